From an optimization exercise on the open Yosys and OpenROAD flow, aimed at small area and a short achievable clock period; shortcuts taken in it are not production practice. Where RTL was checked, it was by simulation tests only, not by an equivalence proof against the original. Order is by start time. A run may have started before the one above it ended, and the first run may already hold edits. Not every run is shown, and edits may drop behaviour that the tests do not exercise. No functional check of the RTL was part of runs 2 to 8, 12, 15 to 20, 22, 24, 26 to 32 and 40. The clock cells of runs 10 to 27 and 29 to 40 come from the design's own scripts or RTL, not from TritonCTS. The flow treats the clock pin as an ideal source. Dropping or thinning the clock tree relies on that and would not hold on a real chip.

==> design/flow/design.v <==
module ram_dp_ar_aw (
clk       ,  
address_0 ,  
data_0    ,  
cs_0      ,  
we_0      ,  
oe_0      ,  
address_1 ,  
data_1    ,  
cs_1      ,  
we_1      ,  
oe_1         
); 
parameter DATA_WIDTH = 8 ;
parameter ADDR_WIDTH = 8 ;
parameter RAM_DEPTH = 1 << ADDR_WIDTH;
input clk ;
input [ADDR_WIDTH-1:0] address_0 ;
input cs_0 ;
input we_0 ;
input oe_0 ; 
input [ADDR_WIDTH-1:0] address_1 ;
input cs_1 ;
input we_1 ;
input oe_1 ; 
input  [DATA_WIDTH-1:0] data_0 ; 
output [DATA_WIDTH-1:0] data_1 ;
reg [DATA_WIDTH-1:0] data_1_out ;
reg [DATA_WIDTH-1:0] mem [0:RAM_DEPTH-1];
always @ (posedge clk)
begin : MEM_WRITE
  if ( cs_0 && we_0 ) begin
     mem[address_0] <= data_0;
  end
end
assign data_1 = (cs_1 && oe_1 && !we_1) ? data_1_out : {DATA_WIDTH{1'b0}}; 
always @ (*)
begin : MEM_READ_1
  if (cs_1 && !we_1 && oe_1) begin
    data_1_out = mem[address_1]; 
  end else begin
    data_1_out = 0; 
  end
end
endmodule  
module syn_fifo (
clk      ,  
rst      ,  
wr_cs    ,  
rd_cs    ,  
data_in  ,  
rd_en    ,  
wr_en    ,  
data_out ,  
empty    ,  
full        
);    
parameter DATA_WIDTH = 8;
parameter ADDR_WIDTH = 8;
parameter RAM_DEPTH = (1 << ADDR_WIDTH);
input clk ;
input rst ;
input wr_cs ;
input rd_cs ;
input rd_en ;
input wr_en ;
input [DATA_WIDTH-1:0] data_in ;
output full ;
output empty ;
output [DATA_WIDTH-1:0] data_out ;
reg [ADDR_WIDTH-1:0] wr_pointer;
reg [ADDR_WIDTH-1:0] rd_pointer;
reg [ADDR_WIDTH :0] status_cnt;
reg [DATA_WIDTH-1:0] data_out ;
wire [DATA_WIDTH-1:0] data_ram ;
assign full = (status_cnt == (RAM_DEPTH-1));
assign empty = (status_cnt == 0);
always @ (posedge clk or posedge rst)
begin : WRITE_POINTER
  if (rst) 
   begin
    wr_pointer <= 0;
   end 
  else 
   if (wr_cs && wr_en )
    begin
     wr_pointer <= wr_pointer + 1;
    end
end
always @ (posedge clk or posedge rst)
begin : READ_POINTER
  if (rst) begin
    rd_pointer <= 0;
  end 
 else 
  if (rd_cs && rd_en ) 
   begin
    rd_pointer <= rd_pointer + 1;
   end
  end
always  @ (posedge clk or posedge rst)
begin : READ_DATA
  if (rst) 
   begin
    data_out <= 0;
   end 
 else 
  if (rd_cs && rd_en ) 
   begin
    data_out <= data_ram;
   end
  end
always @ (posedge clk or posedge rst)
begin : STATUS_COUNTER
  if (rst) begin
    status_cnt <= 0;
  end else if ((rd_cs && rd_en) && !(wr_cs && wr_en) 
                && (status_cnt != 0)) begin
    status_cnt <= status_cnt - 1;
  end else if ((wr_cs && wr_en) && !(rd_cs && rd_en) 
               && (status_cnt != RAM_DEPTH)) begin
    status_cnt <= status_cnt + 1;
  end
end 
ram_dp_ar_aw #(DATA_WIDTH,ADDR_WIDTH)DP_RAM (
.clk       (clk)        ,  
.address_0 (wr_pointer) ,  
.data_0    (data_in)    ,  
.cs_0      (wr_cs)      ,  
.we_0      (wr_en)      ,  
.oe_0      (1'b0)       ,  
.address_1 (rd_pointer) ,  
.data_1    (data_ram)   ,  
.cs_1      (rd_cs)      ,  
.we_1      (1'b0)       ,  
.oe_1      (rd_en)         
);     
endmodule
==> design/flow/run.sh <==
#!/bin/bash
# synth_recipe.tcl (not shown) runs the flow's synth.tcl, then flattens the netlist and writes it again
# the make line also repeats each setting of config.mk as NAME=value (left out here)
make -C /OpenROAD-flow-scripts/flow DESIGN_CONFIG=/design/flow/config.mk WORK_HOME=/design/flow/orfs CLKGATE_MAP_FILE= SYNTH_SCRIPT=/design/flow/synth_recipe.tcl finish
==> design/flow/constraint.sdc <==
create_clock -name core_clock -period 4.0 [get_ports {clk}]
set_input_delay 0.8000 -clock core_clock [delete_from_list [all_inputs] [get_ports {clk}]]
set_output_delay 0.8000 -clock core_clock [all_outputs]
set_load 0.01 [all_outputs]
==> design/flow/config.mk <==
export PLATFORM = sky130hd
export DESIGN_NAME = syn_fifo
export DESIGN_NICKNAME = syn_fifo
export VERILOG_FILES = /design/flow/design.v
export SDC_FILE = /design/flow/constraint.sdc
export NUM_CORES = 8
export LEC_CHECK = 0
export CAP_MARGIN = 20
export CORE_MARGIN = 2
export CORE_UTILIZATION = 40
export SLEW_MARGIN = 20
export SYNTH_MEMORY_MAX_BITS = 4096
==> results of run 1 <==
==> layer usage <==
layer / routed length [um] / track usage, %
met1: 89000 / 29.7
met2: 102000 / 32.7
met3: 17400 / 3.75
met4: 7110 / 6.76
met5: 0 / 0
==> synth_stat cells (9+ instances only) <==
cell type / instances / share of area (%)
buf_6: 37 / 0.51
mux2i_1: 166 / 2.0
mux2_2: 12 / 0.17
a22oi_1: 44 / 0.41
nor2_1: 288 / 1.3
buf_4: 19 / 0.18
buf_1: 17 / 0.078
or2_2: 9 / 0.069
dfrtp_1: 33 / 1.0
o21ai_0: 30 / 0.18
nor3_1: 18 / 0.11
inv_1: 10 / 0.046
buf_2: 62 / 0.38
a21oi_1: 62 / 0.38
o211ai_1: 9 / 0.083
xnor2_1: 18 / 0.19
edfxtp_1: 2048 / 76
ha_1: 12 / 0.18
a211oi_1: 20 / 0.18
nand2_1: 109 / 0.50
nand3_1: 47 / 0.29
mux4_2: 498 / 14
o22ai_1: 26 / 0.20
clkbuf_1: 84 / 0.39
nor2b_1: 19 / 0.15
a31oi_1: 10 / 0.077
a221oi_1: 21 / 0.23
==> cell families (layout without fill, tap and decap cells) <==
group                    Yosys count  count (layout)  share of synthesized area [%]
multiplexers                     676             676                           16.0
buffers and inverters            237             876                           1.70
flip-flops                      2081            2081                           76.6
XOR/XNOR                          20              20                          0.215
other                              0               4                              0
adder cells (fa/ha/maj)           13              13                          0.209
AO/OA/AOI/OAI                    292             292                           2.49
AND/OR/NAND/NOR                  531             531                           2.79
==> how the worst min path moves through the flow <==
stage,endpoint,start,slack (ns),cells after the start
floorplan,rd_pointer[7],rd_pointer[7],0.48,1
global placement,wr_pointer[5],wr_pointer[5],0.52,1
detailed placement,wr_pointer[5],wr_pointer[5],0.53,1
CTS,status_cnt[6],rst,0.50,2
global route,DP_RAM.mem[176][2],data_in[2],0.41,1
finish,DP_RAM.mem[176][2],data_in[2],0.43,1
==> cells in the final DEF (no fill, tap or decap), drive strengths merged, types with 15 or more instances in the layout <==
cell type,n
nand3,47
inv,16
a211oi,21
clkbuf,264
a22oi,44
nor2,288
mux2i,166
o21ai,33
o22ai,26
edfxtp,2048
bufinv,15
clkdlybuf4s50,15
buf,463
clkinv,98
nor3,18
a221oi,21
nor2b,19
nand2,109
mux4,498
a21oi,62
xnor2,18
dfrtp,33
==> per-stage QoR <==
| stage | std cells | instance area, um^2 | hold slack, ns |
|---|---|---|---|
| 3_5_place_dp | 6782 | 87700 | 0.526 |
| 6_report | 7165 | 94300 | 0.433 |
| 5_1_grt | 7162 | 94300 | 0.407 |
| 3_3_place_gp | 6782 | 87700 | 0.517 |
| 4_1_cts | 7160 | 94200 | 0.497 |
| 2_1_floorplan | 3850 | 81400 | 0.477 |
==> sequential cells by signal (all words and copies together) (netlist names) <==
register and cells:
DP_RAM.mem 2048, data_out 8, rd_pointer 8, status_cnt 9
wr_pointer 8
==> cell type report <==
cell class | instances | area (um^2)
clock buffers | 256 | 5460
well taps | 2672 | 3340
fillers | 16607 | 108000
flip-flops and latches | 2081 | 62300
clock inverters | 122 | 1120
repair buffers | 486 | 4260
multi-input cells | 1532 | 17700
inverters | 12 | 50.0
diodes | 4 | 10.0
==> results.py, run 1 <==
metrics = {
    "run_status": {
        "outcome": "timing/DRC/antenna clean",
    },
    "synth": {
        "ys_async_sr_fraction_pct": 1.59,
        "synth_edf_count": 2048,
        "synth_area_um2": 81400,
        "seq_area_frac_synth_pct": 76.6,
        "synthCells": 3850,
        "ys.flop_type": "edfxtp_1",
        "syn_nets": 3877,
        "yosysUniqueCellTypes": 73,
        "syn_avg_cell_area_um2": 21.1,
        "synth-seq-cells": 2081,
        "ys.warnings.count": 2,
    },
    "routing": {
        "wl_um": 216000,
        "drt_iter0_drc": 5277,
        "postRouteAntennaNets": 0,
        "dr_total_vias": 41412,
        "dr.pass1.iters": 5,
        "avgRoutedWirePerCell_um": 30.1,
        "via_per_inst": 5.78,
        "route.detailed.drc": 0,
    },
    "sta": {
        "rsz0062_at_grt": "false",
        "final_hold_viol_count": 0,
        "skew_ns": 0.0525,
        "max_freq_mhz": 266,
        "fin_tns_setup_ns": 0,
        "max-slew-margin-rel_pct": 31.9,
        "finalMaxSlewViolations": 0,
        "fin_crit_ns": 3.76,
        "tightest_slew_ns": 1.02,
        "final.setup.worst_slack_ns": 0.243,
        "setup_violations": 0,
        "fin_crit_sh_pct": 93.9,
    },
    "grt": {
        "grt_max_degree": 141,
        "grt_pass1_vias": 41393,
        "track_usage_pct": 20.9,
        "grt_antenna_before_repair": 7,
        "grt_pass1_wl_um": 309000,
        "grt-ovfl-total": 0,
    },
    "setup_path": {
        "path_delay_family": "simple AND/OR/NAND/NOR gates",
        "critPathMaxFanout": 32,
        "r2r_slack_ns": 0.24,
        "r2r-start": "rd_pointer[1]",
        "critical_path.max_stage_delay_ns": 0.85,
        "crit_arrival_ns": 4.48,
        "end_kind": "register",
        "critical_path_required_ns": 4.72,
        "endpoint": "data_out[5]",
        "critPathLaunchType": "register",
        "path_depth": 9,
        "critPathLaunch": "rd_pointer[1]",
        "worstPathCellList": "buf_12 -> buf_12 -> mux4_2 -> mux4_2 -> nand2_1 -> a21oi_1 -> nor4_1 -> o21ai_1 -> o2bb2ai_1",
        "crit-reg2reg-capture": "data_out[5]",
        "worstSetupPathType": "register to register",
        "path_buf_inv": 2,
        "r2r_cells": 9,
        "slowest_stage": "dfrtp_4",
    },
    "floorplan": {
        "rows": 165,
        "fp.dieH_um": 455,
        "fp.dieW_um": 455,
        "initial_core_util_pct": 40.3,
        "core_um2": 202000,
        "pin_count": 24,
        "dieArea_um2": 207000,
    },
    "place": {
        "dp_hpwl_um": 137000,
        "port_buffers": 23,
        "post-place-ws_ns": 0.304,
        "gp_congestion": 0.867,
    },
    "clock_network": {
        "cts_max_path_buffers": 3,
        "cts_setup_buffers": 0,
        "tritoncts": "built",
        "cts-root-buf": "clkbuf_16",
        "htree_levels": 4,
        "clock_sinks": 2081,
        "clk_pin_slew_ns": 0.07,
        "clk_latency_ns": 0.85,
        "postCtsHoldBufs": 0,
        "cts_buffers": 206,
        "cts.repair.resized": 0,
    },
    "finish": {
        "nNetsFinal": 4346,
        "drive_gt1_share_pct": 28.8,
        "area_growth_pct": 15.9,
        "fin_util_pct": 46.6,
    },
    "flow_run": {
        "maxCapViolCount": 0,
    },
    "hold_path": {
        "hold_class": "input pin to register",
    },
}
Power of run 1 is not shown: the default activity estimate is doubtful for this run.
==> inputs of run 2 (changes only) <==
==> design/flow/design.v (replaced) <==
module ram_dp_ar_aw (
  input             clk,
  input             we,        
  input       [7:0] waddr,     
  input       [7:0] wdata,
  input      [15:0] rsel_hi,   
  input      [15:0] rsel_lo,   
  output reg  [7:0] rdata
);
reg [7:0] mem [0:255];
always @(posedge clk)
  if (we)
    mem[waddr] <= wdata;
integer g, l;
reg [7:0] grp;
always @(*) begin
  rdata = 8'd0;
  for (g = 0; g < 16; g = g + 1) begin
    grp = 8'd0;
    for (l = 0; l < 16; l = l + 1)
      grp = grp | (mem[g*16+l] & {8{rsel_lo[l]}});
    rdata = rdata | (grp & {8{rsel_hi[g]}});
  end
end
endmodule
module syn_fifo (
  input        clk,
  input        rst,
  input        wr_cs,
  input        rd_cs,
  input  [7:0] data_in,
  input        rd_en,
  input        wr_en,
  output reg [7:0] data_out,
  output reg   empty,
  output reg   full
);
wire wr = wr_cs & wr_en;
wire rd = rd_cs & rd_en;
reg  [7:0]  wr_pointer;
reg  [15:0] rd_hi, rd_lo;      
reg  [7:0]  status_cnt;        
wire [7:0]  data_ram;
always @(posedge clk or posedge rst)
  if (rst)
    wr_pointer <= 8'd0;
  else if (wr)
    wr_pointer <= wr_pointer + 8'd1;
always @(posedge clk or posedge rst)
  if (rst) begin
    rd_lo <= 16'd1;
    rd_hi <= 16'd1;
  end else if (rd) begin
    rd_lo <= {rd_lo[14:0], rd_lo[15]};
    if (rd_lo[15])
      rd_hi <= {rd_hi[14:0], rd_hi[15]};
  end
always @(posedge clk or posedge rst)
  if (rst)
    data_out <= 8'd0;
  else if (rd)
    data_out <= data_ram;
always @(posedge clk or posedge rst)
  if (rst) begin
    status_cnt <= 8'd0;
    empty      <= 1'b1;
    full       <= 1'b0;
  end else if (rd & ~wr) begin
    status_cnt <= status_cnt - 8'd1;
    empty      <= (status_cnt == 8'd1);
    full       <= 1'b0;
  end else if (wr & ~rd) begin
    status_cnt <= status_cnt + 8'd1;
    empty      <= 1'b0;
    full       <= (status_cnt == 8'd254);
  end
ram_dp_ar_aw DP_RAM (
  .clk     (clk),
  .we      (wr),
  .waddr   (wr_pointer),
  .wdata   (data_in),
  .rsel_hi (rd_hi),
  .rsel_lo (rd_lo),
  .rdata   (data_ram)
);
endmodule
==> run 2 against run 1 <==
Compared with the run above: clock skew decreased by 0.013 ns; hold slack got worse by 0.034 ns; area after synthesis decreased by 5.7%; die area decreased by 5.7%; non-clock buffer count decreased by 113; final area decreased by 5.8%; core utilization about the same; largest cell class unchanged.
==> results.py, run 2 <==
metrics = {
    "sta": {
        "setup_violations": 0,
        "max_freq_mhz": 299,
        "fin_crit_sh_pct": 83.7,
        "max-slew-margin-rel_pct": 29.7,
        "tightest_slew_ns": 1.06,
        "skew_ns": 0.0398,
        "finalMaxSlewViolations": 0,
        "final_hold_viol_count": 0,
        "fin_tns_setup_ns": 0,
        "rsz0062_at_grt": "false",
        "fin_crit_ns": 3.35,
    },
    "finish": {
        "reg_top3": "DP_RAM.mem (2048), rd_hi (16), rd_lo (16)",
        "largest_reg_flops": 2048,
        "final_cell_mix": "2,048 x edfxtp_1, 526 x a22o_1, 524 x a221oi_1",
        "nNetsFinal": 4391,
        "final_common_cell": "edfxtp_1",
        "n_fill_cell": 15660,
        "drive_gt1_share_pct": 15.7,
        "largest-register": "DP_RAM.mem",
        "area_growth_pct": 15.8,
    },
    "clock_network": {
        "postCtsHoldBufs": 0,
        "cts-root-buf": "clkbuf_16",
        "htree_levels": 4,
        "cts_buffers": 207,
        "cts.repair.resized": 0,
        "cts_max_path_buffers": 3,
        "tritoncts": "built",
        "cts_setup_buffers": 0,
        "clk_pin_slew_ns": 0.06,
        "clk_latency_ns": 0.85,
        "clock_sinks": 2106,
    },
    "synth": {
        "ys.warnings.count": 2,
        "synth_top_area_cell": "edfxtp_1",
        "synthCells": 4068,
        "syn_avg_cell_area_um2": 18.9,
        "synthXorXnorAreaFrac_pct": 0.171,
        "synth_fa_ha_area_share_pct": 0.147,
        "synth_compound_area_share_pct": 12.5,
        "seq_area_frac_synth_pct": 82.1,
        "yosys-top-cells-area": "edfxtp_1 80%, a22o_1 6.0%, a221oi_1 6.0%, dfrtp_1 1.8%, nor2_1 1.3%",
        "synth_commonest_cells": "2,048 x edfxtp_1, 526 x a22o_1, 524 x a221oi_1",
        "synth_top_family_by_area": "compound AO/OA/AOI/OAI gates",
        "ys_async_sr_fraction_pct": 2.75,
        "synthMostInstantiatedCell": "edfxtp_1",
        "synthMuxAreaShare_pct": 0.263,
        "yosysUniqueCellTypes": 37,
        "synth_edf_count": 2048,
        "synth_area_um2": 76700,
        "synth-seq-cells": 2106,
        "synthSimpleGateAreaFrac_pct": 3.14,
        "synth_top_cell_area_share_pct": 80.2,
        "ys.flop_type": "edfxtp_1",
        "syn_nets": 4091,
    },
    "grt": {
        "grt-ovfl-total": 0,
        "grt_pass1_vias": 41711,
        "grt_antenna_before_repair": 2,
        "grt_max_degree": 99,
        "track_usage_pct": 21.7,
        "grt_pass1_wl_um": 309000,
    },
    "floorplan": {
        "initial_core_util_pct": 40.3,
        "dieArea_um2": 195000,
        "fp.dieH_um": 442,
        "rows": 160,
        "fp.dieW_um": 442,
        "pin_count": 24,
        "core_um2": 190000,
    },
    "place": {
        "gp_congestion": 0.880,
        "dp_hpwl_um": 132000,
        "port_buffers": 23,
    },
    "routing": {
        "dr.pass1.iters": 6,
        "postRouteAntennaNets": 0,
        "avgRoutedWirePerCell_um": 30.7,
        "via_per_inst": 6.10,
        "dr_total_vias": 43027,
        "wl_um": 217000,
        "route.detailed.drc": 0,
        "drt_iter0_drc": 6058,
    },
    "setup_path": {
        "end_kind": "register",
        "r2r_cells": 7,
        "r2r-start": "rd_lo[9]",
        "worstSetupPathType": "register to register",
        "r2r_slack_ns": 0.65,
        "crit-reg2reg-capture": "data_out[0]",
        "critPathLaunchType": "register",
        "critPathMaxFanout": 61,
        "crit_arrival_ns": 4.05,
        "critical_path_required_ns": 4.70,
    },
    "flow_run": {
        "maxCapViolCount": 0,
    },
    "hold_path": {
        "holdPathStages": 1,
        "hold_class": "input pin to register",
        "hp-start": "data_in[0]",
        "whs_endpoint": "DP_RAM.mem[169][0]",
    },
    "run_status": {
        "outcome": "timing/DRC/antenna clean",
    },
}
-- run 2: layer usage --
layer	global-route usage (%)	wire length, um	vias to the layer above
met1	31.1	88600	22504
met4	5.72	5550	0
met5	0	0	-
li1	-	-	17907
met3	3.97	20300	317
met2	34.3	102000	2299
-- run 2: how the worst max path moves through the flow --
stage,startpoint,cells past startpoint,slack [ns],end
global route,rd_lo[9],7,0.54,data_out[0]
finish,rd_lo[9],7,0.65,data_out[0]
global placement,wr_cs,6,0.60,DP_RAM.mem[36][4]
detailed placement,wr_cs,6,0.50,DP_RAM.mem[182][0]
CTS,rd_lo[9],7,0.66,data_out[0]
floorplan,rd_cs,10,1.37,status_cnt[6]
-- run 2: metrics by stage --
stage	cell area, um^2	utilization [%]	setup WS [ns]	hold WS [ns]	std cells
2_1_floorplan	76700	-	1.37	0.444	4068
5_1_grt	88800	46.7	0.544	0.386	7055
3_3_place_gp	82000	43.1	0.600	0.478	6670
3_5_place_dp	82000	43.1	0.497	0.472	6670
6_report	88800	46.7	0.650	0.399	7057
4_1_cts	88800	46.7	0.665	0.366	7053
-- run 2: worst max-delay path: stages, from the launching register on --
cell      delay, ns
dfrtp_4        0.83
buf_4          0.43
buf_4          0.23
a221oi_1       0.42
nand4_1        0.32
a22o_1         0.26
a221oi_1       0.45
a41oi_1        0.18
-- run 2: area by class of cell --
| cell class | instances | area [um^2] | share of cell area [%] |
|---|---|---|---|
| Clock buffer | 256 | 5420 | 6.10 |
| Timing Repair Buffer | 373 | 3350 | 3.77 |
| Sequential cell | 2106 | 63000 | 70.9 |
| Tap cell | 2511 | 3140 | 3.54 |
| Inverter | 7 | 26.3 | 0.0296 |
| Clock inverter | 127 | 1380 | 1.55 |
| Multi-Input combinational cell | 1673 | 12500 | 14.1 |
| Antenna cell | 4 | 10.0 | 0.0113 |
-- run 2: kinds of logic (layout without fill, tap and decap cells) --
logic type,count (synthesis),in the layout
flip-flops,2106,2106
AO/OA/AOI/OAI,1104,1104
other,0,4
multiplexers,18,18
buffers and inverters,289,763
XOR/XNOR,15,15
AND/OR/NAND/NOR,527,527
adder cells (fa/ha/maj),9,9
Power of run 2 is not shown: the default activity estimate is doubtful for this run.
==> inputs of run 3 (changes only) <==
--- a/design/flow/config.mk
+++ b/design/flow/config.mk
@@ -8,5 +8,6 @@
 export CAP_MARGIN = 20
 export CORE_MARGIN = 2
-export CORE_UTILIZATION = 40
+export CORE_UTILIZATION = 60
+export SETUP_SLACK_MARGIN = 2.0
 export SLEW_MARGIN = 20
 export SYNTH_MEMORY_MAX_BITS = 4096
==> run 3 against run 2 <==
Compared with the run above: first-iteration DRC count rose by 14%; maximum frequency up 20%; count of clock-buffer cells in the layout grew 7; final area up 4.3%; core utilization rose by 26 points; global-route usage up 15 points; flip-flop and latch count unchanged; die area decreased by 33%; synthesized cell count is the same; critical path type unchanged; critical endpoint is now data_out[3]; largest cell class unchanged.
==> results.py, run 3 <==
metrics = {
    "grt": {
        "grt_max_degree": 86,
        "grt_antenna_before_repair": 4,
        "grt_pass1_wl_um": 334000,
        "grt-ovfl-total": 0,
        "track_usage_pct": 36.9,
        "grt_pass1_vias": 43817,
    },
    "synth": {
        "synth_commonest_cells": "2,048 x edfxtp_1, 526 x a22o_1, 524 x a221oi_1",
        "ys.warnings.count": 2,
        "yosysUniqueCellTypes": 37,
        "synth-seq-cells": 2106,
        "yosys-top-cells-area": "edfxtp_1 80%, a22o_1 6.0%, a221oi_1 6.0%, dfrtp_1 1.8%, nor2_1 1.3%",
        "ys.flop_type": "edfxtp_1",
        "ys_async_sr_fraction_pct": 2.75,
        "synth_top_area_cell": "edfxtp_1",
        "syn_nets": 4091,
        "synthMostInstantiatedCell": "edfxtp_1",
        "synth_top_cell_area_share_pct": 80.2,
        "synthCells": 4068,
        "synth_area_um2": 76700,
        "synth_edf_count": 2048,
        "syn_avg_cell_area_um2": 18.9,
        "seq_area_frac_synth_pct": 82.1,
    },
    "clock_network": {
        "cts_max_path_buffers": 3,
        "cts-root-buf": "clkbuf_16",
        "cts_buffers": 202,
        "clk_latency_ns": 0.84,
        "htree_levels": 4,
        "clk_pin_slew_ns": 0.06,
        "clock_sinks": 2106,
        "tritoncts": "built",
    },
    "flow_run": {
        "maxCapViolCount": 0,
    },
    "routing": {
        "via_per_inst": 7.25,
        "postRouteAntennaNets": 0,
        "dr_total_vias": 44966,
        "dr.pass1.iters": 6,
        "drt_iter0_drc": 6900,
        "route.detailed.drc": 0,
        "avgRoutedWirePerCell_um": 39.2,
        "wl_um": 243000,
    },
    "floorplan": {
        "fp.dieW_um": 362,
        "initial_core_util_pct": 60.3,
        "fp.dieH_um": 362,
        "rows": 131,
        "dieArea_um2": 131000,
        "core_um2": 127000,
        "pin_count": 24,
    },
    "finish": {
        "largest-register": "DP_RAM.mem",
        "final_common_cell": "edfxtp_1",
        "largest_reg_flops": 2048,
        "drive_gt1_share_pct": 26.7,
        "n_fill_cell": 7417,
        "final_cell_mix": "2,048 x edfxtp_1, 518 x a22o_1, 350 x a221oi_1",
        "reg_top3": "DP_RAM.mem (2048), rd_hi (16), rd_lo (16)",
        "area_growth_pct": 20.7,
        "nNetsFinal": 4390,
        "final_cells": 6199,
    },
    "setup_path": {
        "r2r_slack_ns": 1.21,
        "slowest_stage": "a221oi_1",
        "critical_path_required_ns": 4.71,
        "crit_arrival_ns": 3.49,
        "critical_path.max_stage_delay_ns": 0.53,
        "worstPathCellList": "buf_12 -> a22o_1 -> a221oi_1 -> nand4_1 -> a221oi_2 -> a41oi_2",
        "critPathMaxFanout": 80,
        "end_kind": "register",
        "critPathLaunchType": "register",
        "worstSetupPathType": "register to register",
    },
    "sta": {
        "skew_ns": 0.0233,
        "finalMaxSlewViolations": 0,
        "max_freq_mhz": 359,
        "max-slew-margin-rel_pct": 36.2,
        "tightest_slew_ns": 0.957,
        "fin_tns_setup_ns": 0,
        "setup_violations": 0,
        "fin_crit_ns": 2.79,
        "final_hold_viol_count": 0,
        "rsz0062_at_grt": "true",
        "fin_crit_sh_pct": 69.7,
    },
    "place": {
        "port_buffers": 23,
        "place_inst": 5641,
        "dp_hpwl_um": 137000,
        "gp_congestion": 0.890,
    },
    "run_status": {
        "outcome": "timing/DRC/antenna clean",
    },
    "hold_path": {
        "hold_class": "register to register",
    },
}
==> run 3: cell counts after synthesis <==
No cell type changed its count.
==> run 3: path summary, 6_finish.rpt <==
path,startpoint,endpoint,cells past startpoint
worst max-delay path,rd_lo[6],data_out[3],6
worst min-delay path,status_cnt[7],empty,1
worst max register to register,rd_lo[6],data_out[3],6
worst min register to register,status_cnt[7],empty,1
max in group asynchronous,rst,data_out[2],3
min in group asynchronous,rst,status_cnt[2],2
==> run 3: worst max-delay path, delay by kind of cell, from the launching register on <==
kind | cells | cell delay [ns]
simple gates | 1 | 0.31
buf+inv | 1 | 0.20
flops | 1 | 0.51
compound gates | 4 | 1.40
==> run 3: area by class of cell <==
| type | count | area, um^2 | share of cell area (%) |
|---|---|---|---|
| sequential | 2106 | 63000 | 68.1 |
| multi-input combinational | 1674 | 16200 | 17.5 |
| clock buffer | 263 | 5510 | 5.94 |
| timing repair buffer | 376 | 5000 | 5.40 |
| tap | 1662 | 2080 | 2.25 |
| clock inverter | 105 | 692 | 0.747 |
| inverter | 7 | 56.3 | 0.0608 |
| antenna | 6 | 15.0 | 0.0162 |
==> run 3: kinds of logic (layout without fill, tap and decap cells) <==
| group | after synthesis | count (layout) | share of synthesized area, % |
|---|---|---|---|
| and+or+nand+nor | 527 | 528 | 3.14 |
| buffers and inverters | 289 | 751 | 1.69 |
| xor gates and xnor gates | 15 | 15 | 0.171 |
| AOI/OAI and AO/OA | 1104 | 1104 | 12.5 |
| DFF | 2106 | 2106 | 82.1 |
| adders and majority gates | 9 | 9 | 0.147 |
| muxes | 18 | 18 | 0.263 |
| other | 0 | 6 | 0 |
==> run 3: stage by stage <==
step	utilization (%)	instance area (um^2)	setup WS, ns	hold slack [ns]
after floorplan	-	78500	1.79	0.443
after global placement	63.8	81200	0.373	0.475
after detailed placement	63.8	81200	0.465	0.474
after CTS	72.0	91600	1.36	0.474
after global routing	72.8	92600	1.22	0.521
final	72.8	92600	1.21	0.483
==> run 3: repair_timing <==
action / CTS / global route
buffers inserted: 141 / 27
resized for setup: 441 / 74
setup endpoints to repair: 2038 / 1216
cloned: 8 / 8
pin swaps: 128 / 80
hold buffers: 0 / 0
==> run 3: metal layers <==
layer | vias up | global-route usage (%) | part of all wire, %
met1 | 23353 | 52.0 | 37
met4 | 0 | 15.4 | 4.6
li1 | 18036 | - | -
met5 | - | 0 | 0
met2 | 3074 | 56.6 | 47
met3 | 503 | 8.01 | 12
Power of run 3 is not shown: the default activity estimate is doubtful for this run.
==> inputs of run 4 (changes only) <==
--- a/design/flow/config.mk
+++ b/design/flow/config.mk
@@ -6,8 +6,10 @@
 export NUM_CORES = 8
 export LEC_CHECK = 0
+export ABC_CLOCK_PERIOD_IN_PS = 1000
 export CAP_MARGIN = 20
 export CORE_MARGIN = 2
 export CORE_UTILIZATION = 60
-export SETUP_SLACK_MARGIN = 2.0
+export SETUP_SLACK_MARGIN = 2.2
 export SLEW_MARGIN = 20
 export SYNTH_MEMORY_MAX_BITS = 4096
+export TNS_END_PERCENT = 100
==> run 4 against run 3 <==
Compared with the run above: routed wire length rose by 4.6%; largest cell class unchanged; hold slack got worse by 0.0079 ns; critical path type unchanged; final area rose by 4.0%; die area unchanged; register-to-register slack lost 0.099 ns; setup slack got worse by 0.099 ns.
==> results.py, run 4 <==
metrics = {
    "place": {
        "port_buffers": 23,
        "dp_hpwl_um": 136000,
        "gp_congestion": 0.923,
        "dpl_cell_area_um2": 81700,
    },
    "floorplan": {
        "fp.dieW_um": 362,
        "rows": 131,
        "pin_count": 24,
        "core_um2": 127000,
        "dieArea_um2": 131000,
        "fp.dieH_um": 362,
        "initial_core_util_pct": 60.3,
    },
    "setup_path": {
        "crit-reg2reg-capture": "data_out[5]",
        "r2r_cells": 8,
        "r2r-start": "rd_lo[0]",
        "endpoint": "data_out[5]",
        "path_buf_inv": 2,
        "critical_path_required_ns": 4.68,
        "path_depth": 8,
        "critPathLaunch": "rd_lo[0]",
        "crit_arrival_ns": 3.57,
        "critPathMaxFanout": 19,
        "r2r_slack_ns": 1.11,
        "worstPathCellList": "buf_12 -> buf_4 -> a22o_1 -> a221oi_1 -> nand4_1 -> a22oi_2 -> and4_1 -> a41oi_1",
        "end_kind": "register",
        "critical_path.max_stage_delay_ns": 0.58,
        "critPathLaunchType": "register",
        "path_delay_family": "compound AO/OA/AOI/OAI gates",
        "worstSetupPathType": "register to register",
        "slowest_stage": "dfstp_4",
    },
    "clock_network": {
        "cts_max_path_buffers": 3,
        "htree_levels": 4,
        "clk_pin_slew_ns": 0.07,
        "clock_sinks": 2106,
        "cts_buffers": 198,
        "clk_latency_ns": 0.85,
        "cts-root-buf": "clkbuf_16",
        "tritoncts": "built",
    },
    "synth": {
        "synth_area_um2": 76700,
        "synth_commonest_cells": "2,048 x edfxtp_1, 526 x a22o_1, 524 x a221oi_1",
        "syn_nets": 4091,
        "synthSimpleGateAreaFrac_pct": 3.14,
        "syn_avg_cell_area_um2": 18.9,
        "synth_fa_ha_area_share_pct": 0.147,
        "yosysUniqueCellTypes": 37,
        "ys_async_sr_fraction_pct": 2.75,
        "synth_top_area_cell": "edfxtp_1",
        "synthMostInstantiatedCell": "edfxtp_1",
        "synth-seq-cells": 2106,
        "synth_top_cell_area_share_pct": 80.2,
        "synth_top_family_by_area": "compound AO/OA/AOI/OAI gates",
        "yosys-top-cells-area": "edfxtp_1 80%, a22o_1 6.0%, a221oi_1 6.0%, dfrtp_1 1.8%, nor2_1 1.3%",
        "ys.flop_type": "edfxtp_1",
        "synthCells": 4068,
        "synth_compound_area_share_pct": 12.5,
        "ys.warnings.count": 2,
        "synthXorXnorAreaFrac_pct": 0.171,
        "synthMuxAreaShare_pct": 0.263,
        "seq_area_frac_synth_pct": 82.1,
        "synth_edf_count": 2048,
    },
    "routing": {
        "postRouteAntennaNets": 0,
        "dr_total_vias": 46379,
        "via_per_inst": 7.28,
        "avgRoutedWirePerCell_um": 39.9,
        "drt_iter0_drc": 7707,
        "dr.pass1.iters": 7,
        "route.detailed.drc": 0,
        "wl_um": 254000,
    },
    "finish": {
        "drive_gt1_share_pct": 30.3,
        "final_cell_mix": "2,048 x edfxtp_1, 521 x a22o_1, 336 x a221oi_1",
        "largest_reg_flops": 2048,
        "nNetsFinal": 4572,
        "fin_util_pct": 75.7,
        "reg_top3": "DP_RAM.mem (2048), rd_hi (16), rd_lo (16)",
        "area_growth_pct": 25.6,
        "n_fill_cell": 6817,
        "fin_area_um2": 96300,
        "largest-register": "DP_RAM.mem",
        "final_common_cell": "edfxtp_1",
    },
    "sta": {
        "tightest_slew_ns": 1.14,
        "setup_violations": 0,
        "fin_tns_setup_ns": 0,
        "max_freq_mhz": 347,
        "max-slew-margin-rel_pct": 24.0,
        "final_hold_viol_count": 0,
        "finalMaxSlewViolations": 0,
        "skew_ns": 0.0401,
        "fin_crit_sh_pct": 72.1,
        "fin_crit_ns": 2.89,
        "rsz0062_at_grt": "true",
    },
    "hold_path": {
        "hold_class": "register to register",
    },
    "grt": {
        "grt-ovfl-total": 0,
        "grt_pass1_wl_um": 346000,
        "track_usage_pct": 38.4,
        "grt_max_degree": 96,
        "grt_antenna_before_repair": 12,
        "grt_pass1_vias": 44572,
    },
    "flow_run": {
        "maxCapViolCount": 0,
    },
    "run_status": {
        "outcome": "timing/DRC/antenna clean",
    },
}
## run 4: cell counts after synthesis
No cell type changed its count.
## run 4: layout make-up
class | count | area [um^2] | share of cell area (%)
timing repair buffer | 556 | 8060 | 8.37
multi-input combinational | 1679 | 16800 | 17.5
clock inverter | 99 | 817 | 0.848
clock buffer | 258 | 5420 | 5.63
inverter | 7 | 56.3 | 0.0585
sequential | 2106 | 63000 | 65.4
timing repair inverter | 1 | 16.3 | 0.0169
tap | 1662 | 2080 | 2.16
antenna | 4 | 10.0 | 0.0104
## run 4: per-stage QoR
step	instances	hold WS [ns]	setup WS, ns
3_5_place_dp	5626	0.477	0.274
4_1_cts	6293	0.442	1.27
2_1_floorplan	4068	0.443	1.85
5_1_grt	6369	0.503	1.13
6_report	6372	0.476	1.11
3_3_place_gp	5626	0.470	0.330
## run 4: metal layers
layer,vias to the layer above,track usage [%],routed length [um]
met4,14,17.3,14800
met5,-,0,107
met3,728,10.8,35400
met1,23785,53.1,89800
li1,18407,-,-
met2,3445,57.5,114000
## run 4: worst min-delay path by stage
stage / start / to / slack (ns) / depth (start not counted)
after floorplan: status_cnt[7] / empty / 0.44 / 1
after global placement: status_cnt[7] / empty / 0.47 / 1
after detailed placement: status_cnt[7] / empty / 0.48 / 1
after CTS: wr_en / wr_pointer[2] / 0.44 / 3
after global routing: status_cnt[7] / empty / 0.50 / 1
final: status_cnt[7] / empty / 0.48 / 1
## run 4: logic make-up (layout without fill, tap and decap cells)
group	count (synthesis)	in the layout
AOI/OAI and AO/OA	1104	1104
xor gates and xnor gates	15	15
adders and majority gates	9	9
buffers and inverters	289	921
DFF	2106	2106
muxes	18	18
other	0	4
and+or+nand+nor	527	533
## run 4: what timing repair did
item | 4_1_cts | 5_1_grt
gates resized for setup | 550 | 164
setup buffers | 292 | 68
hold buffers | 0 | 0
cloned | 18 | 7
pin swaps | 263 | 151
setup endpoints to repair | 2092 | 2074
## run 4: worst reg2reg max path, cell delays in order (launching register included)
cell,delay [ns]
dfstp_4,0.58
buf_12,0.20
buf_4,0.24
a22o_1,0.28
a221oi_1,0.40
nand4_1,0.21
a22oi_2,0.40
and4_1,0.26
a41oi_1,0.15
Power of run 4 is not shown: the default activity estimate is doubtful for this run.
==> inputs of run 5 (changes only) <==
==> design/flow/design.v (replaced) <==
module ram_dp_ar_aw (
  input             clk,
  input             we,         
  input       [7:0] waddr,      
  input       [7:0] wdata,
  input      [31:0] row_sel,    
  input      [31:0] row_sel0,   
  output reg [63:0] col_q       
);
reg [7:0] mem [0:255];
always @(posedge clk)
  if (we)
    mem[waddr] <= wdata;
integer r, c;
reg [63:0] col_d;
always @(*) begin
  col_d = 64'd0;
  for (c = 0; c < 8; c = c + 1)
    for (r = 0; r < 32; r = r + 1)
      col_d[8*c +: 8] = col_d[8*c +: 8] |
        (mem[8*r+c] & {8{(c == 0) ? row_sel0[r] : row_sel[r]}});
end
always @(posedge clk)
  col_q <= col_d;
endmodule
module syn_fifo (
  input        clk,
  input        rst,
  input        wr_cs,
  input        rd_cs,
  input  [7:0] data_in,
  input        rd_en,
  input        wr_en,
  output reg [7:0] data_out,
  output reg   empty,
  output reg   full
);
wire wr = wr_cs & wr_en;
wire rd = rd_cs & rd_en;
reg        wr_q;
reg  [7:0] din_q, din_qq;
reg  [7:0] wr_pointer;
always @(posedge clk or posedge rst)
  if (rst)
    wr_q <= 1'b0;
  else
    wr_q <= wr;
always @(posedge clk) begin
  din_q  <= data_in;
  din_qq <= din_q;
end
always @(posedge clk or posedge rst)
  if (rst)
    wr_pointer <= 8'd0;
  else if (wr_q)
    wr_pointer <= wr_pointer + 8'd1;
reg  [7:0]  rd_col;
reg  [31:0] rd_row;
always @(posedge clk or posedge rst)
  if (rst) begin
    rd_col <= 8'd1;
    rd_row <= 32'd1;
  end else if (rd) begin
    rd_col <= {rd_col[6:0], rd_col[7]};
    if (rd_col[7])
      rd_row <= {rd_row[30:0], rd_row[31]};
  end
wire [31:0] row_sel0 = rd_col[0] ? rd_row : {rd_row[30:0], rd_row[31]};
reg  [7:0] status_cnt;
reg        byp1, byp2;     
always @(posedge clk or posedge rst)
  if (rst) begin
    status_cnt <= 8'd0;
    empty      <= 1'b1;
    full       <= 1'b0;
  end else if (rd & ~wr) begin
    status_cnt <= status_cnt - 8'd1;
    empty      <= (status_cnt == 8'd1);
    full       <= 1'b0;
  end else if (wr & ~rd) begin
    status_cnt <= status_cnt + 8'd1;
    empty      <= 1'b0;
    full       <= (status_cnt == 8'd254);
  end
always @(posedge clk or posedge rst)
  if (rst) begin
    byp1 <= 1'b0;
    byp2 <= 1'b0;
  end else begin
    byp1 <= wr   & (rd ? (status_cnt == 8'd1) : (status_cnt == 8'd0));
    byp2 <= wr_q & (rd ? (status_cnt == 8'd2) : (status_cnt == 8'd1));
  end
wire [63:0] col_q;
reg  [7:0]  col_word;
integer c;
always @(*) begin
  col_word = 8'd0;
  for (c = 0; c < 8; c = c + 1)
    col_word = col_word | (col_q[8*c +: 8] & {8{rd_col[c]}});
end
wire [7:0] head = byp1 ? din_q : (byp2 ? din_qq : col_word);
always @(posedge clk or posedge rst)
  if (rst)
    data_out <= 8'd0;
  else if (rd)
    data_out <= head;
ram_dp_ar_aw DP_RAM (
  .clk      (clk),
  .we       (wr_q),
  .waddr    (wr_pointer),
  .wdata    (din_q),
  .row_sel  (rd_row),
  .row_sel0 (row_sel0),
  .col_q    (col_q)
);
endmodule
==> design/flow/config.mk (replaced) <==
export PLATFORM = sky130hd
export DESIGN_NAME = syn_fifo
export DESIGN_NICKNAME = syn_fifo
export VERILOG_FILES = /design/flow/design.v
export SDC_FILE = /design/flow/constraint.sdc
export NUM_CORES = 8
export LEC_CHECK = 0
export CAP_MARGIN = 20
export CORE_MARGIN = 2
export CORE_UTILIZATION = 60
export SETUP_SLACK_MARGIN = 2.0
export SLEW_MARGIN = 20
export SYNTH_MEMORY_MAX_BITS = 4096
==> run 5 against run 4 <==
Compared with the run above: final area is 5.5% higher; first-iteration DRC count increased by 51%; setup slack improved by 0.33 ns; final cell count rose by 12%; count of clock-buffer cells in the layout up 30; largest cell class unchanged; routed wire length up 28%; still clean; critical path depth decreased by 4.
==> results.py, run 5 <==
metrics = {
    "finish": {
        "final_common_cell": "edfxtp_1",
        "area_growth_pct": 27.8,
        "largest-register": "DP_RAM.mem",
        "n_fill_cell": 7043,
        "drive_gt1_share_pct": 32.7,
        "nNetsFinal": 5223,
        "seqCellArea_um2": 65000,
        "multi_input_comb_area_um2": 16700,
        "reg_top3": "DP_RAM.mem (2048), DP_RAM.col_q (64), rd_row (32)",
        "largest_reg_flops": 2048,
        "final_cell_mix": "2,048 x edfxtp_1, 673 x a22oi_1, 408 x buf_4",
    },
    "setup_path": {
        "critical_path.max_stage_delay_ns": 1.20,
        "critPathMaxFanout": 7,
        "end_kind": "register",
        "cp_common_cell": "a21oi_1",
        "worstPathCellList": "a222oi_1 -> a311oi_1 -> a21oi_1 -> a21oi_1",
        "path_buf_inv": 0,
        "critical_path_required_ns": 4.70,
        "path_delay_family": "compound AO/OA/AOI/OAI gates",
        "crit_arrival_ns": 3.26,
        "slowest_stage": "a222oi_1",
        "critPathLaunchType": "register",
        "worstSetupPathType": "register to register",
    },
    "synth": {
        "yosys-top-cells-area": "edfxtp_1 77%, a22oi_1 7.4%, dfrtp_1 2.1%, dfxtp_1 2.0%, a221oi_1 1.5%",
        "ys.warnings.count": 2,
        "synth_area_um2": 79500,
        "yosysUniqueCellTypes": 44,
        "syn_nets": 4477,
        "synthMostInstantiatedCell": "edfxtp_1",
        "syn_avg_cell_area_um2": 17.9,
        "ys_async_sr_fraction_pct": 3.14,
        "synth_top_cell_area_share_pct": 77.4,
        "synthCells": 4453,
        "synth_commonest_cells": "2,048 x edfxtp_1, 779 x a22oi_1, 269 x nor2_1",
        "synth_edf_count": 2048,
        "seq_area_frac_synth_pct": 81.6,
        "synth-seq-cells": 2197,
        "synth_top_area_cell": "edfxtp_1",
        "ys.flop_type": "edfxtp_1",
    },
    "run_status": {
        "outcome": "timing/DRC/antenna clean",
    },
    "clock_network": {
        "clk_latency_ns": 0.86,
        "cts_buffers": 213,
        "htree_levels": 4,
        "cts_max_path_buffers": 3,
        "clock_sinks": 2197,
        "clk_pin_slew_ns": 0.06,
        "tritoncts": "built",
        "cts-root-buf": "clkbuf_16",
    },
    "routing": {
        "postRouteAntennaNets": 0,
        "dr.pass1.iters": 9,
        "avgRoutedWirePerCell_um": 45.5,
        "dr_total_vias": 54281,
        "drt_iter0_drc": 11666,
        "via_per_inst": 7.58,
        "wl_um": 326000,
        "route.detailed.drc": 0,
    },
    "sta": {
        "finalMaxSlewViolations": 0,
        "rsz0062_at_grt": "true",
        "fin_tns_setup_ns": 0,
        "fin_crit_ns": 2.56,
        "fin_crit_sh_pct": 64.0,
        "final_hold_viol_count": 0,
        "max-slew-margin-rel_pct": 6.68,
        "skew_ns": 0.0400,
        "setup_violations": 0,
        "max_freq_mhz": 391,
        "tightest_slew_ns": 1.40,
    },
    "floorplan": {
        "fp.dieW_um": 368,
        "dieArea_um2": 135000,
        "rows": 133,
        "pin_count": 24,
        "core_um2": 131000,
        "fp.dieH_um": 368,
        "initial_core_util_pct": 60.5,
    },
    "grt": {
        "grt_antenna_before_repair": 35,
        "grt_pass1_wl_um": 427000,
        "grt_max_degree": 123,
        "grt-ovfl-total": 0,
        "grt_pass1_vias": 49763,
        "track_usage_pct": 47.2,
    },
    "place": {
        "dp_hpwl_um": 162000,
        "port_buffers": 23,
        "gp_congestion": 0.941,
    },
    "hold_path": {
        "hold_class": "input pin to async pin",
    },
    "flow_run": {
        "maxCapViolCount": 0,
    },
}
run 5: timing repair:
item / 4_1_cts / 5_1_grt
setup buffers: 403 / 75
hold buffers: 0 / 0
gates resized for setup: 844 / 195
pin swaps: 240 / 119
hold endpoints to repair: 0 / 0
setup endpoints to repair: 2068 / 1095
cloned: 29 / 10
run 5: area by class of cell:
cell class | count | share of cell area, %
sequential | 2197 | 64.0
multi-input combinational | 1956 | 16.5
timing repair buffer | 822 | 10.3
clock buffer | 288 | 5.86
tap | 1755 | 2.16
clock inverter | 117 | 1.10
antenna | 17 | 0.0419
inverter | 9 | 0.0369
run 5: worst reg2reg max path: stages, from the launching register on:
cell      delay (ns)
dfrtp_2         0.49
a222oi_1        1.21
a311oi_1        0.24
a21oi_1         0.34
a21oi_1         0.13
run 5: final timing paths:
| path | from | end | slack [ns] | cells past startpoint |
|---|---|---|---|---|
| setup / recovery | rd_col[3] | data_out[6] | 1.44 | 4 |
| hold / removal | rst | status_cnt[2] | 0.30 | 2 |
| setup reg to reg | rd_col[3] | data_out[6] | 1.44 | 4 |
| hold reg to reg | status_cnt[5] | status_cnt[5] | 0.52 | 1 |
| max in group asynchronous | rst | rd_row[10] | 2.73 | 3 |
| min in group core_clock | data_in[3] | din_q[3] | 0.38 | 1 |
run 5: routing by layer:
metal | vias to the layer above | wire length, um | track usage, %
li1 | 20026 | - | -
met1 | 27349 | 107000 | 63.8
met2 | 5540 | 136000 | 65.3
met3 | 1322 | 58000 | 18.9
met4 | 44 | 24700 | 26.9
met5 | - | 443 | 0
run 5: kinds of logic (layout without fill, tap and decap cells):
family                   count (synthesis)  count (layout)  synth area share [%]
AND/OR/NAND/NOR                        733             734                  4.56
adder cells (fa/ha/maj)                 10              10                 0.157
other                                    0              17                     0
multiplexers                            76              76                  1.11
AO/OA/AOI/OAI                         1121            1121                  11.0
XOR/XNOR                                15              15                 0.165
flip-flops                            2197            2197                  81.6
buffers and inverters                  301            1236                  1.49
run 5: stage by stage:
stage	worst slack, ns	instances	utilization, %	hold WS (ns)	cell area, um^2
after floorplan	1.54	4453	-	0.447	79500
after global placement	0.915	6220	63.4	0.485	83300
after detailed placement	0.913	6220	63.4	0.483	83300
after CTS	1.51	7057	75.8	0.276	99700
after global routing	1.47	7147	77.3	0.315	102000
final	1.44	7161	77.3	0.304	102000
Power of run 5 is not shown: the default activity estimate is doubtful for this run.
==> inputs of run 6 (changes only) <==
--- a/design/flow/config.mk
+++ b/design/flow/config.mk
@@ -9,5 +9,5 @@
 export CORE_MARGIN = 2
 export CORE_UTILIZATION = 60
-export SETUP_SLACK_MARGIN = 2.0
+export SETUP_SLACK_MARGIN = 1.6
 export SLEW_MARGIN = 20
 export SYNTH_MEMORY_MAX_BITS = 4096
==> run 6 against run 5 <==
Compared with the run above: die area is the same; final area decreased by 7.8%; sequential share of layout area is 5.4 points higher; critical path type unchanged; critical path depth increased by 3; flip-flop and latch count is the same; setup slack better by 0.022 ns; area after synthesis unchanged.
==> results.py, run 6 <==
metrics = {
    "finish": {
        "drive_gt1_share_pct": 21.5,
        "largest_reg_flops": 2048,
        "largest-register": "DP_RAM.mem",
        "reg_top3": "DP_RAM.mem (2048), DP_RAM.col_q (64), rd_row (32)",
        "final_common_cell": "edfxtp_1",
        "n_fill_cell": 8241,
        "area_growth_pct": 17.9,
        "fin_util_pct": 71.3,
        "nNetsFinal": 4856,
        "final_cells": 6785,
        "final_cell_mix": "2,048 x edfxtp_1, 765 x a22oi_1, 321 x buf_4",
    },
    "clock_network": {
        "clock_sinks": 2197,
        "cts_buffers": 213,
        "clk_pin_slew_ns": 0.06,
        "postCtsHoldBufs": 0,
        "htree_levels": 4,
        "tritoncts": "built",
        "cts-root-buf": "clkbuf_16",
        "clk_latency_ns": 0.85,
        "cts_max_path_buffers": 3,
    },
    "place": {
        "port_buffers": 23,
        "place_inst": 6220,
        "dp_hpwl_um": 162000,
        "gp_congestion": 0.941,
    },
    "sta": {
        "finalMaxSlewViolations": 0,
        "hold-worst-slack_ns": 0.302,
        "max-slew-margin-rel_pct": 9.52,
        "setup_violations": 0,
        "tightest_slew_ns": 1.36,
        "fin_crit_ns": 2.54,
        "rsz0062_at_grt": "true",
        "final_hold_viol_count": 0,
        "fin_crit_sh_pct": 63.4,
        "skew_ns": 0.0283,
        "fin_tns_setup_ns": 0,
        "max_freq_mhz": 394,
    },
    "floorplan": {
        "dieArea_um2": 135000,
        "fp.dieH_um": 368,
        "initial_core_util_pct": 60.5,
        "core_um2": 131000,
        "pin_count": 24,
        "rows": 133,
        "fp.dieW_um": 368,
    },
    "routing": {
        "via_per_inst": 7.42,
        "avgRoutedWirePerCell_um": 43.0,
        "dr.pass1.iters": 9,
        "postRouteAntennaNets": 0,
        "route.detailed.drc": 0,
        "wl_um": 292000,
        "drt_iter0_drc": 9389,
        "dr_total_vias": 50370,
    },
    "synth": {
        "yosys-top-cells-area": "edfxtp_1 77%, a22oi_1 7.4%, dfrtp_1 2.1%, dfxtp_1 2.0%, a221oi_1 1.5%",
        "synthMostInstantiatedCell": "edfxtp_1",
        "synth-seq-cells": 2197,
        "synth_commonest_cells": "2,048 x edfxtp_1, 779 x a22oi_1, 269 x nor2_1",
        "yosysUniqueCellTypes": 44,
        "ys_async_sr_fraction_pct": 3.14,
        "ys.flop_type": "edfxtp_1",
        "seq_area_frac_synth_pct": 81.6,
        "synth_top_area_cell": "edfxtp_1",
        "synthCells": 4453,
        "synth_edf_count": 2048,
        "ys.warnings.count": 2,
        "syn_avg_cell_area_um2": 17.9,
        "synth_area_um2": 79500,
        "syn_nets": 4477,
        "synth_top_cell_area_share_pct": 77.4,
    },
    "setup_path": {
        "path_buf_inv": 3,
        "worstPathCellList": "buf_12 -> buf_16 -> mux2_4 -> buf_12 -> a22oi_1 -> nand3_1 -> or4_1",
        "worstSetupPathType": "register to register",
        "critical_path.max_stage_delay_ns": 0.65,
        "critical_path_required_ns": 4.71,
        "path_depth": 7,
        "end_kind": "register",
        "slowest_stage": "dfstp_4",
        "r2r_cells": 7,
        "path_delay_family": "simple AND/OR/NAND/NOR gates",
        "cp_common_cell": "buf_12",
        "crit_arrival_ns": 3.25,
        "critPathMaxFanout": 5,
        "critPathLaunchType": "register",
    },
    "grt": {
        "grt_max_degree": 123,
        "grt_pass1_wl_um": 393000,
        "grt_pass1_vias": 46428,
        "track_usage_pct": 43.1,
        "grt-ovfl-total": 0,
        "grt_antenna_before_repair": 16,
    },
    "run_status": {
        "outcome": "timing/DRC/antenna clean",
    },
    "hold_path": {
        "hold_class": "input pin to async pin",
    },
    "flow_run": {
        "maxCapViolCount": 0,
    },
}
run 6: changes by cell type in the layout (fill, tap and decap cells not counted), moves of 87 or more:
cell	before	now
a22oi_1	673	765
buf_4	408	321
a22oi_2	106	14
buf_6	103	16
buf_12	211	85
a221oi_1	28	118
run 6: area by class of cell:
cell class | instances | area (um^2) | area share (%)
Clock buffer | 288 | 5950 | 6.35
Tap cell | 1755 | 2200 | 2.34
Timing Repair Buffer | 456 | 4740 | 5.06
Clock inverter | 117 | 1110 | 1.19
Antenna cell | 8 | 20.0 | 0.0214
Sequential cell | 2197 | 65000 | 69.4
Multi-Input combinational cell | 1955 | 14600 | 15.6
Inverter | 9 | 37.5 | 0.0401
run 6: per-layer routing:
metal,part of all wire (%),global-route usage [%]
met2,43,61.3
met3,16,13.2
met5,0.052,0
met1,36,61.6
met4,5.4,19.9
run 6: metrics by stage:
stage	setup slack (ns)	area, um^2
6_report	1.46	93700
5_1_grt	1.45	93700
4_1_cts	1.34	92900
3_5_place_dp	0.913	83300
3_3_place_gp	0.915	83300
2_1_floorplan	1.54	79500
run 6: logic make-up after synthesis:
family                   count (synthesis)  share of synthesized area, %
AO/OA/AOI/OAI                         1121                          11.0
XOR/XNOR                                15                         0.165
adder cells (fa/ha/maj)                 10                         0.157
buffers and inverters                  301                          1.49
flip-flops                            2197                          81.6
multiplexers                            76                          1.11
AND/OR/NAND/NOR                        733                          4.56
run 6: worst paths after layout:
| kind | start | end | slack (ns) |
|---|---|---|---|
| setup / recovery | rd_col[0] | DP_RAM.col_q[7] | 1.46 |
| hold / removal | rst | status_cnt[2] | 0.30 |
| setup reg to reg | rd_col[0] | DP_RAM.col_q[7] | 1.46 |
| hold reg to reg | status_cnt[5] | status_cnt[5] | 0.49 |
| max in group asynchronous | rst | rd_row[10] | 2.78 |
| min in group core_clock | data_in[3] | din_q[3] | 0.38 |
run 6: timing repair:
action / 4_1_cts / 5_1_grt
pin swaps: 6 / 17
buffers inserted: 113 / 34
setup endpoints to repair: 1242 / 1150
cloned: 2 / 1
resized for setup: 240 / 96
Power of run 6 is not shown: the default activity estimate is doubtful for this run.
==> inputs of run 7 (changes only) <==
==> design/flow/design.v (replaced) <==
module ram_dp_ar_aw (
  input             clk,
  input             we,         
  input       [7:0] wcol,       
  input       [4:0] wrow,       
  input       [7:0] wdata,
  input      [31:0] row_sel,    
  input      [31:0] row_sel0,   
  output reg [63:0] col_q       
);
reg [7:0] mem [0:255];
integer r, c;
always @(posedge clk)
  for (r = 0; r < 32; r = r + 1)
    for (c = 0; c < 8; c = c + 1)
      if (we && wcol[c] && wrow == r)
        mem[8*r+c] <= wdata;
reg [63:0] col_d;
always @(*) begin
  col_d = 64'd0;
  for (c = 0; c < 8; c = c + 1)
    for (r = 0; r < 32; r = r + 1)
      col_d[8*c +: 8] = col_d[8*c +: 8] |
        (mem[8*r+c] & {8{(c == 0) ? row_sel0[r] : row_sel[r]}});
end
always @(posedge clk)
  col_q <= col_d;
endmodule
module syn_fifo (
  input        clk,
  input        rst,
  input        wr_cs,
  input        rd_cs,
  input  [7:0] data_in,
  input        rd_en,
  input        wr_en,
  output [7:0] data_out,
  output       empty,
  output       full
);
wire wr = wr_cs & wr_en;
wire rd = rd_cs & rd_en;
reg        wr_q;
reg  [7:0] din_q, din_qq;
reg  [7:1] wr_col_h;           
reg        wr_col0_n;
reg  [4:0] wr_row;             
wire [7:0] wr_col = {wr_col_h, ~wr_col0_n};
always @(posedge clk or posedge rst)
  if (rst)
    wr_q <= 1'b0;
  else
    wr_q <= wr;
always @(posedge clk) begin
  din_q  <= data_in;
  din_qq <= din_q;
end
always @(posedge clk or posedge rst)
  if (rst) begin
    wr_col_h  <= 7'd0;
    wr_col0_n <= 1'b0;
    wr_row    <= 5'd0;
  end else if (wr_q) begin
    wr_col_h  <= wr_col[6:0];
    wr_col0_n <= ~wr_col[7];
    if (wr_col[7])
      wr_row <= wr_row + 5'd1;
  end
reg  [7:1]  rd_col_h;
reg         rd_col0_n;
reg  [31:1] rd_row_h;
reg         rd_row0_n;
reg  [31:1] rd_nrow_h;         
reg         rd_nrow0_n;
wire [7:0]  rd_col  = {rd_col_h, ~rd_col0_n};
wire [31:0] rd_row  = {rd_row_h, ~rd_row0_n};
wire [31:0] rd_row0 = {rd_nrow_h, ~rd_nrow0_n};
always @(posedge clk or posedge rst)
  if (rst) begin
    rd_col_h   <= 7'd0;
    rd_col0_n  <= 1'b0;
    rd_row_h   <= 31'd0;
    rd_row0_n  <= 1'b0;
    rd_nrow_h  <= 31'd0;
    rd_nrow0_n <= 1'b0;
  end else if (rd) begin
    rd_col_h  <= rd_col[6:0];
    rd_col0_n <= ~rd_col[7];
    if (rd_col[7]) begin
      rd_row_h  <= rd_row[30:0];
      rd_row0_n <= ~rd_row[31];
    end
    if (rd_col[0]) begin
      rd_nrow_h  <= rd_row0[30:0];
      rd_nrow0_n <= ~rd_row0[31];
    end
  end
reg  [7:0] status_cnt;
reg        not_empty, is1, is2, is254, full_r;
reg        byp1, byp2;     
wire       inc = wr & ~rd;
wire       dec = rd & ~wr;
always @(posedge clk or posedge rst)
  if (rst) begin
    status_cnt <= 8'd0;
    not_empty  <= 1'b0;
    is1        <= 1'b0;
    is2        <= 1'b0;
    is254      <= 1'b0;
    full_r     <= 1'b0;
  end else if (dec) begin
    status_cnt <= status_cnt - 8'd1;
    not_empty  <= ~is1;
    is1        <= is2;
    is2        <= (status_cnt == 8'd3);
    is254      <= full_r;
    full_r     <= 1'b0;
  end else if (inc) begin
    status_cnt <= status_cnt + 8'd1;
    not_empty  <= 1'b1;
    is1        <= ~not_empty;
    is2        <= is1;
    is254      <= (status_cnt == 8'd253);
    full_r     <= is254;
  end
always @(posedge clk or posedge rst)
  if (rst) begin
    byp1 <= 1'b0;
    byp2 <= 1'b0;
  end else begin
    byp1 <= wr   & (rd ? is1 : ~not_empty);
    byp2 <= wr_q & (rd ? is2 : is1);
  end
assign empty = ~not_empty;
assign full  = full_r;
wire [63:0] col_q;
reg  [7:0]  col_word;
integer c;
always @(*) begin
  col_word = 8'd0;
  for (c = 0; c < 8; c = c + 1)
    col_word = col_word | (col_q[8*c +: 8] & {8{rd_col[c]}});
end
wire [7:0] head = byp1 ? din_q : (byp2 ? din_qq : col_word);
reg [7:0] data_out_r;
always @(posedge clk or posedge rst)
  if (rst)
    data_out_r <= 8'd0;
  else if (rd)
    data_out_r <= head;
assign data_out = data_out_r;
ram_dp_ar_aw DP_RAM (
  .clk      (clk),
  .we       (wr_q),
  .wcol     (wr_col),
  .wrow     (wr_row),
  .wdata    (din_q),
  .row_sel  (rd_row),
  .row_sel0 (rd_row0),
  .col_q    (col_q)
);
endmodule
==> run 7 against run 6 <==
Compared with the run above: die area grew 0.73%; clock skew shrank 0.0051 ns; via count shrank 1.4%; routed wire length shrank 0.59%; final area shrank 1.4%; still clean on timing, DRC and antenna; sequential share of layout area grew 2.1 points; core utilization shrank 1.8 points; register-to-register slack lost 0.03 ns.
==> results.py, run 7 <==
metrics = {
    "synth": {
        "synth_compound_area_share_pct": 10.5,
        "ys.warnings.count": 3,
        "synth_area_um2": 80100,
        "synth_fa_ha_area_share_pct": 0.228,
        "syn_nets": 4468,
        "yosys-top-cells-area": "edfxtp_1 77%, a22oi_1 9.5%, dfrtp_1 3.4%, nand4_1 2.0%, dfxtp_1 2.0%",
        "synthCells": 4440,
        "synth_top_area_cell": "edfxtp_1",
        "ys.flop_type": "edfxtp_1",
        "synth_top_family_by_area": "compound AO/OA/AOI/OAI gates",
        "yosysUniqueCellTypes": 47,
        "synth-seq-cells": 2237,
        "synthMostInstantiatedCell": "edfxtp_1",
        "synthMuxAreaShare_pct": 0.955,
        "ys_async_sr_fraction_pct": 4.87,
        "synth_edf_count": 2048,
        "synth_top_cell_area_share_pct": 76.8,
        "seq_area_frac_synth_pct": 82.2,
        "synthXorXnorAreaFrac_pct": 0.0547,
        "syn_avg_cell_area_um2": 18.0,
        "synth_commonest_cells": "2,048 x edfxtp_1, 1,014 x a22oi_1, 262 x nor2_1",
        "synthSimpleGateAreaFrac_pct": 4.48,
    },
    "finish": {
        "fin_area_um2": 92300,
        "largest-register": "DP_RAM.mem",
        "final_common_cell": "edfxtp_1",
        "n_fill_cell": 8637,
        "seqCellArea_um2": 66000,
        "final_cells": 6741,
        "nNetsFinal": 4805,
        "largest_reg_flops": 2048,
        "fin_util_pct": 69.5,
        "drive_gt1_share_pct": 18.4,
        "final_cell_mix": "2,048 x edfxtp_1, 1,012 x a22oi_1, 308 x buf_4",
        "area_growth_pct": 15.3,
        "reg_top3": "DP_RAM.mem (2048), DP_RAM.col_q (64)",
        "multi_input_comb_area_um2": 13400,
    },
    "grt": {
        "grt_use_met3_pct": 12.3,
        "track_usage_pct": 42.6,
        "grt_max_degree": 135,
        "gr-max-usage-layer": "met2",
        "grt_pass1_wl_um": 390000,
        "met2_usage_pct": 61.7,
        "grt_pass1_vias": 46269,
        "met1_usage_pct": 60.1,
        "grt-ovfl-total": 0,
        "grt_antenna_before_repair": 20,
    },
    "setup_path": {
        "crit-reg2reg-capture": "DP_RAM.mem[143][7]",
        "critPathLaunch": "wr_row[2]",
        "endpoint": "DP_RAM.mem[143][7]",
        "end_kind": "register",
        "r2r_cells": 5,
        "crit_arrival_ns": 3.12,
        "cp_common_cell": "buf_4",
        "worstSetupPathType": "register to register",
        "critical_path_required_ns": 4.55,
        "critPathMaxFanout": 8,
        "r2r-start": "wr_row[2]",
        "r2r_slack_ns": 1.43,
        "worstPathCellList": "nor2_2 -> nand3_1 -> buf_4 -> nor2_1 -> buf_4",
        "slowest_stage": "nand3_1",
        "critical_path.max_stage_delay_ns": 0.56,
        "critPathLaunchType": "register",
    },
    "sta": {
        "skew_ns": 0.0232,
        "tightest_slew_ns": 1.04,
        "final_hold_viol_count": 0,
        "max-slew-margin-rel_pct": 31.0,
        "fin_tns_setup_ns": 0,
        "fin_crit_sh_pct": 64.2,
        "fin_crit_ns": 2.57,
        "rsz0062_at_grt": "true",
        "finalMaxSlewViolations": 0,
        "setup_violations": 0,
        "max_freq_mhz": 390,
    },
    "clock_network": {
        "cts_buffers": 214,
        "clock_sinks": 2237,
        "htree_levels": 4,
        "postCtsHoldBufs": 0,
        "clk_pin_slew_ns": 0.06,
        "tritoncts": "built",
        "cts_max_path_buffers": 3,
        "cts-root-buf": "clkbuf_16",
        "clk_latency_ns": 0.87,
    },
    "floorplan": {
        "core_um2": 133000,
        "dieArea_um2": 136000,
        "fp.dieH_um": 369,
        "initial_core_util_pct": 60.2,
        "pin_count": 24,
        "rows": 134,
        "fp.dieW_um": 369,
    },
    "routing": {
        "drt_iter0_drc": 9563,
        "dr_total_vias": 49687,
        "route.detailed.drc": 0,
        "postRouteAntennaNets": 0,
        "via_per_inst": 7.37,
        "avgRoutedWirePerCell_um": 43.0,
        "wl_um": 290000,
        "dr.pass1.iters": 9,
    },
    "hold_path": {
        "hold_class": "input pin to register",
    },
    "place": {
        "place_inst": 6270,
        "dpl_cell_area_um2": 84100,
        "gp_congestion": 0.911,
        "dp_hpwl_um": 158000,
        "port_buffers": 23,
    },
    "flow_run": {
        "maxCapViolCount": 0,
    },
    "run_status": {
        "outcome": "timing/DRC/antenna clean",
    },
}
run 7: cell types whose count changed in the layout (fill, tap and decap cells not counted), moves of 50 or more:
cell      change
nand3_1     -128
a22o_1      -125
nand4_1     +125
a22oi_1     +247
a221oi_1    -109
dfrtp_1      +50
run 7: critical path: cells and delay by family (launching register included):
| kind | cells | cell delay [ns] |
|---|---|---|
| and+or+nand+nor | 3 | 1.10 |
| buffers and inverters | 2 | 0.69 |
| DFF | 1 | 0.46 |
run 7: area by class of cell:
| type | instances | share of cell area (%) |
|---|---|---|
| Antenna cell | 11 | 0.0298 |
| Clock inverter | 106 | 0.845 |
| Multi-Input combinational cell | 1901 | 14.5 |
| Clock buffer | 295 | 6.50 |
| Tap cell | 1768 | 2.40 |
| Inverter | 24 | 0.111 |
| Timing Repair Buffer | 399 | 4.17 |
| Sequential cell | 2237 | 71.4 |
run 7: worst min path at each step:
stage                   from       endpoint  cells past startpoint
3_5_place_dp   data_out_r[7]  data_out_r[7]                      2
3_3_place_gp       wr_col0_n      wr_col0_n                      1
2_1_floorplan      not_empty           byp1                      1
6_report          data_in[7]       din_q[7]                      1
5_1_grt           data_in[3]       din_q[3]                      1
4_1_cts           data_in[7]       din_q[7]                      1
run 7: metrics by stage:
stage | hold WS, ns | worst slack, ns
3_5_place_dp | 0.475 | 0.855
6_report | 0.369 | 1.43
4_1_cts | 0.325 | 1.49
2_1_floorplan | 0.423 | 1.14
3_3_place_gp | 0.457 | 0.815
5_1_grt | 0.362 | 1.49
run 7: repair_timing:
| item | 4_1_cts | 5_1_grt |
|---|---|---|
| pin swaps | 0 | 1 |
| buffers inserted | 42 | 17 |
| resized for setup | 128 | 31 |
| setup endpoints to repair | 870 | 646 |
run 7: logic make-up after synthesis:
kind of cell             after synthesis
flip-flops                          2237
AO/OA/AOI/OAI                       1124
AND/OR/NAND/NOR                      690
buffers and inverters                302
multiplexers                          68
adder cells (fa/ha/maj)               14
XOR/XNOR                               5
run 7: metal layers:
layer	part of all wire (%)	vias to the layer above	routed length, um
li1	-	19099	-
met1	35	25463	102000
met2	44	4283	128000
met3	15	821	43800
met4	5.5	21	15900
met5	0.13	-	391
Power of run 7 is not shown: the default activity estimate is doubtful for this run.
==> inputs of run 8 (changes only) <==
--- a/design/flow/config.mk
+++ b/design/flow/config.mk
@@ -9,5 +9,5 @@
 export CORE_MARGIN = 2
 export CORE_UTILIZATION = 60
-export SETUP_SLACK_MARGIN = 1.6
+export SETUP_SLACK_MARGIN = 1.8
 export SLEW_MARGIN = 20
 export SYNTH_MEMORY_MAX_BITS = 4096
==> run 8 against run 7 <==
Compared with the run above: still clean on timing, DRC and antenna; flip-flop and latch count unchanged; sequential share of layout area decreased by 1.4 points; die area unchanged; maximum frequency increased by 8.7%; global-route usage increased by 1.5 points; area after synthesis unchanged; register-to-register slack improved by 0.21 ns; hold slack improved by 0.0035 ns; non-clock buffer count increased by 112; critical path depth increased by 1.
==> results.py, run 8 <==
metrics = {
    "run_status": {
        "outcome": "timing/DRC/antenna clean",
    },
    "hold_path": {
        "whs_endpoint": "din_q[7]",
        "hold_class": "input pin to register",
        "hp-start": "data_in[7]",
        "holdPathStages": 1,
    },
    "setup_path": {
        "crit_arrival_ns": 2.90,
        "r2r_slack_ns": 1.64,
        "worstPathCellList": "inv_1 -> ha_2 -> nand3_2 -> buf_4 -> nor2_1 -> buf_4",
        "critical_path.max_stage_delay_ns": 0.42,
        "worstSetupPathType": "register to register",
        "critPathLaunch": "wr_row[1]",
        "critical_path_required_ns": 4.54,
        "path_delay_family": "buffers and inverters",
        "critPathMaxFanout": 8,
        "r2r-start": "wr_row[1]",
        "r2r_cells": 6,
        "end_kind": "register",
        "crit-reg2reg-capture": "DP_RAM.mem[166][1]",
        "path_buf_inv": 3,
        "cp_common_cell": "buf_4",
        "critPathLaunchType": "register",
        "slowest_stage": "dfrtp_1",
    },
    "synth": {
        "synth_compound_area_share_pct": 10.5,
        "syn_nets": 4468,
        "synthXorXnorAreaFrac_pct": 0.0547,
        "synth_top_cell_area_share_pct": 76.8,
        "yosysUniqueCellTypes": 47,
        "syn_avg_cell_area_um2": 18.0,
        "synthCells": 4440,
        "synth_area_um2": 80100,
        "ys_async_sr_fraction_pct": 4.87,
        "synth_fa_ha_area_share_pct": 0.228,
        "seq_area_frac_synth_pct": 82.2,
        "synthMuxAreaShare_pct": 0.955,
        "synthMostInstantiatedCell": "edfxtp_1",
        "synth_commonest_cells": "2,048 x edfxtp_1, 1,014 x a22oi_1, 262 x nor2_1",
        "synth_top_family_by_area": "compound AO/OA/AOI/OAI gates",
        "synthSimpleGateAreaFrac_pct": 4.48,
        "synth-seq-cells": 2237,
        "ys.flop_type": "edfxtp_1",
        "synth_edf_count": 2048,
        "synth_top_area_cell": "edfxtp_1",
        "ys.warnings.count": 3,
        "yosys-top-cells-area": "edfxtp_1 77%, a22oi_1 9.5%, dfrtp_1 3.4%, nand4_1 2.0%, dfxtp_1 2.0%",
    },
    "grt": {
        "track_usage_pct": 44.0,
        "grt-ovfl-total": 0,
        "grt_antenna_before_repair": 23,
        "grt_pass1_wl_um": 401000,
        "grt_pass1_vias": 46932,
        "grt_max_degree": 135,
    },
    "sta": {
        "fin_crit_ns": 2.36,
        "rsz0062_at_grt": "true",
        "max-slew-margin-rel_pct": 32.6,
        "final_hold_viol_count": 0,
        "max_freq_mhz": 423,
        "setup_violations": 0,
        "fin_crit_sh_pct": 59.0,
        "tightest_slew_ns": 1.01,
        "finalMaxSlewViolations": 0,
        "skew_ns": 0.0294,
        "fin_tns_setup_ns": 0,
    },
    "finish": {
        "seqCellArea_um2": 66000,
        "final_cell_mix": "2,048 x edfxtp_1, 1,011 x a22oi_1, 345 x buf_4",
        "final_common_cell": "edfxtp_1",
        "reg_top3": "DP_RAM.mem (2048), DP_RAM.col_q (64)",
        "multi_input_comb_area_um2": 13700,
        "drive_gt1_share_pct": 21.4,
        "n_fill_cell": 8387,
        "area_growth_pct": 17.7,
        "largest_reg_flops": 2048,
        "largest-register": "DP_RAM.mem",
        "nNetsFinal": 4917,
    },
    "floorplan": {
        "fp.dieW_um": 369,
        "fp.dieH_um": 369,
        "core_um2": 133000,
        "pin_count": 24,
        "initial_core_util_pct": 60.2,
        "dieArea_um2": 136000,
        "rows": 134,
    },
    "clock_network": {
        "clock_sinks": 2237,
        "cts-root-buf": "clkbuf_16",
        "postCtsHoldBufs": 0,
        "tritoncts": "built",
        "cts_max_path_buffers": 3,
        "htree_levels": 4,
        "clk_pin_slew_ns": 0.06,
        "clk_latency_ns": 0.86,
        "cts_buffers": 214,
    },
    "flow_run": {
        "maxCapViolCount": 0,
    },
    "routing": {
        "wl_met1_um": 103000,
        "drt_iter0_drc": 9878,
        "wl_um": 299000,
        "avgRoutedWirePerCell_um": 43.5,
        "postRouteAntennaNets": 0,
        "route.detailed.drc": 0,
        "met3_length_um": 47400,
        "via_per_inst": 7.45,
        "wl_met2_um": 130000,
        "dr.pass1.iters": 8,
        "highest_layer": "met5",
        "dr_total_vias": 51079,
    },
    "place": {
        "dp_hpwl_um": 158000,
        "gp_congestion": 0.911,
        "port_buffers": 23,
    },
}
## run 8: cell counts after synthesis
Identical to the previous run, type by type.
## run 8: logic make-up (layout without fill, tap and decap cells)
kind of cell / after synthesis / in the layout
AO/OA/AOI/OAI: 1124 / 1124
XOR/XNOR: 5 / 5
adder cells (fa/ha/maj): 14 / 14
buffers and inverters: 302 / 936
flip-flops: 2237 / 2237
multiplexers: 68 / 68
other: 0 / 18
AND/OR/NAND/NOR: 690 / 690
## run 8: worst max path at each step
stage	to	slack, ns	cells after the start
2_1_floorplan	status_cnt[6]	1.14	11
3_3_place_gp	status_cnt[6]	0.82	10
3_5_place_dp	status_cnt[6]	0.85	10
4_1_cts	DP_RAM.mem[156][5]	1.59	5
5_1_grt	DP_RAM.mem[155][5]	1.67	5
6_report	DP_RAM.mem[166][1]	1.64	6
## run 8: layout make-up
cell class,count,area share (%)
multi-input combinational,1901,14.6
clock buffer,295,6.38
sequential,2237,70.0
antenna,18,0.0478
tap,1768,2.35
timing repair buffer,511,5.67
inverter,24,0.121
clock inverter,106,0.829
## run 8: metal layers
layer,global-route usage [%],vias to the layer above
li1,-,19342
met1,60.4,26116
met2,62.8,4655
met3,15.7,944
met4,22.3,22
met5,0.214,-
## run 8: per-stage QoR
step / setup slack (ns) / area (um^2) / hold WS, ns / utilization [%] / instances
global route: 1.67 / 94200 / 0.362 / 70.8 / 6842
detailed placement: 0.855 / 84100 / 0.475 / 63.2 / 6270
floorplan: 1.14 / 80100 / 0.423 / - / 4440
global placement: 0.815 / 84100 / 0.457 / 63.2 / 6270
finish: 1.64 / 94200 / 0.373 / 70.9 / 6860
CTS: 1.59 / 93600 / 0.325 / 70.4 / 6819
## run 8: repair_timing
action,CTS,global route
pin swaps,3,17
gates resized for setup,240,80
gates cloned,0,0
setup buffers,148,23
setup endpoints to repair,1531,1275
Power of run 8 is not shown: the default activity estimate is doubtful for this run.
==> inputs of run 9 (changes only) <==
--- a/design/flow/design.v
+++ b/design/flow/design.v
@@ -2,6 +2,6 @@
   input             clk,
   input             we,         
-  input       [7:0] wcol,       
-  input       [4:0] wrow,       
+  input      [15:0] wlo,        
+  input      [15:0] whi,        
   input       [7:0] wdata,
   input      [31:0] row_sel,    
@@ -10,10 +10,13 @@
 );
 reg [7:0] mem [0:255];
+genvar wi;
+generate
+  for (wi = 0; wi < 256; wi = wi + 1) begin : wr_g
+    always @(posedge clk)
+      if (we && whi[wi/16] && wlo[wi%16])
+        mem[wi] <= wdata;
+  end
+endgenerate
 integer r, c;
-always @(posedge clk)
-  for (r = 0; r < 32; r = r + 1)
-    for (c = 0; c < 8; c = c + 1)
-      if (we && wcol[c] && wrow == r)
-        mem[8*r+c] <= wdata;
 reg [63:0] col_d;
 always @(*) begin
@@ -43,8 +46,10 @@
 reg        wr_q;
 reg  [7:0] din_q, din_qq;
-reg  [7:1] wr_col_h;           
-reg        wr_col0_n;
-reg  [4:0] wr_row;             
-wire [7:0] wr_col = {wr_col_h, ~wr_col0_n};
+reg  [15:1] wr_lo_h;           
+reg         wr_lo0_n;          
+reg  [15:1] wr_hi_h;           
+reg         wr_hi0_n;
+wire [15:0] wr_lo = {wr_lo_h, ~wr_lo0_n};
+wire [15:0] wr_hi = {wr_hi_h, ~wr_hi0_n};
 always @(posedge clk or posedge rst)
   if (rst)
@@ -58,12 +63,15 @@
 always @(posedge clk or posedge rst)
   if (rst) begin
-    wr_col_h  <= 7'd0;
-    wr_col0_n <= 1'b0;
-    wr_row    <= 5'd0;
+    wr_lo_h  <= 15'd0;
+    wr_lo0_n <= 1'b0;
+    wr_hi_h  <= 15'd0;
+    wr_hi0_n <= 1'b0;
   end else if (wr_q) begin
-    wr_col_h  <= wr_col[6:0];
-    wr_col0_n <= ~wr_col[7];
-    if (wr_col[7])
-      wr_row <= wr_row + 5'd1;
+    wr_lo_h  <= wr_lo[14:0];
+    wr_lo0_n <= ~wr_lo[15];
+    if (wr_lo[15]) begin
+      wr_hi_h  <= wr_hi[14:0];
+      wr_hi0_n <= ~wr_hi[15];
+    end
   end
 reg  [7:1]  rd_col_h;
@@ -96,12 +104,25 @@
     end
   end
-reg  [7:0] status_cnt;
+reg  [7:0] cnt_q;
+reg        inc_q, dec_q;
 reg        not_empty, is1, is2, is254, full_r;
 reg        byp1, byp2;     
 wire       inc = wr & ~rd;
 wire       dec = rd & ~wr;
+wire [7:0] cnt = cnt_q + {{7{dec_q}}, dec_q | inc_q};
+wire       cnt_is3   = inc_q ? (cnt_q == 8'd2)   : dec_q ? (cnt_q == 8'd4)   : (cnt_q == 8'd3);
+wire       cnt_is253 = inc_q ? (cnt_q == 8'd252) : dec_q ? (cnt_q == 8'd254) : (cnt_q == 8'd253);
 always @(posedge clk or posedge rst)
   if (rst) begin
-    status_cnt <= 8'd0;
+    cnt_q <= 8'd0;
+    inc_q <= 1'b0;
+    dec_q <= 1'b0;
+  end else begin
+    cnt_q <= cnt;
+    inc_q <= inc;
+    dec_q <= dec;
+  end
+always @(posedge clk or posedge rst)
+  if (rst) begin
     not_empty  <= 1'b0;
     is1        <= 1'b0;
@@ -110,16 +131,14 @@
     full_r     <= 1'b0;
   end else if (dec) begin
-    status_cnt <= status_cnt - 8'd1;
     not_empty  <= ~is1;
     is1        <= is2;
-    is2        <= (status_cnt == 8'd3);
+    is2        <= cnt_is3;
     is254      <= full_r;
     full_r     <= 1'b0;
   end else if (inc) begin
-    status_cnt <= status_cnt + 8'd1;
     not_empty  <= 1'b1;
     is1        <= ~not_empty;
     is2        <= is1;
-    is254      <= (status_cnt == 8'd253);
+    is254      <= cnt_is253;
     full_r     <= is254;
   end
@@ -153,6 +172,6 @@
   .clk      (clk),
   .we       (wr_q),
-  .wcol     (wr_col),
-  .wrow     (wr_row),
+  .wlo      (wr_lo),
+  .whi      (wr_hi),
   .wdata    (din_q),
   .row_sel  (rd_row),
==> run 9 against run 8 <==
Compared with the run above: die area rose by 1.4%; critical path depth fell by 5; hold slack improved by 0.019 ns; setup slack improved by 0.087 ns; first-iteration DRC count fell by 6.7%; sequential share of layout area rose by 1.9 points; count of clock-buffer cells in the layout rose by 18; synthesized cell count rose by 0.77%; routed wire length fell by 5.5%; non-clock buffer count fell by 269; still clean on timing, DRC and antenna; final area fell by 1.9%.
==> results.py, run 9 <==
metrics = {
    "run_status": {
        "outcome": "timing/DRC/antenna clean",
    },
    "synth": {
        "synth_commonest_cells": "2,048 x edfxtp_1, 1,008 x a22oi_1, 257 x nand4_1",
        "seq_area_frac_synth_pct": 81.7,
        "ys.flop_type": "edfxtp_1",
        "yosysUniqueCellTypes": 49,
        "synth_area_um2": 81200,
        "synthSimpleGateAreaFrac_pct": 4.98,
        "ys_async_sr_fraction_pct": 5.76,
        "synth_top_family_by_area": "compound AO/OA/AOI/OAI gates",
        "synth_fa_ha_area_share_pct": 0.163,
        "synth_edf_count": 2048,
        "syn_nets": 4498,
        "yosys-top-cells-area": "edfxtp_1 76%, a22oi_1 9.3%, dfrtp_1 4.0%, nand4_1 2.0%, dfxtp_1 2.0%",
        "ys.warnings.count": 3,
        "synth_top_area_cell": "edfxtp_1",
        "synthMuxAreaShare_pct": 0.857,
        "synth-seq-cells": 2258,
        "syn_avg_cell_area_um2": 18.2,
        "synth_compound_area_share_pct": 10.5,
        "synth_top_cell_area_share_pct": 75.7,
        "synthCells": 4474,
        "synthMostInstantiatedCell": "edfxtp_1",
        "synthXorXnorAreaFrac_pct": 0.0647,
    },
    "floorplan": {
        "core_um2": 134000,
        "initial_core_util_pct": 60.6,
        "dieArea_um2": 138000,
        "fp.dieW_um": 372,
        "fp.dieH_um": 372,
        "rows": 134,
        "pin_count": 24,
    },
    "place": {
        "dpl_cell_area_um2": 83500,
        "gp_congestion": 0.881,
        "port_buffers": 23,
        "dp_hpwl_um": 151000,
        "place_inst": 6053,
    },
    "sta": {
        "finalMaxSlewViolations": 0,
        "skew_ns": 0.0268,
        "fin_tns_setup_ns": 0,
        "max_freq_mhz": 440,
        "rsz0062_at_grt": "true",
        "final_hold_viol_count": 0,
        "max-slew-margin-rel_pct": 30.7,
        "setup_violations": 0,
        "fin_crit_ns": 2.27,
        "fin_crit_sh_pct": 56.9,
        "tightest_slew_ns": 1.04,
    },
    "finish": {
        "area_growth_pct": 13.8,
        "nNetsFinal": 4653,
        "fin_util_pct": 69.0,
        "final_cells": 6593,
        "largest_reg_flops": 2048,
        "n_fill_cell": 8635,
        "largest-register": "DP_RAM.mem",
        "final_common_cell": "edfxtp_1",
        "reg_top3": "DP_RAM.mem (2048), DP_RAM.col_q (64)",
        "fin_area_um2": 92500,
        "final_cell_mix": "2,048 x edfxtp_1, 1,005 x a22oi_1, 257 x nand4_1",
        "drive_gt1_share_pct": 16.1,
    },
    "clock_network": {
        "clk_latency_ns": 0.85,
        "htree_levels": 4,
        "cts_buffers": 216,
        "cts-root-buf": "clkbuf_16",
        "cts_max_path_buffers": 3,
        "clk_pin_slew_ns": 0.07,
        "clock_sinks": 2258,
        "tritoncts": "built",
    },
    "hold_path": {
        "hp-start": "data_in[5]",
        "holdPathStages": 1,
        "hold_class": "input pin to register",
        "whs_endpoint": "din_q[5]",
    },
    "grt": {
        "grt_pass1_wl_um": 381000,
        "grt_antenna_before_repair": 29,
        "grt_pass1_vias": 45532,
        "grt_max_degree": 155,
        "track_usage_pct": 41.1,
        "grt-ovfl-total": 0,
    },
    "setup_path": {
        "path_buf_inv": 1,
        "slowest_stage": "dfrtp_2",
        "crit_arrival_ns": 1.47,
        "critPathLaunchType": "register",
        "worstPathCellList": "buf_6",
        "worstSetupPathType": "register to primary output",
        "critical_path_required_ns": 3.20,
        "critPathLaunch": "data_out_r[3]",
        "path_delay_family": "flip-flops",
        "crit-reg2reg-capture": "DP_RAM.col_q[14]",
        "r2r-start": "rd_row_h[16]",
        "r2r_slack_ns": 1.75,
        "end_kind": "primary output",
        "critPathMaxFanout": 2,
        "critical_path.max_stage_delay_ns": 0.48,
        "r2r_cells": 4,
    },
    "routing": {
        "dr.pass1.iters": 8,
        "via_per_inst": 7.46,
        "postRouteAntennaNets": 0,
        "drt_iter0_drc": 9215,
        "dr_total_vias": 49154,
        "avgRoutedWirePerCell_um": 42.8,
        "route.detailed.drc": 0,
        "wl_um": 282000,
    },
    "flow_run": {
        "maxCapViolCount": 0,
    },
}
[run 9: per-stage QoR]
step / worst slack [ns] / hold WS [ns]
after detailed placement: 0.884 / 0.502
after global placement: 0.791 / 0.477
final: 1.73 / 0.392
after floorplan: 1.59 / 0.423
after CTS: 1.55 / 0.348
after global routing: 1.70 / 0.375
[run 9: cells by family (layout without fill, tap and decap cells)]
logic type | after synthesis | in the layout
DFF | 2258 | 2258
AOI/OAI and AO/OA | 1137 | 1137
and+or+nand+nor | 664 | 664
buffers and inverters | 337 | 683
muxes | 62 | 62
adders and majority gates | 10 | 10
xor gates and xnor gates | 6 | 6
other | 0 | 5
[run 9: area by class of cell]
class | instances | area, um^2 | area share [%]
sequential | 2258 | 66500 | 71.9
clock inverter | 96 | 684 | 0.740
antenna | 5 | 12.5 | 0.0135
timing repair buffer | 242 | 3060 | 3.31
clock buffer | 313 | 6160 | 6.66
inverter | 32 | 136 | 0.148
tap | 1768 | 2210 | 2.39
multi-input combinational | 1879 | 13700 | 14.8
[run 9: repair_timing]
action | CTS | global route
hold buffers | 0 | 0
pin swaps | 0 | 7
endpoints found under the setup margin | 1620 | 247
setup buffers | 105 | 20
gates resized for setup | 167 | 42
cloned | 0 | 0
[run 9: worst max-delay path by stage]
| stage | to | slack [ns] | cells after the start |
|---|---|---|---|
| 6_report | data_out[3] | 1.73 | 1 |
| 5_1_grt | data_out[2] | 1.70 | 1 |
| 4_1_cts | data_out[2] | 1.55 | 1 |
| 3_5_place_dp | is2 | 0.88 | 8 |
| 3_3_place_gp | is2 | 0.79 | 8 |
| 2_1_floorplan | byp1 | 1.59 | 1 |
[run 9: layer usage]
metal,up-vias,part of all wire [%],track usage [%]
li1,18995,-,-
met2,3974,44,59.7
met4,20,5.0,18.2
met5,-,0.056,0
met3,764,14,11.9
met1,25401,36,58.4
Power of run 9 is not shown: the default activity estimate is doubtful for this run.
==> inputs of run 10 (changes only) <==
--- a/design/flow/design.v
+++ b/design/flow/design.v
@@ -5,7 +5,7 @@
   input      [15:0] whi,        
   input       [7:0] wdata,
-  input      [31:0] row_sel,    
-  input      [31:0] row_sel0,   
-  output reg [63:0] col_q       
+  input      [15:0] row_sel,    
+  input      [15:0] row_sel0,   
+  output reg [127:0] col_q      
 );
 reg [7:0] mem [0:255];
@@ -19,11 +19,11 @@
 endgenerate
 integer r, c;
-reg [63:0] col_d;
+reg [127:0] col_d;
 always @(*) begin
-  col_d = 64'd0;
-  for (c = 0; c < 8; c = c + 1)
-    for (r = 0; r < 32; r = r + 1)
+  col_d = 128'd0;
+  for (c = 0; c < 16; c = c + 1)
+    for (r = 0; r < 16; r = r + 1)
       col_d[8*c +: 8] = col_d[8*c +: 8] |
-        (mem[8*r+c] & {8{(c == 0) ? row_sel0[r] : row_sel[r]}});
+        (mem[16*r+c] & {8{(c == 0) ? row_sel0[r] : row_sel[r]}});
 end
 always @(posedge clk)
@@ -75,31 +75,31 @@
     end
   end
-reg  [7:1]  rd_col_h;
+reg  [15:1] rd_col_h;
 reg         rd_col0_n;
-reg  [31:1] rd_row_h;
+reg  [15:1] rd_row_h;
 reg         rd_row0_n;
-reg  [31:1] rd_nrow_h;         
+reg  [15:1] rd_nrow_h;         
 reg         rd_nrow0_n;
-wire [7:0]  rd_col  = {rd_col_h, ~rd_col0_n};
-wire [31:0] rd_row  = {rd_row_h, ~rd_row0_n};
-wire [31:0] rd_row0 = {rd_nrow_h, ~rd_nrow0_n};
+wire [15:0] rd_col  = {rd_col_h, ~rd_col0_n};
+wire [15:0] rd_row  = {rd_row_h, ~rd_row0_n};
+wire [15:0] rd_row0 = {rd_nrow_h, ~rd_nrow0_n};
 always @(posedge clk or posedge rst)
   if (rst) begin
-    rd_col_h   <= 7'd0;
+    rd_col_h   <= 15'd0;
     rd_col0_n  <= 1'b0;
-    rd_row_h   <= 31'd0;
+    rd_row_h   <= 15'd0;
     rd_row0_n  <= 1'b0;
-    rd_nrow_h  <= 31'd0;
+    rd_nrow_h  <= 15'd0;
     rd_nrow0_n <= 1'b0;
   end else if (rd) begin
-    rd_col_h  <= rd_col[6:0];
-    rd_col0_n <= ~rd_col[7];
-    if (rd_col[7]) begin
-      rd_row_h  <= rd_row[30:0];
-      rd_row0_n <= ~rd_row[31];
+    rd_col_h  <= rd_col[14:0];
+    rd_col0_n <= ~rd_col[15];
+    if (rd_col[15]) begin
+      rd_row_h  <= rd_row[14:0];
+      rd_row0_n <= ~rd_row[15];
     end
     if (rd_col[0]) begin
-      rd_nrow_h  <= rd_row0[30:0];
-      rd_nrow0_n <= ~rd_row0[31];
+      rd_nrow_h  <= rd_row0[14:0];
+      rd_nrow0_n <= ~rd_row0[15];
     end
   end
@@ -153,10 +153,10 @@
 assign empty = ~not_empty;
 assign full  = full_r;
-wire [63:0] col_q;
+wire [127:0] col_q;
 reg  [7:0]  col_word;
 integer c;
 always @(*) begin
   col_word = 8'd0;
-  for (c = 0; c < 8; c = c + 1)
+  for (c = 0; c < 16; c = c + 1)
     col_word = col_word | (col_q[8*c +: 8] & {8{rd_col[c]}});
 end
==> design/flow/flow/run.sh (new file) <==
#!/bin/bash
# Own flow: the standard layout, except that the clock tree is built by
# flow/mcts.tcl (a shallow H-like tree of clkbuf_16) instead of TritonCTS.
# Every tool's output goes to the ORFS logs under orfs/logs; this script's
# own output goes to run.log.
set -euo pipefail
cd "$(dirname "$0")/.."
exec > >(tee run.log) 2>&1
bash standard.sh PRE_CTS_TCL="$PWD/flow/cts_hook.tcl" finish
==> design/flow/flow/cts_hook.tcl (new file) <==
# PRE_CTS_TCL hook: build the clock tree by hand (flow/mcts.tcl) in place of
# TritonCTS, then let the rest of ORFS's CTS step (legalisation, timing
# repair) run as usual.
source [file join [file dirname [info script]] mcts.tcl]
set mcts_grids {{12 12 sky130_fd_sc_hd__clkbuf_8} {4 4} {2 2}}
if {[info exists ::env(MCTS_GRIDS)]} { set mcts_grids $::env(MCTS_GRIDS) }
mcts_build $mcts_grids
rename clock_tree_synthesis tritoncts_unused
proc clock_tree_synthesis {args} {
  puts "clock tree built by flow/mcts.tcl"
  set_propagated_clock [all_clocks]
}
==> design/flow/flow/mcts.tcl (new file) <==
proc mcts_centroid {insts} {
  set sx 0; set sy 0
  foreach b $insts { set l [$b getLocation]; set sx [expr {$sx+[lindex $l 0]}]; set sy [expr {$sy+[lindex $l 1]}] }
  return [list [expr {int($sx/[llength $insts])}] [expr {int($sy/[llength $insts])}]]
}
proc mcts_build {grids {bufname sky130_fd_sc_hd__clkbuf_16}} {
  set db [ord::get_db]
  set block [ord::get_db_block]
  set clknet [$block findNet clk]
  set core [$block getCoreArea]
  set x0 [$core xMin]; set y0 [$core yMin]
  set w [expr {double([$core xMax]-$x0)}]; set h [expr {double([$core yMax]-$y0)}]
  # items: list of {iterm x y}
  set items {}
  foreach it [$clknet getITerms] {
    set l [[$it getInst] getLocation]
    lappend items [list $it [lindex $l 0] [lindex $l 1]]
  }
  set lvl 0
  foreach g $grids {
    lassign $g gx gy bn
    if {$bn eq ""} { set bn $bufname }
    set buf [$db findMaster $bn]
    array unset cl
    foreach item $items {
      lassign $item it x y
      set i [expr {max(0,min($gx-1, int(($x-$x0)/$w*$gx)))}]
      set j [expr {max(0,min($gy-1, int(($y-$y0)/$h*$gy)))}]
      lappend cl($i,$j) $item
    }
    set next {}
    foreach key [lsort [array names cl]] {
      lassign [split $key ,] i j
      set sx 0; set sy 0
      foreach item $cl($key) { set sx [expr {$sx+[lindex $item 1]}]; set sy [expr {$sy+[lindex $item 2]}] }
      set n [llength $cl($key)]
      set cx [expr {int($sx/$n)}]; set cy [expr {int($sy/$n)}]
      set bi [odb::dbInst_create $block $buf "ctsbuf_L${lvl}_${i}_${j}"]
      $bi setLocation $cx $cy
      $bi setPlacementStatus PLACED
      set net [odb::dbNet_create $block "clknet_L${lvl}_${i}_${j}"]
      $net setSigType CLOCK
      foreach item $cl($key) { set it [lindex $item 0]; $it disconnect; $it connect $net }
      [$bi findITerm X] connect $net
      lappend next [list [$bi findITerm A] $cx $cy]
    }
    puts "mcts: level $lvl: [llength $next] buffers for [llength $items] loads"
    set items $next
    incr lvl
  }
  foreach item $items { [lindex $item 0] connect $clknet }
}
==> design/flow/standard.sh (new file) <==
#!/bin/bash
# synth_recipe.tcl (not shown) runs the flow's synth.tcl, then flattens the netlist and writes it again
# the make line also repeats each setting of config.mk as NAME=value (left out here)
make -C /OpenROAD-flow-scripts/flow DESIGN_CONFIG=/design/flow/config.mk WORK_HOME=/design/flow/orfs CLKGATE_MAP_FILE= SYNTH_SCRIPT=/design/flow/synth_recipe.tcl "${@:-finish}"
--- a/design/flow/config.mk
+++ b/design/flow/config.mk
@@ -9,5 +9,5 @@
 export CORE_MARGIN = 2
 export CORE_UTILIZATION = 60
-export SETUP_SLACK_MARGIN = 1.8
+export SETUP_SLACK_MARGIN = 2.1
 export SLEW_MARGIN = 20
 export SYNTH_MEMORY_MAX_BITS = 4096
removed: design/flow/run.sh
==> run 10 against run 9 <==
Compared with the run above: critical path depth up 3; final cell count is 1.0% lower; clock skew up 0.032 ns; routed wire length fell by 9.4%; maximum frequency is 0.17% lower; hold slack gained 0.084 ns; critical endpoint is now data_out_r[6]; final area decreased by 2.2%; die area rose by 1.3%; first-iteration DRC count fell by 21%; still clean on timing, DRC and antenna; register-to-register slack worse by 0.03 ns.
==> results.py, run 10 <==
metrics = {
    "finish": {
        "reg_top3": "DP_RAM.mem (2048), DP_RAM.col_q (128)",
        "largest_reg_flops": 2048,
        "fin_util_pct": 66.6,
        "final_cells": 6525,
        "area_growth_pct": 9.86,
        "final_cell_mix": "2,048 x edfxtp_1, 415 x a221oi_1, 382 x a22o_1",
        "nNetsFinal": 4742,
        "final_common_cell": "edfxtp_1",
        "drive_gt1_share_pct": 16.4,
        "largest-register": "DP_RAM.mem",
    },
    "synth": {
        "ys.warnings.count": 3,
        "yosys-top-cells-area": "edfxtp_1 75%, a221oi_1 5.5%, a22o_1 4.1%, dfxtp_1 3.5%, dfrtp_1 3.2%",
        "seq_area_frac_synth_pct": 81.5,
        "synth_top_cell_area_share_pct": 74.7,
        "synth_edf_count": 2048,
        "syn_nets": 4627,
        "yosysUniqueCellTypes": 42,
        "synth_commonest_cells": "2,048 x edfxtp_1, 513 x a221oi_1, 384 x a22o_1",
        "ys.flop_type": "edfxtp_1",
        "synthCells": 4603,
        "synth-seq-cells": 2298,
        "ys_async_sr_fraction_pct": 4.61,
        "synth_top_area_cell": "edfxtp_1",
        "synthMostInstantiatedCell": "edfxtp_1",
        "syn_avg_cell_area_um2": 17.9,
        "synth_area_um2": 82300,
    },
    "flow_run": {
        "maxCapViolCount": 0,
    },
    "grt": {
        "grt_antenna_before_repair": 22,
        "grt_pass1_vias": 44255,
        "grt_max_degree": 165,
        "grt-ovfl-total": 0,
        "grt_pass1_wl_um": 350000,
        "track_usage_pct": 35.5,
    },
    "floorplan": {
        "initial_core_util_pct": 60.6,
        "core_um2": 136000,
        "fp.dieW_um": 374,
        "fp.dieH_um": 374,
        "pin_count": 24,
        "rows": 135,
        "dieArea_um2": 140000,
    },
    "clock_network": {
        "postCtsHoldBufs": 0,
        "clk_latency_ns": 0.58,
        "clk_pin_slew_ns": 0.11,
    },
    "routing": {
        "via_per_inst": 7.31,
        "dr_total_vias": 47680,
        "dr.pass1.iters": 7,
        "avgRoutedWirePerCell_um": 39.2,
        "drt_iter0_drc": 7315,
        "wl_um": 256000,
        "postRouteAntennaNets": 0,
        "route.detailed.drc": 0,
    },
    "setup_path": {
        "critical_path_required_ns": 4.46,
        "worstSetupPathType": "register to register",
        "critPathMaxFanout": 5,
        "crit_arrival_ns": 2.74,
        "end_kind": "register",
        "r2r_cells": 4,
        "critPathLaunchType": "register",
    },
    "sta": {
        "fin_tns_setup_ns": 0,
        "max_freq_mhz": 439,
        "skew_ns": 0.0589,
        "final_hold_viol_count": 0,
        "max-slew-margin-rel_pct": 31.8,
        "rsz0062_at_grt": "true",
        "hold-worst-slack_ns": 0.476,
        "setup_violations": 0,
        "tightest_slew_ns": 1.02,
        "fin_crit_ns": 2.28,
        "fin_crit_sh_pct": 56.9,
        "finalMaxSlewViolations": 0,
    },
    "run_status": {
        "outcome": "timing/DRC/antenna clean",
    },
    "place": {
        "dp_hpwl_um": 142000,
        "gp_congestion": 0.884,
        "place_inst": 6202,
        "port_buffers": 23,
    },
    "hold_path": {
        "hold_class": "register to register",
        "holdPathStages": 2,
    },
}
==> run 10: critical path, stage by stage (launching register included) <==
cell	delay [ns]
dfrtp_2	0.44
a222oi_1	0.77
nand3_1	0.41
a2111oi_4	0.47
o31ai_1	0.10
==> run 10: kinds of logic (layout without fill, tap and decap cells) <==
| family | after synthesis | count (layout) | share of synthesized area, % |
|---|---|---|---|
| DFF | 2298 | 2298 | 81.5 |
| AOI/OAI and AO/OA | 1159 | 1159 | 11.5 |
| and+or+nand+nor | 596 | 596 | 3.96 |
| buffers and inverters | 489 | 602 | 2.27 |
| muxes | 44 | 44 | 0.599 |
| adders and majority gates | 10 | 10 | 0.161 |
| xor gates and xnor gates | 7 | 7 | 0.0745 |
| other | 0 | 28 | 0 |
==> run 10: final timing paths <==
check	start	to	slack (ns)
min	DP_RAM.mem[174][4]	DP_RAM.col_q[116]	0.48
max	rd_col_h[3]	data_out_r[6]	1.72
min reg2reg	DP_RAM.mem[174][4]	DP_RAM.col_q[116]	0.48
max reg2reg	rd_col_h[3]	data_out_r[6]	1.72
min in group asynchronous	rst	cnt_q[6]	0.65
max in group asynchronous	rst	rd_col_h[6]	2.53
==> run 10: layout make-up <==
type	count	area [um^2]
antenna	28	70.1
fill	9192	45400
sequential	2298	67200
timing repair buffer	276	3370
multi-input combinational	1816	14400
tap	1781	2230
inverter	162	614
buffer	164	2480
==> run 10: timing repair <==
| item | CTS | global route |
|---|---|---|
| pin swaps | 24 | 27 |
| setup buffers | 84 | 37 |
| setup endpoints to repair | 2116 | 327 |
| gates cloned | 2 | 6 |
| resized for setup | 241 | 145 |
==> run 10: routing by layer <==
| metal | GRT usage [%] | vias to the layer above | share of wire, % |
|---|---|---|---|
| met5 | 0 | - | 0.034 |
| met1 | 52.9 | 25003 | 39 |
| met3 | 6.58 | 418 | 12 |
| met2 | 54.2 | 3259 | 46 |
| li1 | - | 18988 | - |
| met4 | 10.5 | 12 | 3.3 |
==> run 10: per-stage QoR <==
step / area, um^2 / setup WS [ns]
floorplan: 82300 / 1.50
global placement: 85000 / 1.15
detailed placement: 85000 / 1.18
CTS: 89200 / 1.85
global route: 90300 / 1.82
finish: 90400 / 1.72
Power of run 10 is not shown: the default activity estimate is doubtful for this run.
==> inputs of run 11 (changes only) <==
==> design/flow/design.v: back to that of run 9 <==
--- a/design/flow/flow/cts_hook.tcl
+++ b/design/flow/flow/cts_hook.tcl
@@ -3,5 +3,5 @@
 # repair) run as usual.
 source [file join [file dirname [info script]] mcts.tcl]
-set mcts_grids {{12 12 sky130_fd_sc_hd__clkbuf_8} {4 4} {2 2}}
+set mcts_grids {{12 12} {4 4} {2 2}}
 if {[info exists ::env(MCTS_GRIDS)]} { set mcts_grids $::env(MCTS_GRIDS) }
 mcts_build $mcts_grids
--- a/design/flow/flow/mcts.tcl
+++ b/design/flow/flow/mcts.tcl
@@ -5,6 +5,6 @@
 }
 proc mcts_build {grids {bufname sky130_fd_sc_hd__clkbuf_16}} {
-  set db [ord::get_db]
   set block [ord::get_db_block]
+  set buf [[ord::get_db] findMaster $bufname]
   set clknet [$block findNet clk]
   set core [$block getCoreArea]
@@ -19,7 +19,5 @@
   set lvl 0
   foreach g $grids {
-    lassign $g gx gy bn
-    if {$bn eq ""} { set bn $bufname }
-    set buf [$db findMaster $bn]
+    lassign $g gx gy
     array unset cl
     foreach item $items {
==> run 11 against run 10 <==
Compared with the run above: critical endpoint is now DP_RAM.col_q[28]; register-to-register slack better by 0.08 ns; global-route usage is 7.6 points higher; final area is 4.0% higher; first-iteration DRC count is 38% higher; highest routed layer unchanged.
==> results.py, run 11 <==
metrics = {
    "synth": {
        "synth_area_um2": 81200,
        "synth_edf_count": 2048,
        "synth-seq-cells": 2258,
        "ys_async_sr_fraction_pct": 5.76,
        "syn_nets": 4498,
        "ys.flop_type": "edfxtp_1",
        "syn_avg_cell_area_um2": 18.2,
        "synthMostInstantiatedCell": "edfxtp_1",
        "yosysUniqueCellTypes": 49,
        "synthCells": 4474,
        "synth_top_area_cell": "edfxtp_1",
        "yosys-top-cells-area": "edfxtp_1 76%, a22oi_1 9.3%, dfrtp_1 4.0%, nand4_1 2.0%, dfxtp_1 2.0%",
        "synth_top_cell_area_share_pct": 75.7,
        "synth_commonest_cells": "2,048 x edfxtp_1, 1,008 x a22oi_1, 257 x nand4_1",
        "ys.warnings.count": 3,
        "seq_area_frac_synth_pct": 81.7,
    },
    "sta": {
        "max-slew-margin-rel_pct": 32.2,
        "fin_crit_sh_pct": 55.0,
        "skew_ns": 0.0375,
        "rsz0062_at_grt": "true",
        "setup_violations": 0,
        "tightest_slew_ns": 1.01,
        "fin_tns_setup_ns": 0,
        "max_freq_mhz": 455,
        "fin_crit_ns": 2.20,
        "finalMaxSlewViolations": 0,
        "final_hold_viol_count": 0,
    },
    "grt": {
        "grt_pass1_vias": 45797,
        "gr-max-usage-layer": "met2",
        "met1_usage_pct": 61.0,
        "track_usage_pct": 43.1,
        "grt_pass1_wl_um": 399000,
        "grt_max_degree": 155,
        "grt-ovfl-total": 0,
        "grt_antenna_before_repair": 23,
        "met2_usage_pct": 61.8,
        "grt_use_met3_pct": 13.0,
    },
    "setup_path": {
        "end_kind": "register",
        "r2r_cells": 5,
        "worstPathCellList": "buf_12 -> buf_16 -> a22oi_2 -> nand4_1 -> or4_1",
        "critical_path_required_ns": 4.44,
        "r2r_slack_ns": 1.80,
        "crit_arrival_ns": 2.64,
        "worstSetupPathType": "register to register",
        "critPathMaxFanout": 6,
        "crit-reg2reg-capture": "DP_RAM.col_q[28]",
        "slowest_stage": "or4_1",
        "r2r-start": "rd_row_h[4]",
        "critPathLaunchType": "register",
        "critical_path.max_stage_delay_ns": 0.63,
    },
    "hold_path": {
        "hold_class": "register to register",
        "hp-start": "is254",
        "whs_endpoint": "is254",
        "holdPathStages": 2,
    },
    "clock_network": {
        "clk_latency_ns": 0.58,
        "postCtsHoldBufs": 0,
        "clk_pin_slew_ns": 0.08,
    },
    "floorplan": {
        "core_um2": 134000,
        "rows": 134,
        "fp.dieH_um": 372,
        "initial_core_util_pct": 60.6,
        "fp.dieW_um": 372,
        "dieArea_um2": 138000,
        "pin_count": 24,
    },
    "run_status": {
        "outcome": "timing/DRC/antenna clean",
    },
    "finish": {
        "reg_top3": "DP_RAM.mem (2048), DP_RAM.col_q (64)",
        "nNetsFinal": 4751,
        "fin_area_um2": 94000,
        "largest-register": "DP_RAM.mem",
        "final_cell_mix": "2,048 x edfxtp_1, 827 x a22oi_1, 257 x nand4_1",
        "largest_reg_flops": 2048,
        "n_fill_cell": 8311,
        "drive_gt1_share_pct": 23.4,
        "final_common_cell": "edfxtp_1",
        "area_growth_pct": 15.8,
    },
    "flow_run": {
        "maxCapViolCount": 0,
    },
    "routing": {
        "via_per_inst": 7.80,
        "route.detailed.drc": 0,
        "avgRoutedWirePerCell_um": 47.0,
        "dr.pass1.iters": 8,
        "drt_iter0_drc": 10078,
        "wl_um": 306000,
        "dr_total_vias": 50853,
        "postRouteAntennaNets": 0,
    },
    "place": {
        "port_buffers": 23,
        "dpl_cell_area_um2": 83500,
        "dp_hpwl_um": 151000,
        "gp_congestion": 0.881,
    },
}
run 11: changes by cell type in the layout (fill, tap and decap cells not counted), sizes merged, moves of 11 or more:
cell	delta
inv	-133
a221oi	-503
buf	+100
mux2	+18
o21ai	-136
a22o	-376
a21oi	+19
dfrtp	+24
nor2	+11
dfxtp	-64
a22oi	+984
nand2	-123
nand4	+117
or4	+63
run 11: final cells by class:
cell class	count	area, um^2	share of cell area, %
Sequential cell	2258	66500	70.8
Multi-Input combinational cell	1879	14900	15.8
Timing Repair Buffer	391	6090	6.47
Buffer	164	4100	4.36
Tap cell	1768	2210	2.35
Inverter	32	145	0.154
Antenna cell	27	67.6	0.0719
Timing Repair inverter	1	8.76	0.00932
run 11: cell families after synthesis:
| logic type | after synthesis | synth area share, % |
|---|---|---|
| simple gates | 664 | 4.98 |
| xor+xnor | 6 | 0.0647 |
| fa+ha+maj | 10 | 0.163 |
| flops | 2258 | 81.7 |
| mux | 62 | 0.857 |
| buf+inv | 337 | 1.71 |
| compound gates | 1137 | 10.5 |
run 11: critical path, delay by kind of cell (launching register included):
family	cells	cell delay [ns]
flip-flops	1	0.52
AND/OR/NAND/NOR	2	0.99
buffers and inverters	2	0.34
AO/OA/AOI/OAI	1	0.17
run 11: worst max path at each step:
stage | start | endpoint | slack, ns | depth (start not counted)
floorplan | rst | byp1 | 1.59 | 1
global placement | rd_cs | is2 | 0.79 | 8
detailed placement | rd_cs | is2 | 0.88 | 8
CTS | rd_row_h[5] | DP_RAM.col_q[14] | 1.89 | 4
global route | rd_row_h[4] | DP_RAM.col_q[47] | 1.85 | 6
finish | rd_row_h[4] | DP_RAM.col_q[28] | 1.80 | 5
run 11: timing repair:
action	4_1_cts	5_1_grt
pin swaps	96	113
gates resized for setup	470	207
endpoints found under the setup margin	2170	478
cloned	29	17
endpoints found under the hold margin	0	0
buffers inserted	182	47
run 11: through the flow:
step | hold WS (ns) | worst slack (ns) | instances | utilization [%]
2_1_floorplan | 0.423 | 1.59 | 4474 | -
3_3_place_gp | 0.477 | 0.791 | 6053 | 62.3
3_5_place_dp | 0.502 | 0.884 | 6053 | 62.3
4_1_cts | 0.535 | 1.89 | 6428 | 68.8
5_1_grt | 0.578 | 1.85 | 6494 | 70.1
6_report | 0.539 | 1.80 | 6520 | 70.2
run 11: routing by layer:
| metal | up-vias | wire, um |
|---|---|---|
| li1 | 19042 | - |
| met5 | - | 98 |
| met2 | 4709 | 131000 |
| met3 | 931 | 49200 |
| met4 | 14 | 19600 |
| met1 | 26157 | 106000 |
Power of run 11 is not shown: the default activity estimate is doubtful for this run.
==> inputs of run 12 (changes only) <==
--- a/design/flow/design.v
+++ b/design/flow/design.v
@@ -5,7 +5,7 @@
   input      [15:0] whi,        
   input       [7:0] wdata,
-  input      [31:0] row_sel,    
-  input      [31:0] row_sel0,   
-  output reg [63:0] col_q       
+  input      [15:0] row_sel,    
+  input      [15:0] row_sel0,   
+  output reg [127:0] col_q      
 );
 reg [7:0] mem [0:255];
@@ -19,11 +19,11 @@
 endgenerate
 integer r, c;
-reg [63:0] col_d;
+reg [127:0] col_d;
 always @(*) begin
-  col_d = 64'd0;
-  for (c = 0; c < 8; c = c + 1)
-    for (r = 0; r < 32; r = r + 1)
+  col_d = 128'd0;
+  for (c = 0; c < 16; c = c + 1)
+    for (r = 0; r < 16; r = r + 1)
       col_d[8*c +: 8] = col_d[8*c +: 8] |
-        (mem[8*r+c] & {8{(c == 0) ? row_sel0[r] : row_sel[r]}});
+        (mem[16*r+c] & {8{(c == 0) ? row_sel0[r] : row_sel[r]}});
 end
 always @(posedge clk)
@@ -75,36 +75,37 @@
     end
   end
-reg  [7:1]  rd_col_h;
+reg  [15:1] rd_col_h;
 reg         rd_col0_n;
-reg  [31:1] rd_row_h;
+reg  [15:1] rd_row_h;
 reg         rd_row0_n;
-reg  [31:1] rd_nrow_h;         
+reg  [15:1] rd_nrow_h;         
 reg         rd_nrow0_n;
-wire [7:0]  rd_col  = {rd_col_h, ~rd_col0_n};
-wire [31:0] rd_row  = {rd_row_h, ~rd_row0_n};
-wire [31:0] rd_row0 = {rd_nrow_h, ~rd_nrow0_n};
+wire [15:0] rd_col  = {rd_col_h, ~rd_col0_n};
+wire [15:0] rd_row  = {rd_row_h, ~rd_row0_n};
+wire [15:0] rd_row0 = {rd_nrow_h, ~rd_nrow0_n};
 always @(posedge clk or posedge rst)
   if (rst) begin
-    rd_col_h   <= 7'd0;
+    rd_col_h   <= 15'd0;
     rd_col0_n  <= 1'b0;
-    rd_row_h   <= 31'd0;
+    rd_row_h   <= 15'd0;
     rd_row0_n  <= 1'b0;
-    rd_nrow_h  <= 31'd0;
+    rd_nrow_h  <= 15'd0;
     rd_nrow0_n <= 1'b0;
   end else if (rd) begin
-    rd_col_h  <= rd_col[6:0];
-    rd_col0_n <= ~rd_col[7];
-    if (rd_col[7]) begin
-      rd_row_h  <= rd_row[30:0];
-      rd_row0_n <= ~rd_row[31];
+    rd_col_h  <= rd_col[14:0];
+    rd_col0_n <= ~rd_col[15];
+    if (rd_col[15]) begin
+      rd_row_h  <= rd_row[14:0];
+      rd_row0_n <= ~rd_row[15];
     end
     if (rd_col[0]) begin
-      rd_nrow_h  <= rd_row0[30:0];
-      rd_nrow0_n <= ~rd_row0[31];
+      rd_nrow_h  <= rd_row0[14:0];
+      rd_nrow0_n <= ~rd_row0[15];
     end
   end
 reg  [7:0] cnt_q;
 reg        inc_q, dec_q;
-reg        not_empty, is1, is2, is254, full_r;
+reg        empty_r, is1, is2, is254, full_r;
+wire       not_empty = ~empty_r;
 reg        byp1, byp2;     
 wire       inc = wr & ~rd;
@@ -125,20 +126,25 @@
 always @(posedge clk or posedge rst)
   if (rst) begin
-    not_empty  <= 1'b0;
     is1        <= 1'b0;
     is2        <= 1'b0;
     is254      <= 1'b0;
-    full_r     <= 1'b0;
   end else if (dec) begin
-    not_empty  <= ~is1;
     is1        <= is2;
     is2        <= cnt_is3;
     is254      <= full_r;
-    full_r     <= 1'b0;
   end else if (inc) begin
-    not_empty  <= 1'b1;
     is1        <= ~not_empty;
     is2        <= is1;
     is254      <= cnt_is253;
+  end
+always @(posedge clk)
+  if (rst) begin
+    empty_r    <= 1'b1;
+    full_r     <= 1'b0;
+  end else if (dec) begin
+    empty_r    <= is1;
+    full_r     <= 1'b0;
+  end else if (inc) begin
+    empty_r    <= 1'b0;
     full_r     <= is254;
   end
@@ -151,17 +157,17 @@
     byp2 <= wr_q & (rd ? is2 : is1);
   end
-assign empty = ~not_empty;
+assign empty = empty_r;
 assign full  = full_r;
-wire [63:0] col_q;
+wire [127:0] col_q;
 reg  [7:0]  col_word;
 integer c;
 always @(*) begin
   col_word = 8'd0;
-  for (c = 0; c < 8; c = c + 1)
+  for (c = 0; c < 16; c = c + 1)
     col_word = col_word | (col_q[8*c +: 8] & {8{rd_col[c]}});
 end
 wire [7:0] head = byp1 ? din_q : (byp2 ? din_qq : col_word);
 reg [7:0] data_out_r;
-always @(posedge clk or posedge rst)
+always @(posedge clk)
   if (rst)
     data_out_r <= 8'd0;
==> design/flow/flow/run.sh (replaced) <==
#!/bin/bash
# Own flow: the standard layout, except that
#  - the clock tree is built by flow/mcts.tcl (a shallow tree of clock
#    buffers over a grid of flip-flop clusters) instead of TritonCTS, and
#  - sky130_fd_sc_hd__a222oi_1, which comes in one weak size only, is added
#    to the platform's don't-use list, so that synthesis does not put it on
#    paths that the resizer then cannot speed up.
# Every tool's output goes to the ORFS logs under orfs/logs; this script's
# own output goes to run.log.
set -euo pipefail
cd "$(dirname "$0")/.."
exec > >(tee run.log) 2>&1
DU="sky130_fd_sc_hd__probe_p_8 sky130_fd_sc_hd__probec_p_8 sky130_fd_sc_hd__lpflow_bleeder_1 sky130_fd_sc_hd__lpflow_clkbufkapwr_1 sky130_fd_sc_hd__lpflow_clkbufkapwr_16 sky130_fd_sc_hd__lpflow_clkbufkapwr_2 sky130_fd_sc_hd__lpflow_clkbufkapwr_4 sky130_fd_sc_hd__lpflow_clkbufkapwr_8 sky130_fd_sc_hd__lpflow_clkinvkapwr_1 sky130_fd_sc_hd__lpflow_clkinvkapwr_16 sky130_fd_sc_hd__lpflow_clkinvkapwr_2 sky130_fd_sc_hd__lpflow_clkinvkapwr_4 sky130_fd_sc_hd__lpflow_clkinvkapwr_8 sky130_fd_sc_hd__lpflow_decapkapwr_12 sky130_fd_sc_hd__lpflow_decapkapwr_3 sky130_fd_sc_hd__lpflow_decapkapwr_4 sky130_fd_sc_hd__lpflow_decapkapwr_6 sky130_fd_sc_hd__lpflow_decapkapwr_8 sky130_fd_sc_hd__lpflow_inputiso0n_1 sky130_fd_sc_hd__lpflow_inputiso0p_1 sky130_fd_sc_hd__lpflow_inputiso1n_1 sky130_fd_sc_hd__lpflow_inputiso1p_1 sky130_fd_sc_hd__lpflow_inputisolatch_1 sky130_fd_sc_hd__lpflow_isobufsrc_1 sky130_fd_sc_hd__lpflow_isobufsrc_16 sky130_fd_sc_hd__lpflow_isobufsrc_2 sky130_fd_sc_hd__lpflow_isobufsrc_4 sky130_fd_sc_hd__lpflow_isobufsrc_8 sky130_fd_sc_hd__lpflow_isobufsrckapwr_16 sky130_fd_sc_hd__lpflow_lsbuf_lh_hl_isowell_tap_1 sky130_fd_sc_hd__lpflow_lsbuf_lh_hl_isowell_tap_2 sky130_fd_sc_hd__lpflow_lsbuf_lh_hl_isowell_tap_4 sky130_fd_sc_hd__lpflow_lsbuf_lh_isowell_4 sky130_fd_sc_hd__lpflow_lsbuf_lh_isowell_tap_1 sky130_fd_sc_hd__lpflow_lsbuf_lh_isowell_tap_2 sky130_fd_sc_hd__lpflow_lsbuf_lh_isowell_tap_4 sky130_fd_sc_hd__a222oi_1"
bash standard.sh DONT_USE_CELLS="$DU" PRE_CTS_TCL="$PWD/flow/cts_hook.tcl" finish
--- a/design/flow/flow/cts_hook.tcl
+++ b/design/flow/flow/cts_hook.tcl
@@ -3,5 +3,5 @@
 # repair) run as usual.
 source [file join [file dirname [info script]] mcts.tcl]
-set mcts_grids {{12 12} {4 4} {2 2}}
+set mcts_grids {{14 14 sky130_fd_sc_hd__clkbuf_8} {4 4} {2 2}}
 if {[info exists ::env(MCTS_GRIDS)]} { set mcts_grids $::env(MCTS_GRIDS) }
 mcts_build $mcts_grids
--- a/design/flow/flow/mcts.tcl
+++ b/design/flow/flow/mcts.tcl
@@ -5,6 +5,6 @@
 }
 proc mcts_build {grids {bufname sky130_fd_sc_hd__clkbuf_16}} {
+  set db [ord::get_db]
   set block [ord::get_db_block]
-  set buf [[ord::get_db] findMaster $bufname]
   set clknet [$block findNet clk]
   set core [$block getCoreArea]
@@ -19,5 +19,7 @@
   set lvl 0
   foreach g $grids {
-    lassign $g gx gy
+    lassign $g gx gy bn
+    if {$bn eq ""} { set bn $bufname }
+    set buf [$db findMaster $bn]
     array unset cl
     foreach item $items {
--- a/design/flow/config.mk
+++ b/design/flow/config.mk
@@ -9,5 +9,5 @@
 export CORE_MARGIN = 2
 export CORE_UTILIZATION = 60
-export SETUP_SLACK_MARGIN = 2.1
+export SETUP_SLACK_MARGIN = 2.0
 export SLEW_MARGIN = 20
 export SYNTH_MEMORY_MAX_BITS = 4096
==> run 12 against run 11 <==
Compared with the run above: register-to-register slack improved by 0.12 ns; global-route usage is 8.1 points lower; via count shrank 8.1%; area after synthesis up 2.3%; core utilization shrank 4.7 points; setup slack improved by 0.12 ns; critical path type unchanged; critical endpoint is now data_out_r[1]; largest cell class unchanged.
==> results.py, run 12 <==
metrics = {
    "setup_path": {
        "critical_path_required_ns": 4.47,
        "critPathMaxFanout": 10,
        "critical_path.max_stage_delay_ns": 0.67,
        "crit_arrival_ns": 2.55,
        "worstPathCellList": "a22o_1 -> a221oi_1 -> nand4_1 -> nor2_1 -> nor3_1",
        "worstSetupPathType": "register to register",
        "end_kind": "register",
        "critPathLaunchType": "register",
        "slowest_stage": "dfrtp_1",
    },
    "synth": {
        "seq_area_frac_synth_pct": 80.6,
        "ys.flop_type": "edfxtp_1",
        "syn_nets": 4667,
        "synthCells": 4643,
        "yosys-top-cells-area": "edfxtp_1 74%, a221oi_1 4.9%, a22o_1 4.2%, dfxtp_1 3.7%, dfrtp_1 2.9%",
        "synthMostInstantiatedCell": "edfxtp_1",
        "syn_avg_cell_area_um2": 17.9,
        "synth_top_cell_area_share_pct": 74.0,
        "synth_edf_count": 2048,
        "yosysUniqueCellTypes": 53,
        "synth_commonest_cells": "2,048 x edfxtp_1, 464 x a221oi_1, 400 x a22o_1",
        "ys_async_sr_fraction_pct": 4.18,
        "synth_top_area_cell": "edfxtp_1",
        "synth-seq-cells": 2298,
        "ys.warnings.count": 3,
        "synth_area_um2": 83100,
    },
    "floorplan": {
        "initial_core_util_pct": 60.4,
        "fp.dieH_um": 376,
        "dieArea_um2": 142000,
        "core_um2": 137000,
        "pin_count": 24,
        "fp.dieW_um": 376,
        "rows": 136,
    },
    "finish": {
        "final_cell_mix": "2,048 x edfxtp_1, 446 x a221oi_1, 400 x a22o_1",
        "drive_gt1_share_pct": 15.7,
        "largest-register": "DP_RAM.mem",
        "nNetsFinal": 4771,
        "seqCellArea_um2": 67200,
        "final_common_cell": "edfxtp_1",
        "reg_top3": "DP_RAM.mem (2048), DP_RAM.col_q (128)",
        "largest_reg_flops": 2048,
        "area_growth_pct": 8.42,
        "n_fill_cell": 9444,
        "multi_input_comb_area_um2": 14400,
    },
    "place": {
        "port_buffers": 23,
        "gp_congestion": 0.860,
        "dp_hpwl_um": 139000,
        "post-place-ws_ns": 1.18,
    },
    "clock_network": {
        "clk_latency_ns": 0.58,
        "clk_pin_slew_ns": 0.09,
    },
    "sta": {
        "skew_ns": 0.0594,
        "max-slew-margin-rel_pct": 20.6,
        "fin_crit_sh_pct": 52.0,
        "fin_tns_setup_ns": 0,
        "max_freq_mhz": 481,
        "finalMaxSlewViolations": 0,
        "final_hold_viol_count": 0,
        "setup_violations": 0,
        "final.setup.worst_slack_ns": 1.92,
        "tightest_slew_ns": 1.19,
        "fin_crit_ns": 2.08,
        "rsz0062_at_grt": "true",
    },
    "hold_path": {
        "hold_class": "register to register",
    },
    "routing": {
        "wl_met2_um": 114000,
        "route.detailed.drc": 0,
        "highest_layer": "met5",
        "dr_total_vias": 46726,
        "dr.pass1.iters": 6,
        "wl_met1_um": 100000,
        "wl_um": 250000,
        "avgRoutedWirePerCell_um": 38.2,
        "met3_length_um": 26300,
        "postRouteAntennaNets": 0,
        "drt_iter0_drc": 6643,
        "via_per_inst": 7.13,
    },
    "run_status": {
        "outcome": "timing/DRC/antenna clean",
    },
    "grt": {
        "grt_max_degree": 112,
        "grt_antenna_before_repair": 10,
        "grt-ovfl-total": 0,
        "grt_pass1_wl_um": 347000,
        "grt_pass1_vias": 44445,
        "track_usage_pct": 35.0,
    },
    "flow_run": {
        "maxCapViolCount": 0,
    },
}
-- run 12: cell types whose count changed after synthesis, moves of 64 or more --
cell and change:
o21ai_0 +120, dfxtp_1 +74, a22o_1 +392, inv_1 +124, a22oi_1 -984, or4_1 -64
nand2_1 +157, nand4_1 -119, a221oi_1 +454
-- run 12: worst max-delay path, delay by kind of cell, from the launching register on --
| kind | cells | cell delay, ns |
|---|---|---|
| flip-flops | 1 | 0.67 |
| AND/OR/NAND/NOR | 3 | 0.51 |
| AO/OA/AOI/OAI | 2 | 0.79 |
-- run 12: final timing paths --
kind | from | end | slack (ns) | cells after the start
max reg2reg | rd_col_h[9] | data_out_r[1] | 1.92 | 5
min | DP_RAM.mem[135][1] | DP_RAM.col_q[57] | 0.47 | 2
min reg2reg | DP_RAM.mem[135][1] | DP_RAM.col_q[57] | 0.47 | 2
min in group asynchronous | rst | wr_lo_h[3] | 0.75 | 3
max in group asynchronous | rst | wr_hi_h[4] | 2.27 | 4
max | rd_col_h[9] | data_out_r[1] | 1.92 | 5
-- run 12: through the flow --
step / hold WS (ns) / std cells / util [%] / instance area [um^2]
final: 0.466 / 6550 / 65.5 / 90100
after CTS: 0.474 / 6533 / 65.3 / 89700
after global routing: 0.481 / 6539 / 65.5 / 90100
after floorplan: 0.443 / 4643 / - / 83100
after global placement: 0.454 / 6265 / 62.1 / 85400
after detailed placement: 0.457 / 6265 / 62.1 / 85400
-- run 12: cell type report --
cell class	instances	area share, %
flip-flops and latches	2298	74.5
plain buffers	216	3.55
well taps	1794	2.49
multi-input cells	1864	16.0
diodes	11	0.0305
inverters	154	0.651
repair buffers	213	2.79
-- run 12: routing by layer --
layer / global-route usage (%) / up-vias
li1: - / 19065
met1: 52.0 / 24455
met2: 53.0 / 2732
met3: 6.45 / 472
met4: 11.7 / 2
met5: 0 / -
-- run 12: logic make-up after synthesis --
group	after synthesis	share of synthesized area, %
flip-flops	2298	80.6
AO/OA/AOI/OAI	1151	11.8
AND/OR/NAND/NOR	664	4.26
buffers and inverters	481	2.68
multiplexers	32	0.452
adder cells (fa/ha/maj)	10	0.160
XOR/XNOR	7	0.0738
-- run 12: timing repair --
action / in CTS / in global routing
hold buffers: 0 / 0
gates resized for setup: 152 / 133
pin swaps: 4 / 4
gates cloned: 3 / 0
setup buffers: 49 / 6
setup endpoints to repair: 1379 / 597
Power of run 12 is not shown: the default activity estimate is doubtful for this run.
==> inputs of run 13 (changes only) <==
--- a/design/flow/design.v
+++ b/design/flow/design.v
@@ -106,6 +106,5 @@
 reg  [7:0] cnt_q;
 reg        inc_q, dec_q;
-reg        empty_r, is1, is2, is254, full_r;
-wire       not_empty = ~empty_r;
+reg        not_empty, is1, is2, is254, full_r;
 reg        byp1, byp2;     
 wire       inc = wr & ~rd;
@@ -126,25 +125,20 @@
 always @(posedge clk or posedge rst)
   if (rst) begin
+    not_empty  <= 1'b0;
     is1        <= 1'b0;
     is2        <= 1'b0;
     is254      <= 1'b0;
+    full_r     <= 1'b0;
   end else if (dec) begin
+    not_empty  <= ~is1;
     is1        <= is2;
     is2        <= cnt_is3;
     is254      <= full_r;
+    full_r     <= 1'b0;
   end else if (inc) begin
+    not_empty  <= 1'b1;
     is1        <= ~not_empty;
     is2        <= is1;
     is254      <= cnt_is253;
-  end
-always @(posedge clk)
-  if (rst) begin
-    empty_r    <= 1'b1;
-    full_r     <= 1'b0;
-  end else if (dec) begin
-    empty_r    <= is1;
-    full_r     <= 1'b0;
-  end else if (inc) begin
-    empty_r    <= 1'b0;
     full_r     <= is254;
   end
@@ -157,5 +151,5 @@
     byp2 <= wr_q & (rd ? is2 : is1);
   end
-assign empty = empty_r;
+assign empty = ~not_empty;
 assign full  = full_r;
 wire [127:0] col_q;
@@ -169,5 +163,5 @@
 wire [7:0] head = byp1 ? din_q : (byp2 ? din_qq : col_word);
 reg [7:0] data_out_r;
-always @(posedge clk)
+always @(posedge clk or posedge rst)
   if (rst)
     data_out_r <= 8'd0;
==> design/flow/flow/run.sh (replaced) <==
#!/bin/bash
# Own flow: the standard layout, except that
#  - the clock tree is built by flow/mcts.tcl (a shallow tree of clock
#    buffers over flip-flop clusters found by recursive bisection) instead
#    of TritonCTS,
#  - the port buffers are buf_4 (buffer_ports otherwise picks a delay
#    buffer, which is slow on the input and output paths), and
#  - sky130_fd_sc_hd__a222oi_1, which comes in one weak size only, is added
#    to the platform's don't-use list, so that synthesis does not put it on
#    paths that the resizer then cannot speed up.
# Every tool's output goes to the ORFS logs under orfs/logs; this script's
# own output goes to run.log.
set -euo pipefail
cd "$(dirname "$0")/.."
exec > >(tee run.log) 2>&1
DU="sky130_fd_sc_hd__probe_p_8 sky130_fd_sc_hd__probec_p_8 sky130_fd_sc_hd__lpflow_bleeder_1 sky130_fd_sc_hd__lpflow_clkbufkapwr_1 sky130_fd_sc_hd__lpflow_clkbufkapwr_16 sky130_fd_sc_hd__lpflow_clkbufkapwr_2 sky130_fd_sc_hd__lpflow_clkbufkapwr_4 sky130_fd_sc_hd__lpflow_clkbufkapwr_8 sky130_fd_sc_hd__lpflow_clkinvkapwr_1 sky130_fd_sc_hd__lpflow_clkinvkapwr_16 sky130_fd_sc_hd__lpflow_clkinvkapwr_2 sky130_fd_sc_hd__lpflow_clkinvkapwr_4 sky130_fd_sc_hd__lpflow_clkinvkapwr_8 sky130_fd_sc_hd__lpflow_decapkapwr_12 sky130_fd_sc_hd__lpflow_decapkapwr_3 sky130_fd_sc_hd__lpflow_decapkapwr_4 sky130_fd_sc_hd__lpflow_decapkapwr_6 sky130_fd_sc_hd__lpflow_decapkapwr_8 sky130_fd_sc_hd__lpflow_inputiso0n_1 sky130_fd_sc_hd__lpflow_inputiso0p_1 sky130_fd_sc_hd__lpflow_inputiso1n_1 sky130_fd_sc_hd__lpflow_inputiso1p_1 sky130_fd_sc_hd__lpflow_inputisolatch_1 sky130_fd_sc_hd__lpflow_isobufsrc_1 sky130_fd_sc_hd__lpflow_isobufsrc_16 sky130_fd_sc_hd__lpflow_isobufsrc_2 sky130_fd_sc_hd__lpflow_isobufsrc_4 sky130_fd_sc_hd__lpflow_isobufsrc_8 sky130_fd_sc_hd__lpflow_isobufsrckapwr_16 sky130_fd_sc_hd__lpflow_lsbuf_lh_hl_isowell_tap_1 sky130_fd_sc_hd__lpflow_lsbuf_lh_hl_isowell_tap_2 sky130_fd_sc_hd__lpflow_lsbuf_lh_hl_isowell_tap_4 sky130_fd_sc_hd__lpflow_lsbuf_lh_isowell_4 sky130_fd_sc_hd__lpflow_lsbuf_lh_isowell_tap_1 sky130_fd_sc_hd__lpflow_lsbuf_lh_isowell_tap_2 sky130_fd_sc_hd__lpflow_lsbuf_lh_isowell_tap_4 sky130_fd_sc_hd__a222oi_1"
bash standard.sh DONT_USE_CELLS="$DU" PRE_CTS_TCL="$PWD/flow/cts_hook.tcl" \
  BUFFER_PORTS_ARGS="-buffer_cell sky130_fd_sc_hd__buf_4" finish
==> design/flow/flow/cts_hook.tcl (replaced) <==
# PRE_CTS_TCL hook: build the clock tree by hand (flow/mcts.tcl) in place of
# TritonCTS, then let the rest of ORFS's CTS step (legalisation, timing
# repair) run as usual.
source [file join [file dirname [info script]] mcts.tcl]
set mcts_levels {{128 sky130_fd_sc_hd__clkbuf_8} {16 sky130_fd_sc_hd__clkbuf_16} {4 sky130_fd_sc_hd__clkbuf_16}}
if {[info exists ::env(MCTS_LEVELS)]} { set mcts_levels $::env(MCTS_LEVELS) }
mcts_build2 $mcts_levels
rename clock_tree_synthesis tritoncts_unused
proc clock_tree_synthesis {args} {
  puts "clock tree built by flow/mcts.tcl"
  set_propagated_clock [all_clocks]
}
==> design/flow/flow/mcts.tcl (replaced) <==
proc mcts_split {items n} {
  # items: list of {obj x y}; return n groups (n a power of 2)
  if {$n <= 1} { return [list $items] }
  set xs {}; set ys {}
  foreach it $items { lappend xs [lindex $it 1]; lappend ys [lindex $it 2] }
  set xs [lsort -integer $xs]; set ys [lsort -integer $ys]
  set dx [expr {[lindex $xs end]-[lindex $xs 0]}]
  set dy [expr {[lindex $ys end]-[lindex $ys 0]}]
  set k [expr {$dx >= $dy ? 1 : 2}]
  set s [lsort -integer -index $k $items]
  set h [expr {[llength $s]/2}]
  set a [lrange $s 0 [expr {$h-1}]]; set b [lrange $s $h end]
  return [concat [mcts_split $a [expr {$n/2}]] [mcts_split $b [expr {$n/2}]]]
}
proc mcts_build2 {levels} {
  # levels: list of {ngroups master} from the leaves up
  set block [ord::get_db_block]
  set db [ord::get_db]
  set clknet [$block findNet clk]
  set items {}
  foreach it [$clknet getITerms] {
    set l [[$it getInst] getLocation]
    lappend items [list $it [lindex $l 0] [lindex $l 1]]
  }
  set lvl 0
  foreach lv $levels {
    lassign $lv ng bn
    set buf [$db findMaster $bn]
    set next {}
    set gi 0
    foreach grp [mcts_split $items $ng] {
      set sx 0; set sy 0
      foreach item $grp { set sx [expr {$sx+[lindex $item 1]}]; set sy [expr {$sy+[lindex $item 2]}] }
      set n [llength $grp]
      set cx [expr {int($sx/$n)}]; set cy [expr {int($sy/$n)}]
      set bi [odb::dbInst_create $block $buf "ctsbuf_L${lvl}_${gi}"]
      $bi setLocation $cx $cy
      $bi setPlacementStatus PLACED
      set net [odb::dbNet_create $block "clknet_L${lvl}_${gi}"]
      $net setSigType CLOCK
      foreach item $grp { set it [lindex $item 0]; $it disconnect; $it connect $net }
      [$bi findITerm X] connect $net
      lappend next [list [$bi findITerm A] $cx $cy]
      incr gi
    }
    puts "mcts: level $lvl: [llength $next] x $bn for [llength $items] loads"
    set items $next
    incr lvl
  }
  foreach item $items { [lindex $item 0] connect $clknet }
}
--- a/design/flow/config.mk
+++ b/design/flow/config.mk
@@ -9,5 +9,5 @@
 export CORE_MARGIN = 2
 export CORE_UTILIZATION = 60
-export SETUP_SLACK_MARGIN = 2.0
+export SETUP_SLACK_MARGIN = 2.1
 export SLEW_MARGIN = 20
 export SYNTH_MEMORY_MAX_BITS = 4096
==> run 13 against run 12 <==
Compared with the run above: via count increased by 0.55%; critical path type is now register to primary output; setup slack improved by 0.083 ns; die area decreased by 0.95%; highest routed layer unchanged.
==> results.py, run 13 <==
metrics = {
    "finish": {
        "largest_reg_flops": 2048,
        "largest-register": "DP_RAM.mem",
        "fin_util_pct": 66.0,
        "nNetsFinal": 4706,
        "drive_gt1_share_pct": 15.6,
        "multi_input_comb_area_um2": 14300,
        "final_cell_mix": "2,048 x edfxtp_1, 437 x a221oi_1, 384 x a22o_1",
        "area_growth_pct": 8.95,
        "n_fill_cell": 9314,
        "reg_top3": "DP_RAM.mem (2048), DP_RAM.col_q (128)",
        "final_common_cell": "edfxtp_1",
        "fin_area_um2": 89700,
        "seqCellArea_um2": 67200,
        "final_cells": 6473,
    },
    "setup_path": {
        "worstPathCellList": "buf_6",
        "end_kind": "primary output",
        "slowest_stage": "dfrtp_2",
        "r2r_slack_ns": 2.03,
        "critPathLaunchType": "register",
        "crit_arrival_ns": 1.20,
        "path_buf_inv": 1,
        "critical_path_required_ns": 3.20,
        "worstSetupPathType": "register to primary output",
        "critical_path.max_stage_delay_ns": 0.49,
        "path_delay_family": "flip-flops",
        "critPathMaxFanout": 2,
    },
    "synth": {
        "yosys-top-cells-area": "edfxtp_1 75%, a221oi_1 5.5%, a22o_1 4.1%, dfxtp_1 3.5%, dfrtp_1 3.2%",
        "synthCells": 4610,
        "syn_nets": 4634,
        "synth-seq-cells": 2298,
        "yosysUniqueCellTypes": 40,
        "synthMostInstantiatedCell": "edfxtp_1",
        "synth_top_cell_area_share_pct": 74.7,
        "ys.warnings.count": 3,
        "synth_top_area_cell": "edfxtp_1",
        "synth_edf_count": 2048,
        "seq_area_frac_synth_pct": 81.4,
        "syn_avg_cell_area_um2": 17.9,
        "ys.flop_type": "edfxtp_1",
        "synth_commonest_cells": "2,048 x edfxtp_1, 513 x a221oi_1, 384 x a22o_1",
        "synth_area_um2": 82300,
        "ys_async_sr_fraction_pct": 4.61,
    },
    "clock_network": {
        "clk_latency_ns": 0.57,
        "postCtsHoldBufs": 0,
        "clk_pin_slew_ns": 0.11,
    },
    "hold_path": {
        "hold_class": "input pin to async pin",
    },
    "sta": {
        "rsz0062_at_grt": "true",
        "max-slew-margin-rel_pct": 34.4,
        "tightest_slew_ns": 0.984,
        "fin_crit_sh_pct": 50.0,
        "max_freq_mhz": 500,
        "setup_violations": 0,
        "skew_ns": 0.0270,
        "fin_crit_ns": 2.00,
        "final_hold_viol_count": 0,
        "finalMaxSlewViolations": 0,
        "fin_tns_setup_ns": 0,
    },
    "run_status": {
        "outcome": "timing/DRC/antenna clean",
    },
    "routing": {
        "via_per_inst": 7.26,
        "dr.pass1.iters": 6,
        "postRouteAntennaNets": 0,
        "avgRoutedWirePerCell_um": 39.2,
        "dr_total_vias": 46982,
        "wl_um": 254000,
        "drt_iter0_drc": 7623,
        "route.detailed.drc": 0,
    },
    "grt": {
        "grt_max_degree": 103,
        "met1_usage_pct": 54.1,
        "track_usage_pct": 35.7,
        "grt_pass1_wl_um": 350000,
        "grt_pass1_vias": 43956,
        "gr-max-usage-layer": "met1",
        "met2_usage_pct": 54.0,
        "grt-ovfl-total": 0,
        "grt_antenna_before_repair": 21,
        "grt_use_met3_pct": 6.03,
    },
    "floorplan": {
        "core_um2": 136000,
        "fp.dieH_um": 374,
        "dieArea_um2": 140000,
        "pin_count": 24,
        "rows": 135,
        "fp.dieW_um": 374,
        "initial_core_util_pct": 60.6,
    },
    "place": {
        "port_buffers": 23,
        "dpl_cell_area_um2": 84900,
        "gp_congestion": 0.877,
        "dp_hpwl_um": 141000,
        "place_inst": 6210,
    },
    "flow_run": {
        "maxCapViolCount": 0,
    },
}
run 13: changes by cell type after synthesis, moves of 21 or more:
cell	delta
buf_1	+21
nand2_1	-30
buf_2	-75
a22oi_1	+24
a221oi_1	+49
buf_6	-37
a221oi_2	-62
clkbuf_1	+100
run 13: worst paths after layout:
path | end | cells after the start | start
min in group core_clock | din_q[7] | 1 | data_in[7]
max in group asynchronous | wr_hi_h[6] | 3 | rst
min reg2reg | DP_RAM.col_q[46] | 2 | DP_RAM.mem[165][6]
min | rd_nrow_h[14] | 2 | rst
max | data_out[6] | 1 | data_out_r[6]
max reg2reg | DP_RAM.col_q[103] | 5 | rd_row_h[11]
run 13: per-layer routing:
metal | up-vias | wire length (um)
met5 | - | 103
met1 | 24545 | 100000
met4 | 16 | 8120
met2 | 3090 | 116000
li1 | 18873 | -
met3 | 458 | 29300
run 13: final cells by class:
| cell class | count | area share [%] |
|---|---|---|
| Sequential cell | 2298 | 74.9 |
| Multi-Input combinational cell | 1828 | 16.0 |
| Timing Repair Buffer | 248 | 3.36 |
| Buffer | 148 | 2.52 |
| Tap cell | 1781 | 2.49 |
| Inverter | 158 | 0.670 |
| Antenna cell | 12 | 0.0335 |
run 13: repair_timing:
action / CTS / global route
gates cloned: 0 / 2
buffers inserted: 91 / 10
resized for setup: 228 / 86
pin swaps: 9 / 20
setup endpoints to repair: 2209 / 189
run 13: cells by family after synthesis:
family | after synthesis | synth area share, %
mux | 44 | 0.599
compound gates | 1159 | 11.4
buf+inv | 484 | 2.25
flops | 2298 | 81.4
fa+ha+maj | 10 | 0.161
simple gates | 608 | 4.04
xor+xnor | 7 | 0.0745
run 13: per-stage QoR:
| step | worst slack, ns | hold WS (ns) |
|---|---|---|
| after detailed placement | 1.20 | 0.460 |
| after global placement | 1.21 | 0.455 |
| after floorplan | 1.50 | 0.423 |
| final | 2.00 | 0.308 |
| after global routing | 2.02 | 0.333 |
| after CTS | 2.03 | 0.310 |
Power of run 13 is not shown: the default activity estimate is doubtful for this run.
==> inputs of run 14 (changes only) <==
==> design/flow/flow/run.sh (replaced) <==
#!/bin/bash
# Own flow: the standard layout, except that
#  - the clock tree is built by flow/mcts.tcl (a shallow tree of clock
#    buffers over a grid of flip-flop clusters) instead of TritonCTS, and
#  - sky130_fd_sc_hd__a222oi_1, which comes in one weak size only, is added
#    to the platform's don't-use list, so that synthesis does not put it on
#    paths that the resizer then cannot speed up.
# Every tool's output goes to the ORFS logs under orfs/logs; this script's
# own output goes to run.log.
set -euo pipefail
cd "$(dirname "$0")/.."
exec > >(tee run.log) 2>&1
DU="sky130_fd_sc_hd__probe_p_8 sky130_fd_sc_hd__probec_p_8 sky130_fd_sc_hd__lpflow_bleeder_1 sky130_fd_sc_hd__lpflow_clkbufkapwr_1 sky130_fd_sc_hd__lpflow_clkbufkapwr_16 sky130_fd_sc_hd__lpflow_clkbufkapwr_2 sky130_fd_sc_hd__lpflow_clkbufkapwr_4 sky130_fd_sc_hd__lpflow_clkbufkapwr_8 sky130_fd_sc_hd__lpflow_clkinvkapwr_1 sky130_fd_sc_hd__lpflow_clkinvkapwr_16 sky130_fd_sc_hd__lpflow_clkinvkapwr_2 sky130_fd_sc_hd__lpflow_clkinvkapwr_4 sky130_fd_sc_hd__lpflow_clkinvkapwr_8 sky130_fd_sc_hd__lpflow_decapkapwr_12 sky130_fd_sc_hd__lpflow_decapkapwr_3 sky130_fd_sc_hd__lpflow_decapkapwr_4 sky130_fd_sc_hd__lpflow_decapkapwr_6 sky130_fd_sc_hd__lpflow_decapkapwr_8 sky130_fd_sc_hd__lpflow_inputiso0n_1 sky130_fd_sc_hd__lpflow_inputiso0p_1 sky130_fd_sc_hd__lpflow_inputiso1n_1 sky130_fd_sc_hd__lpflow_inputiso1p_1 sky130_fd_sc_hd__lpflow_inputisolatch_1 sky130_fd_sc_hd__lpflow_isobufsrc_1 sky130_fd_sc_hd__lpflow_isobufsrc_16 sky130_fd_sc_hd__lpflow_isobufsrc_2 sky130_fd_sc_hd__lpflow_isobufsrc_4 sky130_fd_sc_hd__lpflow_isobufsrc_8 sky130_fd_sc_hd__lpflow_isobufsrckapwr_16 sky130_fd_sc_hd__lpflow_lsbuf_lh_hl_isowell_tap_1 sky130_fd_sc_hd__lpflow_lsbuf_lh_hl_isowell_tap_2 sky130_fd_sc_hd__lpflow_lsbuf_lh_hl_isowell_tap_4 sky130_fd_sc_hd__lpflow_lsbuf_lh_isowell_4 sky130_fd_sc_hd__lpflow_lsbuf_lh_isowell_tap_1 sky130_fd_sc_hd__lpflow_lsbuf_lh_isowell_tap_2 sky130_fd_sc_hd__lpflow_lsbuf_lh_isowell_tap_4 sky130_fd_sc_hd__a222oi_1"
bash standard.sh DONT_USE_CELLS="$DU" PRE_CTS_TCL="$PWD/flow/cts_hook.tcl" finish
==> design/flow/flow/cts_hook.tcl (replaced) <==
# PRE_CTS_TCL hook: build the clock tree by hand (flow/mcts.tcl) in place of
# TritonCTS, then let the rest of ORFS's CTS step (legalisation, timing
# repair) run as usual.
source [file join [file dirname [info script]] mcts.tcl]
set mcts_grids {{14 14 sky130_fd_sc_hd__clkbuf_8} {4 4} {2 2}}
if {[info exists ::env(MCTS_GRIDS)]} { set mcts_grids $::env(MCTS_GRIDS) }
mcts_build $mcts_grids
rename clock_tree_synthesis tritoncts_unused
proc clock_tree_synthesis {args} {
  puts "clock tree built by flow/mcts.tcl"
  set_propagated_clock [all_clocks]
}
==> design/flow/flow/mcts.tcl (replaced) <==
proc mcts_centroid {insts} {
  set sx 0; set sy 0
  foreach b $insts { set l [$b getLocation]; set sx [expr {$sx+[lindex $l 0]}]; set sy [expr {$sy+[lindex $l 1]}] }
  return [list [expr {int($sx/[llength $insts])}] [expr {int($sy/[llength $insts])}]]
}
proc mcts_build {grids {bufname sky130_fd_sc_hd__clkbuf_16}} {
  set db [ord::get_db]
  set block [ord::get_db_block]
  set clknet [$block findNet clk]
  set core [$block getCoreArea]
  set x0 [$core xMin]; set y0 [$core yMin]
  set w [expr {double([$core xMax]-$x0)}]; set h [expr {double([$core yMax]-$y0)}]
  # items: list of {iterm x y}
  set items {}
  foreach it [$clknet getITerms] {
    set l [[$it getInst] getLocation]
    lappend items [list $it [lindex $l 0] [lindex $l 1]]
  }
  set lvl 0
  foreach g $grids {
    lassign $g gx gy bn
    if {$bn eq ""} { set bn $bufname }
    set buf [$db findMaster $bn]
    array unset cl
    foreach item $items {
      lassign $item it x y
      set i [expr {max(0,min($gx-1, int(($x-$x0)/$w*$gx)))}]
      set j [expr {max(0,min($gy-1, int(($y-$y0)/$h*$gy)))}]
      lappend cl($i,$j) $item
    }
    set next {}
    foreach key [lsort [array names cl]] {
      lassign [split $key ,] i j
      set sx 0; set sy 0
      foreach item $cl($key) { set sx [expr {$sx+[lindex $item 1]}]; set sy [expr {$sy+[lindex $item 2]}] }
      set n [llength $cl($key)]
      set cx [expr {int($sx/$n)}]; set cy [expr {int($sy/$n)}]
      set bi [odb::dbInst_create $block $buf "ctsbuf_L${lvl}_${i}_${j}"]
      $bi setLocation $cx $cy
      $bi setPlacementStatus PLACED
      set net [odb::dbNet_create $block "clknet_L${lvl}_${i}_${j}"]
      $net setSigType CLOCK
      foreach item $cl($key) { set it [lindex $item 0]; $it disconnect; $it connect $net }
      [$bi findITerm X] connect $net
      lappend next [list [$bi findITerm A] $cx $cy]
    }
    puts "mcts: level $lvl: [llength $next] buffers for [llength $items] loads"
    set items $next
    incr lvl
  }
  foreach item $items { [lindex $item 0] connect $clknet }
}
--- a/design/flow/config.mk
+++ b/design/flow/config.mk
@@ -9,5 +9,5 @@
 export CORE_MARGIN = 2
 export CORE_UTILIZATION = 60
-export SETUP_SLACK_MARGIN = 2.1
+export SETUP_SLACK_MARGIN = 2.0
 export SLEW_MARGIN = 20
 export SYNTH_MEMORY_MAX_BITS = 4096
==> run 14 against run 13 <==
Compared with the run above: still clean on timing, DRC and antenna; die area is the same; final cell count grew 0.65%; routed wire length shrank 0.69%; first-iteration DRC count shrank 8.1%; hold slack gained 0.16 ns; area after synthesis is the same; critical endpoint is now empty.
==> results.py, run 14 <==
metrics = {
    "run_status": {
        "outcome": "timing/DRC/antenna clean",
    },
    "routing": {
        "via_per_inst": 7.21,
        "route.detailed.drc": 0,
        "postRouteAntennaNets": 0,
        "wl_um": 252000,
        "dr_total_vias": 46989,
        "drt_iter0_drc": 7007,
        "dr.pass1.iters": 5,
        "avgRoutedWirePerCell_um": 38.7,
    },
    "finish": {
        "fin_area_um2": 89600,
        "drive_gt1_share_pct": 12.5,
        "n_fill_cell": 9276,
        "area_growth_pct": 8.86,
        "reg_top3": "DP_RAM.mem (2048), DP_RAM.col_q (128)",
        "largest_reg_flops": 2048,
        "largest-register": "DP_RAM.mem",
        "final_cell_mix": "2,048 x edfxtp_1, 484 x a221oi_1, 384 x a22o_1",
        "nNetsFinal": 4743,
        "final_common_cell": "edfxtp_1",
    },
    "setup_path": {
        "worstPathCellList": "inv_1 -> clkbuf_2",
        "crit_arrival_ns": 1.27,
        "critical_path_required_ns": 3.20,
        "path_delay_family": "flip-flops",
        "critPathLaunchType": "register",
        "critPathMaxFanout": 3,
        "r2r-start": "rd_row_h[1]",
        "slowest_stage": "dfrtp_1",
        "r2r_cells": 5,
        "critical_path.max_stage_delay_ns": 0.39,
        "crit-reg2reg-capture": "DP_RAM.col_q[46]",
        "worstSetupPathType": "register to primary output",
        "r2r_slack_ns": 1.94,
        "end_kind": "primary output",
        "path_buf_inv": 2,
    },
    "floorplan": {
        "dieArea_um2": 140000,
        "core_um2": 136000,
        "pin_count": 24,
        "rows": 135,
        "initial_core_util_pct": 60.6,
        "fp.dieH_um": 374,
        "fp.dieW_um": 374,
    },
    "sta": {
        "skew_ns": 0.0665,
        "tightest_slew_ns": 0.997,
        "fin_tns_setup_ns": 0,
        "setup_violations": 0,
        "finalMaxSlewViolations": 0,
        "max_freq_mhz": 484,
        "fin_crit_sh_pct": 51.7,
        "max-slew-margin-rel_pct": 33.5,
        "final_hold_viol_count": 0,
        "rsz0062_at_grt": "true",
        "fin_crit_ns": 2.07,
        "hold-worst-slack_ns": 0.465,
    },
    "synth": {
        "synth_fa_ha_area_share_pct": 0.161,
        "synthSimpleGateAreaFrac_pct": 4.04,
        "synthXorXnorAreaFrac_pct": 0.0745,
        "synth_edf_count": 2048,
        "synth_commonest_cells": "2,048 x edfxtp_1, 513 x a221oi_1, 384 x a22o_1",
        "yosysUniqueCellTypes": 40,
        "synthMostInstantiatedCell": "edfxtp_1",
        "synthMuxAreaShare_pct": 0.599,
        "synth_top_area_cell": "edfxtp_1",
        "synth_top_cell_area_share_pct": 74.7,
        "ys_async_sr_fraction_pct": 4.61,
        "synthCells": 4610,
        "ys.warnings.count": 3,
        "synth_top_family_by_area": "compound AO/OA/AOI/OAI gates",
        "synth_compound_area_share_pct": 11.4,
        "seq_area_frac_synth_pct": 81.4,
        "ys.flop_type": "edfxtp_1",
        "yosys-top-cells-area": "edfxtp_1 75%, a221oi_1 5.5%, a22o_1 4.1%, dfxtp_1 3.5%, dfrtp_1 3.2%",
        "synth-seq-cells": 2298,
        "syn_avg_cell_area_um2": 17.9,
        "synth_area_um2": 82300,
        "syn_nets": 4634,
    },
    "grt": {
        "grt_use_met3_pct": 7.31,
        "gr-max-usage-layer": "met2",
        "grt-ovfl-total": 0,
        "grt_pass1_vias": 43899,
        "grt_max_degree": 97,
        "grt_antenna_before_repair": 26,
        "grt_pass1_wl_um": 349000,
        "met1_usage_pct": 53.0,
        "met2_usage_pct": 53.0,
        "track_usage_pct": 35.5,
    },
    "place": {
        "dp_hpwl_um": 137000,
        "gp_congestion": 0.885,
        "dpl_cell_area_um2": 84900,
        "port_buffers": 23,
    },
    "hold_path": {
        "hold_class": "register to register",
        "whs_endpoint": "byp1",
        "holdPathStages": 1,
        "hp-start": "not_empty",
    },
    "clock_network": {
        "clk_pin_slew_ns": 0.08,
        "postCtsHoldBufs": 0,
        "clk_latency_ns": 0.60,
    },
    "flow_run": {
        "maxCapViolCount": 0,
    },
}
[run 14: cell count changes in the layout (fill, tap and decap cells not counted), moves of 14 or more]
| cell | previous run | this run |
|---|---|---|
| a221oi_1 | 437 | 484 |
| a22oi_1 | 34 | 48 |
| a221oi_2 | 75 | 29 |
| clkbuf_8 | 128 | 196 |
| and3_1 | 129 | 215 |
| buf_6 | 22 | 5 |
| buf_4 | 147 | 119 |
| and3_2 | 96 | 10 |
| a22oi_2 | 14 | 0 |
[run 14: worst reg2reg max path: stages, from the launching register on]
cell and delay, ns:
dfrtp_4 0.58, buf_4 0.18, buf_12 0.16, a22o_1 0.30
a221oi_1 0.52, nand4_1 0.15
[run 14: how the worst max path moves through the flow]
stage / start / to / slack (ns) / cells after the start
after CTS: not_empty / empty / 1.81 / 2
final: not_empty / empty / 1.93 / 2
after detailed placement: wr_cs / is2 / 1.08 / 8
after global routing: not_empty / empty / 1.88 / 2
after global placement: rd_cs / is2 / 1.05 / 9
after floorplan: din_q[6] / DP_RAM.mem[0][6] / 1.50 / 0
[run 14: logic make-up after synthesis]
family | Yosys count
AOI/OAI and AO/OA | 1159
muxes | 44
adders and majority gates | 10
DFF | 2298
buffers and inverters | 484
and+or+nand+nor | 608
xor gates and xnor gates | 7
[run 14: metal layers]
layer / vias up / part of all wire (%)
li1: 18966 / -
met5: - / 0.037
met4: 14 / 3.9
met1: 24597 / 40
met2: 2938 / 45
met3: 474 / 11
[run 14: repair_timing]
action                                  CTS  global route
resized for setup                       125            39
setup buffers                            70             7
setup endpoints to repair              1589            71
endpoints found under the hold margin     0             0
pin swaps                                 8             8
[run 14: stage by stage]
stage               util (%)  setup WS (ns)  std cells
global placement        62.5           1.05       6205
global route            65.9           1.88       6498
detailed placement      62.5           1.08       6205
finish                  66.0           1.93       6515
CTS                     65.8           1.81       6491
floorplan                  -           1.50       4610
[run 14: final cells by class]
class,instances,area (um^2),share of cell area [%]
Tap cell,1781,2230,2.49
Multi-Input combinational cell,1828,13800,15.4
Timing Repair Buffer,217,2570,2.87
Buffer,216,3200,3.57
Antenna cell,17,42.5,0.0475
Inverter,158,597,0.666
Sequential cell,2298,67200,75.0
Power of run 14 is not shown: the default activity estimate is doubtful for this run.
==> inputs of run 15 (changes only) <==
--- a/design/flow/design.v
+++ b/design/flow/design.v
@@ -106,5 +106,6 @@
 reg  [7:0] cnt_q;
 reg        inc_q, dec_q;
-reg        not_empty, is1, is2, is254, full_r;
+reg        empty_r, is1, is2, is254, full_r;
+wire       not_empty = ~empty_r;
 reg        byp1, byp2;     
 wire       inc = wr & ~rd;
@@ -125,20 +126,25 @@
 always @(posedge clk or posedge rst)
   if (rst) begin
-    not_empty  <= 1'b0;
     is1        <= 1'b0;
     is2        <= 1'b0;
     is254      <= 1'b0;
-    full_r     <= 1'b0;
   end else if (dec) begin
-    not_empty  <= ~is1;
     is1        <= is2;
     is2        <= cnt_is3;
     is254      <= full_r;
-    full_r     <= 1'b0;
   end else if (inc) begin
-    not_empty  <= 1'b1;
     is1        <= ~not_empty;
     is2        <= is1;
     is254      <= cnt_is253;
+  end
+always @(posedge clk)
+  if (rst) begin
+    empty_r    <= 1'b1;
+    full_r     <= 1'b0;
+  end else if (dec) begin
+    empty_r    <= is1;
+    full_r     <= 1'b0;
+  end else if (inc) begin
+    empty_r    <= 1'b0;
     full_r     <= is254;
   end
@@ -151,5 +157,5 @@
     byp2 <= wr_q & (rd ? is2 : is1);
   end
-assign empty = ~not_empty;
+assign empty = empty_r;
 assign full  = full_r;
 wire [127:0] col_q;
@@ -163,5 +169,5 @@
 wire [7:0] head = byp1 ? din_q : (byp2 ? din_qq : col_word);
 reg [7:0] data_out_r;
-always @(posedge clk or posedge rst)
+always @(posedge clk)
   if (rst)
     data_out_r <= 8'd0;
==> design/flow/flow/run.sh (replaced) <==
#!/bin/bash
# Own flow: the standard layout, except that
#  - the clock tree is built by flow/mcts.tcl (a shallow tree of clock
#    buffers over flip-flop clusters found by recursive bisection) instead
#    of TritonCTS,
#  - the port buffers are buf_4 (buffer_ports otherwise picks a delay
#    buffer, which is slow on the input and output paths), and
#  - sky130_fd_sc_hd__a222oi_1, which comes in one weak size only, is added
#    to the platform's don't-use list, so that synthesis does not put it on
#    paths that the resizer then cannot speed up.
# Every tool's output goes to the ORFS logs under orfs/logs; this script's
# own output goes to run.log.
set -euo pipefail
cd "$(dirname "$0")/.."
exec > >(tee run.log) 2>&1
DU="sky130_fd_sc_hd__probe_p_8 sky130_fd_sc_hd__probec_p_8 sky130_fd_sc_hd__lpflow_bleeder_1 sky130_fd_sc_hd__lpflow_clkbufkapwr_1 sky130_fd_sc_hd__lpflow_clkbufkapwr_16 sky130_fd_sc_hd__lpflow_clkbufkapwr_2 sky130_fd_sc_hd__lpflow_clkbufkapwr_4 sky130_fd_sc_hd__lpflow_clkbufkapwr_8 sky130_fd_sc_hd__lpflow_clkinvkapwr_1 sky130_fd_sc_hd__lpflow_clkinvkapwr_16 sky130_fd_sc_hd__lpflow_clkinvkapwr_2 sky130_fd_sc_hd__lpflow_clkinvkapwr_4 sky130_fd_sc_hd__lpflow_clkinvkapwr_8 sky130_fd_sc_hd__lpflow_decapkapwr_12 sky130_fd_sc_hd__lpflow_decapkapwr_3 sky130_fd_sc_hd__lpflow_decapkapwr_4 sky130_fd_sc_hd__lpflow_decapkapwr_6 sky130_fd_sc_hd__lpflow_decapkapwr_8 sky130_fd_sc_hd__lpflow_inputiso0n_1 sky130_fd_sc_hd__lpflow_inputiso0p_1 sky130_fd_sc_hd__lpflow_inputiso1n_1 sky130_fd_sc_hd__lpflow_inputiso1p_1 sky130_fd_sc_hd__lpflow_inputisolatch_1 sky130_fd_sc_hd__lpflow_isobufsrc_1 sky130_fd_sc_hd__lpflow_isobufsrc_16 sky130_fd_sc_hd__lpflow_isobufsrc_2 sky130_fd_sc_hd__lpflow_isobufsrc_4 sky130_fd_sc_hd__lpflow_isobufsrc_8 sky130_fd_sc_hd__lpflow_isobufsrckapwr_16 sky130_fd_sc_hd__lpflow_lsbuf_lh_hl_isowell_tap_1 sky130_fd_sc_hd__lpflow_lsbuf_lh_hl_isowell_tap_2 sky130_fd_sc_hd__lpflow_lsbuf_lh_hl_isowell_tap_4 sky130_fd_sc_hd__lpflow_lsbuf_lh_isowell_4 sky130_fd_sc_hd__lpflow_lsbuf_lh_isowell_tap_1 sky130_fd_sc_hd__lpflow_lsbuf_lh_isowell_tap_2 sky130_fd_sc_hd__lpflow_lsbuf_lh_isowell_tap_4 sky130_fd_sc_hd__a222oi_1"
bash standard.sh DONT_USE_CELLS="$DU" PRE_CTS_TCL="$PWD/flow/cts_hook.tcl" \
  BUFFER_PORTS_ARGS="-buffer_cell sky130_fd_sc_hd__buf_4" finish
==> design/flow/flow/cts_hook.tcl (replaced) <==
# PRE_CTS_TCL hook: build the clock tree by hand (flow/mcts.tcl) in place of
# TritonCTS, then let the rest of ORFS's CTS step (legalisation, timing
# repair) run as usual.
source [file join [file dirname [info script]] mcts.tcl]
set mcts_levels {{256 sky130_fd_sc_hd__clkbuf_4} {16 sky130_fd_sc_hd__clkbuf_16} {4 sky130_fd_sc_hd__clkbuf_16}}
if {[info exists ::env(MCTS_LEVELS)]} { set mcts_levels $::env(MCTS_LEVELS) }
mcts_build2 $mcts_levels
rename clock_tree_synthesis tritoncts_unused
proc clock_tree_synthesis {args} {
  puts "clock tree built by flow/mcts.tcl"
  set_propagated_clock [all_clocks]
}
==> design/flow/flow/mcts.tcl (replaced) <==
proc mcts_split {items n} {
  # items: list of {obj x y}; return n groups (n a power of 2)
  if {$n <= 1} { return [list $items] }
  set xs {}; set ys {}
  foreach it $items { lappend xs [lindex $it 1]; lappend ys [lindex $it 2] }
  set xs [lsort -integer $xs]; set ys [lsort -integer $ys]
  set dx [expr {[lindex $xs end]-[lindex $xs 0]}]
  set dy [expr {[lindex $ys end]-[lindex $ys 0]}]
  set k [expr {$dx >= $dy ? 1 : 2}]
  set s [lsort -integer -index $k $items]
  set h [expr {[llength $s]/2}]
  set a [lrange $s 0 [expr {$h-1}]]; set b [lrange $s $h end]
  return [concat [mcts_split $a [expr {$n/2}]] [mcts_split $b [expr {$n/2}]]]
}
proc mcts_build2 {levels} {
  # levels: list of {ngroups master} from the leaves up
  set block [ord::get_db_block]
  set db [ord::get_db]
  set clknet [$block findNet clk]
  set items {}
  foreach it [$clknet getITerms] {
    set l [[$it getInst] getLocation]
    lappend items [list $it [lindex $l 0] [lindex $l 1]]
  }
  set lvl 0
  foreach lv $levels {
    lassign $lv ng bn
    set buf [$db findMaster $bn]
    set next {}
    set gi 0
    foreach grp [mcts_split $items $ng] {
      set sx 0; set sy 0
      foreach item $grp { set sx [expr {$sx+[lindex $item 1]}]; set sy [expr {$sy+[lindex $item 2]}] }
      set n [llength $grp]
      set cx [expr {int($sx/$n)}]; set cy [expr {int($sy/$n)}]
      set bi [odb::dbInst_create $block $buf "ctsbuf_L${lvl}_${gi}"]
      $bi setLocation $cx $cy
      $bi setPlacementStatus PLACED
      set net [odb::dbNet_create $block "clknet_L${lvl}_${gi}"]
      $net setSigType CLOCK
      foreach item $grp { set it [lindex $item 0]; $it disconnect; $it connect $net }
      [$bi findITerm X] connect $net
      lappend next [list [$bi findITerm A] $cx $cy]
      incr gi
    }
    puts "mcts: level $lvl: [llength $next] x $bn for [llength $items] loads"
    set items $next
    incr lvl
  }
  foreach item $items { [lindex $item 0] connect $clknet }
}
--- a/design/flow/config.mk
+++ b/design/flow/config.mk
@@ -9,5 +9,5 @@
 export CORE_MARGIN = 2
 export CORE_UTILIZATION = 60
-export SETUP_SLACK_MARGIN = 2.0
+export SETUP_SLACK_MARGIN = 2.2
 export SLEW_MARGIN = 20
 export SYNTH_MEMORY_MAX_BITS = 4096
==> run 15 against run 14 <==
Compared with the run above: die area rose by 0.96%; maximum frequency is 7.6% higher; synthesized cell count rose by 0.72%; area after synthesis is 0.97% higher; register-to-register slack improved by 0.18 ns; global-route usage up 1.7 points.
==> results.py, run 15 <==
metrics = {
    "run_status": {
        "outcome": "timing/DRC/antenna clean",
    },
    "synth": {
        "synthMostInstantiatedCell": "edfxtp_1",
        "syn_nets": 4667,
        "ys.flop_type": "edfxtp_1",
        "syn_avg_cell_area_um2": 17.9,
        "synth_area_um2": 83100,
        "yosys-top-cells-area": "edfxtp_1 74%, a221oi_1 4.9%, a22o_1 4.2%, dfxtp_1 3.7%, dfrtp_1 2.9%",
        "ys_async_sr_fraction_pct": 4.18,
        "synth_top_area_cell": "edfxtp_1",
        "yosysUniqueCellTypes": 53,
        "synth_top_cell_area_share_pct": 74.0,
        "synth_compound_area_share_pct": 11.8,
        "synthMuxAreaShare_pct": 0.452,
        "synth_top_family_by_area": "compound AO/OA/AOI/OAI gates",
        "synthXorXnorAreaFrac_pct": 0.0738,
        "synth_edf_count": 2048,
        "ys.warnings.count": 3,
        "seq_area_frac_synth_pct": 80.6,
        "synthCells": 4643,
        "synth-seq-cells": 2298,
        "synth_fa_ha_area_share_pct": 0.160,
        "synthSimpleGateAreaFrac_pct": 4.26,
        "synth_commonest_cells": "2,048 x edfxtp_1, 464 x a221oi_1, 400 x a22o_1",
    },
    "setup_path": {
        "crit_arrival_ns": 1.12,
        "critPathMaxFanout": 2,
        "path_depth": 1,
        "critPathLaunchType": "register",
        "critical_path_required_ns": 3.20,
        "worstPathCellList": "buf_6",
        "r2r_cells": 2,
        "path_buf_inv": 1,
        "path_delay_family": "flip-flops",
        "end_kind": "primary output",
        "critical_path.max_stage_delay_ns": 0.40,
        "worstSetupPathType": "register to primary output",
        "slowest_stage": "dfxtp_4",
    },
    "routing": {
        "dr.pass1.iters": 6,
        "via_per_inst": 7.29,
        "dr_total_vias": 48696,
        "drt_iter0_drc": 7961,
        "postRouteAntennaNets": 0,
        "avgRoutedWirePerCell_um": 40.2,
        "route.detailed.drc": 0,
        "wl_um": 269000,
    },
    "sta": {
        "max-slew-margin-rel_pct": 44.6,
        "rsz0062_at_grt": "true",
        "fin_crit_ns": 1.92,
        "final_hold_viol_count": 0,
        "fin_crit_sh_pct": 48.0,
        "finalMaxSlewViolations": 0,
        "setup_violations": 0,
        "skew_ns": 0.0499,
        "max_freq_mhz": 520,
        "fin_tns_setup_ns": 0,
        "tightest_slew_ns": 0.830,
        "hold-worst-slack_ns": 0.316,
    },
    "floorplan": {
        "initial_core_util_pct": 60.4,
        "pin_count": 24,
        "fp.dieW_um": 376,
        "core_um2": 137000,
        "rows": 136,
        "fp.dieH_um": 376,
        "dieArea_um2": 142000,
    },
    "hold_path": {
        "holdPathStages": 1,
        "hold_class": "input pin to register",
    },
    "finish": {
        "drive_gt1_share_pct": 22.7,
        "nNetsFinal": 4895,
        "final_cell_mix": "2,048 x edfxtp_1, 398 x a22o_1, 319 x a221oi_1",
        "fin_area_um2": 91700,
        "largest-register": "DP_RAM.mem",
        "area_growth_pct": 10.3,
        "final_cells": 6683,
        "largest_reg_flops": 2048,
        "final_common_cell": "edfxtp_1",
        "reg_top3": "DP_RAM.mem (2048), DP_RAM.col_q (128)",
    },
    "clock_network": {
        "postCtsHoldBufs": 0,
        "clk_latency_ns": 0.60,
        "clk_pin_slew_ns": 0.11,
    },
    "place": {
        "dpl_cell_area_um2": 85300,
        "gp_congestion": 0.885,
        "place_inst": 6259,
        "port_buffers": 23,
        "dp_hpwl_um": 141000,
    },
    "grt": {
        "grt_max_degree": 113,
        "grt_pass1_wl_um": 366000,
        "grt-ovfl-total": 0,
        "track_usage_pct": 37.3,
        "grt_pass1_vias": 45947,
        "grt_antenna_before_repair": 22,
    },
    "flow_run": {
        "maxCapViolCount": 0,
    },
}
-- run 15: cell types whose count changed after synthesis, sizes merged, moves of 13 or more --
| cell | delta |
|---|---|
| nand2 | +31 |
| a22oi | -24 |
| mux2 | -13 |
| a221oi | +13 |
| buf | +93 |
| a22o | +16 |
| clkbuf | -92 |
-- run 15: logic make-up after synthesis --
logic type               count (synthesis)
buffers and inverters                  481
AO/OA/AOI/OAI                         1151
multiplexers                            32
AND/OR/NAND/NOR                        664
XOR/XNOR                                 7
adder cells (fa/ha/maj)                 10
flip-flops                            2298
-- run 15: final timing paths --
kind,from,to,slack (ns)
hold / removal,data_in[7],din_q[7],0.32
max in group asynchronous,rst,wr_hi0_n,2.56
hold reg to reg,DP_RAM.mem[201][6],DP_RAM.col_q[78],0.47
setup reg to reg,wr_hi_h[7],DP_RAM.mem[112][4],2.12
min in group asynchronous,rst,rd_col_h[3],0.38
setup / recovery,data_out_r[0],data_out[0],2.08
-- run 15: repair_timing --
action | in CTS | in global routing
pin swaps | 12 | 25
endpoints found under the setup margin | 2382 | 658
cloned | 8 | 8
buffers inserted | 90 | 22
gates resized for setup | 435 | 152
-- run 15: layer usage --
| layer | up-vias | wire length, um | track usage, % |
|---|---|---|---|
| met5 | - | 102 | 0 |
| met4 | 16 | 11000 | 13.9 |
| li1 | 19493 | - | - |
| met2 | 3450 | 121000 | 55.3 |
| met3 | 534 | 35000 | 9.13 |
| met1 | 25203 | 102000 | 54.2 |
-- run 15: final cells by class --
cell class | instances | area, um^2
Antenna cell | 20 | 50.0
Timing Repair Buffer | 277 | 3710
Tap cell | 1794 | 2240
Multi-Input combinational cell | 1864 | 15500
Buffer | 276 | 2420
Inverter | 154 | 582
Fill cell | 9366 | 45800
Sequential cell | 2298 | 67200
-- run 15: metrics by stage --
| stage | setup slack, ns | utilization [%] |
|---|---|---|
| after floorplan | 1.78 | - |
| after global placement | 1.54 | 62.0 |
| after detailed placement | 1.63 | 62.0 |
| after CTS | 2.09 | 65.8 |
| after global routing | 1.99 | 66.6 |
| final | 2.08 | 66.7 |
Power of run 15 is not shown: the default activity estimate is doubtful for this run.
==> inputs of run 16 (changes only) <==
--- a/design/flow/config.mk
+++ b/design/flow/config.mk
@@ -6,4 +6,5 @@
 export NUM_CORES = 8
 export LEC_CHECK = 0
+export ABC_AREA = 1
 export CAP_MARGIN = 20
 export CORE_MARGIN = 2
==> run 16 against run 15 <==
Compared with the run above: register-to-register slack about the same; via count grew 3.4%; routed wire length fell by 3.2%; area after synthesis increased by 0.63%; flip-flop and latch count unchanged; core utilization rose by 0.77 points; hold slack gained 0.0082 ns; setup slack gained 0.050 ns; final area up 1.4%; clock skew hardly changed; die area is 0.62% higher; critical path depth is the same; highest routed layer unchanged.
==> results.py, run 16 <==
metrics = {
    "routing": {
        "wl_um": 260000,
        "via_per_inst": 6.60,
        "postRouteAntennaNets": 0,
        "drt_iter0_drc": 7659,
        "dr_total_vias": 50360,
        "met3_length_um": 29300,
        "wl_met1_um": 102000,
        "highest_layer": "met5",
        "wl_met2_um": 116000,
        "dr.pass1.iters": 6,
        "avgRoutedWirePerCell_um": 34.1,
        "route.detailed.drc": 0,
    },
    "synth": {
        "ys.flop_type": "edfxtp_1",
        "synthXorXnorAreaFrac_pct": 0.0733,
        "synth_edf_count": 2048,
        "yosys-top-cells-area": "edfxtp_1 74%, nand2_1 7.2%, dfxtp_1 3.7%, a221oi_1 3.1%, dfrtp_1 2.9%",
        "synth_fa_ha_area_share_pct": 0.159,
        "syn_avg_cell_area_um2": 14.9,
        "synth-seq-cells": 2298,
        "synth_top_area_cell": "edfxtp_1",
        "synth_top_cell_area_share_pct": 73.5,
        "synthCells": 5605,
        "synth_area_um2": 83600,
        "synth_top_family_by_area": "simple AND/OR/NAND/NOR gates",
        "synthMostInstantiatedCell": "edfxtp_1",
        "synth_compound_area_share_pct": 6.58,
        "syn_nets": 5629,
        "synthSimpleGateAreaFrac_pct": 10.7,
        "ys.warnings.count": 3,
        "seq_area_frac_synth_pct": 80.1,
        "synth_commonest_cells": "2,048 x edfxtp_1, 1,610 x nand2_1, 323 x nor2_1",
        "synthMuxAreaShare_pct": 0.0120,
        "yosysUniqueCellTypes": 40,
        "ys_async_sr_fraction_pct": 4.18,
    },
    "floorplan": {
        "core_um2": 138000,
        "fp.dieH_um": 377,
        "fp.dieW_um": 377,
        "pin_count": 24,
        "dieArea_um2": 142000,
        "rows": 136,
        "initial_core_util_pct": 60.7,
    },
    "flow_run": {
        "maxCapViolCount": 0,
    },
    "grt": {
        "grt_antenna_before_repair": 7,
        "grt_max_degree": 79,
        "track_usage_pct": 36.2,
        "grt-ovfl-total": 0,
        "grt_pass1_vias": 48137,
        "grt_pass1_wl_um": 360000,
    },
    "finish": {
        "largest_reg_flops": 2048,
        "fin_util_pct": 67.4,
        "largest-register": "DP_RAM.mem",
        "area_growth_pct": 11.2,
        "nNetsFinal": 5862,
        "final_cell_mix": "2,048 x edfxtp_1, 1,589 x nand2_1, 257 x clkbuf_4",
        "reg_top3": "DP_RAM.mem (2048), DP_RAM.col_q (128)",
        "final_common_cell": "edfxtp_1",
        "antenna_cells": 0,
        "drive_gt1_share_pct": 18.9,
    },
    "sta": {
        "hold-worst-slack_ns": 0.324,
        "skew_ns": 0.0501,
        "final_hold_viol_count": 0,
        "fin_crit_sh_pct": 46.8,
        "setup_violations": 0,
        "fin_crit_ns": 1.87,
        "finalMaxSlewViolations": 0,
        "max-slew-margin-rel_pct": 39.3,
        "max_freq_mhz": 534,
        "tightest_slew_ns": 0.911,
        "rsz0062_at_grt": "true",
        "fin_tns_setup_ns": 0,
    },
    "setup_path": {
        "path_buf_inv": 1,
        "worstSetupPathType": "register to primary output",
        "crit_arrival_ns": 1.07,
        "end_kind": "primary output",
        "r2r-start": "rd_row_h[11]",
        "critPathLaunchType": "register",
        "critical_path_required_ns": 3.20,
        "critPathMaxFanout": 2,
        "path_delay_family": "flip-flops",
        "r2r_cells": 5,
        "critical_path.max_stage_delay_ns": 0.37,
        "worstPathCellList": "buf_6",
        "crit-reg2reg-capture": "DP_RAM.col_q[26]",
        "r2r_slack_ns": 2.13,
        "slowest_stage": "dfxtp_4",
    },
    "hold_path": {
        "hp-start": "data_in[5]",
        "whs_endpoint": "din_q[5]",
        "hold_class": "input pin to register",
        "holdPathStages": 1,
    },
    "place": {
        "gp_congestion": 0.892,
        "dp_hpwl_um": 148000,
        "port_buffers": 23,
    },
    "clock_network": {
        "clk_latency_ns": 0.60,
        "postCtsHoldBufs": 0,
        "clk_pin_slew_ns": 0.10,
    },
    "run_status": {
        "outcome": "timing/DRC/antenna clean",
    },
}
-- run 16: changes by cell type after synthesis, moves of 27 or more --
cell / before / now
nand2_1: 207 / 1610
nor2_1: 29 / 323
a22o_1: 400 / 113
and3_1: 226 / 0
a221oi_1: 464 / 297
nand3_1: 12 / 179
o21ai_0: 142 / 39
inv_1: 153 / 63
a21oi_1: 16 / 87
clkbuf_1: 173 / 103
a211oi_1: 2 / 63
buf_2: 101 / 131
a221oi_2: 62 / 35
-- run 16: layout make-up --
| type | count | area, um^2 |
|---|---|---|
| inverters | 71 | 339 |
| fillers | 9685 | 44900 |
| plain buffers | 276 | 2420 |
| repair buffers | 254 | 3340 |
| well taps | 1794 | 2240 |
| flip-flops and latches | 2298 | 67100 |
| multi-input cells | 2937 | 17500 |
-- run 16: how the worst max path moves through the flow --
stage	slack, ns	cells past startpoint	from	endpoint
floorplan	1.81	2	rst	byp1
global placement	1.54	9	rd_cs	is2
detailed placement	1.57	3	wr_hi_h[6]	DP_RAM.mem[103][2]
CTS	2.03	5	wr_q	DP_RAM.mem[40][7]
global route	2.03	3	wr_hi_h[6]	DP_RAM.mem[97][4]
finish	2.13	1	data_out_r[3]	data_out[3]
-- run 16: cells by family (layout without fill, tap and decap cells) --
| group | after synthesis | count (layout) |
|---|---|---|
| compound gates | 674 | 674 |
| xor+xnor | 7 | 7 |
| fa+ha+maj | 10 | 10 |
| buf+inv | 370 | 601 |
| flops | 2298 | 2298 |
| mux | 1 | 1 |
| simple gates | 2245 | 2245 |
-- run 16: metal layers --
metal  GRT usage [%]  up-vias
met2            54.1     3121
met4            14.4        6
met3            6.78      550
met5               0        -
met1            53.2    25441
li1                -    21242
-- run 16: stage by stage --
stage / std cells / instance area, um^2 / setup WS [ns]
3_5_place_dp: 7247 / 85800 / 1.57
5_1_grt: 7630 / 93000 / 2.03
2_1_floorplan: 5605 / 83700 / 1.81
6_report: 7630 / 93000 / 2.13
4_1_cts: 7603 / 91700 / 2.03
3_3_place_gp: 7247 / 85800 / 1.54
-- run 16: repair_timing --
| item | CTS | global route |
|---|---|---|
| gates resized for setup | 607 | 195 |
| pin swaps | 9 | 24 |
| cloned | 0 | 6 |
| buffers inserted | 80 | 21 |
| endpoints found under the setup margin | 2285 | 1069 |
Power of run 16 is not shown: the default activity estimate is doubtful for this run.
==> inputs of run 17 (changes only) <==
--- a/design/flow/design.v
+++ b/design/flow/design.v
@@ -5,6 +5,5 @@
   input      [15:0] whi,        
   input       [7:0] wdata,
-  input      [15:0] row_sel,    
-  input      [15:0] row_sel0,   
+  input      [63:0] row_sel,    
   output reg [127:0] col_q      
 );
@@ -19,4 +18,7 @@
 endgenerate
 integer r, c;
+function integer grp(input integer col);
+  grp = (col == 0) ? 0 : (col <= 5) ? 1 : (col <= 10) ? 2 : 3;
+endfunction
 reg [127:0] col_d;
 always @(*) begin
@@ -25,5 +27,5 @@
     for (r = 0; r < 16; r = r + 1)
       col_d[8*c +: 8] = col_d[8*c +: 8] |
-        (mem[16*r+c] & {8{(c == 0) ? row_sel0[r] : row_sel[r]}});
+        (mem[16*r+c] & {8{row_sel[16*grp(c) + r]}});
 end
 always @(posedge clk)
@@ -77,31 +79,33 @@
 reg  [15:1] rd_col_h;
 reg         rd_col0_n;
-reg  [15:1] rd_row_h;
-reg         rd_row0_n;
-reg  [15:1] rd_nrow_h;         
-reg         rd_nrow0_n;
-wire [15:0] rd_col  = {rd_col_h, ~rd_col0_n};
-wire [15:0] rd_row  = {rd_row_h, ~rd_row0_n};
-wire [15:0] rd_row0 = {rd_nrow_h, ~rd_nrow0_n};
-always @(posedge clk or posedge rst)
-  if (rst) begin
-    rd_col_h   <= 15'd0;
-    rd_col0_n  <= 1'b0;
-    rd_row_h   <= 15'd0;
-    rd_row0_n  <= 1'b0;
-    rd_nrow_h  <= 15'd0;
-    rd_nrow0_n <= 1'b0;
-  end else if (rd) begin
-    rd_col_h  <= rd_col[14:0];
-    rd_col0_n <= ~rd_col[15];
-    if (rd_col[15]) begin
-      rd_row_h  <= rd_row[14:0];
-      rd_row0_n <= ~rd_row[15];
-    end
-    if (rd_col[0]) begin
-      rd_nrow_h  <= rd_row0[14:0];
-      rd_nrow0_n <= ~rd_row0[15];
-    end
-  end
+wire [15:0] rd_col = {rd_col_h, ~rd_col0_n};
+wire [15:0] rd_col_nx = rd ? {rd_col[14:0], rd_col[15]} : rd_col;
+always @(posedge clk or posedge rst)
+  if (rst) begin
+    rd_col_h  <= 15'd0;
+    rd_col0_n <= 1'b0;
+  end else begin
+    rd_col_h  <= rd_col_nx[15:1];
+    rd_col0_n <= ~rd_col_nx[0];
+  end
+localparam [15:0] GHI = {4'd15, 4'd10, 4'd5, 4'd0};    
+reg  [15:1] rd_rows_h [0:3];
+reg  [3:0]  rd_rows0_n;
+wire [63:0] rd_rows;
+genvar gg;
+generate
+  for (gg = 0; gg < 4; gg = gg + 1) begin : ring_g
+    wire [15:0] cur = {rd_rows_h[gg], ~rd_rows0_n[gg]};
+    assign rd_rows[16*gg +: 16] = cur;
+    always @(posedge clk or posedge rst)
+      if (rst) begin
+        rd_rows_h[gg]  <= 15'd0;
+        rd_rows0_n[gg] <= 1'b0;
+      end else if (rd && rd_col[GHI[4*gg +: 4]]) begin
+        rd_rows_h[gg]  <= cur[14:0];
+        rd_rows0_n[gg] <= ~cur[15];
+      end
+  end
+endgenerate
 reg  [7:0] cnt_q;
 reg        inc_q, dec_q;
@@ -149,4 +153,6 @@
     full_r     <= is254;
   end
+wire byp1_nx = wr   & (rd ? is1 : ~not_empty);
+wire byp2_nx = wr_q & (rd ? is2 : is1);
 always @(posedge clk or posedge rst)
   if (rst) begin
@@ -154,18 +160,29 @@
     byp2 <= 1'b0;
   end else begin
-    byp1 <= wr   & (rd ? is1 : ~not_empty);
-    byp2 <= wr_q & (rd ? is2 : is1);
+    byp1 <= byp1_nx;
+    byp2 <= byp2_nx;
   end
 assign empty = empty_r;
 assign full  = full_r;
+reg  [15:1] col_sel_h;
+reg         col_sel0_n;
+wire [15:0] col_sel = {col_sel_h, ~col_sel0_n};
+wire [15:0] col_sel_nx = rd_col_nx & {16{~(byp1_nx | byp2_nx)}};
+always @(posedge clk or posedge rst)
+  if (rst) begin
+    col_sel_h  <= 15'd0;
+    col_sel0_n <= 1'b0;
+  end else begin
+    col_sel_h  <= col_sel_nx[15:1];
+    col_sel0_n <= ~col_sel_nx[0];
+  end
 wire [127:0] col_q;
-reg  [7:0]  col_word;
+reg  [7:0]  head;
 integer c;
 always @(*) begin
-  col_word = 8'd0;
+  head = (din_q & {8{byp1}}) | (din_qq & {8{byp2}});
   for (c = 0; c < 16; c = c + 1)
-    col_word = col_word | (col_q[8*c +: 8] & {8{rd_col[c]}});
+    head = head | (col_q[8*c +: 8] & {8{col_sel[c]}});
 end
-wire [7:0] head = byp1 ? din_q : (byp2 ? din_qq : col_word);
 reg [7:0] data_out_r;
 always @(posedge clk)
@@ -181,6 +198,5 @@
   .whi      (wr_hi),
   .wdata    (din_q),
-  .row_sel  (rd_row),
-  .row_sel0 (rd_row0),
+  .row_sel  (rd_rows),
   .col_q    (col_q)
 );
--- a/design/flow/config.mk
+++ b/design/flow/config.mk
@@ -6,9 +6,8 @@
 export NUM_CORES = 8
 export LEC_CHECK = 0
-export ABC_AREA = 1
 export CAP_MARGIN = 20
 export CORE_MARGIN = 2
 export CORE_UTILIZATION = 60
-export SETUP_SLACK_MARGIN = 2.2
+export SETUP_SLACK_MARGIN = 2.35
 export SLEW_MARGIN = 20
 export SYNTH_MEMORY_MAX_BITS = 4096
==> run 17 against run 16 <==
Compared with the run above: critical path type unchanged; final area is 3.9% higher; critical endpoint is now data_out[0]; hold slack worse by 0.026 ns; routed wire length is 1.6% higher; maximum frequency is 4.1% lower; flip-flop and latch count is 48 higher; sequential share of layout area is 1.3 points lower.
==> results.py, run 17 <==
metrics = {
    "grt": {
        "track_usage_pct": 36.0,
        "grt_pass1_vias": 47075,
        "grt_max_degree": 121,
        "grt_pass1_wl_um": 361000,
        "grt_antenna_before_repair": 14,
        "grt-ovfl-total": 0,
    },
    "synth": {
        "synth_top_area_cell": "edfxtp_1",
        "synthMostInstantiatedCell": "edfxtp_1",
        "syn_nets": 4769,
        "synth_edf_count": 2048,
        "syn_avg_cell_area_um2": 17.7,
        "ys_async_sr_fraction_pct": 6.14,
        "seq_area_frac_synth_pct": 81.1,
        "synth-seq-cells": 2346,
        "synthCells": 4745,
        "synth_top_cell_area_share_pct": 73.1,
        "yosys-top-cells-area": "edfxtp_1 73%, a221oi_1 5.4%, dfrtp_1 4.3%, a22o_1 4.2%, dfxtp_1 3.7%",
        "synth_commonest_cells": "2,048 x edfxtp_1, 521 x a221oi_1, 408 x a22o_1",
        "ys.flop_type": "edfxtp_1",
        "synth_area_um2": 84100,
        "yosysUniqueCellTypes": 51,
        "ys.warnings.count": 4,
    },
    "place": {
        "dpl_cell_area_um2": 86300,
        "dp_hpwl_um": 144000,
        "gp_congestion": 0.885,
        "port_buffers": 23,
    },
    "sta": {
        "fin_tns_setup_ns": 0,
        "max-slew-margin-rel_pct": 40.5,
        "fin_crit_ns": 1.95,
        "finalMaxSlewViolations": 0,
        "skew_ns": 0.0343,
        "fin_crit_sh_pct": 48.8,
        "tightest_slew_ns": 0.893,
        "max_freq_mhz": 512,
        "hold-worst-slack_ns": 0.298,
        "final_hold_viol_count": 0,
        "rsz0062_at_grt": "true",
        "setup_violations": 0,
    },
    "floorplan": {
        "rows": 137,
        "core_um2": 139000,
        "pin_count": 24,
        "initial_core_util_pct": 60.3,
        "dieArea_um2": 143000,
        "fp.dieW_um": 378,
        "fp.dieH_um": 378,
    },
    "clock_network": {
        "clk_pin_slew_ns": 0.10,
        "clk_latency_ns": 0.60,
    },
    "routing": {
        "via_per_inst": 7.10,
        "postRouteAntennaNets": 0,
        "dr.pass1.iters": 5,
        "route.detailed.drc": 0,
        "dr_total_vias": 49570,
        "avgRoutedWirePerCell_um": 37.9,
        "wl_um": 264000,
        "drt_iter0_drc": 7374,
    },
    "finish": {
        "final_common_cell": "edfxtp_1",
        "largest_reg_flops": 2048,
        "reg_top3": "DP_RAM.mem (2048), DP_RAM.col_q (128), rd_rows_h (60)",
        "largest-register": "DP_RAM.mem",
        "fin_area_um2": 96600,
        "area_growth_pct": 14.9,
        "drive_gt1_share_pct": 28.5,
        "nNetsFinal": 5121,
        "final_cell_mix": "2,048 x edfxtp_1, 396 x a22o_1, 256 x a221oi_2, 256 x clkbuf_4, 229 x a221oi_1",
    },
    "setup_path": {
        "critPathLaunchType": "register",
        "path_buf_inv": 1,
        "critical_path_required_ns": 3.20,
        "critical_path.max_stage_delay_ns": 0.44,
        "crit_arrival_ns": 1.15,
        "slowest_stage": "dfxtp_4",
        "end_kind": "primary output",
        "path_delay_family": "flip-flops",
        "worstSetupPathType": "register to primary output",
        "critPathMaxFanout": 2,
        "worstPathCellList": "buf_6",
    },
    "flow_run": {
        "maxCapViolCount": 0,
    },
    "run_status": {
        "outcome": "timing/DRC/antenna clean",
    },
    "hold_path": {
        "hold_class": "input pin to async pin",
    },
}
==> run 17: cell count changes after synthesis, moves of 54 or more <==
cell | previous run | this run
nand2_1 | 1610 | 204
nor2_1 | 323 | 21
a22o_1 | 113 | 408
and3_1 | 0 | 236
a221oi_1 | 297 | 521
clkbuf_1 | 103 | 295
nand3_1 | 179 | 2
o21ai_0 | 39 | 163
buf_2 | 131 | 33
inv_1 | 63 | 153
a211oi_1 | 63 | 2
mux2_2 | 0 | 57
a21oi_1 | 87 | 33
==> run 17: per-stage QoR <==
| stage | worst slack [ns] | std cells | utilization, % |
|---|---|---|---|
| after floorplan | 0.597 | 4745 | - |
| after global placement | 1.49 | 6399 | 61.9 |
| after detailed placement | 1.44 | 6399 | 61.9 |
| after CTS | 2.04 | 6896 | 67.6 |
| after global routing | 2.04 | 6972 | 69.3 |
| final | 2.05 | 6984 | 69.3 |
==> run 17: cell families (layout without fill, tap and decap cells) <==
logic type	Yosys count	in the layout	synth area share (%)
fa+ha+maj	10	10	0.158
xor+xnor	6	6	0.0625
buf+inv	499	847	2.33
mux	60	60	0.799
flops	2346	2346	81.1
compound gates	1195	1195	11.5
simple gates	629	631	4.01
other cells	0	13	0
==> run 17: worst paths after layout <==
check / start / endpoint / slack (ns) / cells past startpoint
setup / recovery: data_out_r[0] / data_out[0] / 2.05 / 1
hold / removal: rst / wr_lo0_n / 0.30 / 2
setup reg to reg: rd_rows_h[3][14] / DP_RAM.col_q[108] / 2.16 / 6
hold reg to reg: DP_RAM.mem[118][4] / DP_RAM.col_q[52] / 0.49 / 2
max in group asynchronous: rst / rd_rows_h[2][5] / 2.71 / 3
min in group core_clock: data_in[1] / din_q[1] / 0.33 / 1
==> run 17: cell type report <==
cell class	instances	area, um^2
multi-input combinational	1902	17100
buffer	276	2420
sequential	2346	68500
fill	9063	42700
tap	1876	2350
timing repair buffer	417	5640
inverter	154	594
antenna	13	32.5
==> run 17: timing repair <==
action                                  in CTS  in global routing
endpoints found under the setup margin    2789                793
gates cloned                                 5                 22
buffers inserted                           216                 53
gates resized for setup                    735                270
hold buffers                                 0                  0
pin swaps                                   61                 98
==> run 17: layer usage <==
metal	GRT usage [%]	share of wire, %	vias to the layer above
met5	0	0.033	-
met4	13.2	4.0	8
met3	6.68	11	538
met2	54.9	46	3212
met1	52.4	39	25717
li1	-	-	20095
==> run 17: worst reg2reg max path, cell delays in order (launching register included) <==
cell and delay [ns]:
dfrtp_4 0.52, buf_12 0.15, buf_12 0.15, buf_8 0.14, a22o_4 0.23, a221oi_4 0.29
nand4_1 0.18
Power of run 17 is not shown: the default activity estimate is doubtful for this run.
==> inputs of run 18 (changes only) <==
--- a/design/flow/config.mk
+++ b/design/flow/config.mk
@@ -9,5 +9,5 @@
 export CORE_MARGIN = 2
 export CORE_UTILIZATION = 60
-export SETUP_SLACK_MARGIN = 2.35
+export SETUP_SLACK_MARGIN = 2.2
 export SLEW_MARGIN = 20
 export SYNTH_MEMORY_MAX_BITS = 4096
==> run 18 against run 17 <==
Compared with the run above: flip-flop and latch count did not move; via count fell by 3.0%; first-iteration DRC count fell by 3.9%; setup slack improved by 0.0027 ns.
==> results.py, run 18 <==
metrics = {
    "routing": {
        "drt_iter0_drc": 7086,
        "postRouteAntennaNets": 0,
        "via_per_inst": 7.05,
        "avgRoutedWirePerCell_um": 36.8,
        "wl_um": 251000,
        "dr.pass1.iters": 7,
        "route.detailed.drc": 0,
        "dr_total_vias": 48060,
    },
    "finish": {
        "area_growth_pct": 8.98,
        "multi_input_comb_area_um2": 15000,
        "seqCellArea_um2": 68500,
        "final_common_cell": "edfxtp_1",
        "reg_top3": "DP_RAM.mem (2048), DP_RAM.col_q (128), rd_rows_h (60)",
        "final_cells": 6817,
        "largest_reg_flops": 2048,
        "largest-register": "DP_RAM.mem",
        "nNetsFinal": 4944,
        "n_fill_cell": 9688,
        "drive_gt1_share_pct": 19.2,
        "final_cell_mix": "2,048 x edfxtp_1, 431 x a221oi_1, 408 x a22o_1",
    },
    "sta": {
        "setup_violations": 0,
        "rsz0062_at_grt": "true",
        "final_hold_viol_count": 0,
        "max_freq_mhz": 513,
        "max-slew-margin-rel_pct": 43.7,
        "tightest_slew_ns": 0.844,
        "fin_tns_setup_ns": 0,
        "finalMaxSlewViolations": 0,
        "skew_ns": 0.0348,
        "fin_crit_ns": 1.95,
        "fin_crit_sh_pct": 48.7,
    },
    "setup_path": {
        "critPathMaxFanout": 2,
        "path_delay_family": "flip-flops",
        "crit-reg2reg-capture": "DP_RAM.col_q[111]",
        "r2r_cells": 5,
        "end_kind": "primary output",
        "worstPathCellList": "buf_6",
        "worstSetupPathType": "register to primary output",
        "critical_path.max_stage_delay_ns": 0.43,
        "crit_arrival_ns": 1.15,
        "critPathLaunchType": "register",
        "r2r-start": "rd_rows_h[3][15]",
        "critical_path_required_ns": 3.20,
        "r2r_slack_ns": 2.15,
        "slowest_stage": "dfxtp_4",
        "path_buf_inv": 1,
    },
    "grt": {
        "grt_pass1_wl_um": 350000,
        "grt_antenna_before_repair": 21,
        "grt_pass1_vias": 45911,
        "track_usage_pct": 34.8,
        "grt-ovfl-total": 0,
        "grt_max_degree": 121,
    },
    "place": {
        "port_buffers": 23,
        "place_inst": 6399,
        "gp_congestion": 0.885,
        "dp_hpwl_um": 144000,
    },
    "floorplan": {
        "dieArea_um2": 143000,
        "pin_count": 24,
        "fp.dieW_um": 378,
        "fp.dieH_um": 378,
        "core_um2": 139000,
        "initial_core_util_pct": 60.3,
        "rows": 137,
    },
    "clock_network": {
        "postCtsHoldBufs": 0,
        "clk_latency_ns": 0.59,
        "clk_pin_slew_ns": 0.11,
    },
    "synth": {
        "ys_async_sr_fraction_pct": 6.14,
        "yosysUniqueCellTypes": 51,
        "synth_top_cell_area_share_pct": 73.1,
        "synth_area_um2": 84100,
        "syn_avg_cell_area_um2": 17.7,
        "yosys-top-cells-area": "edfxtp_1 73%, a221oi_1 5.4%, dfrtp_1 4.3%, a22o_1 4.2%, dfxtp_1 3.7%",
        "synth-seq-cells": 2346,
        "ys.flop_type": "edfxtp_1",
        "synth_top_area_cell": "edfxtp_1",
        "seq_area_frac_synth_pct": 81.1,
        "ys.warnings.count": 4,
        "synthMostInstantiatedCell": "edfxtp_1",
        "synthCells": 4745,
        "synth_commonest_cells": "2,048 x edfxtp_1, 521 x a221oi_1, 408 x a22o_1",
        "synth_edf_count": 2048,
        "syn_nets": 4769,
    },
    "flow_run": {
        "maxCapViolCount": 0,
    },
    "hold_path": {
        "hold_class": "input pin to async pin",
    },
    "run_status": {
        "outcome": "timing/DRC/antenna clean",
    },
}
## run 18: cell counts after synthesis
Identical to the previous run, type by type.
## run 18: kinds of logic after synthesis
| group | share of synthesized area, % |
|---|---|
| compound gates | 11.5 |
| simple gates | 4.01 |
| fa+ha+maj | 0.158 |
| xor+xnor | 0.0625 |
| flops | 81.1 |
| mux | 0.799 |
| buf+inv | 2.33 |
## run 18: worst max path at each step
stage / startpoint / end / cells past startpoint
after floorplan: rst / data_out_r[0] / 3
after global placement: rd_cs / rd_rows_h[1][10] / 5
after detailed placement: rd_cs / rd_rows_h[1][10] / 5
after CTS: data_out_r[5] / data_out[5] / 1
after global routing: data_out_r[5] / data_out[5] / 1
final: data_out_r[5] / data_out[5] / 1
## run 18: repair_timing
item,4_1_cts,5_1_grt
setup buffers,101,18
pin swaps,14,14
endpoints found under the setup margin,2223,736
resized for setup,323,110
## run 18: metrics by stage
step	area [um^2]	setup WS, ns	util (%)	hold WS [ns]
final	91600	2.05	65.8	0.289
after global routing	91600	2.04	65.7	0.283
after CTS	91000	2.04	65.3	0.273
after detailed placement	86300	1.44	61.9	0.468
after global placement	86300	1.49	61.9	0.450
after floorplan	84100	0.597	-	0.443
## run 18: final cells by class
| class | count | share of cell area, % |
|---|---|---|
| multi-input combinational | 1900 | 16.3 |
| timing repair buffer | 242 | 3.04 |
| inverter | 154 | 0.638 |
| sequential | 2346 | 74.7 |
| buffer | 276 | 2.64 |
| antenna | 23 | 0.0628 |
| tap | 1876 | 2.56 |
## run 18: metal layers
| metal | wire length, um | vias to the layer above | global-route usage [%] |
|---|---|---|---|
| li1 | - | 19708 | - |
| met1 | 99300 | 25006 | 51.1 |
| met2 | 117000 | 2880 | 53.2 |
| met3 | 26100 | 458 | 6.65 |
| met4 | 8650 | 8 | 11.1 |
| met5 | 47 | - | 0 |
Power of run 18 is not shown: the default activity estimate is doubtful for this run.
==> inputs of run 19 (changes only) <==
==> design/flow/design.v (replaced) <==
module ram_dp_ar_aw (
  input             clk,
  input             we,         
  input      [15:0] wlo,        
  input      [15:0] whi,        
  input       [7:0] wdata,
  input      [15:0] row_sel,    
  input      [15:0] row_sel0,   
  output reg [127:0] col_q      
);
reg [7:0] mem [0:255];
genvar wi;
generate
  for (wi = 0; wi < 256; wi = wi + 1) begin : wr_g
    always @(posedge clk)
      if (we && whi[wi/16] && wlo[wi%16])
        mem[wi] <= wdata;
  end
endgenerate
integer r, c;
reg [127:0] col_d;
always @(*) begin
  col_d = 128'd0;
  for (c = 0; c < 16; c = c + 1)
    for (r = 0; r < 16; r = r + 1)
      col_d[8*c +: 8] = col_d[8*c +: 8] |
        (mem[16*r+c] & {8{(c == 0) ? row_sel0[r] : row_sel[r]}});
end
always @(posedge clk)
  col_q <= col_d;
endmodule
module syn_fifo (
  input        clk,
  input        rst,
  input        wr_cs,
  input        rd_cs,
  input  [7:0] data_in,
  input        rd_en,
  input        wr_en,
  output [7:0] data_out,
  output       empty,
  output       full
);
wire wr = wr_cs & wr_en;
wire rd = rd_cs & rd_en;
reg        wr_q;
reg  [7:0] din_q, din_qq;
reg  [15:1] wr_lo_h;           
reg         wr_lo0_n;          
reg  [15:1] wr_hi_h;           
reg         wr_hi0_n;
wire [15:0] wr_lo = {wr_lo_h, ~wr_lo0_n};
wire [15:0] wr_hi = {wr_hi_h, ~wr_hi0_n};
always @(posedge clk or posedge rst)
  if (rst)
    wr_q <= 1'b0;
  else
    wr_q <= wr;
always @(posedge clk) begin
  din_q  <= data_in;
  din_qq <= din_q;
end
always @(posedge clk or posedge rst)
  if (rst) begin
    wr_lo_h  <= 15'd0;
    wr_lo0_n <= 1'b0;
    wr_hi_h  <= 15'd0;
    wr_hi0_n <= 1'b0;
  end else if (wr_q) begin
    wr_lo_h  <= wr_lo[14:0];
    wr_lo0_n <= ~wr_lo[15];
    if (wr_lo[15]) begin
      wr_hi_h  <= wr_hi[14:0];
      wr_hi0_n <= ~wr_hi[15];
    end
  end
reg  [15:1] rd_col_h;
reg         rd_col0_n;
reg  [15:1] rd_row_h;
reg         rd_row0_n;
reg  [15:1] rd_nrow_h;         
reg         rd_nrow0_n;
wire [15:0] rd_col  = {rd_col_h, ~rd_col0_n};
wire [15:0] rd_row  = {rd_row_h, ~rd_row0_n};
wire [15:0] rd_row0 = {rd_nrow_h, ~rd_nrow0_n};
always @(posedge clk or posedge rst)
  if (rst) begin
    rd_col_h   <= 15'd0;
    rd_col0_n  <= 1'b0;
    rd_row_h   <= 15'd0;
    rd_row0_n  <= 1'b0;
    rd_nrow_h  <= 15'd0;
    rd_nrow0_n <= 1'b0;
  end else if (rd) begin
    rd_col_h  <= rd_col[14:0];
    rd_col0_n <= ~rd_col[15];
    if (rd_col[15]) begin
      rd_row_h  <= rd_row[14:0];
      rd_row0_n <= ~rd_row[15];
    end
    if (rd_col[0]) begin
      rd_nrow_h  <= rd_row0[14:0];
      rd_nrow0_n <= ~rd_row0[15];
    end
  end
reg  [7:0] cnt_q;
reg        inc_q, dec_q;
reg        not_empty, is1, is2, is254, is255;
reg        empty_r, full_r;      
reg        byp1, byp2;     
wire       inc = wr & ~rd;
wire       dec = rd & ~wr;
wire [7:0] cnt = cnt_q + {{7{dec_q}}, dec_q | inc_q};
wire       cnt_is3   = inc_q ? (cnt_q == 8'd2)   : dec_q ? (cnt_q == 8'd4)   : (cnt_q == 8'd3);
wire       cnt_is253 = inc_q ? (cnt_q == 8'd252) : dec_q ? (cnt_q == 8'd254) : (cnt_q == 8'd253);
always @(posedge clk or posedge rst)
  if (rst) begin
    cnt_q <= 8'd0;
    inc_q <= 1'b0;
    dec_q <= 1'b0;
  end else begin
    cnt_q <= cnt;
    inc_q <= inc;
    dec_q <= dec;
  end
always @(posedge clk or posedge rst)
  if (rst) begin
    not_empty  <= 1'b0;
    is1        <= 1'b0;
    is2        <= 1'b0;
    is254      <= 1'b0;
    is255      <= 1'b0;
  end else if (dec) begin
    not_empty  <= ~is1;
    is1        <= is2;
    is2        <= cnt_is3;
    is254      <= is255;
    is255      <= 1'b0;
  end else if (inc) begin
    not_empty  <= 1'b1;
    is1        <= ~not_empty;
    is2        <= is1;
    is254      <= cnt_is253;
    is255      <= is254;
  end
always @(posedge clk)
  if (rst) begin
    empty_r    <= 1'b1;
    full_r     <= 1'b0;
  end else if (dec) begin
    empty_r    <= is1;
    full_r     <= 1'b0;
  end else if (inc) begin
    empty_r    <= 1'b0;
    full_r     <= is254;
  end
always @(posedge clk or posedge rst)
  if (rst) begin
    byp1 <= 1'b0;
    byp2 <= 1'b0;
  end else begin
    byp1 <= wr   & (rd ? is1 : ~not_empty);
    byp2 <= wr_q & (rd ? is2 : is1);
  end
assign empty = empty_r;
assign full  = full_r;
wire [127:0] col_q;
reg  [7:0]  col_word;
integer c;
always @(*) begin
  col_word = 8'd0;
  for (c = 0; c < 16; c = c + 1)
    col_word = col_word | (col_q[8*c +: 8] & {8{rd_col[c]}});
end
wire [7:0] head = byp1 ? din_q : (byp2 ? din_qq : col_word);
reg [7:0] data_out_r, data_keep_n;
always @(posedge clk)
  if (rst) begin
    data_out_r  <= 8'd0;
    data_keep_n <= 8'hff;
  end else begin
    data_out_r  <= rd ? head : ~data_keep_n;
    data_keep_n <= rd ? ~head : data_keep_n;
  end
assign data_out = data_out_r;
ram_dp_ar_aw DP_RAM (
  .clk      (clk),
  .we       (wr_q),
  .wlo      (wr_lo),
  .whi      (wr_hi),
  .wdata    (din_q),
  .row_sel  (rd_row),
  .row_sel0 (rd_row0),
  .col_q    (col_q)
);
endmodule
==> run 19 against run 18 <==
Compared with the run above: now fails the layout checks on antenna rules; first-iteration DRC count increased by 19%; setup slack got worse by 0.014 ns; flip-flop and latch count decreased by 38; hold slack improved by 0.036 ns; clock skew increased by 0.022 ns; maximum frequency decreased by 0.71%; synthesized cell count decreased by 1.4%; global-route usage increased by 2.5 points; register-to-register slack got worse by 0.11 ns; die area decreased by 1.0%; critical endpoint is now DP_RAM.col_q[59].
==> results.py, run 19 <==
metrics = {
    "grt": {
        "grt_pass1_wl_um": 367000,
        "grt_antenna_before_repair": 28,
        "grt-ovfl-total": 0,
        "grt_pass1_vias": 46227,
        "grt_max_degree": 143,
        "track_usage_pct": 37.3,
    },
    "synth": {
        "synthMostInstantiatedCell": "edfxtp_1",
        "synth_edf_count": 2048,
        "ys.flop_type": "edfxtp_1",
        "synth-seq-cells": 2308,
        "synth_top_area_cell": "edfxtp_1",
        "seq_area_frac_synth_pct": 80.8,
        "yosys-top-cells-area": "edfxtp_1 74%, a221oi_1 5.2%, a22o_1 4.1%, dfxtp_1 3.9%, dfrtp_1 2.9%",
        "synth_commonest_cells": "2,048 x edfxtp_1, 493 x a221oi_1, 392 x a22o_1",
        "syn_nets": 4701,
        "synth_top_cell_area_share_pct": 73.9,
        "syn_avg_cell_area_um2": 17.8,
        "synthCells": 4677,
        "yosysUniqueCellTypes": 49,
        "ys.warnings.count": 3,
        "synth_area_um2": 83200,
        "ys_async_sr_fraction_pct": 4.25,
    },
    "clock_network": {
        "clk_latency_ns": 0.61,
        "clk_pin_slew_ns": 0.12,
        "postCtsHoldBufs": 0,
    },
    "floorplan": {
        "pin_count": 24,
        "initial_core_util_pct": 60.5,
        "fp.dieH_um": 376,
        "core_um2": 137000,
        "rows": 136,
        "fp.dieW_um": 376,
        "dieArea_um2": 142000,
    },
    "sta": {
        "tightest_slew_ns": 0.904,
        "rsz0062_at_grt": "true",
        "fin_crit_sh_pct": 49.1,
        "setup_violations": 0,
        "fin_crit_ns": 1.96,
        "skew_ns": 0.0568,
        "max_freq_mhz": 509,
        "fin_tns_setup_ns": 0,
        "finalMaxSlewViolations": 0,
        "final.setup.worst_slack_ns": 2.04,
        "max-slew-margin-rel_pct": 39.7,
        "final_hold_viol_count": 0,
    },
    "routing": {
        "wl_um": 274000,
        "avgRoutedWirePerCell_um": 40.4,
        "postRouteAntennaNets": 1,
        "drt_iter0_drc": 8430,
        "route.detailed.drc": 0,
        "dr_total_vias": 49255,
        "dr.pass1.iters": 6,
        "via_per_inst": 7.28,
    },
    "place": {
        "gp_congestion": 0.875,
        "dpl_cell_area_um2": 85300,
        "dp_hpwl_um": 142000,
        "post-place-ws_ns": 1.31,
        "port_buffers": 23,
    },
    "setup_path": {
        "path_delay_family": "flip-flops",
        "end_kind": "register",
        "crit_arrival_ns": 2.39,
        "worstPathCellList": "buf_12 -> buf_16 -> buf_6 -> a22o_1 -> a221oi_2 -> nand4_1",
        "worstSetupPathType": "register to register",
        "r2r_slack_ns": 2.04,
        "critPathMaxFanout": 7,
        "path_buf_inv": 3,
        "critPathLaunchType": "register",
        "critical_path.max_stage_delay_ns": 0.61,
        "critical_path_required_ns": 4.43,
        "slowest_stage": "dfrtp_4",
    },
    "run_status": {
        "outcome": "failed layout checks",
        "so_faults": "antenna rules",
    },
    "finish": {
        "reg_top3": "DP_RAM.mem (2048), DP_RAM.col_q (128)",
        "drive_gt1_share_pct": 23.5,
        "fin_area_um2": 93300,
        "nNetsFinal": 4985,
        "largest-register": "DP_RAM.mem",
        "area_growth_pct": 12.2,
        "n_fill_cell": 9181,
        "final_common_cell": "edfxtp_1",
        "final_cell_mix": "2,048 x edfxtp_1, 384 x a22o_1, 280 x a221oi_1",
        "largest_reg_flops": 2048,
    },
    "flow_run": {
        "maxCapViolCount": 0,
    },
    "hold_path": {
        "hold_class": "input pin to register",
    },
}
==> run 19: cell types whose count changed after synthesis, sizes merged, moves of 10 or more <==
cell    previous run  this run
dfrtp            144        98
and3             236       226
a22o             408       392
a21oi             34        11
buf               50       134
nand2            207       223
mux2              57        28
clkbuf           295       194
o21ai            164       154
a22oi             26        47
==> run 19: metal layers <==
metal | vias up | wire length [um] | track usage (%)
met4 | 14 | 13700 | 15.3
met3 | 626 | 33700 | 8.08
met2 | 3511 | 122000 | 55.5
li1 | 19737 | - | -
met5 | - | 111 | 0
met1 | 25367 | 104000 | 54.2
==> run 19: layout make-up <==
class	instances	area [um^2]	share of cell area, %
sequential	2308	67400	72.2
timing repair inverter	1	5.00	0.00536
inverter	156	594	0.637
antenna	17	42.5	0.0456
multi-input combinational	1885	15900	17.0
buffer	276	2420	2.60
tap	1794	2240	2.41
timing repair buffer	333	4780	5.12
==> run 19: final timing paths <==
| kind | start | endpoint | cells past startpoint |
|---|---|---|---|
| max | rd_row_h[4] | DP_RAM.col_q[59] | 6 |
| min | data_in[7] | din_q[7] | 1 |
| max reg2reg | rd_row_h[4] | DP_RAM.col_q[59] | 6 |
| min reg2reg | not_empty | byp1 | 1 |
| max in group asynchronous | rst | wr_lo_h[15] | 3 |
| min in group asynchronous | rst | byp2 | 3 |
==> run 19: cells by family after synthesis <==
logic type,Yosys count,synth area share (%)
adder cells (fa/ha/maj),10,0.159
XOR/XNOR,6,0.0632
AND/OR/NAND/NOR,662,4.23
flip-flops,2308,80.8
AO/OA/AOI/OAI,1176,11.7
buffers and inverters,484,2.66
multiplexers,31,0.415
==> run 19: stage by stage <==
step / util, % / instances / hold slack [ns]
after floorplan: - / 4677 / 0.423
after global placement: 62.0 / 6275 / 0.450
after detailed placement: 62.0 / 6276 / 0.457
after CTS: 66.4 / 6684 / 0.299
after global routing: 67.9 / 6753 / 0.302
final: 67.9 / 6770 / 0.325
==> run 19: repair_timing <==
action | CTS | global route
pin swaps | 33 | 58
resized for setup | 369 | 260
setup endpoints to repair | 2874 | 938
setup buffers | 125 | 51
gates cloned | 7 | 18
Power of run 19 is not shown: the default activity estimate is doubtful for this run.
==> inputs of run 20 (changes only) <==
--- a/design/flow/flow/cts_hook.tcl
+++ b/design/flow/flow/cts_hook.tcl
@@ -3,5 +3,5 @@
 # repair) run as usual.
 source [file join [file dirname [info script]] mcts.tcl]
-set mcts_levels {{256 sky130_fd_sc_hd__clkbuf_4} {16 sky130_fd_sc_hd__clkbuf_16} {4 sky130_fd_sc_hd__clkbuf_16}}
+set mcts_levels {{128 sky130_fd_sc_hd__clkbuf_8} {16 sky130_fd_sc_hd__clkbuf_16} {4 sky130_fd_sc_hd__clkbuf_16}}
 if {[info exists ::env(MCTS_LEVELS)]} { set mcts_levels $::env(MCTS_LEVELS) }
 mcts_build2 $mcts_levels
==> run 20 against run 19 <==
Compared with the run above: now clean on timing, DRC and antenna; clock skew shrank 0.023 ns; sequential share of layout area is 0.51 points higher; maximum frequency is 0.56% lower; setup slack got worse by 0.011 ns.
==> results.py, run 20 <==
metrics = {
    "routing": {
        "drt_iter0_drc": 8082,
        "dr_total_vias": 48323,
        "postRouteAntennaNets": 0,
        "dr.pass1.iters": 6,
        "wl_um": 269000,
        "via_per_inst": 7.29,
        "route.detailed.drc": 0,
        "avgRoutedWirePerCell_um": 40.5,
    },
    "synth": {
        "synth_area_um2": 83200,
        "ys.warnings.count": 3,
        "ys.flop_type": "edfxtp_1",
        "synth_top_cell_area_share_pct": 73.9,
        "syn_avg_cell_area_um2": 17.8,
        "synth_edf_count": 2048,
        "synth_top_area_cell": "edfxtp_1",
        "synth-seq-cells": 2308,
        "syn_nets": 4701,
        "seq_area_frac_synth_pct": 80.8,
        "synthMostInstantiatedCell": "edfxtp_1",
        "yosys-top-cells-area": "edfxtp_1 74%, a221oi_1 5.2%, a22o_1 4.1%, dfxtp_1 3.9%, dfrtp_1 2.9%",
        "synthCells": 4677,
        "ys_async_sr_fraction_pct": 4.25,
        "yosysUniqueCellTypes": 49,
        "synth_commonest_cells": "2,048 x edfxtp_1, 493 x a221oi_1, 392 x a22o_1",
    },
    "setup_path": {
        "crit_arrival_ns": 2.33,
        "critical_path.max_stage_delay_ns": 0.59,
        "slowest_stage": "dfrtp_4",
        "end_kind": "register",
        "critPathMaxFanout": 5,
        "worstSetupPathType": "register to register",
        "critical_path_required_ns": 4.35,
        "worstPathCellList": "buf_12 -> buf_4 -> a22o_1 -> a221oi_2 -> nand4_1",
        "critPathLaunchType": "register",
    },
    "finish": {
        "final_cells": 6631,
        "final_cell_mix": "2,048 x edfxtp_1, 384 x a22o_1, 279 x a221oi_1",
        "drive_gt1_share_pct": 21.5,
        "area_growth_pct": 11.4,
        "largest_reg_flops": 2048,
        "largest-register": "DP_RAM.mem",
        "final_common_cell": "edfxtp_1",
        "reg_top3": "DP_RAM.mem (2048), DP_RAM.col_q (128)",
        "nNetsFinal": 4831,
        "n_fill_cell": 9142,
    },
    "floorplan": {
        "pin_count": 24,
        "fp.dieW_um": 376,
        "core_um2": 137000,
        "dieArea_um2": 142000,
        "initial_core_util_pct": 60.5,
        "fp.dieH_um": 376,
        "rows": 136,
    },
    "sta": {
        "rsz0062_at_grt": "true",
        "fin_crit_ns": 1.97,
        "fin_crit_sh_pct": 49.4,
        "final_hold_viol_count": 0,
        "tightest_slew_ns": 0.891,
        "max-slew-margin-rel_pct": 40.6,
        "max_freq_mhz": 507,
        "final.setup.worst_slack_ns": 2.03,
        "fin_tns_setup_ns": 0,
        "skew_ns": 0.0342,
        "setup_violations": 0,
        "finalMaxSlewViolations": 0,
    },
    "grt": {
        "grt-ovfl-total": 0,
        "grt_antenna_before_repair": 30,
        "grt_pass1_wl_um": 362000,
        "track_usage_pct": 36.8,
        "grt_max_degree": 143,
        "grt_pass1_vias": 45184,
    },
    "hold_path": {
        "hold_class": "input pin to register",
    },
    "place": {
        "place_inst": 6276,
        "port_buffers": 23,
        "dp_hpwl_um": 142000,
        "gp_congestion": 0.875,
        "post-place-ws_ns": 1.31,
    },
    "clock_network": {
        "clk_pin_slew_ns": 0.12,
        "postCtsHoldBufs": 0,
        "clk_latency_ns": 0.57,
    },
    "run_status": {
        "outcome": "timing/DRC/antenna clean",
    },
    "flow_run": {
        "maxCapViolCount": 0,
    },
}
run 20: stage by stage:
stage          utilization, %  hold WS, ns  area [um^2]
2_1_floorplan               -        0.423        83200
3_3_place_gp             62.0        0.450        85300
3_5_place_dp             62.0        0.457        85300
4_1_cts                  66.2        0.327        91000
5_1_grt                  67.4        0.333        92600
6_report                 67.4        0.337        92700
run 20: final cells by class:
class / count / area, um^2 / area share (%)
sequential: 2308 / 67400 / 72.7
buffer: 148 / 2260 / 2.44
antenna: 32 / 80.1 / 0.0864
tap: 1794 / 2240 / 2.42
multi-input combinational: 1885 / 15800 / 17.1
timing repair inverter: 1 / 5.00 / 0.00540
inverter: 156 / 597 / 0.644
timing repair buffer: 307 / 4260 / 4.60
run 20: cells by family after synthesis:
| logic type | count (synthesis) | share of synthesized area, % |
|---|---|---|
| and+or+nand+nor | 662 | 4.23 |
| adders and majority gates | 10 | 0.159 |
| muxes | 31 | 0.415 |
| DFF | 2308 | 80.8 |
| AOI/OAI and AO/OA | 1176 | 11.7 |
| buffers and inverters | 484 | 2.66 |
| xor gates and xnor gates | 6 | 0.0632 |
run 20: layer usage:
layer  share of wire, %  global-route usage [%]  vias up
li1                   -                       -    19282
met1                 38                    54.0    24998
met2                 45                    55.1     3432
met3                 12                    7.18      595
met4                4.7                    14.6       16
met5              0.032                       0        -
run 20: timing repair:
action | in CTS | in global routing
buffers inserted | 124 | 36
resized for setup | 376 | 274
gates cloned | 5 | 10
hold endpoints to repair | 0 | 0
endpoints found under the setup margin | 2879 | 1009
pin swaps | 26 | 45
run 20: worst paths after layout:
path / start / endpoint / slack, ns / cells past startpoint
worst max-delay path: rd_row_h[12] / DP_RAM.col_q[26] / 2.03 / 5
max in group asynchronous: rst / wr_lo_h[15] / 2.61 / 3
min in group asynchronous: rst / byp2 / 0.67 / 3
worst min-delay path: data_in[7] / din_q[7] / 0.34 / 1
worst min register to register: not_empty / byp1 / 0.47 / 1
worst max register to register: rd_row_h[12] / DP_RAM.col_q[26] / 2.03 / 5
run 20: critical path: cells and delay by family, from the launching register on:
kind | cells | cell delay [ns]
flip-flops | 1 | 0.59
AO/OA/AOI/OAI | 2 | 0.49
buffers and inverters | 2 | 0.36
AND/OR/NAND/NOR | 1 | 0.33
Power of run 20 is not shown: the default activity estimate is doubtful for this run.
==> inputs of run 21 (changes only) <==
--- a/design/flow/design.v
+++ b/design/flow/design.v
@@ -5,6 +5,5 @@
   input      [15:0] whi,        
   input       [7:0] wdata,
-  input      [15:0] row_sel,    
-  input      [15:0] row_sel0,   
+  input      [63:0] row_sel,    
   output reg [127:0] col_q      
 );
@@ -19,4 +18,7 @@
 endgenerate
 integer r, c;
+function integer grp(input integer col);
+  grp = (col == 0) ? 0 : (col <= 5) ? 1 : (col <= 10) ? 2 : 3;
+endfunction
 reg [127:0] col_d;
 always @(*) begin
@@ -25,5 +27,5 @@
     for (r = 0; r < 16; r = r + 1)
       col_d[8*c +: 8] = col_d[8*c +: 8] |
-        (mem[16*r+c] & {8{(c == 0) ? row_sel0[r] : row_sel[r]}});
+        (mem[16*r+c] & {8{row_sel[16*grp(c) + r]}});
 end
 always @(posedge clk)
@@ -77,31 +79,33 @@
 reg  [15:1] rd_col_h;
 reg         rd_col0_n;
-reg  [15:1] rd_row_h;
-reg         rd_row0_n;
-reg  [15:1] rd_nrow_h;         
-reg         rd_nrow0_n;
-wire [15:0] rd_col  = {rd_col_h, ~rd_col0_n};
-wire [15:0] rd_row  = {rd_row_h, ~rd_row0_n};
-wire [15:0] rd_row0 = {rd_nrow_h, ~rd_nrow0_n};
-always @(posedge clk or posedge rst)
-  if (rst) begin
-    rd_col_h   <= 15'd0;
-    rd_col0_n  <= 1'b0;
-    rd_row_h   <= 15'd0;
-    rd_row0_n  <= 1'b0;
-    rd_nrow_h  <= 15'd0;
-    rd_nrow0_n <= 1'b0;
-  end else if (rd) begin
-    rd_col_h  <= rd_col[14:0];
-    rd_col0_n <= ~rd_col[15];
-    if (rd_col[15]) begin
-      rd_row_h  <= rd_row[14:0];
-      rd_row0_n <= ~rd_row[15];
-    end
-    if (rd_col[0]) begin
-      rd_nrow_h  <= rd_row0[14:0];
-      rd_nrow0_n <= ~rd_row0[15];
-    end
-  end
+wire [15:0] rd_col = {rd_col_h, ~rd_col0_n};
+wire [15:0] rd_col_nx = rd ? {rd_col[14:0], rd_col[15]} : rd_col;
+always @(posedge clk or posedge rst)
+  if (rst) begin
+    rd_col_h  <= 15'd0;
+    rd_col0_n <= 1'b0;
+  end else begin
+    rd_col_h  <= rd_col_nx[15:1];
+    rd_col0_n <= ~rd_col_nx[0];
+  end
+localparam [15:0] GHI = {4'd15, 4'd10, 4'd5, 4'd0};    
+reg  [15:1] rd_rows_h [0:3];
+reg  [3:0]  rd_rows0_n;
+wire [63:0] rd_rows;
+genvar gg;
+generate
+  for (gg = 0; gg < 4; gg = gg + 1) begin : ring_g
+    wire [15:0] cur = {rd_rows_h[gg], ~rd_rows0_n[gg]};
+    assign rd_rows[16*gg +: 16] = cur;
+    always @(posedge clk or posedge rst)
+      if (rst) begin
+        rd_rows_h[gg]  <= 15'd0;
+        rd_rows0_n[gg] <= 1'b0;
+      end else if (rd && rd_col[GHI[4*gg +: 4]]) begin
+        rd_rows_h[gg]  <= cur[14:0];
+        rd_rows0_n[gg] <= ~cur[15];
+      end
+  end
+endgenerate
 reg  [7:0] cnt_q;
 reg        inc_q, dec_q;
@@ -155,4 +159,6 @@
     full_r     <= is254;
   end
+wire byp1_nx = wr   & (rd ? is1 : ~not_empty);
+wire byp2_nx = wr_q & (rd ? is2 : is1);
 always @(posedge clk or posedge rst)
   if (rst) begin
@@ -160,18 +166,29 @@
     byp2 <= 1'b0;
   end else begin
-    byp1 <= wr   & (rd ? is1 : ~not_empty);
-    byp2 <= wr_q & (rd ? is2 : is1);
+    byp1 <= byp1_nx;
+    byp2 <= byp2_nx;
   end
 assign empty = empty_r;
 assign full  = full_r;
+reg  [15:1] col_sel_h;
+reg         col_sel0_n;
+wire [15:0] col_sel = {col_sel_h, ~col_sel0_n};
+wire [15:0] col_sel_nx = rd_col_nx & {16{~(byp1_nx | byp2_nx)}};
+always @(posedge clk or posedge rst)
+  if (rst) begin
+    col_sel_h  <= 15'd0;
+    col_sel0_n <= 1'b0;
+  end else begin
+    col_sel_h  <= col_sel_nx[15:1];
+    col_sel0_n <= ~col_sel_nx[0];
+  end
 wire [127:0] col_q;
-reg  [7:0]  col_word;
+reg  [7:0]  head;
 integer c;
 always @(*) begin
-  col_word = 8'd0;
+  head = (din_q & {8{byp1}}) | (din_qq & {8{byp2}});
   for (c = 0; c < 16; c = c + 1)
-    col_word = col_word | (col_q[8*c +: 8] & {8{rd_col[c]}});
+    head = head | (col_q[8*c +: 8] & {8{col_sel[c]}});
 end
-wire [7:0] head = byp1 ? din_q : (byp2 ? din_qq : col_word);
 reg [7:0] data_out_r, data_keep_n;
 always @(posedge clk)
@@ -190,6 +207,5 @@
   .whi      (wr_hi),
   .wdata    (din_q),
-  .row_sel  (rd_row),
-  .row_sel0 (rd_row0),
+  .row_sel  (rd_rows),
   .col_q    (col_q)
 );
--- a/design/flow/flow/cts_hook.tcl
+++ b/design/flow/flow/cts_hook.tcl
@@ -1,6 +1,10 @@
-# PRE_CTS_TCL hook: build the clock tree by hand (flow/mcts.tcl) in place of
+# PRE_CTS_TCL hook: move the output port buffers next to the flip-flops
+# that drive them (flow/obuf.tcl), build the clock tree by hand
+# (flow/mcts.tcl) in place of
 # TritonCTS, then let the rest of ORFS's CTS step (legalisation, timing
 # repair) run as usual.
 source [file join [file dirname [info script]] mcts.tcl]
+source [file join [file dirname [info script]] obuf.tcl]
+obuf_move
 set mcts_levels {{128 sky130_fd_sc_hd__clkbuf_8} {16 sky130_fd_sc_hd__clkbuf_16} {4 sky130_fd_sc_hd__clkbuf_16}}
 if {[info exists ::env(MCTS_LEVELS)]} { set mcts_levels $::env(MCTS_LEVELS) }
==> design/flow/flow/obuf.tcl (new file) <==
# Move each output port's buffer next to the flip-flop that drives it, so
# that the flip-flop sees a short wire and the buffer drives the long one
# to the pin. The buffer stays; detailed placement legalises it afterwards.
proc obuf_move {} {
  set block [ord::get_db_block]
  set n 0
  foreach bt [$block getBTerms] {
    if {[$bt getIoType] ne "OUTPUT"} { continue }
    set net [$bt getNet]
    foreach it [$net getITerms] {
      if {![$it isOutputSignal]} { continue }
      set buf [$it getInst]
      set in [lindex [lmap x [$buf getITerms] {expr {[$x isInputSignal] ? $x : [continue]}}] 0]
      set inet [$in getNet]
      foreach d [$inet getITerms] {
        if {![$d isOutputSignal]} { continue }
        set ff [$d getInst]
        lassign [$ff getLocation] x y
        set w [[$ff getMaster] getWidth]
        $buf setLocation [expr {$x + $w}] $y
        $buf setPlacementStatus PLACED
        incr n
      }
    }
  }
  puts "obuf_move: moved $n output buffers"
}
==> run 21 against run 20 <==
Compared with the run above: synthesized cell count is 2.0% higher; flip-flop and latch count is 48 higher; global-route usage is 2.3 points lower; critical path type unchanged; area after synthesis is 1.4% higher; highest routed layer unchanged; final cell count is 1.4% higher; routed wire length is 6.8% lower.
==> results.py, run 21 <==
metrics = {
    "synth": {
        "ys.flop_type": "edfxtp_1",
        "synth_commonest_cells": "2,048 x edfxtp_1, 518 x a221oi_1, 390 x a22o_1",
        "yosys-top-cells-area": "edfxtp_1 73%, a221oi_1 5.4%, dfrtp_1 4.3%, a22o_1 4.0%, dfxtp_1 3.8%",
        "seq_area_frac_synth_pct": 81.1,
        "synthMuxAreaShare_pct": 0.773,
        "synthXorXnorAreaFrac_pct": 0.0623,
        "yosysUniqueCellTypes": 52,
        "synthSimpleGateAreaFrac_pct": 4.08,
        "synth_top_cell_area_share_pct": 72.9,
        "synthCells": 4769,
        "ys.warnings.count": 4,
        "synth-seq-cells": 2356,
        "synth_compound_area_share_pct": 11.5,
        "synth_edf_count": 2048,
        "synth_top_family_by_area": "compound AO/OA/AOI/OAI gates",
        "ys_async_sr_fraction_pct": 6.20,
        "synthMostInstantiatedCell": "edfxtp_1",
        "synth_area_um2": 84300,
        "syn_avg_cell_area_um2": 17.7,
        "synth_top_area_cell": "edfxtp_1",
        "synth_fa_ha_area_share_pct": 0.157,
        "syn_nets": 4793,
    },
    "routing": {
        "drt_iter0_drc": 6324,
        "wl_um": 251000,
        "dr.pass1.iters": 6,
        "via_per_inst": 7.09,
        "postRouteAntennaNets": 0,
        "dr_total_vias": 47691,
        "avgRoutedWirePerCell_um": 37.3,
        "route.detailed.drc": 0,
    },
    "setup_path": {
        "worstPathCellList": "and3_1",
        "path_depth": 1,
        "critPathMaxFanout": 18,
        "r2r_cells": 1,
        "worstSetupPathType": "register to register",
        "critical_path_required_ns": 4.20,
        "crit_arrival_ns": 2.06,
        "critical_path.max_stage_delay_ns": 0.84,
        "end_kind": "register",
        "slowest_stage": "dfrtp_4",
        "path_delay_family": "flip-flops",
        "critPathLaunchType": "register",
        "path_buf_inv": 0,
    },
    "floorplan": {
        "pin_count": 24,
        "initial_core_util_pct": 60.4,
        "fp.dieW_um": 379,
        "core_um2": 140000,
        "fp.dieH_um": 379,
        "rows": 137,
        "dieArea_um2": 144000,
    },
    "grt": {
        "track_usage_pct": 34.5,
        "grt_max_degree": 124,
        "grt_pass1_vias": 44667,
        "grt_antenna_before_repair": 13,
        "grt_pass1_wl_um": 347000,
        "grt-ovfl-total": 0,
    },
    "finish": {
        "largest-register": "DP_RAM.mem",
        "nNetsFinal": 4853,
        "multi_input_comb_area_um2": 15200,
        "largest_reg_flops": 2048,
        "area_growth_pct": 9.16,
        "drive_gt1_share_pct": 18.6,
        "n_fill_cell": 9685,
        "seqCellArea_um2": 68600,
        "reg_top3": "DP_RAM.mem (2048), DP_RAM.col_q (128), rd_rows_h (60)",
        "final_common_cell": "edfxtp_1",
        "final_cell_mix": "2,048 x edfxtp_1, 436 x a221oi_1, 390 x a22o_1",
    },
    "sta": {
        "final_hold_viol_count": 0,
        "max_freq_mhz": 537,
        "fin_crit_sh_pct": 46.6,
        "tightest_slew_ns": 0.858,
        "fin_tns_setup_ns": 0,
        "skew_ns": 0.0328,
        "rsz0062_at_grt": "true",
        "setup_violations": 0,
        "finalMaxSlewViolations": 0,
        "fin_crit_ns": 1.86,
        "max-slew-margin-rel_pct": 42.8,
    },
    "flow_run": {
        "maxCapViolCount": 0,
    },
    "run_status": {
        "outcome": "timing/DRC/antenna clean",
    },
    "place": {
        "gp_congestion": 0.886,
        "port_buffers": 23,
        "dp_hpwl_um": 144000,
    },
    "clock_network": {
        "clk_latency_ns": 0.57,
        "clk_pin_slew_ns": 0.12,
    },
    "hold_path": {
        "hold_class": "input pin to register",
        "holdPathStages": 1,
    },
}
-- run 21: cell types whose count changed after synthesis, sizes merged, moves of 6 or more --
cell    change
buf        -90
clkbuf    +107
a21oi      +25
dfrtp      +48
nand2      -10
a22oi       +9
nand3       -6
mux2       +29
-- run 21: worst paths after layout --
kind / startpoint / to / slack (ns)
worst max-delay path: wr_hi_h[3] / DP_RAM.mem[49][7] / 2.14
worst min-delay path: data_in[4] / din_q[4] / 0.36
worst max register to register: wr_hi_h[3] / DP_RAM.mem[49][7] / 2.14
worst min register to register: DP_RAM.mem[177][1] / DP_RAM.col_q[9] / 0.48
max in group asynchronous: rst / wr_hi0_n / 2.73
min in group asynchronous: rst / col_sel_h[15] / 0.51
-- run 21: logic make-up (layout without fill, tap and decap cells) --
logic type               count (synthesis)  in the layout
XOR/XNOR                                 6              6
buffers and inverters                  499            556
flip-flops                            2356           2356
AND/OR/NAND/NOR                        641            642
multiplexers                            58             58
other                                    0             20
adder cells (fa/ha/maj)                 10             10
AO/OA/AOI/OAI                         1199           1199
-- run 21: cell type report --
cell class	instances	area share (%)
antenna	20	0.0544
buffer	148	2.46
inverter	154	0.640
multi-input combinational	1915	16.5
sequential	2356	74.6
tap	1876	2.55
timing repair buffer	254	3.23
-- run 21: what timing repair did --
action	in CTS	in global routing
pin swaps	12	12
endpoints found under the setup margin	2416	732
setup buffers	91	31
resized for setup	433	87
cloned	2	1
hold buffers	0	0
-- run 21: stage by stage --
step                      setup WS (ns)  hold WS, ns  instance area, um^2  utilization [%]  instances
final                              2.14        0.357                92100             66.0       6723
after global routing               2.08        0.345                92000             65.9       6704
after CTS                          2.12        0.341                91300             65.5       6671
after detailed placement           1.31        0.446                86700             62.1       6430
after global placement             1.36        0.443                86700             62.1       6430
after floorplan                    1.20        0.423                84400                -       4769
-- run 21: routing by layer --
layer | vias to the layer above | share of wire (%) | routed length, um | track usage, %
met5 | - | 0.011 | 27 | 0
met4 | 4 | 3.8 | 9640 | 10.5
met3 | 489 | 11 | 26400 | 6.50
met2 | 2911 | 47 | 117000 | 53.9
met1 | 24872 | 39 | 97300 | 49.9
li1 | 19415 | - | - | -
Power of run 21 is not shown: the default activity estimate is doubtful for this run.
==> inputs of run 22 (changes only) <==
==> design/flow/design.v: back to that of run 12 <==
==> run 22 against run 21 <==
Compared with the run above: via count up 0.57%; setup slack worse by 0.023 ns; core utilization grew 0.61 points; critical path depth up 5; final cell count is 2.6% lower; register-to-register slack lost 0.02 ns; first-iteration DRC count up 26%; global-route usage is 2.4 points higher; critical path type unchanged; highest routed layer unchanged.
==> results.py, run 22 <==
metrics = {
    "run_status": {
        "outcome": "timing/DRC/antenna clean",
    },
    "synth": {
        "syn_nets": 4667,
        "synth_top_cell_area_share_pct": 74.0,
        "synth-seq-cells": 2298,
        "yosys-top-cells-area": "edfxtp_1 74%, a221oi_1 4.9%, a22o_1 4.2%, dfxtp_1 3.7%, dfrtp_1 2.9%",
        "ys_async_sr_fraction_pct": 4.18,
        "synthCells": 4643,
        "seq_area_frac_synth_pct": 80.6,
        "ys.flop_type": "edfxtp_1",
        "syn_avg_cell_area_um2": 17.9,
        "synth_area_um2": 83100,
        "yosysUniqueCellTypes": 53,
        "synth_commonest_cells": "2,048 x edfxtp_1, 464 x a221oi_1, 400 x a22o_1",
        "ys.warnings.count": 3,
        "synth_top_area_cell": "edfxtp_1",
        "synthMostInstantiatedCell": "edfxtp_1",
        "synth_edf_count": 2048,
    },
    "flow_run": {
        "maxCapViolCount": 0,
    },
    "finish": {
        "reg_top3": "DP_RAM.mem (2048), DP_RAM.col_q (128)",
        "largest-register": "DP_RAM.mem",
        "fin_area_um2": 91600,
        "final_cell_mix": "2,048 x edfxtp_1, 396 x a22o_1, 316 x a221oi_1",
        "n_fill_cell": 9299,
        "drive_gt1_share_pct": 21.0,
        "area_growth_pct": 10.2,
        "nNetsFinal": 4774,
        "largest_reg_flops": 2048,
        "multi_input_comb_area_um2": 15600,
        "seqCellArea_um2": 67100,
        "final_common_cell": "edfxtp_1",
    },
    "setup_path": {
        "end_kind": "register",
        "crit_arrival_ns": 2.34,
        "r2r_cells": 6,
        "r2r_slack_ns": 2.11,
        "worstSetupPathType": "register to register",
        "critPathMaxFanout": 6,
        "critical_path_required_ns": 4.45,
        "crit-reg2reg-capture": "data_out_r[1]",
        "r2r-start": "rd_col_h[14]",
        "critPathLaunchType": "register",
    },
    "routing": {
        "wl_met1_um": 102000,
        "drt_iter0_drc": 7991,
        "wl_um": 267000,
        "via_per_inst": 7.33,
        "dr_total_vias": 47964,
        "met3_length_um": 34700,
        "avgRoutedWirePerCell_um": 40.8,
        "dr.pass1.iters": 6,
        "route.detailed.drc": 0,
        "postRouteAntennaNets": 0,
        "wl_met2_um": 119000,
        "highest_layer": "met5",
    },
    "hold_path": {
        "holdPathStages": 1,
        "whs_endpoint": "din_q[7]",
        "hp-start": "data_in[7]",
        "hold_class": "input pin to register",
    },
    "grt": {
        "grt_pass1_wl_um": 362000,
        "grt_antenna_before_repair": 23,
        "grt_max_degree": 113,
        "track_usage_pct": 36.9,
        "grt_pass1_vias": 44957,
        "grt-ovfl-total": 0,
    },
    "clock_network": {
        "clk_latency_ns": 0.57,
        "clk_pin_slew_ns": 0.11,
        "postCtsHoldBufs": 0,
    },
    "sta": {
        "final_hold_viol_count": 0,
        "fin_tns_setup_ns": 0,
        "max-slew-margin-rel_pct": 45.6,
        "max_freq_mhz": 530,
        "rsz0062_at_grt": "true",
        "hold-worst-slack_ns": 0.349,
        "skew_ns": 0.0385,
        "fin_crit_ns": 1.89,
        "finalMaxSlewViolations": 0,
        "fin_crit_sh_pct": 47.1,
        "setup_violations": 0,
        "tightest_slew_ns": 0.817,
    },
    "floorplan": {
        "fp.dieH_um": 376,
        "rows": 136,
        "fp.dieW_um": 376,
        "pin_count": 24,
        "initial_core_util_pct": 60.4,
        "dieArea_um2": 142000,
        "core_um2": 137000,
    },
    "place": {
        "port_buffers": 23,
        "dp_hpwl_um": 141000,
        "dpl_cell_area_um2": 85300,
        "gp_congestion": 0.885,
    },
}
-- run 22: cell count changes in the layout (fill, tap and decap cells not counted), moves of 14 or more --
cell	previous run	this run
a221oi_1	436	316
a221oi_2	81	203
dfrtp_4	50	28
buf_12	48	68
diode_2	20	5
mux2_2	57	24
dfrtp_1	79	57
a22oi_1	48	22
o21ai_1	1	15
o21ai_0	154	136
nor2_1	3	17
-- run 22: through the flow --
| stage | util, % | instances | setup WS, ns |
|---|---|---|---|
| final | 66.6 | 6547 | 2.11 |
| after global placement | 62.0 | 6258 | 1.54 |
| after CTS | 65.7 | 6512 | 2.10 |
| after global routing | 66.6 | 6542 | 1.99 |
| after floorplan | - | 4643 | 1.78 |
| after detailed placement | 62.0 | 6259 | 1.63 |
-- run 22: how the worst max path moves through the flow --
| stage | from | endpoint | slack [ns] | cells past startpoint |
|---|---|---|---|---|
| 2_1_floorplan | rd_cs | is2 | 1.78 | 8 |
| 3_3_place_gp | wr_hi_h[15] | DP_RAM.mem[249][7] | 1.54 | 2 |
| 3_5_place_dp | wr_q | DP_RAM.mem[6][4] | 1.63 | 4 |
| 4_1_cts | wr_hi0_n | DP_RAM.mem[12][4] | 2.10 | 1 |
| 5_1_grt | dec_q | cnt_q[6] | 1.99 | 9 |
| 6_report | rd_col_h[14] | data_out_r[1] | 2.11 | 6 |
-- run 22: critical path: stages (launching register included) --
cell	delay, ns
dfrtp_4	0.58
clkbuf_2	0.19
a22o_1	0.31
a221oi_1	0.23
nand4_1	0.21
nor2_1	0.18
nor3_1	0.06
-- run 22: routing by layer --
| layer | GRT usage, % | vias up |
|---|---|---|
| met3 | 8.24 | 567 |
| met4 | 13.4 | 22 |
| met5 | 0 | - |
| met2 | 55.1 | 3474 |
| met1 | 54.1 | 24829 |
| li1 | - | 19072 |
-- run 22: area by class of cell --
cell class / instances / area share [%]
Multi-Input combinational cell: 1864 / 17.0
Sequential cell: 2298 / 73.3
Tap cell: 1794 / 2.45
Timing Repair Buffer: 284 / 4.09
Buffer: 148 / 2.47
Antenna cell: 5 / 0.0137
Inverter: 154 / 0.635
-- run 22: repair_timing --
| action | CTS | global route |
|---|---|---|
| pin swaps | 12 | 19 |
| buffers inserted | 96 | 22 |
| endpoints found under the setup margin | 2382 | 807 |
| gates resized for setup | 431 | 174 |
| gates cloned | 9 | 8 |
-- run 22: logic make-up (layout without fill, tap and decap cells) --
logic type      count (synthesis)  count (layout)  share of synthesized area [%]
simple gates                  664             664                           4.26
mux                            32              32                          0.452
compound gates               1151            1151                           11.8
flops                        2298            2298                           80.6
fa+ha+maj                      10              10                          0.160
xor+xnor                        7               7                         0.0738
other cells                     0               5                              0
buf+inv                       481             586                           2.68
Power of run 22 is not shown: the default activity estimate is doubtful for this run.
==> inputs of run 23 (changes only) <==
==> design/flow/design.v: back to that of run 21 <==
--- a/design/flow/flow/cts_hook.tcl
+++ b/design/flow/flow/cts_hook.tcl
@@ -10,4 +10,5 @@
 if {[info exists ::env(MCTS_LEVELS)]} { set mcts_levels $::env(MCTS_LEVELS) }
 mcts_build2 $mcts_levels
+mcts_fix_leaves 0.11 sky130_fd_sc_hd__clkbuf_16
 rename clock_tree_synthesis tritoncts_unused
 proc clock_tree_synthesis {args} {
--- a/design/flow/flow/mcts.tcl
+++ b/design/flow/flow/mcts.tcl
@@ -50,2 +50,28 @@
   foreach item $items { [lindex $item 0] connect $clknet }
 }
+
+# Leaf buffers (level 0) whose flip-flops see a clock slew above lim (ns,
+# placement estimate) are swapped for master big.
+proc mcts_fix_leaves {lim big} {
+  set block [ord::get_db_block]
+  set bigm [[ord::get_db] findMaster $big]
+  set_propagated_clock [all_clocks]
+  estimate_parasitics -placement
+  set n 0
+  foreach inst [$block getInsts] {
+    if {![string match ctsbuf_L0_* [$inst getName]]} { continue }
+    set net [[$inst findITerm X] getNet]
+    set worst 0
+    foreach it [$net getITerms] {
+      if {[$it isOutputSignal]} { continue }
+      set pin [get_pins [$it getName]]
+      set s [get_property $pin slew_max]
+      if {$s > $worst} { set worst $s }
+    }
+    if {$worst > $lim && [[$inst getMaster] getName] ne $big} {
+      $inst swapMaster $bigm
+      incr n
+    }
+  }
+  puts "mcts: $n leaf buffers swapped for $big"
+}
==> run 23 against run 22 <==
Compared with the run above: now fails the layout checks on antenna rules; sequential share of layout area rose by 1.0 points; hold slack improved by 0.013 ns; routed wire length fell by 6.3%; register-to-register slack improved by 0.02 ns; area after synthesis rose by 1.5%; via count fell by 1.0%; first-iteration DRC count fell by 22%; largest cell class unchanged.
==> results.py, run 23 <==
metrics = {
    "run_status": {
        "outcome": "failed layout checks",
        "so_faults": "antenna rules",
    },
    "routing": {
        "via_per_inst": 7.05,
        "wl_um": 250000,
        "dr.pass1.iters": 6,
        "avgRoutedWirePerCell_um": 37.2,
        "drt_iter0_drc": 6236,
        "dr_total_vias": 47465,
        "postRouteAntennaNets": 1,
        "route.detailed.drc": 0,
    },
    "synth": {
        "ys.flop_type": "edfxtp_1",
        "synth-seq-cells": 2356,
        "synth_commonest_cells": "2,048 x edfxtp_1, 518 x a221oi_1, 390 x a22o_1",
        "synth_edf_count": 2048,
        "synth_area_um2": 84300,
        "syn_nets": 4793,
        "ys.warnings.count": 4,
        "synth_top_cell_area_share_pct": 72.9,
        "yosysUniqueCellTypes": 52,
        "synthCells": 4769,
        "synth_top_area_cell": "edfxtp_1",
        "seq_area_frac_synth_pct": 81.1,
        "yosys-top-cells-area": "edfxtp_1 73%, a221oi_1 5.4%, dfrtp_1 4.3%, a22o_1 4.0%, dfxtp_1 3.8%",
        "synthMostInstantiatedCell": "edfxtp_1",
        "ys_async_sr_fraction_pct": 6.20,
        "syn_avg_cell_area_um2": 17.7,
    },
    "setup_path": {
        "end_kind": "register",
        "critPathLaunchType": "register",
        "r2r-start": "col_sel_h[12]",
        "critical_path.max_stage_delay_ns": 0.62,
        "r2r_cells": 3,
        "crit-reg2reg-capture": "data_out_r[6]",
        "r2r_slack_ns": 2.13,
        "slowest_stage": "dfrtp_1",
        "endpoint": "data_out_r[6]",
        "critical_path_required_ns": 4.43,
        "critPathLaunch": "col_sel_h[12]",
        "worstPathCellList": "a22oi_1 -> nand2_1 -> o31a_1",
        "critPathMaxFanout": 8,
        "crit_arrival_ns": 2.30,
        "worstSetupPathType": "register to register",
    },
    "sta": {
        "rsz0062_at_grt": "true",
        "tightest_slew_ns": 0.828,
        "final_hold_viol_count": 0,
        "max_freq_mhz": 535,
        "max-slew-margin-rel_pct": 44.7,
        "fin_tns_setup_ns": 0,
        "hold-worst-slack_ns": 0.362,
        "fin_crit_ns": 1.87,
        "skew_ns": 0.0501,
        "setup_violations": 0,
        "fin_crit_sh_pct": 46.7,
        "finalMaxSlewViolations": 0,
    },
    "finish": {
        "drive_gt1_share_pct": 18.7,
        "n_fill_cell": 9642,
        "reg_top3": "DP_RAM.mem (2048), DP_RAM.col_q (128), rd_rows_h (60)",
        "final_common_cell": "edfxtp_1",
        "largest_reg_flops": 2048,
        "nNetsFinal": 4857,
        "area_growth_pct": 9.49,
        "final_cell_mix": "2,048 x edfxtp_1, 430 x a221oi_1, 390 x a22o_1",
        "largest-register": "DP_RAM.mem",
        "fin_area_um2": 92300,
    },
    "clock_network": {
        "clk_latency_ns": 0.58,
        "postCtsHoldBufs": 0,
        "clk_pin_slew_ns": 0.10,
    },
    "grt": {
        "grt_pass1_vias": 44724,
        "grt_max_degree": 124,
        "track_usage_pct": 34.5,
        "grt_antenna_before_repair": 16,
        "grt_pass1_wl_um": 347000,
        "grt-ovfl-total": 0,
    },
    "place": {
        "port_buffers": 23,
        "gp_congestion": 0.886,
        "dpl_cell_area_um2": 86700,
        "dp_hpwl_um": 144000,
    },
    "floorplan": {
        "initial_core_util_pct": 60.4,
        "fp.dieH_um": 379,
        "core_um2": 140000,
        "rows": 137,
        "dieArea_um2": 144000,
        "fp.dieW_um": 379,
        "pin_count": 24,
    },
    "hold_path": {
        "hold_class": "input pin to register",
    },
    "flow_run": {
        "maxCapViolCount": 0,
    },
}
## run 23: cell count changes in the layout (fill, tap and decap cells not counted), sizes merged, moves of 10 or more
cell	delta
buf	-16
diode	+20
mux2	+28
a22oi	+32
a21oi	+20
a22o	-10
dfrtp	+50
## run 23: layout make-up
type / instances / area, um^2 / share of cell area, %
well taps: 1876 / 2350 / 2.54
plain buffers: 148 / 2580 / 2.79
multi-input cells: 1915 / 15100 / 16.4
diodes: 25 / 62.6 / 0.0677
repair buffers: 258 / 3010 / 3.25
flip-flops and latches: 2356 / 68600 / 74.3
inverters: 154 / 589 / 0.638
## run 23: critical path: cells and delay by family, from the launching register on
kind | cells | cell delay (ns)
AND/OR/NAND/NOR | 1 | 0.17
flip-flops | 1 | 0.62
AO/OA/AOI/OAI | 2 | 0.95
## run 23: cells by family after synthesis
group                      share of synthesized area, %
and+or+nand+nor                                    4.08
xor gates and xnor gates                         0.0623
AOI/OAI and AO/OA                                  11.5
muxes                                             0.773
buffers and inverters                              2.30
adders and majority gates                         0.157
DFF                                                81.1
## run 23: through the flow
| step | setup WS [ns] | std cells | util, % |
|---|---|---|---|
| 4_1_cts | 1.99 | 6675 | 65.6 |
| 3_3_place_gp | 1.36 | 6430 | 62.1 |
| 2_1_floorplan | 1.20 | 4769 | - |
| 3_5_place_dp | 1.31 | 6430 | 62.1 |
| 5_1_grt | 2.09 | 6707 | 66.1 |
| 6_report | 2.13 | 6732 | 66.2 |
## run 23: repair_timing
action	4_1_cts	5_1_grt
pin swaps	12	13
gates cloned	0	2
resized for setup	400	84
endpoints found under the setup margin	2411	975
buffers inserted	97	30
## run 23: how the worst min path moves through the flow
stage                   startpoint              to  slack, ns  cells past startpoint
floorplan           data_keep_n[1]   data_out_r[1]       0.42                      1
global placement    data_keep_n[3]  data_keep_n[3]       0.44                      2
detailed placement  data_keep_n[1]   data_out_r[1]       0.45                      1
CTS                     data_in[4]        din_q[4]       0.34                      1
global route            data_in[0]        din_q[0]       0.34                      1
finish                  data_in[4]        din_q[4]       0.36                      1
## run 23: routing by layer
metal | up-vias | track usage (%) | share of wire (%)
met5 | - | 0 | 0.033
met4 | 12 | 10.6 | 3.5
met3 | 447 | 6.30 | 10
met2 | 2799 | 53.9 | 47
met1 | 24776 | 50.0 | 39
li1 | 19431 | - | -
Power of run 23 is not shown: the default activity estimate is doubtful for this run.
==> inputs of run 24 (changes only) <==
--- a/design/flow/design.v
+++ b/design/flow/design.v
@@ -1,5 +1,4 @@
 module ram_dp_ar_aw (
   input             clk,
-  input             we,         
   input      [15:0] wlo,        
   input      [15:0] whi,        
@@ -13,5 +12,5 @@
   for (wi = 0; wi < 256; wi = wi + 1) begin : wr_g
     always @(posedge clk)
-      if (we && whi[wi/16] && wlo[wi%16])
+      if (whi[wi/16] && wlo[wi%16])
         mem[wi] <= wdata;
   end
@@ -77,4 +76,11 @@
     end
   end
+wire [15:0] wr_lo_nx = wr_q ? {wr_lo[14:0], wr_lo[15]} : wr_lo;
+reg  [15:0] wr_en_lo;
+always @(posedge clk or posedge rst)
+  if (rst)
+    wr_en_lo <= 16'd0;
+  else
+    wr_en_lo <= wr ? wr_lo_nx : 16'd0;
 reg  [15:1] rd_col_h;
 reg         rd_col0_n;
@@ -108,6 +114,8 @@
   end
 endgenerate
-reg  [7:0] cnt_q;
-reg        inc_q, dec_q;
+reg  [15:1] cnt_lo_h, cnt_hi_h;
+reg         cnt_lo0_n, cnt_hi0_n;
+wire [15:0] cnt_lo = {cnt_lo_h, ~cnt_lo0_n};
+wire [15:0] cnt_hi = {cnt_hi_h, ~cnt_hi0_n};
 reg        not_empty, is1, is2, is254, is255;
 reg        empty_r, full_r;      
@@ -115,16 +123,21 @@
 wire       inc = wr & ~rd;
 wire       dec = rd & ~wr;
-wire [7:0] cnt = cnt_q + {{7{dec_q}}, dec_q | inc_q};
-wire       cnt_is3   = inc_q ? (cnt_q == 8'd2)   : dec_q ? (cnt_q == 8'd4)   : (cnt_q == 8'd3);
-wire       cnt_is253 = inc_q ? (cnt_q == 8'd252) : dec_q ? (cnt_q == 8'd254) : (cnt_q == 8'd253);
-always @(posedge clk or posedge rst)
-  if (rst) begin
-    cnt_q <= 8'd0;
-    inc_q <= 1'b0;
-    dec_q <= 1'b0;
-  end else begin
-    cnt_q <= cnt;
-    inc_q <= inc;
-    dec_q <= dec;
+wire       cnt_is3   = cnt_hi[0]  & cnt_lo[3];
+wire       cnt_is253 = cnt_hi[15] & cnt_lo[13];
+wire [15:0] cnt_lo_nx = inc ? {cnt_lo[14:0], cnt_lo[15]} :
+                        dec ? {cnt_lo[0], cnt_lo[15:1]} : cnt_lo;
+wire [15:0] cnt_hi_nx = (inc & cnt_lo[15]) ? {cnt_hi[14:0], cnt_hi[15]} :
+                        (dec & cnt_lo[0])  ? {cnt_hi[0], cnt_hi[15:1]} : cnt_hi;
+always @(posedge clk or posedge rst)
+  if (rst) begin
+    cnt_lo_h  <= 15'd0;
+    cnt_lo0_n <= 1'b0;
+    cnt_hi_h  <= 15'd0;
+    cnt_hi0_n <= 1'b0;
+  end else begin
+    cnt_lo_h  <= cnt_lo_nx[15:1];
+    cnt_lo0_n <= ~cnt_lo_nx[0];
+    cnt_hi_h  <= cnt_hi_nx[15:1];
+    cnt_hi0_n <= ~cnt_hi_nx[0];
   end
 always @(posedge clk or posedge rst)
@@ -203,6 +216,5 @@
 ram_dp_ar_aw DP_RAM (
   .clk      (clk),
-  .we       (wr_q),
-  .wlo      (wr_lo),
+  .wlo      (wr_en_lo),
   .whi      (wr_hi),
   .wdata    (din_q),
--- a/design/flow/flow/cts_hook.tcl
+++ b/design/flow/flow/cts_hook.tcl
@@ -7,8 +7,7 @@
 source [file join [file dirname [info script]] obuf.tcl]
 obuf_move
-set mcts_levels {{128 sky130_fd_sc_hd__clkbuf_8} {16 sky130_fd_sc_hd__clkbuf_16} {4 sky130_fd_sc_hd__clkbuf_16}}
+set mcts_levels {{96 sky130_fd_sc_hd__clkbuf_16} {16 sky130_fd_sc_hd__clkbuf_16} {4 sky130_fd_sc_hd__clkbuf_16}}
 if {[info exists ::env(MCTS_LEVELS)]} { set mcts_levels $::env(MCTS_LEVELS) }
 mcts_build2 $mcts_levels
-mcts_fix_leaves 0.11 sky130_fd_sc_hd__clkbuf_16
 rename clock_tree_synthesis tritoncts_unused
 proc clock_tree_synthesis {args} {
--- a/design/flow/flow/mcts.tcl
+++ b/design/flow/flow/mcts.tcl
@@ -1,4 +1,4 @@
 proc mcts_split {items n} {
-  # items: list of {obj x y}; return n groups (n a power of 2)
+  # items: list of {obj x y}; return n groups of near equal size
   if {$n <= 1} { return [list $items] }
   set xs {}; set ys {}
@@ -9,7 +9,8 @@
   set k [expr {$dx >= $dy ? 1 : 2}]
   set s [lsort -integer -index $k $items]
-  set h [expr {[llength $s]/2}]
+  set n1 [expr {$n/2}]
+  set h [expr {int(round(double([llength $s])*$n1/$n))}]
   set a [lrange $s 0 [expr {$h-1}]]; set b [lrange $s $h end]
-  return [concat [mcts_split $a [expr {$n/2}]] [mcts_split $b [expr {$n/2}]]]
+  return [concat [mcts_split $a $n1] [mcts_split $b [expr {$n-$n1}]]]
 }
 proc mcts_build2 {levels} {
--- a/design/flow/config.mk
+++ b/design/flow/config.mk
@@ -8,5 +8,5 @@
 export CAP_MARGIN = 20
 export CORE_MARGIN = 2
-export CORE_UTILIZATION = 60
+export CORE_UTILIZATION = 70
 export SETUP_SLACK_MARGIN = 2.2
 export SLEW_MARGIN = 20
==> run 24 against run 23 <==
Compared with the run above: synthesized cell count up 1.6%; final cell count down 3.8%; first-iteration DRC count up 24%; critical path type unchanged; critical endpoint is now DP_RAM.col_q[56]; routed wire length down 7.6%; the run now finishes clean.
==> results.py, run 24 <==
metrics = {
    "sta": {
        "fin_tns_setup_ns": 0,
        "skew_ns": 0.0221,
        "finalMaxSlewViolations": 0,
        "max_freq_mhz": 531,
        "fin_crit_sh_pct": 47.1,
        "fin_crit_ns": 1.88,
        "max-slew-margin-rel_pct": 42.0,
        "final_hold_viol_count": 0,
        "tightest_slew_ns": 0.869,
        "setup_violations": 0,
        "rsz0062_at_grt": "true",
    },
    "synth": {
        "yosys-top-cells-area": "edfxtp_1 71%, dfrtp_1 5.3%, a221oi_1 5.2%, a22o_1 4.0%, dfxtp_1 3.8%",
        "yosysUniqueCellTypes": 45,
        "synth_edf_count": 2048,
        "syn_avg_cell_area_um2": 17.8,
        "synth_fa_ha_area_share_pct": 0.0290,
        "synthMostInstantiatedCell": "edfxtp_1",
        "synth_commonest_cells": "2,048 x edfxtp_1, 513 x a221oi_1, 396 x a22o_1",
        "ys.warnings.count": 4,
        "synthSimpleGateAreaFrac_pct": 4.14,
        "synth_compound_area_share_pct": 11.3,
        "seq_area_frac_synth_pct": 80.4,
        "syn_nets": 4863,
        "synthCells": 4847,
        "synth_top_area_cell": "edfxtp_1",
        "ys_async_sr_fraction_pct": 7.69,
        "synth_top_cell_area_share_pct": 71.3,
        "synth_top_family_by_area": "compound AO/OA/AOI/OAI gates",
        "synthMuxAreaShare_pct": 1.47,
        "synthXorXnorAreaFrac_pct": 0,
        "synth-seq-cells": 2394,
        "synth_area_um2": 86300,
        "ys.flop_type": "edfxtp_1",
    },
    "finish": {
        "n_fill_cell": 6928,
        "nNetsFinal": 4857,
        "largest_reg_flops": 2048,
        "largest-register": "DP_RAM.mem",
        "final_common_cell": "edfxtp_1",
        "drive_gt1_share_pct": 13.9,
        "area_growth_pct": 7.36,
        "final_cell_mix": "2,048 x edfxtp_1, 438 x a221oi_1, 395 x a22o_1",
        "reg_top3": "DP_RAM.mem (2048), DP_RAM.col_q (128), rd_rows_h (60)",
    },
    "routing": {
        "route.detailed.drc": 0,
        "postRouteAntennaNets": 0,
        "avgRoutedWirePerCell_um": 35.7,
        "via_per_inst": 7.30,
        "wl_um": 231000,
        "dr_total_vias": 47245,
        "drt_iter0_drc": 7718,
        "dr.pass1.iters": 6,
    },
    "setup_path": {
        "critPathMaxFanout": 38,
        "end_kind": "register",
        "endpoint": "DP_RAM.col_q[56]",
        "crit_arrival_ns": 2.22,
        "r2r_slack_ns": 2.12,
        "worstPathCellList": "buf_8 -> a22o_1 -> a221oi_1 -> nand4_1",
        "crit-reg2reg-capture": "DP_RAM.col_q[56]",
        "r2r-start": "rd_rows_h[2][6]",
        "critical_path_required_ns": 4.34,
        "critPathLaunch": "rd_rows_h[2][6]",
        "critical_path.max_stage_delay_ns": 0.51,
        "worstSetupPathType": "register to register",
        "r2r_cells": 4,
        "critPathLaunchType": "register",
        "slowest_stage": "dfrtp_1",
    },
    "flow_run": {
        "maxCapViolCount": 0,
    },
    "floorplan": {
        "dieArea_um2": 126000,
        "initial_core_util_pct": 70.7,
        "rows": 128,
        "core_um2": 122000,
        "fp.dieW_um": 355,
        "pin_count": 24,
        "fp.dieH_um": 355,
    },
    "grt": {
        "track_usage_pct": 36.3,
        "grt_max_degree": 144,
        "grt_pass1_wl_um": 327000,
        "grt-ovfl-total": 0,
        "grt_antenna_before_repair": 16,
        "grt_pass1_vias": 44604,
    },
    "place": {
        "dp_hpwl_um": 139000,
        "port_buffers": 23,
        "gp_congestion": 0.904,
    },
    "hold_path": {
        "hold_class": "input pin to register",
    },
    "clock_network": {
        "clk_pin_slew_ns": 0.09,
        "clk_latency_ns": 0.55,
        "postCtsHoldBufs": 0,
    },
    "run_status": {
        "outcome": "timing/DRC/antenna clean",
    },
}
run 24: cell count changes after synthesis, moves of 18 or more:
| cell | previous run | this run |
|---|---|---|
| clkbuf_1 | 301 | 160 |
| dfrtp_1 | 146 | 184 |
| and2_1 | 15 | 256 |
| and3_1 | 226 | 1 |
| inv_1 | 153 | 135 |
| a21oi_1 | 26 | 46 |
| buf_6 | 1 | 42 |
| mux2_4 | 0 | 34 |
| buf_2 | 33 | 115 |
run 24: cells by family after synthesis:
logic type / count (synthesis)
DFF: 2394
AOI/OAI and AO/OA: 1213
and+or+nand+nor: 663
buffers and inverters: 472
muxes: 103
adders and majority gates: 2
run 24: layout make-up:
cell class                      instances  area (um^2)  area share [%]
Sequential cell                      2394        69500            75.1
Multi-Input combinational cell       1983        15400            16.6
Buffer                                116         2900            3.13
Timing Repair Buffer                  209         2220            2.40
Tap cell                             1625         2030            2.20
Inverter                              137          528           0.570
Antenna cell                           10         25.0          0.0270
run 24: how the worst min path moves through the flow:
stage	start	endpoint	slack [ns]	depth (start not counted)
6_report	data_in[3]	din_q[3]	0.35	1
5_1_grt	data_in[3]	din_q[3]	0.34	1
4_1_cts	data_in[3]	din_q[3]	0.34	1
3_5_place_dp	not_empty	byp1	0.45	1
3_3_place_gp	data_keep_n[7]	data_keep_n[7]	0.44	2
2_1_floorplan	data_keep_n[5]	data_out_r[5]	0.42	1
run 24: repair_timing:
| item | in CTS | in global routing |
|---|---|---|
| resized for setup | 231 | 76 |
| cloned | 2 | 0 |
| setup endpoints to repair | 2301 | 524 |
| buffers inserted | 47 | 17 |
| pin swaps | 14 | 15 |
run 24: worst max-delay path, delay by kind of cell, from the launching register on:
| family | cells | cell delay, ns |
|---|---|---|
| DFF | 1 | 0.51 |
| buffers and inverters | 1 | 0.27 |
| and+or+nand+nor | 1 | 0.31 |
| AOI/OAI and AO/OA | 2 | 0.52 |
run 24: per-layer routing:
metal  share of wire [%]  global-route usage, %  up-vias
li1                    -                      -    19366
met1                  37                   53.8    24326
met2                  47                   56.4     3114
met3                  11                   6.27      435
met4                 3.8                   11.7        4
met5               0.012                      0        -
run 24: through the flow:
step	cells	hold slack, ns	utilization, %	worst slack (ns)	area (um^2)
5_1_grt	6467	0.335	75.9	2.14	92600
6_report	6474	0.350	75.9	2.12	92600
4_1_cts	6447	0.338	75.4	2.17	92000
3_5_place_dp	6282	0.452	72.0	0.990	87900
3_3_place_gp	6282	0.444	72.0	0.993	87900
2_1_floorplan	4847	0.423	-	0.669	86300
Power of run 24 is not shown: the default activity estimate is doubtful for this run.
==> inputs of run 25 (changes only) <==
--- a/design/flow/design.v
+++ b/design/flow/design.v
@@ -1,4 +1,5 @@
 module ram_dp_ar_aw (
   input             clk,
+  input             we,         
   input      [15:0] wlo,        
   input      [15:0] whi,        
@@ -12,5 +13,5 @@
   for (wi = 0; wi < 256; wi = wi + 1) begin : wr_g
     always @(posedge clk)
-      if (whi[wi/16] && wlo[wi%16])
+      if (we && whi[wi/16] && wlo[wi%16])
         mem[wi] <= wdata;
   end
@@ -76,11 +77,4 @@
     end
   end
-wire [15:0] wr_lo_nx = wr_q ? {wr_lo[14:0], wr_lo[15]} : wr_lo;
-reg  [15:0] wr_en_lo;
-always @(posedge clk or posedge rst)
-  if (rst)
-    wr_en_lo <= 16'd0;
-  else
-    wr_en_lo <= wr ? wr_lo_nx : 16'd0;
 reg  [15:1] rd_col_h;
 reg         rd_col0_n;
@@ -114,8 +108,6 @@
   end
 endgenerate
-reg  [15:1] cnt_lo_h, cnt_hi_h;
-reg         cnt_lo0_n, cnt_hi0_n;
-wire [15:0] cnt_lo = {cnt_lo_h, ~cnt_lo0_n};
-wire [15:0] cnt_hi = {cnt_hi_h, ~cnt_hi0_n};
+reg  [7:0] cnt_q;
+reg        inc_q, dec_q;
 reg        not_empty, is1, is2, is254, is255;
 reg        empty_r, full_r;      
@@ -123,21 +115,16 @@
 wire       inc = wr & ~rd;
 wire       dec = rd & ~wr;
-wire       cnt_is3   = cnt_hi[0]  & cnt_lo[3];
-wire       cnt_is253 = cnt_hi[15] & cnt_lo[13];
-wire [15:0] cnt_lo_nx = inc ? {cnt_lo[14:0], cnt_lo[15]} :
-                        dec ? {cnt_lo[0], cnt_lo[15:1]} : cnt_lo;
-wire [15:0] cnt_hi_nx = (inc & cnt_lo[15]) ? {cnt_hi[14:0], cnt_hi[15]} :
-                        (dec & cnt_lo[0])  ? {cnt_hi[0], cnt_hi[15:1]} : cnt_hi;
-always @(posedge clk or posedge rst)
-  if (rst) begin
-    cnt_lo_h  <= 15'd0;
-    cnt_lo0_n <= 1'b0;
-    cnt_hi_h  <= 15'd0;
-    cnt_hi0_n <= 1'b0;
-  end else begin
-    cnt_lo_h  <= cnt_lo_nx[15:1];
-    cnt_lo0_n <= ~cnt_lo_nx[0];
-    cnt_hi_h  <= cnt_hi_nx[15:1];
-    cnt_hi0_n <= ~cnt_hi_nx[0];
+wire [7:0] cnt = cnt_q + {{7{dec_q}}, dec_q | inc_q};
+wire       cnt_is3   = inc_q ? (cnt_q == 8'd2)   : dec_q ? (cnt_q == 8'd4)   : (cnt_q == 8'd3);
+wire       cnt_is253 = inc_q ? (cnt_q == 8'd252) : dec_q ? (cnt_q == 8'd254) : (cnt_q == 8'd253);
+always @(posedge clk or posedge rst)
+  if (rst) begin
+    cnt_q <= 8'd0;
+    inc_q <= 1'b0;
+    dec_q <= 1'b0;
+  end else begin
+    cnt_q <= cnt;
+    inc_q <= inc;
+    dec_q <= dec;
   end
 always @(posedge clk or posedge rst)
@@ -216,5 +203,6 @@
 ram_dp_ar_aw DP_RAM (
   .clk      (clk),
-  .wlo      (wr_en_lo),
+  .we       (wr_q),
+  .wlo      (wr_lo),
   .whi      (wr_hi),
   .wdata    (din_q),
--- a/design/flow/flow/cts_hook.tcl
+++ b/design/flow/flow/cts_hook.tcl
@@ -7,7 +7,8 @@
 source [file join [file dirname [info script]] obuf.tcl]
 obuf_move
-set mcts_levels {{96 sky130_fd_sc_hd__clkbuf_16} {16 sky130_fd_sc_hd__clkbuf_16} {4 sky130_fd_sc_hd__clkbuf_16}}
+set mcts_levels {{128 sky130_fd_sc_hd__clkbuf_8} {16 sky130_fd_sc_hd__clkbuf_16} {4 sky130_fd_sc_hd__clkbuf_16}}
 if {[info exists ::env(MCTS_LEVELS)]} { set mcts_levels $::env(MCTS_LEVELS) }
 mcts_build2 $mcts_levels
+mcts_fix_leaves 0.11 sky130_fd_sc_hd__clkbuf_16
 rename clock_tree_synthesis tritoncts_unused
 proc clock_tree_synthesis {args} {
--- a/design/flow/flow/mcts.tcl
+++ b/design/flow/flow/mcts.tcl
@@ -1,4 +1,4 @@
 proc mcts_split {items n} {
-  # items: list of {obj x y}; return n groups of near equal size
+  # items: list of {obj x y}; return n groups (n a power of 2)
   if {$n <= 1} { return [list $items] }
   set xs {}; set ys {}
@@ -9,8 +9,7 @@
   set k [expr {$dx >= $dy ? 1 : 2}]
   set s [lsort -integer -index $k $items]
-  set n1 [expr {$n/2}]
-  set h [expr {int(round(double([llength $s])*$n1/$n))}]
+  set h [expr {[llength $s]/2}]
   set a [lrange $s 0 [expr {$h-1}]]; set b [lrange $s $h end]
-  return [concat [mcts_split $a $n1] [mcts_split $b [expr {$n-$n1}]]]
+  return [concat [mcts_split $a [expr {$n/2}]] [mcts_split $b [expr {$n/2}]]]
 }
 proc mcts_build2 {levels} {
==> run 25 against run 24 <==
Compared with the run above: critical path type unchanged; maximum frequency rose by 1.0%; still clean; via count rose by 1.4%; routed wire length rose by 2.4%; synthesized cell count fell by 1.6%; die area fell by 2.2%; global-route usage rose by 1.8 points.
==> results.py, run 25 <==
metrics = {
    "run_status": {
        "outcome": "timing/DRC/antenna clean",
    },
    "finish": {
        "final_cell_mix": "2,048 x edfxtp_1, 426 x a221oi_1, 390 x a22o_1",
        "seqCellArea_um2": 68600,
        "drive_gt1_share_pct": 19.1,
        "n_fill_cell": 6697,
        "nNetsFinal": 4882,
        "final_cells": 6483,
        "reg_top3": "DP_RAM.mem (2048), DP_RAM.col_q (128), rd_rows_h (60)",
        "fin_area_um2": 91900,
        "largest-register": "DP_RAM.mem",
        "largest_reg_flops": 2048,
        "final_common_cell": "edfxtp_1",
        "area_growth_pct": 9.00,
        "multi_input_comb_area_um2": 15100,
    },
    "sta": {
        "max-slew-margin-rel_pct": 27.2,
        "fin_crit_sh_pct": 46.6,
        "skew_ns": 0.0523,
        "final_hold_viol_count": 0,
        "final.setup.worst_slack_ns": 2.13,
        "fin_crit_ns": 1.87,
        "tightest_slew_ns": 1.09,
        "max_freq_mhz": 536,
        "finalMaxSlewViolations": 0,
        "setup_violations": 0,
        "fin_tns_setup_ns": 0,
        "rsz0062_at_grt": "true",
    },
    "grt": {
        "met2_usage_pct": 58.5,
        "grt_pass1_vias": 44988,
        "track_usage_pct": 38.1,
        "met1_usage_pct": 55.7,
        "grt_use_met3_pct": 6.93,
        "grt-ovfl-total": 0,
        "grt_pass1_wl_um": 331000,
        "gr-max-usage-layer": "met2",
        "grt_antenna_before_repair": 11,
        "grt_max_degree": 153,
    },
    "hold_path": {
        "hp-start": "data_in[4]",
        "hold_class": "input pin to register",
        "holdPathStages": 1,
        "whs_endpoint": "din_q[4]",
    },
    "synth": {
        "synthCells": 4769,
        "syn_avg_cell_area_um2": 17.7,
        "synth_area_um2": 84300,
        "synth_commonest_cells": "2,048 x edfxtp_1, 518 x a221oi_1, 390 x a22o_1",
        "ys_async_sr_fraction_pct": 6.20,
        "ys.flop_type": "edfxtp_1",
        "synthMostInstantiatedCell": "edfxtp_1",
        "yosys-top-cells-area": "edfxtp_1 73%, a221oi_1 5.4%, dfrtp_1 4.3%, a22o_1 4.0%, dfxtp_1 3.8%",
        "ys.warnings.count": 4,
        "synth-seq-cells": 2356,
        "seq_area_frac_synth_pct": 81.1,
        "synth_top_area_cell": "edfxtp_1",
        "synth_edf_count": 2048,
        "synth_top_cell_area_share_pct": 72.9,
        "syn_nets": 4793,
        "yosysUniqueCellTypes": 52,
    },
    "routing": {
        "postRouteAntennaNets": 0,
        "dr.pass1.iters": 7,
        "via_per_inst": 7.39,
        "wl_um": 237000,
        "avgRoutedWirePerCell_um": 36.5,
        "drt_iter0_drc": 7950,
        "route.detailed.drc": 0,
        "dr_total_vias": 47915,
    },
    "setup_path": {
        "r2r_slack_ns": 2.13,
        "slowest_stage": "dfrtp_2",
        "critical_path.max_stage_delay_ns": 0.58,
        "worstSetupPathType": "register to register",
        "r2r-start": "wr_hi_h[1]",
        "r2r_cells": 2,
        "critPathMaxFanout": 12,
        "crit-reg2reg-capture": "DP_RAM.mem[20][4]",
        "worstPathCellList": "buf_4 -> and3_2",
        "critical_path_required_ns": 4.22,
        "end_kind": "register",
        "critPathLaunchType": "register",
        "crit_arrival_ns": 2.08,
    },
    "floorplan": {
        "initial_core_util_pct": 70.5,
        "fp.dieH_um": 351,
        "fp.dieW_um": 351,
        "dieArea_um2": 123000,
        "pin_count": 24,
        "rows": 127,
        "core_um2": 120000,
    },
    "place": {
        "dp_hpwl_um": 139000,
        "port_buffers": 23,
        "place_inst": 6181,
        "gp_congestion": 0.914,
        "post-place-ws_ns": 1.16,
        "dpl_cell_area_um2": 86400,
    },
    "clock_network": {
        "clk_latency_ns": 0.57,
        "clk_pin_slew_ns": 0.11,
    },
    "flow_run": {
        "maxCapViolCount": 0,
    },
}
## run 25: area by class of cell
class                   instances  share of cell area [%]
repair buffers                283                    3.42
plain buffers                 148                    2.61
inverters                     154                   0.645
diodes                         15                  0.0408
flip-flops and latches       2356                    74.6
multi-input cells            1915                    16.4
well taps                    1612                    2.19
## run 25: repair_timing
item	4_1_cts	5_1_grt
gates cloned	1	4
buffers inserted	107	27
pin swaps	28	35
hold buffers	0	0
resized for setup	410	135
setup endpoints to repair	2220	821
## run 25: per-stage QoR
stage / util, % / hold slack [ns]
detailed placement: 72.2 / 0.452
global placement: 72.2 / 0.443
CTS: 76.1 / 0.338
floorplan: - / 0.423
global route: 76.8 / 0.341
finish: 76.8 / 0.346
## run 25: per-layer routing
layer,share of wire (%),vias up
met3,12,528
met2,47,3523
met5,0,-
met1,36,24405
li1,-,19459
met4,4.6,0
## run 25: worst max path at each step
stage / start / to / slack, ns / cells past startpoint
5_1_grt: dec_q / cnt_q[6] / 2.08 / 8
3_5_place_dp: rd_cs / rd_rows_h[0][3] / 1.16 / 5
6_report: wr_hi_h[1] / DP_RAM.mem[20][4] / 2.13 / 2
3_3_place_gp: rd_cs / rd_rows_h[0][15] / 1.20 / 5
4_1_cts: wr_q / DP_RAM.mem[5][2] / 2.10 / 4
2_1_floorplan: rst / byp1 / 1.20 / 2
## run 25: logic make-up (layout without fill, tap and decap cells)
group,Yosys count,in the layout,synth area share [%]
flip-flops,2356,2356,81.1
buffers and inverters,499,585,2.30
XOR/XNOR,6,6,0.0623
multiplexers,58,58,0.773
other,0,15,0
adder cells (fa/ha/maj),10,10,0.157
AND/OR/NAND/NOR,641,642,4.08
AO/OA/AOI/OAI,1199,1199,11.5
## run 25: worst max-delay path: cells and delay by family, from the launching register on
family / cells / cell delay (ns)
DFF: 1 / 0.58
buffers and inverters: 1 / 0.46
and+or+nand+nor: 1 / 0.46
Power of run 25 is not shown: the default activity estimate is doubtful for this run.
==> inputs of run 26 (changes only) <==
--- a/design/flow/design.v
+++ b/design/flow/design.v
@@ -1,5 +1,4 @@
 module ram_dp_ar_aw (
   input             clk,
-  input             we,         
   input      [15:0] wlo,        
   input      [15:0] whi,        
@@ -13,5 +12,5 @@
   for (wi = 0; wi < 256; wi = wi + 1) begin : wr_g
     always @(posedge clk)
-      if (we && whi[wi/16] && wlo[wi%16])
+      if (whi[wi/16] && wlo[wi%16])
         mem[wi] <= wdata;
   end
@@ -54,5 +53,5 @@
 wire [15:0] wr_lo = {wr_lo_h, ~wr_lo0_n};
 wire [15:0] wr_hi = {wr_hi_h, ~wr_hi0_n};
-always @(posedge clk or posedge rst)
+always @(posedge clk)
   if (rst)
     wr_q <= 1'b0;
@@ -63,5 +62,5 @@
   din_qq <= din_q;
 end
-always @(posedge clk or posedge rst)
+always @(posedge clk)
   if (rst) begin
     wr_lo_h  <= 15'd0;
@@ -77,9 +76,16 @@
     end
   end
+wire [15:0] wr_lo_nx = wr_q ? {wr_lo[14:0], wr_lo[15]} : wr_lo;
+reg  [15:0] wr_en_lo;
+always @(posedge clk)
+  if (rst)
+    wr_en_lo <= 16'd0;
+  else
+    wr_en_lo <= wr ? wr_lo_nx : 16'd0;
 reg  [15:1] rd_col_h;
 reg         rd_col0_n;
 wire [15:0] rd_col = {rd_col_h, ~rd_col0_n};
 wire [15:0] rd_col_nx = rd ? {rd_col[14:0], rd_col[15]} : rd_col;
-always @(posedge clk or posedge rst)
+always @(posedge clk)
   if (rst) begin
     rd_col_h  <= 15'd0;
@@ -98,5 +104,5 @@
     wire [15:0] cur = {rd_rows_h[gg], ~rd_rows0_n[gg]};
     assign rd_rows[16*gg +: 16] = cur;
-    always @(posedge clk or posedge rst)
+    always @(posedge clk)
       if (rst) begin
         rd_rows_h[gg]  <= 15'd0;
@@ -108,6 +114,8 @@
   end
 endgenerate
-reg  [7:0] cnt_q;
-reg        inc_q, dec_q;
+reg  [15:1] cnt_lo_h, cnt_hi_h;
+reg         cnt_lo0_n, cnt_hi0_n;
+wire [15:0] cnt_lo = {cnt_lo_h, ~cnt_lo0_n};
+wire [15:0] cnt_hi = {cnt_hi_h, ~cnt_hi0_n};
 reg        not_empty, is1, is2, is254, is255;
 reg        empty_r, full_r;      
@@ -115,18 +123,23 @@
 wire       inc = wr & ~rd;
 wire       dec = rd & ~wr;
-wire [7:0] cnt = cnt_q + {{7{dec_q}}, dec_q | inc_q};
-wire       cnt_is3   = inc_q ? (cnt_q == 8'd2)   : dec_q ? (cnt_q == 8'd4)   : (cnt_q == 8'd3);
-wire       cnt_is253 = inc_q ? (cnt_q == 8'd252) : dec_q ? (cnt_q == 8'd254) : (cnt_q == 8'd253);
-always @(posedge clk or posedge rst)
-  if (rst) begin
-    cnt_q <= 8'd0;
-    inc_q <= 1'b0;
-    dec_q <= 1'b0;
-  end else begin
-    cnt_q <= cnt;
-    inc_q <= inc;
-    dec_q <= dec;
-  end
-always @(posedge clk or posedge rst)
+wire       cnt_is3   = cnt_hi[0]  & cnt_lo[3];
+wire       cnt_is253 = cnt_hi[15] & cnt_lo[13];
+wire [15:0] cnt_lo_nx = inc ? {cnt_lo[14:0], cnt_lo[15]} :
+                        dec ? {cnt_lo[0], cnt_lo[15:1]} : cnt_lo;
+wire [15:0] cnt_hi_nx = (inc & cnt_lo[15]) ? {cnt_hi[14:0], cnt_hi[15]} :
+                        (dec & cnt_lo[0])  ? {cnt_hi[0], cnt_hi[15:1]} : cnt_hi;
+always @(posedge clk)
+  if (rst) begin
+    cnt_lo_h  <= 15'd0;
+    cnt_lo0_n <= 1'b0;
+    cnt_hi_h  <= 15'd0;
+    cnt_hi0_n <= 1'b0;
+  end else begin
+    cnt_lo_h  <= cnt_lo_nx[15:1];
+    cnt_lo0_n <= ~cnt_lo_nx[0];
+    cnt_hi_h  <= cnt_hi_nx[15:1];
+    cnt_hi0_n <= ~cnt_hi_nx[0];
+  end
+always @(posedge clk)
   if (rst) begin
     not_empty  <= 1'b0;
@@ -161,5 +174,5 @@
 wire byp1_nx = wr   & (rd ? is1 : ~not_empty);
 wire byp2_nx = wr_q & (rd ? is2 : is1);
-always @(posedge clk or posedge rst)
+always @(posedge clk)
   if (rst) begin
     byp1 <= 1'b0;
@@ -175,5 +188,5 @@
 wire [15:0] col_sel = {col_sel_h, ~col_sel0_n};
 wire [15:0] col_sel_nx = rd_col_nx & {16{~(byp1_nx | byp2_nx)}};
-always @(posedge clk or posedge rst)
+always @(posedge clk)
   if (rst) begin
     col_sel_h  <= 15'd0;
@@ -203,6 +216,5 @@
 ram_dp_ar_aw DP_RAM (
   .clk      (clk),
-  .we       (wr_q),
-  .wlo      (wr_lo),
+  .wlo      (wr_en_lo),
   .whi      (wr_hi),
   .wdata    (din_q),
--- a/design/flow/flow/cts_hook.tcl
+++ b/design/flow/flow/cts_hook.tcl
@@ -7,8 +7,7 @@
 source [file join [file dirname [info script]] obuf.tcl]
 obuf_move
-set mcts_levels {{128 sky130_fd_sc_hd__clkbuf_8} {16 sky130_fd_sc_hd__clkbuf_16} {4 sky130_fd_sc_hd__clkbuf_16}}
+set mcts_levels {{96 sky130_fd_sc_hd__clkbuf_16} {16 sky130_fd_sc_hd__clkbuf_16} {4 sky130_fd_sc_hd__clkbuf_16}}
 if {[info exists ::env(MCTS_LEVELS)]} { set mcts_levels $::env(MCTS_LEVELS) }
 mcts_build2 $mcts_levels
-mcts_fix_leaves 0.11 sky130_fd_sc_hd__clkbuf_16
 rename clock_tree_synthesis tritoncts_unused
 proc clock_tree_synthesis {args} {
--- a/design/flow/flow/mcts.tcl
+++ b/design/flow/flow/mcts.tcl
@@ -1,4 +1,4 @@
 proc mcts_split {items n} {
-  # items: list of {obj x y}; return n groups (n a power of 2)
+  # items: list of {obj x y}; return n groups of near equal size
   if {$n <= 1} { return [list $items] }
   set xs {}; set ys {}
@@ -9,7 +9,8 @@
   set k [expr {$dx >= $dy ? 1 : 2}]
   set s [lsort -integer -index $k $items]
-  set h [expr {[llength $s]/2}]
+  set n1 [expr {$n/2}]
+  set h [expr {int(round(double([llength $s])*$n1/$n))}]
   set a [lrange $s 0 [expr {$h-1}]]; set b [lrange $s $h end]
-  return [concat [mcts_split $a [expr {$n/2}]] [mcts_split $b [expr {$n/2}]]]
+  return [concat [mcts_split $a $n1] [mcts_split $b [expr {$n-$n1}]]]
 }
 proc mcts_build2 {levels} {
==> run 26 against run 25 <==
Compared with the run above: first-iteration DRC count decreased by 1.6%; highest routed layer is now met5; critical endpoint is now DP_RAM.col_q[126]; maximum frequency down 1.4%; final area down 1.1%; largest cell class unchanged.
==> results.py, run 26 <==
metrics = {
    "synth": {
        "synth_top_cell_area_share_pct": 72.1,
        "yosys-top-cells-area": "edfxtp_1 72%, dfxtp_1 8.1%, a221oi_1 5.4%, a22o_1 4.1%, and2_1 1.8%",
        "syn_nets": 5076,
        "yosysUniqueCellTypes": 44,
        "synthCells": 5060,
        "synth_area_um2": 85300,
        "synth_commonest_cells": "2,048 x edfxtp_1, 524 x a221oi_1, 404 x a22o_1",
        "synthMostInstantiatedCell": "edfxtp_1",
        "syn_avg_cell_area_um2": 16.9,
        "synth-seq-cells": 2393,
        "ys.warnings.count": 4,
        "synth_top_area_cell": "edfxtp_1",
        "synth_edf_count": 2048,
        "ys.flop_type": "edfxtp_1",
        "seq_area_frac_synth_pct": 80.2,
        "ys_async_sr_fraction_pct": 0,
    },
    "grt": {
        "grt_pass1_wl_um": 329000,
        "grt_pass1_vias": 44913,
        "grt_max_degree": 157,
        "grt_antenna_before_repair": 22,
        "grt-ovfl-total": 0,
        "track_usage_pct": 36.8,
    },
    "sta": {
        "fin_crit_sh_pct": 47.3,
        "max-slew-margin-rel_pct": 34.6,
        "fin_crit_ns": 1.89,
        "rsz0062_at_grt": "true",
        "tightest_slew_ns": 0.981,
        "setup_violations": 0,
        "fin_tns_setup_ns": 0,
        "skew_ns": 0.0226,
        "max_freq_mhz": 529,
        "finalMaxSlewViolations": 0,
        "final_hold_viol_count": 0,
    },
    "finish": {
        "n_fill_cell": 7158,
        "drive_gt1_share_pct": 8.79,
        "reg_top3": "DP_RAM.mem (2048), DP_RAM.col_q (128), rd_rows_h (60)",
        "final_common_cell": "edfxtp_1",
        "final_cell_mix": "2,048 x edfxtp_1, 457 x a221oi_1, 403 x a22o_1",
        "nNetsFinal": 4956,
        "area_growth_pct": 6.62,
        "largest-register": "DP_RAM.mem",
        "largest_reg_flops": 2048,
        "fin_util_pct": 74.9,
        "fin_area_um2": 90900,
    },
    "floorplan": {
        "dieArea_um2": 125000,
        "fp.dieH_um": 353,
        "core_um2": 121000,
        "initial_core_util_pct": 70.2,
        "rows": 128,
        "fp.dieW_um": 353,
        "pin_count": 24,
    },
    "place": {
        "dpl_cell_area_um2": 86800,
        "dp_hpwl_um": 137000,
        "port_buffers": 23,
        "gp_congestion": 0.932,
    },
    "setup_path": {
        "critPathLaunchType": "register",
        "crit_arrival_ns": 2.19,
        "worstSetupPathType": "register to register",
        "critical_path.max_stage_delay_ns": 0.62,
        "r2r_cells": 3,
        "critPathMaxFanout": 28,
        "worstPathCellList": "buf_4 -> a221oi_1 -> nand4_1",
        "slowest_stage": "dfxtp_2",
        "critical_path_required_ns": 4.30,
        "end_kind": "register",
    },
    "clock_network": {
        "clk_pin_slew_ns": 0.10,
        "postCtsHoldBufs": 0,
        "clk_latency_ns": 0.56,
    },
    "routing": {
        "dr_total_vias": 48171,
        "postRouteAntennaNets": 0,
        "wl_um": 234000,
        "route.detailed.drc": 0,
        "avgRoutedWirePerCell_um": 35.6,
        "drt_iter0_drc": 7820,
        "via_per_inst": 7.33,
        "dr.pass1.iters": 6,
    },
    "hold_path": {
        "hold_class": "input pin to register",
        "holdPathStages": 1,
    },
    "flow_run": {
        "maxCapViolCount": 0,
    },
    "run_status": {
        "outcome": "timing/DRC/antenna clean",
    },
}
run 26: changes by cell type in the layout (fill, tap and decap cells not counted), moves of 109 or more:
cell      previous run  this run
and2_1               0       240
and3_2             189         0
dfxtp_1            144       263
clkbuf_8           116         0
buf_4              175        64
a21oi_1             26       135
run 26: per-layer routing:
metal / up-vias / wire length [um] / global-route usage, %
li1: 19826 / - / -
met1: 24563 / 87000 / 54.3
met2: 3320 / 108000 / 56.1
met3: 448 / 30000 / 7.60
met4: 14 / 8880 / 12.3
met5: - / 101 / 0
run 26: layout make-up:
type                            instances  area (um^2)  share of cell area, %
Timing Repair Buffer                  124         1390                   1.53
Multi-Input combinational cell       2171        15400                   16.9
Antenna cell                            8         20.0                 0.0220
Inverter                              134          513                  0.564
Buffer                                116         2900                   3.19
Tap cell                             1625         2030                   2.24
Sequential cell                      2393        68700                   75.5
run 26: kinds of logic after synthesis:
kind of cell / after synthesis / share of synthesized area (%)
AND/OR/NAND/NOR: 865 / 5.22
adder cells (fa/ha/maj): 2 / 0.0293
flip-flops: 2393 / 80.2
buffers and inverters: 496 / 2.38
AO/OA/AOI/OAI: 1275 / 11.8
multiplexers: 29 / 0.345
run 26: timing repair:
action / 4_1_cts / 5_1_grt
setup endpoints to repair: 2526 / 558
resized for setup: 151 / 54
setup buffers: 9 / 11
pin swaps: 9 / 12
endpoints found under the hold margin: 0 / 0
run 26: path summary, 6_finish.rpt:
kind                          from                 to  slack [ns]
setup reg to reg   rd_rows_h[3][8]  DP_RAM.col_q[126]        2.11
hold / removal          data_in[7]           din_q[7]        0.35
hold reg to reg   rd_rows_h[2][10]   rd_rows_h[2][10]        0.46
setup / recovery   rd_rows_h[3][8]  DP_RAM.col_q[126]        2.11
run 26: stage by stage:
stage	hold slack, ns	setup slack (ns)	cells
after global placement	0.440	1.26	6427
after floorplan	0.421	1.94	5060
final	0.352	2.11	6571
after global routing	0.334	2.11	6564
after detailed placement	0.445	1.20	6427
after CTS	0.341	2.06	6552
run 26: worst max-delay path: cells and delay by family, from the launching register on:
family / cells / cell delay [ns]
flops: 1 / 0.62
simple gates: 1 / 0.36
buf+inv: 1 / 0.34
compound gates: 1 / 0.28
Power of run 26 is not shown: the default activity estimate is doubtful for this run.
==> inputs of run 27 (changes only) <==
--- a/design/flow/config.mk
+++ b/design/flow/config.mk
@@ -10,4 +10,4 @@
 export CORE_UTILIZATION = 70
 export SETUP_SLACK_MARGIN = 2.2
-export SLEW_MARGIN = 20
+export SLEW_MARGIN = 75
 export SYNTH_MEMORY_MAX_BITS = 4096
==> run 27 against run 26 <==
Compared with the run above: first-iteration DRC count grew 4.6%; via count grew 3.9%; still clean on timing, DRC and antenna; final area grew 5.6%; hold slack lost 0.010 ns; critical path type unchanged.
==> results.py, run 27 <==
metrics = {
    "sta": {
        "fin_crit_ns": 1.86,
        "max-slew-margin-rel_pct": 71.9,
        "finalMaxSlewViolations": 0,
        "fin_crit_sh_pct": 46.4,
        "final.setup.worst_slack_ns": 2.14,
        "fin_tns_setup_ns": 0,
        "final_hold_viol_count": 0,
        "setup_violations": 0,
        "tightest_slew_ns": 0.422,
        "rsz0062_at_grt": "true",
        "skew_ns": 0.0310,
        "max_freq_mhz": 538,
    },
    "routing": {
        "drt_iter0_drc": 8176,
        "postRouteAntennaNets": 0,
        "wl_um": 239000,
        "avgRoutedWirePerCell_um": 34.7,
        "via_per_inst": 7.28,
        "dr.pass1.iters": 6,
        "dr_total_vias": 50055,
        "route.detailed.drc": 0,
    },
    "synth": {
        "yosys-top-cells-area": "edfxtp_1 72%, dfxtp_1 8.1%, a221oi_1 5.4%, a22o_1 4.1%, and2_1 1.8%",
        "synth_top_area_cell": "edfxtp_1",
        "ys.flop_type": "edfxtp_1",
        "synthCells": 5060,
        "synth_top_cell_area_share_pct": 72.1,
        "ys_async_sr_fraction_pct": 0,
        "synth_area_um2": 85300,
        "seq_area_frac_synth_pct": 80.2,
        "synth-seq-cells": 2393,
        "syn_avg_cell_area_um2": 16.9,
        "syn_nets": 5076,
        "synthMostInstantiatedCell": "edfxtp_1",
        "ys.warnings.count": 4,
        "synth_commonest_cells": "2,048 x edfxtp_1, 524 x a221oi_1, 404 x a22o_1",
        "yosysUniqueCellTypes": 44,
        "synth_edf_count": 2048,
    },
    "finish": {
        "largest-register": "DP_RAM.mem",
        "final_common_cell": "edfxtp_1",
        "drive_gt1_share_pct": 19.2,
        "final_cell_mix": "2,048 x edfxtp_1, 408 x a221oi_1, 401 x a22o_1",
        "fin_area_um2": 96000,
        "nNetsFinal": 5262,
        "reg_top3": "DP_RAM.mem (2048), DP_RAM.col_q (128), rd_rows_h (60)",
        "area_growth_pct": 12.6,
        "final_cells": 6874,
        "largest_reg_flops": 2048,
    },
    "grt": {
        "grt_antenna_before_repair": 18,
        "grt_pass1_wl_um": 338000,
        "gr-max-usage-layer": "met2",
        "grt_pass1_vias": 46632,
        "grt_use_met3_pct": 6.37,
        "track_usage_pct": 37.6,
        "grt_max_degree": 84,
        "met1_usage_pct": 56.6,
        "met2_usage_pct": 57.2,
        "grt-ovfl-total": 0,
    },
    "clock_network": {
        "clk_latency_ns": 0.55,
        "clk_pin_slew_ns": 0.10,
        "postCtsHoldBufs": 0,
    },
    "setup_path": {
        "end_kind": "register",
        "crit_arrival_ns": 2.17,
        "critical_path.max_stage_delay_ns": 0.38,
        "worstSetupPathType": "register to register",
        "path_delay_family": "buffers and inverters",
        "critPathMaxFanout": 36,
        "path_buf_inv": 2,
        "critPathLaunchType": "register",
        "critical_path_required_ns": 4.32,
        "slowest_stage": "dfxtp_2",
        "worstPathCellList": "buf_12 -> a22o_1 -> a221oi_1 -> clkdlybuf4s15_1 -> nand4_1",
    },
    "floorplan": {
        "fp.dieH_um": 353,
        "dieArea_um2": 125000,
        "initial_core_util_pct": 70.2,
        "core_um2": 121000,
        "pin_count": 24,
        "fp.dieW_um": 353,
        "rows": 128,
    },
    "place": {
        "post-place-ws_ns": 1.43,
        "dpl_cell_area_um2": 91400,
        "place_inst": 6643,
        "port_buffers": 23,
        "dp_hpwl_um": 154000,
        "gp_congestion": 0.932,
    },
    "run_status": {
        "outcome": "timing/DRC/antenna clean",
    },
    "flow_run": {
        "maxCapViolCount": 0,
    },
    "hold_path": {
        "hold_class": "input pin to register",
    },
}
## run 27: changes by cell type in the layout (fill, tap and decap cells not counted), sizes merged, moves of 2 or more
cell / delta
buf: +214
dlymetal6s2s: +33
dlygate4sd2: +26
clkdlybuf4s25: +9
clkbuf: +7
clkdlybuf4s15: +6
clkdlybuf4s18: +3
clkdlybuf4s50: +3
diode: -3
dlymetal6s4s: +2
## run 27: final timing paths
| path | from | end | slack (ns) | depth (start not counted) |
|---|---|---|---|---|
| setup / recovery | rd_rows_h[2][15] | DP_RAM.col_q[85] | 2.14 | 5 |
| hold / removal | data_in[7] | din_q[7] | 0.34 | 1 |
| setup reg to reg | rd_rows_h[2][15] | DP_RAM.col_q[85] | 2.14 | 5 |
| hold reg to reg | rd_rows_h[2][10] | rd_rows_h[2][10] | 0.48 | 2 |
## run 27: cell type report
type	instances	area, um^2
sequential	2393	68800
fill	6525	25400
multi-input combinational	2173	16300
timing repair buffer	428	5450
buffer	116	2900
tap	1625	2030
inverter	134	518
antenna	5	12.5
## run 27: logic make-up after synthesis
kind of cell | Yosys count | share of synthesized area, %
DFF | 2393 | 80.2
AOI/OAI and AO/OA | 1275 | 11.8
and+or+nand+nor | 865 | 5.22
buffers and inverters | 496 | 2.38
muxes | 29 | 0.345
adders and majority gates | 2 | 0.0293
## run 27: worst reg2reg max path: stages (launching register included)
cell	delay [ns]
dfxtp_2	0.38
buf_12	0.20
a22o_1	0.25
a221oi_1	0.22
clkdlybuf4s15_1	0.27
nand4_1	0.31
## run 27: through the flow
step	utilization, %	hold slack, ns
6_report	79.1	0.342
4_1_cts	78.2	0.331
3_5_place_dp	75.3	0.460
3_3_place_gp	71.5	0.440
2_1_floorplan	-	0.421
5_1_grt	79.1	0.329
## run 27: what timing repair did
item / 4_1_cts / 5_1_grt
resized for setup: 134 / 69
gates cloned: 1 / 6
endpoints found under the setup margin: 84 / 127
pin swaps: 13 / 15
buffers inserted: 43 / 22
## run 27: per-layer routing
layer	routed length, um	share of wire [%]
met5	93	0.039
met2	110000	46
met1	88300	37
met4	10000	4.2
met3	30500	13
Power of run 27 is not shown: the default activity estimate is doubtful for this run.
==> inputs of run 28 (changes only) <==
--- a/design/flow/config.mk
+++ b/design/flow/config.mk
@@ -10,4 +10,4 @@
 export CORE_UTILIZATION = 70
 export SETUP_SLACK_MARGIN = 2.2
-export SLEW_MARGIN = 75
+export SLEW_MARGIN = 88
 export SYNTH_MEMORY_MAX_BITS = 4096
==> run 28 against run 27 <==
Compared with the run above: the run now fails in clock tree synthesis (4_1_cts); synthesized cell count unchanged; area after synthesis unchanged.
==> results.py, run 28 <==
metrics = {
    "synth": {
        "seq_area_frac_synth_pct": 80.2,
        "ys.flop_type": "edfxtp_1",
        "synthMostInstantiatedCell": "edfxtp_1",
        "syn_avg_cell_area_um2": 16.9,
        "synth_edf_count": 2048,
        "yosysUniqueCellTypes": 44,
        "syn_nets": 5076,
        "synthCells": 5060,
        "synth_top_area_cell": "edfxtp_1",
        "synth-seq-cells": 2393,
        "synth_commonest_cells": "2,048 x edfxtp_1, 524 x a221oi_1, 404 x a22o_1",
        "synth_top_cell_area_share_pct": 72.1,
        "ys_async_sr_fraction_pct": 0,
        "yosys-top-cells-area": "edfxtp_1 72%, dfxtp_1 8.1%, a221oi_1 5.4%, a22o_1 4.1%, and2_1 1.8%",
        "ys.warnings.count": 4,
        "synth_area_um2": 85300,
    },
    "floorplan": {
        "pin_count": 24,
        "fp.dieH_um": 353,
        "initial_core_util_pct": 70.2,
        "rows": 128,
        "fp.dieW_um": 353,
    },
    "run_status": {
        "error_line": "[ERROR DPL-0033] detailed placement checks failed during check placement.",
        "outcome": "stopped before the end",
        "haltStage": "clock tree synthesis (4_1_cts)",
    },
    "place": {
        "dpl_cell_area_um2": 108000,
        "port_buffers": 23,
        "gp_congestion": 0.932,
        "dp_hpwl_um": 199000,
        "place_inst": 7591,
    },
    "clock_network": {
        "cts_setup_buffers": 257,
        "cts.repair.resized": 1267,
        "postCtsHoldBufs": 0,
    },
}
-- run 28: cell counts after synthesis --
No cell type changed its count.
-- run 28: per-stage QoR --
step / setup WS, ns / hold slack [ns] / util, %
after floorplan: 1.94 / 0.421 / -
after global placement: 1.26 / 0.440 / 71.5
after detailed placement: -0.224 / 0.467 / 88.8
-- run 28: how the worst max path moves through the flow --
| stage | from | to | slack, ns | cells past startpoint |
|---|---|---|---|---|
| global placement | rd_en | register | 1.26 | 7 |
| floorplan | rd_en | empty_r | 1.94 | 9 |
| detailed placement | rd_en | cnt_hi_h[11] | -0.22 | 14 |
-- run 28: kinds of logic after synthesis --
group | count (synthesis) | synth area share [%]
AO/OA/AOI/OAI | 1275 | 11.8
flip-flops | 2393 | 80.2
AND/OR/NAND/NOR | 865 | 5.22
multiplexers | 29 | 0.345
buffers and inverters | 496 | 2.38
adder cells (fa/ha/maj) | 2 | 0.0293
==> inputs of run 29 (changes only) <==
--- a/design/flow/design.v
+++ b/design/flow/design.v
@@ -1,8 +1,8 @@
 module ram_dp_ar_aw (
   input             clk,
-  input      [15:0] wlo,        
-  input      [15:0] whi,        
+  input      [15:0] wlo_n,      
+  input      [15:0] whi_n,      
   input       [7:0] wdata,
-  input      [63:0] row_sel,    
+  input     [127:0] row_sel,    
   output reg [127:0] col_q      
 );
@@ -12,5 +12,5 @@
   for (wi = 0; wi < 256; wi = wi + 1) begin : wr_g
     always @(posedge clk)
-      if (whi[wi/16] && wlo[wi%16])
+      if (!whi_n[wi/16] && !wlo_n[wi%16])
         mem[wi] <= wdata;
   end
@@ -18,5 +18,5 @@
 integer r, c;
 function integer grp(input integer col);
-  grp = (col == 0) ? 0 : (col <= 5) ? 1 : (col <= 10) ? 2 : 3;
+  grp = (col == 0) ? 0 : (col >= 13) ? 7 : (col + 1) / 2;
 endfunction
 reg [127:0] col_d;
@@ -49,8 +49,6 @@
 reg  [15:1] wr_lo_h;           
 reg         wr_lo0_n;          
-reg  [15:1] wr_hi_h;           
-reg         wr_hi0_n;
+reg  [15:0] wr_hi_n;           
 wire [15:0] wr_lo = {wr_lo_h, ~wr_lo0_n};
-wire [15:0] wr_hi = {wr_hi_h, ~wr_hi0_n};
 always @(posedge clk)
   if (rst)
@@ -66,21 +64,18 @@
     wr_lo_h  <= 15'd0;
     wr_lo0_n <= 1'b0;
-    wr_hi_h  <= 15'd0;
-    wr_hi0_n <= 1'b0;
+    wr_hi_n  <= 16'hfffe;
   end else if (wr_q) begin
     wr_lo_h  <= wr_lo[14:0];
     wr_lo0_n <= ~wr_lo[15];
-    if (wr_lo[15]) begin
-      wr_hi_h  <= wr_hi[14:0];
-      wr_hi0_n <= ~wr_hi[15];
-    end
+    if (wr_lo[15])
+      wr_hi_n  <= {wr_hi_n[14:0], wr_hi_n[15]};
   end
 wire [15:0] wr_lo_nx = wr_q ? {wr_lo[14:0], wr_lo[15]} : wr_lo;
-reg  [15:0] wr_en_lo;
+reg  [15:0] wr_en_lo_n;
 always @(posedge clk)
   if (rst)
-    wr_en_lo <= 16'd0;
+    wr_en_lo_n <= 16'hffff;
   else
-    wr_en_lo <= wr ? wr_lo_nx : 16'd0;
+    wr_en_lo_n <= wr ? ~wr_lo_nx : 16'hffff;
 reg  [15:1] rd_col_h;
 reg         rd_col0_n;
@@ -95,11 +90,12 @@
     rd_col0_n <= ~rd_col_nx[0];
   end
-localparam [15:0] GHI = {4'd15, 4'd10, 4'd5, 4'd0};    
-reg  [15:1] rd_rows_h [0:3];
-reg  [3:0]  rd_rows0_n;
-wire [63:0] rd_rows;
+localparam NG = 8;                                      
+localparam [4*NG-1:0] GHI = {4'd15, 4'd12, 4'd10, 4'd8, 4'd6, 4'd4, 4'd2, 4'd0};
+reg  [15:1] rd_rows_h [0:NG-1];
+reg  [NG-1:0] rd_rows0_n;
+wire [16*NG-1:0] rd_rows;
 genvar gg;
 generate
-  for (gg = 0; gg < 4; gg = gg + 1) begin : ring_g
+  for (gg = 0; gg < NG; gg = gg + 1) begin : ring_g
     wire [15:0] cur = {rd_rows_h[gg], ~rd_rows0_n[gg]};
     assign rd_rows[16*gg +: 16] = cur;
@@ -216,6 +212,6 @@
 ram_dp_ar_aw DP_RAM (
   .clk      (clk),
-  .wlo      (wr_en_lo),
-  .whi      (wr_hi),
+  .wlo_n    (wr_en_lo_n),
+  .whi_n    (wr_hi_n),
   .wdata    (din_q),
   .row_sel  (rd_rows),
--- a/design/flow/config.mk
+++ b/design/flow/config.mk
@@ -9,5 +9,5 @@
 export CORE_MARGIN = 2
 export CORE_UTILIZATION = 70
-export SETUP_SLACK_MARGIN = 2.2
-export SLEW_MARGIN = 88
+export SETUP_SLACK_MARGIN = 2.25
+export SLEW_MARGIN = 20
 export SYNTH_MEMORY_MAX_BITS = 4096
==> run 29 against run 28 <==
Compared with the run above: now clean on timing, DRC and antenna; area after synthesis is 2.0% higher; synthesized cell count is 5.8% higher.
==> results.py, run 29 <==
metrics = {
    "run_status": {
        "outcome": "timing/DRC/antenna clean",
    },
    "synth": {
        "synthCells": 5356,
        "ys.flop_type": "edfxtp_1",
        "synthMostInstantiatedCell": "edfxtp_1",
        "ys_async_sr_fraction_pct": 0,
        "synth_top_cell_area_share_pct": 70.7,
        "synth-seq-cells": 2457,
        "synth_area_um2": 87000,
        "ys.warnings.count": 4,
        "synth_top_area_cell": "edfxtp_1",
        "synth_commonest_cells": "2,048 x edfxtp_1, 518 x a221oi_1, 423 x nand2_1",
        "seq_area_frac_synth_pct": 80.1,
        "syn_nets": 5372,
        "yosysUniqueCellTypes": 48,
        "synth_edf_count": 2048,
        "yosys-top-cells-area": "edfxtp_1 71%, dfxtp_1 9.4%, a221oi_1 5.2%, a22o_1 4.0%, nand2_1 1.8%",
        "syn_avg_cell_area_um2": 16.2,
    },
    "flow_run": {
        "maxCapViolCount": 0,
    },
    "floorplan": {
        "dieArea_um2": 127000,
        "fp.dieH_um": 357,
        "rows": 129,
        "fp.dieW_um": 357,
        "pin_count": 24,
        "core_um2": 123000,
        "initial_core_util_pct": 70.4,
    },
    "finish": {
        "largest-register": "DP_RAM.mem",
        "final_cell_mix": "2,048 x edfxtp_1, 459 x a221oi_1, 420 x nand2_1",
        "area_growth_pct": 6.59,
        "drive_gt1_share_pct": 11.9,
        "nNetsFinal": 5207,
        "n_fill_cell": 7340,
        "final_common_cell": "edfxtp_1",
        "reg_top3": "DP_RAM.mem (2048), DP_RAM.col_q (128), rd_rows_h (120)",
        "fin_util_pct": 75.1,
        "largest_reg_flops": 2048,
    },
    "place": {
        "dp_hpwl_um": 143000,
        "gp_congestion": 0.940,
        "port_buffers": 23,
    },
    "setup_path": {
        "critPathLaunchType": "register",
        "worstPathCellList": "buf_4 -> nor2_1",
        "critical_path_required_ns": 4.18,
        "crit_arrival_ns": 2.14,
        "critical_path.max_stage_delay_ns": 0.76,
        "end_kind": "register",
        "critPathMaxFanout": 12,
        "worstSetupPathType": "register to register",
        "slowest_stage": "nor2_1",
    },
    "clock_network": {
        "postCtsHoldBufs": 0,
        "clk_latency_ns": 0.56,
        "clk_pin_slew_ns": 0.09,
    },
    "sta": {
        "tightest_slew_ns": 1.03,
        "fin_crit_ns": 1.96,
        "skew_ns": 0.0191,
        "final_hold_viol_count": 0,
        "fin_tns_setup_ns": 0,
        "rsz0062_at_grt": "true",
        "max-slew-margin-rel_pct": 31.5,
        "finalMaxSlewViolations": 0,
        "fin_crit_sh_pct": 49.1,
        "max_freq_mhz": 509,
        "setup_violations": 0,
    },
    "routing": {
        "postRouteAntennaNets": 0,
        "via_per_inst": 7.29,
        "drt_iter0_drc": 8456,
        "dr.pass1.iters": 6,
        "dr_total_vias": 49813,
        "wl_um": 235000,
        "route.detailed.drc": 0,
        "avgRoutedWirePerCell_um": 34.4,
    },
    "grt": {
        "grt_pass1_wl_um": 332000,
        "grt_max_degree": 141,
        "grt_pass1_vias": 45981,
        "grt_antenna_before_repair": 11,
        "grt-ovfl-total": 0,
        "track_usage_pct": 36.4,
    },
    "hold_path": {
        "hold_class": "input pin to register",
    },
}
run 29: kinds of logic after synthesis:
kind of cell	Yosys count	share of synthesized area [%]
AOI/OAI and AO/OA	1340	12.0
adders and majority gates	2	0.0288
buffers and inverters	544	2.58
DFF	2457	80.1
and+or+nand+nor	988	4.96
muxes	25	0.288
run 29: timing repair:
| item | 4_1_cts | 5_1_grt |
|---|---|---|
| resized for setup | 286 | 114 |
| endpoints found under the setup margin | 2320 | 1058 |
| cloned | 0 | 2 |
| buffers inserted | 10 | 8 |
| pin swaps | 13 | 9 |
run 29: area by class of cell:
cell class	count	area, um^2	area share (%)
flip-flops and latches	2457	69900	75.4
multi-input cells	2357	16000	17.3
plain buffers	116	2900	3.13
well taps	1637	2050	2.21
repair buffers	125	1300	1.40
inverters	134	513	0.553
diodes	4	10.0	0.0108
run 29: per-stage QoR:
stage          area (um^2)  cells  worst slack [ns]  hold WS [ns]
2_1_floorplan        87200   5356              1.99         0.426
3_3_place_gp         88300   6690              1.03         0.438
3_5_place_dp         88300   6690              1.04         0.446
4_1_cts              92200   6816              2.03         0.328
5_1_grt              92700   6826              2.02         0.332
6_report             92700   6830              2.04         0.341
run 29: final timing paths:
path,cells after the start,slack [ns],start,to
min,1,0.34,data_in[3],din_q[3]
min reg2reg,2,0.48,data_keep_n[2],data_keep_n[2]
max,2,2.04,wr_hi_n[15],DP_RAM.mem[244][4]
max reg2reg,2,2.04,wr_hi_n[15],DP_RAM.mem[244][4]
run 29: routing by layer:
layer	GRT usage, %	share of wire [%]	vias up
met2	55.0	46	3469
met1	55.6	38	25251
met5	0	0.031	-
met3	7.24	13	406
met4	9.35	3.2	12
li1	-	-	20675
run 29: worst max-delay path: cells and delay by family (launching register included):
kind | cells | cell delay [ns]
simple gates | 1 | 0.76
flops | 1 | 0.44
buf+inv | 1 | 0.36
Power of run 29 is not shown: the default activity estimate is doubtful for this run.
==> inputs of run 30 (changes only) <==
--- a/design/flow/config.mk
+++ b/design/flow/config.mk
@@ -6,4 +6,5 @@
 export NUM_CORES = 8
 export LEC_CHECK = 0
+export ABC_CLOCK_PERIOD_IN_PS = 2000
 export CAP_MARGIN = 20
 export CORE_MARGIN = 2
==> run 30 against run 29 <==
Compared with the run above: final area unchanged; final cell count stayed put; area after synthesis unchanged; flip-flop and latch count is the same; die area stayed put; global-route usage stayed put; routed wire length is the same; clock skew did not move; register-to-register slack hardly changed; largest cell class unchanged.
==> results.py, run 30 <==
metrics = {
    "sta": {
        "fin_crit_sh_pct": 49.1,
        "final.setup.worst_slack_ns": 2.04,
        "rsz0062_at_grt": "true",
        "final_hold_viol_count": 0,
        "fin_crit_ns": 1.96,
        "skew_ns": 0.0191,
        "fin_tns_setup_ns": 0,
        "max_freq_mhz": 509,
        "setup_violations": 0,
        "max-slew-margin-rel_pct": 31.5,
        "finalMaxSlewViolations": 0,
        "tightest_slew_ns": 1.03,
    },
    "synth": {
        "synthSimpleGateAreaFrac_pct": 4.96,
        "ys.warnings.count": 4,
        "synth_top_cell_area_share_pct": 70.7,
        "ys_async_sr_fraction_pct": 0,
        "synth_compound_area_share_pct": 12.0,
        "synthMuxAreaShare_pct": 0.288,
        "yosys-top-cells-area": "edfxtp_1 71%, dfxtp_1 9.4%, a221oi_1 5.2%, a22o_1 4.0%, nand2_1 1.8%",
        "seq_area_frac_synth_pct": 80.1,
        "synth_area_um2": 87000,
        "ys.flop_type": "edfxtp_1",
        "syn_nets": 5372,
        "synth_edf_count": 2048,
        "synth_commonest_cells": "2,048 x edfxtp_1, 518 x a221oi_1, 423 x nand2_1",
        "syn_avg_cell_area_um2": 16.2,
        "synthXorXnorAreaFrac_pct": 0,
        "synth-seq-cells": 2457,
        "synth_fa_ha_area_share_pct": 0.0288,
        "yosysUniqueCellTypes": 48,
        "synthCells": 5356,
        "synth_top_area_cell": "edfxtp_1",
        "synthMostInstantiatedCell": "edfxtp_1",
        "synth_top_family_by_area": "compound AO/OA/AOI/OAI gates",
    },
    "floorplan": {
        "fp.dieW_um": 357,
        "core_um2": 123000,
        "initial_core_util_pct": 70.4,
        "dieArea_um2": 127000,
        "fp.dieH_um": 357,
        "pin_count": 24,
        "rows": 129,
    },
    "finish": {
        "nNetsFinal": 5207,
        "final_cell_mix": "2,048 x edfxtp_1, 459 x a221oi_1, 420 x nand2_1",
        "reg_top3": "DP_RAM.mem (2048), DP_RAM.col_q (128), rd_rows_h (120)",
        "area_growth_pct": 6.59,
        "drive_gt1_share_pct": 11.9,
        "n_fill_cell": 7340,
        "largest_reg_flops": 2048,
        "seqCellArea_um2": 69900,
        "final_cells": 6830,
        "multi_input_comb_area_um2": 16000,
        "final_common_cell": "edfxtp_1",
        "largest-register": "DP_RAM.mem",
    },
    "flow_run": {
        "maxCapViolCount": 0,
    },
    "run_status": {
        "outcome": "timing/DRC/antenna clean",
    },
    "routing": {
        "route.detailed.drc": 0,
        "wl_um": 235000,
        "dr_total_vias": 49813,
        "drt_iter0_drc": 8456,
        "postRouteAntennaNets": 0,
        "avgRoutedWirePerCell_um": 34.4,
        "via_per_inst": 7.29,
        "dr.pass1.iters": 6,
    },
    "clock_network": {
        "postCtsHoldBufs": 0,
        "clk_latency_ns": 0.56,
        "clk_pin_slew_ns": 0.09,
    },
    "setup_path": {
        "critPathLaunch": "wr_hi_n[15]",
        "end_kind": "register",
        "crit_arrival_ns": 2.14,
        "critPathMaxFanout": 12,
        "r2r-start": "wr_hi_n[15]",
        "worstSetupPathType": "register to register",
        "critical_path_required_ns": 4.18,
        "critPathLaunchType": "register",
    },
    "grt": {
        "grt_max_degree": 141,
        "track_usage_pct": 36.4,
        "grt_pass1_wl_um": 332000,
        "grt-ovfl-total": 0,
        "grt_antenna_before_repair": 11,
        "grt_pass1_vias": 45981,
    },
    "place": {
        "dp_hpwl_um": 143000,
        "place_inst": 6690,
        "port_buffers": 23,
        "post-place-ws_ns": 1.04,
        "gp_congestion": 0.940,
    },
    "hold_path": {
        "hp-start": "data_in[3]",
        "hold_class": "input pin to register",
    },
}
## run 30: cell counts in the layout (fill, tap and decap cells not counted)
Identical to the previous run, type by type.
## run 30: metrics by stage
| stage | util (%) | area, um^2 | hold slack [ns] |
|---|---|---|---|
| 2_1_floorplan | - | 87200 | 0.426 |
| 3_3_place_gp | 71.5 | 88300 | 0.438 |
| 3_5_place_dp | 71.5 | 88300 | 0.446 |
| 4_1_cts | 74.7 | 92200 | 0.328 |
| 5_1_grt | 75.1 | 92700 | 0.332 |
| 6_report | 75.1 | 92700 | 0.341 |
## run 30: worst max-delay path, stage by stage (launching register included)
cell and delay [ns]:
dfxtp_2 0.44, buf_4 0.36, nor2_1 0.76
## run 30: worst paths after layout
path / depth (start not counted) / to / slack (ns)
max: 2 / DP_RAM.mem[244][4] / 2.04
min: 1 / din_q[3] / 0.34
max reg2reg: 2 / DP_RAM.mem[244][4] / 2.04
min reg2reg: 2 / data_keep_n[2] / 0.48
## run 30: timing repair
action | in CTS | in global routing
setup endpoints to repair | 2320 | 1058
buffers inserted | 10 | 8
pin swaps | 13 | 9
gates cloned | 0 | 2
gates resized for setup | 286 | 114
## run 30: cell families after synthesis
logic type	after synthesis
flops	2457
mux	25
compound gates	1340
simple gates	988
fa+ha+maj	2
buf+inv	544
## run 30: area by class of cell
type	count	share of cell area (%)
sequential	2457	75.4
buffer	116	3.13
antenna	4	0.0108
inverter	134	0.553
timing repair buffer	125	1.40
multi-input combinational	2357	17.3
tap	1637	2.21
## run 30: routing by layer
layer,global-route usage [%],vias up,wire [um]
met5,0,-,72
met4,9.35,12,7550
met3,7.24,406,30600
met2,55.0,3469,107000
met1,55.6,25251,89400
li1,-,20675,-
Power of run 30 is not shown: the default activity estimate is doubtful for this run.
==> inputs of run 31 (changes only) <==
--- a/design/flow/flow/run.sh
+++ b/design/flow/flow/run.sh
@@ -3,7 +3,11 @@
 #  - the clock tree is built by flow/mcts.tcl (a shallow tree of clock
 #    buffers over flip-flop clusters found by recursive bisection) instead
-#    of TritonCTS,
+#    of TritonCTS, and the output port buffers are moved next to the
+#    flip-flops that drive them (flow/obuf.tcl),
 #  - the port buffers are buf_4 (buffer_ports otherwise picks a delay
-#    buffer, which is slow on the input and output paths), and
+#    buffer, which is slow on the input and output paths),
+#  - after ORFS's timing repair at CTS and at global routing, a greedy sizer
+#    (flow/gsize.tcl) sizes up the gates on the worst register and input
+#    paths, which ORFS's repair leaves weak, and
 #  - sky130_fd_sc_hd__a222oi_1, which comes in one weak size only, is added
 #    to the platform's don't-use list, so that synthesis does not put it on
@@ -16,3 +20,5 @@
 DU="sky130_fd_sc_hd__probe_p_8 sky130_fd_sc_hd__probec_p_8 sky130_fd_sc_hd__lpflow_bleeder_1 sky130_fd_sc_hd__lpflow_clkbufkapwr_1 sky130_fd_sc_hd__lpflow_clkbufkapwr_16 sky130_fd_sc_hd__lpflow_clkbufkapwr_2 sky130_fd_sc_hd__lpflow_clkbufkapwr_4 sky130_fd_sc_hd__lpflow_clkbufkapwr_8 sky130_fd_sc_hd__lpflow_clkinvkapwr_1 sky130_fd_sc_hd__lpflow_clkinvkapwr_16 sky130_fd_sc_hd__lpflow_clkinvkapwr_2 sky130_fd_sc_hd__lpflow_clkinvkapwr_4 sky130_fd_sc_hd__lpflow_clkinvkapwr_8 sky130_fd_sc_hd__lpflow_decapkapwr_12 sky130_fd_sc_hd__lpflow_decapkapwr_3 sky130_fd_sc_hd__lpflow_decapkapwr_4 sky130_fd_sc_hd__lpflow_decapkapwr_6 sky130_fd_sc_hd__lpflow_decapkapwr_8 sky130_fd_sc_hd__lpflow_inputiso0n_1 sky130_fd_sc_hd__lpflow_inputiso0p_1 sky130_fd_sc_hd__lpflow_inputiso1n_1 sky130_fd_sc_hd__lpflow_inputiso1p_1 sky130_fd_sc_hd__lpflow_inputisolatch_1 sky130_fd_sc_hd__lpflow_isobufsrc_1 sky130_fd_sc_hd__lpflow_isobufsrc_16 sky130_fd_sc_hd__lpflow_isobufsrc_2 sky130_fd_sc_hd__lpflow_isobufsrc_4 sky130_fd_sc_hd__lpflow_isobufsrc_8 sky130_fd_sc_hd__lpflow_isobufsrckapwr_16 sky130_fd_sc_hd__lpflow_lsbuf_lh_hl_isowell_tap_1 sky130_fd_sc_hd__lpflow_lsbuf_lh_hl_isowell_tap_2 sky130_fd_sc_hd__lpflow_lsbuf_lh_hl_isowell_tap_4 sky130_fd_sc_hd__lpflow_lsbuf_lh_isowell_4 sky130_fd_sc_hd__lpflow_lsbuf_lh_isowell_tap_1 sky130_fd_sc_hd__lpflow_lsbuf_lh_isowell_tap_2 sky130_fd_sc_hd__lpflow_lsbuf_lh_isowell_tap_4 sky130_fd_sc_hd__a222oi_1"
 bash standard.sh DONT_USE_CELLS="$DU" PRE_CTS_TCL="$PWD/flow/cts_hook.tcl" \
+  POST_CTS_TCL="$PWD/flow/post_cts_hook.tcl" \
+  POST_GLOBAL_ROUTE_TCL="$PWD/flow/post_grt_hook.tcl" \
   BUFFER_PORTS_ARGS="-buffer_cell sky130_fd_sc_hd__buf_4" finish
==> design/flow/flow/gsize.tcl (new file) <==
# Greedy gate sizing: repeatedly take the worst register or input endpoint
# whose slack is below target and try each larger drive strength of each
# gate or flip-flop on its worst path, keeping the swap that helps that
# endpoint most without making the worst slack of the design worse.
# Output ports are left out (their paths hold no gate to size).
proc gsize_sizes {ref} {
  if {![regexp {^(sky130_fd_sc_hd__\w+)_(\d+)$} $ref -> base sz]} { return {} }
  if {[regexp {clkbuf|clkinv|edfxtp|a222oi|dly|conb} $base]} { return {} }
  set out {}
  foreach n {2 4 6 8 12 16} {
    if {$n > $sz && [llength [get_lib_cells -quiet */${base}_$n]]} { lappend out ${base}_$n }
  }
  return $out
}
proc gsize_wns {} {
  # worst slack over register and input endpoints, output ports left out
  set w 1e9
  foreach pe [find_timing_paths -path_delay max -group_path_count 20 -endpoint_path_count 1 -sort_by_slack] {
    if {[get_property [get_property $pe endpoint] direction] eq "output"} { continue }
    set w [get_property $pe slack]
    break
  }
  return $w
}
proc gsize {target iters} {
  set skip {}
  set nsw 0
  for {set it 0} {$it < $iters} {incr it} {
    set pe ""
    foreach p [find_timing_paths -path_delay max -group_path_count 200 -endpoint_path_count 1 -sort_by_slack] {
      set ep [get_property $p endpoint]
      if {[get_property $ep direction] eq "output"} { continue }
      if {[get_property $p slack] >= $target} { break }
      if {[lsearch -exact $skip [get_full_name $ep]] >= 0} { continue }
      set pe $p
      break
    }
    if {$pe eq ""} { break }
    set ep [get_property $pe endpoint]
    set epn [get_full_name $ep]
    set s0 [get_property $pe slack]
    set w0 [gsize_wns]
    set insts {}
    foreach pt [get_property $pe points] {
      set c [get_cells -of_objects [get_property $pt pin]]
      set cn [get_full_name $c]
      if {[lsearch -exact $insts $cn] < 0 && ![string match ctsbuf_* $cn]} { lappend insts $cn }
    }
    set best ""; set bests $s0
    foreach cn $insts {
      set ref [get_property [get_cells $cn] ref_name]
      foreach cand [gsize_sizes $ref] {
        replace_cell $cn $cand
        set s [get_property [get_pins $epn] slack_max]
        if {$s > $bests + 0.003 && [gsize_wns] >= min($w0, $s0) - 1e-4} { set bests $s; set best [list $cn $cand] }
        replace_cell $cn $ref
      }
    }
    if {$best eq ""} {
      lappend skip $epn
    } else {
      replace_cell {*}$best
      incr nsw
    }
  }
  puts "gsize: $nsw swaps, [llength $skip] endpoints left as they were, worst slack [gsize_wns]"
}
==> design/flow/flow/post_cts_hook.tcl (new file) <==
# POST_CTS_TCL hook: after ORFS's own timing repair, size up the gates on
# the worst register and input paths (flow/gsize.tcl), then legalise.
source [file join [file dirname [info script]] gsize.tcl]
gsize 2.3 400
detailed_placement
==> design/flow/flow/post_grt_hook.tcl (new file) <==
# POST_GLOBAL_ROUTE_TCL hook: the same sizing with global-route parasitics,
# then legalise and update the global routes of the nets it touched.
source [file join [file dirname [info script]] gsize.tcl]
global_route -start_incremental
gsize 2.3 400
detailed_placement
global_route -end_incremental
estimate_parasitics -global_routing
--- a/design/flow/config.mk
+++ b/design/flow/config.mk
@@ -6,5 +6,4 @@
 export NUM_CORES = 8
 export LEC_CHECK = 0
-export ABC_CLOCK_PERIOD_IN_PS = 2000
 export CAP_MARGIN = 20
 export CORE_MARGIN = 2
==> run 31 against run 30 <==
Compared with the run above: critical path depth fell by 1; global-route usage rose by 0.063 points; clock skew rose by 0.0049 ns; area after synthesis did not move; setup slack got worse by 0.080 ns; final area rose by 0.76%; die area did not move; hold slack improved by 0.0014 ns; register-to-register slack got worse by 0.08 ns; first-iteration DRC count rose by 2.0%; flip-flop and latch count did not move.
==> results.py, run 31 <==
metrics = {
    "setup_path": {
        "critical_path.max_stage_delay_ns": 1.20,
        "critical_path_required_ns": 4.19,
        "worstSetupPathType": "register to register",
        "critPathMaxFanout": 16,
        "r2r-start": "wr_en_lo_n[3]",
        "critPathLaunch": "wr_en_lo_n[3]",
        "crit_arrival_ns": 2.24,
        "end_kind": "register",
        "path_delay_family": "flip-flops",
        "path_buf_inv": 0,
        "slowest_stage": "dfxtp_1",
        "critPathLaunchType": "register",
        "worstPathCellList": "nor2_1",
    },
    "routing": {
        "postRouteAntennaNets": 0,
        "via_per_inst": 7.28,
        "dr_total_vias": 49740,
        "dr.pass1.iters": 6,
        "avgRoutedWirePerCell_um": 34.4,
        "wl_um": 235000,
        "route.detailed.drc": 0,
        "drt_iter0_drc": 8629,
    },
    "synth": {
        "seq_area_frac_synth_pct": 80.1,
        "synth-seq-cells": 2457,
        "ys.flop_type": "edfxtp_1",
        "ys_async_sr_fraction_pct": 0,
        "synth_commonest_cells": "2,048 x edfxtp_1, 518 x a221oi_1, 423 x nand2_1",
        "synthMostInstantiatedCell": "edfxtp_1",
        "synth_top_area_cell": "edfxtp_1",
        "syn_avg_cell_area_um2": 16.2,
        "synth_area_um2": 87000,
        "synthXorXnorAreaFrac_pct": 0,
        "synthSimpleGateAreaFrac_pct": 4.96,
        "yosys-top-cells-area": "edfxtp_1 71%, dfxtp_1 9.4%, a221oi_1 5.2%, a22o_1 4.0%, nand2_1 1.8%",
        "ys.warnings.count": 4,
        "syn_nets": 5372,
        "synth_fa_ha_area_share_pct": 0.0288,
        "synthCells": 5356,
        "synthMuxAreaShare_pct": 0.288,
        "synth_compound_area_share_pct": 12.0,
        "synth_edf_count": 2048,
        "synth_top_family_by_area": "compound AO/OA/AOI/OAI gates",
        "yosysUniqueCellTypes": 48,
        "synth_top_cell_area_share_pct": 70.7,
    },
    "sta": {
        "final_hold_viol_count": 0,
        "max_freq_mhz": 489,
        "skew_ns": 0.0240,
        "fin_tns_setup_ns": 0,
        "finalMaxSlewViolations": 0,
        "setup_violations": 0,
        "max-slew-margin-rel_pct": 13.4,
        "fin_crit_sh_pct": 51.1,
        "fin_crit_ns": 2.04,
        "tightest_slew_ns": 1.30,
    },
    "floorplan": {
        "rows": 129,
        "fp.dieH_um": 357,
        "core_um2": 123000,
        "dieArea_um2": 127000,
        "initial_core_util_pct": 70.4,
        "fp.dieW_um": 357,
        "pin_count": 24,
    },
    "grt": {
        "grt_pass1_vias": 46021,
        "track_usage_pct": 36.5,
        "grt-ovfl-total": 0,
        "grt_pass1_wl_um": 333000,
        "grt_antenna_before_repair": 11,
        "grt_max_degree": 141,
    },
    "finish": {
        "final_common_cell": "edfxtp_1",
        "final_cell_mix": "2,048 x edfxtp_1, 459 x a221oi_1, 420 x nand2_1",
        "nNetsFinal": 5208,
        "reg_top3": "DP_RAM.mem (2048), DP_RAM.col_q (128), rd_rows_h (120)",
        "n_fill_cell": 7228,
        "fin_util_pct": 75.7,
        "seqCellArea_um2": 70000,
        "largest_reg_flops": 2048,
        "fin_area_um2": 93400,
        "final_cells": 6832,
        "drive_gt1_share_pct": 13.2,
        "largest-register": "DP_RAM.mem",
        "multi_input_comb_area_um2": 16600,
        "area_growth_pct": 7.39,
    },
    "hold_path": {
        "hold_class": "input pin to register",
        "hp-start": "data_in[3]",
    },
    "place": {
        "dp_hpwl_um": 143000,
        "gp_congestion": 0.940,
        "dpl_cell_area_um2": 88300,
        "port_buffers": 23,
        "place_inst": 6690,
    },
    "flow_run": {
        "maxCapViolCount": 0,
    },
    "run_status": {
        "outcome": "timing/DRC/antenna clean",
    },
    "clock_network": {
        "clk_latency_ns": 0.57,
        "clk_pin_slew_ns": 0.10,
    },
}
## run 31: changes by cell type in the layout (fill, tap and decap cells not counted), moves of 2 or more
| cell | before | now |
|---|---|---|
| buf_12 | 16 | 14 |
| buf_16 | 2 | 6 |
| buf_6 | 22 | 20 |
| dfxtp_1 | 303 | 261 |
| dfxtp_2 | 75 | 86 |
| dfxtp_4 | 31 | 62 |
| nand4_1 | 141 | 134 |
| nand4_2 | 0 | 5 |
| nand4_4 | 0 | 2 |
| nor2_1 | 171 | 156 |
| nor2_2 | 163 | 141 |
| nor2_4 | 14 | 25 |
| nor2_8 | 0 | 26 |
## run 31: cells by family after synthesis
family | count (synthesis)
flip-flops | 2457
AO/OA/AOI/OAI | 1340
AND/OR/NAND/NOR | 988
buffers and inverters | 544
multiplexers | 25
adder cells (fa/ha/maj) | 2
## run 31: final timing paths
check                                          end  slack [ns]  depth (start not counted)
worst max-delay path            DP_RAM.mem[131][1]        1.96                          1
worst min-delay path                      din_q[3]        0.34                          1
worst max register to register  DP_RAM.mem[131][1]        1.96                          1
worst min register to register      data_keep_n[2]        0.48                          2
## run 31: layout make-up
class | count | area share [%]
antenna | 5 | 0.0134
sequential | 2457 | 75.0
inverter | 134 | 0.549
tap | 1637 | 2.19
buffer | 116 | 3.11
multi-input combinational | 2357 | 17.7
timing repair buffer | 126 | 1.45
## run 31: routing by layer
layer	up-vias	routed length, um	GRT usage, %
met5	-	47	0
met4	8	7110	9.00
met3	359	30100	7.05
met2	3397	108000	55.3
met1	25290	89600	55.8
li1	20686	-	-
## run 31: metrics by stage
step	hold WS (ns)	setup WS, ns
3_5_place_dp	0.446	1.04
3_3_place_gp	0.438	1.03
2_1_floorplan	0.426	1.99
6_report	0.342	1.96
Power of run 31 is not shown: the default activity estimate is doubtful for this run.
==> inputs of run 32 (changes only) <==
--- a/design/flow/flow/gsize.tcl
+++ b/design/flow/flow/gsize.tcl
@@ -23,5 +23,9 @@
   return $w
 }
-proc gsize {target iters} {
+proc gsize_est {} {
+  if {$::gsize_mode eq "grt"} { estimate_parasitics -global_routing } else { estimate_parasitics -placement }
+}
+proc gsize {target iters {mode placement}} {
+  set ::gsize_mode $mode
   set skip {}
   set nsw 0
@@ -52,4 +56,5 @@
       foreach cand [gsize_sizes $ref] {
         replace_cell $cn $cand
+        gsize_est
         set s [get_property [get_pins $epn] slack_max]
         if {$s > $bests + 0.003 && [gsize_wns] >= min($w0, $s0) - 1e-4} { set bests $s; set best [list $cn $cand] }
@@ -63,4 +68,5 @@
       incr nsw
     }
+    gsize_est
   }
   puts "gsize: $nsw swaps, [llength $skip] endpoints left as they were, worst slack [gsize_wns]"
--- a/design/flow/flow/post_grt_hook.tcl
+++ b/design/flow/flow/post_grt_hook.tcl
@@ -3,5 +3,5 @@
 source [file join [file dirname [info script]] gsize.tcl]
 global_route -start_incremental
-gsize 2.3 400
+gsize 2.3 400 grt
 detailed_placement
 global_route -end_incremental
==> run 32 against run 31 <==
Compared with the run above: flip-flop and latch count unchanged; setup slack gained 0.20 ns; critical path type is now register to primary output; still clean on timing, DRC and antenna; global-route usage hardly changed; maximum frequency rose by 11%; sequential share of layout area down 1.2 points; hold slack lost 0.0061 ns; clock skew is 0.0013 ns higher; routed wire length grew 0.28%; core utilization up 1.2 points; area after synthesis did not move.
==> results.py, run 32 <==
metrics = {
    "run_status": {
        "outcome": "timing/DRC/antenna clean",
    },
    "sta": {
        "setup_violations": 0,
        "max_freq_mhz": 542,
        "skew_ns": 0.0253,
        "tightest_slew_ns": 1.07,
        "fin_crit_sh_pct": 46.1,
        "fin_crit_ns": 1.84,
        "final_hold_viol_count": 0,
        "fin_tns_setup_ns": 0,
        "max-slew-margin-rel_pct": 28.6,
        "finalMaxSlewViolations": 0,
        "final.setup.worst_slack_ns": 2.16,
    },
    "setup_path": {
        "path_delay_family": "flip-flops",
        "crit_arrival_ns": 1.04,
        "slowest_stage": "dfxtp_2",
        "worstSetupPathType": "register to primary output",
        "end_kind": "primary output",
        "path_depth": 1,
        "worstPathCellList": "buf_6",
        "crit-reg2reg-capture": "DP_RAM.col_q[65]",
        "path_buf_inv": 1,
        "critPathLaunchType": "register",
        "endpoint": "empty",
        "critical_path.max_stage_delay_ns": 0.36,
        "r2r_slack_ns": 2.21,
        "critPathLaunch": "empty_r",
        "critPathMaxFanout": 2,
        "r2r-start": "rd_rows_h[4][6]",
        "critical_path_required_ns": 3.20,
        "r2r_cells": 3,
    },
    "synth": {
        "synthSimpleGateAreaFrac_pct": 4.96,
        "yosys-top-cells-area": "edfxtp_1 71%, dfxtp_1 9.4%, a221oi_1 5.2%, a22o_1 4.0%, nand2_1 1.8%",
        "ys.flop_type": "edfxtp_1",
        "ys.warnings.count": 4,
        "synth_top_cell_area_share_pct": 70.7,
        "synthCells": 5356,
        "syn_nets": 5372,
        "synth_compound_area_share_pct": 12.0,
        "yosysUniqueCellTypes": 48,
        "synthMostInstantiatedCell": "edfxtp_1",
        "synth_fa_ha_area_share_pct": 0.0288,
        "synth_edf_count": 2048,
        "syn_avg_cell_area_um2": 16.2,
        "synthXorXnorAreaFrac_pct": 0,
        "ys_async_sr_fraction_pct": 0,
        "synthMuxAreaShare_pct": 0.288,
        "synth_commonest_cells": "2,048 x edfxtp_1, 518 x a221oi_1, 423 x nand2_1",
        "synth_area_um2": 87000,
        "synth_top_area_cell": "edfxtp_1",
        "synth_top_family_by_area": "compound AO/OA/AOI/OAI gates",
        "seq_area_frac_synth_pct": 80.1,
        "synth-seq-cells": 2457,
    },
    "place": {
        "port_buffers": 23,
        "gp_congestion": 0.940,
        "post-place-ws_ns": 1.04,
        "dp_hpwl_um": 143000,
    },
    "finish": {
        "multi_input_comb_area_um2": 17800,
        "n_fill_cell": 7001,
        "final_common_cell": "edfxtp_1",
        "seqCellArea_um2": 69900,
        "largest_reg_flops": 2048,
        "nNetsFinal": 5214,
        "reg_top3": "DP_RAM.mem (2048), DP_RAM.col_q (128), rd_rows_h (120)",
        "area_growth_pct": 9.02,
        "largest-register": "DP_RAM.mem",
        "final_cell_mix": "2,048 x edfxtp_1, 455 x a221oi_1, 420 x nand2_1",
        "drive_gt1_share_pct": 14.0,
    },
    "clock_network": {
        "clk_latency_ns": 0.57,
        "clk_pin_slew_ns": 0.10,
    },
    "grt": {
        "grt_pass1_vias": 46038,
        "grt_pass1_wl_um": 333000,
        "grt_max_degree": 141,
        "track_usage_pct": 36.5,
        "grt-ovfl-total": 0,
        "grt_antenna_before_repair": 12,
    },
    "routing": {
        "via_per_inst": 7.31,
        "avgRoutedWirePerCell_um": 34.5,
        "wl_um": 236000,
        "route.detailed.drc": 0,
        "dr.pass1.iters": 6,
        "postRouteAntennaNets": 0,
        "drt_iter0_drc": 8159,
        "dr_total_vias": 49928,
    },
    "floorplan": {
        "core_um2": 123000,
        "dieArea_um2": 127000,
        "pin_count": 24,
        "fp.dieH_um": 357,
        "rows": 129,
        "initial_core_util_pct": 70.4,
        "fp.dieW_um": 357,
    },
    "hold_path": {
        "hold_class": "input pin to register",
    },
    "flow_run": {
        "maxCapViolCount": 0,
    },
}
==> run 32: cell count changes in the layout (fill, tap and decap cells not counted), sizes merged <==
cell | previous run | this run
buf | 125 | 130
diode | 5 | 1
clkbuf | 117 | 118
==> run 32: logic make-up (layout without fill, tap and decap cells) <==
family / count (synthesis) / in the layout
muxes: 25 / 25
and+or+nand+nor: 988 / 990
other: 0 / 1
AOI/OAI and AO/OA: 1340 / 1340
DFF: 2457 / 2457
adders and majority gates: 2 / 2
buffers and inverters: 544 / 382
==> run 32: cell type report <==
class | instances | share of cell area, %
antenna | 1 | 0.00264
buffer | 116 | 3.06
inverter | 134 | 0.544
multi-input combinational | 2357 | 18.8
sequential | 2457 | 73.7
tap | 1637 | 2.16
timing repair buffer | 132 | 1.69
==> run 32: worst min path at each step <==
stage,startpoint,end,slack (ns),depth (start not counted)
2_1_floorplan,wr_lo0_n,wr_lo_h[1],0.43,1
3_3_place_gp,wr_lo0_n,wr_lo_h[1],0.44,1
3_5_place_dp,wr_lo0_n,wr_lo_h[1],0.45,1
6_report,data_in[3],din_q[3],0.34,1
==> run 32: metal layers <==
layer	up-vias	routed length [um]	GRT usage [%]
li1	20744	-	-
met1	25398	90000	56.0
met2	3372	107000	55.1
met3	402	30000	6.66
met4	12	8400	10.0
met5	-	70	0
==> run 32: per-stage QoR <==
| stage | hold slack, ns | cell area, um^2 | utilization [%] | cells |
|---|---|---|---|---|
| after floorplan | 0.426 | 87200 | - | 5356 |
| after global placement | 0.438 | 88300 | 71.5 | 6690 |
| after detailed placement | 0.446 | 88300 | 71.5 | 6690 |
| final | 0.336 | 94800 | 76.8 | 6834 |
Power of run 32 is not shown: the default activity estimate is doubtful for this run.
==> inputs of run 33 (changes only) <==
--- a/design/flow/design.v
+++ b/design/flow/design.v
@@ -4,5 +4,5 @@
   input      [15:0] whi_n,      
   input       [7:0] wdata,
-  input     [127:0] row_sel,    
+  input      [95:0] row_sel,    
   output reg [127:0] col_q      
 );
@@ -18,5 +18,5 @@
 integer r, c;
 function integer grp(input integer col);
-  grp = (col == 0) ? 0 : (col >= 13) ? 7 : (col + 1) / 2;
+  grp = (col == 0) ? 0 : (col + 2) / 3;
 endfunction
 reg [127:0] col_d;
@@ -90,6 +90,6 @@
     rd_col0_n <= ~rd_col_nx[0];
   end
-localparam NG = 8;                                      
-localparam [4*NG-1:0] GHI = {4'd15, 4'd12, 4'd10, 4'd8, 4'd6, 4'd4, 4'd2, 4'd0};
+localparam NG = 6;                                      
+localparam [4*NG-1:0] GHI = {4'd15, 4'd12, 4'd9, 4'd6, 4'd3, 4'd0};  
 reg  [15:1] rd_rows_h [0:NG-1];
 reg  [NG-1:0] rd_rows0_n;
@@ -110,8 +110,5 @@
   end
 endgenerate
-reg  [15:1] cnt_lo_h, cnt_hi_h;
-reg         cnt_lo0_n, cnt_hi0_n;
-wire [15:0] cnt_lo = {cnt_lo_h, ~cnt_lo0_n};
-wire [15:0] cnt_hi = {cnt_hi_h, ~cnt_hi0_n};
+reg  [15:0] cnt_lo, cnt_hi;
 reg        not_empty, is1, is2, is254, is255;
 reg        empty_r, full_r;      
@@ -127,13 +124,9 @@
 always @(posedge clk)
   if (rst) begin
-    cnt_lo_h  <= 15'd0;
-    cnt_lo0_n <= 1'b0;
-    cnt_hi_h  <= 15'd0;
-    cnt_hi0_n <= 1'b0;
-  end else begin
-    cnt_lo_h  <= cnt_lo_nx[15:1];
-    cnt_lo0_n <= ~cnt_lo_nx[0];
-    cnt_hi_h  <= cnt_hi_nx[15:1];
-    cnt_hi0_n <= ~cnt_hi_nx[0];
+    cnt_lo <= 16'd1;
+    cnt_hi <= 16'd1;
+  end else begin
+    cnt_lo <= cnt_lo_nx;
+    cnt_hi <= cnt_hi_nx;
   end
 always @(posedge clk)
==> design/flow/flow/run.sh (replaced) <==
#!/bin/bash
# Own flow: the standard layout, except that
#  - the clock tree is built by flow/mcts.tcl (a shallow tree of clock
#    buffers over flip-flop clusters found by recursive bisection) instead
#    of TritonCTS,
#  - the port buffers are buf_4 (buffer_ports otherwise picks a delay
#    buffer, which is slow on the input and output paths), and
#  - sky130_fd_sc_hd__a222oi_1, which comes in one weak size only, is added
#    to the platform's don't-use list, so that synthesis does not put it on
#    paths that the resizer then cannot speed up.
# Every tool's output goes to the ORFS logs under orfs/logs; this script's
# own output goes to run.log.
set -euo pipefail
cd "$(dirname "$0")/.."
exec > >(tee run.log) 2>&1
DU="sky130_fd_sc_hd__probe_p_8 sky130_fd_sc_hd__probec_p_8 sky130_fd_sc_hd__lpflow_bleeder_1 sky130_fd_sc_hd__lpflow_clkbufkapwr_1 sky130_fd_sc_hd__lpflow_clkbufkapwr_16 sky130_fd_sc_hd__lpflow_clkbufkapwr_2 sky130_fd_sc_hd__lpflow_clkbufkapwr_4 sky130_fd_sc_hd__lpflow_clkbufkapwr_8 sky130_fd_sc_hd__lpflow_clkinvkapwr_1 sky130_fd_sc_hd__lpflow_clkinvkapwr_16 sky130_fd_sc_hd__lpflow_clkinvkapwr_2 sky130_fd_sc_hd__lpflow_clkinvkapwr_4 sky130_fd_sc_hd__lpflow_clkinvkapwr_8 sky130_fd_sc_hd__lpflow_decapkapwr_12 sky130_fd_sc_hd__lpflow_decapkapwr_3 sky130_fd_sc_hd__lpflow_decapkapwr_4 sky130_fd_sc_hd__lpflow_decapkapwr_6 sky130_fd_sc_hd__lpflow_decapkapwr_8 sky130_fd_sc_hd__lpflow_inputiso0n_1 sky130_fd_sc_hd__lpflow_inputiso0p_1 sky130_fd_sc_hd__lpflow_inputiso1n_1 sky130_fd_sc_hd__lpflow_inputiso1p_1 sky130_fd_sc_hd__lpflow_inputisolatch_1 sky130_fd_sc_hd__lpflow_isobufsrc_1 sky130_fd_sc_hd__lpflow_isobufsrc_16 sky130_fd_sc_hd__lpflow_isobufsrc_2 sky130_fd_sc_hd__lpflow_isobufsrc_4 sky130_fd_sc_hd__lpflow_isobufsrc_8 sky130_fd_sc_hd__lpflow_isobufsrckapwr_16 sky130_fd_sc_hd__lpflow_lsbuf_lh_hl_isowell_tap_1 sky130_fd_sc_hd__lpflow_lsbuf_lh_hl_isowell_tap_2 sky130_fd_sc_hd__lpflow_lsbuf_lh_hl_isowell_tap_4 sky130_fd_sc_hd__lpflow_lsbuf_lh_isowell_4 sky130_fd_sc_hd__lpflow_lsbuf_lh_isowell_tap_1 sky130_fd_sc_hd__lpflow_lsbuf_lh_isowell_tap_2 sky130_fd_sc_hd__lpflow_lsbuf_lh_isowell_tap_4 sky130_fd_sc_hd__a222oi_1"
bash standard.sh DONT_USE_CELLS="$DU" PRE_CTS_TCL="$PWD/flow/cts_hook.tcl" \
  BUFFER_PORTS_ARGS="-buffer_cell sky130_fd_sc_hd__buf_4" finish
removed: design/flow/flow/gsize.tcl
removed: design/flow/flow/post_cts_hook.tcl
removed: design/flow/flow/post_grt_hook.tcl
==> run 33 against run 32 <==
Compared with the run above: setup slack gained 0.0089 ns; die area shrank 1.4%; clock skew is essentially flat; final cell count shrank 2.0%; sequential share of layout area grew 1.7 points; critical path depth is the same; register-to-register slack lost 0.03 ns; area after synthesis shrank 1.4%.
==> results.py, run 33 <==
metrics = {
    "run_status": {
        "outcome": "timing/DRC/antenna clean",
    },
    "sta": {
        "setup_violations": 0,
        "skew_ns": 0.0254,
        "max-slew-margin-rel_pct": 29.6,
        "finalMaxSlewViolations": 0,
        "final_hold_viol_count": 0,
        "fin_crit_ns": 1.84,
        "fin_crit_sh_pct": 45.9,
        "rsz0062_at_grt": "true",
        "tightest_slew_ns": 1.05,
        "fin_tns_setup_ns": 0,
        "max_freq_mhz": 545,
    },
    "floorplan": {
        "rows": 128,
        "dieArea_um2": 125000,
        "core_um2": 122000,
        "fp.dieH_um": 354,
        "fp.dieW_um": 354,
        "pin_count": 24,
        "initial_core_util_pct": 70.5,
    },
    "hold_path": {
        "holdPathStages": 1,
        "hold_class": "input pin to register",
        "whs_endpoint": "din_q[4]",
        "hp-start": "data_in[4]",
    },
    "setup_path": {
        "critical_path.max_stage_delay_ns": 0.35,
        "r2r_slack_ns": 2.18,
        "crit-reg2reg-capture": "DP_RAM.mem[81][5]",
        "worstSetupPathType": "register to primary output",
        "r2r_cells": 1,
        "r2r-start": "wr_en_lo_n[1]",
        "end_kind": "primary output",
        "critPathLaunchType": "register",
        "critPathMaxFanout": 1,
        "critical_path_required_ns": 3.20,
        "crit_arrival_ns": 1.04,
        "path_delay_family": "flip-flops",
        "slowest_stage": "dfxtp_2",
        "path_buf_inv": 1,
        "worstPathCellList": "buf_6",
    },
    "clock_network": {
        "clk_pin_slew_ns": 0.10,
        "clk_latency_ns": 0.55,
    },
    "grt": {
        "grt_max_degree": 141,
        "grt-ovfl-total": 0,
        "grt_antenna_before_repair": 4,
        "grt_pass1_vias": 45421,
        "grt_pass1_wl_um": 327000,
        "track_usage_pct": 36.0,
    },
    "finish": {
        "area_growth_pct": 6.94,
        "final_common_cell": "edfxtp_1",
        "reg_top3": "DP_RAM.mem (2048), DP_RAM.col_q (128), rd_rows_h (90)",
        "largest_reg_flops": 2048,
        "drive_gt1_share_pct": 12.0,
        "final_cell_mix": "2,048 x edfxtp_1, 465 x a221oi_1, 395 x a22o_1",
        "n_fill_cell": 7121,
        "nNetsFinal": 5089,
        "antenna_cells": 0,
        "largest-register": "DP_RAM.mem",
    },
    "synth": {
        "ys_async_sr_fraction_pct": 0,
        "synth_edf_count": 2048,
        "ys.flop_type": "edfxtp_1",
        "yosys-top-cells-area": "edfxtp_1 72%, dfxtp_1 8.8%, a221oi_1 5.3%, a22o_1 4.0%, nor2_1 1.6%",
        "syn_avg_cell_area_um2": 16.5,
        "syn_nets": 5213,
        "synthCells": 5197,
        "yosysUniqueCellTypes": 41,
        "synth_commonest_cells": "2,048 x edfxtp_1, 518 x a221oi_1, 395 x a22o_1",
        "synth_top_area_cell": "edfxtp_1",
        "ys.warnings.count": 4,
        "synth_area_um2": 85800,
        "seq_area_frac_synth_pct": 80.5,
        "synth-seq-cells": 2425,
        "synthMostInstantiatedCell": "edfxtp_1",
        "synth_top_cell_area_share_pct": 71.7,
    },
    "routing": {
        "wl_um": 229000,
        "postRouteAntennaNets": 0,
        "route.detailed.drc": 0,
        "drt_iter0_drc": 8494,
        "via_per_inst": 7.27,
        "dr.pass1.iters": 6,
        "avgRoutedWirePerCell_um": 34.3,
        "dr_total_vias": 48654,
    },
    "place": {
        "gp_congestion": 0.884,
        "port_buffers": 23,
        "dp_hpwl_um": 137000,
    },
    "flow_run": {
        "maxCapViolCount": 0,
    },
}
==> run 33: changes by cell type after synthesis, sizes merged, moves of 9 or more <==
| cell | previous run | this run |
|---|---|---|
| a21oi | 182 | 136 |
| nand3 | 9 | 23 |
| clkbuf | 250 | 293 |
| nand3b | 16 | 2 |
| dfxtp | 409 | 377 |
| buf | 160 | 105 |
| mux2i | 25 | 43 |
| nand2 | 424 | 338 |
| nor2 | 348 | 357 |
==> run 33: kinds of logic (layout without fill, tap and decap cells) <==
group	Yosys count	count (layout)	share of synthesized area [%]
AOI/OAI and AO/OA	1288	1288	11.9
DFF	2425	2425	80.5
adders and majority gates	2	2	0.0292
muxes	43	43	0.502
and+or+nand+nor	908	909	4.62
buffers and inverters	531	404	2.49
==> run 33: worst max path at each step <==
stage | to | slack (ns) | cells past startpoint | startpoint
after CTS | DP_RAM.mem[67][6] | 2.02 | 2 | wr_hi_n[4]
after detailed placement | cnt_hi[0] | 1.11 | 8 | rd_cs
final | data_out[4] | 2.16 | 1 | data_out_r[4]
after global routing | DP_RAM.mem[163][1] | 2.13 | 1 | wr_en_lo_n[3]
after floorplan | cnt_lo[10] | 2.05 | 10 | wr_cs
after global placement | cnt_hi[0] | 1.15 | 8 | rd_cs
==> run 33: metrics by stage <==
step | instance area, um^2 | hold WS (ns) | setup slack (ns) | instances | util, %
2_1_floorplan | 85900 | 0.426 | 2.05 | 5197 | -
3_3_place_gp | 87500 | 0.436 | 1.15 | 6564 | 71.9
3_5_place_dp | 87500 | 0.445 | 1.11 | 6564 | 71.9
4_1_cts | 91200 | 0.340 | 2.02 | 6690 | 74.9
5_1_grt | 91700 | 0.340 | 2.13 | 6696 | 75.4
6_report | 91700 | 0.350 | 2.16 | 6696 | 75.4
==> run 33: area by class of cell <==
| type | count | area [um^2] | area share (%) |
|---|---|---|---|
| flip-flops and latches | 2425 | 69200 | 75.5 |
| multi-input cells | 2242 | 15500 | 16.9 |
| plain buffers | 116 | 2900 | 3.16 |
| well taps | 1625 | 2030 | 2.22 |
| repair buffers | 155 | 1500 | 1.64 |
| inverters | 133 | 517 | 0.563 |
==> run 33: metal layers <==
metal	up-vias	part of all wire, %	wire length, um	global-route usage (%)
li1	20229	-	-	-
met1	24718	38	86200	53.8
met2	3269	47	107000	55.9
met3	436	12	27100	5.89
met4	2	3.8	8650	10.7
met5	-	0.0031	7	0
==> run 33: repair_timing <==
action	4_1_cts	5_1_grt
hold buffers	0	0
endpoints found under the setup margin	2053	1108
cloned	0	1
resized for setup	224	136
pin swaps	11	13
setup buffers	10	5
Power of run 33 is not shown: the default activity estimate is doubtful for this run.
==> inputs of run 34 (changes only) <==
==> design/flow/flow/run.sh: back to that of run 31 <==
==> design/flow/flow/gsize.tcl: back to that of run 32 <==
==> design/flow/flow/post_cts_hook.tcl (new file) <==
# POST_CTS_TCL hook: after ORFS's own timing repair, size up the gates on
# the worst register and input paths (flow/gsize.tcl), then legalise.
source [file join [file dirname [info script]] gsize.tcl]
gsize 2.18 400
detailed_placement
==> design/flow/flow/post_grt_hook.tcl (new file) <==
# POST_GLOBAL_ROUTE_TCL hook: the same sizing with global-route parasitics,
# then legalise and update the global routes of the nets it touched.
source [file join [file dirname [info script]] gsize.tcl]
global_route -start_incremental
gsize 2.18 400 grt
detailed_placement
global_route -end_incremental
estimate_parasitics -global_routing
==> run 34 against run 33 <==
Compared with the run above: still clean on timing, DRC and antenna; routed wire length barely moved; sequential share of layout area hardly changed; register-to-register slack is essentially flat; core utilization about the same; final area hardly changed; setup slack worse by 0.0081 ns; final cell count barely moved; hold slack improved by 0.0029 ns; maximum frequency decreased by 0.44%; first-iteration DRC count shrank 5.5%; global-route usage hardly changed; die area is the same; largest cell class unchanged.
==> results.py, run 34 <==
metrics = {
    "run_status": {
        "outcome": "timing/DRC/antenna clean",
    },
    "synth": {
        "syn_nets": 5213,
        "synth_area_um2": 85800,
        "synth-seq-cells": 2425,
        "synth_top_cell_area_share_pct": 71.7,
        "ys_async_sr_fraction_pct": 0,
        "ys.flop_type": "edfxtp_1",
        "seq_area_frac_synth_pct": 80.5,
        "synth_top_area_cell": "edfxtp_1",
        "synth_edf_count": 2048,
        "yosysUniqueCellTypes": 41,
        "syn_avg_cell_area_um2": 16.5,
        "synth_commonest_cells": "2,048 x edfxtp_1, 518 x a221oi_1, 395 x a22o_1",
        "yosys-top-cells-area": "edfxtp_1 72%, dfxtp_1 8.8%, a221oi_1 5.3%, a22o_1 4.0%, nor2_1 1.6%",
        "synthCells": 5197,
        "synthMostInstantiatedCell": "edfxtp_1",
        "ys.warnings.count": 4,
    },
    "sta": {
        "tightest_slew_ns": 1.02,
        "finalMaxSlewViolations": 0,
        "max_freq_mhz": 542,
        "fin_tns_setup_ns": 0,
        "hold-worst-slack_ns": 0.353,
        "skew_ns": 0.0276,
        "max-slew-margin-rel_pct": 31.8,
        "setup_violations": 0,
        "fin_crit_sh_pct": 46.1,
        "fin_crit_ns": 1.84,
        "final_hold_viol_count": 0,
    },
    "setup_path": {
        "critPathLaunchType": "register",
        "critical_path_required_ns": 3.20,
        "path_buf_inv": 1,
        "end_kind": "primary output",
        "critical_path.max_stage_delay_ns": 0.35,
        "slowest_stage": "dfxtp_2",
        "worstPathCellList": "buf_6",
        "worstSetupPathType": "register to primary output",
        "critPathMaxFanout": 1,
        "path_delay_family": "flip-flops",
        "crit_arrival_ns": 1.04,
    },
    "routing": {
        "avgRoutedWirePerCell_um": 34.3,
        "postRouteAntennaNets": 0,
        "via_per_inst": 7.27,
        "dr.pass1.iters": 7,
        "drt_iter0_drc": 8029,
        "route.detailed.drc": 0,
        "wl_um": 230000,
        "dr_total_vias": 48661,
    },
    "flow_run": {
        "maxCapViolCount": 0,
    },
    "grt": {
        "grt_pass1_vias": 45435,
        "grt_antenna_before_repair": 5,
        "grt_max_degree": 141,
        "grt-ovfl-total": 0,
        "grt_pass1_wl_um": 327000,
        "track_usage_pct": 36.0,
    },
    "finish": {
        "drive_gt1_share_pct": 12.0,
        "multi_input_comb_area_um2": 15500,
        "reg_top3": "DP_RAM.mem (2048), DP_RAM.col_q (128), rd_rows_h (90)",
        "final_common_cell": "edfxtp_1",
        "largest-register": "DP_RAM.mem",
        "largest_reg_flops": 2048,
        "nNetsFinal": 5090,
        "n_fill_cell": 7123,
        "area_growth_pct": 6.95,
        "seqCellArea_um2": 69200,
        "final_cell_mix": "2,048 x edfxtp_1, 466 x a221oi_1, 395 x a22o_1",
        "antenna_cells": 0,
    },
    "place": {
        "dp_hpwl_um": 137000,
        "gp_congestion": 0.884,
        "port_buffers": 23,
    },
    "floorplan": {
        "core_um2": 122000,
        "dieArea_um2": 125000,
        "initial_core_util_pct": 70.5,
        "rows": 128,
        "fp.dieW_um": 354,
        "pin_count": 24,
        "fp.dieH_um": 354,
    },
    "clock_network": {
        "clk_pin_slew_ns": 0.10,
        "clk_latency_ns": 0.56,
    },
    "hold_path": {
        "hold_class": "input pin to register",
    },
}
==> run 34: area by class of cell <==
cell class | count | area share (%)
inverter | 133 | 0.563
timing repair buffer | 156 | 1.67
buffer | 116 | 3.16
sequential | 2425 | 75.5
tap | 1625 | 2.22
multi-input combinational | 2242 | 16.9
==> run 34: final timing paths <==
kind                          from                to  slack, ns  cells past startpoint
setup reg to reg     col_sel_h[15]     data_out_r[2]       2.17                      3
hold reg to reg   rd_rows_h[2][13]  rd_rows_h[2][14]       0.46                      2
hold / removal          data_in[4]          din_q[4]       0.35                      1
setup / recovery     data_out_r[4]       data_out[4]       2.16                      1
==> run 34: per-stage QoR <==
| step | utilization (%) | worst slack [ns] | cells | area, um^2 |
|---|---|---|---|---|
| 2_1_floorplan | - | 2.05 | 5197 | 85900 |
| 3_3_place_gp | 71.9 | 1.15 | 6564 | 87500 |
| 3_5_place_dp | 71.9 | 1.11 | 6564 | 87500 |
| 6_report | 75.4 | 2.16 | 6697 | 91700 |
==> run 34: cells by family after synthesis <==
family	synth area share [%]
compound gates	11.9
fa+ha+maj	0.0292
buf+inv	2.49
simple gates	4.62
mux	0.502
flops	80.5
==> run 34: metal layers <==
| layer | routed length, um | global-route usage [%] | up-vias |
|---|---|---|---|
| li1 | - | - | 20221 |
| met1 | 86100 | 53.8 | 24667 |
| met2 | 108000 | 55.9 | 3333 |
| met3 | 27100 | 5.98 | 438 |
| met4 | 8720 | 10.8 | 2 |
| met5 | 7 | 0 | - |
Power of run 34 is not shown: the default activity estimate is doubtful for this run.
==> inputs of run 35 (changes only) <==
--- a/design/flow/flow/gsize.tcl
+++ b/design/flow/flow/gsize.tcl
@@ -44,5 +44,5 @@
     set epn [get_full_name $ep]
     set s0 [get_property $pe slack]
-    set w0 [gsize_wns]
+    # take all from the path before any other timing query frees it
     set insts {}
     foreach pt [get_property $pe points] {
@@ -51,4 +51,5 @@
       if {[lsearch -exact $insts $cn] < 0 && ![string match ctsbuf_* $cn]} { lappend insts $cn }
     }
+    set w0 [gsize_wns]
     set best ""; set bests $s0
     foreach cn $insts {
==> run 35 against run 34 <==
Compared with the run above: routed wire length decreased by 0.10%; hold slack worse by 0.00062 ns; synthesized cell count unchanged; via count rose by 0.13%; still clean; final cell count about the same; register-to-register slack improved by 0.03 ns; largest cell class unchanged; first-iteration DRC count up 4.1%; critical path type unchanged; maximum frequency up 0.42%.
==> results.py, run 35 <==
metrics = {
    "setup_path": {
        "path_buf_inv": 1,
        "path_depth": 1,
        "critPathLaunchType": "register",
        "worstSetupPathType": "register to primary output",
        "worstPathCellList": "buf_6",
        "critical_path_required_ns": 3.20,
        "critPathMaxFanout": 1,
        "slowest_stage": "dfxtp_2",
        "r2r_cells": 1,
        "crit-reg2reg-capture": "DP_RAM.mem[0][1]",
        "critical_path.max_stage_delay_ns": 0.35,
        "end_kind": "primary output",
        "crit_arrival_ns": 1.04,
        "path_delay_family": "flip-flops",
        "r2r-start": "wr_en_lo_n[0]",
        "r2r_slack_ns": 2.20,
    },
    "routing": {
        "dr_total_vias": 48724,
        "wl_um": 229000,
        "drt_iter0_drc": 8357,
        "via_per_inst": 7.28,
        "postRouteAntennaNets": 0,
        "avgRoutedWirePerCell_um": 34.3,
        "dr.pass1.iters": 6,
        "route.detailed.drc": 0,
    },
    "finish": {
        "fin_util_pct": 75.4,
        "area_growth_pct": 7.00,
        "final_cell_mix": "2,048 x edfxtp_1, 465 x a221oi_1, 395 x a22o_1",
        "nNetsFinal": 5088,
        "final_common_cell": "edfxtp_1",
        "reg_top3": "DP_RAM.mem (2048), DP_RAM.col_q (128), rd_rows_h (90)",
        "drive_gt1_share_pct": 12.1,
        "largest_reg_flops": 2048,
        "largest-register": "DP_RAM.mem",
    },
    "grt": {
        "track_usage_pct": 36.0,
        "grt-ovfl-total": 0,
        "grt_pass1_wl_um": 327000,
        "grt_max_degree": 141,
        "grt_antenna_before_repair": 5,
        "grt_pass1_vias": 45405,
    },
    "flow_run": {
        "maxCapViolCount": 0,
    },
    "place": {
        "dp_hpwl_um": 137000,
        "port_buffers": 23,
        "gp_congestion": 0.884,
    },
    "run_status": {
        "outcome": "timing/DRC/antenna clean",
    },
    "synth": {
        "yosysUniqueCellTypes": 41,
        "ys.flop_type": "edfxtp_1",
        "syn_avg_cell_area_um2": 16.5,
        "synth_top_area_cell": "edfxtp_1",
        "ys.warnings.count": 4,
        "synth_top_cell_area_share_pct": 71.7,
        "syn_nets": 5213,
        "synthMostInstantiatedCell": "edfxtp_1",
        "synth-seq-cells": 2425,
        "yosys-top-cells-area": "edfxtp_1 72%, dfxtp_1 8.8%, a221oi_1 5.3%, a22o_1 4.0%, nor2_1 1.6%",
        "synthCells": 5197,
        "synth_area_um2": 85800,
        "synth_edf_count": 2048,
        "ys_async_sr_fraction_pct": 0,
        "synth_commonest_cells": "2,048 x edfxtp_1, 518 x a221oi_1, 395 x a22o_1",
        "seq_area_frac_synth_pct": 80.5,
    },
    "hold_path": {
        "hp-start": "data_in[4]",
        "holdPathStages": 1,
        "whs_endpoint": "din_q[4]",
        "hold_class": "input pin to register",
    },
    "floorplan": {
        "initial_core_util_pct": 70.5,
        "dieArea_um2": 125000,
        "rows": 128,
        "core_um2": 122000,
        "fp.dieH_um": 354,
        "fp.dieW_um": 354,
        "pin_count": 24,
    },
    "sta": {
        "final_hold_viol_count": 0,
        "max-slew-margin-rel_pct": 27.5,
        "fin_tns_setup_ns": 0,
        "skew_ns": 0.0258,
        "setup_violations": 0,
        "fin_crit_ns": 1.84,
        "max_freq_mhz": 545,
        "tightest_slew_ns": 1.09,
        "finalMaxSlewViolations": 0,
        "fin_crit_sh_pct": 45.9,
        "hold-worst-slack_ns": 0.353,
    },
    "clock_network": {
        "clk_pin_slew_ns": 0.10,
        "clk_latency_ns": 0.56,
    },
}
==> run 35: cell count changes in the layout (fill, tap and decap cells not counted), moves of 2 or more <==
cell,change
dfxtp_4,+2
nor2_1,-12
buf_4,-3
nor2_2,+10
dfxtp_2,-3
buf_6,+2
==> run 35: logic make-up (layout without fill, tap and decap cells) <==
logic type	count (synthesis)	in the layout	share of synthesized area (%)
AO/OA/AOI/OAI	1288	1288	11.9
adder cells (fa/ha/maj)	2	2	0.0292
buffers and inverters	531	403	2.49
flip-flops	2425	2425	80.5
multiplexers	43	43	0.502
other	0	1	0
AND/OR/NAND/NOR	908	909	4.62
==> run 35: final cells by class <==
class	count	area, um^2
multi-input cells	2242	15600
flip-flops and latches	2425	69200
diodes	1	2.50
repair buffers	154	1510
well taps	1625	2030
inverters	133	517
fillers	7108	29900
plain buffers	116	2900
==> run 35: worst max path at each step <==
stage	start	to
2_1_floorplan	wr_cs	cnt_lo[10]
3_3_place_gp	rd_cs	cnt_hi[0]
3_5_place_dp	rd_cs	cnt_hi[0]
6_report	data_out_r[4]	data_out[4]
==> run 35: through the flow <==
stage	setup slack, ns	instances	area, um^2
after floorplan	2.05	5197	85900
after global placement	1.15	6564	87500
after detailed placement	1.11	6564	87500
final	2.16	6696	91800
==> run 35: metal layers <==
metal / GRT usage, % / part of all wire [%] / vias up
met4: 10.5 / 3.7 / 4
li1: - / - / 20238
met5: 0 / 0.0092 / -
met1: 53.8 / 38 / 24707
met2: 56.0 / 47 / 3336
met3: 5.99 / 12 / 439
Power of run 35 is not shown: the default activity estimate is doubtful for this run.
==> inputs of run 36 (changes only) <==
--- a/design/flow/config.mk
+++ b/design/flow/config.mk
@@ -8,5 +8,5 @@
 export CAP_MARGIN = 20
 export CORE_MARGIN = 2
-export CORE_UTILIZATION = 70
+export CORE_UTILIZATION = 75
 export SETUP_SLACK_MARGIN = 2.25
 export SLEW_MARGIN = 20
==> run 36 against run 35 <==
Compared with the run above: clock skew rose by 0.0056 ns; first-iteration DRC count decreased by 1.2%; core utilization up 5.0 points; area after synthesis unchanged; global-route usage is 2.3 points higher; routed wire length is 0.97% lower; sequential share of layout area increased by 0.17 points; final area down 0.25%; die area shrank 6.6%; synthesized cell count is the same; critical path depth is 1 higher; critical path type is now register to register; highest routed layer unchanged.
==> results.py, run 36 <==
metrics = {
    "run_status": {
        "outcome": "timing/DRC/antenna clean",
    },
    "routing": {
        "postRouteAntennaNets": 0,
        "wl_um": 227000,
        "met3_length_um": 29700,
        "wl_met1_um": 80200,
        "wl_met2_um": 106000,
        "route.detailed.drc": 0,
        "via_per_inst": 7.46,
        "highest_layer": "met5",
        "drt_iter0_drc": 8259,
        "dr.pass1.iters": 8,
        "avgRoutedWirePerCell_um": 34.5,
        "dr_total_vias": 49208,
    },
    "synth": {
        "ys.flop_type": "edfxtp_1",
        "synthMuxAreaShare_pct": 0.502,
        "synth-seq-cells": 2425,
        "synth_commonest_cells": "2,048 x edfxtp_1, 518 x a221oi_1, 395 x a22o_1",
        "synthSimpleGateAreaFrac_pct": 4.62,
        "syn_nets": 5213,
        "synth_top_cell_area_share_pct": 71.7,
        "synth_compound_area_share_pct": 11.9,
        "synthXorXnorAreaFrac_pct": 0,
        "ys.warnings.count": 4,
        "syn_avg_cell_area_um2": 16.5,
        "yosysUniqueCellTypes": 41,
        "synth_top_area_cell": "edfxtp_1",
        "yosys-top-cells-area": "edfxtp_1 72%, dfxtp_1 8.8%, a221oi_1 5.3%, a22o_1 4.0%, nor2_1 1.6%",
        "synth_area_um2": 85800,
        "ys_async_sr_fraction_pct": 0,
        "synthCells": 5197,
        "synth_edf_count": 2048,
        "synthMostInstantiatedCell": "edfxtp_1",
        "seq_area_frac_synth_pct": 80.5,
        "synth_fa_ha_area_share_pct": 0.0292,
        "synth_top_family_by_area": "compound AO/OA/AOI/OAI gates",
    },
    "sta": {
        "max_freq_mhz": 541,
        "finalMaxSlewViolations": 0,
        "fin_tns_setup_ns": 0,
        "setup_violations": 0,
        "fin_crit_sh_pct": 46.2,
        "hold-worst-slack_ns": 0.356,
        "max-slew-margin-rel_pct": 33.1,
        "tightest_slew_ns": 1.00,
        "skew_ns": 0.0314,
        "fin_crit_ns": 1.85,
        "final_hold_viol_count": 0,
    },
    "finish": {
        "final_cell_mix": "2,048 x edfxtp_1, 471 x a221oi_1, 395 x a22o_1",
        "area_growth_pct": 6.73,
        "final_cells": 6592,
        "nNetsFinal": 5095,
        "largest-register": "DP_RAM.mem",
        "final_common_cell": "edfxtp_1",
        "drive_gt1_share_pct": 11.4,
        "reg_top3": "DP_RAM.mem (2048), DP_RAM.col_q (128), rd_rows_h (90)",
        "multi_input_comb_area_um2": 15500,
        "n_fill_cell": 5824,
        "largest_reg_flops": 2048,
        "seqCellArea_um2": 69200,
    },
    "flow_run": {
        "maxCapViolCount": 0,
    },
    "setup_path": {
        "worstPathCellList": "buf_4 -> nor2_2",
        "r2r_slack_ns": 2.15,
        "critPathLaunch": "wr_hi_n[4]",
        "slowest_stage": "dfxtp_2",
        "crit-reg2reg-capture": "DP_RAM.mem[78][3]",
        "critPathLaunchType": "register",
        "r2r_cells": 2,
        "worstSetupPathType": "register to register",
        "r2r-start": "wr_hi_n[4]",
        "critPathMaxFanout": 11,
        "crit_arrival_ns": 2.07,
        "endpoint": "DP_RAM.mem[78][3]",
        "critical_path_required_ns": 4.23,
        "end_kind": "register",
        "critical_path.max_stage_delay_ns": 0.72,
    },
    "floorplan": {
        "fp.dieW_um": 342,
        "rows": 124,
        "initial_core_util_pct": 75.3,
        "core_um2": 114000,
        "fp.dieH_um": 342,
        "pin_count": 24,
        "dieArea_um2": 117000,
    },
    "place": {
        "port_buffers": 23,
        "dp_hpwl_um": 135000,
        "gp_congestion": 0.898,
        "place_inst": 6445,
    },
    "grt": {
        "grt_antenna_before_repair": 8,
        "track_usage_pct": 38.3,
        "grt_pass1_wl_um": 322000,
        "grt_pass1_vias": 46287,
        "grt_max_degree": 159,
        "grt-ovfl-total": 0,
    },
    "clock_network": {
        "clk_latency_ns": 0.56,
        "clk_pin_slew_ns": 0.09,
    },
    "hold_path": {
        "hold_class": "input pin to register",
    },
}
run 36: cell count changes in the layout (fill, tap and decap cells not counted), moves of 2 or more:
cell	delta
buf_6	+8
buf_12	-2
buf_4	+2
dfxtp_1	+3
diode_2	+2
nor2_1	+35
dfxtp_4	-6
dfxtp_2	+3
a221oi_2	-7
nor2_2	-35
a221oi_1	+6
run 36: final cells by class:
| class | count | area share [%] |
|---|---|---|
| Antenna cell | 3 | 0.00820 |
| Buffer | 116 | 3.17 |
| Multi-Input combinational cell | 2242 | 16.9 |
| Inverter | 133 | 0.564 |
| Timing Repair Buffer | 161 | 1.69 |
| Tap cell | 1512 | 2.07 |
| Sequential cell | 2425 | 75.6 |
run 36: worst min-delay path by stage:
stage / from / to / slack (ns) / cells after the start
global placement: data_keep_n[3] / data_keep_n[3] / 0.44 / 2
floorplan: wr_lo0_n / wr_lo_h[1] / 0.43 / 1
detailed placement: rd_rows_h[1][13] / rd_rows_h[1][14] / 0.45 / 2
finish: data_in[6] / din_q[6] / 0.36 / 1
run 36: stage by stage:
step | area, um^2 | util (%) | setup slack, ns
final | 91600 | 80.4 | 2.15
after floorplan | 85900 | - | 2.05
after global placement | 87300 | 76.7 | 1.17
after detailed placement | 87300 | 76.7 | 1.13
run 36: logic make-up (layout without fill, tap and decap cells):
family	after synthesis	after routing
flip-flops	2425	2425
AO/OA/AOI/OAI	1288	1288
AND/OR/NAND/NOR	908	909
buffers and inverters	531	410
multiplexers	43	43
adder cells (fa/ha/maj)	2	2
other	0	3
run 36: routing by layer:
metal,global-route usage [%],vias to the layer above
li1,-,20242
met1,55.5,24672
met2,59.1,3730
met3,7.16,558
met4,15.1,6
met5,0,-
run 36: worst max-delay path: cells and delay by family, from the launching register on:
family	cells	cell delay (ns)
DFF	1	0.72
and+or+nand+nor	1	0.24
buffers and inverters	1	0.54
Power of run 36 is not shown: the default activity estimate is doubtful for this run.
==> inputs of run 37 (changes only) <==
--- a/design/flow/config.mk
+++ b/design/flow/config.mk
@@ -8,6 +8,6 @@
 export CAP_MARGIN = 20
 export CORE_MARGIN = 2
-export CORE_UTILIZATION = 75
-export SETUP_SLACK_MARGIN = 2.25
+export CORE_UTILIZATION = 70
+export SETUP_SLACK_MARGIN = 1.5
 export SLEW_MARGIN = 20
 export SYNTH_MEMORY_MAX_BITS = 4096
==> run 37 against run 36 <==
Compared with the run above: critical path depth is 1 lower; highest routed layer unchanged; register-to-register slack lost 0.12 ns; routed wire length rose by 0.51%; die area is 7.1% higher; hold slack worse by 0.0031 ns; core utilization down 4.4 points.
==> results.py, run 37 <==
metrics = {
    "sta": {
        "tightest_slew_ns": 1.17,
        "hold-worst-slack_ns": 0.353,
        "fin_crit_sh_pct": 49.2,
        "final_hold_viol_count": 0,
        "max_freq_mhz": 509,
        "fin_tns_setup_ns": 0,
        "fin_crit_ns": 1.97,
        "max-slew-margin-rel_pct": 21.9,
        "skew_ns": 0.0242,
        "finalMaxSlewViolations": 0,
        "setup_violations": 0,
    },
    "clock_network": {
        "clk_pin_slew_ns": 0.09,
        "clk_latency_ns": 0.56,
    },
    "routing": {
        "dr.pass1.iters": 6,
        "route.detailed.drc": 0,
        "via_per_inst": 7.30,
        "wl_um": 228000,
        "postRouteAntennaNets": 0,
        "dr_total_vias": 48823,
        "avgRoutedWirePerCell_um": 34.1,
        "drt_iter0_drc": 8005,
    },
    "finish": {
        "fin_util_pct": 76.0,
        "fin_area_um2": 92500,
        "final_common_cell": "edfxtp_1",
        "reg_top3": "DP_RAM.mem (2048), DP_RAM.col_q (128), rd_rows_h (90)",
        "n_fill_cell": 6984,
        "final_cell_mix": "2,048 x edfxtp_1, 463 x a221oi_1, 395 x a22o_1",
        "antenna_cells": 0,
        "largest-register": "DP_RAM.mem",
        "area_growth_pct": 7.88,
        "nNetsFinal": 5085,
        "drive_gt1_share_pct": 10.7,
        "largest_reg_flops": 2048,
    },
    "setup_path": {
        "critPathMaxFanout": 145,
        "r2r-start": "din_q[1]",
        "worstSetupPathType": "register to register",
        "endpoint": "DP_RAM.mem[102][1]",
        "critical_path.max_stage_delay_ns": 0.80,
        "worstPathCellList": "buf_16",
        "critical_path_required_ns": 4.24,
        "path_depth": 1,
        "r2r_cells": 1,
        "path_delay_family": "flip-flops",
        "slowest_stage": "dfxtp_4",
        "critPathLaunchType": "register",
        "crit-reg2reg-capture": "DP_RAM.mem[102][1]",
        "end_kind": "register",
        "r2r_slack_ns": 2.03,
        "crit_arrival_ns": 2.20,
        "path_buf_inv": 1,
        "critPathLaunch": "din_q[1]",
    },
    "grt": {
        "grt-ovfl-total": 0,
        "grt_pass1_vias": 45719,
        "grt_antenna_before_repair": 11,
        "grt_max_degree": 146,
        "grt_pass1_wl_um": 328000,
        "track_usage_pct": 36.2,
    },
    "floorplan": {
        "dieArea_um2": 125000,
        "fp.dieW_um": 354,
        "core_um2": 122000,
        "pin_count": 24,
        "rows": 128,
        "initial_core_util_pct": 70.5,
        "fp.dieH_um": 354,
    },
    "synth": {
        "synth_top_area_cell": "edfxtp_1",
        "syn_avg_cell_area_um2": 16.5,
        "synthCells": 5197,
        "ys.warnings.count": 4,
        "synth_commonest_cells": "2,048 x edfxtp_1, 518 x a221oi_1, 395 x a22o_1",
        "ys.flop_type": "edfxtp_1",
        "yosys-top-cells-area": "edfxtp_1 72%, dfxtp_1 8.8%, a221oi_1 5.3%, a22o_1 4.0%, nor2_1 1.6%",
        "yosysUniqueCellTypes": 41,
        "seq_area_frac_synth_pct": 80.5,
        "syn_nets": 5213,
        "synth_edf_count": 2048,
        "synth-seq-cells": 2425,
        "ys_async_sr_fraction_pct": 0,
        "synthMostInstantiatedCell": "edfxtp_1",
        "synth_top_cell_area_share_pct": 71.7,
        "synth_area_um2": 85800,
    },
    "place": {
        "dp_hpwl_um": 140000,
        "port_buffers": 23,
        "gp_congestion": 0.922,
        "dpl_cell_area_um2": 87500,
    },
    "flow_run": {
        "maxCapViolCount": 0,
    },
    "hold_path": {
        "hold_class": "input pin to register",
    },
    "run_status": {
        "outcome": "timing/DRC/antenna clean",
    },
}
## run 37: layer usage
metal | share of wire, % | up-vias | track usage [%]
li1 | - | 20256 | -
met1 | 38 | 24807 | 54.6
met2 | 46 | 3334 | 54.7
met3 | 12 | 418 | 7.18
met4 | 3.7 | 8 | 10.8
met5 | 0.025 | - | 0
## run 37: kinds of logic (layout without fill, tap and decap cells)
family	after synthesis	after routing	share of synthesized area [%]
flops	2425	2425	80.5
mux	43	43	0.502
fa+ha+maj	2	2	0.0292
compound gates	1288	1288	11.9
buf+inv	531	401	2.49
simple gates	908	908	4.62
## run 37: through the flow
| stage | setup WS [ns] | cells |
|---|---|---|
| global placement | 0.984 | 6576 |
| finish | 2.03 | 6692 |
| floorplan | -0.266 | 5197 |
| detailed placement | 1.00 | 6576 |
## run 37: worst min-delay path by stage
stage,slack [ns],cells past startpoint,end,from
6_report,0.35,1,din_q[4],data_in[4]
3_5_place_dp,0.45,1,wr_lo_h[1],wr_lo0_n
3_3_place_gp,0.44,2,rd_rows_h[3][13],rd_rows_h[3][13]
2_1_floorplan,0.43,1,wr_lo_h[1],wr_lo0_n
## run 37: area by class of cell
type	count	area [um^2]	share of cell area, %
plain buffers	116	2900	3.14
inverters	133	499	0.540
multi-input cells	2241	16400	17.7
flip-flops and latches	2425	69200	74.8
well taps	1625	2030	2.20
repair buffers	152	1460	1.57
Power of run 37 is not shown: the default activity estimate is doubtful for this run.
==> inputs of run 38 (changes only) <==
--- a/design/flow/config.mk
+++ b/design/flow/config.mk
@@ -9,5 +9,5 @@
 export CORE_MARGIN = 2
 export CORE_UTILIZATION = 70
-export SETUP_SLACK_MARGIN = 1.5
+export SETUP_SLACK_MARGIN = 1.9
 export SLEW_MARGIN = 20
 export SYNTH_MEMORY_MAX_BITS = 4096
==> run 38 against run 37 <==
Compared with the run above: maximum frequency up 4.6%; sequential share of layout area about the same; area after synthesis unchanged; critical path type unchanged; largest cell class unchanged.
==> results.py, run 38 <==
metrics = {
    "run_status": {
        "outcome": "timing/DRC/antenna clean",
    },
    "routing": {
        "highest_layer": "met5",
        "dr.pass1.iters": 5,
        "wl_met2_um": 106000,
        "route.detailed.drc": 0,
        "dr_total_vias": 48752,
        "drt_iter0_drc": 7701,
        "avgRoutedWirePerCell_um": 34.1,
        "wl_um": 228000,
        "postRouteAntennaNets": 0,
        "wl_met1_um": 85400,
        "met3_length_um": 28900,
        "via_per_inst": 7.28,
    },
    "synth": {
        "synthMostInstantiatedCell": "edfxtp_1",
        "synth_top_area_cell": "edfxtp_1",
        "synth_top_cell_area_share_pct": 71.7,
        "synth_edf_count": 2048,
        "synth_area_um2": 85800,
        "ys_async_sr_fraction_pct": 0,
        "synthCells": 5197,
        "synth-seq-cells": 2425,
        "ys.flop_type": "edfxtp_1",
        "syn_nets": 5213,
        "yosys-top-cells-area": "edfxtp_1 72%, dfxtp_1 8.8%, a221oi_1 5.3%, a22o_1 4.0%, nor2_1 1.6%",
        "syn_avg_cell_area_um2": 16.5,
        "yosysUniqueCellTypes": 41,
        "synth_commonest_cells": "2,048 x edfxtp_1, 518 x a221oi_1, 395 x a22o_1",
        "seq_area_frac_synth_pct": 80.5,
        "ys.warnings.count": 4,
    },
    "grt": {
        "grt_pass1_vias": 45645,
        "grt_antenna_before_repair": 11,
        "track_usage_pct": 36.1,
        "grt_pass1_wl_um": 326000,
        "grt_max_degree": 139,
        "grt-ovfl-total": 0,
    },
    "floorplan": {
        "fp.dieW_um": 354,
        "core_um2": 122000,
        "initial_core_util_pct": 70.5,
        "pin_count": 24,
        "dieArea_um2": 125000,
        "rows": 128,
        "fp.dieH_um": 354,
    },
    "setup_path": {
        "critical_path_required_ns": 4.20,
        "critical_path.max_stage_delay_ns": 1.03,
        "r2r_cells": 1,
        "path_depth": 1,
        "r2r_slack_ns": 2.12,
        "critPathLaunchType": "register",
        "slowest_stage": "dfxtp_4",
        "worstSetupPathType": "register to register",
        "critPathMaxFanout": 18,
        "r2r-start": "wr_hi_n[12]",
        "crit-reg2reg-capture": "DP_RAM.mem[203][1]",
        "critPathLaunch": "wr_hi_n[12]",
        "worstPathCellList": "nor2_1",
        "crit_arrival_ns": 2.08,
        "end_kind": "register",
        "path_buf_inv": 0,
        "endpoint": "DP_RAM.mem[203][1]",
        "path_delay_family": "flip-flops",
    },
    "finish": {
        "nNetsFinal": 5086,
        "n_fill_cell": 7005,
        "final_common_cell": "edfxtp_1",
        "area_growth_pct": 7.89,
        "largest-register": "DP_RAM.mem",
        "seqCellArea_um2": 69200,
        "drive_gt1_share_pct": 11.4,
        "largest_reg_flops": 2048,
        "reg_top3": "DP_RAM.mem (2048), DP_RAM.col_q (128), rd_rows_h (90)",
        "final_cell_mix": "2,048 x edfxtp_1, 458 x a221oi_1, 395 x a22o_1",
        "multi_input_comb_area_um2": 16400,
    },
    "place": {
        "port_buffers": 23,
        "gp_congestion": 0.902,
        "dp_hpwl_um": 140000,
    },
    "sta": {
        "fin_crit_ns": 1.88,
        "skew_ns": 0.0176,
        "tightest_slew_ns": 1.11,
        "max-slew-margin-rel_pct": 26.2,
        "final_hold_viol_count": 0,
        "fin_tns_setup_ns": 0,
        "max_freq_mhz": 532,
        "setup_violations": 0,
        "finalMaxSlewViolations": 0,
        "fin_crit_sh_pct": 47.0,
    },
    "flow_run": {
        "maxCapViolCount": 0,
    },
    "clock_network": {
        "clk_latency_ns": 0.55,
        "clk_pin_slew_ns": 0.10,
    },
    "hold_path": {
        "holdPathStages": 1,
        "hold_class": "input pin to register",
    },
}
==> run 38: cell counts after synthesis <==
Identical to the previous run, type by type.
==> run 38: worst min path at each step <==
| stage | from | endpoint |
|---|---|---|
| 3_5_place_dp | data_keep_n[3] | data_keep_n[3] |
| 2_1_floorplan | wr_lo0_n | wr_lo_h[1] |
| 6_report | data_in[1] | din_q[1] |
| 3_3_place_gp | data_keep_n[3] | data_keep_n[3] |
==> run 38: metal layers <==
layer / GRT usage (%) / vias to the layer above
met3: 6.99 / 422
met1: 53.5 / 24775
li1: - / 20283
met5: 0 / -
met4: 11.4 / 4
met2: 55.3 / 3268
==> run 38: cell families after synthesis <==
group,after synthesis,synth area share (%)
AND/OR/NAND/NOR,908,4.62
multiplexers,43,0.502
adder cells (fa/ha/maj),2,0.0292
flip-flops,2425,80.5
buffers and inverters,531,2.49
AO/OA/AOI/OAI,1288,11.9
==> run 38: area by class of cell <==
cell class,count,share of cell area [%]
Antenna cell,6,0.0162
Buffer,116,3.14
Inverter,133,0.542
Multi-Input combinational cell,2241,17.7
Sequential cell,2425,74.8
Tap cell,1625,2.20
Timing Repair Buffer,153,1.55
==> run 38: metrics by stage <==
stage	cells	util (%)	hold slack, ns	cell area [um^2]	setup slack (ns)
6_report	6699	76.0	0.354	92500	2.12
3_5_place_dp	6577	71.9	0.455	87600	0.945
3_3_place_gp	6576	71.9	0.442	87500	0.945
2_1_floorplan	5197	-	0.426	85800	1.47
Power of run 38 is not shown: the default activity estimate is doubtful for this run.
==> inputs of run 39 (changes only) <==
==> design/flow/flow/cts_hook.tcl (replaced) <==
# PRE_CTS_TCL hook: move the output port buffers next to the flip-flops
# that drive them (flow/obuf.tcl), build the clock tree by hand
# (flow/mcts.tcl) in place of TritonCTS, then let the rest of ORFS's CTS
# step (legalisation, timing repair) run as usual.
source [file join [file dirname [info script]] mcts.tcl]
source [file join [file dirname [info script]] obuf.tcl]
obuf_move
# 96 leaf buffers for about 25 flip-flops each, 16 above them, 4 at the top
mcts_build2 {{96 sky130_fd_sc_hd__clkbuf_16} {16 sky130_fd_sc_hd__clkbuf_16} {4 sky130_fd_sc_hd__clkbuf_16}}
rename clock_tree_synthesis tritoncts_unused
proc clock_tree_synthesis {args} {
  puts "clock tree built by flow/mcts.tcl"
  set_propagated_clock [all_clocks]
}
--- a/design/flow/flow/mcts.tcl
+++ b/design/flow/flow/mcts.tcl
@@ -52,27 +52,2 @@
 }
 
-# Leaf buffers (level 0) whose flip-flops see a clock slew above lim (ns,
-# placement estimate) are swapped for master big.
-proc mcts_fix_leaves {lim big} {
-  set block [ord::get_db_block]
-  set bigm [[ord::get_db] findMaster $big]
-  set_propagated_clock [all_clocks]
-  estimate_parasitics -placement
-  set n 0
-  foreach inst [$block getInsts] {
-    if {![string match ctsbuf_L0_* [$inst getName]]} { continue }
-    set net [[$inst findITerm X] getNet]
-    set worst 0
-    foreach it [$net getITerms] {
-      if {[$it isOutputSignal]} { continue }
-      set pin [get_pins [$it getName]]
-      set s [get_property $pin slew_max]
-      if {$s > $worst} { set worst $s }
-    }
-    if {$worst > $lim && [[$inst getMaster] getName] ne $big} {
-      $inst swapMaster $bigm
-      incr n
-    }
-  }
-  puts "mcts: $n leaf buffers swapped for $big"
-}
--- a/design/flow/config.mk
+++ b/design/flow/config.mk
@@ -9,5 +9,5 @@
 export CORE_MARGIN = 2
 export CORE_UTILIZATION = 70
-export SETUP_SLACK_MARGIN = 1.9
+export SETUP_SLACK_MARGIN = 2.25
 export SLEW_MARGIN = 20
 export SYNTH_MEMORY_MAX_BITS = 4096
==> run 39 against run 38 <==
Compared with the run above: flip-flop and latch count unchanged; area after synthesis unchanged; hold slack got worse by 0.0015 ns; core utilization decreased by 0.63 points; final cell count about the same; sequential share of layout area increased by 0.62 points; maximum frequency increased by 2.4%; critical path depth unchanged; highest routed layer unchanged; synthesized cell count unchanged; largest cell class unchanged; still clean on timing, DRC and antenna.
==> results.py, run 39 <==
metrics = {
    "run_status": {
        "outcome": "timing/DRC/antenna clean",
    },
    "finish": {
        "drive_gt1_share_pct": 12.1,
        "final_common_cell": "edfxtp_1",
        "largest_reg_flops": 2048,
        "final_cell_mix": "2,048 x edfxtp_1, 465 x a221oi_1, 395 x a22o_1",
        "largest-register": "DP_RAM.mem",
        "area_growth_pct": 7.00,
        "nNetsFinal": 5088,
        "fin_util_pct": 75.4,
        "fin_area_um2": 91800,
        "reg_top3": "DP_RAM.mem (2048), DP_RAM.col_q (128), rd_rows_h (90)",
    },
    "synth": {
        "ys.warnings.count": 4,
        "synthCells": 5197,
        "synth_edf_count": 2048,
        "yosysUniqueCellTypes": 41,
        "seq_area_frac_synth_pct": 80.5,
        "synth_top_area_cell": "edfxtp_1",
        "ys_async_sr_fraction_pct": 0,
        "syn_nets": 5213,
        "synthMostInstantiatedCell": "edfxtp_1",
        "ys.flop_type": "edfxtp_1",
        "synth_area_um2": 85800,
        "syn_avg_cell_area_um2": 16.5,
        "yosys-top-cells-area": "edfxtp_1 72%, dfxtp_1 8.8%, a221oi_1 5.3%, a22o_1 4.0%, nor2_1 1.6%",
        "synth_commonest_cells": "2,048 x edfxtp_1, 518 x a221oi_1, 395 x a22o_1",
        "synth_top_cell_area_share_pct": 71.7,
        "synth-seq-cells": 2425,
    },
    "sta": {
        "fin_crit_ns": 1.84,
        "fin_tns_setup_ns": 0,
        "final_hold_viol_count": 0,
        "max_freq_mhz": 545,
        "finalMaxSlewViolations": 0,
        "skew_ns": 0.0258,
        "tightest_slew_ns": 1.09,
        "max-slew-margin-rel_pct": 27.5,
        "fin_crit_sh_pct": 45.9,
        "setup_violations": 0,
    },
    "setup_path": {
        "path_depth": 1,
        "critPathLaunch": "data_out_r[4]",
        "endpoint": "data_out[4]",
        "r2r-start": "wr_en_lo_n[0]",
        "r2r_cells": 1,
        "critPathLaunchType": "register",
        "worstPathCellList": "buf_6",
        "critical_path.max_stage_delay_ns": 0.35,
        "end_kind": "primary output",
        "path_delay_family": "flip-flops",
        "path_buf_inv": 1,
        "critical_path_required_ns": 3.20,
        "r2r_slack_ns": 2.20,
        "worstSetupPathType": "register to primary output",
        "slowest_stage": "dfxtp_2",
        "crit-reg2reg-capture": "DP_RAM.mem[0][1]",
        "critPathMaxFanout": 1,
        "crit_arrival_ns": 1.04,
    },
    "routing": {
        "highest_layer": "met5",
        "wl_met2_um": 107000,
        "via_per_inst": 7.28,
        "wl_um": 229000,
        "dr_total_vias": 48724,
        "wl_met1_um": 86400,
        "route.detailed.drc": 0,
        "drt_iter0_drc": 8357,
        "met3_length_um": 27100,
        "postRouteAntennaNets": 0,
        "avgRoutedWirePerCell_um": 34.3,
        "dr.pass1.iters": 6,
    },
    "place": {
        "dp_hpwl_um": 137000,
        "dpl_cell_area_um2": 87500,
        "gp_congestion": 0.884,
        "port_buffers": 23,
    },
    "floorplan": {
        "dieArea_um2": 125000,
        "pin_count": 24,
        "fp.dieW_um": 354,
        "initial_core_util_pct": 70.5,
        "rows": 128,
        "core_um2": 122000,
        "fp.dieH_um": 354,
    },
    "grt": {
        "track_usage_pct": 36.0,
        "grt_max_degree": 141,
        "grt_antenna_before_repair": 5,
        "grt_pass1_vias": 45405,
        "grt_pass1_wl_um": 327000,
        "grt-ovfl-total": 0,
    },
    "clock_network": {
        "clk_latency_ns": 0.56,
        "clk_pin_slew_ns": 0.10,
    },
    "hold_path": {
        "hold_class": "input pin to register",
        "holdPathStages": 1,
    },
    "flow_run": {
        "maxCapViolCount": 0,
    },
}
[run 39: cell counts after synthesis]
No cell type changed its count.
[run 39: area by class of cell]
cell class                 count  area, um^2
sequential                  2425       69200
multi-input combinational   2242       15600
fill                        7108       29900
timing repair buffer         154        1510
buffer                       116        2900
inverter                     133         517
tap                         1625        2030
antenna                        1        2.50
[run 39: how the worst min path moves through the flow]
stage	to	start	slack [ns]
finish	din_q[4]	data_in[4]	0.35
detailed placement	rd_rows_h[2][14]	rd_rows_h[2][13]	0.45
global placement	rd_rows_h[4][10]	rd_rows_h[4][9]	0.44
floorplan	wr_lo_h[1]	wr_lo0_n	0.43
[run 39: metrics by stage]
stage | cells | hold WS [ns] | worst slack, ns
global placement | 6564 | 0.436 | 1.15
detailed placement | 6564 | 0.445 | 1.11
finish | 6696 | 0.353 | 2.16
floorplan | 5197 | 0.426 | 2.05
[run 39: kinds of logic (layout without fill, tap and decap cells)]
family	Yosys count	count (layout)	share of synthesized area, %
and+or+nand+nor	908	909	4.62
adders and majority gates	2	2	0.0292
muxes	43	43	0.502
buffers and inverters	531	403	2.49
other	0	1	0
DFF	2425	2425	80.5
AOI/OAI and AO/OA	1288	1288	11.9
[run 39: metal layers]
| metal | vias to the layer above | track usage, % |
|---|---|---|
| met2 | 3336 | 56.0 |
| met3 | 439 | 5.99 |
| li1 | 20238 | - |
| met1 | 24707 | 53.8 |
| met5 | - | 0 |
| met4 | 4 | 10.5 |
Power of run 39 is not shown: the default activity estimate is doubtful for this run.
==> inputs of run 40 (changes only) <==
--- a/design/flow/design.v
+++ b/design/flow/design.v
@@ -193,13 +193,10 @@
     head = head | (col_q[8*c +: 8] & {8{col_sel[c]}});
 end
-reg [7:0] data_out_r, data_keep_n;
-always @(posedge clk)
-  if (rst) begin
-    data_out_r  <= 8'd0;
-    data_keep_n <= 8'hff;
-  end else begin
-    data_out_r  <= rd ? head : ~data_keep_n;
-    data_keep_n <= rd ? ~head : data_keep_n;
-  end
+reg [7:0] data_out_r;
+always @(posedge clk)
+  if (rst)
+    data_out_r <= 8'd0;
+  else if (rd)
+    data_out_r <= head;
 assign data_out = data_out_r;
 ram_dp_ar_aw DP_RAM (
==> run 40 against run 39 <==
Compared with the run above: still clean on timing, DRC and antenna; die area fell by 0.18%; maximum frequency fell by 1.7%; final cell count rose by 0.30%; sequential share of layout area fell by 0.34 points; critical path type unchanged; critical endpoint is now data_out[3].
==> results.py, run 40 <==
metrics = {
    "run_status": {
        "outcome": "timing/DRC/antenna clean",
    },
    "synth": {
        "yosys-top-cells-area": "edfxtp_1 72%, dfxtp_1 8.6%, a221oi_1 5.2%, a22o_1 4.1%, nor2_1 1.6%",
        "synth_top_area_cell": "edfxtp_1",
        "synthMostInstantiatedCell": "edfxtp_1",
        "syn_avg_cell_area_um2": 16.5,
        "yosysUniqueCellTypes": 39,
        "synth_edf_count": 2048,
        "synth_commonest_cells": "2,048 x edfxtp_1, 512 x a221oi_1, 396 x a22o_1",
        "synth_area_um2": 85600,
        "synth_top_cell_area_share_pct": 71.8,
        "synthCells": 5190,
        "ys_async_sr_fraction_pct": 0,
        "ys.warnings.count": 4,
        "synth-seq-cells": 2417,
        "ys.flop_type": "edfxtp_1",
        "seq_area_frac_synth_pct": 80.5,
        "syn_nets": 5206,
    },
    "floorplan": {
        "rows": 128,
        "fp.dieW_um": 354,
        "core_um2": 122000,
        "initial_core_util_pct": 70.4,
        "dieArea_um2": 125000,
        "fp.dieH_um": 354,
        "pin_count": 24,
    },
    "clock_network": {
        "clk_latency_ns": 0.57,
        "clk_pin_slew_ns": 0.09,
    },
    "setup_path": {
        "crit-reg2reg-capture": "data_out_r[4]",
        "path_delay_family": "flip-flops",
        "r2r_slack_ns": 2.15,
        "critical_path_required_ns": 3.20,
        "r2r_cells": 4,
        "worstPathCellList": "buf_6",
        "worstSetupPathType": "register to primary output",
        "path_buf_inv": 1,
        "critPathMaxFanout": 2,
        "end_kind": "primary output",
        "r2r-start": "col_sel_h[9]",
        "critPathLaunchType": "register",
        "slowest_stage": "dfxtp_2",
        "critical_path.max_stage_delay_ns": 0.35,
        "crit_arrival_ns": 1.07,
    },
    "routing": {
        "avgRoutedWirePerCell_um": 34.8,
        "via_per_inst": 7.32,
        "route.detailed.drc": 0,
        "dr.pass1.iters": 6,
        "wl_um": 234000,
        "postRouteAntennaNets": 0,
        "drt_iter0_drc": 8076,
        "dr_total_vias": 49140,
    },
    "hold_path": {
        "hold_class": "input pin to register",
        "whs_endpoint": "din_q[2]",
        "holdPathStages": 1,
        "hp-start": "data_in[2]",
    },
    "finish": {
        "area_growth_pct": 7.45,
        "drive_gt1_share_pct": 12.9,
        "largest-register": "DP_RAM.mem",
        "final_cell_mix": "2,048 x edfxtp_1, 433 x a221oi_1, 396 x a22o_1",
        "final_common_cell": "edfxtp_1",
        "fin_util_pct": 75.7,
        "reg_top3": "DP_RAM.mem (2048), DP_RAM.col_q (128), rd_rows_h (90)",
        "largest_reg_flops": 2048,
        "final_cells": 6716,
        "nNetsFinal": 5106,
    },
    "sta": {
        "final_hold_viol_count": 0,
        "tightest_slew_ns": 0.979,
        "fin_tns_setup_ns": 0,
        "fin_crit_sh_pct": 46.7,
        "skew_ns": 0.0260,
        "setup_violations": 0,
        "finalMaxSlewViolations": 0,
        "max_freq_mhz": 535,
        "fin_crit_ns": 1.87,
        "max-slew-margin-rel_pct": 34.6,
    },
    "flow_run": {
        "maxCapViolCount": 0,
    },
    "place": {
        "place_inst": 6576,
        "dp_hpwl_um": 142000,
        "gp_congestion": 0.896,
        "port_buffers": 23,
    },
    "grt": {
        "grt_pass1_wl_um": 332000,
        "grt_antenna_before_repair": 6,
        "grt_pass1_vias": 45473,
        "grt-ovfl-total": 0,
        "grt_max_degree": 146,
        "track_usage_pct": 36.9,
    },
}
run 40: cell count changes after synthesis, moves of 7 or more:
cell      before  now
a211oi_1      10   22
nand2b_1       2    9
dfxtp_1      377  369
a21oi_1      136  116
nand2_1      337  344
nor2_1       356  365
run 40: how the worst max path moves through the flow:
stage / start / endpoint / slack [ns] / cells after the start
2_1_floorplan: wr_cs / cnt_lo[10] / 1.54 / 10
3_3_place_gp: rd_cs / cnt_hi[0] / 1.00 / 9
3_5_place_dp: rd_cs / cnt_hi[0] / 0.96 / 9
6_report: data_out_r[3] / data_out[3] / 2.13 / 1
run 40: routing by layer:
metal  global-route usage (%)  share of wire, %  wire length (um)  up-vias
li1                         -                 -                 -    20252
met2                     55.8                46            108000     3354
met3                     6.47                12             29100      416
met4                     11.9               3.8              8840        4
met5                        0            0.0094                22        -
met1                     55.8                38             88100    25114
run 40: final cells by class:
| cell class | count | area [um^2] |
|---|---|---|
| sequential | 2417 | 69100 |
| fill | 7072 | 29600 |
| multi-input combinational | 2242 | 15700 |
| buffer | 116 | 2900 |
| tap | 1625 | 2030 |
| timing repair buffer | 180 | 1780 |
| inverter | 133 | 499 |
| antenna | 3 | 7.51 |
run 40: logic make-up after synthesis:
kind of cell | count (synthesis) | synth area share (%)
DFF | 2417 | 80.5
muxes | 43 | 0.503
adders and majority gates | 2 | 0.0292
AOI/OAI and AO/OA | 1266 | 11.8
and+or+nand+nor | 931 | 4.74
buffers and inverters | 531 | 2.52
run 40: through the flow:
stage	area [um^2]	setup WS, ns	hold WS, ns
finish	92000	2.13	0.348
detailed placement	87400	0.960	0.447
global placement	87400	1.00	0.441
floorplan	85700	1.54	0.426
Power of run 40 is not shown: the default activity estimate is doubtful for this run.

==> re-timing with driven ports <==
No port has a modelled driver above. Below, the same layouts with a new extraction and two added sets of constraints.
Step 1, drivers: a clkbuf_16 drives clk and a buf_2 each remaining input, both assumed.
Step 2 adds t to the input delays and takes it off the output delays; t is the mean of the earliest and latest rising clock arrival at the registers after step 1. Input paths then give back, and output paths get back, about the clock's delay inside the block.
a / b / c = ideal ports / drivers / drivers and shift; a / b = the first two.
run | shift t [ns] | slack for setup (ns) | worst setup path after step 2 | pins driven straight from the clock port
run 1 | 0.911 | 0.243 / 0.243 / 0.243 | register to register | 1
run 2 | 0.920 | 0.650 / 0.650 / 0.487 | input to register | 1
run 3 | 0.913 | 1.213 / 1.213 / 1.146 | input to register | 1
run 4 | 0.911 | 1.114 / 1.114 / 1.114 | register to register | 1
run 5 | 0.923 | 1.441 / 1.441 / 1.185 | input to register | 1
run 6 | 0.923 | 1.463 / 1.463 / 0.948 | input to register | 1
run 7 | 0.929 | 1.433 / 1.433 / 0.924 | input to register | 1
run 8 | 0.929 | 1.638 / 1.638 / 1.031 | input to register | 1
run 9 | 0.924 | 1.726 / 1.637 / 1.053 | input to register | 1
run 10 | 0.744 | 1.722 / 1.722 / 1.620 | input to register | 4
run 11 | 0.758 | 1.801 / 1.801 / 1.534 | input to register | 4
run 12 | 0.746 | 1.919 / 1.815 / 1.416 | input to register | 4
run 13 | 0.738 | 2.002 / 1.815 / 1.599 | input to register | 4
run 14 | 0.742 | 1.932 / 1.760 / 1.498 | input to register | 4
run 15 | 0.766 | 2.078 / 1.892 / 1.801 | input to register | 4
run 16 | 0.753 | 2.129 / 1.953 / 1.737 | input to register | 4
run 17 | 0.766 | 2.048 / 1.860 / 1.711 | input to register | 4
run 18 | 0.764 | 2.051 / 1.863 / 1.673 | input to register | 4
run 19 | 0.766 | 2.037 / 1.857 / 1.610 | input to register | 4
run 20 | 0.729 | 2.026 / 1.896 / 1.714 | input to register | 4
run 21 | 0.736 | 2.138 / 1.973 / 1.691 | input to register | 4
run 22 | 0.740 | 2.115 / 1.962 / 1.706 | input to register | 4
run 23 | 0.738 | 2.131 / 2.005 / 1.671 | input to register | 4
run 24 | 0.723 | 2.116 / 1.979 / 1.687 | input to register | 4
run 25 | 0.732 | 2.135 / 1.985 / 1.713 | input to register | 4
run 26 | 0.714 | 2.108 / 1.992 / 1.591 | input to register | 4
run 27 | 0.708 | 2.143 / 1.996 / 1.656 | input to register | 4
run 29 | 0.728 | 2.037 / 1.982 / 1.601 | input to register | 4
run 30 | 0.728 | 2.037 / 1.982 / 1.601 | input to register | 4
run 31 | 0.728 | 1.957 / 1.957 / 1.571 | input to register | 4
run 32 | 0.730 | 2.155 / 1.982 / 1.678 | input to register | 4
run 33 | 0.728 | 2.164 / 1.980 / 1.655 | input to register | 4
run 34 | 0.724 | 2.156 / 1.975 / 1.614 | input to register | 4
run 35 | 0.724 | 2.164 / 1.983 / 1.620 | input to register | 4
run 36 | 0.722 | 2.152 / 1.993 / 1.617 | input to register | 4
run 37 | 0.718 | 2.034 / 1.958 / 1.638 | input to register | 4
run 38 | 0.720 | 2.120 / 1.947 / 1.546 | input to register | 4
run 39 | 0.724 | 2.164 / 1.983 / 1.620 | input to register | 4
run 40 | 0.734 | 2.131 / 1.950 / 1.582 | input to register | 4
For run 9, which loses most, drivers alone change the setup slack by -0.089 ns; drivers and shift together by -0.673 ns.
